This design comes from an exercise in tuning for small area, a short achievable clock period and few clock cycles per item on the open sky130 flow, not from production work. Function was checked by simulation only, so behaviour that the tests miss may differ from the original. Order is by start time. A run may have started before the one above it ended, and the first run may already hold edits. The series may have gaps, and a smaller design here may also do less where the tests do not look.

### flow/config.mk
export PLATFORM = sky130hd
export DESIGN_NAME = accel_pcpi_wrapper
export DESIGN_NICKNAME = accel_pcpi_wrapper
export VERILOG_FILES = /design/flow/design.v
export SDC_FILE = /design/flow/constraint.sdc
export NUM_CORES = 8
export LEC_CHECK = 0
export CAP_MARGIN = 20
export CORE_MARGIN = 2
export CORE_UTILIZATION = 40
export SLEW_MARGIN = 20
### flow/constraint.sdc
create_clock -name core_clock -period 10.0 [get_ports {clk}]
set_input_delay 2.0000 -clock core_clock [delete_from_list [all_inputs] [get_ports {clk}]]
set_output_delay 2.0000 -clock core_clock [all_outputs]
set_load 0.01 [all_outputs]
### flow/design.v
`timescale 1ns/1ps
module accel_top #(
  parameter int N = 4,
  parameter int W = 32
)(
  input  logic clk,
  input  logic rst_n,
  input  logic start,                  
  input  logic [N*W-1:0] a_in,         
  input  logic [N-1:0]   a_valid,
  input  logic [N*W-1:0] b_in,         
  input  logic [N-1:0]   b_valid,
  output logic [N*N*W-1:0] result_flat
);
  logic [N*N*W-1:0] A_right;
  logic [N*N*W-1:0] B_down;
  logic [N*N*W-1:0] acc;
  logic [N*N-1:0]   validA;
  logic [N*N-1:0]   validB;
  genvar gi, gj;
  generate
    for (gi=0; gi<N; gi++) begin : row
      for (gj=0; gj<N; gj++) begin : col
        localparam int IDX = gi*N + gj;
        logic [W-1:0] a_next, b_next;
        logic         va_next, vb_next;
        if (gj == 0) begin : a_edge
          assign a_next  = a_in[gi*W +: W];
          assign va_next = a_valid[gi];
        end else begin : a_mid
          assign a_next  = A_right[(IDX-1)*W +: W];
          assign va_next = validA[IDX-1];
        end
        if (gi == 0) begin : b_edge
          assign b_next  = b_in[gj*W +: W];
          assign vb_next = b_valid[gj];
        end else begin : b_mid
          assign b_next  = B_down[(IDX-N)*W +: W];
          assign vb_next = validB[IDX-N];
        end
        always_ff @(posedge clk or negedge rst_n) begin
          if (!rst_n) begin
            A_right[IDX*W +: W] <= '0;
            B_down[IDX*W +: W]  <= '0;
            validA[IDX]         <= 1'b0;
            validB[IDX]         <= 1'b0;
            acc[IDX*W +: W]     <= '0;
          end else begin
            A_right[IDX*W +: W] <= a_next;
            B_down[IDX*W +: W]  <= b_next;
            validA[IDX]         <= va_next;
            validB[IDX]         <= vb_next;
            if (start)
              acc[IDX*W +: W] <= '0;
            else if (validA[IDX] && validB[IDX])
              acc[IDX*W +: W] <= acc[IDX*W +: W] +
                                 A_right[IDX*W +: W] * B_down[IDX*W +: W];
          end
        end
      end
    end
  endgenerate
  assign result_flat = acc;
endmodule
`timescale 1ns/1ps
module accel_pcpi_wrapper #(
  parameter int N = 4,
  parameter int W = 32
)(
  input  logic clk,
  input  logic rst_n,
  input  logic start_req,
  input  logic [N*N*W-1:0] memA,
  input  logic [N*N*W-1:0] memB,
  output logic done,
  output logic [N*N*W-1:0] result_flat
);
  typedef enum logic [0:0] {IDLE, STREAM} state_t;
  state_t state;
  localparam int STEPS = 3*N - 1;    
  localparam int PW    = $clog2(STEPS);
  logic [PW-1:0] ptr;
  logic start_pulse;
  logic [N*W-1:0] a_in, b_in;
  logic [N-1:0]   a_valid, b_valid;
  assign start_pulse = (state == IDLE) && start_req;
  always_ff @(posedge clk or negedge rst_n) begin
    if (!rst_n) begin
      state <= IDLE;
      ptr   <= '0;
      done  <= 1'b0;
    end else begin
      done <= 1'b0;
      case (state)
        IDLE: begin
          ptr <= '0;
          if (start_req)
            state <= STREAM;
        end
        STREAM: begin
          ptr <= ptr + 1'b1;
          if (ptr == PW'(STEPS-1)) begin
            state <= IDLE;
            done  <= 1'b1;
          end
        end
        default: state <= IDLE;
      endcase
    end
  end
  genvar g;
  generate
    for (g=0; g<N; g++) begin : feed
      logic [W-1:0] a_sel, b_sel;
      logic         a_ok,  b_ok;
      always_comb begin
        a_sel = '0;
        b_sel = '0;
        a_ok  = 1'b0;
        b_ok  = 1'b0;
        for (int kk=0; kk<N; kk++) begin
          if (state == STREAM && ptr == PW'(g+kk)) begin
            a_sel = memA[(g*N+kk)*W +: W];
            b_sel = memB[(kk*N+g)*W +: W];
            a_ok  = 1'b1;
            b_ok  = 1'b1;
          end
        end
      end
      assign a_in[g*W +: W] = a_sel;
      assign b_in[g*W +: W] = b_sel;
      assign a_valid[g]     = a_ok;
      assign b_valid[g]     = b_ok;
    end
  endgenerate
  accel_top #(.N(N),.W(W)) core (
    .clk(clk), .rst_n(rst_n),
    .start(start_pulse),
    .a_in(a_in), .a_valid(a_valid),
    .b_in(b_in), .b_valid(b_valid),
    .result_flat(result_flat)
  );
endmodule
### flow/run.sh
#!/bin/bash
# synth_recipe.tcl (not shown) runs the flow's synth.tcl, then flattens the netlist and writes it again
# the make line also repeats each setting of config.mk as NAME=value (left out here)
make -C /OpenROAD-flow-scripts/flow DESIGN_CONFIG=/design/flow/config.mk WORK_HOME=/design/flow/orfs CLKGATE_MAP_FILE= SYNTH_SCRIPT=/design/flow/synth_recipe.tcl finish
==> results of run 1 <==
==> cell type report <==
cell class | instances | area (um2) | share of cell area (%)
well taps | 10530 | 13170 | 3.713
diodes | 293 | 733.2 | 0.2067
repair buffers | 2164 | 20420 | 5.756
flip-flops and latches | 1558 | 39050 | 11.01
clock buffers | 264 | 5854 | 1.650
inverters | 7891 | 29620 | 8.349
multi-input cells | 22710 | 244200 | 68.83
clock inverters | 146 | 1742 | 0.4909
==> sequential cells by signal, summed over array words and instances, names as in the netlist <==
signal / flops
core.A_right: 512
core.B_down: 512
core.acc: 512
core.validA: 9
core.validB: 7
done: 1
ptr: 4
state: 1
==> critical path: stages, from the launching register on <==
cell       delay, ps
dfrtp_1          760
buf_4            280
nand2_1           80
fa_1             520
fa_1             570
inv_1             60
fa_1             480
inv_1             60
fa_1             540
inv_1             50
fa_1             480
fa_1             530
fa_1             510
inv_1             50
fa_1             490
inv_1             40
ha_1             340
a21o_1           190
a21o_1           170
a21oi_1          190
nand2_1           80
a21oi_1          340
o21ai_0          380
a21o_1           280
a2111oi_0        420
o21ai_0          140
a32o_1           270
==> synth_stat cells (all sizes together), types with 87 or more instances <==
| library cell | n | area, um2 |
|---|---|---|
| nor2 | 457 | 1715 |
| o21ai | 670 | 3353 |
| dfrtp | 1558 | 38990 |
| a221o | 132 | 1321 |
| clkbuf | 1580 | 5931 |
| a21oi | 486 | 2436 |
| mux2i | 88 | 880.8 |
| nand2 | 4060 | 15240 |
| inv | 7890 | 29620 |
| fa | 7008 | 140300 |
| xnor2 | 1022 | 8951 |
| buf | 87 | 326.6 |
| ha | 1988 | 24870 |
| and2 | 5104 | 31930 |
| a21o | 195 | 1464 |
| xor2 | 343 | 3004 |
| a221oi | 122 | 1081 |
==> cells by family (layout without fill, tap and decap cells) <==
group | count (synthesis) | after routing | share of synthesized area [%]
AND/OR/NAND/NOR | 10070 | 10070 | 16.19
multiplexers | 92 | 92 | 0.2904
buffers and inverters | 9558 | 10470 | 11.25
XOR/XNOR | 1365 | 1365 | 3.750
AO/OA/AOI/OAI | 2188 | 2188 | 4.488
flip-flops | 1558 | 1558 | 12.23
adder cells (fa/ha/maj) | 8996 | 8996 | 51.80
other | 0 | 293 | 0
==> stage by stage <==
step	setup WS [ps]	hold slack (ps)
floorplan	2774	351.9
global placement	1572	371.4
detailed placement	1592	376.6
CTS	1579	386.9
global route	1224	412.8
finish	1554	389.4
==> layer usage <==
layer / vias to the layer above / global-route usage, % / share of wire [%]
met5: - / 0 / 0.017
met4: 32 / 20.05 / 8.3
met3: 2375 / 5.606 / 7.4
met2: 9474 / 49.92 / 47
met1: 124000 / 36.67 / 37
li1: 100000 / - / -
==> cell usage in the layout (no fill, tap or decap), drive strengths merged, types with 32 or more instances in the layout <==
cell           count
nor2             457
clkinvlp          32
ha              1988
a221oi           122
o21bai            50
fa              7008
nand2           4060
buf              626
inv             7916
nor2b             53
dfrtp           1558
xor2             343
clkinv            66
and3              47
a221o            132
mux2i             88
a211oi            59
nand2b            72
a22o              71
a21o             195
o21ai            670
o21a              69
o22ai             68
and2            5104
xnor2           1022
a21oi            486
diode            293
nor3              77
a31oi             47
nand3             72
clkdlybuf4s50   1537
clkbuf           265
==> final timing paths <==
kind | startpoint | end | slack [ps] | cells after the start
max | core.B_down[352] | core.acc[383] | 1550 | 26
min | core.B_down[365] | core.B_down[493] | 390 | 0
max reg2reg | core.B_down[352] | core.acc[383] | 1550 | 26
min reg2reg | core.B_down[365] | core.B_down[493] | 390 | 0
max in group asynchronous | rst_n | core.B_down[97] | 6760 | 3
min in group asynchronous | rst_n | core.acc[495] | 900 | 1
==> impl_metrics.ini, run 1 <==
[clock_tree]
clk_pin_slew_ps = 70
hold_buffers = 0
cts_tree = done
cts_buffer_depth = 4
htree_levels = 4
post_cts_buffers = 0
clkLatencyLatePin_ps = 1070
cts_resized = 0
cts_root_buffer = clkbuf_16
clkSinkCount = 1558
tritoncts.num_buffers = 222

[floorplanning]
fp-row-count = 327
die_h_um = 896.8
die_w_um = 896.8
coreArea_mm2 = 0.7937
initial_core_util_pct = 40.17
die_area_mm2 = 0.8043
num_io_pins = 1540

[run]
drv_cap = 0

[critical_path]
cp.required_ps = 10920
cp-end-kind = flip-flop
worst-setup-path-type = flip-flop to flip-flop
cp.arrival_ps = 9370
cp_max_fo = 9
startpoint_type = flip-flop

[sta]
period_needed_ps = 8446
slew_viol_final = 0
final.setup.tns_ps = 0
finalSetupViolations = 0
rsz0062_at_grt = no
clock_skew_ps = 91.76
min_period_over_period_pct = 84.46
hold_violations = 0
fmax_mhz = 118.4
worst_pin_slew_ps = 1220
relSlewSlack_pct = 18.65

[global_routing]
overflow = 0
grt_pass1_wl_um = 1787000
grt_usage_pct = 30.37
antenna_found_initial = 144
grt_pass1_vias = 262200
grt_max_degree = 163

[routing]
drc = 0
vias = 235900
dr.first_iter.drc_count = 16730
totalWireLength_um = 1206000
wl_per_cell_um = 26.47
final_antenna_net_count = 0
avgViaCountPerCell = 5.178
drt_pass1_iterations = 8

[yosys]
netlist_instances = 33830
ys_ff_latch = 1558
synth-seq-area-share_pct = 12.23
synth-edff-count = 0
async_reset_ff_share_pct = 100.0
syn_area_per_cell_um2 = 9.425
ys.flop_type = dfrtp_1
synth_area_mm2 = 0.3188
synth_warnings = 2
synth_cell_types = 81

[final_layout]
layout.cells.non_filler = 45560
n_fill_cell = 76490
nets = 44570
syn_to_final_growth_pct = 11.27
fin_util_pct = 44.70
drive_gt1_share_pct = 3.302
design_area_mm2 = 0.3548

[placement]
place_area_mm2 = 0.3464
dpl.hpwl_um = 984100
gp_congestion = 0.9856
dp_cells = 44850
port_buffers = 1539

[run_status]
outcome = finished clean

[hold_path]
hp-class = flip-flop to flip-flop
Testbench counts, summed over its fixed seeds: cycles 4,616, items 384.
Power of run 1 is not shown: the default activity estimate is doubtful for this run.
==> run 2: changes to the inputs <==
==> flow/design.v (replaced) <==
`timescale 1ns/1ps
module accel_dot #(parameter int W = 32) (
  input  logic [31:0] a,      
  input  logic [15:0] x1,    
  input  logic [15:0] x2,    
  input  logic [15:0] ng,    
  input  logic [15:0] ne,    
  input  logic [W-1:0] sf,          
  input  logic [W-1:0] cf,          
  output logic [W-1:0] so,
  output logic [W-1:0] co
);
  logic [31:0] pp0_0;
  logic [29:0] pp0_1;
  logic [27:0] pp0_2;
  logic [25:0] pp0_3;
  logic [23:0] pp0_4;
  logic [21:0] pp0_5;
  logic [19:0] pp0_6;
  logic [17:0] pp0_7;
  logic [15:0] pp0_8;
  logic [13:0] pp0_9;
  logic [11:0] pp0_10;
  logic [9:0] pp0_11;
  logic [7:0] pp0_12;
  logic [5:0] pp0_13;
  logic [3:0] pp0_14;
  logic [1:0] pp0_15;
  genvar g;
  generate
    for (g = 0; g < 16; g++) begin : row
      localparam int MM = g / 16, DD = g % 16, WD = W - 2*DD;
      logic [WD:0] t;    
      assign t = ~({a[MM*W +: WD], 1'b0} ^ {(WD+1){ng[g]}});
      logic [WD-1:0] p;
      assign p = ~(({WD{x1[g]}} & t[WD:1]) | ({WD{x2[g]}} & t[WD-1:0]));
    end
  endgenerate
  assign pp0_0 = row[0].p;
  assign pp0_1 = row[1].p;
  assign pp0_2 = row[2].p;
  assign pp0_3 = row[3].p;
  assign pp0_4 = row[4].p;
  assign pp0_5 = row[5].p;
  assign pp0_6 = row[6].p;
  assign pp0_7 = row[7].p;
  assign pp0_8 = row[8].p;
  assign pp0_9 = row[9].p;
  assign pp0_10 = row[10].p;
  assign pp0_11 = row[11].p;
  assign pp0_12 = row[12].p;
  assign pp0_13 = row[13].p;
  assign pp0_14 = row[14].p;
  assign pp0_15 = row[15].p;
  logic [303:0] fs, fc;
  accel_ha u0 (ne[10], sf[20], fs[0], fc[0]);
  accel_ha u1 (sf[21], cf[21], fs[1], fc[1]);
  accel_fa u2 (ne[11], sf[22], cf[22], fs[2], fc[2]);
  accel_ha u3 (pp0_0[22], pp0_1[20], fs[3], fc[3]);
  accel_fa u4 (sf[23], cf[23], pp0_0[23], fs[4], fc[4]);
  accel_ha u5 (pp0_1[21], pp0_2[19], fs[5], fc[5]);
  accel_fa u6 (ne[12], sf[24], cf[24], fs[6], fc[6]);
  accel_fa u7 (pp0_0[24], pp0_1[22], pp0_2[20], fs[7], fc[7]);
  accel_ha u8 (pp0_3[18], pp0_4[16], fs[8], fc[8]);
  accel_fa u9 (sf[25], cf[25], pp0_0[25], fs[9], fc[9]);
  accel_fa u10 (pp0_1[23], pp0_2[21], pp0_3[19], fs[10], fc[10]);
  accel_ha u11 (pp0_4[17], pp0_5[15], fs[11], fc[11]);
  accel_fa u12 (ne[13], sf[26], cf[26], fs[12], fc[12]);
  accel_fa u13 (pp0_0[26], pp0_1[24], pp0_2[22], fs[13], fc[13]);
  accel_fa u14 (pp0_3[20], pp0_4[18], pp0_5[16], fs[14], fc[14]);
  accel_ha u15 (pp0_6[14], pp0_7[12], fs[15], fc[15]);
  accel_fa u16 (sf[27], cf[27], pp0_0[27], fs[16], fc[16]);
  accel_fa u17 (pp0_1[25], pp0_2[23], pp0_3[21], fs[17], fc[17]);
  accel_fa u18 (pp0_4[19], pp0_5[17], pp0_6[15], fs[18], fc[18]);
  accel_ha u19 (pp0_7[13], pp0_8[11], fs[19], fc[19]);
  accel_fa u20 (ne[14], sf[28], cf[28], fs[20], fc[20]);
  accel_fa u21 (pp0_0[28], pp0_1[26], pp0_2[24], fs[21], fc[21]);
  accel_fa u22 (pp0_3[22], pp0_4[20], pp0_5[18], fs[22], fc[22]);
  accel_fa u23 (pp0_6[16], pp0_7[14], pp0_8[12], fs[23], fc[23]);
  accel_ha u24 (pp0_9[10], pp0_10[8], fs[24], fc[24]);
  accel_fa u25 (sf[29], cf[29], pp0_0[29], fs[25], fc[25]);
  accel_fa u26 (pp0_1[27], pp0_2[25], pp0_3[23], fs[26], fc[26]);
  accel_fa u27 (pp0_4[21], pp0_5[19], pp0_6[17], fs[27], fc[27]);
  accel_fa u28 (pp0_7[15], pp0_8[13], pp0_9[11], fs[28], fc[28]);
  accel_ha u29 (pp0_10[9], pp0_11[7], fs[29], fc[29]);
  accel_fa u30 (ne[15], sf[30], cf[30], fs[30], fc[30]);
  accel_fa u31 (pp0_0[30], pp0_1[28], pp0_2[26], fs[31], fc[31]);
  accel_fa u32 (pp0_3[24], pp0_4[22], pp0_5[20], fs[32], fc[32]);
  accel_fa u33 (pp0_6[18], pp0_7[16], pp0_8[14], fs[33], fc[33]);
  accel_fa u34 (pp0_9[12], pp0_10[10], pp0_11[8], fs[34], fc[34]);
  accel_ha u35 (pp0_12[6], pp0_13[4], fs[35], fc[35]);
  accel_fa u36 (sf[31], cf[31], pp0_0[31], fs[36], fc[36]);
  accel_fa u37 (pp0_1[29], pp0_2[27], pp0_3[25], fs[37], fc[37]);
  accel_fa u38 (pp0_4[23], pp0_5[21], pp0_6[19], fs[38], fc[38]);
  accel_fa u39 (pp0_7[17], pp0_8[15], pp0_9[13], fs[39], fc[39]);
  accel_fa u40 (pp0_10[11], pp0_11[9], pp0_12[7], fs[40], fc[40]);
  assign fs[41] = pp0_13[5] ^ pp0_14[3];
  accel_ha u42 (ne[6], sf[12], fs[42], fc[42]);
  accel_ha u43 (sf[13], cf[13], fs[43], fc[43]);
  accel_fa u44 (ne[7], sf[14], cf[14], fs[44], fc[44]);
  accel_ha u45 (pp0_0[14], pp0_1[12], fs[45], fc[45]);
  accel_fa u46 (sf[15], cf[15], pp0_0[15], fs[46], fc[46]);
  accel_ha u47 (pp0_1[13], pp0_2[11], fs[47], fc[47]);
  accel_fa u48 (ne[8], sf[16], cf[16], fs[48], fc[48]);
  accel_fa u49 (pp0_0[16], pp0_1[14], pp0_2[12], fs[49], fc[49]);
  accel_ha u50 (pp0_3[10], pp0_4[8], fs[50], fc[50]);
  accel_fa u51 (sf[17], cf[17], pp0_0[17], fs[51], fc[51]);
  accel_fa u52 (pp0_1[15], pp0_2[13], pp0_3[11], fs[52], fc[52]);
  accel_ha u53 (pp0_4[9], pp0_5[7], fs[53], fc[53]);
  accel_fa u54 (ne[9], sf[18], cf[18], fs[54], fc[54]);
  accel_fa u55 (pp0_0[18], pp0_1[16], pp0_2[14], fs[55], fc[55]);
  accel_fa u56 (pp0_3[12], pp0_4[10], pp0_5[8], fs[56], fc[56]);
  accel_ha u57 (pp0_6[6], pp0_7[4], fs[57], fc[57]);
  accel_fa u58 (sf[19], cf[19], pp0_0[19], fs[58], fc[58]);
  accel_fa u59 (pp0_1[17], pp0_2[15], pp0_3[13], fs[59], fc[59]);
  accel_fa u60 (pp0_4[11], pp0_5[9], pp0_6[7], fs[60], fc[60]);
  accel_ha u61 (pp0_7[5], pp0_8[3], fs[61], fc[61]);
  accel_fa u62 (cf[20], pp0_0[20], pp0_1[18], fs[62], fc[62]);
  accel_fa u63 (pp0_2[16], pp0_3[14], pp0_4[12], fs[63], fc[63]);
  accel_fa u64 (pp0_5[10], pp0_6[8], pp0_7[6], fs[64], fc[64]);
  accel_fa u65 (pp0_8[4], pp0_9[2], pp0_10[0], fs[65], fc[65]);
  accel_fa u66 (pp0_0[21], pp0_1[19], pp0_2[17], fs[66], fc[66]);
  accel_fa u67 (pp0_3[15], pp0_4[13], pp0_5[11], fs[67], fc[67]);
  accel_fa u68 (pp0_6[9], pp0_7[7], pp0_8[5], fs[68], fc[68]);
  accel_fa u69 (pp0_9[3], pp0_10[1], fc[0], fs[69], fc[69]);
  accel_fa u70 (pp0_2[18], pp0_3[16], pp0_4[14], fs[70], fc[70]);
  accel_fa u71 (pp0_5[12], pp0_6[10], pp0_7[8], fs[71], fc[71]);
  accel_fa u72 (pp0_8[6], pp0_9[4], pp0_10[2], fs[72], fc[72]);
  accel_fa u73 (pp0_11[0], fc[1], fs[3], fs[73], fc[73]);
  accel_fa u74 (pp0_3[17], pp0_4[15], pp0_5[13], fs[74], fc[74]);
  accel_fa u75 (pp0_6[11], pp0_7[9], pp0_8[7], fs[75], fc[75]);
  accel_fa u76 (pp0_9[5], pp0_10[3], pp0_11[1], fs[76], fc[76]);
  accel_fa u77 (fc[3], fs[5], fc[2], fs[77], fc[77]);
  accel_fa u78 (pp0_5[14], pp0_6[12], pp0_7[10], fs[78], fc[78]);
  accel_fa u79 (pp0_8[8], pp0_9[6], pp0_10[4], fs[79], fc[79]);
  accel_fa u80 (pp0_11[2], pp0_12[0], fc[5], fs[80], fc[80]);
  accel_fa u81 (fs[8], fc[4], fs[6], fs[81], fc[81]);
  accel_fa u82 (pp0_6[13], pp0_7[11], pp0_8[9], fs[82], fc[82]);
  accel_fa u83 (pp0_9[7], pp0_10[5], pp0_11[3], fs[83], fc[83]);
  accel_fa u84 (pp0_12[1], fc[8], fs[11], fs[84], fc[84]);
  accel_fa u85 (fc[6], fc[7], fs[9], fs[85], fc[85]);
  accel_fa u86 (pp0_8[10], pp0_9[8], pp0_10[6], fs[86], fc[86]);
  accel_fa u87 (pp0_11[4], pp0_12[2], pp0_13[0], fs[87], fc[87]);
  accel_fa u88 (fc[11], fs[15], fc[9], fs[88], fc[88]);
  accel_fa u89 (fc[10], fs[12], fs[13], fs[89], fc[89]);
  accel_fa u90 (pp0_9[9], pp0_10[7], pp0_11[5], fs[90], fc[90]);
  accel_fa u91 (pp0_12[3], pp0_13[1], fc[15], fs[91], fc[91]);
  accel_fa u92 (fs[19], fc[12], fc[13], fs[92], fc[92]);
  accel_fa u93 (fc[14], fs[16], fs[17], fs[93], fc[93]);
  accel_fa u94 (pp0_11[6], pp0_12[4], pp0_13[2], fs[94], fc[94]);
  accel_fa u95 (pp0_14[0], fc[19], fs[24], fs[95], fc[95]);
  accel_fa u96 (fc[16], fc[17], fc[18], fs[96], fc[96]);
  accel_fa u97 (fs[20], fs[21], fs[22], fs[97], fc[97]);
  accel_fa u98 (pp0_12[5], pp0_13[3], pp0_14[1], fs[98], fc[98]);
  accel_fa u99 (fc[24], fs[29], fc[20], fs[99], fc[99]);
  accel_fa u100 (fc[21], fc[22], fc[23], fs[100], fc[100]);
  accel_fa u101 (fs[25], fs[26], fs[27], fs[101], fc[101]);
  accel_fa u102 (pp0_14[2], pp0_15[0], fc[29], fs[102], fc[102]);
  accel_fa u103 (fs[35], fc[25], fc[26], fs[103], fc[103]);
  accel_fa u104 (fc[27], fc[28], fs[30], fs[104], fc[104]);
  accel_fa u105 (fs[31], fs[32], fs[33], fs[105], fc[105]);
  accel_fa u106 (pp0_15[1], fc[35], fs[41], fs[106], fc[106]);
  accel_fa u107 (fc[30], fc[31], fc[32], fs[107], fc[107]);
  accel_fa u108 (fc[33], fc[34], fs[36], fs[108], fc[108]);
  accel_fa u109 (fs[37], fs[38], fs[39], fs[109], fc[109]);
  accel_ha u110 (ne[3], sf[6], fs[110], fc[110]);
  accel_ha u111 (sf[7], cf[7], fs[111], fc[111]);
  accel_fa u112 (ne[4], sf[8], cf[8], fs[112], fc[112]);
  accel_ha u113 (pp0_0[8], pp0_1[6], fs[113], fc[113]);
  accel_fa u114 (sf[9], cf[9], pp0_0[9], fs[114], fc[114]);
  accel_ha u115 (pp0_1[7], pp0_2[5], fs[115], fc[115]);
  accel_fa u116 (ne[5], sf[10], cf[10], fs[116], fc[116]);
  accel_fa u117 (pp0_0[10], pp0_1[8], pp0_2[6], fs[117], fc[117]);
  accel_ha u118 (pp0_3[4], pp0_4[2], fs[118], fc[118]);
  accel_fa u119 (sf[11], cf[11], pp0_0[11], fs[119], fc[119]);
  accel_fa u120 (pp0_1[9], pp0_2[7], pp0_3[5], fs[120], fc[120]);
  accel_ha u121 (pp0_4[3], pp0_5[1], fs[121], fc[121]);
  accel_fa u122 (cf[12], pp0_0[12], pp0_1[10], fs[122], fc[122]);
  accel_fa u123 (pp0_2[8], pp0_3[6], pp0_4[4], fs[123], fc[123]);
  accel_fa u124 (pp0_5[2], pp0_6[0], fs[42], fs[124], fc[124]);
  accel_fa u125 (pp0_0[13], pp0_1[11], pp0_2[9], fs[125], fc[125]);
  accel_fa u126 (pp0_3[7], pp0_4[5], pp0_5[3], fs[126], fc[126]);
  accel_fa u127 (pp0_6[1], fc[42], fs[43], fs[127], fc[127]);
  accel_fa u128 (pp0_2[10], pp0_3[8], pp0_4[6], fs[128], fc[128]);
  accel_fa u129 (pp0_5[4], pp0_6[2], pp0_7[0], fs[129], fc[129]);
  accel_fa u130 (fc[43], fs[45], fs[44], fs[130], fc[130]);
  accel_fa u131 (pp0_3[9], pp0_4[7], pp0_5[5], fs[131], fc[131]);
  accel_fa u132 (pp0_6[3], pp0_7[1], fc[45], fs[132], fc[132]);
  accel_fa u133 (fs[47], fc[44], fs[46], fs[133], fc[133]);
  accel_fa u134 (pp0_5[6], pp0_6[4], pp0_7[2], fs[134], fc[134]);
  accel_fa u135 (pp0_8[0], fc[47], fs[50], fs[135], fc[135]);
  accel_fa u136 (fc[46], fs[48], fs[49], fs[136], fc[136]);
  accel_fa u137 (pp0_6[5], pp0_7[3], pp0_8[1], fs[137], fc[137]);
  accel_fa u138 (fc[50], fs[53], fc[48], fs[138], fc[138]);
  accel_fa u139 (fc[49], fs[51], fs[52], fs[139], fc[139]);
  accel_fa u140 (pp0_8[2], pp0_9[0], fc[53], fs[140], fc[140]);
  accel_fa u141 (fs[57], fc[51], fc[52], fs[141], fc[141]);
  accel_fa u142 (fs[54], fs[55], fs[56], fs[142], fc[142]);
  accel_fa u143 (pp0_9[1], fc[57], fs[61], fs[143], fc[143]);
  accel_fa u144 (fc[54], fc[55], fc[56], fs[144], fc[144]);
  accel_fa u145 (fs[58], fs[59], fs[60], fs[145], fc[145]);
  accel_fa u146 (fc[61], fs[0], fc[58], fs[146], fc[146]);
  accel_fa u147 (fc[59], fc[60], fs[62], fs[147], fc[147]);
  accel_fa u148 (fs[63], fs[64], fs[65], fs[148], fc[148]);
  accel_fa u149 (fs[1], fc[62], fc[63], fs[149], fc[149]);
  accel_fa u150 (fc[64], fc[65], fs[66], fs[150], fc[150]);
  accel_fa u151 (fs[67], fs[68], fs[69], fs[151], fc[151]);
  accel_fa u152 (fc[66], fc[67], fc[68], fs[152], fc[152]);
  accel_fa u153 (fs[2], fs[70], fs[71], fs[153], fc[153]);
  accel_fa u154 (fs[72], fc[69], fs[73], fs[154], fc[154]);
  accel_fa u155 (fc[70], fc[71], fc[72], fs[155], fc[155]);
  accel_fa u156 (fs[74], fs[75], fs[76], fs[156], fc[156]);
  accel_fa u157 (fs[4], fc[73], fs[77], fs[157], fc[157]);
  accel_fa u158 (fc[74], fc[75], fc[76], fs[158], fc[158]);
  accel_fa u159 (fs[78], fs[79], fs[7], fs[159], fc[159]);
  accel_fa u160 (fc[77], fs[80], fs[81], fs[160], fc[160]);
  accel_fa u161 (fc[78], fc[79], fs[82], fs[161], fc[161]);
  accel_fa u162 (fs[83], fs[10], fc[80], fs[162], fc[162]);
  accel_fa u163 (fs[84], fc[81], fs[85], fs[163], fc[163]);
  accel_fa u164 (fc[82], fc[83], fs[86], fs[164], fc[164]);
  accel_fa u165 (fs[87], fs[14], fc[84], fs[165], fc[165]);
  accel_fa u166 (fc[85], fs[88], fs[89], fs[166], fc[166]);
  accel_fa u167 (fc[86], fc[87], fs[90], fs[167], fc[167]);
  accel_fa u168 (fs[18], fs[91], fc[88], fs[168], fc[168]);
  accel_fa u169 (fc[89], fs[92], fs[93], fs[169], fc[169]);
  accel_fa u170 (fc[90], fs[94], fs[23], fs[170], fc[170]);
  accel_fa u171 (fc[91], fc[92], fs[95], fs[171], fc[171]);
  accel_fa u172 (fc[93], fs[96], fs[97], fs[172], fc[172]);
  accel_fa u173 (fc[94], fs[98], fs[28], fs[173], fc[173]);
  accel_fa u174 (fc[95], fc[96], fs[99], fs[174], fc[174]);
  accel_fa u175 (fc[97], fs[100], fs[101], fs[175], fc[175]);
  accel_fa u176 (fc[98], fs[34], fc[99], fs[176], fc[176]);
  accel_fa u177 (fs[102], fc[100], fc[101], fs[177], fc[177]);
  accel_fa u178 (fs[103], fs[104], fs[105], fs[178], fc[178]);
  accel_fa u179 (fs[40], fc[102], fc[103], fs[179], fc[179]);
  accel_fa u180 (fs[106], fc[104], fc[105], fs[180], fc[180]);
  accel_fa u181 (fs[107], fs[108], fs[109], fs[181], fc[181]);
  accel_ha u182 (ne[1], sf[2], fs[182], fc[182]);
  accel_ha u183 (sf[3], cf[3], fs[183], fc[183]);
  accel_fa u184 (ne[2], sf[4], cf[4], fs[184], fc[184]);
  accel_ha u185 (pp0_0[4], pp0_1[2], fs[185], fc[185]);
  accel_fa u186 (sf[5], cf[5], pp0_0[5], fs[186], fc[186]);
  accel_ha u187 (pp0_1[3], pp0_2[1], fs[187], fc[187]);
  accel_fa u188 (cf[6], pp0_0[6], pp0_1[4], fs[188], fc[188]);
  accel_fa u189 (pp0_2[2], pp0_3[0], fs[110], fs[189], fc[189]);
  accel_fa u190 (pp0_0[7], pp0_1[5], pp0_2[3], fs[190], fc[190]);
  accel_fa u191 (pp0_3[1], fc[110], fs[111], fs[191], fc[191]);
  accel_fa u192 (pp0_2[4], pp0_3[2], pp0_4[0], fs[192], fc[192]);
  accel_fa u193 (fc[111], fs[113], fs[112], fs[193], fc[193]);
  accel_fa u194 (pp0_3[3], pp0_4[1], fc[113], fs[194], fc[194]);
  accel_fa u195 (fs[115], fc[112], fs[114], fs[195], fc[195]);
  accel_fa u196 (pp0_5[0], fc[115], fs[118], fs[196], fc[196]);
  accel_fa u197 (fc[114], fs[116], fs[117], fs[197], fc[197]);
  accel_fa u198 (fc[118], fs[121], fc[116], fs[198], fc[198]);
  accel_fa u199 (fc[117], fs[119], fs[120], fs[199], fc[199]);
  accel_fa u200 (fc[121], fc[119], fc[120], fs[200], fc[200]);
  accel_fa u201 (fs[122], fs[123], fs[124], fs[201], fc[201]);
  accel_fa u202 (fc[122], fc[123], fs[125], fs[202], fc[202]);
  accel_fa u203 (fs[126], fc[124], fs[127], fs[203], fc[203]);
  accel_fa u204 (fc[125], fc[126], fs[128], fs[204], fc[204]);
  accel_fa u205 (fs[129], fc[127], fs[130], fs[205], fc[205]);
  accel_fa u206 (fc[128], fc[129], fs[131], fs[206], fc[206]);
  accel_fa u207 (fs[132], fc[130], fs[133], fs[207], fc[207]);
  accel_fa u208 (fc[131], fs[134], fc[132], fs[208], fc[208]);
  accel_fa u209 (fs[135], fc[133], fs[136], fs[209], fc[209]);
  accel_fa u210 (fc[134], fs[137], fc[135], fs[210], fc[210]);
  accel_fa u211 (fs[138], fc[136], fs[139], fs[211], fc[211]);
  accel_fa u212 (fc[137], fc[138], fs[140], fs[212], fc[212]);
  accel_fa u213 (fc[139], fs[141], fs[142], fs[213], fc[213]);
  accel_fa u214 (fc[140], fc[141], fs[143], fs[214], fc[214]);
  accel_fa u215 (fc[142], fs[144], fs[145], fs[215], fc[215]);
  accel_fa u216 (fc[143], fc[144], fc[145], fs[216], fc[216]);
  accel_fa u217 (fs[146], fs[147], fs[148], fs[217], fc[217]);
  accel_fa u218 (fc[146], fc[147], fc[148], fs[218], fc[218]);
  accel_fa u219 (fs[149], fs[150], fs[151], fs[219], fc[219]);
  accel_fa u220 (fc[149], fc[150], fs[152], fs[220], fc[220]);
  accel_fa u221 (fs[153], fc[151], fs[154], fs[221], fc[221]);
  accel_fa u222 (fc[152], fc[153], fs[155], fs[222], fc[222]);
  accel_fa u223 (fs[156], fc[154], fs[157], fs[223], fc[223]);
  accel_fa u224 (fc[155], fc[156], fs[158], fs[224], fc[224]);
  accel_fa u225 (fs[159], fc[157], fs[160], fs[225], fc[225]);
  accel_fa u226 (fc[158], fc[159], fs[161], fs[226], fc[226]);
  accel_fa u227 (fs[162], fc[160], fs[163], fs[227], fc[227]);
  accel_fa u228 (fc[161], fs[164], fc[162], fs[228], fc[228]);
  accel_fa u229 (fs[165], fc[163], fs[166], fs[229], fc[229]);
  accel_fa u230 (fc[164], fs[167], fc[165], fs[230], fc[230]);
  accel_fa u231 (fs[168], fc[166], fs[169], fs[231], fc[231]);
  accel_fa u232 (fc[167], fs[170], fc[168], fs[232], fc[232]);
  accel_fa u233 (fs[171], fc[169], fs[172], fs[233], fc[233]);
  accel_fa u234 (fc[170], fs[173], fc[171], fs[234], fc[234]);
  accel_fa u235 (fs[174], fc[172], fs[175], fs[235], fc[235]);
  accel_fa u236 (fc[173], fc[174], fs[176], fs[236], fc[236]);
  accel_fa u237 (fc[175], fs[177], fs[178], fs[237], fc[237]);
  accel_fa u238 (fc[176], fc[177], fs[179], fs[238], fc[238]);
  accel_fa u239 (fc[178], fs[180], fs[181], fs[239], fc[239]);
  accel_ha u240 (ne[0], sf[0], fs[240], fc[240]);
  accel_ha u241 (sf[1], cf[1], fs[241], fc[241]);
  accel_fa u242 (cf[2], pp0_0[2], pp0_1[0], fs[242], fc[242]);
  accel_fa u243 (pp0_0[3], pp0_1[1], fc[182], fs[243], fc[243]);
  accel_fa u244 (pp0_2[0], fc[183], fs[185], fs[244], fc[244]);
  accel_fa u245 (fc[185], fs[187], fc[184], fs[245], fc[245]);
  accel_fa u246 (fc[187], fc[186], fs[188], fs[246], fc[246]);
  accel_fa u247 (fc[188], fs[190], fc[189], fs[247], fc[247]);
  accel_fa u248 (fc[190], fs[192], fc[191], fs[248], fc[248]);
  accel_fa u249 (fc[192], fs[194], fc[193], fs[249], fc[249]);
  accel_fa u250 (fc[194], fs[196], fc[195], fs[250], fc[250]);
  accel_fa u251 (fc[196], fs[198], fc[197], fs[251], fc[251]);
  accel_fa u252 (fc[198], fc[199], fs[200], fs[252], fc[252]);
  accel_fa u253 (fc[200], fs[202], fc[201], fs[253], fc[253]);
  accel_fa u254 (fc[202], fs[204], fc[203], fs[254], fc[254]);
  accel_fa u255 (fc[204], fs[206], fc[205], fs[255], fc[255]);
  accel_fa u256 (fc[206], fs[208], fc[207], fs[256], fc[256]);
  accel_fa u257 (fc[208], fs[210], fc[209], fs[257], fc[257]);
  accel_fa u258 (fc[210], fs[212], fc[211], fs[258], fc[258]);
  accel_fa u259 (fc[212], fs[214], fc[213], fs[259], fc[259]);
  accel_fa u260 (fc[214], fc[215], fs[216], fs[260], fc[260]);
  accel_fa u261 (fc[216], fc[217], fs[218], fs[261], fc[261]);
  accel_fa u262 (fc[218], fs[220], fc[219], fs[262], fc[262]);
  accel_fa u263 (fc[220], fs[222], fc[221], fs[263], fc[263]);
  accel_fa u264 (fc[222], fs[224], fc[223], fs[264], fc[264]);
  accel_fa u265 (fc[224], fs[226], fc[225], fs[265], fc[265]);
  accel_fa u266 (fc[226], fs[228], fc[227], fs[266], fc[266]);
  accel_fa u267 (fc[228], fs[230], fc[229], fs[267], fc[267]);
  accel_fa u268 (fc[230], fs[232], fc[231], fs[268], fc[268]);
  accel_fa u269 (fc[232], fs[234], fc[233], fs[269], fc[269]);
  accel_fa u270 (fc[234], fs[236], fc[235], fs[270], fc[270]);
  accel_fa u271 (fc[236], fs[238], fc[237], fs[271], fc[271]);
  accel_ha u272 (cf[0], pp0_0[0], fs[272], fc[272]);
  accel_fa u273 (pp0_0[1], fc[240], fs[241], fs[273], fc[273]);
  accel_fa u274 (fc[241], fs[182], fs[242], fs[274], fc[274]);
  accel_fa u275 (fs[183], fc[242], fs[243], fs[275], fc[275]);
  accel_fa u276 (fs[184], fc[243], fs[244], fs[276], fc[276]);
  accel_fa u277 (fs[186], fc[244], fs[245], fs[277], fc[277]);
  accel_fa u278 (fc[245], fs[189], fs[246], fs[278], fc[278]);
  accel_fa u279 (fs[191], fc[246], fs[247], fs[279], fc[279]);
  accel_fa u280 (fs[193], fc[247], fs[248], fs[280], fc[280]);
  accel_fa u281 (fs[195], fc[248], fs[249], fs[281], fc[281]);
  accel_fa u282 (fs[197], fc[249], fs[250], fs[282], fc[282]);
  accel_fa u283 (fs[199], fc[250], fs[251], fs[283], fc[283]);
  accel_fa u284 (fs[201], fc[251], fs[252], fs[284], fc[284]);
  accel_fa u285 (fs[203], fc[252], fs[253], fs[285], fc[285]);
  accel_fa u286 (fs[205], fc[253], fs[254], fs[286], fc[286]);
  accel_fa u287 (fs[207], fc[254], fs[255], fs[287], fc[287]);
  accel_fa u288 (fs[209], fc[255], fs[256], fs[288], fc[288]);
  accel_fa u289 (fs[211], fc[256], fs[257], fs[289], fc[289]);
  accel_fa u290 (fs[213], fc[257], fs[258], fs[290], fc[290]);
  accel_fa u291 (fs[215], fc[258], fs[259], fs[291], fc[291]);
  accel_fa u292 (fs[217], fc[259], fs[260], fs[292], fc[292]);
  accel_fa u293 (fs[219], fc[260], fs[261], fs[293], fc[293]);
  accel_fa u294 (fc[261], fs[221], fs[262], fs[294], fc[294]);
  accel_fa u295 (fs[223], fc[262], fs[263], fs[295], fc[295]);
  accel_fa u296 (fs[225], fc[263], fs[264], fs[296], fc[296]);
  accel_fa u297 (fs[227], fc[264], fs[265], fs[297], fc[297]);
  accel_fa u298 (fs[229], fc[265], fs[266], fs[298], fc[298]);
  accel_fa u299 (fs[231], fc[266], fs[267], fs[299], fc[299]);
  accel_fa u300 (fs[233], fc[267], fs[268], fs[300], fc[300]);
  accel_fa u301 (fs[235], fc[268], fs[269], fs[301], fc[301]);
  accel_fa u302 (fs[237], fc[269], fs[270], fs[302], fc[302]);
  accel_fa u303 (fs[239], fc[270], fs[271], fs[303], fc[303]);
  assign so = {fc[302], fc[301], fc[300], fc[299], fc[298], fc[297], fc[296], fc[295], fc[294], fc[293], fc[292], fc[291], fc[290], fc[289], fc[288], fc[287], fc[286], fc[285], fc[284], fc[283], fc[282], fc[281], fc[280], fc[279], fc[278], fc[277], fc[276], fc[275], fc[274], fc[273], fc[272], fs[272]};
  assign co = {fs[303], fs[302], fs[301], fs[300], fs[299], fs[298], fs[297], fs[296], fs[295], fs[294], fs[293], fs[292], fs[291], fs[290], fs[289], fs[288], fs[287], fs[286], fs[285], fs[284], fs[283], fs[282], fs[281], fs[280], fs[279], fs[278], fs[277], fs[276], fs[275], fs[274], fs[273], fs[240]};
endmodule
module accel_fa (input logic a, b, c, output logic s, co);
  assign s  = a ^ b ^ c;
  assign co = (a & b) | (c & (a ^ b));
endmodule
module accel_ha (input logic a, b, output logic s, co);
  assign s  = a ^ b;
  assign co = a & b;
endmodule
`timescale 1ns/1ps
module accel_pcpi_wrapper #(
  parameter int N = 4,
  parameter int W = 32
)(
  input  logic clk,
  input  logic rst_n,
  input  logic start_req,
  input  logic [N*N*W-1:0] memA,
  input  logic [N*N*W-1:0] memB,
  output logic done,
  output logic [N*N*W-1:0] result_flat
);
  localparam int K  = 4;           
  localparam int M  = N / K;       
  localparam int ND = W / 2;       
  logic [2:0] cnt;
  logic       first_q;             
  logic       idle, ld;
  logic [1:0] sel;               
  assign idle = (cnt == '0);
  assign ld   = idle ? start_req : (cnt != 3'(K));
  assign sel  = cnt[1:0];
  always_ff @(posedge clk or negedge rst_n) begin
    if (!rst_n) begin
      cnt     <= '0;
      first_q <= 1'b0;
      done    <= 1'b0;
    end else begin
      first_q <= idle & start_req;
      done    <= (cnt == 3'(K));
      if (idle)
        cnt <= start_req ? 3'(1) : '0;
      else if (cnt == 3'(K))
        cnt <= '0;
      else
        cnt <= cnt + 3'(1);
    end
  end
  genvar gi, gj, gm, gd;
  generate
    for (gi = 0; gi < N; gi++) begin : ar
      logic [M*W-1:0] a_q;
      for (gm = 0; gm < M; gm++) begin : m
        logic [W-1:0] av;
        always_comb begin
          av = memA[(gi*N+gm*K)*W +: W];
          for (int p = 1; p < K; p++)
            if (sel == 2'(p)) av = memA[(gi*N+gm*K+p)*W +: W];
        end
        always_ff @(posedge clk) a_q[gm*W +: W] <= av;
      end
    end
    for (gj = 0; gj < N; gj++) begin : br
      logic [M*ND-1:0] x1_q, x2_q, ng_q, ne;
      for (gm = 0; gm < M; gm++) begin : m
        logic [W-1:0] bv;
        always_comb begin
          bv = memB[((gm*K)*N+gj)*W +: W];
          for (int p = 1; p < K; p++)
            if (sel == 2'(p)) bv = memB[((gm*K+p)*N+gj)*W +: W];
        end
        logic [W:0] b;
        assign b = {bv, 1'b0};
        for (gd = 0; gd < ND; gd++) begin : d
          always_ff @(posedge clk) begin
            x1_q[gm*ND+gd] <= ld & (b[2*gd+1] ^ b[2*gd]);
            x2_q[gm*ND+gd] <= ld & (b[2*gd+2] ? ~(b[2*gd+1] | b[2*gd]) : (b[2*gd+1] & b[2*gd]));
            ng_q[gm*ND+gd] <= b[2*gd+2];
          end
        end
      end
      assign ne = ng_q | ~(x1_q | x2_q);
    end
    for (gi = 0; gi < N; gi++) begin : row
      for (gj = 0; gj < N; gj++) begin : col
        logic [W-1:0] s_q, c_q, s_d, c_d;
        accel_dot #(.W(W)) dot (
          .a(ar[gi].a_q),
          .x1(br[gj].x1_q), .x2(br[gj].x2_q), .ng(br[gj].ng_q), .ne(br[gj].ne),
          .sf(first_q ? '0 : s_q), .cf(first_q ? '0 : c_q),
          .so(s_d), .co(c_d));
        always_ff @(posedge clk) begin
          s_q <= s_d;
          c_q <= c_d;
        end
        assign result_flat[(gi*N+gj)*W +: W] = s_q + c_q;
      end
    end
  endgenerate
endmodule
--- a/flow/config.mk
+++ b/flow/config.mk
@@ -9,3 +9,4 @@
 export CORE_MARGIN = 2
 export CORE_UTILIZATION = 40
 export SLEW_MARGIN = 20
+export SYNTH_HIERARCHICAL = 1
==> impl_metrics.ini, run 2 <==
[global_routing]
grt_pass1_wl_um = 1574000
grt.busiest_layer = met2
grt_pass1_vias = 207100
met3_usage_pct = 10.51
grt_usage_pct = 33.77
grt_max_degree = 198
use_met2_pct = 48.68
grt_util_met1_pct = 41.96
overflow = 0
antenna_found_initial = 109

[yosys]
synth_cell_types = 92
synth-edff-count = 0
yosysTopAreaCellShare_pct = 34.12
synth_warnings = 7
synth_area_mm2 = 0.2554
yosysMostFrequentCell = xnor2_1
netlist_instances = 24740
ys_ff_latch = 1349
synth-seq-area-share_pct = 10.59
ys.flop_type = dfxtp_1
synth_top_area_cell = fa_1
async_reset_ff_share_pct = 0.3706
synthTopCellsByArea = fa_1 34%, xnor2_1 16%, a22oi_1 12%
syn_area_per_cell_um2 = 10.32
synth.top_cells.by_count = 4654 x xnor2_1, 4352 x fa_1, 4096 x a22oi_1

[final_layout]
nets = 30180
syn_to_final_growth_pct = 7.001
drive_gt1_share_pct = 5.414
largest_registers = row.col.c_q (512), row.col.s_q (512), ar.a_q (128)
fin_util_pct = 42.94
layout.cells.non_filler = 32440
layout_common_cells = 4651 x xnor2_1, 4352 x fa_1, 4096 x a22oi_1, 1539 x clkdlybuf4s50_1, 1475 x nor2b_1
final_common_cell = xnor2_1

[placement]
pre_cts_slack_ps = 3644
dpl.hpwl_um = 877300
dp_cells = 31880
port_buffers = 1539
gp_congestion = 1.027

[hold_path]
hold_depth = 2
min_to = cnt[2]
hp-class = flip-flop to flip-flop
hold_start = cnt[2]

[routing]
vias = 199900
drt_pass1_iterations = 7
drc = 0
dr.first_iter.drc_count = 23180
wl_per_cell_um = 34.47
final_antenna_net_count = 0
avgViaCountPerCell = 6.163
totalWireLength_um = 1118000

[clock_tree]
cts_root_buffer = clkbuf_16
clkSinkCount = 1349
clkLatencyLatePin_ps = 1020
cts_buffer_depth = 4
post_cts_buffers = 0
tritoncts.num_buffers = 192
cts_tree = done
cts_resized = 0
htree_levels = 4
hold_buffers = 0
clk_pin_slew_ps = 70

[critical_path]
rr_startpoint = br[1].ng_q[0]
critPathMostFrequentCell = a21oi_1
reg2reg_depth = 10
cp.arrival_ps = 5500
crit_slowest_cell = a211oi_1
startpoint_type = flip-flop
crit_chain = ha_1 -> a21o_1 -> a21oi_1 -> o21ai_1 -> o31ai_2 -> nor4_1 -> o21bai_1 -> a21oi_1 -> a211oi_1 -> xnor2_2 -> clkdlybuf4s50_1
worst-setup-path-type = flip-flop to primary output
cp_max_fo = 5
rr_endpoint = row[2].col[1].c_q[26]
rrSetupSlack_ps = 4420
slowest_delay_ps = 910
cp.required_ps = 8000
cp-end-kind = primary output

[sta]
final.setup.tns_ps = 0
fmax_mhz = 133.3
hold_violations = 0
postLayoutSetupSlackWorst_ps = 2496
rsz0062_at_grt = no
clock_skew_ps = 98.50
finalSetupViolations = 0
worst_pin_slew_ps = 1331
slew_viol_final = 0
relSlewSlack_pct = 10.60
min_period_over_period_pct = 75.04
period_needed_ps = 7504

[floorplanning]
initial_core_util_pct = 40.13
die_area_mm2 = 0.6448
fp-row-count = 293
die_h_um = 803.0
num_io_pins = 1540
coreArea_mm2 = 0.6364
die_w_um = 803.0

[run]
drv_cap = 0

[run_status]
outcome = finished clean
==> run 2: Yosys stat by module, one instance, submodules excluded, excerpt <==
module	flops+latches	cells	area, um2
accel_pcpi_wrapper	1349	7973	71070
accel_ha	0	1	12.51
accel_fa	0	1	20.02
==> run 2: layout make-up <==
type | count | area [um2]
clock buffers | 241 | 5373
repair buffers | 2026 | 19290
multi-input cells | 19860 | 207400
diodes | 204 | 510.5
well taps | 8407 | 10520
inverters | 244 | 915.9
flip-flops and latches | 1349 | 27750
fillers | 61270 | 363200
clock inverters | 114 | 1501
==> run 2: critical path, delay by kind of cell, from the launching register on <==
kind | cells | cell delay, ps
xor+xnor | 1 | 430
compound gates | 7 | 2530
fa+ha+maj | 1 | 300
simple gates | 1 | 170
buf+inv | 1 | 700
flops | 1 | 340
==> run 2: cell families (layout without fill, tap and decap cells) <==
group,Yosys count,count (layout),share of synthesized area [%]
mux,252,252,0.9878
other cells,0,204,0
buf+inv,3537,2625,8.404
simple gates,2905,2905,6.126
xor+xnor,4828,4828,16.56
fa+ha+maj,5484,5484,39.66
compound gates,6386,6386,17.68
flops,1349,1349,10.59
==> run 2: per-layer routing <==
| layer | vias to the layer above | wire length, um | part of all wire, % |
|---|---|---|---|
| li1 | 82400 | - | - |
| met1 | 102300 | 424000 | 38 |
| met2 | 12510 | 463200 | 41 |
| met3 | 2698 | 122900 | 11 |
| met4 | 44 | 107700 | 9.6 |
| met5 | - | 299 | 0.027 |
==> run 2: worst max path at each step <==
stage,slack (ps),startpoint,cells past startpoint,to
5_1_grt,2310,row[1].col[0].s_q[1],11,result_flat[159]
3_5_place_dp,3640,row[1].col[0].s_q[1],11,result_flat[159]
3_3_place_gp,3590,row[1].col[0].s_q[1],11,result_flat[159]
2_1_floorplan,5360,row[1].col[2].s_q[0],11,result_flat[222]
4_1_cts,2480,row[1].col[0].s_q[1],11,result_flat[159]
6_report,2500,row[1].col[0].s_q[1],11,result_flat[159]
==> run 2: per-stage QoR <==
| step | cell area, um2 | hold slack, ps |
|---|---|---|
| floorplan | 255400 | 491.9 |
| global placement | 265700 | 545.6 |
| global route | 273200 | 587.1 |
| finish | 273200 | 571.1 |
| CTS | 272600 | 569.8 |
| detailed placement | 265700 | 537.0 |
Testbench counts for the RTL of run 2, summed over its fixed seeds: cycles 1,928, items 384.
Power of run 2 is left out: the tool's default activity adds up to more than one toggle a clock period on the data nets, which glitch-free logic cannot reach.
==> run 3: changes to the inputs <==
--- a/flow/design.v
+++ b/flow/design.v
@@ -6,9 +6,9 @@
   input  logic [15:0] ng,    
   input  logic [15:0] ne,    
   input  logic [W-1:0] sf,          
-  input  logic [W-1:0] cf,          
-  output logic [W-1:0] so,
-  output logic [W-1:0] co
+  input  logic [W-2:0] cf,          
+  output logic [W-1:0] so,          
+  output logic [W-2:0] co           
 );
   logic [31:0] pp0_0;
   logic [29:0] pp0_1;
@@ -52,70 +52,70 @@
   assign pp0_13 = row[13].p;
   assign pp0_14 = row[14].p;
   assign pp0_15 = row[15].p;
-  logic [303:0] fs, fc;
+  logic [333:0] fs, fc;
   accel_ha u0 (ne[10], sf[20], fs[0], fc[0]);
-  accel_ha u1 (sf[21], cf[21], fs[1], fc[1]);
-  accel_fa u2 (ne[11], sf[22], cf[22], fs[2], fc[2]);
+  accel_ha u1 (sf[21], cf[20], fs[1], fc[1]);
+  accel_fa u2 (ne[11], sf[22], cf[21], fs[2], fc[2]);
   accel_ha u3 (pp0_0[22], pp0_1[20], fs[3], fc[3]);
-  accel_fa u4 (sf[23], cf[23], pp0_0[23], fs[4], fc[4]);
+  accel_fa u4 (sf[23], cf[22], pp0_0[23], fs[4], fc[4]);
   accel_ha u5 (pp0_1[21], pp0_2[19], fs[5], fc[5]);
-  accel_fa u6 (ne[12], sf[24], cf[24], fs[6], fc[6]);
+  accel_fa u6 (ne[12], sf[24], cf[23], fs[6], fc[6]);
   accel_fa u7 (pp0_0[24], pp0_1[22], pp0_2[20], fs[7], fc[7]);
   accel_ha u8 (pp0_3[18], pp0_4[16], fs[8], fc[8]);
-  accel_fa u9 (sf[25], cf[25], pp0_0[25], fs[9], fc[9]);
+  accel_fa u9 (sf[25], cf[24], pp0_0[25], fs[9], fc[9]);
   accel_fa u10 (pp0_1[23], pp0_2[21], pp0_3[19], fs[10], fc[10]);
   accel_ha u11 (pp0_4[17], pp0_5[15], fs[11], fc[11]);
-  accel_fa u12 (ne[13], sf[26], cf[26], fs[12], fc[12]);
+  accel_fa u12 (ne[13], sf[26], cf[25], fs[12], fc[12]);
   accel_fa u13 (pp0_0[26], pp0_1[24], pp0_2[22], fs[13], fc[13]);
   accel_fa u14 (pp0_3[20], pp0_4[18], pp0_5[16], fs[14], fc[14]);
   accel_ha u15 (pp0_6[14], pp0_7[12], fs[15], fc[15]);
-  accel_fa u16 (sf[27], cf[27], pp0_0[27], fs[16], fc[16]);
+  accel_fa u16 (sf[27], cf[26], pp0_0[27], fs[16], fc[16]);
   accel_fa u17 (pp0_1[25], pp0_2[23], pp0_3[21], fs[17], fc[17]);
   accel_fa u18 (pp0_4[19], pp0_5[17], pp0_6[15], fs[18], fc[18]);
   accel_ha u19 (pp0_7[13], pp0_8[11], fs[19], fc[19]);
-  accel_fa u20 (ne[14], sf[28], cf[28], fs[20], fc[20]);
+  accel_fa u20 (ne[14], sf[28], cf[27], fs[20], fc[20]);
   accel_fa u21 (pp0_0[28], pp0_1[26], pp0_2[24], fs[21], fc[21]);
   accel_fa u22 (pp0_3[22], pp0_4[20], pp0_5[18], fs[22], fc[22]);
   accel_fa u23 (pp0_6[16], pp0_7[14], pp0_8[12], fs[23], fc[23]);
   accel_ha u24 (pp0_9[10], pp0_10[8], fs[24], fc[24]);
-  accel_fa u25 (sf[29], cf[29], pp0_0[29], fs[25], fc[25]);
+  accel_fa u25 (sf[29], cf[28], pp0_0[29], fs[25], fc[25]);
   accel_fa u26 (pp0_1[27], pp0_2[25], pp0_3[23], fs[26], fc[26]);
   accel_fa u27 (pp0_4[21], pp0_5[19], pp0_6[17], fs[27], fc[27]);
   accel_fa u28 (pp0_7[15], pp0_8[13], pp0_9[11], fs[28], fc[28]);
   accel_ha u29 (pp0_10[9], pp0_11[7], fs[29], fc[29]);
-  accel_fa u30 (ne[15], sf[30], cf[30], fs[30], fc[30]);
+  accel_fa u30 (ne[15], sf[30], cf[29], fs[30], fc[30]);
   accel_fa u31 (pp0_0[30], pp0_1[28], pp0_2[26], fs[31], fc[31]);
   accel_fa u32 (pp0_3[24], pp0_4[22], pp0_5[20], fs[32], fc[32]);
   accel_fa u33 (pp0_6[18], pp0_7[16], pp0_8[14], fs[33], fc[33]);
   accel_fa u34 (pp0_9[12], pp0_10[10], pp0_11[8], fs[34], fc[34]);
   accel_ha u35 (pp0_12[6], pp0_13[4], fs[35], fc[35]);
-  accel_fa u36 (sf[31], cf[31], pp0_0[31], fs[36], fc[36]);
+  accel_fa u36 (sf[31], cf[30], pp0_0[31], fs[36], fc[36]);
   accel_fa u37 (pp0_1[29], pp0_2[27], pp0_3[25], fs[37], fc[37]);
   accel_fa u38 (pp0_4[23], pp0_5[21], pp0_6[19], fs[38], fc[38]);
   accel_fa u39 (pp0_7[17], pp0_8[15], pp0_9[13], fs[39], fc[39]);
   accel_fa u40 (pp0_10[11], pp0_11[9], pp0_12[7], fs[40], fc[40]);
   assign fs[41] = pp0_13[5] ^ pp0_14[3];
   accel_ha u42 (ne[6], sf[12], fs[42], fc[42]);
-  accel_ha u43 (sf[13], cf[13], fs[43], fc[43]);
-  accel_fa u44 (ne[7], sf[14], cf[14], fs[44], fc[44]);
+  accel_ha u43 (sf[13], cf[12], fs[43], fc[43]);
+  accel_fa u44 (ne[7], sf[14], cf[13], fs[44], fc[44]);
   accel_ha u45 (pp0_0[14], pp0_1[12], fs[45], fc[45]);
-  accel_fa u46 (sf[15], cf[15], pp0_0[15], fs[46], fc[46]);
+  accel_fa u46 (sf[15], cf[14], pp0_0[15], fs[46], fc[46]);
   accel_ha u47 (pp0_1[13], pp0_2[11], fs[47], fc[47]);
-  accel_fa u48 (ne[8], sf[16], cf[16], fs[48], fc[48]);
+  accel_fa u48 (ne[8], sf[16], cf[15], fs[48], fc[48]);
   accel_fa u49 (pp0_0[16], pp0_1[14], pp0_2[12], fs[49], fc[49]);
   accel_ha u50 (pp0_3[10], pp0_4[8], fs[50], fc[50]);
-  accel_fa u51 (sf[17], cf[17], pp0_0[17], fs[51], fc[51]);
+  accel_fa u51 (sf[17], cf[16], pp0_0[17], fs[51], fc[51]);
   accel_fa u52 (pp0_1[15], pp0_2[13], pp0_3[11], fs[52], fc[52]);
   accel_ha u53 (pp0_4[9], pp0_5[7], fs[53], fc[53]);
-  accel_fa u54 (ne[9], sf[18], cf[18], fs[54], fc[54]);
+  accel_fa u54 (ne[9], sf[18], cf[17], fs[54], fc[54]);
   accel_fa u55 (pp0_0[18], pp0_1[16], pp0_2[14], fs[55], fc[55]);
   accel_fa u56 (pp0_3[12], pp0_4[10], pp0_5[8], fs[56], fc[56]);
   accel_ha u57 (pp0_6[6], pp0_7[4], fs[57], fc[57]);
-  accel_fa u58 (sf[19], cf[19], pp0_0[19], fs[58], fc[58]);
+  accel_fa u58 (sf[19], cf[18], pp0_0[19], fs[58], fc[58]);
   accel_fa u59 (pp0_1[17], pp0_2[15], pp0_3[13], fs[59], fc[59]);
   accel_fa u60 (pp0_4[11], pp0_5[9], pp0_6[7], fs[60], fc[60]);
   accel_ha u61 (pp0_7[5], pp0_8[3], fs[61], fc[61]);
-  accel_fa u62 (cf[20], pp0_0[20], pp0_1[18], fs[62], fc[62]);
+  accel_fa u62 (cf[19], pp0_0[20], pp0_1[18], fs[62], fc[62]);
   accel_fa u63 (pp0_2[16], pp0_3[14], pp0_4[12], fs[63], fc[63]);
   accel_fa u64 (pp0_5[10], pp0_6[8], pp0_7[6], fs[64], fc[64]);
   accel_fa u65 (pp0_8[4], pp0_9[2], pp0_10[0], fs[65], fc[65]);
@@ -164,18 +164,18 @@
   accel_fa u108 (fc[33], fc[34], fs[36], fs[108], fc[108]);
   accel_fa u109 (fs[37], fs[38], fs[39], fs[109], fc[109]);
   accel_ha u110 (ne[3], sf[6], fs[110], fc[110]);
-  accel_ha u111 (sf[7], cf[7], fs[111], fc[111]);
-  accel_fa u112 (ne[4], sf[8], cf[8], fs[112], fc[112]);
+  accel_ha u111 (sf[7], cf[6], fs[111], fc[111]);
+  accel_fa u112 (ne[4], sf[8], cf[7], fs[112], fc[112]);
   accel_ha u113 (pp0_0[8], pp0_1[6], fs[113], fc[113]);
-  accel_fa u114 (sf[9], cf[9], pp0_0[9], fs[114], fc[114]);
+  accel_fa u114 (sf[9], cf[8], pp0_0[9], fs[114], fc[114]);
   accel_ha u115 (pp0_1[7], pp0_2[5], fs[115], fc[115]);
-  accel_fa u116 (ne[5], sf[10], cf[10], fs[116], fc[116]);
+  accel_fa u116 (ne[5], sf[10], cf[9], fs[116], fc[116]);
   accel_fa u117 (pp0_0[10], pp0_1[8], pp0_2[6], fs[117], fc[117]);
   accel_ha u118 (pp0_3[4], pp0_4[2], fs[118], fc[118]);
-  accel_fa u119 (sf[11], cf[11], pp0_0[11], fs[119], fc[119]);
+  accel_fa u119 (sf[11], cf[10], pp0_0[11], fs[119], fc[119]);
   accel_fa u120 (pp0_1[9], pp0_2[7], pp0_3[5], fs[120], fc[120]);
   accel_ha u121 (pp0_4[3], pp0_5[1], fs[121], fc[121]);
-  accel_fa u122 (cf[12], pp0_0[12], pp0_1[10], fs[122], fc[122]);
+  accel_fa u122 (cf[11], pp0_0[12], pp0_1[10], fs[122], fc[122]);
   accel_fa u123 (pp0_2[8], pp0_3[6], pp0_4[4], fs[123], fc[123]);
   accel_fa u124 (pp0_5[2], pp0_6[0], fs[42], fs[124], fc[124]);
   accel_fa u125 (pp0_0[13], pp0_1[11], pp0_2[9], fs[125], fc[125]);
@@ -236,12 +236,12 @@
   accel_fa u180 (fs[106], fc[104], fc[105], fs[180], fc[180]);
   accel_fa u181 (fs[107], fs[108], fs[109], fs[181], fc[181]);
   accel_ha u182 (ne[1], sf[2], fs[182], fc[182]);
-  accel_ha u183 (sf[3], cf[3], fs[183], fc[183]);
-  accel_fa u184 (ne[2], sf[4], cf[4], fs[184], fc[184]);
+  accel_ha u183 (sf[3], cf[2], fs[183], fc[183]);
+  accel_fa u184 (ne[2], sf[4], cf[3], fs[184], fc[184]);
   accel_ha u185 (pp0_0[4], pp0_1[2], fs[185], fc[185]);
-  accel_fa u186 (sf[5], cf[5], pp0_0[5], fs[186], fc[186]);
+  accel_fa u186 (sf[5], cf[4], pp0_0[5], fs[186], fc[186]);
   accel_ha u187 (pp0_1[3], pp0_2[1], fs[187], fc[187]);
-  accel_fa u188 (cf[6], pp0_0[6], pp0_1[4], fs[188], fc[188]);
+  accel_fa u188 (cf[5], pp0_0[6], pp0_1[4], fs[188], fc[188]);
   accel_fa u189 (pp0_2[2], pp0_3[0], fs[110], fs[189], fc[189]);
   accel_fa u190 (pp0_0[7], pp0_1[5], pp0_2[3], fs[190], fc[190]);
   accel_fa u191 (pp0_3[1], fc[110], fs[111], fs[191], fc[191]);
@@ -293,72 +293,102 @@
   accel_fa u237 (fc[175], fs[177], fs[178], fs[237], fc[237]);
   accel_fa u238 (fc[176], fc[177], fs[179], fs[238], fc[238]);
   accel_fa u239 (fc[178], fs[180], fs[181], fs[239], fc[239]);
-  accel_ha u240 (ne[0], sf[0], fs[240], fc[240]);
-  accel_ha u241 (sf[1], cf[1], fs[241], fc[241]);
-  accel_fa u242 (cf[2], pp0_0[2], pp0_1[0], fs[242], fc[242]);
-  accel_fa u243 (pp0_0[3], pp0_1[1], fc[182], fs[243], fc[243]);
-  accel_fa u244 (pp0_2[0], fc[183], fs[185], fs[244], fc[244]);
-  accel_fa u245 (fc[185], fs[187], fc[184], fs[245], fc[245]);
-  accel_fa u246 (fc[187], fc[186], fs[188], fs[246], fc[246]);
-  accel_fa u247 (fc[188], fs[190], fc[189], fs[247], fc[247]);
-  accel_fa u248 (fc[190], fs[192], fc[191], fs[248], fc[248]);
-  accel_fa u249 (fc[192], fs[194], fc[193], fs[249], fc[249]);
-  accel_fa u250 (fc[194], fs[196], fc[195], fs[250], fc[250]);
-  accel_fa u251 (fc[196], fs[198], fc[197], fs[251], fc[251]);
-  accel_fa u252 (fc[198], fc[199], fs[200], fs[252], fc[252]);
-  accel_fa u253 (fc[200], fs[202], fc[201], fs[253], fc[253]);
-  accel_fa u254 (fc[202], fs[204], fc[203], fs[254], fc[254]);
-  accel_fa u255 (fc[204], fs[206], fc[205], fs[255], fc[255]);
-  accel_fa u256 (fc[206], fs[208], fc[207], fs[256], fc[256]);
-  accel_fa u257 (fc[208], fs[210], fc[209], fs[257], fc[257]);
-  accel_fa u258 (fc[210], fs[212], fc[211], fs[258], fc[258]);
-  accel_fa u259 (fc[212], fs[214], fc[213], fs[259], fc[259]);
-  accel_fa u260 (fc[214], fc[215], fs[216], fs[260], fc[260]);
-  accel_fa u261 (fc[216], fc[217], fs[218], fs[261], fc[261]);
-  accel_fa u262 (fc[218], fs[220], fc[219], fs[262], fc[262]);
-  accel_fa u263 (fc[220], fs[222], fc[221], fs[263], fc[263]);
-  accel_fa u264 (fc[222], fs[224], fc[223], fs[264], fc[264]);
-  accel_fa u265 (fc[224], fs[226], fc[225], fs[265], fc[265]);
-  accel_fa u266 (fc[226], fs[228], fc[227], fs[266], fc[266]);
-  accel_fa u267 (fc[228], fs[230], fc[229], fs[267], fc[267]);
-  accel_fa u268 (fc[230], fs[232], fc[231], fs[268], fc[268]);
-  accel_fa u269 (fc[232], fs[234], fc[233], fs[269], fc[269]);
-  accel_fa u270 (fc[234], fs[236], fc[235], fs[270], fc[270]);
-  accel_fa u271 (fc[236], fs[238], fc[237], fs[271], fc[271]);
-  accel_ha u272 (cf[0], pp0_0[0], fs[272], fc[272]);
-  accel_fa u273 (pp0_0[1], fc[240], fs[241], fs[273], fc[273]);
-  accel_fa u274 (fc[241], fs[182], fs[242], fs[274], fc[274]);
-  accel_fa u275 (fs[183], fc[242], fs[243], fs[275], fc[275]);
-  accel_fa u276 (fs[184], fc[243], fs[244], fs[276], fc[276]);
-  accel_fa u277 (fs[186], fc[244], fs[245], fs[277], fc[277]);
-  accel_fa u278 (fc[245], fs[189], fs[246], fs[278], fc[278]);
-  accel_fa u279 (fs[191], fc[246], fs[247], fs[279], fc[279]);
-  accel_fa u280 (fs[193], fc[247], fs[248], fs[280], fc[280]);
-  accel_fa u281 (fs[195], fc[248], fs[249], fs[281], fc[281]);
-  accel_fa u282 (fs[197], fc[249], fs[250], fs[282], fc[282]);
-  accel_fa u283 (fs[199], fc[250], fs[251], fs[283], fc[283]);
-  accel_fa u284 (fs[201], fc[251], fs[252], fs[284], fc[284]);
-  accel_fa u285 (fs[203], fc[252], fs[253], fs[285], fc[285]);
-  accel_fa u286 (fs[205], fc[253], fs[254], fs[286], fc[286]);
-  accel_fa u287 (fs[207], fc[254], fs[255], fs[287], fc[287]);
-  accel_fa u288 (fs[209], fc[255], fs[256], fs[288], fc[288]);
-  accel_fa u289 (fs[211], fc[256], fs[257], fs[289], fc[289]);
-  accel_fa u290 (fs[213], fc[257], fs[258], fs[290], fc[290]);
-  accel_fa u291 (fs[215], fc[258], fs[259], fs[291], fc[291]);
-  accel_fa u292 (fs[217], fc[259], fs[260], fs[292], fc[292]);
-  accel_fa u293 (fs[219], fc[260], fs[261], fs[293], fc[293]);
-  accel_fa u294 (fc[261], fs[221], fs[262], fs[294], fc[294]);
-  accel_fa u295 (fs[223], fc[262], fs[263], fs[295], fc[295]);
-  accel_fa u296 (fs[225], fc[263], fs[264], fs[296], fc[296]);
-  accel_fa u297 (fs[227], fc[264], fs[265], fs[297], fc[297]);
-  accel_fa u298 (fs[229], fc[265], fs[266], fs[298], fc[298]);
-  accel_fa u299 (fs[231], fc[266], fs[267], fs[299], fc[299]);
-  accel_fa u300 (fs[233], fc[267], fs[268], fs[300], fc[300]);
-  accel_fa u301 (fs[235], fc[268], fs[269], fs[301], fc[301]);
-  accel_fa u302 (fs[237], fc[269], fs[270], fs[302], fc[302]);
-  accel_fa u303 (fs[239], fc[270], fs[271], fs[303], fc[303]);
-  assign so = {fc[302], fc[301], fc[300], fc[299], fc[298], fc[297], fc[296], fc[295], fc[294], fc[293], fc[292], fc[291], fc[290], fc[289], fc[288], fc[287], fc[286], fc[285], fc[284], fc[283], fc[282], fc[281], fc[280], fc[279], fc[278], fc[277], fc[276], fc[275], fc[274], fc[273], fc[272], fs[272]};
-  assign co = {fs[303], fs[302], fs[301], fs[300], fs[299], fs[298], fs[297], fs[296], fs[295], fs[294], fs[293], fs[292], fs[291], fs[290], fs[289], fs[288], fs[287], fs[286], fs[285], fs[284], fs[283], fs[282], fs[281], fs[280], fs[279], fs[278], fs[277], fs[276], fs[275], fs[274], fs[273], fs[240]};
+  accel_ha u240 (cf[1], pp0_0[2], fs[240], fc[240]);
+  accel_fa u241 (pp0_0[3], pp0_1[1], fc[182], fs[241], fc[241]);
+  accel_fa u242 (pp0_2[0], fc[183], fs[185], fs[242], fc[242]);
+  accel_fa u243 (fc[185], fs[187], fc[184], fs[243], fc[243]);
+  accel_fa u244 (fc[187], fc[186], fs[188], fs[244], fc[244]);
+  accel_fa u245 (fc[188], fs[190], fc[189], fs[245], fc[245]);
+  accel_fa u246 (fc[190], fs[192], fc[191], fs[246], fc[246]);
+  accel_fa u247 (fc[192], fs[194], fc[193], fs[247], fc[247]);
+  accel_fa u248 (fc[194], fs[196], fc[195], fs[248], fc[248]);
+  accel_fa u249 (fc[196], fs[198], fc[197], fs[249], fc[249]);
+  accel_fa u250 (fc[198], fc[199], fs[200], fs[250], fc[250]);
+  accel_fa u251 (fc[200], fs[202], fc[201], fs[251], fc[251]);
+  accel_fa u252 (fc[202], fs[204], fc[203], fs[252], fc[252]);
+  accel_fa u253 (fc[204], fs[206], fc[205], fs[253], fc[253]);
+  accel_fa u254 (fc[206], fs[208], fc[207], fs[254], fc[254]);
+  accel_fa u255 (fc[208], fs[210], fc[209], fs[255], fc[255]);
+  accel_fa u256 (fc[210], fs[212], fc[211], fs[256], fc[256]);
+  accel_fa u257 (fc[212], fs[214], fc[213], fs[257], fc[257]);
+  accel_fa u258 (fc[214], fc[215], fs[216], fs[258], fc[258]);
+  accel_fa u259 (fc[216], fc[217], fs[218], fs[259], fc[259]);
+  accel_fa u260 (fc[218], fs[220], fc[219], fs[260], fc[260]);
+  accel_fa u261 (fc[220], fs[222], fc[221], fs[261], fc[261]);
+  accel_fa u262 (fc[222], fs[224], fc[223], fs[262], fc[262]);
+  accel_fa u263 (fc[224], fs[226], fc[225], fs[263], fc[263]);
+  accel_fa u264 (fc[226], fs[228], fc[227], fs[264], fc[264]);
+  accel_fa u265 (fc[228], fs[230], fc[229], fs[265], fc[265]);
+  accel_fa u266 (fc[230], fs[232], fc[231], fs[266], fc[266]);
+  accel_fa u267 (fc[232], fs[234], fc[233], fs[267], fc[267]);
+  accel_fa u268 (fc[234], fs[236], fc[235], fs[268], fc[268]);
+  accel_fa u269 (fc[236], fs[238], fc[237], fs[269], fc[269]);
+  accel_ha u270 (ne[0], sf[0], fs[270], fc[270]);
+  accel_fa u271 (sf[1], cf[0], pp0_0[1], fs[271], fc[271]);
+  accel_fa u272 (pp0_1[0], fs[182], fs[240], fs[272], fc[272]);
+  accel_fa u273 (fc[240], fs[183], fs[241], fs[273], fc[273]);
+  accel_fa u274 (fs[184], fc[241], fs[242], fs[274], fc[274]);
+  accel_fa u275 (fs[186], fc[242], fs[243], fs[275], fc[275]);
+  accel_fa u276 (fc[243], fs[189], fs[244], fs[276], fc[276]);
+  accel_fa u277 (fs[191], fc[244], fs[245], fs[277], fc[277]);
+  accel_fa u278 (fs[193], fc[245], fs[246], fs[278], fc[278]);
+  accel_fa u279 (fs[195], fc[246], fs[247], fs[279], fc[279]);
+  accel_fa u280 (fs[197], fc[247], fs[248], fs[280], fc[280]);
+  accel_fa u281 (fs[199], fc[248], fs[249], fs[281], fc[281]);
+  accel_fa u282 (fs[201], fc[249], fs[250], fs[282], fc[282]);
+  accel_fa u283 (fs[203], fc[250], fs[251], fs[283], fc[283]);
+  accel_fa u284 (fs[205], fc[251], fs[252], fs[284], fc[284]);
+  accel_fa u285 (fs[207], fc[252], fs[253], fs[285], fc[285]);
+  accel_fa u286 (fs[209], fc[253], fs[254], fs[286], fc[286]);
+  accel_fa u287 (fs[211], fc[254], fs[255], fs[287], fc[287]);
+  accel_fa u288 (fs[213], fc[255], fs[256], fs[288], fc[288]);
+  accel_fa u289 (fs[215], fc[256], fs[257], fs[289], fc[289]);
+  accel_fa u290 (fs[217], fc[257], fs[258], fs[290], fc[290]);
+  accel_fa u291 (fs[219], fc[258], fs[259], fs[291], fc[291]);
+  accel_fa u292 (fc[259], fs[221], fs[260], fs[292], fc[292]);
+  accel_fa u293 (fs[223], fc[260], fs[261], fs[293], fc[293]);
+  accel_fa u294 (fs[225], fc[261], fs[262], fs[294], fc[294]);
+  accel_fa u295 (fs[227], fc[262], fs[263], fs[295], fc[295]);
+  accel_fa u296 (fs[229], fc[263], fs[264], fs[296], fc[296]);
+  accel_fa u297 (fs[231], fc[264], fs[265], fs[297], fc[297]);
+  accel_fa u298 (fs[233], fc[265], fs[266], fs[298], fc[298]);
+  accel_fa u299 (fs[235], fc[266], fs[267], fs[299], fc[299]);
+  accel_fa u300 (fs[237], fc[267], fs[268], fs[300], fc[300]);
+  accel_fa u301 (fs[239], fc[268], fs[269], fs[301], fc[301]);
+  accel_ha u302 (fs[270], pp0_0[0], fs[302], fc[302]);
+  accel_ha u303 (fc[270], fs[271], fs[303], fc[303]);
+  accel_ha u304 (fc[271], fs[272], fs[304], fc[304]);
+  accel_ha u305 (fc[272], fs[273], fs[305], fc[305]);
+  accel_ha u306 (fc[273], fs[274], fs[306], fc[306]);
+  accel_ha u307 (fc[274], fs[275], fs[307], fc[307]);
+  accel_ha u308 (fc[275], fs[276], fs[308], fc[308]);
+  accel_ha u309 (fc[276], fs[277], fs[309], fc[309]);
+  accel_ha u310 (fc[277], fs[278], fs[310], fc[310]);
+  accel_ha u311 (fc[278], fs[279], fs[311], fc[311]);
+  accel_ha u312 (fc[279], fs[280], fs[312], fc[312]);
+  accel_ha u313 (fc[280], fs[281], fs[313], fc[313]);
+  accel_ha u314 (fc[281], fs[282], fs[314], fc[314]);
+  accel_ha u315 (fc[282], fs[283], fs[315], fc[315]);
+  accel_ha u316 (fc[283], fs[284], fs[316], fc[316]);
+  accel_ha u317 (fc[284], fs[285], fs[317], fc[317]);
+  accel_ha u318 (fc[285], fs[286], fs[318], fc[318]);
+  accel_ha u319 (fc[286], fs[287], fs[319], fc[319]);
+  accel_ha u320 (fc[287], fs[288], fs[320], fc[320]);
+  accel_ha u321 (fc[288], fs[289], fs[321], fc[321]);
+  accel_ha u322 (fc[289], fs[290], fs[322], fc[322]);
+  accel_ha u323 (fc[290], fs[291], fs[323], fc[323]);
+  accel_ha u324 (fc[291], fs[292], fs[324], fc[324]);
+  accel_ha u325 (fc[292], fs[293], fs[325], fc[325]);
+  accel_ha u326 (fc[293], fs[294], fs[326], fc[326]);
+  accel_ha u327 (fc[294], fs[295], fs[327], fc[327]);
+  accel_ha u328 (fc[295], fs[296], fs[328], fc[328]);
+  accel_ha u329 (fc[296], fs[297], fs[329], fc[329]);
+  accel_ha u330 (fc[297], fs[298], fs[330], fc[330]);
+  accel_ha u331 (fc[298], fs[299], fs[331], fc[331]);
+  accel_ha u332 (fc[299], fs[300], fs[332], fc[332]);
+  assign fs[333] = fc[300] ^ fs[301];
+  assign so = {fs[333], fs[332], fs[331], fs[330], fs[329], fs[328], fs[327], fs[326], fs[325], fs[324], fs[323], fs[322], fs[321], fs[320], fs[319], fs[318], fs[317], fs[316], fs[315], fs[314], fs[313], fs[312], fs[311], fs[310], fs[309], fs[308], fs[307], fs[306], fs[305], fs[304], fs[303], fs[302]};
+  assign co = {fc[332], fc[331], fc[330], fc[329], fc[328], fc[327], fc[326], fc[325], fc[324], fc[323], fc[322], fc[321], fc[320], fc[319], fc[318], fc[317], fc[316], fc[315], fc[314], fc[313], fc[312], fc[311], fc[310], fc[309], fc[308], fc[307], fc[306], fc[305], fc[304], fc[303], fc[302]};
 endmodule
 module accel_fa (input logic a, b, c, output logic s, co);
   assign s  = a ^ b ^ c;
@@ -368,6 +398,31 @@
   assign s  = a ^ b;
   assign co = a & b;
 endmodule
+module accel_cpa (
+  input  logic [31:0] p,
+  input  logic [30:0] g,
+  output logic [31:0] y
+);
+  logic [30:0] g0, p0;
+  assign g0 = g;
+  assign p0 = p[30:0];
+  logic [30:0] g1, p1;
+  assign g1 = g0 | (p0 & {g0[29:0], 1'b0});
+  assign p1 = p0 & {p0[29:0], 1'b0};
+  logic [30:0] g2, p2;
+  assign g2 = g1 | (p1 & {g1[28:0], 2'b0});
+  assign p2 = p1 & {p1[28:0], 2'b0};
+  logic [30:0] g3, p3;
+  assign g3 = g2 | (p2 & {g2[26:0], 4'b0});
+  assign p3 = p2 & {p2[26:0], 4'b0};
+  logic [30:0] g4, p4;
+  assign g4 = g3 | (p3 & {g3[22:0], 8'b0});
+  assign p4 = p3 & {p3[22:0], 8'b0};
+  logic [30:0] g5, p5;
+  assign g5 = g4 | (p4 & {g4[14:0], 16'b0});
+  assign p5 = p4 & {p4[14:0], 16'b0};
+  assign y = p ^ {g5, 1'b0};
+endmodule
 `timescale 1ns/1ps
 module accel_pcpi_wrapper #(
   parameter int N = 4,
@@ -444,7 +499,8 @@
     end
     for (gi = 0; gi < N; gi++) begin : row
       for (gj = 0; gj < N; gj++) begin : col
-        logic [W-1:0] s_q, c_q, s_d, c_d;
+        logic [W-1:0] s_q, s_d;
+        logic [W-2:0] c_q, c_d;
         accel_dot #(.W(W)) dot (
           .a(ar[gi].a_q),
           .x1(br[gj].x1_q), .x2(br[gj].x2_q), .ng(br[gj].ng_q), .ne(br[gj].ne),
@@ -454,7 +510,7 @@
           s_q <= s_d;
           c_q <= c_d;
         end
-        assign result_flat[(gi*N+gj)*W +: W] = s_q + c_q;
+        accel_cpa cpa (.p(s_q), .g(c_q), .y(result_flat[(gi*N+gj)*W +: W]));
       end
     end
   endgenerate
--- a/flow/config.mk
+++ b/flow/config.mk
@@ -8,5 +8,6 @@
 export CAP_MARGIN = 20
 export CORE_MARGIN = 2
 export CORE_UTILIZATION = 40
+export SETUP_SLACK_MARGIN = 5
 export SLEW_MARGIN = 20
 export SYNTH_HIERARCHICAL = 1
==> impl_metrics.ini, run 3 <==
[critical_path]
rrSetupSlack_ps = 4940
cp.arrival_ps = 3520
cp_max_fo = 4
worst-setup-path-type = flip-flop to primary output
cp.required_ps = 8000
startpoint_type = flip-flop
cp-end-kind = primary output

[floorplanning]
initial_core_util_pct = 40.09
fp-row-count = 293
num_io_pins = 1540
die_h_um = 802.4
coreArea_mm2 = 0.6361
die_w_um = 802.4
die_area_mm2 = 0.6439

[routing]
drc = 0
dr.first_iter.drc_count = 27150
wl_per_cell_um = 38.67
top_layer = met5
vias = 211500
totalWireLength_um = 1282000
drt_pass1_iterations = 11
wl_met1_um = 460800
wl_met3_um = 157300
wl_met2_um = 529100
final_antenna_net_count = 0
avgViaCountPerCell = 6.380

[sta]
final.setup.tns_ps = 0
rsz0062_at_grt = yes
worst_pin_slew_ps = 1320
finalSetupViolations = 0
relSlewSlack_pct = 11.84
min_period_over_period_pct = 55.19
fmax_mhz = 181.2
clock_skew_ps = 106.9
period_needed_ps = 5519
hold_violations = 0
slew_viol_final = 0

[global_routing]
grt_pass1_vias = 218000
grt_max_degree = 153
grt_usage_pct = 38.11
antenna_found_initial = 152
grt_pass1_wl_um = 1738000
overflow = 0

[yosys]
async_reset_ff_share_pct = 0.3751
synth_top_area_cell = fa_1
synth-edff-count = 0
netlist_instances = 24930
synth_cell_types = 64
yosysMostFrequentCell = xnor2_1
yosysTopAreaCellShare_pct = 33.92
synth_warnings = 7
synth-seq-area-share_pct = 10.48
synth.top_cells.by_count = 4697 x xnor2_1, 4320 x fa_1, 4112 x a22oi_1
ys.flop_type = dfxtp_1
syn_area_per_cell_um2 = 10.23
ys_ff_latch = 1333
synthTopCellsByArea = fa_1 34%, xnor2_1 16%, a22oi_1 12%
synth_area_mm2 = 0.2550

[run]
drv_cap = 0

[final_layout]
largest_register = row.col.s_q
layout_common_cells = 4513 x xnor2_1, 4320 x fa_1, 4109 x a22oi_1, 1307 x nor2b_1, 1129 x clkdlybuf4s50_1
final_common_cell = xnor2_1
largest_reg_flops = 512
nets = 30810
largest_registers = row.col.s_q (512), row.col.c_q (496), ar.a_q (128)
drive_gt1_share_pct = 15.03
fin_util_pct = 45.66
syn_to_final_growth_pct = 13.90
n_fill_cell = 59520

[clock_tree]
cts_tree = done
tritoncts.num_buffers = 195
clkLatencyLatePin_ps = 1030
clk_pin_slew_ps = 60
cts_root_buffer = clkbuf_16
cts_buffer_depth = 4
clkSinkCount = 1333
htree_levels = 4

[hold_path]
hp-class = flip-flop to flip-flop

[run_status]
outcome = finished clean

[placement]
port_buffers = 1539
gp_congestion = 1.035
dpl.hpwl_um = 960500
## run 3: per-module statistics from Yosys (local to each module, per instance), excerpt
module | flip-flops and latches | cells inside | cell area (um2) | copies in the design
accel_pcpi_wrapper | 1333 | 4174 | 43910 | 1
accel_ha | 0 | 1 | 12.51 | 992
accel_cpa | 0 | 220 | 1318 | 16
accel_fa | 0 | 1 | 20.02 | 4320
## run 3: cells by family (layout without fill, tap and decap cells)
kind of cell,Yosys count,count (layout),share of synthesized area [%]
adder cells (fa/ha/maj),5332,5332,38.88
other,0,133,0
flip-flops,1333,1333,10.48
AO/OA/AOI/OAI,6548,6548,18.17
multiplexers,272,272,1.072
AND/OR/NAND/NOR,2954,2954,6.121
XOR/XNOR,4861,4861,16.70
buffers and inverters,3626,3308,8.585
## run 3: layout make-up
type	count	area, um2	area share, %
Timing Repair Buffer	2622	26270	9.045
Antenna cell	133	332.8	0.1146
Inverter	327	1227	0.4226
Clock buffer	244	5469	1.883
Clock inverter	115	1495	0.5148
Tap cell	8407	10520	3.622
Multi-Input combinational cell	19970	216800	74.63
Sequential cell	1333	28350	9.763
## run 3: through the flow
stage                     hold WS (ps)  instance area [um2]  setup slack, ps  std cells
after floorplan                  491.7               255000             5266      24930
after global placement           518.3               265400             4178      32080
after detailed placement         530.2               265400             4268      32080
after CTS                        540.4               284200             4490      32730
after global routing             551.4               290200             4475      33070
final                            546.5               290400             4481      33150
## run 3: per-layer routing
layer  up-vias  GRT usage, %
met1    108600         45.03
met5         -        0.4937
met3      3769         14.32
met2     14340         55.30
met4        64         30.76
li1      84670             -
## run 3: worst paths after layout
kind,start,to,cells after the start
max,row[0].col[0].s_q[1],result_flat[31],9
min,cnt[2],done,1
max reg2reg,ar[2].a_q[5],row[2].col[3].s_q[24],9
min reg2reg,cnt[2],done,1
max in group asynchronous,rst_n,first_q,1
min in group asynchronous,rst_n,first_q,1
## run 3: worst max-delay path, cell delays in order, from the launching register on
cell and delay, ps:
dfxtp_4 380, a211oi_2 90, o21ai_2 300, a31oi_4 210, buf_6 170, a211oi_4 290, o2111ai_4 220, a21oi_4 280
xor2_4 430, buf_6 170
## run 3: repair_timing
action	4_1_cts	5_1_grt
hold buffers	0	0
setup endpoints to repair	814	540
gates resized for setup	3690	857
pin swaps	559	455
cloned	8	5
hold endpoints to repair	0	0
buffers inserted	279	278
Testbench counts for the RTL of run 3, summed over its fixed seeds: cycles 1,928, items 384.
Power of run 3 is left out for the same reason.
==> run 4: changes to the inputs <==
--- a/flow/design.v
+++ b/flow/design.v
@@ -407,21 +407,333 @@
   assign g0 = g;
   assign p0 = p[30:0];
   logic [30:0] g1, p1;
-  assign g1 = g0 | (p0 & {g0[29:0], 1'b0});
-  assign p1 = p0 & {p0[29:0], 1'b0};
+  assign g1[0] = ~g0[0];
+  assign p1[0] = 1'b0;
+  accel_aoi21 ug1_1 (p0[1], g0[0], g0[1], g1[1]);
+  assign p1[1] = 1'b0;
+  accel_aoi21 ug1_2 (p0[2], g0[1], g0[2], g1[2]);
+  accel_nand2 up1_2 (p0[2], p0[1], p1[2]);
+  accel_aoi21 ug1_3 (p0[3], g0[2], g0[3], g1[3]);
+  accel_nand2 up1_3 (p0[3], p0[2], p1[3]);
+  accel_aoi21 ug1_4 (p0[4], g0[3], g0[4], g1[4]);
+  accel_nand2 up1_4 (p0[4], p0[3], p1[4]);
+  accel_aoi21 ug1_5 (p0[5], g0[4], g0[5], g1[5]);
+  accel_nand2 up1_5 (p0[5], p0[4], p1[5]);
+  accel_aoi21 ug1_6 (p0[6], g0[5], g0[6], g1[6]);
+  accel_nand2 up1_6 (p0[6], p0[5], p1[6]);
+  accel_aoi21 ug1_7 (p0[7], g0[6], g0[7], g1[7]);
+  accel_nand2 up1_7 (p0[7], p0[6], p1[7]);
+  accel_aoi21 ug1_8 (p0[8], g0[7], g0[8], g1[8]);
+  accel_nand2 up1_8 (p0[8], p0[7], p1[8]);
+  accel_aoi21 ug1_9 (p0[9], g0[8], g0[9], g1[9]);
+  accel_nand2 up1_9 (p0[9], p0[8], p1[9]);
+  accel_aoi21 ug1_10 (p0[10], g0[9], g0[10], g1[10]);
+  accel_nand2 up1_10 (p0[10], p0[9], p1[10]);
+  accel_aoi21 ug1_11 (p0[11], g0[10], g0[11], g1[11]);
+  accel_nand2 up1_11 (p0[11], p0[10], p1[11]);
+  accel_aoi21 ug1_12 (p0[12], g0[11], g0[12], g1[12]);
+  accel_nand2 up1_12 (p0[12], p0[11], p1[12]);
+  accel_aoi21 ug1_13 (p0[13], g0[12], g0[13], g1[13]);
+  accel_nand2 up1_13 (p0[13], p0[12], p1[13]);
+  accel_aoi21 ug1_14 (p0[14], g0[13], g0[14], g1[14]);
+  accel_nand2 up1_14 (p0[14], p0[13], p1[14]);
+  accel_aoi21 ug1_15 (p0[15], g0[14], g0[15], g1[15]);
+  accel_nand2 up1_15 (p0[15], p0[14], p1[15]);
+  accel_aoi21 ug1_16 (p0[16], g0[15], g0[16], g1[16]);
+  accel_nand2 up1_16 (p0[16], p0[15], p1[16]);
+  accel_aoi21 ug1_17 (p0[17], g0[16], g0[17], g1[17]);
+  accel_nand2 up1_17 (p0[17], p0[16], p1[17]);
+  accel_aoi21 ug1_18 (p0[18], g0[17], g0[18], g1[18]);
+  accel_nand2 up1_18 (p0[18], p0[17], p1[18]);
+  accel_aoi21 ug1_19 (p0[19], g0[18], g0[19], g1[19]);
+  accel_nand2 up1_19 (p0[19], p0[18], p1[19]);
+  accel_aoi21 ug1_20 (p0[20], g0[19], g0[20], g1[20]);
+  accel_nand2 up1_20 (p0[20], p0[19], p1[20]);
+  accel_aoi21 ug1_21 (p0[21], g0[20], g0[21], g1[21]);
+  accel_nand2 up1_21 (p0[21], p0[20], p1[21]);
+  accel_aoi21 ug1_22 (p0[22], g0[21], g0[22], g1[22]);
+  accel_nand2 up1_22 (p0[22], p0[21], p1[22]);
+  accel_aoi21 ug1_23 (p0[23], g0[22], g0[23], g1[23]);
+  accel_nand2 up1_23 (p0[23], p0[22], p1[23]);
+  accel_aoi21 ug1_24 (p0[24], g0[23], g0[24], g1[24]);
+  accel_nand2 up1_24 (p0[24], p0[23], p1[24]);
+  accel_aoi21 ug1_25 (p0[25], g0[24], g0[25], g1[25]);
+  accel_nand2 up1_25 (p0[25], p0[24], p1[25]);
+  accel_aoi21 ug1_26 (p0[26], g0[25], g0[26], g1[26]);
+  accel_nand2 up1_26 (p0[26], p0[25], p1[26]);
+  accel_aoi21 ug1_27 (p0[27], g0[26], g0[27], g1[27]);
+  accel_nand2 up1_27 (p0[27], p0[26], p1[27]);
+  accel_aoi21 ug1_28 (p0[28], g0[27], g0[28], g1[28]);
+  accel_nand2 up1_28 (p0[28], p0[27], p1[28]);
+  accel_aoi21 ug1_29 (p0[29], g0[28], g0[29], g1[29]);
+  accel_nand2 up1_29 (p0[29], p0[28], p1[29]);
+  accel_aoi21 ug1_30 (p0[30], g0[29], g0[30], g1[30]);
+  accel_nand2 up1_30 (p0[30], p0[29], p1[30]);
   logic [30:0] g2, p2;
-  assign g2 = g1 | (p1 & {g1[28:0], 2'b0});
-  assign p2 = p1 & {p1[28:0], 2'b0};
+  assign g2[0] = ~g1[0];
+  assign p2[0] = 1'b0;
+  assign g2[1] = ~g1[1];
+  assign p2[1] = 1'b0;
+  accel_oai21 ug2_2 (p1[2], g1[0], g1[2], g2[2]);
+  assign p2[2] = 1'b0;
+  accel_oai21 ug2_3 (p1[3], g1[1], g1[3], g2[3]);
+  assign p2[3] = 1'b0;
+  accel_oai21 ug2_4 (p1[4], g1[2], g1[4], g2[4]);
+  accel_nor2 up2_4 (p1[4], p1[2], p2[4]);
+  accel_oai21 ug2_5 (p1[5], g1[3], g1[5], g2[5]);
+  accel_nor2 up2_5 (p1[5], p1[3], p2[5]);
+  accel_oai21 ug2_6 (p1[6], g1[4], g1[6], g2[6]);
+  accel_nor2 up2_6 (p1[6], p1[4], p2[6]);
+  accel_oai21 ug2_7 (p1[7], g1[5], g1[7], g2[7]);
+  accel_nor2 up2_7 (p1[7], p1[5], p2[7]);
+  accel_oai21 ug2_8 (p1[8], g1[6], g1[8], g2[8]);
+  accel_nor2 up2_8 (p1[8], p1[6], p2[8]);
+  accel_oai21 ug2_9 (p1[9], g1[7], g1[9], g2[9]);
+  accel_nor2 up2_9 (p1[9], p1[7], p2[9]);
+  accel_oai21 ug2_10 (p1[10], g1[8], g1[10], g2[10]);
+  accel_nor2 up2_10 (p1[10], p1[8], p2[10]);
+  accel_oai21 ug2_11 (p1[11], g1[9], g1[11], g2[11]);
+  accel_nor2 up2_11 (p1[11], p1[9], p2[11]);
+  accel_oai21 ug2_12 (p1[12], g1[10], g1[12], g2[12]);
+  accel_nor2 up2_12 (p1[12], p1[10], p2[12]);
+  accel_oai21 ug2_13 (p1[13], g1[11], g1[13], g2[13]);
+  accel_nor2 up2_13 (p1[13], p1[11], p2[13]);
+  accel_oai21 ug2_14 (p1[14], g1[12], g1[14], g2[14]);
+  accel_nor2 up2_14 (p1[14], p1[12], p2[14]);
+  accel_oai21 ug2_15 (p1[15], g1[13], g1[15], g2[15]);
+  accel_nor2 up2_15 (p1[15], p1[13], p2[15]);
+  accel_oai21 ug2_16 (p1[16], g1[14], g1[16], g2[16]);
+  accel_nor2 up2_16 (p1[16], p1[14], p2[16]);
+  accel_oai21 ug2_17 (p1[17], g1[15], g1[17], g2[17]);
+  accel_nor2 up2_17 (p1[17], p1[15], p2[17]);
+  accel_oai21 ug2_18 (p1[18], g1[16], g1[18], g2[18]);
+  accel_nor2 up2_18 (p1[18], p1[16], p2[18]);
+  accel_oai21 ug2_19 (p1[19], g1[17], g1[19], g2[19]);
+  accel_nor2 up2_19 (p1[19], p1[17], p2[19]);
+  accel_oai21 ug2_20 (p1[20], g1[18], g1[20], g2[20]);
+  accel_nor2 up2_20 (p1[20], p1[18], p2[20]);
+  accel_oai21 ug2_21 (p1[21], g1[19], g1[21], g2[21]);
+  accel_nor2 up2_21 (p1[21], p1[19], p2[21]);
+  accel_oai21 ug2_22 (p1[22], g1[20], g1[22], g2[22]);
+  accel_nor2 up2_22 (p1[22], p1[20], p2[22]);
+  accel_oai21 ug2_23 (p1[23], g1[21], g1[23], g2[23]);
+  accel_nor2 up2_23 (p1[23], p1[21], p2[23]);
+  accel_oai21 ug2_24 (p1[24], g1[22], g1[24], g2[24]);
+  accel_nor2 up2_24 (p1[24], p1[22], p2[24]);
+  accel_oai21 ug2_25 (p1[25], g1[23], g1[25], g2[25]);
+  accel_nor2 up2_25 (p1[25], p1[23], p2[25]);
+  accel_oai21 ug2_26 (p1[26], g1[24], g1[26], g2[26]);
+  accel_nor2 up2_26 (p1[26], p1[24], p2[26]);
+  accel_oai21 ug2_27 (p1[27], g1[25], g1[27], g2[27]);
+  accel_nor2 up2_27 (p1[27], p1[25], p2[27]);
+  accel_oai21 ug2_28 (p1[28], g1[26], g1[28], g2[28]);
+  accel_nor2 up2_28 (p1[28], p1[26], p2[28]);
+  accel_oai21 ug2_29 (p1[29], g1[27], g1[29], g2[29]);
+  accel_nor2 up2_29 (p1[29], p1[27], p2[29]);
+  accel_oai21 ug2_30 (p1[30], g1[28], g1[30], g2[30]);
+  accel_nor2 up2_30 (p1[30], p1[28], p2[30]);
   logic [30:0] g3, p3;
-  assign g3 = g2 | (p2 & {g2[26:0], 4'b0});
-  assign p3 = p2 & {p2[26:0], 4'b0};
+  assign g3[0] = ~g2[0];
+  assign p3[0] = 1'b0;
+  assign g3[1] = ~g2[1];
+  assign p3[1] = 1'b0;
+  assign g3[2] = ~g2[2];
+  assign p3[2] = 1'b0;
+  assign g3[3] = ~g2[3];
+  assign p3[3] = 1'b0;
+  accel_aoi21 ug3_4 (p2[4], g2[0], g2[4], g3[4]);
+  assign p3[4] = 1'b0;
+  accel_aoi21 ug3_5 (p2[5], g2[1], g2[5], g3[5]);
+  assign p3[5] = 1'b0;
+  accel_aoi21 ug3_6 (p2[6], g2[2], g2[6], g3[6]);
+  assign p3[6] = 1'b0;
+  accel_aoi21 ug3_7 (p2[7], g2[3], g2[7], g3[7]);
+  assign p3[7] = 1'b0;
+  accel_aoi21 ug3_8 (p2[8], g2[4], g2[8], g3[8]);
+  accel_nand2 up3_8 (p2[8], p2[4], p3[8]);
+  accel_aoi21 ug3_9 (p2[9], g2[5], g2[9], g3[9]);
+  accel_nand2 up3_9 (p2[9], p2[5], p3[9]);
+  accel_aoi21 ug3_10 (p2[10], g2[6], g2[10], g3[10]);
+  accel_nand2 up3_10 (p2[10], p2[6], p3[10]);
+  accel_aoi21 ug3_11 (p2[11], g2[7], g2[11], g3[11]);
+  accel_nand2 up3_11 (p2[11], p2[7], p3[11]);
+  accel_aoi21 ug3_12 (p2[12], g2[8], g2[12], g3[12]);
+  accel_nand2 up3_12 (p2[12], p2[8], p3[12]);
+  accel_aoi21 ug3_13 (p2[13], g2[9], g2[13], g3[13]);
+  accel_nand2 up3_13 (p2[13], p2[9], p3[13]);
+  accel_aoi21 ug3_14 (p2[14], g2[10], g2[14], g3[14]);
+  accel_nand2 up3_14 (p2[14], p2[10], p3[14]);
+  accel_aoi21 ug3_15 (p2[15], g2[11], g2[15], g3[15]);
+  accel_nand2 up3_15 (p2[15], p2[11], p3[15]);
+  accel_aoi21 ug3_16 (p2[16], g2[12], g2[16], g3[16]);
+  accel_nand2 up3_16 (p2[16], p2[12], p3[16]);
+  accel_aoi21 ug3_17 (p2[17], g2[13], g2[17], g3[17]);
+  accel_nand2 up3_17 (p2[17], p2[13], p3[17]);
+  accel_aoi21 ug3_18 (p2[18], g2[14], g2[18], g3[18]);
+  accel_nand2 up3_18 (p2[18], p2[14], p3[18]);
+  accel_aoi21 ug3_19 (p2[19], g2[15], g2[19], g3[19]);
+  accel_nand2 up3_19 (p2[19], p2[15], p3[19]);
+  accel_aoi21 ug3_20 (p2[20], g2[16], g2[20], g3[20]);
+  accel_nand2 up3_20 (p2[20], p2[16], p3[20]);
+  accel_aoi21 ug3_21 (p2[21], g2[17], g2[21], g3[21]);
+  accel_nand2 up3_21 (p2[21], p2[17], p3[21]);
+  accel_aoi21 ug3_22 (p2[22], g2[18], g2[22], g3[22]);
+  accel_nand2 up3_22 (p2[22], p2[18], p3[22]);
+  accel_aoi21 ug3_23 (p2[23], g2[19], g2[23], g3[23]);
+  accel_nand2 up3_23 (p2[23], p2[19], p3[23]);
+  accel_aoi21 ug3_24 (p2[24], g2[20], g2[24], g3[24]);
+  accel_nand2 up3_24 (p2[24], p2[20], p3[24]);
+  accel_aoi21 ug3_25 (p2[25], g2[21], g2[25], g3[25]);
+  accel_nand2 up3_25 (p2[25], p2[21], p3[25]);
+  accel_aoi21 ug3_26 (p2[26], g2[22], g2[26], g3[26]);
+  accel_nand2 up3_26 (p2[26], p2[22], p3[26]);
+  accel_aoi21 ug3_27 (p2[27], g2[23], g2[27], g3[27]);
+  accel_nand2 up3_27 (p2[27], p2[23], p3[27]);
+  accel_aoi21 ug3_28 (p2[28], g2[24], g2[28], g3[28]);
+  accel_nand2 up3_28 (p2[28], p2[24], p3[28]);
+  accel_aoi21 ug3_29 (p2[29], g2[25], g2[29], g3[29]);
+  accel_nand2 up3_29 (p2[29], p2[25], p3[29]);
+  accel_aoi21 ug3_30 (p2[30], g2[26], g2[30], g3[30]);
+  accel_nand2 up3_30 (p2[30], p2[26], p3[30]);
   logic [30:0] g4, p4;
-  assign g4 = g3 | (p3 & {g3[22:0], 8'b0});
-  assign p4 = p3 & {p3[22:0], 8'b0};
+  assign g4[0] = ~g3[0];
+  assign p4[0] = 1'b0;
+  assign g4[1] = ~g3[1];
+  assign p4[1] = 1'b0;
+  assign g4[2] = ~g3[2];
+  assign p4[2] = 1'b0;
+  assign g4[3] = ~g3[3];
+  assign p4[3] = 1'b0;
+  assign g4[4] = ~g3[4];
+  assign p4[4] = 1'b0;
+  assign g4[5] = ~g3[5];
+  assign p4[5] = 1'b0;
+  assign g4[6] = ~g3[6];
+  assign p4[6] = 1'b0;
+  assign g4[7] = ~g3[7];
+  assign p4[7] = 1'b0;
+  accel_oai21 ug4_8 (p3[8], g3[0], g3[8], g4[8]);
+  assign p4[8] = 1'b0;
+  accel_oai21 ug4_9 (p3[9], g3[1], g3[9], g4[9]);
+  assign p4[9] = 1'b0;
+  accel_oai21 ug4_10 (p3[10], g3[2], g3[10], g4[10]);
+  assign p4[10] = 1'b0;
+  accel_oai21 ug4_11 (p3[11], g3[3], g3[11], g4[11]);
+  assign p4[11] = 1'b0;
+  accel_oai21 ug4_12 (p3[12], g3[4], g3[12], g4[12]);
+  assign p4[12] = 1'b0;
+  accel_oai21 ug4_13 (p3[13], g3[5], g3[13], g4[13]);
+  assign p4[13] = 1'b0;
+  accel_oai21 ug4_14 (p3[14], g3[6], g3[14], g4[14]);
+  assign p4[14] = 1'b0;
+  accel_oai21 ug4_15 (p3[15], g3[7], g3[15], g4[15]);
+  assign p4[15] = 1'b0;
+  accel_oai21 ug4_16 (p3[16], g3[8], g3[16], g4[16]);
+  accel_nor2 up4_16 (p3[16], p3[8], p4[16]);
+  accel_oai21 ug4_17 (p3[17], g3[9], g3[17], g4[17]);
+  accel_nor2 up4_17 (p3[17], p3[9], p4[17]);
+  accel_oai21 ug4_18 (p3[18], g3[10], g3[18], g4[18]);
+  accel_nor2 up4_18 (p3[18], p3[10], p4[18]);
+  accel_oai21 ug4_19 (p3[19], g3[11], g3[19], g4[19]);
+  accel_nor2 up4_19 (p3[19], p3[11], p4[19]);
+  accel_oai21 ug4_20 (p3[20], g3[12], g3[20], g4[20]);
+  accel_nor2 up4_20 (p3[20], p3[12], p4[20]);
+  accel_oai21 ug4_21 (p3[21], g3[13], g3[21], g4[21]);
+  accel_nor2 up4_21 (p3[21], p3[13], p4[21]);
+  accel_oai21 ug4_22 (p3[22], g3[14], g3[22], g4[22]);
+  accel_nor2 up4_22 (p3[22], p3[14], p4[22]);
+  accel_oai21 ug4_23 (p3[23], g3[15], g3[23], g4[23]);
+  accel_nor2 up4_23 (p3[23], p3[15], p4[23]);
+  accel_oai21 ug4_24 (p3[24], g3[16], g3[24], g4[24]);
+  accel_nor2 up4_24 (p3[24], p3[16], p4[24]);
+  accel_oai21 ug4_25 (p3[25], g3[17], g3[25], g4[25]);
+  accel_nor2 up4_25 (p3[25], p3[17], p4[25]);
+  accel_oai21 ug4_26 (p3[26], g3[18], g3[26], g4[26]);
+  accel_nor2 up4_26 (p3[26], p3[18], p4[26]);
+  accel_oai21 ug4_27 (p3[27], g3[19], g3[27], g4[27]);
+  accel_nor2 up4_27 (p3[27], p3[19], p4[27]);
+  accel_oai21 ug4_28 (p3[28], g3[20], g3[28], g4[28]);
+  accel_nor2 up4_28 (p3[28], p3[20], p4[28]);
+  accel_oai21 ug4_29 (p3[29], g3[21], g3[29], g4[29]);
+  accel_nor2 up4_29 (p3[29], p3[21], p4[29]);
+  accel_oai21 ug4_30 (p3[30], g3[22], g3[30], g4[30]);
+  accel_nor2 up4_30 (p3[30], p3[22], p4[30]);
   logic [30:0] g5, p5;
-  assign g5 = g4 | (p4 & {g4[14:0], 16'b0});
-  assign p5 = p4 & {p4[14:0], 16'b0};
-  assign y = p ^ {g5, 1'b0};
+  assign g5[0] = ~g4[0];
+  assign p5[0] = 1'b0;
+  assign g5[1] = ~g4[1];
+  assign p5[1] = 1'b0;
+  assign g5[2] = ~g4[2];
+  assign p5[2] = 1'b0;
+  assign g5[3] = ~g4[3];
+  assign p5[3] = 1'b0;
+  assign g5[4] = ~g4[4];
+  assign p5[4] = 1'b0;
+  assign g5[5] = ~g4[5];
+  assign p5[5] = 1'b0;
+  assign g5[6] = ~g4[6];
+  assign p5[6] = 1'b0;
+  assign g5[7] = ~g4[7];
+  assign p5[7] = 1'b0;
+  assign g5[8] = ~g4[8];
+  assign p5[8] = 1'b0;
+  assign g5[9] = ~g4[9];
+  assign p5[9] = 1'b0;
+  assign g5[10] = ~g4[10];
+  assign p5[10] = 1'b0;
+  assign g5[11] = ~g4[11];
+  assign p5[11] = 1'b0;
+  assign g5[12] = ~g4[12];
+  assign p5[12] = 1'b0;
+  assign g5[13] = ~g4[13];
+  assign p5[13] = 1'b0;
+  assign g5[14] = ~g4[14];
+  assign p5[14] = 1'b0;
+  assign g5[15] = ~g4[15];
+  assign p5[15] = 1'b0;
+  accel_aoi21 ug5_16 (p4[16], g4[0], g4[16], g5[16]);
+  assign p5[16] = 1'b0;
+  accel_aoi21 ug5_17 (p4[17], g4[1], g4[17], g5[17]);
+  assign p5[17] = 1'b0;
+  accel_aoi21 ug5_18 (p4[18], g4[2], g4[18], g5[18]);
+  assign p5[18] = 1'b0;
+  accel_aoi21 ug5_19 (p4[19], g4[3], g4[19], g5[19]);
+  assign p5[19] = 1'b0;
+  accel_aoi21 ug5_20 (p4[20], g4[4], g4[20], g5[20]);
+  assign p5[20] = 1'b0;
+  accel_aoi21 ug5_21 (p4[21], g4[5], g4[21], g5[21]);
+  assign p5[21] = 1'b0;
+  accel_aoi21 ug5_22 (p4[22], g4[6], g4[22], g5[22]);
+  assign p5[22] = 1'b0;
+  accel_aoi21 ug5_23 (p4[23], g4[7], g4[23], g5[23]);
+  assign p5[23] = 1'b0;
+  accel_aoi21 ug5_24 (p4[24], g4[8], g4[24], g5[24]);
+  assign p5[24] = 1'b0;
+  accel_aoi21 ug5_25 (p4[25], g4[9], g4[25], g5[25]);
+  assign p5[25] = 1'b0;
+  accel_aoi21 ug5_26 (p4[26], g4[10], g4[26], g5[26]);
+  assign p5[26] = 1'b0;
+  accel_aoi21 ug5_27 (p4[27], g4[11], g4[27], g5[27]);
+  assign p5[27] = 1'b0;
+  accel_aoi21 ug5_28 (p4[28], g4[12], g4[28], g5[28]);
+  assign p5[28] = 1'b0;
+  accel_aoi21 ug5_29 (p4[29], g4[13], g4[29], g5[29]);
+  assign p5[29] = 1'b0;
+  accel_aoi21 ug5_30 (p4[30], g4[14], g4[30], g5[30]);
+  assign p5[30] = 1'b0;
+  assign y = p ^ {~g5, 1'b0};
+endmodule
+module accel_aoi21 (input logic a1, a2, b, output logic y);
+  assign y = ~((a1 & a2) | b);
+endmodule
+module accel_oai21 (input logic a1, a2, b, output logic y);
+  assign y = ~((a1 | a2) & b);
+endmodule
+module accel_nand2 (input logic a, b, output logic y);
+  assign y = ~(a & b);
+endmodule
+module accel_nor2 (input logic a, b, output logic y);
+  assign y = ~(a | b);
 endmodule
 `timescale 1ns/1ps
 module accel_pcpi_wrapper #(
@@ -439,6 +751,7 @@
   localparam int K  = 4;           
   localparam int M  = N / K;       
   localparam int ND = W / 2;       
+  localparam int DUP = 1;         
   logic [2:0] cnt;
   logic       first_q;             
   logic       idle, ld;
@@ -462,7 +775,7 @@
         cnt <= cnt + 3'(1);
     end
   end
-  genvar gi, gj, gm, gd;
+  genvar gi, gj, gm, gd, gc;
   generate
     for (gi = 0; gi < N; gi++) begin : ar
       logic [M*W-1:0] a_q;
@@ -477,25 +790,29 @@
       end
     end
     for (gj = 0; gj < N; gj++) begin : br
-      logic [M*ND-1:0] x1_q, x2_q, ng_q, ne;
+      logic [M*W-1:0] bv;
       for (gm = 0; gm < M; gm++) begin : m
-        logic [W-1:0] bv;
         always_comb begin
-          bv = memB[((gm*K)*N+gj)*W +: W];
+          bv[gm*W +: W] = memB[((gm*K)*N+gj)*W +: W];
           for (int p = 1; p < K; p++)
-            if (sel == 2'(p)) bv = memB[((gm*K+p)*N+gj)*W +: W];
+            if (sel == 2'(p)) bv[gm*W +: W] = memB[((gm*K+p)*N+gj)*W +: W];
         end
-        logic [W:0] b;
-        assign b = {bv, 1'b0};
-        for (gd = 0; gd < ND; gd++) begin : d
-          always_ff @(posedge clk) begin
-            x1_q[gm*ND+gd] <= ld & (b[2*gd+1] ^ b[2*gd]);
-            x2_q[gm*ND+gd] <= ld & (b[2*gd+2] ? ~(b[2*gd+1] | b[2*gd]) : (b[2*gd+1] & b[2*gd]));
-            ng_q[gm*ND+gd] <= b[2*gd+2];
+      end
+      for (gc = 0; gc < DUP; gc++) begin : cp
+        logic [M*ND-1:0] x1_q, x2_q, ng_q, ne;
+        for (gm = 0; gm < M; gm++) begin : m
+          logic [W:0] b;
+          assign b = {bv[gm*W +: W], 1'b0};
+          for (gd = 0; gd < ND; gd++) begin : d
+            always_ff @(posedge clk) begin
+              x1_q[gm*ND+gd] <= ld & (b[2*gd+1] ^ b[2*gd]);
+              x2_q[gm*ND+gd] <= ld & (b[2*gd+2] ? ~(b[2*gd+1] | b[2*gd]) : (b[2*gd+1] & b[2*gd]));
+              ng_q[gm*ND+gd] <= b[2*gd+2];
+            end
           end
         end
+        assign ne = ng_q | ~(x1_q | x2_q);
       end
-      assign ne = ng_q | ~(x1_q | x2_q);
     end
     for (gi = 0; gi < N; gi++) begin : row
       for (gj = 0; gj < N; gj++) begin : col
@@ -503,7 +820,8 @@
         logic [W-2:0] c_q, c_d;
         accel_dot #(.W(W)) dot (
           .a(ar[gi].a_q),
-          .x1(br[gj].x1_q), .x2(br[gj].x2_q), .ng(br[gj].ng_q), .ne(br[gj].ne),
+          .x1(br[gj].cp[gi*DUP/N].x1_q), .x2(br[gj].cp[gi*DUP/N].x2_q),
+          .ng(br[gj].cp[gi*DUP/N].ng_q), .ne(br[gj].cp[gi*DUP/N].ne),
           .sf(first_q ? '0 : s_q), .cf(first_q ? '0 : c_q),
           .so(s_d), .co(c_d));
         always_ff @(posedge clk) begin
==> impl_metrics.ini, run 4 <==
[critical_path]
cp.required_ps = 10920
startpoint_type = flip-flop
cp_max_fo = 24
rrSetupSlack_ps = 4880
cp-end-kind = flip-flop
worst-setup-path-type = flip-flop to flip-flop
cp.arrival_ps = 6040

[clock_tree]
cts_root_buffer = clkbuf_16
cts_buffer_depth = 4
clkSinkCount = 1333
clk_pin_slew_ps = 70
tritoncts.num_buffers = 190
clkLatencyLatePin_ps = 1040
cts_tree = done
htree_levels = 4

[sta]
period_needed_ps = 5118
rsz0062_at_grt = yes
worst_pin_slew_ps = 1285
final.setup.tns_ps = 0
hold_violations = 0
fmax_mhz = 195.4
postLayoutSetupSlackWorst_ps = 4882
clock_skew_ps = 85.48
relSlewSlack_pct = 14.13
min_period_over_period_pct = 51.18
finalSetupViolations = 0
slew_viol_final = 0

[yosys]
async_reset_ff_share_pct = 0.3751
synthTopCellsByArea = fa_1 33%, xnor2_1 16%, a22oi_1 12%
yosysTopAreaCellShare_pct = 33.42
synth-seq-area-share_pct = 10.32
netlist_instances = 25530
synth_warnings = 7
synth_top_area_cell = fa_1
ys.flop_type = dfxtp_1
yosysMostFrequentCell = xnor2_1
synth_area_mm2 = 0.2588
synth_cell_types = 42
syn_area_per_cell_um2 = 10.13
synth-edff-count = 0
ys_ff_latch = 1333
synth.top_cells.by_count = 4729 x xnor2_1, 4320 x fa_1, 4096 x a22oi_1

[floorplanning]
initial_core_util_pct = 40.13
coreArea_mm2 = 0.6448
num_io_pins = 1540
die_h_um = 808.3
fp-row-count = 295
die_w_um = 808.3
die_area_mm2 = 0.6533

[placement]
port_buffers = 1539
gp_congestion = 1.018
pre_cts_slack_ps = 4185
dpl.hpwl_um = 977900

[final_layout]
largest_register = row.col.s_q
drive_gt1_share_pct = 15.87
largest_registers = row.col.s_q (512), row.col.c_q (496), ar.a_q (128)
syn_to_final_growth_pct = 11.45
n_fill_cell = 61750
nets = 31140
final_common_cell = xnor2_1
layout_common_cells = 4592 x xnor2_1, 4320 x fa_1, 4096 x a22oi_1, 1289 x nor2b_1, 1272 x clkdlybuf4s50_1
largest_reg_flops = 512

[global_routing]
grt_pass1_wl_um = 1738000
grt_pass1_vias = 221100
overflow = 0
antenna_found_initial = 174
grt_max_degree = 196
grt_usage_pct = 37.41

[routing]
final_antenna_net_count = 0
avgViaCountPerCell = 6.222
totalWireLength_um = 1279000
drt_pass1_iterations = 13
dr.first_iter.drc_count = 24060
vias = 211700
drc = 0
wl_per_cell_um = 37.59

[hold_path]
hp-class = flip-flop to flip-flop

[run_status]
outcome = finished clean

[run]
drv_cap = 0
-- run 4: cell count changes in the layout (fill, tap and decap cells not counted), sizes merged, moves of 143 or more --
| cell | change |
|---|---|
| o21ai | +576 |
| a21o | -160 |
| dlygate4sd2 | +148 |
| buf | -679 |
| nand2 | +416 |
| a21oi | +528 |
| clkdlybuf4s50 | +143 |
| diode | +326 |
| nor2 | +320 |
-- run 4: Yosys stat by module (local to each module, per instance), a selection --
module,cell area (um2),cells,flip-flops and latches,times used
accel_oai21,5.005,1,0,832
accel_nor2,3.754,1,0,672
accel_nand2,3.754,1,0,832
accel_ha,12.51,1,0,992
accel_cpa,309.0,40,0,16
accel_fa,20.02,1,0,4320
accel_pcpi_wrapper,43910,4174,1333,1
accel_aoi21,8.758,1,0,1152
-- run 4: layer usage --
metal	wire length, um	vias up	global-route usage, %	part of all wire (%)
li1	-	85740	-	-
met1	472400	108800	44.88	37
met2	540300	13620	55.67	42
met3	138200	3446	11.87	11
met4	127500	50	29.06	10
met5	313	-	0	0.024
-- run 4: worst paths after layout --
kind,from,to,depth (start not counted)
hold reg to reg,cnt[2],done,1
setup reg to reg,ar[1].a_q[8],row[1].col[2].s_q[21],10
setup / recovery,ar[1].a_q[8],row[1].col[2].s_q[21],10
hold / removal,cnt[2],done,1
max in group asynchronous,rst_n,first_q,1
min in group asynchronous,rst_n,first_q,1
-- run 4: cells by family (layout without fill, tap and decap cells) --
logic type,count (synthesis),after routing,synth area share [%]
other cells,0,459,0
simple gates,3258,3258,6.110
fa+ha+maj,5316,5316,38.24
xor+xnor,4941,4941,16.72
mux,256,256,0.9942
flops,1333,1333,10.32
compound gates,6852,6852,19.23
buf+inv,3578,2992,8.382
-- run 4: timing repair --
| item | 4_1_cts | 5_1_grt |
|---|---|---|
| endpoints found under the setup margin | 794 | 394 |
| setup buffers | 73 | 88 |
| gates resized for setup | 1925 | 528 |
| hold buffers | 0 | 0 |
| cloned | 9 | 5 |
| pin swaps | 150 | 61 |
-- run 4: layout make-up --
| cell class | count | area, um2 | share of cell area (%) |
|---|---|---|---|
| diodes | 459 | 1149 | 0.3983 |
| clock buffers | 264 | 5694 | 1.975 |
| clock inverters | 83 | 1016 | 0.3523 |
| inverters | 375 | 1408 | 0.4881 |
| multi-input cells | 20620 | 216600 | 75.12 |
| flip-flops and latches | 1333 | 28490 | 9.880 |
| well taps | 8613 | 10780 | 3.737 |
| repair buffers | 2270 | 23200 | 8.046 |
-- run 4: worst max-delay path: stages (launching register included) --
cell,delay (ps)
dfxtp_4,510
buf_4,450
buf_8,400
xnor2_1,270
a22oi_1,550
fa_1,570
fa_1,490
fa_1,410
fa_1,540
fa_1,440
ha_1,280
-- run 4: stage by stage --
step | cell area (um2) | util, % | hold WS (ps) | cells
finish | 288400 | 44.72 | 565.1 | 34020
global route | 288100 | 44.68 | 581.8 | 33910
CTS | 283900 | 44.03 | 560.8 | 33470
detailed placement | 270300 | 41.92 | 550.8 | 33040
global placement | 270200 | 41.90 | 523.8 | 33030
floorplan | 258800 | - | 491.7 | 25530
Testbench counts for the RTL of run 4, summed over its fixed seeds: cycles 1,928, items 384.
Power of run 4 is left out for the same reason.
==> run 5: changes to the inputs <==
==> flow/design.v (replaced) <==
`timescale 1ns/1ps
module accel_dot (
  input  logic [31:0] a,           
  input  logic [10:0] x1, x2, ng,   
  input  logic [9:0] h0, h1,       
  input  logic [31:0] sf,          
  input  logic [30:0] cf,          
  input  logic clr,                
  output logic [31:0] so,          
  output logic [30:0] co           
);
  logic [10:0] ne;    
  assign ne = ng | ~(x1 | x2);
  logic [31:0] pp0;
  accel_pp #(.WD(32)) r0 (.a(a[31:0]), .x1(x1[0]), .x2(x2[0]), .ng(ng[0]), .p(pp0));
  logic [29:0] pp1;
  accel_pp #(.WD(30)) r1 (.a(a[29:0]), .x1(x1[1]), .x2(x2[1]), .ng(ng[1]), .p(pp1));
  logic [27:0] pp2;
  accel_pp #(.WD(28)) r2 (.a(a[27:0]), .x1(x1[2]), .x2(x2[2]), .ng(ng[2]), .p(pp2));
  logic [25:0] pp3;
  accel_pp #(.WD(26)) r3 (.a(a[25:0]), .x1(x1[3]), .x2(x2[3]), .ng(ng[3]), .p(pp3));
  logic [23:0] pp4;
  accel_pp #(.WD(24)) r4 (.a(a[23:0]), .x1(x1[4]), .x2(x2[4]), .ng(ng[4]), .p(pp4));
  logic [21:0] pp5;
  accel_pp #(.WD(22)) r5 (.a(a[21:0]), .x1(x1[5]), .x2(x2[5]), .ng(ng[5]), .p(pp5));
  logic [19:0] pp6;
  accel_pp #(.WD(20)) r6 (.a(a[19:0]), .x1(x1[6]), .x2(x2[6]), .ng(ng[6]), .p(pp6));
  logic [17:0] pp7;
  accel_pp #(.WD(18)) r7 (.a(a[17:0]), .x1(x1[7]), .x2(x2[7]), .ng(ng[7]), .p(pp7));
  logic [15:0] pp8;
  accel_pp #(.WD(16)) r8 (.a(a[15:0]), .x1(x1[8]), .x2(x2[8]), .ng(ng[8]), .p(pp8));
  logic [13:0] pp9;
  accel_pp #(.WD(14)) r9 (.a(a[13:0]), .x1(x1[9]), .x2(x2[9]), .ng(ng[9]), .p(pp9));
  logic [11:0] pp10;
  accel_pp #(.WD(12)) r10 (.a(a[11:0]), .x1(x1[10]), .x2(x2[10]), .ng(ng[10]), .p(pp10));
  logic [281:0] fs, fc;
  logic [31:0] ps;
  logic [30:0] gs;
  accel_ha fu0 (sf[22], cf[21], fs[0], fc[0]);
  accel_fa fu1 (sf[23], cf[22], h0[1], fs[1], fc[1]);
  accel_fa fu2 (sf[24], cf[23], h0[2], fs[2], fc[2]);
  accel_fa fu3 (sf[25], cf[24], h0[3], fs[3], fc[3]);
  accel_fa fu4 (sf[26], cf[25], h0[4], fs[4], fc[4]);
  accel_fa fu5 (sf[27], cf[26], h0[5], fs[5], fc[5]);
  accel_fa fu6 (sf[28], cf[27], h0[6], fs[6], fc[6]);
  accel_fa fu7 (sf[29], cf[28], h0[7], fs[7], fc[7]);
  accel_fa fu8 (sf[30], cf[29], h0[8], fs[8], fc[8]);
  accel_fa fu9 (sf[31], cf[30], h0[9], fs[9], fc[9]);
  accel_ha fu10 (sf[2], cf[1], fs[10], fc[10]);
  accel_ha fu11 (sf[3], cf[2], fs[11], fc[11]);
  accel_fa fu12 (sf[4], cf[3], ne[2], fs[12], fc[12]);
  accel_ha fu13 (sf[5], cf[4], fs[13], fc[13]);
  accel_fa fu14 (sf[6], cf[5], ne[3], fs[14], fc[14]);
  accel_ha fu15 (sf[7], cf[6], fs[15], fc[15]);
  accel_fa fu16 (sf[8], cf[7], ne[4], fs[16], fc[16]);
  accel_ha fu17 (sf[9], cf[8], fs[17], fc[17]);
  accel_fa fu18 (sf[10], cf[9], ne[5], fs[18], fc[18]);
  accel_ha fu19 (sf[11], cf[10], fs[19], fc[19]);
  accel_fa fu20 (sf[12], cf[11], ne[6], fs[20], fc[20]);
  accel_ha fu21 (sf[13], cf[12], fs[21], fc[21]);
  accel_fa fu22 (sf[14], cf[13], ne[7], fs[22], fc[22]);
  accel_ha fu23 (sf[15], cf[14], fs[23], fc[23]);
  accel_fa fu24 (sf[16], cf[15], ne[8], fs[24], fc[24]);
  accel_ha fu25 (sf[17], cf[16], fs[25], fc[25]);
  accel_fa fu26 (sf[18], cf[17], ne[9], fs[26], fc[26]);
  accel_ha fu27 (sf[19], cf[18], fs[27], fc[27]);
  accel_fa fu28 (sf[20], cf[19], ne[10], fs[28], fc[28]);
  accel_ha fu29 (sf[21], cf[20], fs[29], fc[29]);
  accel_fa fu30 (h0[0], h1[0], fs[0], fs[30], fc[30]);
  accel_fa fu31 (h1[1], fc[0], fs[1], fs[31], fc[31]);
  accel_fa fu32 (h1[2], fc[1], fs[2], fs[32], fc[32]);
  accel_fa fu33 (h1[3], fc[2], fs[3], fs[33], fc[33]);
  accel_fa fu34 (h1[4], fc[3], fs[4], fs[34], fc[34]);
  accel_fa fu35 (h1[5], fc[4], fs[5], fs[35], fc[35]);
  accel_fa fu36 (h1[6], fc[5], fs[6], fs[36], fc[36]);
  accel_fa fu37 (h1[7], fc[6], fs[7], fs[37], fc[37]);
  accel_fa fu38 (h1[8], fc[7], fs[8], fs[38], fc[38]);
  accel_fa fu39 (h1[9], fc[8], fs[9], fs[39], fc[39]);
  accel_ha fu40 (fc[21], pp0[14], fs[40], fc[40]);
  accel_fa fu41 (fs[23], pp0[15], pp1[13], fs[41], fc[41]);
  accel_fa fu42 (fc[23], pp0[16], pp1[14], fs[42], fc[42]);
  accel_ha fu43 (pp2[12], pp3[10], fs[43], fc[43]);
  accel_fa fu44 (fs[25], pp0[17], pp1[15], fs[44], fc[44]);
  accel_fa fu45 (pp2[13], pp3[11], pp4[9], fs[45], fc[45]);
  accel_fa fu46 (fc[25], pp0[18], pp1[16], fs[46], fc[46]);
  accel_fa fu47 (pp2[14], pp3[12], pp4[10], fs[47], fc[47]);
  accel_ha fu48 (pp5[8], pp6[6], fs[48], fc[48]);
  accel_fa fu49 (fs[27], pp0[19], pp1[17], fs[49], fc[49]);
  accel_fa fu50 (pp2[15], pp3[13], pp4[11], fs[50], fc[50]);
  accel_fa fu51 (pp5[9], pp6[7], pp7[5], fs[51], fc[51]);
  accel_fa fu52 (fc[27], pp0[20], pp1[18], fs[52], fc[52]);
  accel_fa fu53 (pp2[16], pp3[14], pp4[12], fs[53], fc[53]);
  accel_fa fu54 (pp5[10], pp6[8], pp7[6], fs[54], fc[54]);
  accel_ha fu55 (pp8[4], pp9[2], fs[55], fc[55]);
  accel_fa fu56 (fs[29], pp0[21], pp1[19], fs[56], fc[56]);
  accel_fa fu57 (pp2[17], pp3[15], pp4[13], fs[57], fc[57]);
  accel_fa fu58 (pp5[11], pp6[9], pp7[7], fs[58], fc[58]);
  accel_fa fu59 (pp8[5], pp9[3], pp10[1], fs[59], fc[59]);
  accel_fa fu60 (fc[29], pp0[22], pp1[20], fs[60], fc[60]);
  accel_fa fu61 (pp2[18], pp3[16], pp4[14], fs[61], fc[61]);
  accel_fa fu62 (pp5[12], pp6[10], pp7[8], fs[62], fc[62]);
  accel_fa fu63 (pp8[6], pp9[4], pp10[2], fs[63], fc[63]);
  accel_fa fu64 (pp0[23], pp1[21], pp2[19], fs[64], fc[64]);
  accel_fa fu65 (pp3[17], pp4[15], pp5[13], fs[65], fc[65]);
  accel_fa fu66 (pp6[11], pp7[9], pp8[7], fs[66], fc[66]);
  accel_fa fu67 (pp9[5], pp10[3], fc[30], fs[67], fc[67]);
  accel_fa fu68 (pp0[24], pp1[22], pp2[20], fs[68], fc[68]);
  accel_fa fu69 (pp3[18], pp4[16], pp5[14], fs[69], fc[69]);
  accel_fa fu70 (pp6[12], pp7[10], pp8[8], fs[70], fc[70]);
  accel_fa fu71 (pp9[6], pp10[4], fc[31], fs[71], fc[71]);
  accel_fa fu72 (pp0[25], pp1[23], pp2[21], fs[72], fc[72]);
  accel_fa fu73 (pp3[19], pp4[17], pp5[15], fs[73], fc[73]);
  accel_fa fu74 (pp6[13], pp7[11], pp8[9], fs[74], fc[74]);
  accel_fa fu75 (pp9[7], pp10[5], fc[32], fs[75], fc[75]);
  accel_fa fu76 (pp0[26], pp1[24], pp2[22], fs[76], fc[76]);
  accel_fa fu77 (pp3[20], pp4[18], pp5[16], fs[77], fc[77]);
  accel_fa fu78 (pp6[14], pp7[12], pp8[10], fs[78], fc[78]);
  accel_fa fu79 (pp9[8], pp10[6], fc[33], fs[79], fc[79]);
  accel_fa fu80 (pp0[27], pp1[25], pp2[23], fs[80], fc[80]);
  accel_fa fu81 (pp3[21], pp4[19], pp5[17], fs[81], fc[81]);
  accel_fa fu82 (pp6[15], pp7[13], pp8[11], fs[82], fc[82]);
  accel_fa fu83 (pp9[9], pp10[7], fc[34], fs[83], fc[83]);
  accel_fa fu84 (pp0[28], pp1[26], pp2[24], fs[84], fc[84]);
  accel_fa fu85 (pp3[22], pp4[20], pp5[18], fs[85], fc[85]);
  accel_fa fu86 (pp6[16], pp7[14], pp8[12], fs[86], fc[86]);
  accel_fa fu87 (pp9[10], pp10[8], fc[35], fs[87], fc[87]);
  accel_fa fu88 (pp0[29], pp1[27], pp2[25], fs[88], fc[88]);
  accel_fa fu89 (pp3[23], pp4[21], pp5[19], fs[89], fc[89]);
  accel_fa fu90 (pp6[17], pp7[15], pp8[13], fs[90], fc[90]);
  accel_fa fu91 (pp9[11], pp10[9], fc[36], fs[91], fc[91]);
  accel_fa fu92 (pp0[30], pp1[28], pp2[26], fs[92], fc[92]);
  accel_fa fu93 (pp3[24], pp4[22], pp5[20], fs[93], fc[93]);
  accel_fa fu94 (pp6[18], pp7[16], pp8[14], fs[94], fc[94]);
  accel_fa fu95 (pp9[12], pp10[10], fc[37], fs[95], fc[95]);
  accel_fa fu96 (pp0[31], pp1[29], pp2[27], fs[96], fc[96]);
  accel_fa fu97 (pp3[25], pp4[23], pp5[21], fs[97], fc[97]);
  accel_fa fu98 (pp6[19], pp7[17], pp8[15], fs[98], fc[98]);
  accel_fa fu99 (pp9[13], pp10[11], fc[38], fs[99], fc[99]);
  accel_ha fu100 (fc[15], pp0[8], fs[100], fc[100]);
  accel_fa fu101 (fs[17], pp0[9], pp1[7], fs[101], fc[101]);
  accel_fa fu102 (fc[17], pp0[10], pp1[8], fs[102], fc[102]);
  accel_ha fu103 (pp2[6], pp3[4], fs[103], fc[103]);
  accel_fa fu104 (fs[19], pp0[11], pp1[9], fs[104], fc[104]);
  accel_fa fu105 (pp2[7], pp3[5], pp4[3], fs[105], fc[105]);
  accel_fa fu106 (fc[19], pp0[12], pp1[10], fs[106], fc[106]);
  accel_fa fu107 (pp2[8], pp3[6], pp4[4], fs[107], fc[107]);
  accel_ha fu108 (pp5[2], pp6[0], fs[108], fc[108]);
  accel_fa fu109 (fs[21], pp0[13], pp1[11], fs[109], fc[109]);
  accel_fa fu110 (pp2[9], pp3[7], pp4[5], fs[110], fc[110]);
  accel_fa fu111 (pp5[3], pp6[1], fc[20], fs[111], fc[111]);
  accel_fa fu112 (pp1[12], pp2[10], pp3[8], fs[112], fc[112]);
  accel_fa fu113 (pp4[6], pp5[4], pp6[2], fs[113], fc[113]);
  accel_fa fu114 (pp7[0], fs[22], fs[40], fs[114], fc[114]);
  accel_fa fu115 (pp2[11], pp3[9], pp4[7], fs[115], fc[115]);
  accel_fa fu116 (pp5[5], pp6[3], pp7[1], fs[116], fc[116]);
  accel_fa fu117 (fc[22], fc[40], fs[41], fs[117], fc[117]);
  accel_fa fu118 (pp4[8], pp5[6], pp6[4], fs[118], fc[118]);
  accel_fa fu119 (pp7[2], pp8[0], fs[24], fs[119], fc[119]);
  accel_fa fu120 (fs[43], fc[41], fs[42], fs[120], fc[120]);
  accel_fa fu121 (pp5[7], pp6[5], pp7[3], fs[121], fc[121]);
  accel_fa fu122 (pp8[1], fc[24], fc[43], fs[122], fc[122]);
  accel_fa fu123 (fc[42], fs[44], fs[45], fs[123], fc[123]);
  accel_fa fu124 (pp7[4], pp8[2], pp9[0], fs[124], fc[124]);
  accel_fa fu125 (fs[26], fs[48], fc[44], fs[125], fc[125]);
  accel_fa fu126 (fc[45], fs[46], fs[47], fs[126], fc[126]);
  accel_fa fu127 (pp8[3], pp9[1], fc[26], fs[127], fc[127]);
  accel_fa fu128 (fc[48], fc[46], fc[47], fs[128], fc[128]);
  accel_fa fu129 (fs[49], fs[50], fs[51], fs[129], fc[129]);
  accel_fa fu130 (pp10[0], fs[28], fs[55], fs[130], fc[130]);
  accel_fa fu131 (fc[49], fc[50], fc[51], fs[131], fc[131]);
  accel_fa fu132 (fs[52], fs[53], fs[54], fs[132], fc[132]);
  accel_fa fu133 (fc[28], fc[55], fc[52], fs[133], fc[133]);
  accel_fa fu134 (fc[53], fc[54], fs[56], fs[134], fc[134]);
  accel_fa fu135 (fs[57], fs[58], fs[59], fs[135], fc[135]);
  accel_fa fu136 (fc[56], fc[57], fc[58], fs[136], fc[136]);
  accel_fa fu137 (fc[59], fs[30], fs[60], fs[137], fc[137]);
  accel_fa fu138 (fs[61], fs[62], fs[63], fs[138], fc[138]);
  accel_fa fu139 (fc[60], fc[61], fc[62], fs[139], fc[139]);
  accel_fa fu140 (fc[63], fs[64], fs[65], fs[140], fc[140]);
  accel_fa fu141 (fs[66], fs[31], fs[67], fs[141], fc[141]);
  accel_fa fu142 (fc[64], fc[65], fc[66], fs[142], fc[142]);
  accel_fa fu143 (fs[68], fs[69], fs[70], fs[143], fc[143]);
  accel_fa fu144 (fs[32], fc[67], fs[71], fs[144], fc[144]);
  accel_fa fu145 (fc[68], fc[69], fc[70], fs[145], fc[145]);
  accel_fa fu146 (fs[72], fs[73], fs[74], fs[146], fc[146]);
  accel_fa fu147 (fs[33], fc[71], fs[75], fs[147], fc[147]);
  accel_fa fu148 (fc[72], fc[73], fc[74], fs[148], fc[148]);
  accel_fa fu149 (fs[76], fs[77], fs[78], fs[149], fc[149]);
  accel_fa fu150 (fs[34], fc[75], fs[79], fs[150], fc[150]);
  accel_fa fu151 (fc[76], fc[77], fc[78], fs[151], fc[151]);
  accel_fa fu152 (fs[80], fs[81], fs[82], fs[152], fc[152]);
  accel_fa fu153 (fs[35], fc[79], fs[83], fs[153], fc[153]);
  accel_fa fu154 (fc[80], fc[81], fc[82], fs[154], fc[154]);
  accel_fa fu155 (fs[84], fs[85], fs[86], fs[155], fc[155]);
  accel_fa fu156 (fs[36], fc[83], fs[87], fs[156], fc[156]);
  accel_fa fu157 (fc[84], fc[85], fc[86], fs[157], fc[157]);
  accel_fa fu158 (fs[88], fs[89], fs[90], fs[158], fc[158]);
  accel_fa fu159 (fs[37], fc[87], fs[91], fs[159], fc[159]);
  accel_fa fu160 (fc[88], fc[89], fc[90], fs[160], fc[160]);
  accel_fa fu161 (fs[92], fs[93], fs[94], fs[161], fc[161]);
  accel_fa fu162 (fs[38], fc[91], fs[95], fs[162], fc[162]);
  accel_fa fu163 (fc[92], fc[93], fc[94], fs[163], fc[163]);
  accel_fa fu164 (fs[96], fs[97], fs[98], fs[164], fc[164]);
  accel_fa fu165 (fs[39], fc[95], fs[99], fs[165], fc[165]);
  accel_ha fu166 (fc[11], pp0[4], fs[166], fc[166]);
  accel_fa fu167 (fs[13], pp0[5], pp1[3], fs[167], fc[167]);
  accel_fa fu168 (fc[13], pp0[6], pp1[4], fs[168], fc[168]);
  accel_ha fu169 (pp2[2], pp3[0], fs[169], fc[169]);
  accel_fa fu170 (fs[15], pp0[7], pp1[5], fs[170], fc[170]);
  accel_fa fu171 (pp2[3], pp3[1], fc[14], fs[171], fc[171]);
  accel_fa fu172 (pp1[6], pp2[4], pp3[2], fs[172], fc[172]);
  accel_fa fu173 (pp4[0], fs[16], fs[100], fs[173], fc[173]);
  accel_fa fu174 (pp2[5], pp3[3], pp4[1], fs[174], fc[174]);
  accel_fa fu175 (fc[16], fc[100], fs[101], fs[175], fc[175]);
  accel_fa fu176 (pp4[2], pp5[0], fs[18], fs[176], fc[176]);
  accel_fa fu177 (fs[103], fc[101], fs[102], fs[177], fc[177]);
  accel_fa fu178 (pp5[1], fc[18], fc[103], fs[178], fc[178]);
  accel_fa fu179 (fc[102], fs[104], fs[105], fs[179], fc[179]);
  accel_fa fu180 (fs[20], fs[108], fc[104], fs[180], fc[180]);
  accel_fa fu181 (fc[105], fs[106], fs[107], fs[181], fc[181]);
  accel_fa fu182 (fc[108], fc[106], fc[107], fs[182], fc[182]);
  accel_fa fu183 (fs[109], fs[110], fs[111], fs[183], fc[183]);
  accel_fa fu184 (fc[109], fc[110], fs[112], fs[184], fc[184]);
  accel_fa fu185 (fs[113], fc[111], fs[114], fs[185], fc[185]);
  accel_fa fu186 (fc[112], fc[113], fs[115], fs[186], fc[186]);
  accel_fa fu187 (fs[116], fc[114], fs[117], fs[187], fc[187]);
  accel_fa fu188 (fc[115], fc[116], fs[118], fs[188], fc[188]);
  accel_fa fu189 (fs[119], fc[117], fs[120], fs[189], fc[189]);
  accel_fa fu190 (fc[118], fs[121], fc[119], fs[190], fc[190]);
  accel_fa fu191 (fs[122], fc[120], fs[123], fs[191], fc[191]);
  accel_fa fu192 (fc[121], fs[124], fc[122], fs[192], fc[192]);
  accel_fa fu193 (fc[123], fs[125], fs[126], fs[193], fc[193]);
  accel_fa fu194 (fc[124], fs[127], fc[125], fs[194], fc[194]);
  accel_fa fu195 (fc[126], fs[128], fs[129], fs[195], fc[195]);
  accel_fa fu196 (fc[127], fs[130], fc[128], fs[196], fc[196]);
  accel_fa fu197 (fc[129], fs[131], fs[132], fs[197], fc[197]);
  accel_fa fu198 (fc[130], fc[131], fc[132], fs[198], fc[198]);
  accel_fa fu199 (fs[133], fs[134], fs[135], fs[199], fc[199]);
  accel_fa fu200 (fc[133], fc[134], fc[135], fs[200], fc[200]);
  accel_fa fu201 (fs[136], fs[137], fs[138], fs[201], fc[201]);
  accel_fa fu202 (fc[136], fc[137], fc[138], fs[202], fc[202]);
  accel_fa fu203 (fs[139], fs[140], fs[141], fs[203], fc[203]);
  accel_fa fu204 (fc[139], fc[140], fs[142], fs[204], fc[204]);
  accel_fa fu205 (fs[143], fc[141], fs[144], fs[205], fc[205]);
  accel_fa fu206 (fc[142], fc[143], fs[145], fs[206], fc[206]);
  accel_fa fu207 (fs[146], fc[144], fs[147], fs[207], fc[207]);
  accel_fa fu208 (fc[145], fc[146], fs[148], fs[208], fc[208]);
  accel_fa fu209 (fs[149], fc[147], fs[150], fs[209], fc[209]);
  accel_fa fu210 (fc[148], fc[149], fs[151], fs[210], fc[210]);
  accel_fa fu211 (fs[152], fc[150], fs[153], fs[211], fc[211]);
  accel_fa fu212 (fc[151], fc[152], fs[154], fs[212], fc[212]);
  accel_fa fu213 (fs[155], fc[153], fs[156], fs[213], fc[213]);
  accel_fa fu214 (fc[154], fc[155], fs[157], fs[214], fc[214]);
  accel_fa fu215 (fs[158], fc[156], fs[159], fs[215], fc[215]);
  accel_fa fu216 (fc[157], fc[158], fs[160], fs[216], fc[216]);
  accel_fa fu217 (fs[161], fc[159], fs[162], fs[217], fc[217]);
  accel_fa fu218 (fc[160], fc[161], fs[163], fs[218], fc[218]);
  accel_fa fu219 (fs[164], fc[162], fs[165], fs[219], fc[219]);
  accel_ha fu220 (ne[1], fs[10], fs[220], fc[220]);
  accel_fa fu221 (fc[10], fs[11], pp0[3], fs[221], fc[221]);
  accel_fa fu222 (pp1[2], pp2[0], fs[12], fs[222], fc[222]);
  accel_fa fu223 (pp2[1], fc[12], fc[166], fs[223], fc[223]);
  accel_fa fu224 (fs[14], fs[169], fc[167], fs[224], fc[224]);
  accel_fa fu225 (fc[169], fc[168], fs[170], fs[225], fc[225]);
  accel_fa fu226 (fc[170], fs[172], fc[171], fs[226], fc[226]);
  accel_fa fu227 (fc[172], fs[174], fc[173], fs[227], fc[227]);
  accel_fa fu228 (fc[174], fs[176], fc[175], fs[228], fc[228]);
  accel_fa fu229 (fc[176], fs[178], fc[177], fs[229], fc[229]);
  accel_fa fu230 (fc[178], fc[179], fs[180], fs[230], fc[230]);
  accel_fa fu231 (fc[180], fc[181], fs[182], fs[231], fc[231]);
  accel_fa fu232 (fc[182], fs[184], fc[183], fs[232], fc[232]);
  accel_fa fu233 (fc[184], fs[186], fc[185], fs[233], fc[233]);
  accel_fa fu234 (fc[186], fs[188], fc[187], fs[234], fc[234]);
  accel_fa fu235 (fc[188], fs[190], fc[189], fs[235], fc[235]);
  accel_fa fu236 (fc[190], fs[192], fc[191], fs[236], fc[236]);
  accel_fa fu237 (fc[192], fs[194], fc[193], fs[237], fc[237]);
  accel_fa fu238 (fc[194], fs[196], fc[195], fs[238], fc[238]);
  accel_fa fu239 (fc[196], fc[197], fs[198], fs[239], fc[239]);
  accel_fa fu240 (fc[198], fc[199], fs[200], fs[240], fc[240]);
  accel_fa fu241 (fc[200], fc[201], fs[202], fs[241], fc[241]);
  accel_fa fu242 (fc[202], fs[204], fc[203], fs[242], fc[242]);
  accel_fa fu243 (fc[204], fs[206], fc[205], fs[243], fc[243]);
  accel_fa fu244 (fc[206], fs[208], fc[207], fs[244], fc[244]);
  accel_fa fu245 (fc[208], fs[210], fc[209], fs[245], fc[245]);
  accel_fa fu246 (fc[210], fs[212], fc[211], fs[246], fc[246]);
  accel_fa fu247 (fc[212], fs[214], fc[213], fs[247], fc[247]);
  accel_fa fu248 (fc[214], fs[216], fc[215], fs[248], fc[248]);
  accel_fa fu249 (fc[216], fs[218], fc[217], fs[249], fc[249]);
  accel_ha fu250 (sf[0], ne[0], fs[250], fc[250]);
  accel_fa fu251 (sf[1], cf[0], pp0[1], fs[251], fc[251]);
  accel_fa fu252 (pp0[2], pp1[0], fs[220], fs[252], fc[252]);
  accel_fa fu253 (pp1[1], fc[220], fs[221], fs[253], fc[253]);
  accel_fa fu254 (fs[166], fc[221], fs[222], fs[254], fc[254]);
  accel_fa fu255 (fs[167], fc[222], fs[223], fs[255], fc[255]);
  accel_fa fu256 (fs[168], fc[223], fs[224], fs[256], fc[256]);
  accel_fa fu257 (fs[171], fc[224], fs[225], fs[257], fc[257]);
  accel_fa fu258 (fs[173], fc[225], fs[226], fs[258], fc[258]);
  accel_fa fu259 (fs[175], fc[226], fs[227], fs[259], fc[259]);
  accel_fa fu260 (fs[177], fc[227], fs[228], fs[260], fc[260]);
  accel_fa fu261 (fs[179], fc[228], fs[229], fs[261], fc[261]);
  accel_fa fu262 (fs[181], fc[229], fs[230], fs[262], fc[262]);
  accel_fa fu263 (fs[183], fc[230], fs[231], fs[263], fc[263]);
  accel_fa fu264 (fs[185], fc[231], fs[232], fs[264], fc[264]);
  accel_fa fu265 (fs[187], fc[232], fs[233], fs[265], fc[265]);
  accel_fa fu266 (fs[189], fc[233], fs[234], fs[266], fc[266]);
  accel_fa fu267 (fs[191], fc[234], fs[235], fs[267], fc[267]);
  accel_fa fu268 (fs[193], fc[235], fs[236], fs[268], fc[268]);
  accel_fa fu269 (fs[195], fc[236], fs[237], fs[269], fc[269]);
  accel_fa fu270 (fs[197], fc[237], fs[238], fs[270], fc[270]);
  accel_fa fu271 (fs[199], fc[238], fs[239], fs[271], fc[271]);
  accel_fa fu272 (fs[201], fc[239], fs[240], fs[272], fc[272]);
  accel_fa fu273 (fc[240], fs[203], fs[241], fs[273], fc[273]);
  accel_fa fu274 (fc[241], fs[205], fs[242], fs[274], fc[274]);
  accel_fa fu275 (fs[207], fc[242], fs[243], fs[275], fc[275]);
  accel_fa fu276 (fs[209], fc[243], fs[244], fs[276], fc[276]);
  accel_fa fu277 (fs[211], fc[244], fs[245], fs[277], fc[277]);
  accel_fa fu278 (fs[213], fc[245], fs[246], fs[278], fc[278]);
  accel_fa fu279 (fs[215], fc[246], fs[247], fs[279], fc[279]);
  accel_fa fu280 (fs[217], fc[247], fs[248], fs[280], fc[280]);
  accel_fa fu281 (fs[219], fc[248], fs[249], fs[281], fc[281]);
  accel_hp ep0 (fs[250], pp0[0], clr, ps[0]);
  accel_hg eg0 (fs[250], pp0[0], clr, gs[0]);
  accel_hp ep1 (fc[250], fs[251], clr, ps[1]);
  accel_hg eg1 (fc[250], fs[251], clr, gs[1]);
  accel_hp ep2 (fc[251], fs[252], clr, ps[2]);
  accel_hg eg2 (fc[251], fs[252], clr, gs[2]);
  accel_hp ep3 (fc[252], fs[253], clr, ps[3]);
  accel_hg eg3 (fc[252], fs[253], clr, gs[3]);
  accel_hp ep4 (fc[253], fs[254], clr, ps[4]);
  accel_hg eg4 (fc[253], fs[254], clr, gs[4]);
  accel_hp ep5 (fc[254], fs[255], clr, ps[5]);
  accel_hg eg5 (fc[254], fs[255], clr, gs[5]);
  accel_hp ep6 (fc[255], fs[256], clr, ps[6]);
  accel_hg eg6 (fc[255], fs[256], clr, gs[6]);
  accel_hp ep7 (fc[256], fs[257], clr, ps[7]);
  accel_hg eg7 (fc[256], fs[257], clr, gs[7]);
  accel_hp ep8 (fc[257], fs[258], clr, ps[8]);
  accel_hg eg8 (fc[257], fs[258], clr, gs[8]);
  accel_hp ep9 (fc[258], fs[259], clr, ps[9]);
  accel_hg eg9 (fc[258], fs[259], clr, gs[9]);
  accel_hp ep10 (fc[259], fs[260], clr, ps[10]);
  accel_hg eg10 (fc[259], fs[260], clr, gs[10]);
  accel_hp ep11 (fc[260], fs[261], clr, ps[11]);
  accel_hg eg11 (fc[260], fs[261], clr, gs[11]);
  accel_hp ep12 (fc[261], fs[262], clr, ps[12]);
  accel_hg eg12 (fc[261], fs[262], clr, gs[12]);
  accel_hp ep13 (fc[262], fs[263], clr, ps[13]);
  accel_hg eg13 (fc[262], fs[263], clr, gs[13]);
  accel_hp ep14 (fc[263], fs[264], clr, ps[14]);
  accel_hg eg14 (fc[263], fs[264], clr, gs[14]);
  accel_hp ep15 (fc[264], fs[265], clr, ps[15]);
  accel_hg eg15 (fc[264], fs[265], clr, gs[15]);
  accel_hp ep16 (fc[265], fs[266], clr, ps[16]);
  accel_hg eg16 (fc[265], fs[266], clr, gs[16]);
  accel_hp ep17 (fc[266], fs[267], clr, ps[17]);
  accel_hg eg17 (fc[266], fs[267], clr, gs[17]);
  accel_hp ep18 (fc[267], fs[268], clr, ps[18]);
  accel_hg eg18 (fc[267], fs[268], clr, gs[18]);
  accel_hp ep19 (fc[268], fs[269], clr, ps[19]);
  accel_hg eg19 (fc[268], fs[269], clr, gs[19]);
  accel_hp ep20 (fc[269], fs[270], clr, ps[20]);
  accel_hg eg20 (fc[269], fs[270], clr, gs[20]);
  accel_hp ep21 (fc[270], fs[271], clr, ps[21]);
  accel_hg eg21 (fc[270], fs[271], clr, gs[21]);
  accel_hp ep22 (fc[271], fs[272], clr, ps[22]);
  accel_hg eg22 (fc[271], fs[272], clr, gs[22]);
  accel_hp ep23 (fc[272], fs[273], clr, ps[23]);
  accel_hg eg23 (fc[272], fs[273], clr, gs[23]);
  accel_hp ep24 (fc[273], fs[274], clr, ps[24]);
  accel_hg eg24 (fc[273], fs[274], clr, gs[24]);
  accel_hp ep25 (fc[274], fs[275], clr, ps[25]);
  accel_hg eg25 (fc[274], fs[275], clr, gs[25]);
  accel_hp ep26 (fc[275], fs[276], clr, ps[26]);
  accel_hg eg26 (fc[275], fs[276], clr, gs[26]);
  accel_hp ep27 (fc[276], fs[277], clr, ps[27]);
  accel_hg eg27 (fc[276], fs[277], clr, gs[27]);
  accel_hp ep28 (fc[277], fs[278], clr, ps[28]);
  accel_hg eg28 (fc[277], fs[278], clr, gs[28]);
  accel_hp ep29 (fc[278], fs[279], clr, ps[29]);
  accel_hg eg29 (fc[278], fs[279], clr, gs[29]);
  accel_hp ep30 (fc[279], fs[280], clr, ps[30]);
  accel_hg eg30 (fc[279], fs[280], clr, gs[30]);
  accel_hp ep31 (fc[280], fs[281], clr, ps[31]);
  assign so = {ps[31], ps[30], ps[29], ps[28], ps[27], ps[26], ps[25], ps[24], ps[23], ps[22], ps[21], ps[20], ps[19], ps[18], ps[17], ps[16], ps[15], ps[14], ps[13], ps[12], ps[11], ps[10], ps[9], ps[8], ps[7], ps[6], ps[5], ps[4], ps[3], ps[2], ps[1], ps[0]};
  assign co = {gs[30], gs[29], gs[28], gs[27], gs[26], gs[25], gs[24], gs[23], gs[22], gs[21], gs[20], gs[19], gs[18], gs[17], gs[16], gs[15], gs[14], gs[13], gs[12], gs[11], gs[10], gs[9], gs[8], gs[7], gs[6], gs[5], gs[4], gs[3], gs[2], gs[1], gs[0]};
endmodule
module accel_hi (
  input  logic [9:0] a,            
  input  logic [15:11] x1, x2, ng,    
  output logic [9:0] h0, h1
);
  logic [15:11] ne;
  assign ne = ng | ~(x1 | x2);
  logic [9:0] pp11;
  accel_pp #(.WD(10)) r11 (.a(a[9:0]), .x1(x1[11]), .x2(x2[11]), .ng(ng[11]), .p(pp11));
  logic [7:0] pp12;
  accel_pp #(.WD(8)) r12 (.a(a[7:0]), .x1(x1[12]), .x2(x2[12]), .ng(ng[12]), .p(pp12));
  logic [5:0] pp13;
  accel_pp #(.WD(6)) r13 (.a(a[5:0]), .x1(x1[13]), .x2(x2[13]), .ng(ng[13]), .p(pp13));
  logic [3:0] pp14;
  accel_pp #(.WD(4)) r14 (.a(a[3:0]), .x1(x1[14]), .x2(x2[14]), .ng(ng[14]), .p(pp14));
  logic [1:0] pp15;
  accel_pp #(.WD(2)) r15 (.a(a[1:0]), .x1(x1[15]), .x2(x2[15]), .ng(ng[15]), .p(pp15));
  logic [19:0] hs, hc;
  accel_ha hu0 (ne[14], pp11[6], hs[0], hc[0]);
  accel_ha hu1 (pp11[7], pp12[5], hs[1], hc[1]);
  accel_fa hu2 (ne[15], pp11[8], pp12[6], hs[2], hc[2]);
  accel_ha hu3 (pp13[4], pp14[2], hs[3], hc[3]);
  accel_fa hu4 (pp11[9], pp12[7], pp13[5], hs[4], hc[4]);
  assign hs[5] = pp14[3] ^ pp15[1];
  accel_ha hu6 (ne[13], pp11[4], hs[6], hc[6]);
  accel_ha hu7 (pp11[5], pp12[3], hs[7], hc[7]);
  accel_fa hu8 (pp12[4], pp13[2], pp14[0], hs[8], hc[8]);
  accel_fa hu9 (pp13[3], pp14[1], hc[0], hs[9], hc[9]);
  accel_fa hu10 (pp15[0], hc[1], hs[3], hs[10], hc[10]);
  accel_fa hu11 (hc[3], hs[5], hc[2], hs[11], hc[11]);
  accel_ha hu12 (ne[12], pp11[2], hs[12], hc[12]);
  accel_ha hu13 (pp11[3], pp12[1], hs[13], hc[13]);
  accel_fa hu14 (pp12[2], pp13[0], hs[6], hs[14], hc[14]);
  accel_fa hu15 (pp13[1], hc[6], hs[7], hs[15], hc[15]);
  accel_fa hu16 (hc[7], hs[0], hs[8], hs[16], hc[16]);
  accel_fa hu17 (hs[1], hc[8], hs[9], hs[17], hc[17]);
  accel_fa hu18 (hs[2], hc[9], hs[10], hs[18], hc[18]);
  accel_fa hu19 (hs[4], hc[10], hs[11], hs[19], hc[19]);
  assign h0 = {hc[18], hc[17], hc[16], hc[15], hc[14], hc[13], hc[12], hs[12], pp11[1], ne[11]};
  assign h1 = {hs[19], hs[18], hs[17], hs[16], hs[15], hs[14], hs[13], pp12[0], 1'b0, pp11[0]};
endmodule
module accel_pp #(parameter int WD = 32) (
  input  logic [WD-1:0] a,
  input  logic x1, x2, ng,
  output logic [WD-1:0] p
);
  logic [WD:0] t;    
  assign t = ~({a, 1'b0} ^ {(WD+1){ng}});
  assign p = ~(({WD{x1}} & t[WD:1]) | ({WD{x2}} & t[WD-1:0]));
endmodule
module accel_enc (
  input  logic [31:0] b,
  output logic [15:0] x1,    
  output logic [15:0] x2,    
  output logic [15:0] ng     
);
  logic [32:0] bb;
  assign bb = {b, 1'b0};
  genvar d;
  generate
    for (d = 0; d < 16; d++) begin : dig
      accel_ex1 e1 (.b1(bb[2*d+1]), .b0(bb[2*d]), .y(x1[d]));
      accel_ex2 e2 (.b2(bb[2*d+2]), .b1(bb[2*d+1]), .b0(bb[2*d]), .y(x2[d]));
      assign ng[d] = bb[2*d+2];
    end
  endgenerate
endmodule
module accel_ex1 (input logic b1, b0, output logic y);
  assign y = b1 ^ b0;
endmodule
module accel_ex2 (input logic b2, b1, b0, output logic y);
  assign y = b2 ? ~(b1 | b0) : (b1 & b0);
endmodule
module accel_fa (input logic a, b, c, output logic s, co);
  assign s  = a ^ b ^ c;
  assign co = (a & b) | (c & (a ^ b));
endmodule
module accel_ha (input logic a, b, output logic s, co);
  assign s  = a ^ b;
  assign co = a & b;
endmodule
module accel_hp (input logic a, b, clr, output logic y);
  assign y = (a ^ b) & ~clr;
endmodule
module accel_hg (input logic a, b, clr, output logic y);
  assign y = a & b & ~clr;
endmodule
module accel_cpa (
  input  logic [31:0] p,
  input  logic [30:0] g,
  output logic [31:0] y
);
  logic [30:0] g0, p0;
  assign g0 = g;
  assign p0 = p[30:0];
  logic [30:0] g1, p1;
  assign g1[0] = ~g0[0];
  assign p1[0] = 1'b0;
  accel_aoi21 ug1_1 (p0[1], g0[0], g0[1], g1[1]);
  assign p1[1] = 1'b0;
  accel_aoi21 ug1_2 (p0[2], g0[1], g0[2], g1[2]);
  accel_nand2 up1_2 (p0[2], p0[1], p1[2]);
  accel_aoi21 ug1_3 (p0[3], g0[2], g0[3], g1[3]);
  accel_nand2 up1_3 (p0[3], p0[2], p1[3]);
  accel_aoi21 ug1_4 (p0[4], g0[3], g0[4], g1[4]);
  accel_nand2 up1_4 (p0[4], p0[3], p1[4]);
  accel_aoi21 ug1_5 (p0[5], g0[4], g0[5], g1[5]);
  accel_nand2 up1_5 (p0[5], p0[4], p1[5]);
  accel_aoi21 ug1_6 (p0[6], g0[5], g0[6], g1[6]);
  accel_nand2 up1_6 (p0[6], p0[5], p1[6]);
  accel_aoi21 ug1_7 (p0[7], g0[6], g0[7], g1[7]);
  accel_nand2 up1_7 (p0[7], p0[6], p1[7]);
  accel_aoi21 ug1_8 (p0[8], g0[7], g0[8], g1[8]);
  accel_nand2 up1_8 (p0[8], p0[7], p1[8]);
  accel_aoi21 ug1_9 (p0[9], g0[8], g0[9], g1[9]);
  accel_nand2 up1_9 (p0[9], p0[8], p1[9]);
  accel_aoi21 ug1_10 (p0[10], g0[9], g0[10], g1[10]);
  accel_nand2 up1_10 (p0[10], p0[9], p1[10]);
  accel_aoi21 ug1_11 (p0[11], g0[10], g0[11], g1[11]);
  accel_nand2 up1_11 (p0[11], p0[10], p1[11]);
  accel_aoi21 ug1_12 (p0[12], g0[11], g0[12], g1[12]);
  accel_nand2 up1_12 (p0[12], p0[11], p1[12]);
  accel_aoi21 ug1_13 (p0[13], g0[12], g0[13], g1[13]);
  accel_nand2 up1_13 (p0[13], p0[12], p1[13]);
  accel_aoi21 ug1_14 (p0[14], g0[13], g0[14], g1[14]);
  accel_nand2 up1_14 (p0[14], p0[13], p1[14]);
  accel_aoi21 ug1_15 (p0[15], g0[14], g0[15], g1[15]);
  accel_nand2 up1_15 (p0[15], p0[14], p1[15]);
  accel_aoi21 ug1_16 (p0[16], g0[15], g0[16], g1[16]);
  accel_nand2 up1_16 (p0[16], p0[15], p1[16]);
  accel_aoi21 ug1_17 (p0[17], g0[16], g0[17], g1[17]);
  accel_nand2 up1_17 (p0[17], p0[16], p1[17]);
  accel_aoi21 ug1_18 (p0[18], g0[17], g0[18], g1[18]);
  accel_nand2 up1_18 (p0[18], p0[17], p1[18]);
  accel_aoi21 ug1_19 (p0[19], g0[18], g0[19], g1[19]);
  accel_nand2 up1_19 (p0[19], p0[18], p1[19]);
  accel_aoi21 ug1_20 (p0[20], g0[19], g0[20], g1[20]);
  accel_nand2 up1_20 (p0[20], p0[19], p1[20]);
  accel_aoi21 ug1_21 (p0[21], g0[20], g0[21], g1[21]);
  accel_nand2 up1_21 (p0[21], p0[20], p1[21]);
  accel_aoi21 ug1_22 (p0[22], g0[21], g0[22], g1[22]);
  accel_nand2 up1_22 (p0[22], p0[21], p1[22]);
  accel_aoi21 ug1_23 (p0[23], g0[22], g0[23], g1[23]);
  accel_nand2 up1_23 (p0[23], p0[22], p1[23]);
  accel_aoi21 ug1_24 (p0[24], g0[23], g0[24], g1[24]);
  accel_nand2 up1_24 (p0[24], p0[23], p1[24]);
  accel_aoi21 ug1_25 (p0[25], g0[24], g0[25], g1[25]);
  accel_nand2 up1_25 (p0[25], p0[24], p1[25]);
  accel_aoi21 ug1_26 (p0[26], g0[25], g0[26], g1[26]);
  accel_nand2 up1_26 (p0[26], p0[25], p1[26]);
  accel_aoi21 ug1_27 (p0[27], g0[26], g0[27], g1[27]);
  accel_nand2 up1_27 (p0[27], p0[26], p1[27]);
  accel_aoi21 ug1_28 (p0[28], g0[27], g0[28], g1[28]);
  accel_nand2 up1_28 (p0[28], p0[27], p1[28]);
  accel_aoi21 ug1_29 (p0[29], g0[28], g0[29], g1[29]);
  accel_nand2 up1_29 (p0[29], p0[28], p1[29]);
  accel_aoi21 ug1_30 (p0[30], g0[29], g0[30], g1[30]);
  accel_nand2 up1_30 (p0[30], p0[29], p1[30]);
  logic [30:0] g2, p2;
  assign g2[0] = ~g1[0];
  assign p2[0] = 1'b0;
  assign g2[1] = ~g1[1];
  assign p2[1] = 1'b0;
  accel_oai21 ug2_2 (p1[2], g1[0], g1[2], g2[2]);
  assign p2[2] = 1'b0;
  accel_oai21 ug2_3 (p1[3], g1[1], g1[3], g2[3]);
  assign p2[3] = 1'b0;
  accel_oai21 ug2_4 (p1[4], g1[2], g1[4], g2[4]);
  accel_nor2 up2_4 (p1[4], p1[2], p2[4]);
  accel_oai21 ug2_5 (p1[5], g1[3], g1[5], g2[5]);
  accel_nor2 up2_5 (p1[5], p1[3], p2[5]);
  accel_oai21 ug2_6 (p1[6], g1[4], g1[6], g2[6]);
  accel_nor2 up2_6 (p1[6], p1[4], p2[6]);
  accel_oai21 ug2_7 (p1[7], g1[5], g1[7], g2[7]);
  accel_nor2 up2_7 (p1[7], p1[5], p2[7]);
  accel_oai21 ug2_8 (p1[8], g1[6], g1[8], g2[8]);
  accel_nor2 up2_8 (p1[8], p1[6], p2[8]);
  accel_oai21 ug2_9 (p1[9], g1[7], g1[9], g2[9]);
  accel_nor2 up2_9 (p1[9], p1[7], p2[9]);
  accel_oai21 ug2_10 (p1[10], g1[8], g1[10], g2[10]);
  accel_nor2 up2_10 (p1[10], p1[8], p2[10]);
  accel_oai21 ug2_11 (p1[11], g1[9], g1[11], g2[11]);
  accel_nor2 up2_11 (p1[11], p1[9], p2[11]);
  accel_oai21 ug2_12 (p1[12], g1[10], g1[12], g2[12]);
  accel_nor2 up2_12 (p1[12], p1[10], p2[12]);
  accel_oai21 ug2_13 (p1[13], g1[11], g1[13], g2[13]);
  accel_nor2 up2_13 (p1[13], p1[11], p2[13]);
  accel_oai21 ug2_14 (p1[14], g1[12], g1[14], g2[14]);
  accel_nor2 up2_14 (p1[14], p1[12], p2[14]);
  accel_oai21 ug2_15 (p1[15], g1[13], g1[15], g2[15]);
  accel_nor2 up2_15 (p1[15], p1[13], p2[15]);
  accel_oai21 ug2_16 (p1[16], g1[14], g1[16], g2[16]);
  accel_nor2 up2_16 (p1[16], p1[14], p2[16]);
  accel_oai21 ug2_17 (p1[17], g1[15], g1[17], g2[17]);
  accel_nor2 up2_17 (p1[17], p1[15], p2[17]);
  accel_oai21 ug2_18 (p1[18], g1[16], g1[18], g2[18]);
  accel_nor2 up2_18 (p1[18], p1[16], p2[18]);
  accel_oai21 ug2_19 (p1[19], g1[17], g1[19], g2[19]);
  accel_nor2 up2_19 (p1[19], p1[17], p2[19]);
  accel_oai21 ug2_20 (p1[20], g1[18], g1[20], g2[20]);
  accel_nor2 up2_20 (p1[20], p1[18], p2[20]);
  accel_oai21 ug2_21 (p1[21], g1[19], g1[21], g2[21]);
  accel_nor2 up2_21 (p1[21], p1[19], p2[21]);
  accel_oai21 ug2_22 (p1[22], g1[20], g1[22], g2[22]);
  accel_nor2 up2_22 (p1[22], p1[20], p2[22]);
  accel_oai21 ug2_23 (p1[23], g1[21], g1[23], g2[23]);
  accel_nor2 up2_23 (p1[23], p1[21], p2[23]);
  accel_oai21 ug2_24 (p1[24], g1[22], g1[24], g2[24]);
  accel_nor2 up2_24 (p1[24], p1[22], p2[24]);
  accel_oai21 ug2_25 (p1[25], g1[23], g1[25], g2[25]);
  accel_nor2 up2_25 (p1[25], p1[23], p2[25]);
  accel_oai21 ug2_26 (p1[26], g1[24], g1[26], g2[26]);
  accel_nor2 up2_26 (p1[26], p1[24], p2[26]);
  accel_oai21 ug2_27 (p1[27], g1[25], g1[27], g2[27]);
  accel_nor2 up2_27 (p1[27], p1[25], p2[27]);
  accel_oai21 ug2_28 (p1[28], g1[26], g1[28], g2[28]);
  accel_nor2 up2_28 (p1[28], p1[26], p2[28]);
  accel_oai21 ug2_29 (p1[29], g1[27], g1[29], g2[29]);
  accel_nor2 up2_29 (p1[29], p1[27], p2[29]);
  accel_oai21 ug2_30 (p1[30], g1[28], g1[30], g2[30]);
  accel_nor2 up2_30 (p1[30], p1[28], p2[30]);
  logic [30:0] g3, p3;
  assign g3[0] = ~g2[0];
  assign p3[0] = 1'b0;
  assign g3[1] = ~g2[1];
  assign p3[1] = 1'b0;
  assign g3[2] = ~g2[2];
  assign p3[2] = 1'b0;
  assign g3[3] = ~g2[3];
  assign p3[3] = 1'b0;
  accel_aoi21 ug3_4 (p2[4], g2[0], g2[4], g3[4]);
  assign p3[4] = 1'b0;
  accel_aoi21 ug3_5 (p2[5], g2[1], g2[5], g3[5]);
  assign p3[5] = 1'b0;
  accel_aoi21 ug3_6 (p2[6], g2[2], g2[6], g3[6]);
  assign p3[6] = 1'b0;
  accel_aoi21 ug3_7 (p2[7], g2[3], g2[7], g3[7]);
  assign p3[7] = 1'b0;
  accel_aoi21 ug3_8 (p2[8], g2[4], g2[8], g3[8]);
  accel_nand2 up3_8 (p2[8], p2[4], p3[8]);
  accel_aoi21 ug3_9 (p2[9], g2[5], g2[9], g3[9]);
  accel_nand2 up3_9 (p2[9], p2[5], p3[9]);
  accel_aoi21 ug3_10 (p2[10], g2[6], g2[10], g3[10]);
  accel_nand2 up3_10 (p2[10], p2[6], p3[10]);
  accel_aoi21 ug3_11 (p2[11], g2[7], g2[11], g3[11]);
  accel_nand2 up3_11 (p2[11], p2[7], p3[11]);
  accel_aoi21 ug3_12 (p2[12], g2[8], g2[12], g3[12]);
  accel_nand2 up3_12 (p2[12], p2[8], p3[12]);
  accel_aoi21 ug3_13 (p2[13], g2[9], g2[13], g3[13]);
  accel_nand2 up3_13 (p2[13], p2[9], p3[13]);
  accel_aoi21 ug3_14 (p2[14], g2[10], g2[14], g3[14]);
  accel_nand2 up3_14 (p2[14], p2[10], p3[14]);
  accel_aoi21 ug3_15 (p2[15], g2[11], g2[15], g3[15]);
  accel_nand2 up3_15 (p2[15], p2[11], p3[15]);
  accel_aoi21 ug3_16 (p2[16], g2[12], g2[16], g3[16]);
  accel_nand2 up3_16 (p2[16], p2[12], p3[16]);
  accel_aoi21 ug3_17 (p2[17], g2[13], g2[17], g3[17]);
  accel_nand2 up3_17 (p2[17], p2[13], p3[17]);
  accel_aoi21 ug3_18 (p2[18], g2[14], g2[18], g3[18]);
  accel_nand2 up3_18 (p2[18], p2[14], p3[18]);
  accel_aoi21 ug3_19 (p2[19], g2[15], g2[19], g3[19]);
  accel_nand2 up3_19 (p2[19], p2[15], p3[19]);
  accel_aoi21 ug3_20 (p2[20], g2[16], g2[20], g3[20]);
  accel_nand2 up3_20 (p2[20], p2[16], p3[20]);
  accel_aoi21 ug3_21 (p2[21], g2[17], g2[21], g3[21]);
  accel_nand2 up3_21 (p2[21], p2[17], p3[21]);
  accel_aoi21 ug3_22 (p2[22], g2[18], g2[22], g3[22]);
  accel_nand2 up3_22 (p2[22], p2[18], p3[22]);
  accel_aoi21 ug3_23 (p2[23], g2[19], g2[23], g3[23]);
  accel_nand2 up3_23 (p2[23], p2[19], p3[23]);
  accel_aoi21 ug3_24 (p2[24], g2[20], g2[24], g3[24]);
  accel_nand2 up3_24 (p2[24], p2[20], p3[24]);
  accel_aoi21 ug3_25 (p2[25], g2[21], g2[25], g3[25]);
  accel_nand2 up3_25 (p2[25], p2[21], p3[25]);
  accel_aoi21 ug3_26 (p2[26], g2[22], g2[26], g3[26]);
  accel_nand2 up3_26 (p2[26], p2[22], p3[26]);
  accel_aoi21 ug3_27 (p2[27], g2[23], g2[27], g3[27]);
  accel_nand2 up3_27 (p2[27], p2[23], p3[27]);
  accel_aoi21 ug3_28 (p2[28], g2[24], g2[28], g3[28]);
  accel_nand2 up3_28 (p2[28], p2[24], p3[28]);
  accel_aoi21 ug3_29 (p2[29], g2[25], g2[29], g3[29]);
  accel_nand2 up3_29 (p2[29], p2[25], p3[29]);
  accel_aoi21 ug3_30 (p2[30], g2[26], g2[30], g3[30]);
  accel_nand2 up3_30 (p2[30], p2[26], p3[30]);
  logic [30:0] g4, p4;
  assign g4[0] = ~g3[0];
  assign p4[0] = 1'b0;
  assign g4[1] = ~g3[1];
  assign p4[1] = 1'b0;
  assign g4[2] = ~g3[2];
  assign p4[2] = 1'b0;
  assign g4[3] = ~g3[3];
  assign p4[3] = 1'b0;
  assign g4[4] = ~g3[4];
  assign p4[4] = 1'b0;
  assign g4[5] = ~g3[5];
  assign p4[5] = 1'b0;
  assign g4[6] = ~g3[6];
  assign p4[6] = 1'b0;
  assign g4[7] = ~g3[7];
  assign p4[7] = 1'b0;
  accel_oai21 ug4_8 (p3[8], g3[0], g3[8], g4[8]);
  assign p4[8] = 1'b0;
  accel_oai21 ug4_9 (p3[9], g3[1], g3[9], g4[9]);
  assign p4[9] = 1'b0;
  accel_oai21 ug4_10 (p3[10], g3[2], g3[10], g4[10]);
  assign p4[10] = 1'b0;
  accel_oai21 ug4_11 (p3[11], g3[3], g3[11], g4[11]);
  assign p4[11] = 1'b0;
  accel_oai21 ug4_12 (p3[12], g3[4], g3[12], g4[12]);
  assign p4[12] = 1'b0;
  accel_oai21 ug4_13 (p3[13], g3[5], g3[13], g4[13]);
  assign p4[13] = 1'b0;
  accel_oai21 ug4_14 (p3[14], g3[6], g3[14], g4[14]);
  assign p4[14] = 1'b0;
  accel_oai21 ug4_15 (p3[15], g3[7], g3[15], g4[15]);
  assign p4[15] = 1'b0;
  accel_oai21 ug4_16 (p3[16], g3[8], g3[16], g4[16]);
  accel_nor2 up4_16 (p3[16], p3[8], p4[16]);
  accel_oai21 ug4_17 (p3[17], g3[9], g3[17], g4[17]);
  accel_nor2 up4_17 (p3[17], p3[9], p4[17]);
  accel_oai21 ug4_18 (p3[18], g3[10], g3[18], g4[18]);
  accel_nor2 up4_18 (p3[18], p3[10], p4[18]);
  accel_oai21 ug4_19 (p3[19], g3[11], g3[19], g4[19]);
  accel_nor2 up4_19 (p3[19], p3[11], p4[19]);
  accel_oai21 ug4_20 (p3[20], g3[12], g3[20], g4[20]);
  accel_nor2 up4_20 (p3[20], p3[12], p4[20]);
  accel_oai21 ug4_21 (p3[21], g3[13], g3[21], g4[21]);
  accel_nor2 up4_21 (p3[21], p3[13], p4[21]);
  accel_oai21 ug4_22 (p3[22], g3[14], g3[22], g4[22]);
  accel_nor2 up4_22 (p3[22], p3[14], p4[22]);
  accel_oai21 ug4_23 (p3[23], g3[15], g3[23], g4[23]);
  accel_nor2 up4_23 (p3[23], p3[15], p4[23]);
  accel_oai21 ug4_24 (p3[24], g3[16], g3[24], g4[24]);
  accel_nor2 up4_24 (p3[24], p3[16], p4[24]);
  accel_oai21 ug4_25 (p3[25], g3[17], g3[25], g4[25]);
  accel_nor2 up4_25 (p3[25], p3[17], p4[25]);
  accel_oai21 ug4_26 (p3[26], g3[18], g3[26], g4[26]);
  accel_nor2 up4_26 (p3[26], p3[18], p4[26]);
  accel_oai21 ug4_27 (p3[27], g3[19], g3[27], g4[27]);
  accel_nor2 up4_27 (p3[27], p3[19], p4[27]);
  accel_oai21 ug4_28 (p3[28], g3[20], g3[28], g4[28]);
  accel_nor2 up4_28 (p3[28], p3[20], p4[28]);
  accel_oai21 ug4_29 (p3[29], g3[21], g3[29], g4[29]);
  accel_nor2 up4_29 (p3[29], p3[21], p4[29]);
  accel_oai21 ug4_30 (p3[30], g3[22], g3[30], g4[30]);
  accel_nor2 up4_30 (p3[30], p3[22], p4[30]);
  logic [30:0] g5, p5;
  assign g5[0] = ~g4[0];
  assign p5[0] = 1'b0;
  assign g5[1] = ~g4[1];
  assign p5[1] = 1'b0;
  assign g5[2] = ~g4[2];
  assign p5[2] = 1'b0;
  assign g5[3] = ~g4[3];
  assign p5[3] = 1'b0;
  assign g5[4] = ~g4[4];
  assign p5[4] = 1'b0;
  assign g5[5] = ~g4[5];
  assign p5[5] = 1'b0;
  assign g5[6] = ~g4[6];
  assign p5[6] = 1'b0;
  assign g5[7] = ~g4[7];
  assign p5[7] = 1'b0;
  assign g5[8] = ~g4[8];
  assign p5[8] = 1'b0;
  assign g5[9] = ~g4[9];
  assign p5[9] = 1'b0;
  assign g5[10] = ~g4[10];
  assign p5[10] = 1'b0;
  assign g5[11] = ~g4[11];
  assign p5[11] = 1'b0;
  assign g5[12] = ~g4[12];
  assign p5[12] = 1'b0;
  assign g5[13] = ~g4[13];
  assign p5[13] = 1'b0;
  assign g5[14] = ~g4[14];
  assign p5[14] = 1'b0;
  assign g5[15] = ~g4[15];
  assign p5[15] = 1'b0;
  accel_aoi21 ug5_16 (p4[16], g4[0], g4[16], g5[16]);
  assign p5[16] = 1'b0;
  accel_aoi21 ug5_17 (p4[17], g4[1], g4[17], g5[17]);
  assign p5[17] = 1'b0;
  accel_aoi21 ug5_18 (p4[18], g4[2], g4[18], g5[18]);
  assign p5[18] = 1'b0;
  accel_aoi21 ug5_19 (p4[19], g4[3], g4[19], g5[19]);
  assign p5[19] = 1'b0;
  accel_aoi21 ug5_20 (p4[20], g4[4], g4[20], g5[20]);
  assign p5[20] = 1'b0;
  accel_aoi21 ug5_21 (p4[21], g4[5], g4[21], g5[21]);
  assign p5[21] = 1'b0;
  accel_aoi21 ug5_22 (p4[22], g4[6], g4[22], g5[22]);
  assign p5[22] = 1'b0;
  accel_aoi21 ug5_23 (p4[23], g4[7], g4[23], g5[23]);
  assign p5[23] = 1'b0;
  accel_aoi21 ug5_24 (p4[24], g4[8], g4[24], g5[24]);
  assign p5[24] = 1'b0;
  accel_aoi21 ug5_25 (p4[25], g4[9], g4[25], g5[25]);
  assign p5[25] = 1'b0;
  accel_aoi21 ug5_26 (p4[26], g4[10], g4[26], g5[26]);
  assign p5[26] = 1'b0;
  accel_aoi21 ug5_27 (p4[27], g4[11], g4[27], g5[27]);
  assign p5[27] = 1'b0;
  accel_aoi21 ug5_28 (p4[28], g4[12], g4[28], g5[28]);
  assign p5[28] = 1'b0;
  accel_aoi21 ug5_29 (p4[29], g4[13], g4[29], g5[29]);
  assign p5[29] = 1'b0;
  accel_aoi21 ug5_30 (p4[30], g4[14], g4[30], g5[30]);
  assign p5[30] = 1'b0;
  assign y = p ^ {~g5, 1'b0};
endmodule
module accel_aoi21 (input logic a1, a2, b, output logic y);
  assign y = ~((a1 & a2) | b);
endmodule
module accel_oai21 (input logic a1, a2, b, output logic y);
  assign y = ~((a1 | a2) & b);
endmodule
module accel_nand2 (input logic a, b, output logic y);
  assign y = ~(a & b);
endmodule
module accel_nor2 (input logic a, b, output logic y);
  assign y = ~(a | b);
endmodule
`timescale 1ns/1ps
module accel_pcpi_wrapper #(
  parameter int N = 4,
  parameter int W = 32
)(
  input  logic clk,
  input  logic rst_n,
  input  logic start_req,
  input  logic [N*N*W-1:0] memA,
  input  logic [N*N*W-1:0] memB,
  output logic done,
  output logic [N*N*W-1:0] result_flat
);
  localparam int K  = 4;           
  localparam int LD = 11;          
  logic [2:0] cnt, cnt_d;
  logic [K-1:0] sel_q, bsel;
  logic       idle, clr;
  assign idle = (cnt == '0);
  assign clr  = idle & start_req;    
  assign bsel = {sel_q[K-1:1], sel_q[0] & start_req};
  always_comb begin
    if (idle)
      cnt_d = start_req ? 3'(1) : '0;
    else if (cnt == 3'(K))
      cnt_d = '0;
    else
      cnt_d = cnt + 3'(1);
  end
  always_ff @(posedge clk or negedge rst_n) begin
    if (!rst_n) begin
      cnt   <= '0;
      sel_q <= K'(1);
      done  <= 1'b0;
    end else begin
      cnt  <= cnt_d;
      done <= (cnt == 3'(K));
      for (int p = 0; p < K; p++)
        sel_q[p] <= (cnt_d == 3'(p));
    end
  end
  genvar gi, gj;
  generate
    for (gi = 0; gi < N; gi++) begin : ar
      logic [W-1:0] av, a_q;
      always_comb begin
        av = '0;
        for (int p = 0; p < K; p++)
          av = av | ({W{sel_q[p]}} & memA[(gi*N+p)*W +: W]);
      end
      always_ff @(posedge clk) a_q <= av;
    end
    for (gj = 0; gj < N; gj++) begin : br
      logic [W-1:0] bv;
      always_comb begin
        bv = '0;
        for (int p = 0; p < K; p++)
          bv = bv | ({W{bsel[p]}} & memB[(p*N+gj)*W +: W]);
      end
      logic [15:0] x1, x2, ng;
      accel_enc enc (.b(bv), .x1(x1), .x2(x2), .ng(ng));
      logic [LD-1:0] x1_q, x2_q, ng_q;
      always_ff @(posedge clk) begin
        x1_q <= x1[LD-1:0];
        x2_q <= x2[LD-1:0];
        ng_q <= ng[LD-1:0];
      end
    end
    for (gi = 0; gi < N; gi++) begin : row
      for (gj = 0; gj < N; gj++) begin : col
        logic [W-2*LD-1:0] h0, h1, h0_q, h1_q;
        accel_hi hi (
          .a(ar[gi].av[W-2*LD-1:0]),
          .x1(br[gj].x1[15:LD]), .x2(br[gj].x2[15:LD]), .ng(br[gj].ng[15:LD]),
          .h0(h0), .h1(h1));
        always_ff @(posedge clk) begin
          h0_q <= h0;
          h1_q <= h1;
        end
        logic [W-1:0] s_q, s_d;
        logic [W-2:0] c_q, c_d;
        accel_dot dot (
          .a(ar[gi].a_q),
          .x1(br[gj].x1_q), .x2(br[gj].x2_q), .ng(br[gj].ng_q),
          .h0(h0_q), .h1(h1_q),
          .sf(s_q), .cf(c_q), .clr(clr),
          .so(s_d), .co(c_d));
        always_ff @(posedge clk) begin
          s_q <= s_d;
          c_q <= c_d;
        end
        accel_cpa cpa (.p(s_q), .g(c_q), .y(result_flat[(gi*N+gj)*W +: W]));
      end
    end
  endgenerate
endmodule
==> flow/flow/run.sh (new file) <==
#!/bin/bash
set -euo pipefail
bash standard.sh synth > synth.log 2>&1
bash standard.sh "BUFFER_PORTS_ARGS=-buffer_cell sky130_fd_sc_hd__buf_2" finish > layout.log 2>&1
mkdir -p step_logs
cp orfs/logs/*/*/*/*.log step_logs/ 2>/dev/null || true
==> flow/standard.sh (new file) <==
#!/bin/bash
# synth_recipe.tcl (not shown) runs the flow's synth.tcl, then flattens the netlist and writes it again
# the make line also repeats each setting of config.mk as NAME=value (left out here)
make -C /OpenROAD-flow-scripts/flow DESIGN_CONFIG=/design/flow/config.mk WORK_HOME=/design/flow/orfs CLKGATE_MAP_FILE= SYNTH_SCRIPT=/design/flow/synth_recipe.tcl "${@:-finish}"
--- a/flow/config.mk
+++ b/flow/config.mk
@@ -7,7 +7,7 @@
 export LEC_CHECK = 0
 export CAP_MARGIN = 20
 export CORE_MARGIN = 2
-export CORE_UTILIZATION = 40
+export CORE_UTILIZATION = 55
 export SETUP_SLACK_MARGIN = 5
 export SLEW_MARGIN = 20
 export SYNTH_HIERARCHICAL = 1
removed: flow/run.sh
==> impl_metrics.ini, run 5 <==
[critical_path]
cp_max_fo = 6
slowest_delay_ps = 530
startpoint_type = flip-flop
cp.required_ps = 8000
reg2reg_depth = 10
crit_chain = a21oi_4 -> o21ai_2 -> a21oi_2 -> o21ai_1 -> xor2_2 -> buf_2
cp-end-kind = primary output
cp.arrival_ps = 3070
cp_num_cells = 6
crit_slowest_cell = xor2_2
worst-path-buf-inv = 1
worst-setup-path-type = flip-flop to primary output
path_delay_family = compound AO/OA/AOI/OAI gates

[yosys]
yosysTopAreaCellShare_pct = 33.86
synth_cell_types = 35
synthTopCellsByArea = fa_1 34%, xnor2_1 18%, a22oi_1 13%
syn_area_per_cell_um2 = 10.60
synth-edff-count = 0
netlist_instances = 24180
ys.flop_type = dfxtp_1
synth_warnings = 7
yosysMostFrequentCell = xnor2_1
synth-seq-area-share_pct = 12.48
synth.top_cells.by_count = 5185 x xnor2_1, 4352 x a22oi_1, 4336 x fa_1
synth_top_area_cell = fa_1
async_reset_ff_share_pct = 0.5013
synth_area_mm2 = 0.2564
ys_ff_latch = 1596

[sta]
fmax_mhz = 197.3
min_period_over_period_pct = 50.69
final.setup.tns_ps = 0
hold_violations = 0
finalSetupViolations = 0
worst_pin_slew_ps = 1235
relSlewSlack_pct = 17.65
clock_skew_ps = 66.51
slew_viol_final = 0
period_needed_ps = 5069
rsz0062_at_grt = yes

[routing]
wl_met2_um = 464300
vias = 214100
avgViaCountPerCell = 6.893
dr.first_iter.drc_count = 29080
wl_met1_um = 423000
totalWireLength_um = 1155000
wl_met3_um = 168600
final_antenna_net_count = 0
top_layer = met5
wl_per_cell_um = 37.20
drc = 0
drt_pass1_iterations = 14

[placement]
dpl.hpwl_um = 853300
port_buffers = 1539
place_area_mm2 = 0.2613
gp_congestion = 1.027

[clock_tree]
clk_pin_slew_ps = 70
htree_levels = 4
tritoncts.num_buffers = 215
cts_root_buffer = clkbuf_16
clkSinkCount = 1596
cts_tree = done
cts_buffer_depth = 4
clkLatencyLatePin_ps = 1020

[floorplanning]
die_area_mm2 = 0.4716
num_io_pins = 1540
die_h_um = 686.8
initial_core_util_pct = 55.27
fp-row-count = 250
coreArea_mm2 = 0.4639
die_w_um = 686.8

[global_routing]
overflow = 0
antenna_found_initial = 134
grt_max_degree = 172
grt_usage_pct = 47.41
grt_pass1_vias = 217400
grt_pass1_wl_um = 1609000

[final_layout]
final_common_cell = xnor2_1
largest_reg_flops = 512
largest_register = row.col.s_q
largest_registers = row.col.s_q (512), row.col.c_q (496)
drive_gt1_share_pct = 18.25
layout_common_cells = 5102 x xnor2_1, 4352 x a22oi_1, 4336 x fa_1, 1538 x buf_2, 1229 x nand2_1
syn_to_final_growth_pct = 6.605
nets = 30440
design_area_mm2 = 0.2733

[hold_path]
hold_depth = 1
hp-class = flip-flop to flip-flop

[run]
drv_cap = 0

[run_status]
outcome = finished clean
## run 5: cell count changes after synthesis, moves of 312 or more
| cell | delta |
|---|---|
| and3b_1 | +496 |
| buf_4 | -1095 |
| ha_1 | -513 |
| nand2_1 | +312 |
| xnor2_1 | +456 |
| nor2b_1 | -1180 |
## run 5: final timing paths
kind	startpoint	end	slack (ps)
hold / removal	cnt[2]	done	590
setup reg to reg	ar[1].a_q[4]	row[1].col[2].s_q[23]	4950
min in group asynchronous	rst_n	cnt[0]	880
hold reg to reg	cnt[2]	done	590
setup / recovery	row[2].col[2].c_q[0]	result_flat[336]	4930
max in group asynchronous	rst_n	sel_q[0]	8870
## run 5: worst register-to-register path, stage by stage, from the launching register on
cell	delay (ps)
dfxtp_4	890
buf_4	770
xnor2_1	340
a22oi_1	300
fa_1	480
fa_1	500
fa_1	420
fa_1	540
fa_1	460
xnor2_1	170
nor2_1	50
## run 5: cell type report
class | instances | area, um2
multi-input cells | 20630 | 211600
fillers | 40790 | 190600
flip-flops and latches | 1596 | 33120
repair buffers | 2017 | 12570
well taps | 6174 | 7725
clock buffers | 288 | 6180
clock inverters | 109 | 1374
inverters | 130 | 488.0
diodes | 111 | 277.8
## run 5: what timing repair did
action | 4_1_cts | 5_1_grt
cloned | 10 | 8
hold buffers | 0 | 0
pin swaps | 32 | 25
resized for setup | 424 | 276
setup endpoints to repair | 591 | 467
buffers inserted | 29 | 41
## run 5: Yosys stat by module (local to each module, per instance), a selection
module,area [um2],cells,flip-flops and latches,times used
accel_ha,12.51,1,0,480
accel_pcpi_wrapper,37460,2494,1596,1
accel_aoi21,8.758,1,0,1152
accel_cpa,309.0,40,0,16
accel_nor2,3.754,1,0,672
accel_oai21,5.005,1,0,832
accel_fa,20.02,1,0,4336
accel_enc,123.9,17,0,4
accel_hp,12.51,2,0,512
accel_ex1,8.758,1,0,64
accel_dot,82.58,11,0,16
accel_nand2,3.754,1,0,832
accel_ex2,22.52,3,0,64
accel_hi,177.7,24,0,16
## run 5: metrics by stage
stage | util [%] | hold slack [ps] | std cells | worst slack [ps]
after floorplan | - | 555.3 | 24190 | 3245
after global placement | 56.33 | 585.3 | 30460 | 3186
after detailed placement | 56.33 | 579.5 | 30460 | 3110
after CTS | 58.48 | 590.8 | 30900 | 4908
after global routing | 58.88 | 633.9 | 30980 | 4865
final | 58.92 | 589.4 | 31060 | 4931
## run 5: routing by layer
metal | global-route usage (%) | vias up
met5 | 0.6735 | -
met4 | 32.60 | 92
met3 | 20.89 | 3364
met2 | 65.84 | 15780
met1 | 58.96 | 109300
li1 | - | 85500
## run 5: logic make-up after synthesis
family,after synthesis,share of synthesized area (%)
AOI/OAI and AO/OA,7043,20.37
xor gates and xnor gates,5441,18.59
adders and majority gates,4819,36.21
and+or+nand+nor,3289,6.244
buffers and inverters,1970,6.077
DFF,1596,12.48
other,20,0.02928
Testbench counts for the RTL of run 5, summed over its fixed seeds: cycles 1,928, items 384.
Power of run 5 is left out for the same reason.
==> run 6: changes to the inputs <==
==> flow/design.v (replaced) <==
`timescale 1ns/1ps
module accel_dot (
  input  logic [31:0] a,           
  input  logic [10:0] x1, x2, ng,   
  input  logic [9:0] h0, h1,       
  input  logic [31:0] sf,          
  input  logic [14:0] cf,           
  input  logic clr,                
  output logic [31:0] so,          
  output logic [14:0] co            
);
  logic [10:0] ne;    
  assign ne = ng | ~(x1 | x2);
  logic [31:0] pp0;
  accel_pp #(.WD(32)) r0 (.a(a[31:0]), .x1(x1[0]), .x2(x2[0]), .ng(ng[0]), .p(pp0));
  logic [29:0] pp1;
  accel_pp #(.WD(30)) r1 (.a(a[29:0]), .x1(x1[1]), .x2(x2[1]), .ng(ng[1]), .p(pp1));
  logic [27:0] pp2;
  accel_pp #(.WD(28)) r2 (.a(a[27:0]), .x1(x1[2]), .x2(x2[2]), .ng(ng[2]), .p(pp2));
  logic [25:0] pp3;
  accel_pp #(.WD(26)) r3 (.a(a[25:0]), .x1(x1[3]), .x2(x2[3]), .ng(ng[3]), .p(pp3));
  logic [23:0] pp4;
  accel_pp #(.WD(24)) r4 (.a(a[23:0]), .x1(x1[4]), .x2(x2[4]), .ng(ng[4]), .p(pp4));
  logic [21:0] pp5;
  accel_pp #(.WD(22)) r5 (.a(a[21:0]), .x1(x1[5]), .x2(x2[5]), .ng(ng[5]), .p(pp5));
  logic [19:0] pp6;
  accel_pp #(.WD(20)) r6 (.a(a[19:0]), .x1(x1[6]), .x2(x2[6]), .ng(ng[6]), .p(pp6));
  logic [17:0] pp7;
  accel_pp #(.WD(18)) r7 (.a(a[17:0]), .x1(x1[7]), .x2(x2[7]), .ng(ng[7]), .p(pp7));
  logic [15:0] pp8;
  accel_pp #(.WD(16)) r8 (.a(a[15:0]), .x1(x1[8]), .x2(x2[8]), .ng(ng[8]), .p(pp8));
  logic [13:0] pp9;
  accel_pp #(.WD(14)) r9 (.a(a[13:0]), .x1(x1[9]), .x2(x2[9]), .ng(ng[9]), .p(pp9));
  logic [11:0] pp10;
  accel_pp #(.WD(12)) r10 (.a(a[11:0]), .x1(x1[10]), .x2(x2[10]), .ng(ng[10]), .p(pp10));
  logic [271:0] fs, fc;
  accel_ha fu0 (sf[22], cf[10], fs[0], fc[0]);
  accel_ha fu1 (sf[23], h0[1], fs[1], fc[1]);
  accel_fa fu2 (sf[24], cf[11], h0[2], fs[2], fc[2]);
  accel_ha fu3 (sf[25], h0[3], fs[3], fc[3]);
  accel_fa fu4 (sf[26], cf[12], h0[4], fs[4], fc[4]);
  accel_ha fu5 (sf[27], h0[5], fs[5], fc[5]);
  accel_fa fu6 (sf[28], cf[13], h0[6], fs[6], fc[6]);
  accel_ha fu7 (sf[29], h0[7], fs[7], fc[7]);
  accel_fa fu8 (sf[30], cf[14], h0[8], fs[8], fc[8]);
  assign fs[9] = sf[31] ^ h0[9];
  accel_ha fu10 (sf[2], cf[0], fs[10], fc[10]);
  accel_ha fu11 (sf[4], cf[1], fs[11], fc[11]);
  accel_ha fu12 (sf[6], cf[2], fs[12], fc[12]);
  accel_ha fu13 (sf[8], cf[3], fs[13], fc[13]);
  accel_ha fu14 (sf[10], cf[4], fs[14], fc[14]);
  accel_ha fu15 (sf[12], cf[5], fs[15], fc[15]);
  accel_ha fu16 (sf[14], cf[6], fs[16], fc[16]);
  accel_ha fu17 (sf[16], cf[7], fs[17], fc[17]);
  accel_ha fu18 (sf[18], cf[8], fs[18], fc[18]);
  accel_ha fu19 (sf[20], cf[9], fs[19], fc[19]);
  accel_ha fu20 (h0[0], h1[0], fs[20], fc[20]);
  accel_fa fu21 (h1[1], fc[0], fs[1], fs[21], fc[21]);
  accel_fa fu22 (h1[2], fc[1], fs[2], fs[22], fc[22]);
  accel_fa fu23 (h1[3], fs[3], fc[2], fs[23], fc[23]);
  accel_fa fu24 (h1[4], fc[3], fs[4], fs[24], fc[24]);
  accel_fa fu25 (h1[5], fs[5], fc[4], fs[25], fc[25]);
  accel_fa fu26 (h1[6], fc[5], fs[6], fs[26], fc[26]);
  accel_fa fu27 (h1[7], fs[7], fc[6], fs[27], fc[27]);
  accel_fa fu28 (h1[8], fc[7], fs[8], fs[28], fc[28]);
  accel_fa fu29 (h1[9], fs[9], fc[8], fs[29], fc[29]);
  accel_ha fu30 (ne[7], fs[16], fs[30], fc[30]);
  accel_fa fu31 (sf[15], fc[16], pp0[15], fs[31], fc[31]);
  accel_fa fu32 (ne[8], fs[17], pp0[16], fs[32], fc[32]);
  accel_ha fu33 (pp1[14], pp2[12], fs[33], fc[33]);
  accel_fa fu34 (sf[17], fc[17], pp0[17], fs[34], fc[34]);
  accel_fa fu35 (pp1[15], pp2[13], pp3[11], fs[35], fc[35]);
  accel_fa fu36 (ne[9], fs[18], pp0[18], fs[36], fc[36]);
  accel_fa fu37 (pp1[16], pp2[14], pp3[12], fs[37], fc[37]);
  accel_ha fu38 (pp4[10], pp5[8], fs[38], fc[38]);
  accel_fa fu39 (sf[19], fc[18], pp0[19], fs[39], fc[39]);
  accel_fa fu40 (pp1[17], pp2[15], pp3[13], fs[40], fc[40]);
  accel_fa fu41 (pp4[11], pp5[9], pp6[7], fs[41], fc[41]);
  accel_fa fu42 (ne[10], fs[19], pp0[20], fs[42], fc[42]);
  accel_fa fu43 (pp1[18], pp2[16], pp3[14], fs[43], fc[43]);
  accel_fa fu44 (pp4[12], pp5[10], pp6[8], fs[44], fc[44]);
  accel_ha fu45 (pp7[6], pp8[4], fs[45], fc[45]);
  accel_fa fu46 (sf[21], fc[19], pp0[21], fs[46], fc[46]);
  accel_fa fu47 (pp1[19], pp2[17], pp3[15], fs[47], fc[47]);
  accel_fa fu48 (pp4[13], pp5[11], pp6[9], fs[48], fc[48]);
  accel_fa fu49 (pp7[7], pp8[5], pp9[3], fs[49], fc[49]);
  accel_fa fu50 (fs[20], fs[0], pp0[22], fs[50], fc[50]);
  accel_fa fu51 (pp1[20], pp2[18], pp3[16], fs[51], fc[51]);
  accel_fa fu52 (pp4[14], pp5[12], pp6[10], fs[52], fc[52]);
  accel_fa fu53 (pp7[8], pp8[6], pp9[4], fs[53], fc[53]);
  accel_fa fu54 (fc[20], pp0[23], pp1[21], fs[54], fc[54]);
  accel_fa fu55 (pp2[19], pp3[17], pp4[15], fs[55], fc[55]);
  accel_fa fu56 (pp5[13], pp6[11], pp7[9], fs[56], fc[56]);
  accel_fa fu57 (pp8[7], pp9[5], pp10[3], fs[57], fc[57]);
  accel_fa fu58 (pp0[24], pp1[22], pp2[20], fs[58], fc[58]);
  accel_fa fu59 (pp3[18], pp4[16], pp5[14], fs[59], fc[59]);
  accel_fa fu60 (pp6[12], pp7[10], pp8[8], fs[60], fc[60]);
  accel_fa fu61 (pp9[6], pp10[4], fc[21], fs[61], fc[61]);
  accel_fa fu62 (pp0[25], pp1[23], pp2[21], fs[62], fc[62]);
  accel_fa fu63 (pp3[19], pp4[17], pp5[15], fs[63], fc[63]);
  accel_fa fu64 (pp6[13], pp7[11], pp8[9], fs[64], fc[64]);
  accel_fa fu65 (pp9[7], pp10[5], fc[22], fs[65], fc[65]);
  accel_fa fu66 (pp0[26], pp1[24], pp2[22], fs[66], fc[66]);
  accel_fa fu67 (pp3[20], pp4[18], pp5[16], fs[67], fc[67]);
  accel_fa fu68 (pp6[14], pp7[12], pp8[10], fs[68], fc[68]);
  accel_fa fu69 (pp9[8], pp10[6], fc[23], fs[69], fc[69]);
  accel_fa fu70 (pp0[27], pp1[25], pp2[23], fs[70], fc[70]);
  accel_fa fu71 (pp3[21], pp4[19], pp5[17], fs[71], fc[71]);
  accel_fa fu72 (pp6[15], pp7[13], pp8[11], fs[72], fc[72]);
  accel_fa fu73 (pp9[9], pp10[7], fc[24], fs[73], fc[73]);
  accel_fa fu74 (pp0[28], pp1[26], pp2[24], fs[74], fc[74]);
  accel_fa fu75 (pp3[22], pp4[20], pp5[18], fs[75], fc[75]);
  accel_fa fu76 (pp6[16], pp7[14], pp8[12], fs[76], fc[76]);
  accel_fa fu77 (pp9[10], pp10[8], fc[25], fs[77], fc[77]);
  accel_fa fu78 (pp0[29], pp1[27], pp2[25], fs[78], fc[78]);
  accel_fa fu79 (pp3[23], pp4[21], pp5[19], fs[79], fc[79]);
  accel_fa fu80 (pp6[17], pp7[15], pp8[13], fs[80], fc[80]);
  accel_fa fu81 (pp9[11], pp10[9], fc[26], fs[81], fc[81]);
  accel_fa fu82 (pp0[30], pp1[28], pp2[26], fs[82], fc[82]);
  accel_fa fu83 (pp3[24], pp4[22], pp5[20], fs[83], fc[83]);
  accel_fa fu84 (pp6[18], pp7[16], pp8[14], fs[84], fc[84]);
  accel_fa fu85 (pp9[12], pp10[10], fc[27], fs[85], fc[85]);
  accel_fa fu86 (pp0[31], pp1[29], pp2[27], fs[86], fc[86]);
  accel_fa fu87 (pp3[25], pp4[23], pp5[21], fs[87], fc[87]);
  accel_fa fu88 (pp6[19], pp7[17], pp8[15], fs[88], fc[88]);
  accel_fa fu89 (pp9[13], pp10[11], fc[28], fs[89], fc[89]);
  accel_ha fu90 (ne[4], fs[13], fs[90], fc[90]);
  accel_fa fu91 (sf[9], fc[13], pp0[9], fs[91], fc[91]);
  accel_fa fu92 (ne[5], fs[14], pp0[10], fs[92], fc[92]);
  accel_ha fu93 (pp1[8], pp2[6], fs[93], fc[93]);
  accel_fa fu94 (sf[11], fc[14], pp0[11], fs[94], fc[94]);
  accel_fa fu95 (pp1[9], pp2[7], pp3[5], fs[95], fc[95]);
  accel_fa fu96 (ne[6], fs[15], pp0[12], fs[96], fc[96]);
  accel_fa fu97 (pp1[10], pp2[8], pp3[6], fs[97], fc[97]);
  accel_ha fu98 (pp4[4], pp5[2], fs[98], fc[98]);
  accel_fa fu99 (sf[13], fc[15], pp0[13], fs[99], fc[99]);
  accel_fa fu100 (pp1[11], pp2[9], pp3[7], fs[100], fc[100]);
  accel_fa fu101 (pp4[5], pp5[3], pp6[1], fs[101], fc[101]);
  accel_fa fu102 (pp0[14], pp1[12], pp2[10], fs[102], fc[102]);
  accel_fa fu103 (pp3[8], pp4[6], pp5[4], fs[103], fc[103]);
  accel_fa fu104 (pp6[2], pp7[0], fs[30], fs[104], fc[104]);
  accel_fa fu105 (pp1[13], pp2[11], pp3[9], fs[105], fc[105]);
  accel_fa fu106 (pp4[7], pp5[5], pp6[3], fs[106], fc[106]);
  accel_fa fu107 (pp7[1], fc[30], fs[31], fs[107], fc[107]);
  accel_fa fu108 (pp3[10], pp4[8], pp5[6], fs[108], fc[108]);
  accel_fa fu109 (pp6[4], pp7[2], pp8[0], fs[109], fc[109]);
  accel_fa fu110 (fs[33], fc[31], fs[32], fs[110], fc[110]);
  accel_fa fu111 (pp4[9], pp5[7], pp6[5], fs[111], fc[111]);
  accel_fa fu112 (pp7[3], pp8[1], fc[33], fs[112], fc[112]);
  accel_fa fu113 (fc[32], fs[34], fs[35], fs[113], fc[113]);
  accel_fa fu114 (pp6[6], pp7[4], pp8[2], fs[114], fc[114]);
  accel_fa fu115 (pp9[0], fs[38], fc[34], fs[115], fc[115]);
  accel_fa fu116 (fc[35], fs[36], fs[37], fs[116], fc[116]);
  accel_fa fu117 (pp7[5], pp8[3], pp9[1], fs[117], fc[117]);
  accel_fa fu118 (fc[38], fc[36], fc[37], fs[118], fc[118]);
  accel_fa fu119 (fs[39], fs[40], fs[41], fs[119], fc[119]);
  accel_fa fu120 (pp9[2], pp10[0], fs[45], fs[120], fc[120]);
  accel_fa fu121 (fc[39], fc[40], fc[41], fs[121], fc[121]);
  accel_fa fu122 (fs[42], fs[43], fs[44], fs[122], fc[122]);
  accel_fa fu123 (pp10[1], fc[45], fc[42], fs[123], fc[123]);
  accel_fa fu124 (fc[43], fc[44], fs[46], fs[124], fc[124]);
  accel_fa fu125 (fs[47], fs[48], fs[49], fs[125], fc[125]);
  accel_fa fu126 (pp10[2], fc[46], fc[47], fs[126], fc[126]);
  accel_fa fu127 (fc[48], fc[49], fs[50], fs[127], fc[127]);
  accel_fa fu128 (fs[51], fs[52], fs[53], fs[128], fc[128]);
  accel_fa fu129 (fc[50], fc[51], fc[52], fs[129], fc[129]);
  accel_fa fu130 (fc[53], fs[21], fs[54], fs[130], fc[130]);
  accel_fa fu131 (fs[55], fs[56], fs[57], fs[131], fc[131]);
  accel_fa fu132 (fc[54], fc[55], fc[56], fs[132], fc[132]);
  accel_fa fu133 (fc[57], fs[58], fs[59], fs[133], fc[133]);
  accel_fa fu134 (fs[60], fs[22], fs[61], fs[134], fc[134]);
  accel_fa fu135 (fc[58], fc[59], fc[60], fs[135], fc[135]);
  accel_fa fu136 (fs[62], fs[63], fs[64], fs[136], fc[136]);
  accel_fa fu137 (fs[23], fc[61], fs[65], fs[137], fc[137]);
  accel_fa fu138 (fc[62], fc[63], fc[64], fs[138], fc[138]);
  accel_fa fu139 (fs[66], fs[67], fs[68], fs[139], fc[139]);
  accel_fa fu140 (fs[24], fc[65], fs[69], fs[140], fc[140]);
  accel_fa fu141 (fc[66], fc[67], fc[68], fs[141], fc[141]);
  accel_fa fu142 (fs[70], fs[71], fs[72], fs[142], fc[142]);
  accel_fa fu143 (fs[25], fc[69], fs[73], fs[143], fc[143]);
  accel_fa fu144 (fc[70], fc[71], fc[72], fs[144], fc[144]);
  accel_fa fu145 (fs[74], fs[75], fs[76], fs[145], fc[145]);
  accel_fa fu146 (fs[26], fc[73], fs[77], fs[146], fc[146]);
  accel_fa fu147 (fc[74], fc[75], fc[76], fs[147], fc[147]);
  accel_fa fu148 (fs[78], fs[79], fs[80], fs[148], fc[148]);
  accel_fa fu149 (fs[27], fc[77], fs[81], fs[149], fc[149]);
  accel_fa fu150 (fc[78], fc[79], fc[80], fs[150], fc[150]);
  accel_fa fu151 (fs[82], fs[83], fs[84], fs[151], fc[151]);
  accel_fa fu152 (fs[28], fc[81], fs[85], fs[152], fc[152]);
  accel_fa fu153 (fc[82], fc[83], fc[84], fs[153], fc[153]);
  accel_fa fu154 (fs[86], fs[87], fs[88], fs[154], fc[154]);
  accel_fa fu155 (fs[29], fc[85], fs[89], fs[155], fc[155]);
  accel_ha fu156 (ne[2], fs[11], fs[156], fc[156]);
  accel_fa fu157 (sf[5], fc[11], pp0[5], fs[157], fc[157]);
  accel_fa fu158 (ne[3], fs[12], pp0[6], fs[158], fc[158]);
  accel_ha fu159 (pp1[4], pp2[2], fs[159], fc[159]);
  accel_fa fu160 (sf[7], fc[12], pp0[7], fs[160], fc[160]);
  accel_fa fu161 (pp1[5], pp2[3], pp3[1], fs[161], fc[161]);
  accel_fa fu162 (pp0[8], pp1[6], pp2[4], fs[162], fc[162]);
  accel_fa fu163 (pp3[2], pp4[0], fs[90], fs[163], fc[163]);
  accel_fa fu164 (pp1[7], pp2[5], pp3[3], fs[164], fc[164]);
  accel_fa fu165 (pp4[1], fc[90], fs[91], fs[165], fc[165]);
  accel_fa fu166 (pp3[4], pp4[2], pp5[0], fs[166], fc[166]);
  accel_fa fu167 (fs[93], fc[91], fs[92], fs[167], fc[167]);
  accel_fa fu168 (pp4[3], pp5[1], fc[93], fs[168], fc[168]);
  accel_fa fu169 (fc[92], fs[94], fs[95], fs[169], fc[169]);
  accel_fa fu170 (pp6[0], fs[98], fc[94], fs[170], fc[170]);
  accel_fa fu171 (fc[95], fs[96], fs[97], fs[171], fc[171]);
  accel_fa fu172 (fc[98], fc[96], fc[97], fs[172], fc[172]);
  accel_fa fu173 (fs[99], fs[100], fs[101], fs[173], fc[173]);
  accel_fa fu174 (fc[99], fc[100], fc[101], fs[174], fc[174]);
  accel_fa fu175 (fs[102], fs[103], fs[104], fs[175], fc[175]);
  accel_fa fu176 (fc[102], fc[103], fs[105], fs[176], fc[176]);
  accel_fa fu177 (fs[106], fc[104], fs[107], fs[177], fc[177]);
  accel_fa fu178 (fc[105], fc[106], fs[108], fs[178], fc[178]);
  accel_fa fu179 (fs[109], fc[107], fs[110], fs[179], fc[179]);
  accel_fa fu180 (fc[108], fc[109], fs[111], fs[180], fc[180]);
  accel_fa fu181 (fs[112], fc[110], fs[113], fs[181], fc[181]);
  accel_fa fu182 (fc[111], fs[114], fc[112], fs[182], fc[182]);
  accel_fa fu183 (fc[113], fs[115], fs[116], fs[183], fc[183]);
  accel_fa fu184 (fc[114], fs[117], fc[115], fs[184], fc[184]);
  accel_fa fu185 (fc[116], fs[118], fs[119], fs[185], fc[185]);
  accel_fa fu186 (fc[117], fs[120], fc[118], fs[186], fc[186]);
  accel_fa fu187 (fc[119], fs[121], fs[122], fs[187], fc[187]);
  accel_fa fu188 (fc[120], fc[121], fc[122], fs[188], fc[188]);
  accel_fa fu189 (fs[123], fs[124], fs[125], fs[189], fc[189]);
  accel_fa fu190 (fc[123], fc[124], fc[125], fs[190], fc[190]);
  accel_fa fu191 (fs[126], fs[127], fs[128], fs[191], fc[191]);
  accel_fa fu192 (fc[126], fc[127], fc[128], fs[192], fc[192]);
  accel_fa fu193 (fs[129], fs[130], fs[131], fs[193], fc[193]);
  accel_fa fu194 (fc[129], fc[130], fc[131], fs[194], fc[194]);
  accel_fa fu195 (fs[132], fs[133], fs[134], fs[195], fc[195]);
  accel_fa fu196 (fc[132], fc[133], fs[135], fs[196], fc[196]);
  accel_fa fu197 (fs[136], fc[134], fs[137], fs[197], fc[197]);
  accel_fa fu198 (fc[135], fc[136], fs[138], fs[198], fc[198]);
  accel_fa fu199 (fs[139], fs[140], fc[137], fs[199], fc[199]);
  accel_fa fu200 (fc[138], fc[139], fs[141], fs[200], fc[200]);
  accel_fa fu201 (fs[142], fc[140], fs[143], fs[201], fc[201]);
  accel_fa fu202 (fc[141], fc[142], fs[144], fs[202], fc[202]);
  accel_fa fu203 (fs[145], fs[146], fc[143], fs[203], fc[203]);
  accel_fa fu204 (fc[144], fc[145], fs[147], fs[204], fc[204]);
  accel_fa fu205 (fs[148], fc[146], fs[149], fs[205], fc[205]);
  accel_fa fu206 (fc[147], fc[148], fs[150], fs[206], fc[206]);
  accel_fa fu207 (fs[151], fs[152], fc[149], fs[207], fc[207]);
  accel_fa fu208 (fc[150], fc[151], fs[153], fs[208], fc[208]);
  accel_fa fu209 (fs[154], fc[152], fs[155], fs[209], fc[209]);
  accel_ha fu210 (ne[1], fs[10], fs[210], fc[210]);
  accel_fa fu211 (sf[3], fc[10], pp0[3], fs[211], fc[211]);
  accel_fa fu212 (pp0[4], pp1[2], pp2[0], fs[212], fc[212]);
  accel_fa fu213 (pp1[3], pp2[1], fc[156], fs[213], fc[213]);
  accel_fa fu214 (pp3[0], fs[159], fc[157], fs[214], fc[214]);
  accel_fa fu215 (fc[159], fc[158], fs[160], fs[215], fc[215]);
  accel_fa fu216 (fc[160], fc[161], fs[162], fs[216], fc[216]);
  accel_fa fu217 (fc[162], fs[164], fc[163], fs[217], fc[217]);
  accel_fa fu218 (fc[164], fs[166], fc[165], fs[218], fc[218]);
  accel_fa fu219 (fc[166], fs[168], fc[167], fs[219], fc[219]);
  accel_fa fu220 (fc[168], fc[169], fs[170], fs[220], fc[220]);
  accel_fa fu221 (fc[170], fc[171], fs[172], fs[221], fc[221]);
  accel_fa fu222 (fc[172], fc[173], fs[174], fs[222], fc[222]);
  accel_fa fu223 (fc[174], fs[176], fc[175], fs[223], fc[223]);
  accel_fa fu224 (fc[176], fs[178], fc[177], fs[224], fc[224]);
  accel_fa fu225 (fc[178], fs[180], fc[179], fs[225], fc[225]);
  accel_fa fu226 (fc[180], fs[182], fc[181], fs[226], fc[226]);
  accel_fa fu227 (fc[182], fs[184], fc[183], fs[227], fc[227]);
  accel_fa fu228 (fc[184], fs[186], fc[185], fs[228], fc[228]);
  accel_fa fu229 (fc[186], fc[187], fs[188], fs[229], fc[229]);
  accel_fa fu230 (fc[188], fc[189], fs[190], fs[230], fc[230]);
  accel_fa fu231 (fc[190], fc[191], fs[192], fs[231], fc[231]);
  accel_fa fu232 (fc[192], fc[193], fs[194], fs[232], fc[232]);
  accel_fa fu233 (fc[194], fs[196], fc[195], fs[233], fc[233]);
  accel_fa fu234 (fc[196], fs[198], fc[197], fs[234], fc[234]);
  accel_fa fu235 (fc[198], fs[200], fc[199], fs[235], fc[235]);
  accel_fa fu236 (fc[200], fs[202], fc[201], fs[236], fc[236]);
  accel_fa fu237 (fc[202], fs[204], fc[203], fs[237], fc[237]);
  accel_fa fu238 (fc[204], fs[206], fc[205], fs[238], fc[238]);
  accel_fa fu239 (fc[206], fs[208], fc[207], fs[239], fc[239]);
  accel_ha fu240 (sf[0], ne[0], fs[240], fc[240]);
  accel_ha fu241 (sf[1], pp0[1], fs[241], fc[241]);
  accel_fa fu242 (pp0[2], pp1[0], fs[210], fs[242], fc[242]);
  accel_fa fu243 (pp1[1], fc[210], fs[211], fs[243], fc[243]);
  accel_fa fu244 (fs[156], fc[211], fs[212], fs[244], fc[244]);
  accel_fa fu245 (fc[212], fs[157], fs[213], fs[245], fc[245]);
  accel_fa fu246 (fs[158], fc[213], fs[214], fs[246], fc[246]);
  accel_fa fu247 (fs[161], fc[214], fs[215], fs[247], fc[247]);
  accel_fa fu248 (fs[163], fc[215], fs[216], fs[248], fc[248]);
  accel_fa fu249 (fc[216], fs[165], fs[217], fs[249], fc[249]);
  accel_fa fu250 (fs[167], fc[217], fs[218], fs[250], fc[250]);
  accel_fa fu251 (fs[169], fc[218], fs[219], fs[251], fc[251]);
  accel_fa fu252 (fs[171], fc[219], fs[220], fs[252], fc[252]);
  accel_fa fu253 (fs[173], fc[220], fs[221], fs[253], fc[253]);
  accel_fa fu254 (fs[175], fc[221], fs[222], fs[254], fc[254]);
  accel_fa fu255 (fc[222], fs[177], fs[223], fs[255], fc[255]);
  accel_fa fu256 (fs[179], fc[223], fs[224], fs[256], fc[256]);
  accel_fa fu257 (fs[181], fc[224], fs[225], fs[257], fc[257]);
  accel_fa fu258 (fs[183], fc[225], fs[226], fs[258], fc[258]);
  accel_fa fu259 (fs[185], fc[226], fs[227], fs[259], fc[259]);
  accel_fa fu260 (fs[187], fc[227], fs[228], fs[260], fc[260]);
  accel_fa fu261 (fs[189], fc[228], fs[229], fs[261], fc[261]);
  accel_fa fu262 (fs[191], fc[229], fs[230], fs[262], fc[262]);
  accel_fa fu263 (fs[193], fc[230], fs[231], fs[263], fc[263]);
  accel_fa fu264 (fc[231], fs[195], fs[232], fs[264], fc[264]);
  accel_fa fu265 (fc[232], fs[197], fs[233], fs[265], fc[265]);
  accel_fa fu266 (fs[199], fc[233], fs[234], fs[266], fc[266]);
  accel_fa fu267 (fs[201], fc[234], fs[235], fs[267], fc[267]);
  accel_fa fu268 (fs[203], fc[235], fs[236], fs[268], fc[268]);
  accel_fa fu269 (fs[205], fc[236], fs[237], fs[269], fc[269]);
  accel_fa fu270 (fs[207], fc[237], fs[238], fs[270], fc[270]);
  accel_fa fu271 (fs[209], fc[238], fs[239], fs[271], fc[271]);
  logic [31:0] bp, bg;    
  logic [15:0] bc;
  accel_ha eh0 (fs[240], pp0[0], bp[0], bg[0]);
  accel_ha eh1 (fc[240], fs[241], bp[1], bg[1]);
  accel_ha eh2 (fc[241], fs[242], bp[2], bg[2]);
  accel_ha eh3 (fc[242], fs[243], bp[3], bg[3]);
  accel_ha eh4 (fc[243], fs[244], bp[4], bg[4]);
  accel_ha eh5 (fc[244], fs[245], bp[5], bg[5]);
  accel_ha eh6 (fc[245], fs[246], bp[6], bg[6]);
  accel_ha eh7 (fc[246], fs[247], bp[7], bg[7]);
  accel_ha eh8 (fc[247], fs[248], bp[8], bg[8]);
  accel_ha eh9 (fc[248], fs[249], bp[9], bg[9]);
  accel_ha eh10 (fc[249], fs[250], bp[10], bg[10]);
  accel_ha eh11 (fc[250], fs[251], bp[11], bg[11]);
  accel_ha eh12 (fc[251], fs[252], bp[12], bg[12]);
  accel_ha eh13 (fc[252], fs[253], bp[13], bg[13]);
  accel_ha eh14 (fc[253], fs[254], bp[14], bg[14]);
  accel_ha eh15 (fc[254], fs[255], bp[15], bg[15]);
  accel_ha eh16 (fc[255], fs[256], bp[16], bg[16]);
  accel_ha eh17 (fc[256], fs[257], bp[17], bg[17]);
  accel_ha eh18 (fc[257], fs[258], bp[18], bg[18]);
  accel_ha eh19 (fc[258], fs[259], bp[19], bg[19]);
  accel_ha eh20 (fc[259], fs[260], bp[20], bg[20]);
  accel_ha eh21 (fc[260], fs[261], bp[21], bg[21]);
  accel_ha eh22 (fc[261], fs[262], bp[22], bg[22]);
  accel_ha eh23 (fc[262], fs[263], bp[23], bg[23]);
  accel_ha eh24 (fc[263], fs[264], bp[24], bg[24]);
  accel_ha eh25 (fc[264], fs[265], bp[25], bg[25]);
  accel_ha eh26 (fc[265], fs[266], bp[26], bg[26]);
  accel_ha eh27 (fc[266], fs[267], bp[27], bg[27]);
  accel_ha eh28 (fc[267], fs[268], bp[28], bg[28]);
  accel_ha eh29 (fc[268], fs[269], bp[29], bg[29]);
  accel_ha eh30 (fc[269], fs[270], bp[30], bg[30]);
  accel_ha eh31 (fc[270], fs[271], bp[31], bg[31]);
  accel_blk2 eb0 (.p(bp[1:0]), .g(bg[1:0]), .clr(clr), .s(so[1:0]), .co(bc[0]));
  accel_blk2 eb1 (.p(bp[3:2]), .g(bg[3:2]), .clr(clr), .s(so[3:2]), .co(bc[1]));
  accel_blk2 eb2 (.p(bp[5:4]), .g(bg[5:4]), .clr(clr), .s(so[5:4]), .co(bc[2]));
  accel_blk2 eb3 (.p(bp[7:6]), .g(bg[7:6]), .clr(clr), .s(so[7:6]), .co(bc[3]));
  accel_blk2 eb4 (.p(bp[9:8]), .g(bg[9:8]), .clr(clr), .s(so[9:8]), .co(bc[4]));
  accel_blk2 eb5 (.p(bp[11:10]), .g(bg[11:10]), .clr(clr), .s(so[11:10]), .co(bc[5]));
  accel_blk2 eb6 (.p(bp[13:12]), .g(bg[13:12]), .clr(clr), .s(so[13:12]), .co(bc[6]));
  accel_blk2 eb7 (.p(bp[15:14]), .g(bg[15:14]), .clr(clr), .s(so[15:14]), .co(bc[7]));
  accel_blk2 eb8 (.p(bp[17:16]), .g(bg[17:16]), .clr(clr), .s(so[17:16]), .co(bc[8]));
  accel_blk2 eb9 (.p(bp[19:18]), .g(bg[19:18]), .clr(clr), .s(so[19:18]), .co(bc[9]));
  accel_blk2 eb10 (.p(bp[21:20]), .g(bg[21:20]), .clr(clr), .s(so[21:20]), .co(bc[10]));
  accel_blk2 eb11 (.p(bp[23:22]), .g(bg[23:22]), .clr(clr), .s(so[23:22]), .co(bc[11]));
  accel_blk2 eb12 (.p(bp[25:24]), .g(bg[25:24]), .clr(clr), .s(so[25:24]), .co(bc[12]));
  accel_blk2 eb13 (.p(bp[27:26]), .g(bg[27:26]), .clr(clr), .s(so[27:26]), .co(bc[13]));
  accel_blk2 eb14 (.p(bp[29:28]), .g(bg[29:28]), .clr(clr), .s(so[29:28]), .co(bc[14]));
  accel_blk2 eb15 (.p(bp[31:30]), .g(bg[31:30]), .clr(clr), .s(so[31:30]), .co(bc[15]));
  assign co = bc[14:0];
endmodule
module accel_hi (
  input  logic [9:0] a,            
  input  logic [15:11] x1, x2, ng,    
  output logic [9:0] h0, h1
);
  logic [15:11] ne;
  assign ne = ng | ~(x1 | x2);
  logic [9:0] pp11;
  accel_pp #(.WD(10)) r11 (.a(a[9:0]), .x1(x1[11]), .x2(x2[11]), .ng(ng[11]), .p(pp11));
  logic [7:0] pp12;
  accel_pp #(.WD(8)) r12 (.a(a[7:0]), .x1(x1[12]), .x2(x2[12]), .ng(ng[12]), .p(pp12));
  logic [5:0] pp13;
  accel_pp #(.WD(6)) r13 (.a(a[5:0]), .x1(x1[13]), .x2(x2[13]), .ng(ng[13]), .p(pp13));
  logic [3:0] pp14;
  accel_pp #(.WD(4)) r14 (.a(a[3:0]), .x1(x1[14]), .x2(x2[14]), .ng(ng[14]), .p(pp14));
  logic [1:0] pp15;
  accel_pp #(.WD(2)) r15 (.a(a[1:0]), .x1(x1[15]), .x2(x2[15]), .ng(ng[15]), .p(pp15));
  logic [19:0] hs, hc;
  accel_ha hu0 (ne[14], pp11[6], hs[0], hc[0]);
  accel_ha hu1 (pp11[7], pp12[5], hs[1], hc[1]);
  accel_fa hu2 (ne[15], pp11[8], pp12[6], hs[2], hc[2]);
  accel_ha hu3 (pp13[4], pp14[2], hs[3], hc[3]);
  accel_fa hu4 (pp11[9], pp12[7], pp13[5], hs[4], hc[4]);
  assign hs[5] = pp14[3] ^ pp15[1];
  accel_ha hu6 (ne[13], pp11[4], hs[6], hc[6]);
  accel_ha hu7 (pp11[5], pp12[3], hs[7], hc[7]);
  accel_fa hu8 (pp12[4], pp13[2], pp14[0], hs[8], hc[8]);
  accel_fa hu9 (pp13[3], pp14[1], hc[0], hs[9], hc[9]);
  accel_fa hu10 (pp15[0], hc[1], hs[3], hs[10], hc[10]);
  accel_fa hu11 (hc[3], hs[5], hc[2], hs[11], hc[11]);
  accel_ha hu12 (ne[12], pp11[2], hs[12], hc[12]);
  accel_ha hu13 (pp11[3], pp12[1], hs[13], hc[13]);
  accel_fa hu14 (pp12[2], pp13[0], hs[6], hs[14], hc[14]);
  accel_fa hu15 (pp13[1], hc[6], hs[7], hs[15], hc[15]);
  accel_fa hu16 (hc[7], hs[0], hs[8], hs[16], hc[16]);
  accel_fa hu17 (hs[1], hc[8], hs[9], hs[17], hc[17]);
  accel_fa hu18 (hs[2], hc[9], hs[10], hs[18], hc[18]);
  accel_fa hu19 (hs[4], hc[10], hs[11], hs[19], hc[19]);
  assign h0 = {hc[18], hc[17], hc[16], hc[15], hc[14], hc[13], hc[12], hs[12], pp11[1], ne[11]};
  assign h1 = {hs[19], hs[18], hs[17], hs[16], hs[15], hs[14], hs[13], pp12[0], 1'b0, pp11[0]};
endmodule
module accel_pp #(parameter int WD = 32) (
  input  logic [WD-1:0] a,
  input  logic x1, x2, ng,
  output logic [WD-1:0] p
);
  logic [WD:0] t;    
  assign t = ~({a, 1'b0} ^ {(WD+1){ng}});
  assign p = ~(({WD{x1}} & t[WD:1]) | ({WD{x2}} & t[WD-1:0]));
endmodule
module accel_enc (
  input  logic [31:0] b,
  output logic [15:0] x1,    
  output logic [15:0] x2,    
  output logic [15:0] ng     
);
  logic [32:0] bb;
  assign bb = {b, 1'b0};
  genvar d;
  generate
    for (d = 0; d < 16; d++) begin : dig
      accel_ex1 e1 (.b1(bb[2*d+1]), .b0(bb[2*d]), .y(x1[d]));
      accel_ex2 e2 (.b2(bb[2*d+2]), .b1(bb[2*d+1]), .b0(bb[2*d]), .y(x2[d]));
      assign ng[d] = bb[2*d+2];
    end
  endgenerate
endmodule
module accel_ex1 (input logic b1, b0, output logic y);
  assign y = b1 ^ b0;
endmodule
module accel_ex2 (input logic b2, b1, b0, output logic y);
  assign y = b2 ? ~(b1 | b0) : (b1 & b0);
endmodule
module accel_fa (input logic a, b, c, output logic s, co);
  assign s  = a ^ b ^ c;
  assign co = (a & b) | (c & (a ^ b));
endmodule
module accel_ha (input logic a, b, output logic s, co);
  assign s  = a ^ b;
  assign co = a & b;
endmodule
module accel_blk2 (input logic [1:0] p, g, input logic clr, output logic [1:0] s, output logic co);
  assign s[0] = p[0] & ~clr;
  assign s[1] = (p[1] ^ g[0]) & ~clr;
  assign co = (g[1] | (p[1] & g[0])) & ~clr;
endmodule
module accel_blk4 (input logic [3:0] p, g, input logic clr, output logic [3:0] s, output logic co);
  logic c1, c2, c3, c4;
  assign c1 = g[0];
  assign c2 = g[1] | (p[1] & g[0]);
  assign c3 = g[2] | (p[2] & g[1]) | (p[2] & p[1] & g[0]);
  assign c4 = g[3] | (p[3] & g[2]) | (p[3] & p[2] & g[1]) | (p[3] & p[2] & p[1] & g[0]);
  assign s = ({p[3] ^ c3, p[2] ^ c2, p[1] ^ c1, p[0]}) & ~{4{clr}};
  assign co = c4 & ~clr;
endmodule
module accel_hp (input logic a, b, clr, output logic y);
  assign y = (a ^ b) & ~clr;
endmodule
module accel_hg (input logic a, b, clr, output logic y);
  assign y = a & b & ~clr;
endmodule
module accel_cpa (
  input  logic [31:0] s,
  input  logic [14:0] c,
  output logic [31:0] y
);
  logic [14:0] g0, p0;
  assign g0 = c;
  genvar k;
  generate
    for (k = 0; k < 15; k++) begin : pr
      assign p0[k] = &s[k*2 +: 2];
    end
  endgenerate
  logic [14:0] g1, p1;
  assign g1[0] = ~g0[0];
  assign p1[0] = 1'b0;
  accel_aoi21 ug1_1 (p0[1], g0[0], g0[1], g1[1]);
  assign p1[1] = 1'b0;
  accel_aoi21 ug1_2 (p0[2], g0[1], g0[2], g1[2]);
  accel_nand2 up1_2 (p0[2], p0[1], p1[2]);
  accel_aoi21 ug1_3 (p0[3], g0[2], g0[3], g1[3]);
  accel_nand2 up1_3 (p0[3], p0[2], p1[3]);
  accel_aoi21 ug1_4 (p0[4], g0[3], g0[4], g1[4]);
  accel_nand2 up1_4 (p0[4], p0[3], p1[4]);
  accel_aoi21 ug1_5 (p0[5], g0[4], g0[5], g1[5]);
  accel_nand2 up1_5 (p0[5], p0[4], p1[5]);
  accel_aoi21 ug1_6 (p0[6], g0[5], g0[6], g1[6]);
  accel_nand2 up1_6 (p0[6], p0[5], p1[6]);
  accel_aoi21 ug1_7 (p0[7], g0[6], g0[7], g1[7]);
  accel_nand2 up1_7 (p0[7], p0[6], p1[7]);
  accel_aoi21 ug1_8 (p0[8], g0[7], g0[8], g1[8]);
  accel_nand2 up1_8 (p0[8], p0[7], p1[8]);
  accel_aoi21 ug1_9 (p0[9], g0[8], g0[9], g1[9]);
  accel_nand2 up1_9 (p0[9], p0[8], p1[9]);
  accel_aoi21 ug1_10 (p0[10], g0[9], g0[10], g1[10]);
  accel_nand2 up1_10 (p0[10], p0[9], p1[10]);
  accel_aoi21 ug1_11 (p0[11], g0[10], g0[11], g1[11]);
  accel_nand2 up1_11 (p0[11], p0[10], p1[11]);
  accel_aoi21 ug1_12 (p0[12], g0[11], g0[12], g1[12]);
  accel_nand2 up1_12 (p0[12], p0[11], p1[12]);
  accel_aoi21 ug1_13 (p0[13], g0[12], g0[13], g1[13]);
  accel_nand2 up1_13 (p0[13], p0[12], p1[13]);
  accel_aoi21 ug1_14 (p0[14], g0[13], g0[14], g1[14]);
  accel_nand2 up1_14 (p0[14], p0[13], p1[14]);
  logic [14:0] g2, p2;
  assign g2[0] = ~g1[0];
  assign p2[0] = 1'b0;
  assign g2[1] = ~g1[1];
  assign p2[1] = 1'b0;
  accel_oai21 ug2_2 (p1[2], g1[0], g1[2], g2[2]);
  assign p2[2] = 1'b0;
  accel_oai21 ug2_3 (p1[3], g1[1], g1[3], g2[3]);
  assign p2[3] = 1'b0;
  accel_oai21 ug2_4 (p1[4], g1[2], g1[4], g2[4]);
  accel_nor2 up2_4 (p1[4], p1[2], p2[4]);
  accel_oai21 ug2_5 (p1[5], g1[3], g1[5], g2[5]);
  accel_nor2 up2_5 (p1[5], p1[3], p2[5]);
  accel_oai21 ug2_6 (p1[6], g1[4], g1[6], g2[6]);
  accel_nor2 up2_6 (p1[6], p1[4], p2[6]);
  accel_oai21 ug2_7 (p1[7], g1[5], g1[7], g2[7]);
  accel_nor2 up2_7 (p1[7], p1[5], p2[7]);
  accel_oai21 ug2_8 (p1[8], g1[6], g1[8], g2[8]);
  accel_nor2 up2_8 (p1[8], p1[6], p2[8]);
  accel_oai21 ug2_9 (p1[9], g1[7], g1[9], g2[9]);
  accel_nor2 up2_9 (p1[9], p1[7], p2[9]);
  accel_oai21 ug2_10 (p1[10], g1[8], g1[10], g2[10]);
  accel_nor2 up2_10 (p1[10], p1[8], p2[10]);
  accel_oai21 ug2_11 (p1[11], g1[9], g1[11], g2[11]);
  accel_nor2 up2_11 (p1[11], p1[9], p2[11]);
  accel_oai21 ug2_12 (p1[12], g1[10], g1[12], g2[12]);
  accel_nor2 up2_12 (p1[12], p1[10], p2[12]);
  accel_oai21 ug2_13 (p1[13], g1[11], g1[13], g2[13]);
  accel_nor2 up2_13 (p1[13], p1[11], p2[13]);
  accel_oai21 ug2_14 (p1[14], g1[12], g1[14], g2[14]);
  accel_nor2 up2_14 (p1[14], p1[12], p2[14]);
  logic [14:0] g3, p3;
  assign g3[0] = ~g2[0];
  assign p3[0] = 1'b0;
  assign g3[1] = ~g2[1];
  assign p3[1] = 1'b0;
  assign g3[2] = ~g2[2];
  assign p3[2] = 1'b0;
  assign g3[3] = ~g2[3];
  assign p3[3] = 1'b0;
  accel_aoi21 ug3_4 (p2[4], g2[0], g2[4], g3[4]);
  assign p3[4] = 1'b0;
  accel_aoi21 ug3_5 (p2[5], g2[1], g2[5], g3[5]);
  assign p3[5] = 1'b0;
  accel_aoi21 ug3_6 (p2[6], g2[2], g2[6], g3[6]);
  assign p3[6] = 1'b0;
  accel_aoi21 ug3_7 (p2[7], g2[3], g2[7], g3[7]);
  assign p3[7] = 1'b0;
  accel_aoi21 ug3_8 (p2[8], g2[4], g2[8], g3[8]);
  accel_nand2 up3_8 (p2[8], p2[4], p3[8]);
  accel_aoi21 ug3_9 (p2[9], g2[5], g2[9], g3[9]);
  accel_nand2 up3_9 (p2[9], p2[5], p3[9]);
  accel_aoi21 ug3_10 (p2[10], g2[6], g2[10], g3[10]);
  accel_nand2 up3_10 (p2[10], p2[6], p3[10]);
  accel_aoi21 ug3_11 (p2[11], g2[7], g2[11], g3[11]);
  accel_nand2 up3_11 (p2[11], p2[7], p3[11]);
  accel_aoi21 ug3_12 (p2[12], g2[8], g2[12], g3[12]);
  accel_nand2 up3_12 (p2[12], p2[8], p3[12]);
  accel_aoi21 ug3_13 (p2[13], g2[9], g2[13], g3[13]);
  accel_nand2 up3_13 (p2[13], p2[9], p3[13]);
  accel_aoi21 ug3_14 (p2[14], g2[10], g2[14], g3[14]);
  accel_nand2 up3_14 (p2[14], p2[10], p3[14]);
  logic [14:0] g4, p4;
  assign g4[0] = ~g3[0];
  assign p4[0] = 1'b0;
  assign g4[1] = ~g3[1];
  assign p4[1] = 1'b0;
  assign g4[2] = ~g3[2];
  assign p4[2] = 1'b0;
  assign g4[3] = ~g3[3];
  assign p4[3] = 1'b0;
  assign g4[4] = ~g3[4];
  assign p4[4] = 1'b0;
  assign g4[5] = ~g3[5];
  assign p4[5] = 1'b0;
  assign g4[6] = ~g3[6];
  assign p4[6] = 1'b0;
  assign g4[7] = ~g3[7];
  assign p4[7] = 1'b0;
  accel_oai21 ug4_8 (p3[8], g3[0], g3[8], g4[8]);
  assign p4[8] = 1'b0;
  accel_oai21 ug4_9 (p3[9], g3[1], g3[9], g4[9]);
  assign p4[9] = 1'b0;
  accel_oai21 ug4_10 (p3[10], g3[2], g3[10], g4[10]);
  assign p4[10] = 1'b0;
  accel_oai21 ug4_11 (p3[11], g3[3], g3[11], g4[11]);
  assign p4[11] = 1'b0;
  accel_oai21 ug4_12 (p3[12], g3[4], g3[12], g4[12]);
  assign p4[12] = 1'b0;
  accel_oai21 ug4_13 (p3[13], g3[5], g3[13], g4[13]);
  assign p4[13] = 1'b0;
  accel_oai21 ug4_14 (p3[14], g3[6], g3[14], g4[14]);
  assign p4[14] = 1'b0;
  logic [14:0] ci;
  assign ci = g4;
  assign y[1:0] = s[1:0];
  generate
    for (k = 1; k < 16; k++) begin : inc
      accel_inc2 u (.s(s[k*2 +: 2]), .ci(ci[k-1]), .y(y[k*2 +: 2]));
    end
  endgenerate
endmodule
module accel_inc2 (input logic [1:0] s, input logic ci, output logic [1:0] y);
  assign y[0] = s[0] ^ ci;
  assign y[1] = s[1] ^ (ci & s[0]);
endmodule
module accel_inc4 (input logic [3:0] s, input logic ci, output logic [3:0] y);
  assign y[0] = s[0] ^ ci;
  assign y[1] = s[1] ^ (ci & s[0]);
  assign y[2] = s[2] ^ (ci & s[0] & s[1]);
  assign y[3] = s[3] ^ (ci & s[0] & s[1] & s[2]);
endmodule
module accel_aoi21 (input logic a1, a2, b, output logic y);
  assign y = ~((a1 & a2) | b);
endmodule
module accel_oai21 (input logic a1, a2, b, output logic y);
  assign y = ~((a1 | a2) & b);
endmodule
module accel_nand2 (input logic a, b, output logic y);
  assign y = ~(a & b);
endmodule
module accel_nor2 (input logic a, b, output logic y);
  assign y = ~(a | b);
endmodule
`timescale 1ns/1ps
module accel_pcpi_wrapper #(
  parameter int N = 4,
  parameter int W = 32
)(
  input  logic clk,
  input  logic rst_n,
  input  logic start_req,
  input  logic [N*N*W-1:0] memA,
  input  logic [N*N*W-1:0] memB,
  output logic done,
  output logic [N*N*W-1:0] result_flat
);
  localparam int K  = 4;           
  localparam int LD = 11;          
  localparam int BLK = 2;         
  logic [2:0] cnt, cnt_d;
  logic [K-1:0] sel_q, bsel;
  logic       idle, clr;
  assign idle = (cnt == '0);
  assign clr  = idle & start_req;    
  assign bsel = {sel_q[K-1:1], sel_q[0] & start_req};
  always_comb begin
    if (idle)
      cnt_d = start_req ? 3'(1) : '0;
    else if (cnt == 3'(K))
      cnt_d = '0;
    else
      cnt_d = cnt + 3'(1);
  end
  always_ff @(posedge clk or negedge rst_n) begin
    if (!rst_n) begin
      cnt   <= '0;
      sel_q <= K'(1);
      done  <= 1'b0;
    end else begin
      cnt  <= cnt_d;
      done <= (cnt == 3'(K));
      for (int p = 0; p < K; p++)
        sel_q[p] <= (cnt_d == 3'(p));
    end
  end
  genvar gi, gj;
  generate
    for (gi = 0; gi < N; gi++) begin : ar
      logic [W-1:0] av, a_q;
      always_comb begin
        av = '0;
        for (int p = 0; p < K; p++)
          av = av | ({W{sel_q[p]}} & memA[(gi*N+p)*W +: W]);
      end
      always_ff @(posedge clk) a_q <= av;
    end
    for (gj = 0; gj < N; gj++) begin : br
      logic [W-1:0] bv;
      always_comb begin
        bv = '0;
        for (int p = 0; p < K; p++)
          bv = bv | ({W{bsel[p]}} & memB[(p*N+gj)*W +: W]);
      end
      logic [15:0] x1, x2, ng;
      accel_enc enc (.b(bv), .x1(x1), .x2(x2), .ng(ng));
      logic [LD-1:0] x1_q, x2_q, ng_q;
      always_ff @(posedge clk) begin
        x1_q <= x1[LD-1:0];
        x2_q <= x2[LD-1:0];
        ng_q <= ng[LD-1:0];
      end
    end
    for (gi = 0; gi < N; gi++) begin : row
      for (gj = 0; gj < N; gj++) begin : col
        logic [W-2*LD-1:0] h0, h1, h0_q, h1_q;
        accel_hi hi (
          .a(ar[gi].av[W-2*LD-1:0]),
          .x1(br[gj].x1[15:LD]), .x2(br[gj].x2[15:LD]), .ng(br[gj].ng[15:LD]),
          .h0(h0), .h1(h1));
        always_ff @(posedge clk) begin
          h0_q <= h0;
          h1_q <= h1;
        end
        logic [W-1:0] s_q, s_d;
        logic [W/BLK-2:0] c_q, c_d;
        accel_dot dot (
          .a(ar[gi].a_q),
          .x1(br[gj].x1_q), .x2(br[gj].x2_q), .ng(br[gj].ng_q),
          .h0(h0_q), .h1(h1_q),
          .sf(s_q), .cf(c_q), .clr(clr),
          .so(s_d), .co(c_d));
        always_ff @(posedge clk) begin
          s_q <= s_d;
          c_q <= c_d;
        end
        accel_cpa cpa (.s(s_q), .c(c_q), .y(result_flat[(gi*N+gj)*W +: W]));
      end
    end
  endgenerate
endmodule
==> impl_metrics.ini, run 6 <==
[yosys]
netlist_instances = 21950
synth_area_mm2 = 0.2429
synth_warnings = 7
syn_area_per_cell_um2 = 11.06

[critical_path]
cp.arrival_ps = 3040
cp-end-kind = primary output
cp.required_ps = 8000
startpoint_type = flip-flop
rrSetupSlack_ps = 4970
worst-setup-path-type = flip-flop to primary output
cp_max_fo = 3

[placement]
dpl.hpwl_um = 779600
pre_cts_slack_ps = 3412
port_buffers = 1539
place_area_mm2 = 0.2456
gp_congestion = 1.011

[global_routing]
antenna_found_initial = 112
grt_usage_pct = 47.12
overflow = 0
grt_max_degree = 187
grt_pass1_wl_um = 1500000
grt_pass1_vias = 199000

[sta]
clock_skew_ps = 70.27
hold_violations = 0
fmax_mhz = 198.5
postLayoutSetupSlackWorst_ps = 4963
rsz0062_at_grt = yes
period_needed_ps = 5037
final.setup.tns_ps = 0
relSlewSlack_pct = 12.43
finalSetupViolations = 0
slew_viol_final = 0
worst_pin_slew_ps = 1314
min_period_over_period_pct = 50.37

[floorplanning]
num_io_pins = 1540
die_h_um = 668.5
initial_core_util_pct = 55.10
fp-row-count = 244
coreArea_mm2 = 0.4408
die_w_um = 668.5
die_area_mm2 = 0.4470

[routing]
vias = 196000
dr.first_iter.drc_count = 26610
final_antenna_net_count = 0
drc = 0
avgViaCountPerCell = 6.873
drt_pass1_iterations = 14
totalWireLength_um = 1089000
wl_per_cell_um = 38.20

[run_status]
outcome = finished clean

[final_layout]
design_area_mm2 = 0.2607
largest_reg_flops = 512
drive_gt1_share_pct = 18.17
multi_input_area_mm2 = 0.2017
largest_registers = row.col.s_q (512), row.col.c_q (240)
n_fill_cell = 38220
largest_register = row.col.s_q
syn_to_final_growth_pct = 7.346
final_common_cell = xnor2_1
nets = 28930
layout_common_cells = 4353 x xnor2_1, 4352 x a22oi_1, 4080 x fa_1, 1546 x ha_1, 1532 x buf_2
fin_util_pct = 59.14
regArea_mm2 = 0.02808

[clock_tree]
clkSinkCount = 1340
clkLatencyLatePin_ps = 1000
cts_tree = done
htree_levels = 4
tritoncts.num_buffers = 188
cts_root_buffer = clkbuf_16
clk_pin_slew_ps = 60
cts_buffer_depth = 4

[hold_path]
hp-class = flip-flop to flip-flop

[run]
drv_cap = 0
## run 6: routing by layer
metal / routed length, um / share of wire (%) / global-route usage, %
met4: 96980 / 8.9 / 34.23
met3: 150100 / 14 / 17.96
met5: 1650 / 0.15 / 1.335
met2: 445300 / 41 / 66.52
met1: 395100 / 36 / 58.63
## run 6: timing repair
item                                    in CTS  in global routing
cloned                                      16                  4
pin swaps                                   64                 42
setup buffers                              111                128
gates resized for setup                    818                442
hold buffers                                 0                  0
endpoints found under the setup margin     610                329
## run 6: path summary, 6_finish.rpt
| path | start | endpoint | cells after the start |
|---|---|---|---|
| min in group asynchronous | rst_n | cnt[0] | 1 |
| worst min register to register | cnt[2] | done | 1 |
| worst min-delay path | cnt[2] | done | 1 |
| worst max register to register | ar[0].a_q[10] | row[0].col[3].s_q[23] | 11 |
| worst max-delay path | row[1].col[3].s_q[21] | result_flat[253] | 8 |
| max in group asynchronous | rst_n | sel_q[0] | 1 |
## run 6: per-stage QoR
stage / instances / hold slack [ps]
floorplan: 21960 / 555.3
global placement: 27710 / 619.4
detailed placement: 27710 / 630.2
CTS: 28180 / 640.5
global route: 28460 / 668.9
finish: 28510 / 639.2
## run 6: area by class of cell
class,instances,share of cell area [%]
inverter,130,0.1872
sequential,1340,10.77
clock inverter,98,0.4842
clock buffer,248,2.039
timing repair buffer,2186,6.125
tap,5904,2.833
antenna,202,0.1939
multi-input combinational,18410,77.37
## run 6: critical path, cell delays in order (launching register included)
cell and delay [ps]:
dfxtp_2 440, and2_1 230, nand2_1 130, nor2_2 170
nand2_1 110, o21ai_4 210, ha_2 260, xor2_4 290
buf_2 200
Testbench counts for the RTL of run 6, summed over its fixed seeds: cycles 1,928, items 384.
Power of run 6 is left out for the same reason.
==> run 7: changes to the inputs <==
--- a/flow/design.v
+++ b/flow/design.v
@@ -410,6 +410,7 @@
 endmodule
 module accel_enc (
   input  logic [31:0] b,
+  input  logic go,           
   output logic [15:0] x1,    
   output logic [15:0] x2,    
   output logic [15:0] ng     
@@ -419,17 +420,17 @@
   genvar d;
   generate
     for (d = 0; d < 16; d++) begin : dig
-      accel_ex1 e1 (.b1(bb[2*d+1]), .b0(bb[2*d]), .y(x1[d]));
-      accel_ex2 e2 (.b2(bb[2*d+2]), .b1(bb[2*d+1]), .b0(bb[2*d]), .y(x2[d]));
+      accel_ex1 e1 (.go(go), .b1(bb[2*d+1]), .b0(bb[2*d]), .y(x1[d]));
+      accel_ex2 e2 (.go(go), .b2(bb[2*d+2]), .b1(bb[2*d+1]), .b0(bb[2*d]), .y(x2[d]));
       assign ng[d] = bb[2*d+2];
     end
   endgenerate
 endmodule
-module accel_ex1 (input logic b1, b0, output logic y);
-  assign y = b1 ^ b0;
+module accel_ex1 (input logic go, b1, b0, output logic y);
+  assign y = go & (b1 ^ b0);
 endmodule
-module accel_ex2 (input logic b2, b1, b0, output logic y);
-  assign y = b2 ? ~(b1 | b0) : (b1 & b0);
+module accel_ex2 (input logic go, b2, b1, b0, output logic y);
+  assign y = go & (b2 ? ~(b1 | b0) : (b1 & b0));
 endmodule
 module accel_fa (input logic a, b, c, output logic s, co);
   assign s  = a ^ b ^ c;
@@ -648,7 +649,9 @@
   logic       idle, clr;
   assign idle = (cnt == '0);
   assign clr  = idle & start_req;    
-  assign bsel = {sel_q[K-1:1], sel_q[0] & start_req};
+  assign bsel = sel_q;
+  logic go;
+  assign go = start_req | ~sel_q[0];
   always_comb begin
     if (idle)
       cnt_d = start_req ? 3'(1) : '0;
@@ -688,7 +691,7 @@
           bv = bv | ({W{bsel[p]}} & memB[(p*N+gj)*W +: W]);
       end
       logic [15:0] x1, x2, ng;
-      accel_enc enc (.b(bv), .x1(x1), .x2(x2), .ng(ng));
+      accel_enc enc (.b(bv), .go(go), .x1(x1), .x2(x2), .ng(ng));
       logic [LD-1:0] x1_q, x2_q, ng_q;
       always_ff @(posedge clk) begin
         x1_q <= x1[LD-1:0];
==> impl_metrics.ini, run 7 <==
[run_status]
outcome = finished clean

[global_routing]
grt_usage_pct = 44.33
grt_max_degree = 148
overflow = 0
grt_pass1_vias = 201900
antenna_found_initial = 159
grt_pass1_wl_um = 1448000

[critical_path]
rrSetupSlack_ps = 5000
cp-end-kind = primary output
worst-setup-path-type = flip-flop to primary output
rr_endpoint = row[3].col[1].h1_q[9]
rr_startpoint = sel_q[1]
cp.arrival_ps = 3090
crit_chain = and2_4 -> nand2_1 -> nor2_2 -> nand2_1 -> o21ai_4 -> ha_4 -> xor2_4 -> buf_6
reg2reg_depth = 11
cp_max_fo = 3
worst-path-buf-inv = 1
path_delay_family = simple AND/OR/NAND/NOR gates
cp.required_ps = 8000
critPathMostFrequentCell = nand2_1
startpoint_type = flip-flop
slowest_delay_ps = 400
crit_slowest_cell = dfxtp_4

[hold_path]
hold_start = cnt[2]
hold_depth = 1
min_to = done
hp-class = flip-flop to flip-flop

[sta]
slew_viol_final = 0
worst_pin_slew_ps = 1233
finalSetupViolations = 0
min_period_over_period_pct = 50.85
period_needed_ps = 5085
hold_violations = 0
final.setup.tns_ps = 0
fmax_mhz = 196.6
rsz0062_at_grt = yes
clock_skew_ps = 107.6
relSlewSlack_pct = 17.78

[floorplanning]
initial_core_util_pct = 55.12
coreArea_mm2 = 0.4442
die_w_um = 671.2
die_h_um = 671.2
num_io_pins = 1540
fp-row-count = 245
die_area_mm2 = 0.4505

[clock_tree]
cts_root_buffer = clkbuf_16
cts_tree = done
clkLatencyLatePin_ps = 1010
clkSinkCount = 1340
tritoncts.num_buffers = 190
hold_buffers = 0
clk_pin_slew_ps = 70
htree_levels = 4
cts_buffer_depth = 4

[final_layout]
nets = 28860
largest_register = row.col.s_q
n_fill_cell = 38120
drive_gt1_share_pct = 18.93
layout_common_cells = 4353 x xnor2_1, 4319 x a22oi_1, 4008 x fa_1, 1529 x ha_1, 1529 x buf_2
syn_to_final_growth_pct = 6.358
largest_registers = row.col.s_q (512), row.col.c_q (240)
largest_reg_flops = 512
final_common_cell = xnor2_1

[yosys]
syn_area_per_cell_um2 = 11.12
synth_warnings = 7
netlist_instances = 22020
synth_area_mm2 = 0.2448

[placement]
dpl.hpwl_um = 757300
gp_congestion = 0.9840
port_buffers = 1539

[routing]
dr.first_iter.drc_count = 20100
wl_per_cell_um = 36.26
drc = 0
vias = 190600
totalWireLength_um = 1029000
final_antenna_net_count = 0
drt_pass1_iterations = 7
avgViaCountPerCell = 6.715

[run]
drv_cap = 0
-- run 7: cell type report --
| class | count | area, um2 | area share, % |
|---|---|---|---|
| multi-input cells | 18460 | 203400 | 78.11 |
| clock buffers | 244 | 5361 | 2.059 |
| diodes | 127 | 317.8 | 0.1220 |
| repair buffers | 2059 | 14370 | 5.520 |
| well taps | 5928 | 7417 | 2.848 |
| clock inverters | 105 | 1016 | 0.3901 |
| inverters | 130 | 488.0 | 0.1874 |
| flip-flops and latches | 1340 | 28020 | 10.76 |
-- run 7: metrics by stage --
| step | setup WS, ps | utilization (%) | instance area (um2) | hold WS [ps] | cells |
|---|---|---|---|---|---|
| after floorplan | 4069 | - | 246100 | 555.3 | 22030 |
| after CTS | 4781 | 58.01 | 257700 | 603.2 | 28190 |
| after detailed placement | 4051 | 55.72 | 247500 | 589.8 | 27770 |
| final | 4915 | 58.63 | 260400 | 603.8 | 28390 |
| after global placement | 4137 | 55.72 | 247500 | 582.0 | 27770 |
| after global routing | 4905 | 58.59 | 260300 | 630.0 | 28340 |
-- run 7: metal layers --
layer	up-vias	GRT usage, %	part of all wire (%)
met4	132	33.74	9.3
li1	77570	-	-
met2	12070	68.48	44
met3	3629	15.40	12
met1	97250	50.62	35
met5	-	0.04252	0.082
-- run 7: worst register-to-register path, delay by kind of cell (launching register included) --
kind            cells  cell delay [ps]
buf+inv             4             2000
fa+ha+maj           3             1360
flops               1              790
xor+xnor            1              330
compound gates      2              250
simple gates        1              100
-- run 7: worst max-delay path by stage --
stage / from / end / slack (ps) / cells past startpoint
2_1_floorplan: start_req / row[0].col[0].c_q[0] / 4070 / 4
3_3_place_gp: start_req / row[0].col[2].h1_q[9] / 4140 / 8
3_5_place_dp: memB[471] / row[0].col[2].h1_q[9] / 4050 / 10
4_1_cts: row[2].col[2].s_q[26] / result_flat[349] / 4780 / 8
5_1_grt: row[2].col[2].s_q[27] / result_flat[349] / 4910 / 8
6_report: row[2].col[2].s_q[27] / result_flat[349] / 4910 / 8
-- run 7: repair_timing --
action                                  4_1_cts  5_1_grt
pin swaps                                    53       26
endpoints found under the setup margin      560      301
setup buffers                                69       73
gates cloned                                  3        2
resized for setup                           708      387
Testbench counts for the RTL of run 7, summed over its fixed seeds: cycles 1,928, items 384.
Power of run 7 is left out for the same reason.
==> run 8: changes to the inputs <==
==> flow/design.v (replaced) <==
`timescale 1ns/1ps
module accel_dot (
  input  logic [31:0] a,           
  input  logic [10:0] x1, x2, ng,   
  input  logic [9:0] h0, h1,       
  input  logic [31:0] sf,          
  input  logic [6:0] cf,           
  input  logic clr,                
  output logic [31:0] so,          
  output logic [6:0] co            
);
  logic [10:0] ne;    
  assign ne = ng | ~(x1 | x2);
  logic [31:0] pp0;
  accel_pp #(.WD(32)) r0 (.a(a[31:0]), .x1(x1[0]), .x2(x2[0]), .ng(ng[0]), .p(pp0));
  logic [29:0] pp1;
  accel_pp #(.WD(30)) r1 (.a(a[29:0]), .x1(x1[1]), .x2(x2[1]), .ng(ng[1]), .p(pp1));
  logic [27:0] pp2;
  accel_pp #(.WD(28)) r2 (.a(a[27:0]), .x1(x1[2]), .x2(x2[2]), .ng(ng[2]), .p(pp2));
  logic [25:0] pp3;
  accel_pp #(.WD(26)) r3 (.a(a[25:0]), .x1(x1[3]), .x2(x2[3]), .ng(ng[3]), .p(pp3));
  logic [23:0] pp4;
  accel_pp #(.WD(24)) r4 (.a(a[23:0]), .x1(x1[4]), .x2(x2[4]), .ng(ng[4]), .p(pp4));
  logic [21:0] pp5;
  accel_pp #(.WD(22)) r5 (.a(a[21:0]), .x1(x1[5]), .x2(x2[5]), .ng(ng[5]), .p(pp5));
  logic [19:0] pp6;
  accel_pp #(.WD(20)) r6 (.a(a[19:0]), .x1(x1[6]), .x2(x2[6]), .ng(ng[6]), .p(pp6));
  logic [17:0] pp7;
  accel_pp #(.WD(18)) r7 (.a(a[17:0]), .x1(x1[7]), .x2(x2[7]), .ng(ng[7]), .p(pp7));
  logic [15:0] pp8;
  accel_pp #(.WD(16)) r8 (.a(a[15:0]), .x1(x1[8]), .x2(x2[8]), .ng(ng[8]), .p(pp8));
  logic [13:0] pp9;
  accel_pp #(.WD(14)) r9 (.a(a[13:0]), .x1(x1[9]), .x2(x2[9]), .ng(ng[9]), .p(pp9));
  logic [11:0] pp10;
  accel_pp #(.WD(12)) r10 (.a(a[11:0]), .x1(x1[10]), .x2(x2[10]), .ng(ng[10]), .p(pp10));
  logic [264:0] fs, fc;
  accel_ha fu0 (sf[24], cf[5], fs[0], fc[0]);
  accel_ha fu1 (sf[25], h0[3], fs[1], fc[1]);
  accel_ha fu2 (sf[26], h0[4], fs[2], fc[2]);
  accel_ha fu3 (sf[27], h0[5], fs[3], fc[3]);
  accel_fa fu4 (sf[28], cf[6], h0[6], fs[4], fc[4]);
  accel_ha fu5 (sf[29], h0[7], fs[5], fc[5]);
  accel_ha fu6 (sf[30], h0[8], fs[6], fc[6]);
  assign fs[7] = sf[31] ^ h0[9];
  accel_ha fu8 (sf[4], cf[0], fs[8], fc[8]);
  accel_ha fu9 (sf[8], cf[1], fs[9], fc[9]);
  accel_ha fu10 (sf[12], cf[2], fs[10], fc[10]);
  accel_ha fu11 (sf[16], cf[3], fs[11], fc[11]);
  accel_ha fu12 (sf[20], cf[4], fs[12], fc[12]);
  accel_ha fu13 (sf[22], h0[0], fs[13], fc[13]);
  accel_fa fu14 (sf[23], h0[1], h1[1], fs[14], fc[14]);
  accel_fa fu15 (h0[2], h1[2], fs[0], fs[15], fc[15]);
  accel_fa fu16 (h1[3], fc[0], fs[1], fs[16], fc[16]);
  accel_fa fu17 (h1[4], fc[1], fs[2], fs[17], fc[17]);
  accel_fa fu18 (h1[5], fc[2], fs[3], fs[18], fc[18]);
  accel_fa fu19 (h1[6], fc[3], fs[4], fs[19], fc[19]);
  accel_fa fu20 (h1[7], fs[5], fc[4], fs[20], fc[20]);
  accel_fa fu21 (h1[8], fc[5], fs[6], fs[21], fc[21]);
  accel_fa fu22 (h1[9], fc[6], fs[7], fs[22], fc[22]);
  accel_ha fu23 (sf[14], ne[7], fs[23], fc[23]);
  accel_ha fu24 (sf[15], pp0[15], fs[24], fc[24]);
  accel_fa fu25 (ne[8], fs[11], pp0[16], fs[25], fc[25]);
  accel_ha fu26 (pp1[14], pp2[12], fs[26], fc[26]);
  accel_fa fu27 (sf[17], fc[11], pp0[17], fs[27], fc[27]);
  accel_fa fu28 (pp1[15], pp2[13], pp3[11], fs[28], fc[28]);
  accel_fa fu29 (sf[18], ne[9], pp0[18], fs[29], fc[29]);
  accel_fa fu30 (pp1[16], pp2[14], pp3[12], fs[30], fc[30]);
  accel_ha fu31 (pp4[10], pp5[8], fs[31], fc[31]);
  accel_fa fu32 (sf[19], pp0[19], pp1[17], fs[32], fc[32]);
  accel_fa fu33 (pp2[15], pp3[13], pp4[11], fs[33], fc[33]);
  accel_ha fu34 (pp5[9], pp6[7], fs[34], fc[34]);
  accel_fa fu35 (ne[10], fs[12], pp0[20], fs[35], fc[35]);
  accel_fa fu36 (pp1[18], pp2[16], pp3[14], fs[36], fc[36]);
  accel_fa fu37 (pp4[12], pp5[10], pp6[8], fs[37], fc[37]);
  accel_ha fu38 (pp7[6], pp8[4], fs[38], fc[38]);
  accel_fa fu39 (sf[21], fc[12], pp0[21], fs[39], fc[39]);
  accel_fa fu40 (pp1[19], pp2[17], pp3[15], fs[40], fc[40]);
  accel_fa fu41 (pp4[13], pp5[11], pp6[9], fs[41], fc[41]);
  accel_fa fu42 (pp7[7], pp8[5], pp9[3], fs[42], fc[42]);
  accel_fa fu43 (h1[0], fs[13], pp0[22], fs[43], fc[43]);
  accel_fa fu44 (pp1[20], pp2[18], pp3[16], fs[44], fc[44]);
  accel_fa fu45 (pp4[14], pp5[12], pp6[10], fs[45], fc[45]);
  accel_fa fu46 (pp7[8], pp8[6], pp9[4], fs[46], fc[46]);
  accel_fa fu47 (fc[13], pp0[23], pp1[21], fs[47], fc[47]);
  accel_fa fu48 (pp2[19], pp3[17], pp4[15], fs[48], fc[48]);
  accel_fa fu49 (pp5[13], pp6[11], pp7[9], fs[49], fc[49]);
  accel_fa fu50 (pp8[7], pp9[5], pp10[3], fs[50], fc[50]);
  accel_fa fu51 (pp0[24], pp1[22], pp2[20], fs[51], fc[51]);
  accel_fa fu52 (pp3[18], pp4[16], pp5[14], fs[52], fc[52]);
  accel_fa fu53 (pp6[12], pp7[10], pp8[8], fs[53], fc[53]);
  accel_fa fu54 (pp9[6], pp10[4], fc[14], fs[54], fc[54]);
  accel_fa fu55 (pp0[25], pp1[23], pp2[21], fs[55], fc[55]);
  accel_fa fu56 (pp3[19], pp4[17], pp5[15], fs[56], fc[56]);
  accel_fa fu57 (pp6[13], pp7[11], pp8[9], fs[57], fc[57]);
  accel_fa fu58 (pp9[7], pp10[5], fc[15], fs[58], fc[58]);
  accel_fa fu59 (pp0[26], pp1[24], pp2[22], fs[59], fc[59]);
  accel_fa fu60 (pp3[20], pp4[18], pp5[16], fs[60], fc[60]);
  accel_fa fu61 (pp6[14], pp7[12], pp8[10], fs[61], fc[61]);
  accel_fa fu62 (pp9[8], pp10[6], fc[16], fs[62], fc[62]);
  accel_fa fu63 (pp0[27], pp1[25], pp2[23], fs[63], fc[63]);
  accel_fa fu64 (pp3[21], pp4[19], pp5[17], fs[64], fc[64]);
  accel_fa fu65 (pp6[15], pp7[13], pp8[11], fs[65], fc[65]);
  accel_fa fu66 (pp9[9], pp10[7], fc[17], fs[66], fc[66]);
  accel_fa fu67 (pp0[28], pp1[26], pp2[24], fs[67], fc[67]);
  accel_fa fu68 (pp3[22], pp4[20], pp5[18], fs[68], fc[68]);
  accel_fa fu69 (pp6[16], pp7[14], pp8[12], fs[69], fc[69]);
  accel_fa fu70 (pp9[10], pp10[8], fc[18], fs[70], fc[70]);
  accel_fa fu71 (pp0[29], pp1[27], pp2[25], fs[71], fc[71]);
  accel_fa fu72 (pp3[23], pp4[21], pp5[19], fs[72], fc[72]);
  accel_fa fu73 (pp6[17], pp7[15], pp8[13], fs[73], fc[73]);
  accel_fa fu74 (pp9[11], pp10[9], fc[19], fs[74], fc[74]);
  accel_fa fu75 (pp0[30], pp1[28], pp2[26], fs[75], fc[75]);
  accel_fa fu76 (pp3[24], pp4[22], pp5[20], fs[76], fc[76]);
  accel_fa fu77 (pp6[18], pp7[16], pp8[14], fs[77], fc[77]);
  accel_fa fu78 (pp9[12], pp10[10], fs[21], fs[78], fc[78]);
  accel_fa fu79 (pp0[31], pp1[29], pp2[27], fs[79], fc[79]);
  accel_fa fu80 (pp3[25], pp4[23], pp5[21], fs[80], fc[80]);
  accel_fa fu81 (pp6[19], pp7[17], pp8[15], fs[81], fc[81]);
  accel_fa fu82 (pp9[13], pp10[11], fc[21], fs[82], fc[82]);
  accel_ha fu83 (ne[4], fs[9], fs[83], fc[83]);
  accel_fa fu84 (sf[9], fc[9], pp0[9], fs[84], fc[84]);
  accel_fa fu85 (sf[10], ne[5], pp0[10], fs[85], fc[85]);
  accel_ha fu86 (pp1[8], pp2[6], fs[86], fc[86]);
  accel_fa fu87 (sf[11], pp0[11], pp1[9], fs[87], fc[87]);
  accel_ha fu88 (pp2[7], pp3[5], fs[88], fc[88]);
  accel_fa fu89 (ne[6], fs[10], pp0[12], fs[89], fc[89]);
  accel_fa fu90 (pp1[10], pp2[8], pp3[6], fs[90], fc[90]);
  accel_ha fu91 (pp4[4], pp5[2], fs[91], fc[91]);
  accel_fa fu92 (sf[13], fc[10], pp0[13], fs[92], fc[92]);
  accel_fa fu93 (pp1[11], pp2[9], pp3[7], fs[93], fc[93]);
  accel_fa fu94 (pp4[5], pp5[3], pp6[1], fs[94], fc[94]);
  accel_fa fu95 (pp0[14], pp1[12], pp2[10], fs[95], fc[95]);
  accel_fa fu96 (pp3[8], pp4[6], pp5[4], fs[96], fc[96]);
  accel_fa fu97 (pp6[2], pp7[0], fs[23], fs[97], fc[97]);
  accel_fa fu98 (pp1[13], pp2[11], pp3[9], fs[98], fc[98]);
  accel_fa fu99 (pp4[7], pp5[5], pp6[3], fs[99], fc[99]);
  accel_fa fu100 (pp7[1], fc[23], fs[24], fs[100], fc[100]);
  accel_fa fu101 (pp3[10], pp4[8], pp5[6], fs[101], fc[101]);
  accel_fa fu102 (pp6[4], pp7[2], pp8[0], fs[102], fc[102]);
  accel_fa fu103 (fc[24], fs[26], fs[25], fs[103], fc[103]);
  accel_fa fu104 (pp4[9], pp5[7], pp6[5], fs[104], fc[104]);
  accel_fa fu105 (pp7[3], pp8[1], fc[26], fs[105], fc[105]);
  accel_fa fu106 (fc[25], fs[27], fs[28], fs[106], fc[106]);
  accel_fa fu107 (pp6[6], pp7[4], pp8[2], fs[107], fc[107]);
  accel_fa fu108 (pp9[0], fs[31], fc[27], fs[108], fc[108]);
  accel_fa fu109 (fc[28], fs[29], fs[30], fs[109], fc[109]);
  accel_fa fu110 (pp7[5], pp8[3], pp9[1], fs[110], fc[110]);
  accel_fa fu111 (fc[31], fs[34], fc[29], fs[111], fc[111]);
  accel_fa fu112 (fc[30], fs[32], fs[33], fs[112], fc[112]);
  accel_fa fu113 (pp9[2], pp10[0], fc[34], fs[113], fc[113]);
  accel_fa fu114 (fs[38], fc[32], fc[33], fs[114], fc[114]);
  accel_fa fu115 (fs[35], fs[36], fs[37], fs[115], fc[115]);
  accel_fa fu116 (pp10[1], fc[38], fc[35], fs[116], fc[116]);
  accel_fa fu117 (fc[36], fc[37], fs[39], fs[117], fc[117]);
  accel_fa fu118 (fs[40], fs[41], fs[42], fs[118], fc[118]);
  accel_fa fu119 (pp10[2], fc[39], fc[40], fs[119], fc[119]);
  accel_fa fu120 (fc[41], fc[42], fs[43], fs[120], fc[120]);
  accel_fa fu121 (fs[44], fs[45], fs[46], fs[121], fc[121]);
  accel_fa fu122 (fs[14], fc[43], fc[44], fs[122], fc[122]);
  accel_fa fu123 (fc[45], fc[46], fs[47], fs[123], fc[123]);
  accel_fa fu124 (fs[48], fs[49], fs[50], fs[124], fc[124]);
  accel_fa fu125 (fc[47], fc[48], fc[49], fs[125], fc[125]);
  accel_fa fu126 (fc[50], fs[15], fs[51], fs[126], fc[126]);
  accel_fa fu127 (fs[52], fs[53], fs[54], fs[127], fc[127]);
  accel_fa fu128 (fc[51], fc[52], fc[53], fs[128], fc[128]);
  accel_fa fu129 (fs[16], fs[55], fs[56], fs[129], fc[129]);
  accel_fa fu130 (fs[57], fc[54], fs[58], fs[130], fc[130]);
  accel_fa fu131 (fc[55], fc[56], fc[57], fs[131], fc[131]);
  accel_fa fu132 (fs[17], fs[59], fs[60], fs[132], fc[132]);
  accel_fa fu133 (fs[61], fc[58], fs[62], fs[133], fc[133]);
  accel_fa fu134 (fc[59], fc[60], fc[61], fs[134], fc[134]);
  accel_fa fu135 (fs[18], fs[63], fs[64], fs[135], fc[135]);
  accel_fa fu136 (fs[65], fc[62], fs[66], fs[136], fc[136]);
  accel_fa fu137 (fc[63], fc[64], fc[65], fs[137], fc[137]);
  accel_fa fu138 (fs[67], fs[68], fs[69], fs[138], fc[138]);
  accel_fa fu139 (fs[19], fc[66], fs[70], fs[139], fc[139]);
  accel_fa fu140 (fc[67], fc[68], fc[69], fs[140], fc[140]);
  accel_fa fu141 (fs[71], fs[72], fs[73], fs[141], fc[141]);
  accel_fa fu142 (fs[20], fc[70], fs[74], fs[142], fc[142]);
  accel_fa fu143 (fc[71], fc[72], fc[73], fs[143], fc[143]);
  accel_fa fu144 (fs[75], fs[76], fs[77], fs[144], fc[144]);
  accel_fa fu145 (fc[20], fs[78], fc[74], fs[145], fc[145]);
  accel_fa fu146 (fc[75], fc[76], fc[77], fs[146], fc[146]);
  accel_fa fu147 (fs[22], fs[79], fs[80], fs[147], fc[147]);
  accel_fa fu148 (fs[81], fc[78], fs[82], fs[148], fc[148]);
  accel_ha fu149 (ne[2], fs[8], fs[149], fc[149]);
  accel_fa fu150 (sf[5], fc[8], pp0[5], fs[150], fc[150]);
  accel_fa fu151 (sf[6], ne[3], pp0[6], fs[151], fc[151]);
  accel_ha fu152 (pp1[4], pp2[2], fs[152], fc[152]);
  accel_fa fu153 (sf[7], pp0[7], pp1[5], fs[153], fc[153]);
  accel_ha fu154 (pp2[3], pp3[1], fs[154], fc[154]);
  accel_fa fu155 (pp0[8], pp1[6], pp2[4], fs[155], fc[155]);
  accel_fa fu156 (pp3[2], pp4[0], fs[83], fs[156], fc[156]);
  accel_fa fu157 (pp1[7], pp2[5], pp3[3], fs[157], fc[157]);
  accel_fa fu158 (pp4[1], fc[83], fs[84], fs[158], fc[158]);
  accel_fa fu159 (pp3[4], pp4[2], pp5[0], fs[159], fc[159]);
  accel_fa fu160 (fs[86], fc[84], fs[85], fs[160], fc[160]);
  accel_fa fu161 (pp4[3], pp5[1], fc[86], fs[161], fc[161]);
  accel_fa fu162 (fs[88], fc[85], fs[87], fs[162], fc[162]);
  accel_fa fu163 (pp6[0], fc[88], fs[91], fs[163], fc[163]);
  accel_fa fu164 (fc[87], fs[89], fs[90], fs[164], fc[164]);
  accel_fa fu165 (fc[91], fc[89], fc[90], fs[165], fc[165]);
  accel_fa fu166 (fs[92], fs[93], fs[94], fs[166], fc[166]);
  accel_fa fu167 (fc[92], fc[93], fc[94], fs[167], fc[167]);
  accel_fa fu168 (fs[95], fs[96], fs[97], fs[168], fc[168]);
  accel_fa fu169 (fc[95], fc[96], fc[97], fs[169], fc[169]);
  accel_fa fu170 (fs[98], fs[99], fs[100], fs[170], fc[170]);
  accel_fa fu171 (fc[98], fc[99], fs[101], fs[171], fc[171]);
  accel_fa fu172 (fs[102], fc[100], fs[103], fs[172], fc[172]);
  accel_fa fu173 (fc[101], fc[102], fs[104], fs[173], fc[173]);
  accel_fa fu174 (fs[105], fc[103], fs[106], fs[174], fc[174]);
  accel_fa fu175 (fc[104], fs[107], fc[105], fs[175], fc[175]);
  accel_fa fu176 (fc[106], fs[108], fs[109], fs[176], fc[176]);
  accel_fa fu177 (fc[107], fs[110], fc[108], fs[177], fc[177]);
  accel_fa fu178 (fc[109], fs[111], fs[112], fs[178], fc[178]);
  accel_fa fu179 (fc[110], fs[113], fc[111], fs[179], fc[179]);
  accel_fa fu180 (fc[112], fs[114], fs[115], fs[180], fc[180]);
  accel_fa fu181 (fc[113], fc[114], fc[115], fs[181], fc[181]);
  accel_fa fu182 (fs[116], fs[117], fs[118], fs[182], fc[182]);
  accel_fa fu183 (fc[116], fc[117], fc[118], fs[183], fc[183]);
  accel_fa fu184 (fs[119], fs[120], fs[121], fs[184], fc[184]);
  accel_fa fu185 (fc[119], fc[120], fc[121], fs[185], fc[185]);
  accel_fa fu186 (fs[122], fs[123], fs[124], fs[186], fc[186]);
  accel_fa fu187 (fc[122], fc[123], fc[124], fs[187], fc[187]);
  accel_fa fu188 (fs[125], fs[126], fs[127], fs[188], fc[188]);
  accel_fa fu189 (fc[125], fc[126], fs[128], fs[189], fc[189]);
  accel_fa fu190 (fs[129], fc[127], fs[130], fs[190], fc[190]);
  accel_fa fu191 (fc[128], fc[129], fs[131], fs[191], fc[191]);
  accel_fa fu192 (fs[132], fc[130], fs[133], fs[192], fc[192]);
  accel_fa fu193 (fc[131], fc[132], fs[134], fs[193], fc[193]);
  accel_fa fu194 (fs[135], fc[133], fs[136], fs[194], fc[194]);
  accel_fa fu195 (fc[134], fc[135], fs[137], fs[195], fc[195]);
  accel_fa fu196 (fs[138], fc[136], fs[139], fs[196], fc[196]);
  accel_fa fu197 (fc[137], fc[138], fs[140], fs[197], fc[197]);
  accel_fa fu198 (fs[141], fc[139], fs[142], fs[198], fc[198]);
  accel_fa fu199 (fc[140], fc[141], fs[143], fs[199], fc[199]);
  accel_fa fu200 (fs[144], fs[145], fc[142], fs[200], fc[200]);
  accel_fa fu201 (fc[143], fc[144], fs[146], fs[201], fc[201]);
  accel_fa fu202 (fs[147], fs[148], fc[145], fs[202], fc[202]);
  accel_ha fu203 (sf[2], ne[1], fs[203], fc[203]);
  accel_ha fu204 (sf[3], pp0[3], fs[204], fc[204]);
  accel_fa fu205 (pp0[4], pp1[2], pp2[0], fs[205], fc[205]);
  accel_fa fu206 (pp1[3], pp2[1], fc[149], fs[206], fc[206]);
  accel_fa fu207 (pp3[0], fs[152], fc[150], fs[207], fc[207]);
  accel_fa fu208 (fc[152], fs[154], fc[151], fs[208], fc[208]);
  accel_fa fu209 (fc[154], fc[153], fs[155], fs[209], fc[209]);
  accel_fa fu210 (fc[155], fs[157], fc[156], fs[210], fc[210]);
  accel_fa fu211 (fc[157], fs[159], fc[158], fs[211], fc[211]);
  accel_fa fu212 (fc[159], fs[161], fc[160], fs[212], fc[212]);
  accel_fa fu213 (fc[161], fs[163], fc[162], fs[213], fc[213]);
  accel_fa fu214 (fc[163], fc[164], fs[165], fs[214], fc[214]);
  accel_fa fu215 (fc[165], fc[166], fs[167], fs[215], fc[215]);
  accel_fa fu216 (fc[167], fc[168], fs[169], fs[216], fc[216]);
  accel_fa fu217 (fc[169], fs[171], fc[170], fs[217], fc[217]);
  accel_fa fu218 (fc[171], fs[173], fc[172], fs[218], fc[218]);
  accel_fa fu219 (fc[173], fs[175], fc[174], fs[219], fc[219]);
  accel_fa fu220 (fc[175], fs[177], fc[176], fs[220], fc[220]);
  accel_fa fu221 (fc[177], fs[179], fc[178], fs[221], fc[221]);
  accel_fa fu222 (fc[179], fc[180], fs[181], fs[222], fc[222]);
  accel_fa fu223 (fc[181], fc[182], fs[183], fs[223], fc[223]);
  accel_fa fu224 (fc[183], fc[184], fs[185], fs[224], fc[224]);
  accel_fa fu225 (fc[185], fc[186], fs[187], fs[225], fc[225]);
  accel_fa fu226 (fc[187], fs[189], fc[188], fs[226], fc[226]);
  accel_fa fu227 (fc[189], fs[191], fc[190], fs[227], fc[227]);
  accel_fa fu228 (fc[191], fs[193], fc[192], fs[228], fc[228]);
  accel_fa fu229 (fc[193], fs[195], fc[194], fs[229], fc[229]);
  accel_fa fu230 (fc[195], fs[197], fc[196], fs[230], fc[230]);
  accel_fa fu231 (fc[197], fs[199], fc[198], fs[231], fc[231]);
  accel_fa fu232 (fc[199], fs[201], fs[202], fs[232], fc[232]);
  accel_ha fu233 (sf[0], ne[0], fs[233], fc[233]);
  accel_ha fu234 (sf[1], pp0[1], fs[234], fc[234]);
  accel_fa fu235 (pp0[2], pp1[0], fs[203], fs[235], fc[235]);
  accel_fa fu236 (pp1[1], fc[203], fs[204], fs[236], fc[236]);
  accel_fa fu237 (fs[149], fc[204], fs[205], fs[237], fc[237]);
  accel_fa fu238 (fc[205], fs[150], fs[206], fs[238], fc[238]);
  accel_fa fu239 (fs[151], fc[206], fs[207], fs[239], fc[239]);
  accel_fa fu240 (fs[153], fc[207], fs[208], fs[240], fc[240]);
  accel_fa fu241 (fs[156], fc[208], fs[209], fs[241], fc[241]);
  accel_fa fu242 (fc[209], fs[158], fs[210], fs[242], fc[242]);
  accel_fa fu243 (fs[160], fc[210], fs[211], fs[243], fc[243]);
  accel_fa fu244 (fs[162], fc[211], fs[212], fs[244], fc[244]);
  accel_fa fu245 (fs[164], fc[212], fs[213], fs[245], fc[245]);
  accel_fa fu246 (fs[166], fc[213], fs[214], fs[246], fc[246]);
  accel_fa fu247 (fs[168], fc[214], fs[215], fs[247], fc[247]);
  accel_fa fu248 (fs[170], fc[215], fs[216], fs[248], fc[248]);
  accel_fa fu249 (fc[216], fs[172], fs[217], fs[249], fc[249]);
  accel_fa fu250 (fs[174], fc[217], fs[218], fs[250], fc[250]);
  accel_fa fu251 (fs[176], fc[218], fs[219], fs[251], fc[251]);
  accel_fa fu252 (fs[178], fc[219], fs[220], fs[252], fc[252]);
  accel_fa fu253 (fs[180], fc[220], fs[221], fs[253], fc[253]);
  accel_fa fu254 (fs[182], fc[221], fs[222], fs[254], fc[254]);
  accel_fa fu255 (fs[184], fc[222], fs[223], fs[255], fc[255]);
  accel_fa fu256 (fs[186], fc[223], fs[224], fs[256], fc[256]);
  accel_fa fu257 (fs[188], fc[224], fs[225], fs[257], fc[257]);
  accel_fa fu258 (fc[225], fs[190], fs[226], fs[258], fc[258]);
  accel_fa fu259 (fs[192], fc[226], fs[227], fs[259], fc[259]);
  accel_fa fu260 (fs[194], fc[227], fs[228], fs[260], fc[260]);
  accel_fa fu261 (fs[196], fc[228], fs[229], fs[261], fc[261]);
  accel_fa fu262 (fs[198], fc[229], fs[230], fs[262], fc[262]);
  accel_fa fu263 (fs[200], fc[230], fs[231], fs[263], fc[263]);
  accel_fa fu264 (fc[200], fs[232], fc[231], fs[264], fc[264]);
  logic [31:0] bp, bg;    
  logic [7:0] bc;
  accel_ha eh0 (fs[233], pp0[0], bp[0], bg[0]);
  accel_ha eh1 (fc[233], fs[234], bp[1], bg[1]);
  accel_ha eh2 (fc[234], fs[235], bp[2], bg[2]);
  accel_ha eh3 (fc[235], fs[236], bp[3], bg[3]);
  accel_ha eh4 (fc[236], fs[237], bp[4], bg[4]);
  accel_ha eh5 (fc[237], fs[238], bp[5], bg[5]);
  accel_ha eh6 (fc[238], fs[239], bp[6], bg[6]);
  accel_ha eh7 (fc[239], fs[240], bp[7], bg[7]);
  accel_ha eh8 (fc[240], fs[241], bp[8], bg[8]);
  accel_ha eh9 (fc[241], fs[242], bp[9], bg[9]);
  accel_ha eh10 (fc[242], fs[243], bp[10], bg[10]);
  accel_ha eh11 (fc[243], fs[244], bp[11], bg[11]);
  accel_ha eh12 (fc[244], fs[245], bp[12], bg[12]);
  accel_ha eh13 (fc[245], fs[246], bp[13], bg[13]);
  accel_ha eh14 (fc[246], fs[247], bp[14], bg[14]);
  accel_ha eh15 (fc[247], fs[248], bp[15], bg[15]);
  accel_ha eh16 (fc[248], fs[249], bp[16], bg[16]);
  accel_ha eh17 (fc[249], fs[250], bp[17], bg[17]);
  accel_ha eh18 (fc[250], fs[251], bp[18], bg[18]);
  accel_ha eh19 (fc[251], fs[252], bp[19], bg[19]);
  accel_ha eh20 (fc[252], fs[253], bp[20], bg[20]);
  accel_ha eh21 (fc[253], fs[254], bp[21], bg[21]);
  accel_ha eh22 (fc[254], fs[255], bp[22], bg[22]);
  accel_ha eh23 (fc[255], fs[256], bp[23], bg[23]);
  accel_ha eh24 (fc[256], fs[257], bp[24], bg[24]);
  accel_ha eh25 (fc[257], fs[258], bp[25], bg[25]);
  accel_ha eh26 (fc[258], fs[259], bp[26], bg[26]);
  accel_ha eh27 (fc[259], fs[260], bp[27], bg[27]);
  accel_ha eh28 (fc[260], fs[261], bp[28], bg[28]);
  accel_ha eh29 (fc[261], fs[262], bp[29], bg[29]);
  accel_ha eh30 (fc[262], fs[263], bp[30], bg[30]);
  accel_ha eh31 (fc[263], fs[264], bp[31], bg[31]);
  accel_blk4 eb0 (.p(bp[3:0]), .g(bg[3:0]), .clr(clr), .s(so[3:0]), .co(bc[0]));
  accel_blk4 eb1 (.p(bp[7:4]), .g(bg[7:4]), .clr(clr), .s(so[7:4]), .co(bc[1]));
  accel_blk4 eb2 (.p(bp[11:8]), .g(bg[11:8]), .clr(clr), .s(so[11:8]), .co(bc[2]));
  accel_blk4 eb3 (.p(bp[15:12]), .g(bg[15:12]), .clr(clr), .s(so[15:12]), .co(bc[3]));
  accel_blk4 eb4 (.p(bp[19:16]), .g(bg[19:16]), .clr(clr), .s(so[19:16]), .co(bc[4]));
  accel_blk4 eb5 (.p(bp[23:20]), .g(bg[23:20]), .clr(clr), .s(so[23:20]), .co(bc[5]));
  accel_blk4 eb6 (.p(bp[27:24]), .g(bg[27:24]), .clr(clr), .s(so[27:24]), .co(bc[6]));
  accel_blk4 eb7 (.p(bp[31:28]), .g(bg[31:28]), .clr(clr), .s(so[31:28]), .co(bc[7]));
  assign co = bc[6:0];
endmodule
module accel_hi (
  input  logic [9:0] a,            
  input  logic [15:11] x1, x2, ng,    
  output logic [9:0] h0, h1
);
  logic [15:11] ne;
  assign ne = ng | ~(x1 | x2);
  logic [9:0] pp11;
  accel_pp #(.WD(10)) r11 (.a(a[9:0]), .x1(x1[11]), .x2(x2[11]), .ng(ng[11]), .p(pp11));
  logic [7:0] pp12;
  accel_pp #(.WD(8)) r12 (.a(a[7:0]), .x1(x1[12]), .x2(x2[12]), .ng(ng[12]), .p(pp12));
  logic [5:0] pp13;
  accel_pp #(.WD(6)) r13 (.a(a[5:0]), .x1(x1[13]), .x2(x2[13]), .ng(ng[13]), .p(pp13));
  logic [3:0] pp14;
  accel_pp #(.WD(4)) r14 (.a(a[3:0]), .x1(x1[14]), .x2(x2[14]), .ng(ng[14]), .p(pp14));
  logic [1:0] pp15;
  accel_pp #(.WD(2)) r15 (.a(a[1:0]), .x1(x1[15]), .x2(x2[15]), .ng(ng[15]), .p(pp15));
  logic [19:0] hs, hc;
  accel_ha hu0 (ne[14], pp11[6], hs[0], hc[0]);
  accel_ha hu1 (pp11[7], pp12[5], hs[1], hc[1]);
  accel_fa hu2 (ne[15], pp11[8], pp12[6], hs[2], hc[2]);
  accel_ha hu3 (pp13[4], pp14[2], hs[3], hc[3]);
  accel_fa hu4 (pp11[9], pp12[7], pp13[5], hs[4], hc[4]);
  assign hs[5] = pp14[3] ^ pp15[1];
  accel_ha hu6 (ne[13], pp11[4], hs[6], hc[6]);
  accel_ha hu7 (pp11[5], pp12[3], hs[7], hc[7]);
  accel_fa hu8 (pp12[4], pp13[2], pp14[0], hs[8], hc[8]);
  accel_fa hu9 (pp13[3], pp14[1], hc[0], hs[9], hc[9]);
  accel_fa hu10 (pp15[0], hc[1], hs[3], hs[10], hc[10]);
  accel_fa hu11 (hc[3], hs[5], hc[2], hs[11], hc[11]);
  accel_ha hu12 (ne[12], pp11[2], hs[12], hc[12]);
  accel_ha hu13 (pp11[3], pp12[1], hs[13], hc[13]);
  accel_fa hu14 (pp12[2], pp13[0], hs[6], hs[14], hc[14]);
  accel_fa hu15 (pp13[1], hc[6], hs[7], hs[15], hc[15]);
  accel_fa hu16 (hc[7], hs[0], hs[8], hs[16], hc[16]);
  accel_fa hu17 (hs[1], hc[8], hs[9], hs[17], hc[17]);
  accel_fa hu18 (hs[2], hc[9], hs[10], hs[18], hc[18]);
  accel_fa hu19 (hs[4], hc[10], hs[11], hs[19], hc[19]);
  assign h0 = {hc[18], hc[17], hc[16], hc[15], hc[14], hc[13], hc[12], hs[12], pp11[1], ne[11]};
  assign h1 = {hs[19], hs[18], hs[17], hs[16], hs[15], hs[14], hs[13], pp12[0], 1'b0, pp11[0]};
endmodule
module accel_pp #(parameter int WD = 32) (
  input  logic [WD-1:0] a,
  input  logic x1, x2, ng,
  output logic [WD-1:0] p
);
  logic [WD:0] t;    
  assign t = ~({a, 1'b0} ^ {(WD+1){ng}});
  assign p = ~(({WD{x1}} & t[WD:1]) | ({WD{x2}} & t[WD-1:0]));
endmodule
module accel_enc (
  input  logic [31:0] b,
  input  logic go,           
  output logic [15:0] x1,    
  output logic [15:0] x2,    
  output logic [15:0] ng     
);
  logic [32:0] bb;
  assign bb = {b, 1'b0};
  genvar d;
  generate
    for (d = 0; d < 16; d++) begin : dig
      accel_ex1 e1 (.go(go), .b1(bb[2*d+1]), .b0(bb[2*d]), .y(x1[d]));
      accel_ex2 e2 (.go(go), .b2(bb[2*d+2]), .b1(bb[2*d+1]), .b0(bb[2*d]), .y(x2[d]));
      assign ng[d] = bb[2*d+2];
    end
  endgenerate
endmodule
module accel_ex1 (input logic go, b1, b0, output logic y);
  assign y = go & (b1 ^ b0);
endmodule
module accel_ex2 (input logic go, b2, b1, b0, output logic y);
  assign y = go & (b2 ? ~(b1 | b0) : (b1 & b0));
endmodule
module accel_fa (input logic a, b, c, output logic s, co);
  assign s  = a ^ b ^ c;
  assign co = (a & b) | (c & (a ^ b));
endmodule
module accel_ha (input logic a, b, output logic s, co);
  assign s  = a ^ b;
  assign co = a & b;
endmodule
module accel_blk2 (input logic [1:0] p, g, input logic clr, output logic [1:0] s, output logic co);
  assign s[0] = p[0] & ~clr;
  assign s[1] = (p[1] ^ g[0]) & ~clr;
  assign co = (g[1] | (p[1] & g[0])) & ~clr;
endmodule
module accel_blk4 (input logic [3:0] p, g, input logic clr, output logic [3:0] s, output logic co);
  logic c1, c2, c3, c4;
  assign c1 = g[0];
  assign c2 = g[1] | (p[1] & g[0]);
  assign c3 = g[2] | (p[2] & g[1]) | (p[2] & p[1] & g[0]);
  assign c4 = g[3] | (p[3] & g[2]) | (p[3] & p[2] & g[1]) | (p[3] & p[2] & p[1] & g[0]);
  assign s = ({p[3] ^ c3, p[2] ^ c2, p[1] ^ c1, p[0]}) & ~{4{clr}};
  assign co = c4 & ~clr;
endmodule
module accel_hp (input logic a, b, clr, output logic y);
  assign y = (a ^ b) & ~clr;
endmodule
module accel_hg (input logic a, b, clr, output logic y);
  assign y = a & b & ~clr;
endmodule
module accel_cpa (
  input  logic [31:0] s,
  input  logic [6:0] c,
  output logic [31:0] y
);
  logic [6:0] g0, p0;
  assign g0 = c;
  genvar k;
  generate
    for (k = 0; k < 7; k++) begin : pr
      assign p0[k] = &s[k*4 +: 4];
    end
  endgenerate
  logic [6:0] g1, p1;
  assign g1[0] = ~g0[0];
  assign p1[0] = 1'b0;
  accel_aoi21 ug1_1 (p0[1], g0[0], g0[1], g1[1]);
  assign p1[1] = 1'b0;
  accel_aoi21 ug1_2 (p0[2], g0[1], g0[2], g1[2]);
  accel_nand2 up1_2 (p0[2], p0[1], p1[2]);
  accel_aoi21 ug1_3 (p0[3], g0[2], g0[3], g1[3]);
  accel_nand2 up1_3 (p0[3], p0[2], p1[3]);
  accel_aoi21 ug1_4 (p0[4], g0[3], g0[4], g1[4]);
  accel_nand2 up1_4 (p0[4], p0[3], p1[4]);
  accel_aoi21 ug1_5 (p0[5], g0[4], g0[5], g1[5]);
  accel_nand2 up1_5 (p0[5], p0[4], p1[5]);
  accel_aoi21 ug1_6 (p0[6], g0[5], g0[6], g1[6]);
  accel_nand2 up1_6 (p0[6], p0[5], p1[6]);
  logic [6:0] g2, p2;
  assign g2[0] = ~g1[0];
  assign p2[0] = 1'b0;
  assign g2[1] = ~g1[1];
  assign p2[1] = 1'b0;
  accel_oai21 ug2_2 (p1[2], g1[0], g1[2], g2[2]);
  assign p2[2] = 1'b0;
  accel_oai21 ug2_3 (p1[3], g1[1], g1[3], g2[3]);
  assign p2[3] = 1'b0;
  accel_oai21 ug2_4 (p1[4], g1[2], g1[4], g2[4]);
  accel_nor2 up2_4 (p1[4], p1[2], p2[4]);
  accel_oai21 ug2_5 (p1[5], g1[3], g1[5], g2[5]);
  accel_nor2 up2_5 (p1[5], p1[3], p2[5]);
  accel_oai21 ug2_6 (p1[6], g1[4], g1[6], g2[6]);
  accel_nor2 up2_6 (p1[6], p1[4], p2[6]);
  logic [6:0] g3, p3;
  assign g3[0] = ~g2[0];
  assign p3[0] = 1'b0;
  assign g3[1] = ~g2[1];
  assign p3[1] = 1'b0;
  assign g3[2] = ~g2[2];
  assign p3[2] = 1'b0;
  assign g3[3] = ~g2[3];
  assign p3[3] = 1'b0;
  accel_aoi21 ug3_4 (p2[4], g2[0], g2[4], g3[4]);
  assign p3[4] = 1'b0;
  accel_aoi21 ug3_5 (p2[5], g2[1], g2[5], g3[5]);
  assign p3[5] = 1'b0;
  accel_aoi21 ug3_6 (p2[6], g2[2], g2[6], g3[6]);
  assign p3[6] = 1'b0;
  logic [6:0] ci;
  assign ci = ~g3;
  assign y[3:0] = s[3:0];
  generate
    for (k = 1; k < 8; k++) begin : inc
      accel_inc4 u (.s(s[k*4 +: 4]), .ci(ci[k-1]), .y(y[k*4 +: 4]));
    end
  endgenerate
endmodule
module accel_inc2 (input logic [1:0] s, input logic ci, output logic [1:0] y);
  assign y[0] = s[0] ^ ci;
  assign y[1] = s[1] ^ (ci & s[0]);
endmodule
module accel_inc4 (input logic [3:0] s, input logic ci, output logic [3:0] y);
  assign y[0] = s[0] ^ ci;
  assign y[1] = s[1] ^ (ci & s[0]);
  assign y[2] = s[2] ^ (ci & s[0] & s[1]);
  assign y[3] = s[3] ^ (ci & s[0] & s[1] & s[2]);
endmodule
module accel_aoi21 (input logic a1, a2, b, output logic y);
  assign y = ~((a1 & a2) | b);
endmodule
module accel_oai21 (input logic a1, a2, b, output logic y);
  assign y = ~((a1 | a2) & b);
endmodule
module accel_nand2 (input logic a, b, output logic y);
  assign y = ~(a & b);
endmodule
module accel_nor2 (input logic a, b, output logic y);
  assign y = ~(a | b);
endmodule
`timescale 1ns/1ps
module accel_pcpi_wrapper #(
  parameter int N = 4,
  parameter int W = 32
)(
  input  logic clk,
  input  logic rst_n,
  input  logic start_req,
  input  logic [N*N*W-1:0] memA,
  input  logic [N*N*W-1:0] memB,
  output logic done,
  output logic [N*N*W-1:0] result_flat
);
  localparam int K  = 4;           
  localparam int LD = 11;          
  localparam int BLK = 4;         
  logic [2:0] cnt, cnt_d;
  logic [K-1:0] sel_q, bsel;
  logic       idle, clr;
  assign idle = (cnt == '0);
  assign clr  = idle & start_req;    
  assign bsel = sel_q;
  logic go;
  assign go = start_req | ~sel_q[0];
  always_comb begin
    if (idle)
      cnt_d = start_req ? 3'(1) : '0;
    else if (cnt == 3'(K))
      cnt_d = '0;
    else
      cnt_d = cnt + 3'(1);
  end
  always_ff @(posedge clk or negedge rst_n) begin
    if (!rst_n) begin
      cnt   <= '0;
      sel_q <= K'(1);
      done  <= 1'b0;
    end else begin
      cnt  <= cnt_d;
      done <= (cnt == 3'(K));
      for (int p = 0; p < K; p++)
        sel_q[p] <= (cnt_d == 3'(p));
    end
  end
  genvar gi, gj;
  generate
    for (gi = 0; gi < N; gi++) begin : ar
      logic [W-1:0] av, a_q;
      always_comb begin
        av = '0;
        for (int p = 0; p < K; p++)
          av = av | ({W{sel_q[p]}} & memA[(gi*N+p)*W +: W]);
      end
      always_ff @(posedge clk) a_q <= av;
    end
    for (gj = 0; gj < N; gj++) begin : br
      logic [W-1:0] bv;
      always_comb begin
        bv = '0;
        for (int p = 0; p < K; p++)
          bv = bv | ({W{bsel[p]}} & memB[(p*N+gj)*W +: W]);
      end
      logic [15:0] x1, x2, ng;
      accel_enc enc (.b(bv), .go(go), .x1(x1), .x2(x2), .ng(ng));
      logic [LD-1:0] x1_q, x2_q, ng_q;
      always_ff @(posedge clk) begin
        x1_q <= x1[LD-1:0];
        x2_q <= x2[LD-1:0];
        ng_q <= ng[LD-1:0];
      end
    end
    for (gi = 0; gi < N; gi++) begin : row
      for (gj = 0; gj < N; gj++) begin : col
        logic [W-2*LD-1:0] h0, h1, h0_q, h1_q;
        accel_hi hi (
          .a(ar[gi].av[W-2*LD-1:0]),
          .x1(br[gj].x1[15:LD]), .x2(br[gj].x2[15:LD]), .ng(br[gj].ng[15:LD]),
          .h0(h0), .h1(h1));
        always_ff @(posedge clk) begin
          h0_q <= h0;
          h1_q <= h1;
        end
        logic [W-1:0] s_q, s_d;
        logic [W/BLK-2:0] c_q, c_d;
        accel_dot dot (
          .a(ar[gi].a_q),
          .x1(br[gj].x1_q), .x2(br[gj].x2_q), .ng(br[gj].ng_q),
          .h0(h0_q), .h1(h1_q),
          .sf(s_q), .cf(c_q), .clr(clr),
          .so(s_d), .co(c_d));
        always_ff @(posedge clk) begin
          s_q <= s_d;
          c_q <= c_d;
        end
        accel_cpa cpa (.s(s_q), .c(c_q), .y(result_flat[(gi*N+gj)*W +: W]));
      end
    end
  endgenerate
endmodule
==> impl_metrics.ini, run 8 <==
[critical_path]
cp.arrival_ps = 3180
cp-end-kind = primary output
startpoint_type = flip-flop
cp_max_fo = 3
worst-setup-path-type = flip-flop to primary output
cp.required_ps = 8000

[clock_tree]
cts_root_buffer = clkbuf_16
clkLatencyLatePin_ps = 990
htree_levels = 4
clkSinkCount = 1212
clk_pin_slew_ps = 60
tritoncts.num_buffers = 170
cts_tree = done
cts_buffer_depth = 4

[routing]
vias = 188800
drt_pass1_iterations = 9
dr.first_iter.drc_count = 20390
top_layer = met5
wl_met3_um = 112900
final_antenna_net_count = 0
wl_per_cell_um = 36.66
avgViaCountPerCell = 6.844
drc = 0
wl_met2_um = 442300
totalWireLength_um = 1011000
wl_met1_um = 346800

[global_routing]
grt_usage_pct = 45.11
grt_pass1_wl_um = 1415000
antenna_found_initial = 142
overflow = 0
grt_pass1_vias = 199200
grt_max_degree = 129

[floorplanning]
die_w_um = 659.0
num_io_pins = 1540
fp-row-count = 240
initial_core_util_pct = 55.22
die_h_um = 659.0
die_area_mm2 = 0.4343
coreArea_mm2 = 0.4273

[sta]
min_period_over_period_pct = 51.76
final.setup.tns_ps = 0
worst_pin_slew_ps = 1279
relSlewSlack_pct = 14.70
clock_skew_ps = 64.77
finalSetupViolations = 0
slew_viol_final = 0
fmax_mhz = 193.2
rsz0062_at_grt = yes
hold_violations = 0
period_needed_ps = 5176

[hold_path]
hp-class = flip-flop to flip-flop

[placement]
port_buffers = 1539
gp_congestion = 0.9961
dpl.hpwl_um = 715900

[yosys]
syn_area_per_cell_um2 = 11.17
synth_area_mm2 = 0.2360
netlist_instances = 21120
synth_warnings = 7

[final_layout]
largest_registers = row.col.s_q (512), row.col.h0_q (160), row.col.h1_q (160)
largest_reg_flops = 512
largest_register = row.col.s_q
nets = 28150
final_common_cell = xnor2_1
drive_gt1_share_pct = 19.92
syn_to_final_growth_pct = 8.267
layout_common_cells = 4353 x xnor2_1, 4317 x a22oi_1, 3880 x fa_1, 1512 x buf_2, 1474 x ha_1

[run]
drv_cap = 0

[run_status]
outcome = finished clean
run 8: per-stage QoR:
| step | area, um2 | utilization [%] | cells | hold WS [ps] | setup WS, ps |
|---|---|---|---|---|---|
| 3_3_place_gp | 238900 | 55.92 | 26720 | 663.1 | 3637 |
| 4_1_cts | 250900 | 58.73 | 27230 | 675.8 | 4807 |
| 3_5_place_dp | 238900 | 55.92 | 26720 | 663.7 | 3639 |
| 6_report | 255500 | 59.78 | 27590 | 701.5 | 4824 |
| 2_1_floorplan | 237200 | - | 21130 | 555.3 | 3873 |
| 5_1_grt | 255400 | 59.76 | 27540 | 706.4 | 4869 |
run 8: worst paths after layout:
path / start / end / slack (ps) / cells past startpoint
setup reg to reg: sel_q[1] / row[3].col[0].h1_q[9] / 5030 / 9
hold reg to reg: cnt[2] / done / 700 / 1
max in group asynchronous: rst_n / sel_q[0] / 8890 / 1
hold / removal: cnt[2] / done / 700 / 1
min in group asynchronous: rst_n / sel_q[3] / 870 / 1
setup / recovery: row[0].col[3].s_q[24] / result_flat[127] / 4820 / 10
run 8: per-layer routing:
metal | vias to the layer above | global-route usage, %
li1 | 75880 | -
met3 | 4077 | 14.65
met1 | 96320 | 51.15
met5 | - | 0.2770
met2 | 12410 | 69.07
met4 | 94 | 38.19
run 8: cell type report:
| class | count | area [um2] |
|---|---|---|
| Clock buffer | 224 | 4768 |
| Timing Repair Buffer | 2314 | 17910 |
| Fill cell | 36540 | 171900 |
| Clock inverter | 89 | 1319 |
| Tap cell | 5687 | 7116 |
| Multi-Input combinational cell | 17840 | 197900 |
| Inverter | 82 | 307.8 |
| Sequential cell | 1212 | 25800 |
| Antenna cell | 137 | 342.8 |
run 8: timing repair:
item,4_1_cts,5_1_grt
resized for setup,927,504
pin swaps,86,73
cloned,8,9
setup endpoints to repair,566,302
hold buffers,0,0
buffers inserted,191,211
run 8: critical path: stages (launching register included):
cell	delay (ps)
dfxtp_2	390
and4_4	200
a21oi_2	150
o21ai_2	90
a21oi_4	270
inv_2	80
ha_4	170
ha_4	160
ha_4	170
xor2_4	350
buf_6	160
Testbench counts for the RTL of run 8, summed over its fixed seeds: cycles 1,928, items 384.
Power of run 8 is left out for the same reason.

-- re-timing with driven ports --
Ports are ideal in the flow. The routed layouts listed here were re-timed in OpenROAD. Step 1 assumes that a clkbuf_16 drives the clock port and a buf_2 every other input. Step 2, shift: input delay + t, output delay - t, t = (earliest + latest rising clock arrival at the registers) / 2. This alone moves slack from input paths to output paths. Slacks: no drivers / after step 1 / after step 2; pairs: no drivers / after step 1.
| run | shift t [ns] | setup WS [ns] | hold slack, ns | worst setup path after step 2 | worst slew at a driven data input, ns |
|---|---|---|---|---|---|
| run 1 | 1.188 | 1.554 / 1.554 / 1.554 | 0.389 / 0.389 / 0.389 | register to register | 0.92 |
| run 2 | 1.125 | 2.496 / 2.349 / 3.474 | 0.571 / 0.571 / 0.571 | register to output | 0.83 |
| run 3 | 1.119 | 4.481 / 4.341 / 4.848 | 0.546 / 0.546 / 0.546 | input to register | 0.92 |
| run 4 | 1.135 | 4.882 / 4.784 / 4.817 | 0.565 / 0.565 / 0.565 | input to register | 0.80 |
| run 5 | 1.125 | 4.931 / 4.788 / 3.912 | 0.589 / 0.589 / 0.589 | input to register | 0.67 |
| run 6 | 1.107 | 4.963 / 4.823 / 3.964 | 0.639 / 0.639 / 0.639 | input to register | 0.70 |
| run 7 | 1.091 | 4.915 / 4.780 / 4.153 | 0.604 / 0.604 / 0.604 | input to register | 0.34 |
| run 8 | 1.091 | 4.824 / 4.686 / 4.010 | 0.702 / 0.702 / 0.702 | input to register | 0.47 |
After both steps setup and hold are still met in every run listed. The setup slack of run 5, which loses most, moves by -0.143 ns with the drivers and by -1.019 ns with both steps.
